Source: an optimization exercise on an open RTL-to-GDS flow (aim: small area and a short achievable clock period). Production flows keep margins and buffers that such runs may drop.
At most, simulation tests tie the RTL to the original design; equivalence was not proved.
Order is by start time. A run may have started before the one above it ended, and the first run may already hold edits.
Some runs may be left out. An edit can pass the tests and still lose a function that they never use.
No functional check of the RTL was part of runs 5 to 7, 9 to 25, 29 to 38, 44 to 47, 55, 56, 60, 61, 69 to 72, 74, 77 to 80, 87, 88 and 90.
Power is estimated from default activity; no workload was simulated.

<file path="design.v">
module FP32Adder2(
    input wire [31:0] a,  
	input wire [31:0] b,  
    output wire [31:0]S,  
    output wire Overflow
);
    wire a_sign;
    wire b_sign;
    wire [7:0] a_exp;
    wire [7:0] b_exp;
    wire [22:0] a_mantissa;
    wire [22:0] b_mantissa;
    wire [22:0] zeros;
    assign zeros = 23'b00000000000000000000000;
    assign a_sign = a[31];
    assign b_sign = b[31];
    assign a_exp  = a[30:23];
    assign b_exp  = b[30:23];
    assign a_mantissa = a[22:0];
    assign b_mantissa = b[22:0];
    wire [23:0] l_mantissa;
    wire [23:0] s_mantissa;
    wire [7:0] c_exp;
    wire l_sign;
    wire s_sign;
    wire cmp;
    assign cmp = (a_exp > b_exp || (a_exp == b_exp && a_mantissa > b_mantissa));
    assign l_mantissa = cmp ? { a_exp != 8'b00000000 , a_mantissa} :
                              { b_exp != 8'b00000000 , b_mantissa};
    assign s_mantissa = cmp ? { b_exp != 8'b00000000 , b_mantissa} >> (a_exp - b_exp) : 
                              { a_exp != 8'b00000000 , a_mantissa} >> (b_exp - a_exp);
    assign c_exp  = cmp ? a_exp : b_exp;
    assign l_sign = cmp ? a_sign : b_sign;
    assign s_sign = cmp ? b_sign : a_sign;
    wire equs;
    assign equs = l_sign ^ s_sign;
    wire [24:0] sum_man; assign sum_man = l_mantissa + s_mantissa;
    wire [22:0] ss_m;
    wire [7:0] ss_exp;
    assign ss_m   = sum_man[24] ? sum_man[23:1] : sum_man[22:0];
    assign ss_exp = sum_man[24] ? c_exp + 1 : c_exp;
    wire [24:0] sum_dif; assign sum_dif = l_mantissa - s_mantissa;
    wire [22:0] ds_m;
    wire [7:0] ds_exp_offset;
    assign ds_m = sum_dif[23] ?  sum_dif[22:0] :
                  sum_dif[22] ? {sum_dif[21:0],zeros[0   ]} :
                  sum_dif[21] ? {sum_dif[20:0],zeros[1:0 ]} :
                  sum_dif[20] ? {sum_dif[19:0],zeros[2:0 ]} :
                  sum_dif[19] ? {sum_dif[18:0],zeros[3:0 ]} :
                  sum_dif[18] ? {sum_dif[17:0],zeros[4:0 ]} :
                  sum_dif[17] ? {sum_dif[16:0],zeros[5:0 ]} :
                  sum_dif[16] ? {sum_dif[15:0],zeros[6:0 ]} :
                  sum_dif[15] ? {sum_dif[14:0],zeros[7:0 ]} :
                  sum_dif[14] ? {sum_dif[13:0],zeros[8:0 ]} :
                  sum_dif[13] ? {sum_dif[12:0],zeros[9:0 ]} :
                  sum_dif[12] ? {sum_dif[11:0],zeros[10:0]} :
                  sum_dif[11] ? {sum_dif[10:0],zeros[11:0]} :
                  sum_dif[10] ? {sum_dif[9:0 ],zeros[11:0]} :
                  sum_dif[9]  ? {sum_dif[8:0 ],zeros[12:0]} :
                  sum_dif[8]  ? {sum_dif[7:0 ],zeros[13:0]} :
                  sum_dif[7]  ? {sum_dif[6:0 ],zeros[14:0]} :
                  sum_dif[6]  ? {sum_dif[5:0 ],zeros[15:0]} :
                  sum_dif[5]  ? {sum_dif[4:0 ],zeros[16:0]} :
                  sum_dif[4]  ? {sum_dif[3:0 ],zeros[17:0]} :
                  sum_dif[3]  ? {sum_dif[2:0 ],zeros[18:0]} :
                  sum_dif[2]  ? {sum_dif[1:0 ],zeros[19:0]} :
                  sum_dif[1]  ? {sum_dif[0   ],zeros[20:0]} :
                  sum_dif[0]  ? zeros[22:0] : zeros[22:0];
    assign ds_exp_offset = 
                  sum_dif[23] ? 8'b00000000 :  
                  sum_dif[22] ? 8'b11111111 :  
                  sum_dif[21] ? 8'b11111110 :  
                  sum_dif[20] ? 8'b11111101 :  
                  sum_dif[19] ? 8'b11111100 :  
                  sum_dif[18] ? 8'b11111011 :  
                  sum_dif[17] ? 8'b11111010 :  
                  sum_dif[16] ? 8'b11111001 :  
                  sum_dif[15] ? 8'b11111000 :  
                  sum_dif[14] ? 8'b11110111 :  
                  sum_dif[13] ? 8'b11110110 :  
                  sum_dif[12] ? 8'b11110101 :  
                  sum_dif[11] ? 8'b11110100 :  
                  sum_dif[10] ? 8'b11110011 :  
                  sum_dif[9]  ? 8'b11110010 :  
                  sum_dif[8]  ? 8'b11110001 :  
                  sum_dif[7]  ? 8'b11110000 :  
                  sum_dif[6]  ? 8'b11101111 :  
                  sum_dif[5]  ? 8'b11101110 :  
                  sum_dif[4]  ? 8'b11101101 :  
                  sum_dif[3]  ? 8'b11101100 :  
                  sum_dif[2]  ? 8'b11101011 :  
                  sum_dif[1]  ? 8'b11101010 :  
                  sum_dif[0]  ? 8'b11101001 :  
                        8'b01111111; 
    wire [7:0] ds_exp;
    assign ds_exp = ds_exp_offset[7] | (!ds_exp_offset[0]) ? c_exp + ds_exp_offset : 8'b00000000;
    assign S[31]    = l_sign;
    assign S[30:23] = equs ? ds_exp : ss_exp;
    assign S[22:0]  = equs ? ds_m   : ss_m  ;
    assign Overflow = c_exp == 8'b11111111 || S[30:23] == 8'b11111111;
endmodule
module SyncFP32Adder2(
    input wire [31:0] a,
    input wire [31:0] b,
    output wire [31:0] S,
    output wire Overflow,
    input wire clk,
    input wire rst
);
    reg [31:0] in_a;
    reg [31:0] in_b;
    reg [31:0] out_S;
    reg out_Overflow;
    assign S = out_S;
    assign Overflow = out_Overflow;
    wire [31:0] temp_S;
    wire temp_Overflow;
    FP32Adder2 add(
        .a(in_a),
        .b(in_b),
        .S(temp_S),
        .Overflow(temp_Overflow)
    );
    always @(posedge clk, posedge rst) begin
        if (rst) begin
            in_a <= 32'b0;
            in_b <= 32'b0;
            out_S <= 32'b0;
            out_Overflow <= 1'b0;
        end else begin
            in_a <= a;
            in_b <= b;
            out_S <= temp_S;
            out_Overflow <= temp_Overflow;
        end
    end
endmodule
</file>
<file path="constraint.sdc">
create_clock -name core_clock -period 9.5 [get_ports {clk}]
set_input_delay 1.9000 -clock core_clock [delete_from_list [all_inputs] [get_ports {clk}]]
set_output_delay 1.9000 -clock core_clock [all_outputs]
set_load 0.01 [all_outputs]
</file>
<file path="run.sh">
#!/bin/bash
# synth_recipe.tcl (not shown) runs the flow's synth.tcl, then flattens the netlist and writes it again
# the make line also repeats each setting of config.mk as NAME=value (left out here)
make -C /OpenROAD-flow-scripts/flow DESIGN_CONFIG=/design/flow/config.mk WORK_HOME=/design/flow/orfs CLKGATE_MAP_FILE= SYNTH_SCRIPT=/design/flow/synth_recipe.tcl finish
</file>
<file path="config.mk">
export PLATFORM = sky130hd
export DESIGN_NAME = SyncFP32Adder2
export DESIGN_NICKNAME = SyncFP32Adder2
export VERILOG_FILES = /design/flow/design.v
export SDC_FILE = /design/flow/constraint.sdc
export NUM_CORES = 8
export LEC_CHECK = 0
export CAP_MARGIN = 20
export CORE_MARGIN = 2
export CORE_UTILIZATION = 40
export SLEW_MARGIN = 20
</file>
==> results of run 1 <==
[critical path, delay by kind of cell, from the launching register on]
kind,cells,cell delay [ps]
AND/OR/NAND/NOR,7,1840
flip-flops,1,440
adder cells (fa/ha/maj),4,1130
buffers and inverters,5,760
AO/OA/AOI/OAI,21,4570
XOR/XNOR,1,150
[cell usage in the layout, fill, tap and decap left out, types with 11 or more instances in the layout]
cell type	count
nand2b_1	17
or3_1	13
buf_4	68
nand2_1	184
clkdlybuf4s50_1	98
a21o_1	20
nand3_1	57
a22oi_1	24
o22ai_1	37
nor2b_1	22
dfrtp_1	97
inv_1	82
o21ai_0	142
mux2i_1	35
a211o_1	17
o21a_1	11
nor2_1	150
mux2_2	13
a31oi_1	24
ha_1	95
o211ai_1	29
a211oi_1	37
or2_2	12
a221oi_1	32
a21oi_1	141
nor3_1	29
xor2_1	13
nand4_1	20
xnor2_1	37
a22o_1	13
o21bai_1	12
[metrics by stage]
stage / instances / instance area (sq um) / hold WS (ps) / setup WS (ps)
finish: 2201 / 14800 / 642 / 475
global route: 2201 / 14800 / 677 / 20.1
CTS: 2200 / 14700 / 647 / 137
detailed placement: 2184 / 14400 / 630 / 192
global placement: 2184 / 14400 / 629 / 399
floorplan: 1752 / 12900 / 543 / 1130
[what timing repair did]
action	CTS	global route
setup endpoints to repair	0	2
gates resized for setup	0	10
buffers inserted	0	0
[area by class of cell]
type / instances / area [sq um]
inverters: 83 / 314
clock inverters: 7 / 83.8
fillers: 3176 / 16900
repair buffers: 167 / 1500
clock buffers: 9 / 225
well taps: 402 / 503
flip-flops and latches: 97 / 2430
multi-input cells: 1436 / 9730
[final timing paths]
kind	from	end	slack, ps	cells past startpoint
worst max-delay path	in_a[23]	out_Overflow	470	38
worst min-delay path	in_b[31]	out_S[31]	640	1
worst max register to register	in_a[23]	out_Overflow	470	38
worst min register to register	in_b[31]	out_S[31]	640	1
max in group asynchronous	rst	in_a[4]	6570	3
min in group asynchronous	rst	in_a[28]	1940	2
[report_power, final]
part	switching, mW	internal, mW	leakage (nW)
clock network	0.176	0.209	0.154
logic	1.53	0.821	4.66
registers	0.0315	0.480	1.14
[registers in the layout, summed over array words and instances, names as in the netlist]
signal,flops
in_a,32
out_Overflow,1
out_S,32
in_b,32
[layer usage]
layer	GRT usage, %	share of wire [%]	routed length, microns	vias to the layer above
li1	-	-	-	6597
met1	38.4	41	21200	6651
met2	49.6	46	24000	704
met3	4.00	6.1	3150	161
met4	18.3	6.2	3210	0
met5	0	0	0	-
[logic make-up (layout without fill, tap and decap cells)]
kind of cell	Yosys count	after routing	synth area share, %
AOI/OAI and AO/OA	660	660	34.5
and+or+nand+nor	558	558	20.1
buffers and inverters	219	266	6.75
adders and majority gates	100	100	9.99
DFF	97	97	18.8
xor gates and xnor gates	60	60	4.19
muxes	58	58	5.59
==> flow_metrics.env, run 1 <==
export IMPL_clkLatencyLatePin_ps=380
export IMPL_hpwl_mm=40.4
export IMPL_rsz0062_at_grt="no"
export IMPL_finalCriticalPeriod_ps=9030
export IMPL_diodes=0
export IMPL_synth_commonest_cells="nand2_1, nor2_1, a21oi_1, o21ai_0, dfrtp_1"
export IMPL_max_vdd_ir_drop_mv=0.140
export IMPL_worstSetupPathType="register to register"
export IMPL_max_slew_worst_pin_slew_ps=1070
export IMPL_routed_wl_mm=51.6
export IMPL_path_clk_slew_ps=70
export IMPL_syn_nets=1918
export IMPL_numCtsBuffers=9
export IMPL_drc=0
export IMPL_drt_first_pass_iters=5
export IMPL_synthTopCellsByArea="dfrtp_1, ha_1, a21oi_1"
export IMPL_syn_avg_cell_area_sq_um=7.37
export IMPL_vias=14100
export IMPL_leakagePower_nw=5.96
export IMPL_timing_fmax_mhz=111
export IMPL_clock_root_buffer="clkbuf_16"
export IMPL_htreeDepth=3
export IMPL_ys_flop_type="dfrtp_1"
export IMPL_io_pins=99
export IMPL_timing_hold_violations_final=0
export IMPL_syn_inst=1752
export IMPL_synth_most_common_cell="nand2_1"
export IMPL_synth_top_area_share_pct=18.8
export IMPL_ys_warn_count=1
export IMPL_initialDrtViolationCount=1676
export IMPL_hp_class="register to register"
export IMPL_ant_nets=0
export IMPL_fin_crit_sh_pct=95.0
export IMPL_asyncSetResetFlopFracSynth_pct=100
export IMPL_grt_max_degree=51
export IMPL_timing_final_max_slew_violations=0
export IMPL_gp_congestion=0.994
export IMPL_start_util_pct=40.8
export IMPL_antenna_found_initial=0
export IMPL_slowest_delay_ps=580
export IMPL_max_slew_margin_pct=28.4
export IMPL_grt_pass1_wl_mm=78.4
export IMPL_ys_types=83
export IMPL_crit_required_ps=9780
export IMPL_area_growth_pct=14.6
export IMPL_seq_area_frac_synth_pct=18.8
export IMPL_cts_hold_buffers=0
export IMPL_crit_path_end_kind="register"
export IMPL_finalNetCount=1960
export IMPL_via_per_inst=6.41
export IMPL_p_total_mw=3.25
export IMPL_cts_tree="yes"
export IMPL_clock_sinks=97
export IMPL_grt_pass1_vias=13300
export IMPL_drv_cap=0
export IMPL_die_h_microns=184
export IMPL_grt_overflow_total=0
export IMPL_die_w_microns=184
export IMPL_synth_edf_count=0
export IMPL_port_buffers=98
export IMPL_crit_fanout=23
export IMPL_core_sq_mm=0.0316
export IMPL_synth_seq_cells=97
export IMPL_clock_skew_final_ps=11.0
export IMPL_crit_arrival_ps=9300
export IMPL_synth_area_sq_mm=0.0129
export IMPL_final_layout_size_suffix_gt1_share_pct=9.12
export IMPL_status="no timing/DRC/antenna violations"
export IMPL_fin_util_pct=46.7
export IMPL_finalSetupTns_ps=0
export IMPL_synth_top_cell_by_area="dfrtp_1"
export IMPL_crit_slowest_cell="or4_4"
export IMPL_wl_per_cell_microns=23.4
export IMPL_setup_violations=0
export IMPL_die_area_sq_mm=0.0337
export IMPL_worstSetupStartpointType="register"
export IMPL_row_count=65
export IMPL_grtUsageTotal_pct=30.4
export IMPL_clockBufferDepth=2
export IMPL_powerDensity_mw_per_mm2=219
==> run 2, diff against run 1 <==
==> design.v (replaced) <==
module FP32Adder2_align(
    input  wire [31:0] a,
    input  wire [31:0] b,
    output wire        l_sign,
    output wire [7:0]  l_exp,
    output wire [22:0] l_man,
    output wire        sub,
    output wire [23:0] t_man
);
    wire gt = a[30:0] > b[30:0];
    wire [31:0] L = gt ? a : b;
    wire [31:0] T = gt ? b : a;
    wire [8:0] dab = {1'b0, a[30:23]} - {1'b0, b[30:23]};
    wire [7:0] dba = b[30:23] - a[30:23];
    wire [7:0] d = dab[8] ? dba : dab[7:0];
    wire [23:0] tfull = {|T[30:23], T[22:0]};
    assign t_man  = (|d[7:5]) ? 24'd0 : (tfull >> d[4:0]);
    assign l_sign = L[31];
    assign l_exp  = L[30:23];
    assign l_man  = L[22:0];
    assign sub    = a[31] ^ b[31];
endmodule
module FP32Adder2(
    input  wire        l_sign,
    input  wire [7:0]  l_exp,
    input  wire [22:0] l_man,
    input  wire        sub,
    input  wire [23:0] t_man,
    output wire [31:0] S,
    output wire        l_exp_max
);
    wire [23:0] lm = {|l_exp, l_man};
    wire [24:0] r = sub ? {1'b0, lm} - {1'b0, t_man} : {1'b0, lm} + {1'b0, t_man};
    reg [4:0] lz;
    integer i;
    always @* begin
        lz = 5'd24;
        for (i = 0; i < 24; i = i + 1)
            if (r[i]) lz = 23 - i;
    end
    wire zero  = ~|r[23:0];
    wire quirk = lz >= 5'd13;
    wire [4:0] sh = quirk ? lz - 5'd1 : lz;
    wire [23:0] n = r[23:0] << sh;
    wire [22:0] mant_d = {n[22] & n[23], n[21:0]};
    wire [7:0]  exp_d  = zero ? 8'd0 : l_exp - {3'd0, lz};
    wire [22:0] mant_a = r[24] ? r[23:1] : r[22:0];
    wire [7:0]  exp_a  = l_exp + {7'd0, r[24]};
    assign S = {l_sign, sub ? exp_d : exp_a, sub ? mant_d : mant_a};
    assign l_exp_max = &l_exp;
endmodule
module SyncFP32Adder2(
    input wire [31:0] a,
    input wire [31:0] b,
    output wire [31:0] S,
    output wire Overflow,
    input wire clk,
    input wire rst
);
    wire        l_sign_d, sub_d;
    wire [7:0]  l_exp_d;
    wire [22:0] l_man_d;
    wire [23:0] t_man_d;
    FP32Adder2_align align(
        .a(a), .b(b),
        .l_sign(l_sign_d), .l_exp(l_exp_d), .l_man(l_man_d),
        .sub(sub_d), .t_man(t_man_d)
    );
    reg        l_sign_q, sub_q;
    reg [7:0]  l_exp_q;
    reg [22:0] l_man_q;
    reg [23:0] t_man_q;
    wire [31:0] sum_d;
    wire        l_exp_max_d;
    FP32Adder2 add(
        .l_sign(l_sign_q), .l_exp(l_exp_q), .l_man(l_man_q),
        .sub(sub_q), .t_man(t_man_q),
        .S(sum_d), .l_exp_max(l_exp_max_d)
    );
    reg [31:0] out_S;
    reg        l_exp_max_q;
    always @(posedge clk, posedge rst) begin
        if (rst) begin
            l_sign_q    <= 1'b0;
            sub_q       <= 1'b0;
            l_exp_q     <= 8'd0;
            l_man_q     <= 23'd0;
            t_man_q     <= 24'd0;
            out_S       <= 32'd0;
            l_exp_max_q <= 1'b0;
        end else begin
            l_sign_q    <= l_sign_d;
            sub_q       <= sub_d;
            l_exp_q     <= l_exp_d;
            l_man_q     <= l_man_d;
            t_man_q     <= t_man_d;
            out_S       <= sum_d;
            l_exp_max_q <= l_exp_max_d;
        end
    end
    assign S = out_S;
    assign Overflow = l_exp_max_q | (&out_S[30:23]);
endmodule
==> run 2 against run 1 <==
Still clean. First-iteration DRC count shrank 61%. Routed wire length shrank 45%. Via count shrank 33%. Sequential share of layout area grew 3.0 points. Count of clock-buffer cells in the layout is the same. Critical path depth shrank 14.
==> flow_metrics.env, run 2 <==
export IMPL_nClkBuffers=9
export IMPL_path_clk_slew_ps=80
export IMPL_crit_arrival_ps=7980
export IMPL_synth_commonest_cells="nand2_1, nor2_1, o21ai_0"
export IMPL_start_util_pct=40.9
export IMPL_synth_top_area_share_pct=22.5
export IMPL_multi_input_area_share_pct=62.7
export IMPL_syn_avg_cell_area_sq_um=8.03
export IMPL_cts_tree="yes"
export IMPL_clkLatencyLatePin_ps=360
export IMPL_nMultiInputCombCells=1027
export IMPL_clkCellAreaFrac_pct=2.76
export IMPL_synth_area_sq_mm=0.0100
export IMPL_routed_wl_mm=28.6
export IMPL_worstSetupPathType="register to register"
export IMPL_drv_cap=0
export IMPL_clock_sinks=90
export IMPL_place_area_sq_mm=0.0113
export IMPL_syn_inst=1247
export IMPL_initialDrtViolationCount=661
export IMPL_finalSetupTns_ps=0
export IMPL_diodes=0
export IMPL_finalWorstSetupSlack_ps=1780
export IMPL_cts_resized=0
export IMPL_max_slew_margin_pct=35.4
export IMPL_status="no timing/DRC/antenna violations"
export IMPL_ant_nets=0
export IMPL_tapCellCount=324
export IMPL_max_slew_worst_pin_slew_ps=961
export IMPL_sh_seq_area_pct=19.4
export IMPL_fin_crit_sh_pct=81.2
export IMPL_core_sq_mm=0.0245
export IMPL_slowest_delay_ps=680
export IMPL_grt_overflow_total=0
export IMPL_crit_slowest_cell="or2_1"
export IMPL_timing_final_max_slew_violations=0
export IMPL_clockBufferDepth=2
export IMPL_signal_buffers=110
export IMPL_crit_required_ps=9760
export IMPL_seq_cell_count=90
export IMPL_vias=9423
export IMPL_place_inst=1624
export IMPL_holdWs_ps=350
export IMPL_row_count=57
export IMPL_asyncSetResetFlopFracSynth_pct=100
export IMPL_synth_most_common_cell="nand2_1"
export IMPL_wl_per_cell_microns=17.4
export IMPL_die_w_microns=162
export IMPL_drt_first_pass_iters=5
-- run 2: changes by cell type after synthesis, sizes merged, moves of 29 or more --
cell	delta
mux2i	+46
nand2	-35
nand3	-29
a21oi	-52
o21ai	-41
nor2	-41
clkbuf	-55
-- run 2: cells by family (layout without fill, tap and decap cells) --
family	count (synthesis)	in the layout	synth area share, %
compound gates	366	366	24.8
xor+xnor	63	63	5.51
fa+ha+maj	76	76	9.79
buf+inv	130	199	5.21
flops	90	90	22.5
mux	111	111	13.5
simple gates	411	411	18.8
-- run 2: worst paths after layout --
check,endpoint,slack (ps),cells after the start,start
worst min register to register,out_S[31],350,0,l_sign_q
worst min-delay path,out_S[31],350,0,l_sign_q
max in group asynchronous,out_S[8],6490,3,rst
min in group asynchronous,out_S[27],1770,2,rst
worst max register to register,out_S[22],1780,24,t_man_q[5]
worst max-delay path,out_S[22],1780,24,t_man_q[5]
-- run 2: layer usage --
metal / vias up / part of all wire, % / global-route usage, %
met3: 43 / 2.8 / 1.63
met5: - / 0 / 0
met4: 0 / 2.5 / 7.24
met1: 4488 / 47 / 29.4
met2: 229 / 47 / 37.1
li1: 4663 / - / -
Power of run 2 is not shown: the default activity estimate is doubtful for this run.
==> run 3, diff against run 2 <==
--- a/config.mk
+++ b/config.mk
@@ -8,4 +8,5 @@
 export CAP_MARGIN = 20
 export CORE_MARGIN = 2
 export CORE_UTILIZATION = 40
+export SETUP_SLACK_MARGIN = 3
 export SLEW_MARGIN = 20
==> run 3 against run 2 <==
Still clean on timing, DRC and antenna. Cell area is 3.1% higher. Register-to-register slack better by 1500 ps. Utilization grew 1.4 points. Area after synthesis is the same. Worst hold slack hardly changed. Via count grew 1.1%. Non-clock buffer count increased by 21. Worst setup slack better by 1500 ps. Sequential cell count is the same. Critical endpoint is now out_S[14].
==> flow_metrics.env, run 3 <==
export IMPL_nMultiInputCombCells=1028
export IMPL_seq_cell_count=90
export IMPL_status="no timing/DRC/antenna violations"
export IMPL_top_layer_used="met4"
export IMPL_syn_inst=1247
export IMPL_drt_first_pass_iters=5
export IMPL_synth_top_family_by_area="compound AO/OA/AOI/OAI gates"
export IMPL_sh_seq_area_pct=18.9
export IMPL_routed_wl_mm=29.1
export IMPL_worstSetupPathType="register to register"
export IMPL_clock_sinks=90
export IMPL_asyncSetResetFlopFracSynth_pct=100
export IMPL_row_count=57
export IMPL_multi_input_area_share_pct=62.4
export IMPL_core_sq_mm=0.0245
export IMPL_start_util_pct=40.9
export IMPL_grt_overflow_total=0
export IMPL_cts_tree="yes"
export IMPL_finalSetupTns_ps=0
export IMPL_synth_commonest_cells="nand2_1, nor2_1, o21ai_0"
export IMPL_yosys_mux_area_fraction_pct=13.5
export IMPL_crit_slowest_cell="dfrtp_2"
export IMPL_nClkBuffers=9
export IMPL_yosys_area_share_simple_pct=18.8
export IMPL_drt_met1_wl_mm=13.5
export IMPL_wl_per_cell_microns=17.5
export IMPL_synth_xor_area_share_pct=5.51
export IMPL_die_w_microns=162
export IMPL_signal_buffers=131
export IMPL_diodes=0
export IMPL_clkCellAreaFrac_pct=2.68
export IMPL_wl_met3_microns=917
export IMPL_cts_resized=16
export IMPL_fin_crit_sh_pct=65.6
export IMPL_tapCellCount=324
export IMPL_max_slew_worst_pin_slew_ps=988
export IMPL_syn_avg_cell_area_sq_um=8.03
export IMPL_timing_final_max_slew_violations=0
export IMPL_path_clk_slew_ps=80
export IMPL_synthAdderAreaFrac_pct=9.79
export IMPL_clkLatencyLatePin_ps=370
export IMPL_ant_nets=0
export IMPL_clockBufferDepth=2
export IMPL_synth_area_sq_mm=0.0100
export IMPL_slowest_delay_ps=440
export IMPL_max_slew_margin_pct=34.1
export IMPL_synth_most_common_cell="nand2_1"
export IMPL_crit_arrival_ps=6480
export IMPL_synth_top_area_share_pct=22.5
==> run 3: cell counts after synthesis <==
No cell type changed its count.
==> run 3: per-layer routing <==
layer | vias to the layer above | global-route usage, %
met5 | - | 0
met4 | 0 | 8.09
met2 | 255 | 37.1
met1 | 4502 | 29.4
li1 | 4704 | -
met3 | 64 | 1.61
==> run 3: path summary, 6_finish.rpt <==
kind	from	slack, ps	depth (start not counted)	endpoint
worst max register to register	t_man_q[4]	3270	27	out_S[14]
worst min register to register	l_sign_q	350	0	out_S[31]
min in group asynchronous	rst	1760	2	out_S[27]
worst min-delay path	l_sign_q	350	0	out_S[31]
worst max-delay path	t_man_q[4]	3270	27	out_S[14]
max in group asynchronous	rst	6440	3	t_man_q[4]
==> run 3: metrics by stage <==
stage	instances	instance area, sq um	hold slack, ps	util [%]	worst slack (ps)
after floorplan	1247	10000	331	-	3450
after global placement	1624	11300	332	46.1	2340
after detailed placement	1624	11300	335	46.1	2090
after CTS	1645	11700	350	47.8	3010
after global routing	1662	12000	377	48.9	2930
final	1662	12000	350	48.9	3270
Power of run 3 is not shown: the default activity estimate is doubtful for this run.
==> run 4, diff against run 3 <==
--- a/config.mk
+++ b/config.mk
@@ -8,5 +8,5 @@
 export CAP_MARGIN = 20
 export CORE_MARGIN = 2
 export CORE_UTILIZATION = 40
-export SETUP_SLACK_MARGIN = 3
+export SETUP_SLACK_MARGIN = 5
 export SLEW_MARGIN = 20
==> run 4 against run 3 <==
Cell area rose by 20%. Register-to-register slack improved by 400 ps. Still clean. Maximum frequency rose by 6.9%.
==> flow_metrics.env, run 4 <==
export IMPL_status="no timing/DRC/antenna violations"
export IMPL_crit_arrival_ps=6080
export IMPL_rr_startpoint="t_man_q[4]"
export IMPL_wl_per_cell_microns=18.9
export IMPL_max_slew_worst_pin_slew_ps=931
export IMPL_largest_reg_flops=32
export IMPL_path_clk_slew_ps=70
export IMPL_gr_usage_met1_pct=31.7
export IMPL_slowest_delay_ps=430
export IMPL_crit_path_end="out_S[12]"
export IMPL_die_w_microns=162
export IMPL_crit_start="t_man_q[4]"
export IMPL_syn_inst=1247
export IMPL_hp_start="l_sign_q"
export IMPL_core_sq_mm=0.0245
export IMPL_rrSetupSlack_ps=3670
export IMPL_clock_sinks=90
export IMPL_place_ws_ps=2570
export IMPL_holdPathEnd="out_S[31]"
export IMPL_use_met2_pct=42.2
export IMPL_fin_util_pct=58.6
export IMPL_reg2regPathDepth=25
export IMPL_hold_path_cell_count=0
export IMPL_drt_first_pass_iters=5
export IMPL_worstSetupPathType="register to register"
export IMPL_start_util_pct=40.9
export IMPL_syn_avg_cell_area_sq_um=8.03
export IMPL_final_layout_size_suffix_gt1_share_pct=32.7
export IMPL_diodes=0
export IMPL_cts_tree="yes"
export IMPL_timing_final_max_slew_violations=0
export IMPL_finalNonFillerCells=1766
export IMPL_holdWs_ps=356
export IMPL_clockBufferDepth=2
export IMPL_synth_top_area_share_pct=22.5
export IMPL_routed_wl_mm=33.4
export IMPL_grt_max_degree=59
export IMPL_synth_most_common_cell="nand2_1"
export IMPL_row_count=57
export IMPL_critical_path_depth=25
export IMPL_fin_crit_sh_pct=61.4
export IMPL_max_slew_margin_pct=37.5
export IMPL_r2r_end="out_S[12]"
export IMPL_use_met3_pct=2.45
export IMPL_finalWorstSetupSlack_ps=3670
export IMPL_place_area_sq_mm=0.0116
export IMPL_finalSetupTns_ps=0
export IMPL_synth_area_sq_mm=0.0100
export IMPL_grt_most_used_layer="met2"
==> run 4: cell counts after synthesis <==
No cell type changed its count.
==> run 4: kinds of logic after synthesis <==
family | after synthesis | share of synthesized area, %
simple gates | 411 | 18.8
compound gates | 366 | 24.8
buf+inv | 130 | 5.21
mux | 111 | 13.5
flops | 90 | 22.5
fa+ha+maj | 76 | 9.79
xor+xnor | 63 | 5.51
==> run 4: layout make-up <==
| type | count | area, sq um | area share (%) |
|---|---|---|---|
| multi-input cells | 1030 | 8790 | 61.3 |
| repair buffers | 233 | 2270 | 15.8 |
| flip-flops and latches | 90 | 2260 | 15.7 |
| well taps | 324 | 405 | 2.83 |
| inverters | 73 | 300 | 2.09 |
| clock buffers | 10 | 229 | 1.60 |
| clock inverters | 6 | 96.3 | 0.672 |
==> run 4: metal layers <==
metal,vias to the layer above,routed length (microns)
met5,-,0
met4,0,1500
met3,110,1540
met2,363,16200
met1,4905,14200
li1,4929,-
==> run 4: what timing repair did <==
item,in CTS,in global routing
resized for setup,313,126
pin swaps,91,68
cloned,7,3
setup buffers,80,36
setup endpoints to repair,87,69
Power of run 4 is left out: the tool's default activity adds up to more than one toggle a clock period on the data nets, which glitch-free logic cannot reach.
==> run 5, diff against run 4 <==
--- a/design.v
+++ b/design.v
@@ -7,14 +7,17 @@
     output wire        sub,
     output wire [23:0] t_man
 );
-    wire gt = a[30:0] > b[30:0];
-    wire [31:0] L = gt ? a : b;
-    wire [31:0] T = gt ? b : a;
-    wire [8:0] dab = {1'b0, a[30:23]} - {1'b0, b[30:23]};
-    wire [7:0] dba = b[30:23] - a[30:23];
-    wire [7:0] d = dab[8] ? dba : dab[7:0];
-    wire [23:0] tfull = {|T[30:23], T[22:0]};
-    assign t_man  = (|d[7:5]) ? 24'd0 : (tfull >> d[4:0]);
+    wire [7:0] ea = a[30:23];
+    wire [7:0] eb = b[30:23];
+    wire [8:0] y  = {1'b0, ea} + {1'b0, ~eb};    
+    wire       c  = y[8];
+    wire [7:0] d  = c ? y[7:0] + 8'd1 : ~y[7:0];  
+    wire [31:0] L = c ? a : b;
+    wire [31:0] T = c ? b : a;
+    wire       th = c ? |eb : |ea;
+    wire [23:0] tfull = {th, T[22:0]};
+    wire       far = |d[7:5] | (d[4] & d[3]);
+    assign t_man  = far ? 24'd0 : (tfull >> d[4:0]);
     assign l_sign = L[31];
     assign l_exp  = L[30:23];
     assign l_man  = L[22:0];
@@ -29,25 +32,63 @@
     output wire [31:0] S,
     output wire        l_exp_max
 );
-    wire [23:0] lm = {|l_exp, l_man};
-    wire [24:0] r = sub ? {1'b0, lm} - {1'b0, t_man} : {1'b0, lm} + {1'b0, t_man};
-    reg [4:0] lz;
+    wire [23:0] A = {|l_exp, l_man};
+    wire [23:0] B = t_man ^ {24{sub}};
+    wire [23:0] p0 = A ^ B;
+    wire [23:0] g0 = A & B;
+    wire [23:0] G, P;
+    prefix24 pt(.g(g0), .p(p0), .G(G), .P(P));
+    wire        c2  = G[23];
+    wire        cin = sub & c2;
+    wire        inv = sub & ~c2;
+    wire [23:0] k   = {G[22:0] | (P[22:0] & {23{cin}}), cin};
+    wire [24:0] r   = {c2 & ~sub, p0 ^ k ^ {24{inv}}};
+    wire        zero = ~|r[23:0];
+    wire [23:0] w = {r[23:12], r[11] | r[10], r[9:0], 1'b0};
+    reg [4:0] sh;
     integer i;
     always @* begin
-        lz = 5'd24;
+        sh = 5'd24;
         for (i = 0; i < 24; i = i + 1)
-            if (r[i]) lz = 23 - i;
+            if (w[i]) sh = 23 - i;
     end
-    wire zero  = ~|r[23:0];
-    wire quirk = lz >= 5'd13;
-    wire [4:0] sh = quirk ? lz - 5'd1 : lz;
+    wire q = ~|r[23:11];
     wire [23:0] n = r[23:0] << sh;
     wire [22:0] mant_d = {n[22] & n[23], n[21:0]};
-    wire [7:0]  exp_d  = zero ? 8'd0 : l_exp - {3'd0, lz};
+    wire [7:0]  exp_d  = zero ? 8'd0 : l_exp - {3'd0, sh} - {7'd0, q};
     wire [22:0] mant_a = r[24] ? r[23:1] : r[22:0];
     wire [7:0]  exp_a  = l_exp + {7'd0, r[24]};
-    assign S = {l_sign, sub ? exp_d : exp_a, sub ? mant_d : mant_a};
+    wire        sign   = l_sign ^ (sub & ~c2 & ~zero);
+    assign S = {sign, sub ? exp_d : exp_a, sub ? mant_d : mant_a};
     assign l_exp_max = &l_exp;
+endmodule
+module prefix24(
+    input  wire [23:0] g,
+    input  wire [23:0] p,
+    output wire [23:0] G,
+    output wire [23:0] P
+);
+    wire [23:0] gl [0:5];
+    wire [23:0] pl [0:5];
+    assign gl[0] = g;
+    assign pl[0] = p;
+    genvar l, i;
+    generate
+        for (l = 0; l < 5; l = l + 1) begin : lv
+            for (i = 0; i < 24; i = i + 1) begin : bt
+                if ((i >> l) & 1) begin : m
+                    localparam integer J = ((i >> l) << l) - 1;
+                    assign gl[l+1][i] = gl[l][i] | (pl[l][i] & gl[l][J]);
+                    assign pl[l+1][i] = pl[l][i] & pl[l][J];
+                end else begin : t
+                    assign gl[l+1][i] = gl[l][i];
+                    assign pl[l+1][i] = pl[l][i];
+                end
+            end
+        end
+    endgenerate
+    assign G = gl[5];
+    assign P = pl[5];
 endmodule
 module SyncFP32Adder2(
     input wire [31:0] a,
--- a/config.mk
+++ b/config.mk
@@ -8,5 +8,5 @@
 export CAP_MARGIN = 20
 export CORE_MARGIN = 2
 export CORE_UTILIZATION = 40
-export SETUP_SLACK_MARGIN = 5
+export SETUP_SLACK_MARGIN = 3
 export SLEW_MARGIN = 20
==> run 5 against run 4 <==
Maximum frequency shrank 6.8%. Utilization shrank 7.7 points. Clock skew shrank 3.5 ps. Register-to-register slack lost 430 ps. Highest routed layer unchanged. Worst hold slack gained 83 ps. Die area shrank 1.3%. Synthesized cell count shrank 4.4%. Cell area shrank 14%. Global-route usage shrank 1.3 points.
==> flow_metrics.env, run 5 <==
export IMPL_fin_crit_sh_pct=65.9
export IMPL_crit_arrival_ps=6530
export IMPL_drt_first_pass_iters=5
export IMPL_nMultiInputCombCells=988
export IMPL_wl_per_cell_microns=19.6
export IMPL_synth_area_sq_mm=0.00988
export IMPL_io_pins=99
export IMPL_clockBufferDepth=2
export IMPL_clkCellAreaFrac_pct=2.20
export IMPL_die_w_microns=161
export IMPL_routed_wl_mm=31.5
export IMPL_final_layout_size_suffix_gt1_share_pct=19.5
export IMPL_seqPwrFrac_pct=14.4
export IMPL_cts_tree="yes"
export IMPL_nClkBuffers=11
export IMPL_path_clk_slew_ps=70
export IMPL_largest_reg_flops=32
export IMPL_cts_resized=73
export IMPL_tapCellCount=324
export IMPL_holdWs_ps=439
export IMPL_clock_sinks=90
export IMPL_worstSetupPathType="register to register"
export IMPL_status="no timing/DRC/antenna violations"
export IMPL_nNonClkInverters=48
export IMPL_finalWorstSetupSlack_ps=3240
export IMPL_synth_top_area_share_pct=22.8
export IMPL_synth_most_common_cell="nor2_1"
export IMPL_diodes=0
export IMPL_largestClassByArea="multi-input combinational cells"
export IMPL_grt_overflow_total=0
export IMPL_finalSetupTns_ps=0
export IMPL_syn_inst=1192
export IMPL_signal_buffers=141
export IMPL_buffer_area_share_pct=10.8
export IMPL_final_common_cell="nor2_1"
export IMPL_place_ws_ps=2120
export IMPL_finalNonFillerCells=1607
export IMPL_core_sq_mm=0.0243
export IMPL_row_count=57
export IMPL_start_util_pct=40.6
export IMPL_syn_avg_cell_area_sq_um=8.29
export IMPL_slowest_delay_ps=510
export IMPL_fin_util_pct=50.9
export IMPL_max_slew_margin_pct=44.9
export IMPL_multi_input_area_share_pct=64.0
export IMPL_regArea_sq_mm=0.00226
export IMPL_max_vdd_ir_drop_mv=0.132
export IMPL_place_area_sq_mm=0.0111
export IMPL_multi_input_area_sq_mm=0.00793
-- run 5: worst paths after layout --
check / from / end / slack [ps] / cells past startpoint
worst max-delay path: sub_q / out_S[29] / 3240 / 27
worst min-delay path: l_sign_q / out_S[31] / 440 / 1
worst max register to register: sub_q / out_S[29] / 3240 / 27
worst min register to register: l_sign_q / out_S[31] / 440 / 1
max in group asynchronous: rst / sub_q / 6500 / 3
min in group asynchronous: rst / out_S[31] / 1900 / 2
-- run 5: cells by family (layout without fill, tap and decap cells) --
family	count (synthesis)	count (layout)	share of synthesized area [%]
fa+ha+maj	47	47	6.10
buf+inv	117	205	5.10
mux	145	145	15.5
compound gates	326	326	23.6
flops	90	90	22.8
xor+xnor	86	87	7.77
simple gates	381	383	19.1
-- run 5: critical path, delay by kind of cell, from the launching register on --
kind	cells	cell delay, ps
adders and majority gates	4	1130
AOI/OAI and AO/OA	9	1910
buffers and inverters	2	230
DFF	1	510
and+or+nand+nor	9	1930
xor gates and xnor gates	3	460
-- run 5: routing by layer --
layer / track usage, % / wire length [microns]
met5: 0 / 0
met1: 29.5 / 13400
met2: 40.9 / 15500
met3: 3.03 / 1500
met4: 8.36 / 1130
==> run 6, diff against run 5 <==
--- a/config.mk
+++ b/config.mk
@@ -8,5 +8,4 @@
 export CAP_MARGIN = 20
 export CORE_MARGIN = 2
 export CORE_UTILIZATION = 40
-export SETUP_SLACK_MARGIN = 3
 export SLEW_MARGIN = 20
==> run 6 against run 5 <==
Maximum frequency decreased by 16%. Cell count is 2.2% lower. Die area stayed put. Global-route usage decreased by 0.60 points. Largest power group unchanged. Critical endpoint unchanged. Synthesized cell count did not move. Still clean on timing, DRC and antenna. Critical path depth is 1 lower. Count of clock-buffer cells in the layout is 1 higher.
==> flow_metrics.env, run 6 <==
export IMPL_largest_reg_flops=32
export IMPL_cts_resized=0
export IMPL_wl_per_cell_microns=18.8
export IMPL_die_w_microns=161
export IMPL_row_count=57
export IMPL_synth_compound_area_share_pct=23.6
export IMPL_cts_tree="yes"
export IMPL_max_slew_margin_pct=33.7
export IMPL_wl_met2_mm=14.0
export IMPL_rr_startpoint="sub_q"
export IMPL_top_layer_used="met4"
export IMPL_seqPwrFrac_pct=15.7
export IMPL_diodes=0
export IMPL_use_met3_pct=3.11
export IMPL_clock_sinks=90
export IMPL_yosys_area_share_simple_pct=19.1
export IMPL_synth_most_common_cell="nor2_1"
export IMPL_r2r_end="out_S[29]"
export IMPL_max_vdd_ir_drop_mv=0.139
export IMPL_drt_first_pass_iters=5
export IMPL_final_common_cell="nor2_1"
export IMPL_path_clk_slew_ps=60
export IMPL_synth_top_area_share_pct=22.8
export IMPL_synth_area_sq_mm=0.00988
export IMPL_finalNonFillerCells=1572
export IMPL_crit_start="sub_q"
export IMPL_final_layout_size_suffix_gt1_share_pct=10.6
export IMPL_crit_arrival_ps=7700
export IMPL_core_sq_mm=0.0243
export IMPL_hp_start="l_sign_q"
export IMPL_synth_xor_area_share_pct=7.77
export IMPL_cp_buffers_inverters=1
export IMPL_use_met2_pct=38.5
export IMPL_wl_met3_mm=1.43
export IMPL_io_pins=99
export IMPL_fin_crit_sh_pct=78.2
export IMPL_drt_met1_wl_mm=13.0
export IMPL_holdPathEnd="out_S[31]"
export IMPL_crit_path_end="out_S[29]"
export IMPL_critical_path_depth=26
export IMPL_yosys_mux_area_fraction_pct=15.5
export IMPL_routed_wl_mm=29.6
export IMPL_status="no timing/DRC/antenna violations"
export IMPL_critical_path_top_delay_family="compound AO/OA/AOI/OAI gates"
export IMPL_start_util_pct=40.6
export IMPL_grt_most_used_layer="met2"
export IMPL_synth_top_family_by_area="compound AO/OA/AOI/OAI gates"
export IMPL_slowest_delay_ps=830
export IMPL_synthAdderAreaFrac_pct=6.10
==> run 6: stage by stage <==
| stage | total power, mW | setup WS (ps) | util, % | instance area, sq um |
|---|---|---|---|---|
| final | 3.28 | 2070 | 46.6 | 11300 |
| after CTS | 3.25 | 2020 | 46.6 | 11300 |
| after global placement | 2.91 | 2210 | 45.5 | 11100 |
| after detailed placement | 2.90 | 2070 | 45.5 | 11100 |
| after global routing | 3.53 | 1510 | 46.6 | 11300 |
| after floorplan | 2.22 | 2440 | - | 9880 |
==> run 6: power by group through the flow <==
stage	Clock (mW)	Combinational, mW	Sequential (mW)
floorplan	0	1.67	0.547
global placement	0	2.38	0.526
detailed placement	0	2.37	0.525
CTS	0.354	2.38	0.518
global route	0.373	2.63	0.526
finish	0.347	2.42	0.516
==> run 6: layout make-up <==
| class | instances | area [sq um] |
|---|---|---|
| Fill cell | 2430 | 13000 |
| Clock buffer | 12 | 246 |
| Tap cell | 324 | 405 |
| Multi-Input combinational cell | 985 | 7150 |
| Inverter | 48 | 181 |
| Clock inverter | 4 | 35.0 |
| Timing Repair Buffer | 109 | 1060 |
| Sequential cell | 90 | 2250 |
==> run 7, diff against run 6 <==
--- a/config.mk
+++ b/config.mk
@@ -5,7 +5,9 @@
 export SDC_FILE = /design/flow/constraint.sdc
 export NUM_CORES = 8
 export LEC_CHECK = 0
+export ABC_AREA = 1
 export CAP_MARGIN = 20
 export CORE_MARGIN = 2
 export CORE_UTILIZATION = 40
+export SETUP_SLACK_MARGIN = 3
 export SLEW_MARGIN = 20
==> run 7 against run 6 <==
Utilization is 6.7 points higher. Sequential share of layout area increased by 0.12 points. Still clean on timing, DRC and antenna. Critical path depth up 21. Largest power group unchanged. Routed wire length fell by 9.4%. Maximum frequency grew 18%. First-iteration DRC count increased by 22%. Clock skew decreased by 6.4 ps.
==> flow_metrics.env, run 7 <==
export IMPL_use_met3_pct=2.47
export IMPL_slowest_delay_ps=580
export IMPL_clkCellAreaFrac_pct=2.68
export IMPL_row_count=53
export IMPL_fill_cells=1997
export IMPL_regArea_sq_mm=0.00226
export IMPL_wl_per_cell_microns=15.3
export IMPL_yosys_area_share_simple_pct=32.5
export IMPL_fin_crit_sh_pct=66.2
export IMPL_place_area_sq_mm=0.00978
export IMPL_cts_resized=3
export IMPL_largest_reg_flops=32
export IMPL_buffer_area_share_pct=15.2
export IMPL_nNonClkInverters=174
export IMPL_signal_buffers=183
export IMPL_fin_util_pct=53.4
export IMPL_crit_arrival_ps=6500
export IMPL_yosys_mux_area_fraction_pct=0.347
export IMPL_tapCellCount=275
export IMPL_status="no timing/DRC/antenna violations"
export IMPL_synth_compound_area_share_pct=15.9
export IMPL_synthAdderAreaFrac_pct=6.97
export IMPL_final_common_cell="nand2_1"
export IMPL_finalWorstSetupSlack_ps=3210
export IMPL_drt_first_pass_iters=6
export IMPL_synth_top_area_share_pct=26.0
export IMPL_nMultiInputCombCells=1008
export IMPL_diodes=0
export IMPL_max_slew_margin_pct=22.7
export IMPL_critical_path_depth=47
export IMPL_final_layout_size_suffix_gt1_share_pct=16.0
export IMPL_start_util_pct=40.9
export IMPL_largestClassByArea="multi-input combinational cells"
export IMPL_finalNonFillerCells=1746
export IMPL_synth_xor_area_share_pct=7.86
export IMPL_die_w_microns=151
export IMPL_synth_most_common_cell="nand2_1"
export IMPL_core_sq_mm=0.0212
export IMPL_io_pins=99
export IMPL_rr_startpoint="sub_q"
export IMPL_cp_buffers_inverters=8
export IMPL_path_clk_slew_ps=70
export IMPL_r2r_end="out_S[29]"
export IMPL_synth_area_sq_mm=0.00865
export IMPL_clock_sinks=90
export IMPL_grt_most_used_layer="met2"
export IMPL_use_met2_pct=36.3
export IMPL_routed_wl_mm=26.8
export IMPL_place_ws_ps=2150
run 7: cell count changes in the layout (fill, tap and decap cells not counted), moves of 18 or more:
cell / before / now
nand2_1: 99 / 373
inv_1: 45 / 144
mux2i_1: 98 / 3
buf_4: 11 / 76
nand3_1: 38 / 100
mux2_2: 44 / 0
o21ai_0: 59 / 101
a21oi_1: 64 / 24
nor2_1: 106 / 74
xnor2_1: 44 / 12
nand2_2: 1 / 27
nand2b_1: 18 / 0
run 7: power breakdown:
group,internal [mW],switching (mW)
logic,1.03,1.64
clock network,0.213,0.161
registers,0.482,0.0434
run 7: worst min path at each step:
| stage | from | endpoint | depth (start not counted) |
|---|---|---|---|
| finish | l_sign_q | out_S[31] | 1 |
| global route | l_sign_q | out_S[31] | 1 |
| CTS | l_sign_q | out_S[31] | 1 |
| detailed placement | l_sign_q | out_S[31] | 1 |
| global placement | l_sign_q | out_S[31] | 1 |
| floorplan | l_sign_q | out_S[31] | 1 |
run 7: metal layers:
metal  wire, microns  vias up
li1                -     4579
met1           12100     4122
met2           12400      319
met3            1360       66
met4             902        0
met5               0        -
==> run 8, diff against run 7 <==
==> design.v: back to that of run 2 <==
==> run 8 against run 7 <==
First-iteration DRC count fell by 10%. Largest cell class unchanged. Routed wire length is 20% higher. Still clean. Sequential cell count did not move. Via count rose by 14%. Non-clock buffer count fell by 62. Cell count rose by 12%. Register-to-register slack better by 160 ps. Critical endpoint is now out_S[22]. Sequential share of layout area down 0.69 points.
==> flow_metrics.env, run 8 <==
export IMPL_largest_reg_flops=32
export IMPL_status="no timing/DRC/antenna violations"
export IMPL_final_common_cell="nand2_1"
export IMPL_fin_util_pct=48.0
export IMPL_r2r_end="out_S[22]"
export IMPL_crit_arrival_ps=6390
export IMPL_area_growth_pct=17.9
export IMPL_synth_area_sq_mm=0.00990
export IMPL_finalNetCount=1771
export IMPL_clock_sinks=90
export IMPL_final_layout_size_suffix_gt1_share_pct=8.20
export IMPL_wl_per_cell_microns=16.4
export IMPL_max_slew_worst_pin_slew_ps=873
export IMPL_clockBufferDepth=2
export IMPL_fill_cells=2569
export IMPL_cts_resized=9
export IMPL_max_slew_margin_pct=41.6
export IMPL_routed_wl_mm=32.1
export IMPL_fin_crit_sh_pct=64.5
export IMPL_row_count=57
export IMPL_place_area_sq_mm=0.0111
export IMPL_hp_start="l_sign_q"
export IMPL_place_ws_ps=2220
export IMPL_diodes=0
export IMPL_cp_buffers_inverters=7
export IMPL_clock_root_buffer="clkbuf_16"
export IMPL_critical_path_depth=37
export IMPL_rr_startpoint="t_man_q[1]"
export IMPL_reg2regPathDepth=37
export IMPL_finalNonFillerCells=1958
export IMPL_core_sq_mm=0.0243
export IMPL_die_w_microns=161
export IMPL_slowest_delay_ps=480
export IMPL_clock_skew_final_ps=8.79
export IMPL_drv_cap=0
export IMPL_start_util_pct=40.7
export IMPL_io_pins=99
export IMPL_finalWorstSetupSlack_ps=3370
export IMPL_drt_first_pass_iters=7
export IMPL_holdPathEnd="out_S[31]"
export IMPL_grt_max_degree=56
export IMPL_synth_seq_cells=90
export IMPL_regArea_sq_mm=0.00225
export IMPL_path_clk_slew_ps=70
export IMPL_synth_top_area_share_pct=22.8
export IMPL_rrSetupSlack_ps=3370
export IMPL_ant_nets=0
export IMPL_hold_path_cell_count=0
export IMPL_synth_most_common_cell="nand2_1"
run 8: changes by cell type in the layout (fill, tap and decap cells not counted), sizes merged, moves of 22 or more:
cell,change
a21oi,+48
buf,-60
ha,+27
inv,+23
nand2,+70
nand3,+48
o21ai,+25
xor2,-22
run 8: cell families (layout without fill, tap and decap cells):
logic type	after synthesis	in the layout	synth area share, %
AO/OA/AOI/OAI	287	288	16.5
multiplexers	5	5	0.506
XOR/XNOR	48	48	4.89
adder cells (fa/ha/maj)	76	76	9.91
flip-flops	90	90	22.8
buffers and inverters	250	334	10.1
AND/OR/NAND/NOR	793	793	35.4
run 8: routing by layer:
metal	share of wire, %	up-vias	GRT usage (%)
met3	4.7	42	4.29
met4	2.2	0	7.18
met2	46	310	40.2
li1	-	5258	-
met5	0	-	0
met1	48	4777	34.4
run 8: layout make-up:
cell class                 instances  share of cell area [%]
multi-input combinational       1210                    58.1
timing repair inverter             1                  0.0643
tap                              324                    3.47
clock buffer                      10                    1.96
inverter                         196                    6.35
timing repair buffer             121                    9.92
clock inverter                     6                   0.836
sequential                        90                    19.3
Power of run 8 is left out: the tool's default activity adds up to more than one toggle a clock period on the data nets, which glitch-free logic cannot reach.
==> run 9, diff against run 8 <==
==> design.v (replaced) <==
module FP32Adder2_align(
    input  wire [31:0] a,
    input  wire [31:0] b,
    output wire        l_sign,
    output wire [7:0]  l_exp,
    output wire [22:0] l_man,
    output wire        sub,
    output wire [23:0] t_man
);
    assign sub    = a[31] ^ b[31];
    wire [7:0] ea = a[30:23];
    wire [7:0] eb = b[30:23];
    wire [8:0] dab = {1'b0, ea} - {1'b0, eb};
    wire [7:0] dba = eb - ea;
    wire       c  = ~dab[8] & |dab[7:0];    
    wire [7:0] d  = c ? dab[7:0] : dba;     
    wire [31:0] L = c ? a : b;
    wire [31:0] T = c ? b : a;
    wire       th = c ? |eb : |ea;
    wire [23:0] tfull = {th, T[22:0]};
    wire       far = |d[7:5] | (d[4] & d[3]);
    assign t_man  = (far ? 24'd0 : (tfull >> d[4:0])) ^ {24{sub}};
    assign l_sign = L[31];
    assign l_exp  = L[30:23];
    assign l_man  = L[22:0];
endmodule
module FP32Adder2(
    input  wire        l_sign,
    input  wire [7:0]  l_exp,
    input  wire [22:0] l_man,
    input  wire        sub,
    input  wire [23:0] t_man,     
    output wire [23:0] v,         
    output wire [4:0]  sh,        
    output wire [7:0]  exp,
    output wire        sign,
    output wire        l_exp_max
);
    wire [23:0] A = {|l_exp, l_man};
    wire [23:0] B = t_man;
    wire [23:0] p0 = A ^ B;
    wire [23:0] g0 = A & B;
    wire [23:0] G, P;
    prefix24 pt(.g(g0), .p(p0), .G(G), .P(P));
    wire        c2  = G[23];
    wire        cin = sub & c2;
    wire        inv = sub & ~c2;
    wire [23:0] k   = {G[22:0] | (P[22:0] & {23{cin}}), cin};
    wire [23:0] r   = p0 ^ k ^ {24{inv}};
    wire        ovf = c2 & ~sub;         
    wire [23:0] w = {r[23:12], r[11] | r[10], r[9:0], 1'b0};
    wire [4:0]  lz;
    wire        zero;
    lzc32 lzc(.x({w, 8'hff}), .n(lz), .z());
    assign zero = ~|r;
    wire q = ~|r[23:11];
    assign sh   = sub ? lz : 5'd0;
    assign v    = ovf ? {1'b1, r[23:1]} : r;
    wire [8:0] exp_s = {l_exp, 1'b1} + {3'b111, ~lz, ~q};
    assign exp  = sub ? (zero ? 8'd0 : exp_s[8:1]) : l_exp + {7'd0, ovf};
    assign sign = l_sign ^ (inv & ~zero);
    assign l_exp_max = &l_exp;
endmodule
module FP32Adder2_norm(
    input  wire [23:0] v,
    input  wire [4:0]  sh,
    input  wire        sub,
    output wire [22:0] mant
);
    wire [23:0] n = v << sh;
    assign mant = {n[22] & (n[23] | ~sub), n[21:0]};
endmodule
module prefix24(
    input  wire [23:0] g,
    input  wire [23:0] p,
    output wire [23:0] G,
    output wire [23:0] P
);
    wire [23:0] gl [0:5];
    wire [23:0] pl [0:5];
    assign gl[0] = g;
    assign pl[0] = p;
    genvar l, i;
    generate
        for (l = 0; l < 5; l = l + 1) begin : lv
            for (i = 0; i < 24; i = i + 1) begin : bt
                if ((i >> l) & 1) begin : m
                    localparam integer J = ((i >> l) << l) - 1;
                    assign gl[l+1][i] = gl[l][i] | (pl[l][i] & gl[l][J]);
                    assign pl[l+1][i] = pl[l][i] & pl[l][J];
                end else begin : t
                    assign gl[l+1][i] = gl[l][i];
                    assign pl[l+1][i] = pl[l][i];
                end
            end
        end
    endgenerate
    assign G = gl[5];
    assign P = pl[5];
endmodule
module lzc32(
    input  wire [31:0] x,
    output wire [4:0]  n,
    output wire        z
);
    wire [15:0] a1;  wire [15:0] c1;
    wire [7:0]  a2;  wire [15:0] c2;
    wire [3:0]  a3;  wire [11:0] c3;
    wire [1:0]  a4;  wire [7:0]  c4;
    genvar i;
    generate
        for (i = 0; i < 16; i = i + 1) begin : l1
            assign a1[i] = x[2*i+1] | x[2*i];
            assign c1[i] = ~x[2*i+1];
        end
        for (i = 0; i < 8; i = i + 1) begin : l2
            assign a2[i] = a1[2*i+1] | a1[2*i];
            assign c2[2*i+1:2*i] = a1[2*i+1] ? {1'b0, c1[2*i+1]} : {1'b1, c1[2*i]};
        end
        for (i = 0; i < 4; i = i + 1) begin : l3
            assign a3[i] = a2[2*i+1] | a2[2*i];
            assign c3[3*i+2:3*i] = a2[2*i+1] ? {1'b0, c2[4*i+3:4*i+2]} : {1'b1, c2[4*i+1:4*i]};
        end
        for (i = 0; i < 2; i = i + 1) begin : l4
            assign a4[i] = a3[2*i+1] | a3[2*i];
            assign c4[4*i+3:4*i] = a3[2*i+1] ? {1'b0, c3[6*i+5:6*i+3]} : {1'b1, c3[6*i+2:6*i]};
        end
    endgenerate
    assign z = ~(a4[1] | a4[0]);
    assign n = a4[1] ? {1'b0, c4[7:4]} : {1'b1, c4[3:0]};
endmodule
module SyncFP32Adder2(
    input wire [31:0] a,
    input wire [31:0] b,
    output wire [31:0] S,
    output wire Overflow,
    input wire clk,
    input wire rst
);
    wire        l_sign_d, sub_d;
    wire [7:0]  l_exp_d;
    wire [22:0] l_man_d;
    wire [23:0] t_man_d;
    FP32Adder2_align align(
        .a(a), .b(b),
        .l_sign(l_sign_d), .l_exp(l_exp_d), .l_man(l_man_d),
        .sub(sub_d), .t_man(t_man_d)
    );
    reg        l_sign_q, sub_q;
    reg [7:0]  l_exp_q;
    reg [22:0] l_man_q;
    reg [23:0] t_man_q;
    wire [23:0] v_d;
    wire [4:0]  sh_d;
    wire [7:0]  exp_d;
    wire        sign_d, l_exp_max_d;
    FP32Adder2 add(
        .l_sign(l_sign_q), .l_exp(l_exp_q), .l_man(l_man_q),
        .sub(sub_q), .t_man(t_man_q),
        .v(v_d), .sh(sh_d), .exp(exp_d), .sign(sign_d), .l_exp_max(l_exp_max_d)
    );
    reg [23:0] v_q;
    reg [4:0]  sh_q;
    reg [7:0]  exp_q;
    reg        sign_q, l_exp_max_q, sub2_q;
    always @(posedge clk, posedge rst) begin
        if (rst) begin
            l_sign_q    <= 1'b0;
            sub_q       <= 1'b0;
            l_exp_q     <= 8'd0;
            l_man_q     <= 23'd0;
            t_man_q     <= 24'd0;
            v_q         <= 24'd0;
            sh_q        <= 5'd0;
            exp_q       <= 8'd0;
            sign_q      <= 1'b0;
            l_exp_max_q <= 1'b0;
            sub2_q      <= 1'b0;
        end else begin
            l_sign_q    <= l_sign_d;
            sub_q       <= sub_d;
            l_exp_q     <= l_exp_d;
            l_man_q     <= l_man_d;
            t_man_q     <= t_man_d;
            v_q         <= v_d;
            sh_q        <= sh_d;
            exp_q       <= exp_d;
            sign_q      <= sign_d;
            l_exp_max_q <= l_exp_max_d;
            sub2_q      <= sub_q;
        end
    end
    wire [22:0] mant;
    FP32Adder2_norm norm(.v(v_q), .sh(sh_q), .sub(sub2_q), .mant(mant));
    assign S = {sign_q, exp_q, mant};
    assign Overflow = l_exp_max_q | (&exp_q);
endmodule
--- a/config.mk
+++ b/config.mk
@@ -5,7 +5,6 @@
 export SDC_FILE = /design/flow/constraint.sdc
 export NUM_CORES = 8
 export LEC_CHECK = 0
-export ABC_AREA = 1
 export CAP_MARGIN = 20
 export CORE_MARGIN = 2
 export CORE_UTILIZATION = 40
==> run 9 against run 8 <==
Highest routed layer unchanged. Worst hold slack better by 92 ps. Still clean. Cell area is 3.1% higher. Die area is 5.2% higher.
==> flow_metrics.env, run 9 <==
export IMPL_synth_seq_cells=97
export IMPL_use_met3_pct=1.87
export IMPL_status="no timing/DRC/antenna violations"
export IMPL_grt_pass1_wl_mm=49.1
export IMPL_clock_skew_final_ps=10.1
export IMPL_clock_root_buffer="clkbuf_16"
export IMPL_finalNetCount=1404
export IMPL_ant_nets=0
export IMPL_area_growth_pct=15.4
export IMPL_clock_sinks=97
export IMPL_synth_top_area_share_pct=23.3
export IMPL_max_slew_margin_pct=25.0
export IMPL_place_ws_ps=2410
export IMPL_synth_top_family_by_area="compound AO/OA/AOI/OAI gates"
export IMPL_wl_met2_mm=14.8
export IMPL_wl_per_cell_microns=18.9
export IMPL_hp_class="register to register"
export IMPL_finalWorstSetupSlack_ps=3230
export IMPL_use_met2_pct=38.4
export IMPL_yosys_area_share_simple_pct=20.7
export IMPL_row_count=59
export IMPL_synth_compound_area_share_pct=22.1
export IMPL_crit_arrival_ps=6500
export IMPL_max_slew_worst_pin_slew_ps=1120
export IMPL_synthAdderAreaFrac_pct=6.10
export IMPL_grt_most_used_layer="met2"
export IMPL_synth_xor_area_share_pct=6.90
export IMPL_drv_cap=0
export IMPL_top_layer_used="met4"
export IMPL_core_sq_mm=0.0258
export IMPL_die_w_microns=165
export IMPL_synth_most_common_cell="nand2_1"
export IMPL_path_clk_slew_ps=70
export IMPL_drt_met1_wl_mm=14.5
export IMPL_fin_crit_sh_pct=66.0
export IMPL_synth_area_sq_mm=0.0104
export IMPL_fill_cells=2553
export IMPL_gr_usage_met1_pct=31.6
export IMPL_final_layout_size_suffix_gt1_share_pct=11.8
export IMPL_timing_final_max_slew_violations=0
export IMPL_io_pins=99
export IMPL_grtUsageTotal_pct=22.7
export IMPL_wl_met3_microns=991
export IMPL_clockBufferDepth=2
export IMPL_finalNonFillerCells=1628
export IMPL_fin_util_pct=46.6
export IMPL_grt_max_degree=85
export IMPL_start_util_pct=40.4
export IMPL_drt_first_pass_iters=6
-- run 9: layout make-up --
cell class	count	area [sq um]	area share [%]
clock buffer	10	229	1.90
timing repair buffer	118	1130	9.43
inverter	34	130	1.08
clock inverter	5	40.0	0.333
multi-input combinational	1029	7650	63.6
tap	335	419	3.48
sequential	97	2430	20.2
-- run 9: worst max-delay path, delay by kind of cell (launching register included) --
kind	cells	cell delay [ps]
AND/OR/NAND/NOR	8	2240
AO/OA/AOI/OAI	10	2330
XOR/XNOR	1	260
flip-flops	1	480
adder cells (fa/ha/maj)	2	820
-- run 9: final timing paths --
path	from	to	slack, ps	cells past startpoint
min in group asynchronous	rst	exp_q[5]	1810	2
max in group asynchronous	rst	t_man_q[11]	6710	3
setup reg to reg	l_exp_q[0]	exp_q[6]	3230	21
setup / recovery	l_exp_q[0]	exp_q[6]	3230	21
hold reg to reg	l_sign_q	sign_q	450	1
hold / removal	l_sign_q	sign_q	450	1
-- run 9: what timing repair did --
item / CTS / global route
gates cloned: 1 / 0
pin swaps: 1 / 3
endpoints found under the setup margin: 14 / 27
resized for setup: 8 / 24
buffers inserted: 0 / 11
==> run 10, diff against run 9 <==
--- a/config.mk
+++ b/config.mk
@@ -5,6 +5,7 @@
 export SDC_FILE = /design/flow/constraint.sdc
 export NUM_CORES = 8
 export LEC_CHECK = 0
+export ABC_AREA = 1
 export CAP_MARGIN = 20
 export CORE_MARGIN = 2
 export CORE_UTILIZATION = 40
==> run 10 against run 9 <==
Still clean. Combinational power decreased by 17%. Sequential share of layout area increased by 2.8 points. Synthesized cell count increased by 17%. Area after synthesis decreased by 12%. Worst hold slack improved by 16 ps. Cell count increased by 10%. Critical path type is now input pin to register. Largest power group unchanged. Highest routed layer unchanged.
==> flow_metrics.env, run 10 <==
export IMPL_core_sq_mm=0.0225
export IMPL_row_count=55
export IMPL_drv_cap=0
export IMPL_critical_path_top_delay_family="simple AND/OR/NAND/NOR gates"
export IMPL_max_slew_margin_pct=45.1
export IMPL_clock_skew_final_ps=11.9
export IMPL_rr_startpoint="l_exp_q[0]"
export IMPL_timing_final_max_slew_violations=0
export IMPL_clock_root_buffer="clkbuf_16"
export IMPL_status="no timing/DRC/antenna violations"
export IMPL_synth_xor_area_share_pct=4.98
export IMPL_io_pins=99
export IMPL_clock_sinks=97
export IMPL_cts_resized=0
export IMPL_finalNonFillerCells=1798
export IMPL_synth_top_area_share_pct=26.6
export IMPL_finalWorstSetupSlack_ps=3400
export IMPL_fin_util_pct=47.0
export IMPL_synth_top_family_by_area="simple AND/OR/NAND/NOR gates"
export IMPL_holdPathEnd="sign_q"
export IMPL_drt_met1_wl_mm=11.4
export IMPL_crit_arrival_ps=6340
export IMPL_rrSetupSlack_ps=3850
export IMPL_synth_seq_cells=97
export IMPL_crit_path_end="t_man_q[19]"
export IMPL_area_growth_pct=15.8
export IMPL_die_w_microns=155
export IMPL_grtUsageTotal_pct=22.0
export IMPL_start_util_pct=40.6
export IMPL_synthAdderAreaFrac_pct=6.96
export IMPL_path_clk_slew_ps=80
export IMPL_grt_pass1_wl_mm=42.9
export IMPL_synth_most_common_cell="nand2_1"
export IMPL_place_ws_ps=2770
export IMPL_final_layout_size_suffix_gt1_share_pct=4.63
export IMPL_r2r_end="exp_q[7]"
export IMPL_grt_max_degree=88
export IMPL_use_met3_pct=2.40
export IMPL_hold_path_cell_count=1
export IMPL_wl_met2_mm=12.1
export IMPL_postCtsSetupBuffers=0
export IMPL_finalNetCount=1623
export IMPL_hp_class="register to register"
export IMPL_synth_compound_area_share_pct=12.0
export IMPL_use_met2_pct=37.9
export IMPL_wl_met3_microns=805
export IMPL_fin_crit_sh_pct=64.2
export IMPL_cp_buffers_inverters=3
export IMPL_ant_nets=0
run 10: cell types whose count changed in the layout (fill, tap and decap cells not counted), moves of 17 or more:
cell      previous run  this run
a211oi_1            22         0
a31oi_1             22         3
and2_1              17         0
inv_1               29       118
mux2_2              35         0
mux2i_1             73         2
mux4_2              23         0
nand2_1            119       525
nand2b_1            27         0
nand3_1             43       189
nor2_1              98        78
o21ai_0             72        96
xnor2_1             63        15
xor2_1              12        35
run 10: area by class of cell:
class	instances	area, sq um
Clock buffer	9	225
Clock inverter	7	86.3
Fill cell	2364	11900
Inverter	134	508
Multi-Input combinational cell	1157	5900
Sequential cell	97	2430
Tap cell	285	357
Timing Repair Buffer	109	1070
run 10: power by group through the flow:
stage                     clock, mW  sequential (mW)  combinational (mW)
after CTS                     0.382            0.589                1.80
after global placement            0            0.596                1.78
after detailed placement          0            0.597                1.80
final                         0.372            0.586                1.80
after global routing          0.401            0.600                2.06
after floorplan                   0            0.582                1.25
==> run 11, diff against run 10 <==
--- a/design.v
+++ b/design.v
@@ -5,32 +5,30 @@
     output wire [7:0]  l_exp,
     output wire [22:0] l_man,
     output wire        sub,
-    output wire [23:0] t_man
+    output wire [23:0] t_man      
 );
-    assign sub    = a[31] ^ b[31];
+    assign sub = a[31] ^ b[31];
     wire [7:0] ea = a[30:23];
     wire [7:0] eb = b[30:23];
-    wire [8:0] dab = {1'b0, ea} - {1'b0, eb};
-    wire [7:0] dba = eb - ea;
-    wire       c  = ~dab[8] & |dab[7:0];    
-    wire [7:0] d  = c ? dab[7:0] : dba;     
-    wire [31:0] L = c ? a : b;
-    wire [31:0] T = c ? b : a;
-    wire       th = c ? |eb : |ea;
-    wire [23:0] tfull = {th, T[22:0]};
-    wire       far = |d[7:5] | (d[4] & d[3]);
-    assign t_man  = (far ? 24'd0 : (tfull >> d[4:0])) ^ {24{sub}};
-    assign l_sign = L[31];
-    assign l_exp  = L[30:23];
-    assign l_man  = L[22:0];
+    wire [8:0] y  = {1'b0, ea} + {1'b0, ~eb};
+    wire       c  = y[8];
+    wire [7:0] s  = y[7:0] ^ {8{~c}};
+    wire [23:0] ta = {|ea, a[22:0]};
+    wire [23:0] tb = {|eb, b[22:0]};
+    wire [23:0] t  = c ? {1'b0, tb[23:1]} : ta;
+    wire [4:0]  sa = s[4:0] | {5{|s[7:5]}};       
+    assign t_man  = (t >> sa) ^ {24{sub}};
+    assign l_sign = c ? a[31] : b[31];
+    assign l_exp  = c ? ea : eb;
+    assign l_man  = c ? a[22:0] : b[22:0];
 endmodule
 module FP32Adder2(
     input  wire        l_sign,
     input  wire [7:0]  l_exp,
     input  wire [22:0] l_man,
     input  wire        sub,
-    input  wire [23:0] t_man,     
-    output wire [23:0] v,         
+    input  wire [23:0] t_man,
+    output wire [24:0] v,         
     output wire [4:0]  sh,        
     output wire [7:0]  exp,
     output wire        sign,
@@ -48,27 +46,27 @@
     wire [23:0] k   = {G[22:0] | (P[22:0] & {23{cin}}), cin};
     wire [23:0] r   = p0 ^ k ^ {24{inv}};
     wire        ovf = c2 & ~sub;         
-    wire [23:0] w = {r[23:12], r[11] | r[10], r[9:0], 1'b0};
     wire [4:0]  lz;
-    wire        zero;
-    lzc32 lzc(.x({w, 8'hff}), .n(lz), .z());
-    assign zero = ~|r;
-    wire q = ~|r[23:11];
-    assign sh   = sub ? lz : 5'd0;
-    assign v    = ovf ? {1'b1, r[23:1]} : r;
-    wire [8:0] exp_s = {l_exp, 1'b1} + {3'b111, ~lz, ~q};
-    assign exp  = sub ? (zero ? 8'd0 : exp_s[8:1]) : l_exp + {7'd0, ovf};
+    lzc32 lzc(.x({1'b0, r[23:12], r[11] | r[10], r[9:0], 1'b0, 7'h7f}), .n(lz), .z());
+    wire zero = ~|r;
+    wire q    = ~|r[23:11];
+    assign v    = {ovf, r};
+    assign sh   = sub ? lz : {4'd0, ~ovf};
+    wire [7:0] l_exp1 = l_exp + 8'd1;
+    wire [8:0] e_s   = {l_exp1, 1'b1} + {3'b111, ~(lz & {5{sub}}), sub ? ~q : ovf};
+    wire [7:0] e_r   = e_s[8:1];
+    assign exp  = (sub & zero) ? 8'd0 : e_r;
     assign sign = l_sign ^ (inv & ~zero);
     assign l_exp_max = &l_exp;
 endmodule
 module FP32Adder2_norm(
-    input  wire [23:0] v,
+    input  wire [24:0] v,
     input  wire [4:0]  sh,
     input  wire        sub,
     output wire [22:0] mant
 );
-    wire [23:0] n = v << sh;
-    assign mant = {n[22] & (n[23] | ~sub), n[21:0]};
+    wire [24:0] n = v << sh;
+    assign mant = {n[23] & (n[24] | ~sub), n[22:1]};
 endmodule
 module prefix24(
     input  wire [23:0] g,
@@ -150,7 +148,7 @@
     reg [7:0]  l_exp_q;
     reg [22:0] l_man_q;
     reg [23:0] t_man_q;
-    wire [23:0] v_d;
+    wire [24:0] v_d;
     wire [4:0]  sh_d;
     wire [7:0]  exp_d;
     wire        sign_d, l_exp_max_d;
@@ -159,7 +157,7 @@
         .sub(sub_q), .t_man(t_man_q),
         .v(v_d), .sh(sh_d), .exp(exp_d), .sign(sign_d), .l_exp_max(l_exp_max_d)
     );
-    reg [23:0] v_q;
+    reg [24:0] v_q;
     reg [4:0]  sh_q;
     reg [7:0]  exp_q;
     reg        sign_q, l_exp_max_q, sub2_q;
@@ -170,7 +168,7 @@
             l_exp_q     <= 8'd0;
             l_man_q     <= 23'd0;
             t_man_q     <= 24'd0;
-            v_q         <= 24'd0;
+            v_q         <= 25'd0;
             sh_q        <= 5'd0;
             exp_q       <= 8'd0;
             sign_q      <= 1'b0;
--- a/config.mk
+++ b/config.mk
@@ -9,5 +9,5 @@
 export CAP_MARGIN = 20
 export CORE_MARGIN = 2
 export CORE_UTILIZATION = 40
-export SETUP_SLACK_MARGIN = 3
+export SETUP_SLACK_MARGIN = 4
 export SLEW_MARGIN = 20
==> run 11 against run 10 <==
Via count shrank 3.5%. Still clean on timing, DRC and antenna. Worst hold slack gained 8.3 ps. Clock power barely moved. Die area fell by 3.5%. Sequential cell count is 1 higher. Global-route usage about the same. Critical endpoint is now t_man_q[13].
==> flow_metrics.env, run 11 <==
export IMPL_ant_nets=0
export IMPL_buffer_area_share_pct=11.5
export IMPL_area_growth_pct=20.4
export IMPL_io_pins=99
export IMPL_clkCellAreaFrac_pct=2.94
export IMPL_multi_input_area_sq_mm=0.00559
export IMPL_use_met3_pct=2.36
export IMPL_hold_path_cell_count=2
export IMPL_grtUsageTotal_pct=22.0
export IMPL_grt_max_degree=69
export IMPL_largestClassByArea="multi-input combinational cells"
export IMPL_cp_buffers_inverters=9
export IMPL_core_sq_mm=0.0217
export IMPL_die_w_microns=152
export IMPL_fin_crit_sh_pct=56.1
export IMPL_seq_cell_count=98
export IMPL_signal_buffers=126
export IMPL_holdPathEnd="sign_q"
export IMPL_wl_met2_mm=12.8
export IMPL_crit_arrival_ps=5540
export IMPL_clock_skew_final_ps=7.31
export IMPL_synth_top_family_by_area="simple AND/OR/NAND/NOR gates"
export IMPL_stdcell_area_sq_mm=0.0106
export IMPL_rr_startpoint="l_exp_q[7]"
export IMPL_nClkBuffers=9
export IMPL_max_slew_margin_pct=46.0
export IMPL_rrSetupSlack_ps=4350
export IMPL_finalNetCount=1554
export IMPL_synth_xor_area_share_pct=5.13
export IMPL_row_count=54
export IMPL_via_per_inst=5.14
export IMPL_critical_path_top_delay_family="buffers and inverters"
export IMPL_status="no timing/DRC/antenna violations"
export IMPL_nMultiInputCombCells=1042
export IMPL_synth_compound_area_share_pct=11.6
export IMPL_drv_cap=0
export IMPL_grt_pass1_vias=8415
export IMPL_synth_top_area_share_pct=27.9
export IMPL_wl_met3_mm=1.07
export IMPL_multi_input_area_share_pct=52.7
export IMPL_grt_pass1_wl_mm=42.1
export IMPL_crit_path_end="t_man_q[13]"
export IMPL_r2r_end="exp_q[5]"
export IMPL_hp_class="register to register"
export IMPL_numCtsBuffers=9
export IMPL_use_met2_pct=39.1
export IMPL_tapCellCount=280
export IMPL_synth_seq_cells=98
export IMPL_fill_cells=2252
## run 11: cell count changes after synthesis, sizes merged, moves of 4 or more
| cell | previous run | this run |
|---|---|---|
| nand2 | 536 | 429 |
| inv | 131 | 167 |
| nand3 | 193 | 208 |
| buf | 30 | 20 |
| clkbuf | 31 | 40 |
| nor2 | 86 | 77 |
| o21ai | 104 | 95 |
| a21oi | 51 | 43 |
| ha | 46 | 39 |
| o211ai | 7 | 2 |
| nor4 | 4 | 8 |
| o21bai | 7 | 3 |
| or2 | 3 | 7 |
| xnor2 | 16 | 12 |
## run 11: where the power goes
part           internal (mW)  switching, mW
Combinational          0.593          0.884
Sequential             0.522         0.0709
Clock                  0.209          0.165
## run 11: stage by stage
step | instances | util (%) | setup slack, ps
after floorplan | 1365 | - | 4960
after global placement | 1694 | 45.9 | 3090
after detailed placement | 1694 | 45.9 | 3050
after CTS | 1720 | 47.8 | 4010
after global routing | 1732 | 48.9 | 3930
final | 1732 | 48.9 | 4170
## run 11: timing repair
item                       in CTS  in global routing
buffers inserted                7                 10
hold buffers                    0                  0
gates cloned                    3                  2
gates resized for setup        11                 30
pin swaps                       1                  5
setup endpoints to repair      26                 29
==> run 12, diff against run 11 <==
--- a/config.mk
+++ b/config.mk
@@ -9,5 +9,5 @@
 export CAP_MARGIN = 20
 export CORE_MARGIN = 2
 export CORE_UTILIZATION = 40
-export SETUP_SLACK_MARGIN = 4
+export SETUP_SLACK_MARGIN = 5
 export SLEW_MARGIN = 20
==> run 12 against run 11 <==
Still clean. Critical path depth up 9. Register-to-register slack better by 370 ps. Worst setup slack better by 550 ps. Cell count up 5.4%. Non-clock buffer count up 85. Routed wire length up 20%. Area after synthesis unchanged. Largest power group unchanged.
==> flow_metrics.env, run 12 <==
export IMPL_ant_nets=0
export IMPL_rrSetupSlack_ps=4720
export IMPL_hold_path_cell_count=2
export IMPL_clkCellAreaFrac_pct=2.53
export IMPL_status="no timing/DRC/antenna violations"
export IMPL_p_comb_mw=1.95
export IMPL_finalNonFillerCells=1825
export IMPL_place_inst=1690
export IMPL_numCtsBuffers=9
export IMPL_seqPwrFrac_pct=20.4
export IMPL_r2r_end="exp_q[7]"
export IMPL_power_switching_mw=1.33
export IMPL_row_count=54
export IMPL_finalNetCount=1648
export IMPL_signal_buffers=211
export IMPL_stdcell_area_sq_mm=0.0125
export IMPL_critical_path_top_delay_family="simple AND/OR/NAND/NOR gates"
export IMPL_swShare_pct=45.3
export IMPL_area_growth_pct=41.8
export IMPL_drv_cap=0
export IMPL_nClkBuffers=9
export IMPL_via_per_inst=5.40
export IMPL_p_clk_share_pct=13.2
export IMPL_clock_skew_final_ps=4.56
export IMPL_p_comb_share_pct=66.4
export IMPL_holdPathEnd="sign_q"
export IMPL_hp_class="register to register"
export IMPL_buffer_area_share_pct=16.8
export IMPL_core_sq_mm=0.0217
export IMPL_grt_pass1_vias=9375
export IMPL_die_w_microns=152
export IMPL_finalWorstSetupSlack_ps=4720
export IMPL_largestClassByArea="multi-input combinational cells"
export IMPL_io_pins=99
export IMPL_grtUsageTotal_pct=24.8
export IMPL_maxPowerGroup="combinational logic"
export IMPL_wl_met2_mm=15.5
export IMPL_fill_cells=1957
export IMPL_max_slew_margin_pct=39.4
export IMPL_synth_top_area_share_pct=27.9
export IMPL_synth_seq_cells=98
export IMPL_rr_startpoint="l_exp_q[0]"
export IMPL_fin_util_pct=57.5
export IMPL_nMultiInputCombCells=1044
export IMPL_crit_arrival_ps=5020
export IMPL_fin_crit_sh_pct=50.4
export IMPL_grt_pass1_wl_mm=47.0
export IMPL_powerClk_mw=0.388
export IMPL_multi_input_area_sq_mm=0.00649
[run 12: cell counts after synthesis]
Identical to the previous run, type by type.
[run 12: how the worst max path moves through the flow]
stage / start / to / slack [ps] / cells past startpoint
finish: l_exp_q[0] / exp_q[7] / 4720 / 30
global route: l_exp_q[7] / exp_q[7] / 4500 / 36
CTS: l_exp_q[6] / exp_q[7] / 4880 / 32
detailed placement: b[23] / t_man_q[6] / 3220 / 17
global placement: b[27] / t_man_q[18] / 3220 / 19
floorplan: b[23] / t_man_q[6] / 5030 / 18
[run 12: timing repair]
action                                  CTS  global route
endpoints found under the setup margin   55            43
cloned                                   17             3
setup buffers                            74            26
hold buffers                              0             0
resized for setup                       194           155
pin swaps                                61            76
[run 12: logic make-up (layout without fill, tap and decap cells)]
family,count (synthesis),in the layout,share of synthesized area (%)
adder cells (fa/ha/maj),41,41,6.00
AO/OA/AOI/OAI,178,178,11.6
flip-flops,98,98,27.9
XOR/XNOR,49,49,5.13
multiplexers,5,5,0.569
AND/OR/NAND/NOR,766,771,38.6
buffers and inverters,228,403,10.3
==> run 13, diff against run 12 <==
--- a/config.mk
+++ b/config.mk
@@ -8,6 +8,6 @@
 export ABC_AREA = 1
 export CAP_MARGIN = 20
 export CORE_MARGIN = 2
-export CORE_UTILIZATION = 40
-export SETUP_SLACK_MARGIN = 5
+export CORE_UTILIZATION = 60
+export SETUP_SLACK_MARGIN = 4
 export SLEW_MARGIN = 20
==> run 13 against run 12 <==
Sequential share of layout area grew 3.8 points. Sequential cell count is the same. Area after synthesis is the same. Synthesized cell count is the same. Critical path depth shrank 11. Worst setup slack lost 580 ps. Routed wire length shrank 18%. Combinational power shrank 24%. Die area shrank 33%. Critical path type is now input pin to register. Critical endpoint is now t_man_q[5]. Largest cell class unchanged. Largest power group unchanged.
==> flow_metrics.env, run 13 <==
export IMPL_grt_pass1_wl_mm=40.6
export IMPL_core_sq_mm=0.0144
export IMPL_drv_cap=0
export IMPL_finalNonFillerCells=1626
export IMPL_finalWorstSetupSlack_ps=4130
export IMPL_yosys_mux_area_fraction_pct=0.569
export IMPL_clkCellAreaFrac_pct=3.00
export IMPL_p_clk_share_pct=15.7
export IMPL_cts_hold_buffers=0
export IMPL_power_switching_mw=1.12
export IMPL_grt_pass1_vias=8479
export IMPL_powerClk_mw=0.387
export IMPL_signal_buffers=117
export IMPL_wl_met2_mm=12.6
export IMPL_p_comb_mw=1.48
export IMPL_place_inst=1596
export IMPL_area_growth_pct=18.5
export IMPL_finalNetCount=1545
export IMPL_synth_top_area_share_pct=27.9
export IMPL_critical_path_top_delay_family="simple AND/OR/NAND/NOR gates"
export IMPL_synth_xor_area_share_pct=5.13
export IMPL_synthAdderAreaFrac_pct=6.00
export IMPL_via_per_inst=5.68
export IMPL_seqPwrFrac_pct=24.1
export IMPL_fin_crit_sh_pct=56.5
export IMPL_io_pins=99
export IMPL_synth_compound_area_share_pct=11.6
export IMPL_die_w_microns=125
export IMPL_clock_skew_final_ps=6.20
export IMPL_status="no timing/DRC/antenna violations"
export IMPL_largestClassByArea="multi-input combinational cells"
export IMPL_ant_nets=0
export IMPL_synth_seq_cells=98
export IMPL_fill_cells=1240
## run 13: cell count changes in the layout (fill, tap and decap cells not counted), moves of 11 or more
cell,change
nand3_2,-48
a21oi_1,+12
nand3_1,+58
clkbuf_2,-11
buf_4,-59
inv_1,+15
nand3_4,-11
nand2_2,-27
clkdlybuf4s50_1,+21
a21oi_2,-12
nand2_1,+34
buf_6,-27
## run 13: logic make-up after synthesis
family	after synthesis
xor gates and xnor gates	49
AOI/OAI and AO/OA	178
adders and majority gates	41
and+or+nand+nor	766
muxes	5
buffers and inverters	228
DFF	98
## run 13: final timing paths
check / slack [ps] / end / cells past startpoint / from
min in group asynchronous: 1970 / t_man_q[22] / 2 / rst
worst max register to register: 4200 / exp_q[5] / 31 / l_exp_q[7]
max in group asynchronous: 6460 / l_man_q[4] / 3 / rst
worst min-delay path: 540 / sign_q / 2 / l_sign_q
worst max-delay path: 4130 / t_man_q[5] / 19 / b[27]
worst min register to register: 540 / sign_q / 2 / l_sign_q
## run 13: repair_timing
item | 4_1_cts | 5_1_grt
pin swaps | 1 | 3
resized for setup | 21 | 20
cloned | 4 | 3
endpoints found under the setup margin | 26 | 28
buffers inserted | 3 | 5
==> run 14, diff against run 13 <==
==> design.v (replaced) <==
module FP32Adder2_align(
    input  wire [31:0] a,
    input  wire [31:0] b,
    output wire        l_sign,
    output wire [7:0]  l_exp1,    
    output wire        l_hid,     
    output wire [22:0] l_man,
    output wire        sub,
    output wire [23:0] t_man,     
    output wire [1:0]  t_sh       
);
    assign sub = a[31] ^ b[31];
    wire [7:0] ea = a[30:23];
    wire [7:0] eb = b[30:23];
    wire [8:0] y  = {1'b0, ea} + {1'b0, ~eb};
    wire       c  = y[8];
    wire [7:0] s  = y[7:0] ^ {8{~c}};
    wire       ha = |ea;
    wire       hb = |eb;
    wire [23:0] ta = {ha, a[22:0]};
    wire [23:0] tb = {hb, b[22:0]};
    wire [23:0] t  = c ? {1'b0, tb[23:1]} : ta;
    wire [4:0]  sa = s[4:0] | {5{|s[7:5]}};       
    assign t_man  = (t >> {sa[4:2], 2'b00}) ^ {24{sub}};
    assign t_sh   = sa[1:0];
    wire [7:0] el = c ? ea : eb;
    assign l_exp1 = el + 8'd1;
    assign l_hid  = c ? ha : hb;
    assign l_sign = c ? a[31] : b[31];
    assign l_man  = c ? a[22:0] : b[22:0];
endmodule
module FP32Adder2(
    input  wire        l_sign,
    input  wire        l_hid,
    input  wire [22:0] l_man,
    input  wire        sub,
    input  wire [23:0] t_man,
    input  wire [1:0]  t_sh,
    output wire [24:0] v,         
    output wire [4:0]  sh,        
    output wire        q,         
    output wire        zero,      
    output wire        sign
);
    wire [23:0] A = {l_hid, l_man};
    wire [26:0] te = {{3{sub}}, t_man} >> t_sh;
    wire [23:0] B = te[23:0];
    wire [23:0] p0 = A ^ B;
    wire [23:0] g0 = A & B;
    wire [23:0] G, P;
    prefix24 pt(.g(g0), .p(p0), .G(G), .P(P));
    wire        c2  = G[23];
    wire        cin = sub & c2;
    wire        inv = sub & ~c2;
    wire [23:0] k   = {G[22:0] | (P[22:0] & {23{cin}}), cin};
    wire [23:0] r   = p0 ^ k ^ {24{inv}};
    wire        ovf = c2 & ~sub;         
    wire [4:0]  lz;
    lzc32 lzc(.x({1'b0, r[23:12], r[11] | r[10], r[9:0], 1'b0, 7'h7f}), .n(lz), .z());
    wire rz = ~|r;
    assign v    = {ovf, r};
    assign sh   = sub ? lz : {4'd0, ~ovf};
    assign q    = sub & ~|r[23:11];
    assign zero = sub & rz;
    assign sign = l_sign ^ (inv & ~rz);
endmodule
module FP32Adder2_norm(
    input  wire [24:0] v,
    input  wire [4:0]  sh,
    input  wire        q,
    input  wire        zero,
    input  wire        sub,
    input  wire [7:0]  l_exp1,
    output wire [22:0] mant,
    output wire [7:0]  exp,
    output wire        ovf
);
    wire [24:0] n = v << sh;
    assign mant = {n[23] & (n[24] | ~sub), n[22:1]};
    wire [8:0] e = {l_exp1, 1'b1} + {3'b111, ~sh, ~q};
    assign exp = zero ? 8'd0 : e[8:1];
    assign ovf = ~|l_exp1 | &exp;
endmodule
module prefix24(
    input  wire [23:0] g,
    input  wire [23:0] p,
    output wire [23:0] G,
    output wire [23:0] P
);
    wire [23:0] gl [0:5];
    wire [23:0] pl [0:5];
    assign gl[0] = g;
    assign pl[0] = p;
    genvar l, i;
    generate
        for (l = 0; l < 5; l = l + 1) begin : lv
            for (i = 0; i < 24; i = i + 1) begin : bt
                if ((i >> l) & 1) begin : m
                    localparam integer J = ((i >> l) << l) - 1;
                    assign gl[l+1][i] = gl[l][i] | (pl[l][i] & gl[l][J]);
                    assign pl[l+1][i] = pl[l][i] & pl[l][J];
                end else begin : t
                    assign gl[l+1][i] = gl[l][i];
                    assign pl[l+1][i] = pl[l][i];
                end
            end
        end
    endgenerate
    assign G = gl[5];
    assign P = pl[5];
endmodule
module lzc32(
    input  wire [31:0] x,
    output wire [4:0]  n,
    output wire        z
);
    wire [15:0] a1;  wire [15:0] c1;
    wire [7:0]  a2;  wire [15:0] c2;
    wire [3:0]  a3;  wire [11:0] c3;
    wire [1:0]  a4;  wire [7:0]  c4;
    genvar i;
    generate
        for (i = 0; i < 16; i = i + 1) begin : l1
            assign a1[i] = x[2*i+1] | x[2*i];
            assign c1[i] = ~x[2*i+1];
        end
        for (i = 0; i < 8; i = i + 1) begin : l2
            assign a2[i] = a1[2*i+1] | a1[2*i];
            assign c2[2*i+1:2*i] = a1[2*i+1] ? {1'b0, c1[2*i+1]} : {1'b1, c1[2*i]};
        end
        for (i = 0; i < 4; i = i + 1) begin : l3
            assign a3[i] = a2[2*i+1] | a2[2*i];
            assign c3[3*i+2:3*i] = a2[2*i+1] ? {1'b0, c2[4*i+3:4*i+2]} : {1'b1, c2[4*i+1:4*i]};
        end
        for (i = 0; i < 2; i = i + 1) begin : l4
            assign a4[i] = a3[2*i+1] | a3[2*i];
            assign c4[4*i+3:4*i] = a3[2*i+1] ? {1'b0, c3[6*i+5:6*i+3]} : {1'b1, c3[6*i+2:6*i]};
        end
    endgenerate
    assign z = ~(a4[1] | a4[0]);
    assign n = a4[1] ? {1'b0, c4[7:4]} : {1'b1, c4[3:0]};
endmodule
module SyncFP32Adder2(
    input wire [31:0] a,
    input wire [31:0] b,
    output wire [31:0] S,
    output wire Overflow,
    input wire clk,
    input wire rst
);
    wire        l_sign_d, l_hid_d, sub_d;
    wire [7:0]  l_exp1_d;
    wire [22:0] l_man_d;
    wire [23:0] t_man_d;
    wire [1:0]  t_sh_d;
    FP32Adder2_align align(
        .a(a), .b(b),
        .l_sign(l_sign_d), .l_exp1(l_exp1_d), .l_hid(l_hid_d), .l_man(l_man_d),
        .sub(sub_d), .t_man(t_man_d), .t_sh(t_sh_d)
    );
    reg        l_sign_q, l_hid_q, sub_q;
    reg [7:0]  l_exp1_q;
    reg [22:0] l_man_q;
    reg [23:0] t_man_q;
    reg [1:0]  t_sh_q;
    wire [24:0] v_d;
    wire [4:0]  sh_d;
    wire        q_d, zero_d, sign_d;
    FP32Adder2 add(
        .l_sign(l_sign_q), .l_hid(l_hid_q), .l_man(l_man_q),
        .sub(sub_q), .t_man(t_man_q), .t_sh(t_sh_q),
        .v(v_d), .sh(sh_d), .q(q_d), .zero(zero_d), .sign(sign_d)
    );
    reg [24:0] v_q;
    reg [4:0]  sh_q;
    reg        q_q, zero_q, sign_q, sub2_q;
    reg [7:0]  l_exp1_2q;
    always @(posedge clk, posedge rst) begin
        if (rst) begin
            l_sign_q  <= 1'b0;
            l_hid_q   <= 1'b0;
            sub_q     <= 1'b0;
            l_exp1_q  <= 8'd1;
            l_man_q   <= 23'd0;
            t_man_q   <= 24'd0;
            t_sh_q    <= 2'd0;
            v_q       <= 25'd0;
            sh_q      <= 5'd0;
            q_q       <= 1'b0;
            zero_q    <= 1'b1;
            sign_q    <= 1'b0;
            sub2_q    <= 1'b0;
            l_exp1_2q <= 8'd1;
        end else begin
            l_sign_q  <= l_sign_d;
            l_hid_q   <= l_hid_d;
            sub_q     <= sub_d;
            l_exp1_q  <= l_exp1_d;
            l_man_q   <= l_man_d;
            t_man_q   <= t_man_d;
            t_sh_q    <= t_sh_d;
            v_q       <= v_d;
            sh_q      <= sh_d;
            q_q       <= q_d;
            zero_q    <= zero_d;
            sign_q    <= sign_d;
            sub2_q    <= sub_q;
            l_exp1_2q <= l_exp1_q;
        end
    end
    wire [22:0] mant;
    wire [7:0]  exp;
    wire        ovf;
    FP32Adder2_norm norm(
        .v(v_q), .sh(sh_q), .q(q_q), .zero(zero_q), .sub(sub2_q), .l_exp1(l_exp1_2q),
        .mant(mant), .exp(exp), .ovf(ovf)
    );
    assign S = {sign_q, exp, mant};
    assign Overflow = ovf;
endmodule
--- a/config.mk
+++ b/config.mk
@@ -8,6 +8,6 @@
 export ABC_AREA = 1
 export CAP_MARGIN = 20
 export CORE_MARGIN = 2
-export CORE_UTILIZATION = 60
+export CORE_UTILIZATION = 40
 export SETUP_SLACK_MARGIN = 4
 export SLEW_MARGIN = 20
==> run 14 against run 13 <==
Die area grew 52%. Sequential share of layout area grew 0.83 points. Synthesized cell count grew 5.0%. Critical path depth shrank 4. Maximum frequency shrank 0.84%. Still clean. Sequential power grew 7.3%. Non-clock buffer count shrank 7.
==> flow_metrics.env, run 14 <==
export IMPL_status="no timing/DRC/antenna violations"
export IMPL_crit_slowest_cell="dfrtp_4"
export IMPL_die_w_microns=154
export IMPL_drv_cap=0
export IMPL_place_area_sq_mm=0.0101
export IMPL_slowest_delay_ps=580
export IMPL_synth_seq_cells=102
export IMPL_seqPwrFrac_pct=20.3
export IMPL_p_comb_mw=2.12
export IMPL_stdcell_area_sq_mm=0.0105
export IMPL_cts_resized=6
export IMPL_nClkBuffers=10
export IMPL_drt_first_pass_iters=5
export IMPL_clock_skew_final_ps=7.12
export IMPL_final_common_cell="nand2_1"
export IMPL_worstSetupStartpointType="register"
export IMPL_p_clk_share_pct=12.1
export IMPL_postCtsSetupBuffers=1
export IMPL_cts_hold_buffers=0
export IMPL_synth_top_area_share_pct=27.5
export IMPL_power_switching_mw=1.56
export IMPL_hold_path_cell_count=0
export IMPL_finalSetupTns_ps=0
export IMPL_p_int_mw=1.57
export IMPL_use_met3_pct=2.87
export IMPL_via_per_inst=5.09
export IMPL_grt_pass1_wl_mm=41.0
export IMPL_drc=0
export IMPL_wl_met2_mm=11.3
export IMPL_reg2regPathDepth=22
export IMPL_fin_crit_sh_pct=57.0
export IMPL_grt_pass1_vias=8182
export IMPL_powerClk_mw=0.378
export IMPL_top_register="v_q"
export IMPL_area_growth_pct=16.9
export IMPL_clkCellAreaFrac_pct=2.92
export IMPL_setup_violations=0
export IMPL_finalWorstSetupSlack_ps=4090
export IMPL_signal_buffers=110
export IMPL_io_pins=99
export IMPL_core_sq_mm=0.0220
export IMPL_seq_cell_power_mw=0.636
export IMPL_place_inst=1758
export IMPL_finalNonFillerCells=1780
export IMPL_rrSetupSlack_ps=4630
export IMPL_ys_flop_type="dfrtp_1"
export IMPL_largestClassByArea="multi-input combinational cells"
export IMPL_crit_fanout=25
export IMPL_ant_nets=0
==> run 14: changes by cell type in the layout (fill, tap and decap cells not counted), moves of 11 or more <==
cell     delta
a21oi_1    +11
nand2_1    +91
nand3_1    -75
nor2_1     +16
o21ai_0    +26
==> run 14: cell families after synthesis <==
logic type	count (synthesis)	share of synthesized area, %
fa+ha+maj	40	5.72
mux	6	0.680
xor+xnor	34	3.30
compound gates	211	12.9
buf+inv	237	10.3
flops	102	28.4
simple gates	803	38.7
==> run 14: final timing paths <==
check | from | end
max | sh_q[1] | Overflow
min reg2reg | l_exp1_q[7] | l_exp1_2q[7]
max reg2reg | sub_q | q_q
max in group asynchronous | rst | sh_q[2]
min | l_exp1_q[7] | l_exp1_2q[7]
min in group asynchronous | rst | l_man_q[18]
==> run 14: worst max-delay path, delay by kind of cell (launching register included) <==
kind	cells	cell delay (ps)
AO/OA/AOI/OAI	5	840
adder cells (fa/ha/maj)	1	350
buffers and inverters	5	1000
flip-flops	1	580
AND/OR/NAND/NOR	4	380
==> run 15, diff against run 14 <==
==> flow/run.sh (new file) <==
#!/bin/bash
set -euo pipefail
export BUFFER_PORTS_ARGS="-buffer_cell sky130_fd_sc_hd__buf_2"
bash standard.sh > make.log 2>&1
==> standard.sh (new file) <==
#!/bin/bash
# synth_recipe.tcl (not shown) runs the flow's synth.tcl, then flattens the netlist and writes it again
# the make line also repeats each setting of config.mk as NAME=value (left out here)
make -C /OpenROAD-flow-scripts/flow DESIGN_CONFIG=/design/flow/config.mk WORK_HOME=/design/flow/orfs CLKGATE_MAP_FILE= SYNTH_SCRIPT=/design/flow/synth_recipe.tcl "${@:-finish}"
removed: run.sh
==> run 15 against run 14 <==
Register-to-register slack lost 50 ps. Routed wire length shrank 0.97%. Highest routed layer unchanged. First-iteration DRC count grew 6.3%.
==> flow_metrics.env, run 15 <==
export IMPL_status="no timing/DRC/antenna violations"
export IMPL_reg2regPathDepth=25
export IMPL_p_comb_mw=1.92
export IMPL_synth_xor_area_share_pct=3.30
export IMPL_ant_nets=0
export IMPL_drc=0
export IMPL_r2r_end="q_q"
export IMPL_start_util_pct=41.0
export IMPL_finalNonFillerCells=1773
export IMPL_io_pins=99
export IMPL_cp_buffers_inverters=3
export IMPL_rrSetupSlack_ps=4580
export IMPL_use_met3_pct=2.34
export IMPL_clock_skew_final_ps=6.42
export IMPL_cts_hold_buffers=0
export IMPL_critical_path_top_delay_family="simple AND/OR/NAND/NOR gates"
export IMPL_hp_start="l_exp1_q[3]"
export IMPL_powerClk_mw=0.375
export IMPL_p_int_mw=1.41
export IMPL_nClkBuffers=9
export IMPL_largestClassByArea="multi-input combinational cells"
export IMPL_signal_buffers=104
export IMPL_rr_startpoint="t_sh_q[0]"
export IMPL_holdPathEnd="l_exp1_2q[3]"
export IMPL_place_inst=1755
export IMPL_grt_pass1_wl_mm=40.4
export IMPL_die_w_microns=154
export IMPL_drv_cap=0
export IMPL_synth_seq_cells=102
export IMPL_power_switching_mw=1.55
export IMPL_seq_cell_power_mw=0.656
export IMPL_ys_flop_type="dfrtp_1"
export IMPL_seqPwrFrac_pct=22.2
export IMPL_p_clk_share_pct=12.7
export IMPL_drt_first_pass_iters=5
export IMPL_top_register="v_q"
export IMPL_area_growth_pct=10.8
export IMPL_cts_resized=3
export IMPL_postCtsSetupBuffers=0
export IMPL_clkCellAreaFrac_pct=3.07
export IMPL_hold_path_cell_count=0
export IMPL_wl_met2_mm=11.2
export IMPL_synth_compound_area_share_pct=12.9
export IMPL_worstSetupStartpointType="register"
export IMPL_yosys_mux_area_fraction_pct=0.680
export IMPL_yosys_area_share_simple_pct=38.7
export IMPL_finalSetupTns_ps=0
export IMPL_synthAdderAreaFrac_pct=5.72
export IMPL_crit_slowest_cell="dfrtp_2"
run 15: cell counts after synthesis:
No cell type changed its count.
run 15: how the worst max path moves through the flow:
| stage | startpoint | to | slack [ps] | depth (start not counted) |
|---|---|---|---|---|
| floorplan | sh_q[0] | Overflow | 4860 | 17 |
| global placement | a[23] | t_man_q[14] | 3870 | 16 |
| detailed placement | a[23] | t_man_q[10] | 3830 | 17 |
| CTS | sh_q[1] | Overflow | 4010 | 15 |
| global route | sh_q[0] | Overflow | 3750 | 16 |
| finish | sh_q[0] | Overflow | 4170 | 16 |
run 15: stage by stage:
step | utilization [%] | power, mW | instance area [sq um] | setup WS, ps | hold WS [ps]
floorplan | - | 2.08 | 9010 | 4860 | 331
global placement | 43.9 | 2.56 | 9640 | 3870 | 335
detailed placement | 43.9 | 2.57 | 9640 | 3830 | 335
CTS | 45.3 | 2.96 | 9950 | 4010 | 351
global route | 45.5 | 3.27 | 9980 | 3750 | 358
finish | 45.5 | 2.95 | 9980 | 4170 | 350
run 15: kinds of logic after synthesis:
logic type | count (synthesis)
compound gates | 211
flops | 102
fa+ha+maj | 40
mux | 6
simple gates | 803
xor+xnor | 34
buf+inv | 237
==> run 16, diff against run 15 <==
--- a/config.mk
+++ b/config.mk
@@ -9,5 +9,5 @@
 export CAP_MARGIN = 20
 export CORE_MARGIN = 2
 export CORE_UTILIZATION = 40
-export SETUP_SLACK_MARGIN = 4
+export SETUP_SLACK_MARGIN = 4.5
 export SLEW_MARGIN = 20
==> run 16 against run 15 <==
Count of clock-buffer cells in the layout stayed put. Largest cell class unchanged. Maximum frequency is 11% higher. Clock power is essentially flat. Register-to-register slack better by 340 ps. Combinational power rose by 4%. Worst hold slack about the same. Non-clock buffer count grew 11. Still clean on timing, DRC and antenna. Die area unchanged. Global-route usage grew 0.066 points. Critical path depth shrank 2. Via count up 1.0%. Sequential cell count unchanged.
==> flow_metrics.env, run 16 <==
export IMPL_status="no timing/DRC/antenna violations"
export IMPL_critical_path_depth=14
export IMPL_io_pins=99
export IMPL_top_register="v_q"
export IMPL_ant_nets=0
export IMPL_clock_skew_final_ps=8.48
export IMPL_rr_startpoint="t_sh_q[0]"
export IMPL_p_clk_share_pct=12.5
export IMPL_holdPathEnd="l_exp1_2q[3]"
export IMPL_place_inst=1755
export IMPL_drc=0
export IMPL_yosys_area_share_simple_pct=38.7
export IMPL_seqPwrFrac_pct=21.5
export IMPL_yosys_mux_area_fraction_pct=0.680
export IMPL_cts_hold_buffers=0
export IMPL_ys_types=50
export IMPL_critical_path_top_delay_family="compound AO/OA/AOI/OAI gates"
export IMPL_synth_compound_area_share_pct=12.9
export IMPL_crit_slowest_cell="dfstp_2"
export IMPL_crit_arrival_ps=2900
export IMPL_htreeDepth=3
export IMPL_reg2regPathDepth=25
export IMPL_die_w_microns=154
export IMPL_place_area_sq_mm=0.00964
export IMPL_start_util_pct=41.0
export IMPL_worstSetupStartpointType="register"
export IMPL_area_growth_pct=12.6
export IMPL_synth_seq_cells=102
export IMPL_fin_util_pct=46.2
export IMPL_synthAdderAreaFrac_pct=5.72
export IMPL_p_int_mw=1.44
export IMPL_stdcell_area_sq_mm=0.0101
export IMPL_cp_buffers_inverters=4
export IMPL_finalSetupTns_ps=0
export IMPL_place_ws_ps=3830
export IMPL_max_slew_margin_pct=57.3
export IMPL_power_switching_mw=1.57
export IMPL_hold_path_cell_count=0
export IMPL_synth_xor_area_share_pct=3.30
export IMPL_drv_cap=0
export IMPL_crit_start="l_exp1_2q[0]"
export IMPL_crit_path_end="Overflow"
export IMPL_finalWorstSetupSlack_ps=4700
export IMPL_drt_first_pass_iters=5
export IMPL_rrSetupSlack_ps=4920
export IMPL_holdWs_ps=350
export IMPL_p_total_mw=3.01
export IMPL_crit_fanout=3
export IMPL_hp_start="l_exp1_q[3]"
[run 16: cell counts after synthesis]
Identical to the previous run, type by type.
[run 16: routing by layer]
metal / global-route usage (%) / vias up / share of wire [%]
met1: 29.4 / 4069 / 47
met4: 6.28 / 0 / 2.1
met2: 34.3 / 244 / 46
met3: 2.34 / 39 / 4.5
li1: - / 4755 / -
met5: 0 / - / 0
[run 16: repair_timing]
item,4_1_cts,5_1_grt
pin swaps,0,2
gates resized for setup,12,20
buffers inserted,0,11
gates cloned,2,3
endpoints found under the setup margin,38,37
[run 16: power groups by stage]
stage | Combinational (mW) | Sequential, mW | Clock (mW)
2_1_floorplan | 1.48 | 0.597 | 0
3_3_place_gp | 1.90 | 0.661 | 0
3_5_place_dp | 1.91 | 0.661 | 0
4_1_cts | 1.93 | 0.659 | 0.383
5_1_grt | 2.26 | 0.665 | 0.402
6_report | 1.99 | 0.649 | 0.377
[run 16: area by class of cell]
type	count	area, sq um
clock inverter	7	81.3
fill	2319	11800
timing repair inverter	4	22.5
clock buffer	9	225
inverter	175	686
tap	280	350
sequential	102	2570
multi-input combinational	1095	5560
timing repair buffer	115	646
==> run 17, diff against run 16 <==
--- a/config.mk
+++ b/config.mk
@@ -9,5 +9,5 @@
 export CAP_MARGIN = 20
 export CORE_MARGIN = 2
 export CORE_UTILIZATION = 40
-export SETUP_SLACK_MARGIN = 4.5
+export SETUP_SLACK_MARGIN = 5
 export SLEW_MARGIN = 20
==> run 17 against run 16 <==
Clock power hardly changed. Cell area is 3.4% higher. Largest power group unchanged. Worst setup slack better by 190 ps. Global-route usage is 0.083 points higher. Die area stayed put. Sequential cell count stayed put. Maximum frequency is 4.2% higher. Critical path depth stayed put. Combinational power is 6% higher. Critical path type unchanged. Largest cell class unchanged. Utilization is 1.5 points higher.
==> flow_metrics.env, run 17 <==
export IMPL_status="no timing/DRC/antenna violations"
export IMPL_htreeDepth=3
export IMPL_rr_startpoint="t_sh_q[0]"
export IMPL_regArea_sq_mm=0.00257
export IMPL_holdWs_ps=350
export IMPL_finalWorstSetupSlack_ps=4890
export IMPL_postCtsSetupBuffers=11
export IMPL_crit_arrival_ps=2710
export IMPL_ant_nets=0
export IMPL_worstSetupStartpointType="register"
export IMPL_grt_most_used_layer="met2"
export IMPL_seq_cell_power_mw=0.628
export IMPL_finalSetupTns_ps=0
export IMPL_crit_path_end="Overflow"
export IMPL_power_switching_mw=1.61
export IMPL_top_register="v_q"
export IMPL_top_layer_used="met4"
export IMPL_start_util_pct=41.0
export IMPL_stdcell_area_sq_mm=0.0105
export IMPL_holdPathEnd="l_exp1_2q[7]"
export IMPL_fin_util_pct=47.8
export IMPL_place_area_sq_mm=0.00965
export IMPL_p_comb_mw=2.11
export IMPL_powerClk_mw=0.375
export IMPL_cts_hold_buffers=0
export IMPL_io_pins=99
export IMPL_synth_xor_area_share_pct=3.30
export IMPL_synth_seq_cells=102
export IMPL_max_slew_margin_pct=41.2
export IMPL_synthAdderAreaFrac_pct=5.72
export IMPL_cts_resized=39
export IMPL_rrSetupSlack_ps=5380
export IMPL_place_inst=1756
export IMPL_die_w_microns=154
export IMPL_hp_start="l_exp1_q[7]"
export IMPL_gr_usage_met1_pct=29.5
export IMPL_p_clk_share_pct=12.0
export IMPL_ys_types=50
export IMPL_fill_cells=2268
export IMPL_drt_first_pass_iters=6
export IMPL_wl_met2_mm=11.6
export IMPL_p_total_mw=3.12
export IMPL_reg2regPathDepth=26
export IMPL_p_int_mw=1.51
export IMPL_drv_cap=0
export IMPL_place_ws_ps=3950
export IMPL_yosys_area_share_simple_pct=38.7
export IMPL_crit_start="l_exp1_2q[0]"
export IMPL_drc=0
[run 17: cell counts after synthesis]
Identical to the previous run, type by type.
[run 17: area by class of cell]
class | count | share of cell area [%]
Timing Repair Buffer | 133 | 7.97
Tap cell | 280 | 3.34
Clock inverter | 7 | 0.799
Inverter | 175 | 6.67
Sequential cell | 102 | 24.6
Timing Repair inverter | 3 | 0.191
Clock buffer | 9 | 2.15
Multi-Input combinational cell | 1095 | 54.3
[run 17: logic make-up (layout without fill, tap and decap cells)]
logic type	count (synthesis)	count (layout)
AO/OA/AOI/OAI	211	211
multiplexers	6	6
buffers and inverters	237	327
flip-flops	102	102
XOR/XNOR	34	34
adder cells (fa/ha/maj)	40	40
AND/OR/NAND/NOR	803	804
[run 17: worst max-delay path: stages, from the launching register on]
cell and delay, ps:
dfstp_2 540, inv_2 50, fa_2 420, o31ai_4 270, inv_1 80, nor2_2 120, nor2_1 50, o21ai_1 130
inv_1 90, nand2_2 80, o21ai_2 60, a21oi_2 120, nand4_1 80, o21ai_1 130, buf_2 140
==> run 18, diff against run 17 <==
--- a/design.v
+++ b/design.v
@@ -79,7 +79,15 @@
     assign mant = {n[23] & (n[24] | ~sub), n[22:1]};
     wire [8:0] e = {l_exp1, 1'b1} + {3'b111, ~sh, ~q};
     assign exp = zero ? 8'd0 : e[8:1];
-    assign ovf = ~|l_exp1 | &exp;
+    wire [7:0] d  = l_exp1 ^ {3'd0, sh};
+    wire [7:0] m;
+    assign m[0] = 1'b1;
+    genvar i;
+    generate for (i = 1; i < 8; i = i + 1) begin : tm
+        assign m[i] = &l_exp1[i-1:0];
+    end endgenerate
+    wire top = q ? ~|d : ~|(d ^ m);
+    assign ovf = ~|l_exp1 | (~zero & top);
 endmodule
 module prefix24(
     input  wire [23:0] g,
==> run 18 against run 17 <==
Synthesized cell count grew 1.0%. Die area grew 2.1%. Power grew 2.0%. Highest routed layer unchanged. Utilization grew 0.23 points. Critical path type unchanged. Via count grew 2.9%. Sequential share of layout area shrank 0.89 points.
==> flow_metrics.env, run 18 <==
export IMPL_cp_buffers_inverters=4
export IMPL_tapCellCount=285
export IMPL_sh_seq_area_pct=23.7
export IMPL_place_inst=1770
export IMPL_nMultiInputCombCells=1114
export IMPL_io_pins=99
export IMPL_top_register="v_q"
export IMPL_cts_resized=35
export IMPL_max_slew_margin_pct=50.9
export IMPL_stdcell_area_sq_mm=0.0109
export IMPL_multi_input_area_share_pct=55.3
export IMPL_start_util_pct=40.6
export IMPL_core_sq_mm=0.0226
export IMPL_fill_cells=2338
export IMPL_regArea_sq_mm=0.00257
export IMPL_synth_seq_cells=102
export IMPL_cts_hold_buffers=0
export IMPL_ant_nets=0
export IMPL_fin_util_pct=48.0
export IMPL_ys_types=51
export IMPL_nNonClkInverters=177
export IMPL_htreeDepth=3
export IMPL_die_w_microns=156
export IMPL_drc=0
export IMPL_place_area_sq_mm=0.00979
export IMPL_finalSetupTns_ps=0
export IMPL_place_ws_ps=3350
export IMPL_final_layout_size_suffix_gt1_share_pct=18.9
export IMPL_crit_slowest_cell="dfrtp_4"
export IMPL_buffer_area_share_pct=8.23
export IMPL_via_per_inst=5.13
export IMPL_largestClassByArea="multi-input combinational cells"
export IMPL_crit_chain="buf_4 > buf_4 > nand2_1 > nand2_1 > o21ai_0 > inv_1 > o21ai_0 > o21ai_0 > a31oi_1 > a221oi_2 > buf_2"
export IMPL_status="no timing/DRC/antenna violations"
export IMPL_clkLatencyLatePin_ps=360
export IMPL_crit_fanout=13
export IMPL_worstSetupStartpointType="register"
export IMPL_p_total_mw=3.18
export IMPL_critical_path_depth=11
export IMPL_signal_buffers=147
export IMPL_path_common_cell="o21ai_0"
export IMPL_crit_arrival_ps=2510
export IMPL_seq_cell_count=102
export IMPL_reg2regPathDepth=25
export IMPL_critical_path_top_delay_family="compound AO/OA/AOI/OAI gates"
export IMPL_drv_cap=0
export IMPL_nClkBuffers=9
export IMPL_slowest_delay_ps=510
export IMPL_layout_common_cells="nand2_1, inv_1, o21ai_0, nand3_1, buf_2"
run 18: logic make-up after synthesis:
family | Yosys count | share of synthesized area, %
AND/OR/NAND/NOR | 803 | 38.4
AO/OA/AOI/OAI | 221 | 13.4
adder cells (fa/ha/maj) | 40 | 5.60
XOR/XNOR | 37 | 3.60
flip-flops | 102 | 27.8
multiplexers | 9 | 0.993
buffers and inverters | 236 | 10.3
run 18: path summary, 6_finish.rpt:
check / startpoint / slack, ps / to
setup / recovery: sh_q[0] / 5090 / S[22]
hold / removal: l_exp1_q[2] / 350 / l_exp1_2q[2]
setup reg to reg: t_sh_q[0] / 5390 / sign_q
hold reg to reg: l_exp1_q[2] / 350 / l_exp1_2q[2]
max in group asynchronous: rst / 6960 / t_sh_q[0]
min in group asynchronous: rst / 1490 / l_exp1_q[5]
run 18: where the power goes:
group | switching (mW) | internal, mW
Sequential | 0.0692 | 0.554
Clock | 0.189 | 0.187
Combinational | 1.40 | 0.777
run 18: routing by layer:
metal	track usage, %	wire (microns)	vias up
met3	2.14	1100	39
li1	-	-	4907
met1	29.8	12300	4231
met5	0	0	-
met2	36.2	12700	268
met4	7.95	739	0
==> run 19, diff against run 18 <==
==> flow/run.sh (replaced) <==
#!/bin/bash
set -euo pipefail
export BUFFER_PORTS_ARGS="-buffer_cell sky130_fd_sc_hd__buf_2"
export SETUP_SLACK_MARGIN=6
bash standard.sh > make.log 2>&1
--- a/config.mk
+++ b/config.mk
@@ -9,5 +9,4 @@
 export CAP_MARGIN = 20
 export CORE_MARGIN = 2
 export CORE_UTILIZATION = 40
-export SETUP_SLACK_MARGIN = 5
 export SLEW_MARGIN = 20
==> run 19 against run 18 <==
Still clean. Sequential power is 2% higher. Register-to-register slack improved by 260 ps. Via count is 15% higher. Die area is the same. Cell count grew 9.3%. Combinational power grew 51%. Worst hold slack improved by 2.7 ps. Power increased by 35%. Largest cell class unchanged. Highest routed layer unchanged.
==> flow_metrics.env, run 19 <==
export IMPL_status="no timing/DRC/antenna violations"
export IMPL_grt_overflow_total=0
export IMPL_place_area_sq_mm=0.00999
export IMPL_crit_path_end="S[27]"
export IMPL_syn_inst=1448
export IMPL_holdPathEnd="l_exp1_2q[4]"
export IMPL_cts_hold_buffers=0
export IMPL_crit_arrival_ps=2400
export IMPL_stdcell_area_sq_mm=0.0146
export IMPL_via_per_inst=5.39
export IMPL_drv_cap=0
export IMPL_largest_reg_flops=25
export IMPL_synth_xor_area_share_pct=3.60
export IMPL_htreeDepth=3
export IMPL_io_pins=99
export IMPL_drc=0
export IMPL_postCtsSetupBuffers=129
export IMPL_finalSetupTns_ps=0
export IMPL_synth_top_family_by_area="simple AND/OR/NAND/NOR gates"
export IMPL_yosys_area_share_simple_pct=38.4
export IMPL_p_total_mw=4.30
export IMPL_max_slew_margin_pct=45.9
export IMPL_ant_nets=0
export IMPL_top_register="v_q"
export IMPL_hp_start="l_exp1_q[4]"
export IMPL_synthAdderAreaFrac_pct=5.60
export IMPL_rrSetupSlack_ps=5650
export IMPL_clkLatencyLatePin_ps=370
export IMPL_worstSetupStartpointType="register"
export IMPL_r2r_end="sh_q[0]"
export IMPL_diodes=0
export IMPL_place_inst=1771
export IMPL_final_layout_size_suffix_gt1_share_pct=44.3
export IMPL_die_w_microns=156
export IMPL_start_util_pct=40.6
export IMPL_rr_startpoint="t_sh_q[0]"
export IMPL_grtUsageTotal_pct=25.4
export IMPL_yosys_mux_area_fraction_pct=0.993
export IMPL_crit_start="sh_q[1]"
export IMPL_cts_resized=317
export IMPL_vias=10900
export IMPL_synth_edf_count=0
export IMPL_reg2regPathDepth=26
export IMPL_crit_fanout=5
export IMPL_final_common_cell="nand2_1"
export IMPL_core_sq_mm=0.0226
export IMPL_fin_util_pct=64.3
export IMPL_synth_compound_area_share_pct=13.4
export IMPL_synth_seq_cells=102
[run 19: worst max-delay path: stages (launching register included)]
cell and delay [ps]:
dfrtp_4 510, inv_8 90, ha_4 220, nand2_1 70, nor2_1 50, a211oi_2 180, nor2_1 90, nor2_1 110
o21ai_1 100, buf_4 140, buf_6 100, buf_6 110, nor2_4 100, nor3_2 50, buf_2 140
[run 19: routing by layer]
layer | vias to the layer above | global-route usage (%) | part of all wire [%]
li1 | 5278 | - | -
met3 | 124 | 2.50 | 4.9
met5 | - | 0 | 0
met1 | 5011 | 31.2 | 40
met4 | 0 | 11.9 | 5.4
met2 | 438 | 45.0 | 50
[run 19: cell type report]
cell class	instances	area, sq um
fillers	1829	8080
flip-flops and latches	102	2570
clock buffers	9	225
multi-input cells	1115	7590
well taps	285	357
clock inverters	7	75.1
repair buffers	314	2850
repair inverters	12	129
inverters	169	767
[run 19: power breakdown]
group          switching, mW  internal (mW)
clock                  0.192          0.186
sequential            0.0808          0.554
combinational           1.89           1.40
total                   2.16           2.14
==> run 20, diff against run 19 <==
--- a/design.v
+++ b/design.v
@@ -39,7 +39,6 @@
     output wire [24:0] v,         
     output wire [4:0]  sh,        
     output wire        q,         
-    output wire        zero,      
     output wire        sign
 );
     wire [23:0] A = {l_hid, l_man};
@@ -57,26 +56,26 @@
     wire        ovf = c2 & ~sub;         
     wire [4:0]  lz;
     lzc32 lzc(.x({1'b0, r[23:12], r[11] | r[10], r[9:0], 1'b0, 7'h7f}), .n(lz), .z());
-    wire rz = ~|r;
     assign v    = {ovf, r};
     assign sh   = sub ? lz : {4'd0, ~ovf};
     assign q    = sub & ~|r[23:11];
-    assign zero = sub & rz;
-    assign sign = l_sign ^ (inv & ~rz);
+    assign sign = l_sign ^ inv;
 endmodule
 module FP32Adder2_norm(
     input  wire [24:0] v,
     input  wire [4:0]  sh,
     input  wire        q,
-    input  wire        zero,
-    input  wire        sub,
     input  wire [7:0]  l_exp1,
     output wire [22:0] mant,
+    input  wire        sign_in,
+    output wire        sign,
     output wire [7:0]  exp,
     output wire        ovf
 );
     wire [24:0] n = v << sh;
-    assign mant = {n[23] & (n[24] | ~sub), n[22:1]};
+    assign mant = {n[23] & ~q, n[22:1]};
+    wire zero = sh[4] & sh[3];
+    assign sign = sign_in ^ zero;
     wire [8:0] e = {l_exp1, 1'b1} + {3'b111, ~sh, ~q};
     assign exp = zero ? 8'd0 : e[8:1];
     wire [7:0] d  = l_exp1 ^ {3'd0, sh};
@@ -173,15 +172,15 @@
     reg [1:0]  t_sh_q;
     wire [24:0] v_d;
     wire [4:0]  sh_d;
-    wire        q_d, zero_d, sign_d;
+    wire        q_d, sign_d;
     FP32Adder2 add(
         .l_sign(l_sign_q), .l_hid(l_hid_q), .l_man(l_man_q),
         .sub(sub_q), .t_man(t_man_q), .t_sh(t_sh_q),
-        .v(v_d), .sh(sh_d), .q(q_d), .zero(zero_d), .sign(sign_d)
+        .v(v_d), .sh(sh_d), .q(q_d), .sign(sign_d)
     );
     reg [24:0] v_q;
     reg [4:0]  sh_q;
-    reg        q_q, zero_q, sign_q, sub2_q;
+    reg        q_q, sign_q;
     reg [7:0]  l_exp1_2q;
     always @(posedge clk, posedge rst) begin
         if (rst) begin
@@ -193,11 +192,9 @@
             t_man_q   <= 24'd0;
             t_sh_q    <= 2'd0;
             v_q       <= 25'd0;
-            sh_q      <= 5'd0;
+            sh_q      <= 5'd1;
             q_q       <= 1'b0;
-            zero_q    <= 1'b1;
             sign_q    <= 1'b0;
-            sub2_q    <= 1'b0;
             l_exp1_2q <= 8'd1;
         end else begin
             l_sign_q  <= l_sign_d;
@@ -210,19 +207,17 @@
             v_q       <= v_d;
             sh_q      <= sh_d;
             q_q       <= q_d;
-            zero_q    <= zero_d;
             sign_q    <= sign_d;
-            sub2_q    <= sub_q;
             l_exp1_2q <= l_exp1_q;
         end
     end
     wire [22:0] mant;
     wire [7:0]  exp;
-    wire        ovf;
+    wire        ovf, sign;
     FP32Adder2_norm norm(
-        .v(v_q), .sh(sh_q), .q(q_q), .zero(zero_q), .sub(sub2_q), .l_exp1(l_exp1_2q),
+        .v(v_q), .sh(sh_q), .q(q_q), .l_exp1(l_exp1_2q), .sign_in(sign_q), .sign(sign),
         .mant(mant), .exp(exp), .ovf(ovf)
     );
-    assign S = {sign_q, exp, mant};
+    assign S = {sign, exp, mant};
     assign Overflow = ovf;
 endmodule
==> flow/run.sh (replaced) <==
#!/bin/bash
set -euo pipefail
export BUFFER_PORTS_ARGS="-buffer_cell sky130_fd_sc_hd__buf_2"
bash standard.sh > make.log 2>&1
--- a/config.mk
+++ b/config.mk
@@ -9,4 +9,5 @@
 export CAP_MARGIN = 20
 export CORE_MARGIN = 2
 export CORE_UTILIZATION = 40
+export SETUP_SLACK_MARGIN = 5
 export SLEW_MARGIN = 20
==> run 20 against run 19 <==
Critical endpoint is now Overflow. Largest power group unchanged. Power decreased by 35%. Clock power decreased by 3%. Routed wire length decreased by 23%. Utilization decreased by 17 points. Sequential share of layout area increased by 6.1 points. Critical path type unchanged. Area after synthesis decreased by 1.8%. Critical path depth decreased by 4. Worst setup slack got worse by 160 ps. Cell count decreased by 11%. First-iteration DRC count decreased by 32%.
==> flow_metrics.env, run 20 <==
export IMPL_diodes=0
export IMPL_holdPathEnd="l_exp1_2q[3]"
export IMPL_largestClassByArea="multi-input combinational cells"
export IMPL_finalSetupTns_ps=0
export IMPL_clkLatencyLatePin_ps=360
export IMPL_signal_buffers=138
export IMPL_buffer_area_share_pct=8.17
export IMPL_crit_slowest_cell="dfstp_4"
export IMPL_synth_compound_area_share_pct=14.4
export IMPL_start_util_pct=41.0
export IMPL_crit_start="sh_q[0]"
export IMPL_via_per_inst=5.06
export IMPL_rr_startpoint="t_sh_q[0]"
export IMPL_crit_chain="clkinvlp_4 > ha_4 > a21oi_2 > o21ai_2 > a21oi_1 > o221ai_1 > a2111oi_2 > o211ai_1 > o41ai_1 > buf_2"
export IMPL_seqPwrFrac_pct=21.4
export IMPL_seq_cell_count=99
export IMPL_synth_seq_cells=99
export IMPL_worstSetupStartpointType="register"
export IMPL_tapCellCount=280
export IMPL_multi_input_area_sq_mm=0.00579
export IMPL_drc=0
export IMPL_fill_cells=2307
export IMPL_yosys_area_share_simple_pct=37.2
export IMPL_max_slew_margin_pct=50.1
export IMPL_power_switching_mw=1.44
export IMPL_nNonClkInverters=174
export IMPL_reg2regPathDepth=23
export IMPL_status="no timing/DRC/antenna violations"
export IMPL_nClkBuffers=9
export IMPL_syn_inst=1416
export IMPL_regArea_sq_mm=0.00250
export IMPL_clkCellAreaFrac_pct=2.79
export IMPL_p_total_mw=2.80
export IMPL_cts_hold_buffers=0
export IMPL_grtUsageTotal_pct=21.3
export IMPL_synth_xor_area_share_pct=4.17
export IMPL_hp_start="l_exp1_q[3]"
export IMPL_final_layout_size_suffix_gt1_share_pct=16.9
export IMPL_io_pins=99
export IMPL_place_area_sq_mm=0.00960
export IMPL_ant_nets=0
export IMPL_swShare_pct=51.2
export IMPL_drv_cap=0
export IMPL_powerClk_mw=0.369
export IMPL_place_inst=1733
export IMPL_vias=9055
export IMPL_p_comb_mw=1.83
export IMPL_slowest_delay_ps=660
export IMPL_sh_seq_area_pct=23.8
## run 20: cell types whose count changed in the layout (fill, tap and decap cells not counted), sizes merged, moves of 5 or more
| cell | change |
|---|---|
| nor2 | -20 |
| mux2i | -6 |
| inv | -6 |
| nand3 | -7 |
| nor3 | +7 |
| buf | -171 |
| nand2 | -22 |
| a21oi | +8 |
| o21ai | +6 |
| clkinv | -5 |
## run 20: timing repair
action,4_1_cts,5_1_grt
gates resized for setup,41,29
setup endpoints to repair,64,44
hold endpoints to repair,0,0
pin swaps,5,10
buffers inserted,15,18
cloned,6,3
## run 20: critical path, delay by kind of cell, from the launching register on
kind / cells / cell delay [ps]
AO/OA/AOI/OAI: 7 / 1020
adder cells (fa/ha/maj): 1 / 230
buffers and inverters: 2 / 310
flip-flops: 1 / 660
## run 20: routing by layer
layer	GRT usage, %	vias up	wire length [microns]
li1	-	4784	-
met5	0	-	0
met1	29.5	4060	12300
met3	2.52	21	826
met4	4.50	0	286
met2	35.8	190	12300
==> run 21, diff against run 20 <==
--- a/config.mk
+++ b/config.mk
@@ -9,5 +9,5 @@
 export CAP_MARGIN = 20
 export CORE_MARGIN = 2
 export CORE_UTILIZATION = 40
-export SETUP_SLACK_MARGIN = 5
+export SETUP_SLACK_MARGIN = 4.5
 export SLEW_MARGIN = 20
==> run 21 against run 20 <==
Worst hold slack gained 0.62 ps. Utilization fell by 2.0 points. Area after synthesis did not move. Via count fell by 2.0%. Critical path depth unchanged. Sequential cell count is the same. Die area unchanged. Register-to-register slack got worse by 210 ps. Clock skew is essentially flat. First-iteration DRC count shrank 5.8%. Largest cell class unchanged. Largest power group unchanged.
==> flow_metrics.env, run 21 <==
export IMPL_holdPathEnd="l_exp1_2q[3]"
export IMPL_seq_area_frac_synth_pct=27.5
export IMPL_cts_hold_buffers=0
export IMPL_fill_cells=2356
export IMPL_cts_tree="yes"
export IMPL_drv_cap=0
export IMPL_max_slew_margin_pct=50.1
export IMPL_diodes=0
export IMPL_p_comb_mw=1.70
export IMPL_hpwl_mm=19.0
export IMPL_grtUsageTotal_pct=20.4
export IMPL_rr_startpoint="t_sh_q[1]"
export IMPL_numCtsBuffers=9
export IMPL_port_buffers=98
export IMPL_max_vdd_ir_drop_mv=0.105
export IMPL_status="no timing/DRC/antenna violations"
export IMPL_fin_crit_sh_pct=50.4
export IMPL_reg2regPathDepth=21
export IMPL_ys_flop_type="dfrtp_1"
export IMPL_antenna_found_initial=0
export IMPL_powerClk_mw=0.368
export IMPL_multi_input_area_sq_mm=0.00564
export IMPL_power_switching_mw=1.39
export IMPL_postCtsSetupBuffers=0
export IMPL_final_layout_size_suffix_gt1_share_pct=13.6
export IMPL_finalSetupTns_ps=0
export IMPL_swShare_pct=51.4
export IMPL_ant_nets=0
export IMPL_place_area_sq_mm=0.00960
export IMPL_syn_inst=1416
export IMPL_clkLatencyLatePin_ps=360
export IMPL_start_util_pct=41.0
export IMPL_seqPwrFrac_pct=23.4
export IMPL_rsz0062_at_grt="yes"
export IMPL_regArea_sq_mm=0.00249
export IMPL_synth_area_sq_mm=0.00904
export IMPL_hp_start="l_exp1_q[3]"
export IMPL_finalNonFillerCells=1760
export IMPL_worstSetupStartpointType="register"
export IMPL_drc=0
export IMPL_synth_edf_count=0
export IMPL_wl_per_cell_microns=13.9
export IMPL_clockBufferDepth=2
export IMPL_cts_resized=13
export IMPL_place_inst=1733
export IMPL_p_total_mw=2.70
export IMPL_vias=8875
export IMPL_io_pins=99
export IMPL_synth_seq_cells=99
## run 21: cell counts after synthesis
No cell type changed its count.
## run 21: cell type report
type / instances / area share [%]
multi-input combinational: 1083 / 56.1
sequential: 99 / 24.8
inverter: 169 / 6.56
timing repair buffer: 110 / 5.94
tap: 280 / 3.48
clock buffer: 9 / 2.24
clock inverter: 7 / 0.672
timing repair inverter: 3 / 0.174
## run 21: critical path, cell delays in order (launching register included)
cell,delay (ps)
dfstp_4,800
clkinvlp_4,150
ha_1,330
a21oi_1,120
o21ai_0,120
a21oi_1,130
o221ai_1,110
a2111oi_0,350
o211ai_1,130
o41ai_1,80
buf_2,190
## run 21: cells by family (layout without fill, tap and decap cells)
group	count (synthesis)	count (layout)	synth area share [%]
simple gates	760	762	37.2
buf+inv	236	298	10.7
compound gates	235	235	14.4
flops	99	99	27.5
xor+xnor	43	43	4.17
fa+ha+maj	40	40	5.70
mux	3	3	0.346
## run 21: layer usage
layer	vias up	GRT usage, %	share of wire, %
met2	193	33.7	46
li1	4715	-	-
met4	0	3.97	1.1
met3	15	2.24	3.5
met1	3952	29.1	49
met5	-	0	0
==> run 22, diff against run 21 <==
--- a/design.v
+++ b/design.v
@@ -7,27 +7,59 @@
     output wire [22:0] l_man,
     output wire        sub,
     output wire [23:0] t_man,     
-    output wire [1:0]  t_sh       
+    output wire [1:0]  t_sh,      
+    output wire        t_far      
 );
     assign sub = a[31] ^ b[31];
     wire [7:0] ea = a[30:23];
     wire [7:0] eb = b[30:23];
-    wire [8:0] y  = {1'b0, ea} + {1'b0, ~eb};
-    wire       c  = y[8];
-    wire [7:0] s  = y[7:0] ^ {8{~c}};
+    wire [7:0] y;
+    wire       c;
+    sub8 ed(.x(ea), .y(eb), .d(y), .gt(c));
+    wire [7:0] s  = y ^ {8{~c}};
     wire       ha = |ea;
     wire       hb = |eb;
     wire [23:0] ta = {ha, a[22:0]};
     wire [23:0] tb = {hb, b[22:0]};
     wire [23:0] t  = c ? {1'b0, tb[23:1]} : ta;
-    wire [4:0]  sa = s[4:0] | {5{|s[7:5]}};       
-    assign t_man  = (t >> {sa[4:2], 2'b00}) ^ {24{sub}};
-    assign t_sh   = sa[1:0];
+    assign t_man  = t >> {s[4:2], 2'b00};
+    assign t_sh   = s[1:0];
+    assign t_far  = |s[7:5];
     wire [7:0] el = c ? ea : eb;
     assign l_exp1 = el + 8'd1;
     assign l_hid  = c ? ha : hb;
     assign l_sign = c ? a[31] : b[31];
     assign l_man  = c ? a[22:0] : b[22:0];
+endmodule
+module sub8(
+    input  wire [7:0] x,
+    input  wire [7:0] y,
+    output wire [7:0] d,
+    output wire       gt
+);
+    wire [7:0] p = x ^ ~y;
+    wire [7:0] g = x & ~y;
+    wire [7:0] gl [0:3];
+    wire [7:0] pl [0:3];
+    assign gl[0] = g;
+    assign pl[0] = p;
+    genvar l, i;
+    generate
+        for (l = 0; l < 3; l = l + 1) begin : lv
+            for (i = 0; i < 8; i = i + 1) begin : bt
+                if ((i >> l) & 1) begin : m
+                    localparam integer J = ((i >> l) << l) - 1;
+                    assign gl[l+1][i] = gl[l][i] | (pl[l][i] & gl[l][J]);
+                    assign pl[l+1][i] = pl[l][i] & pl[l][J];
+                end else begin : t
+                    assign gl[l+1][i] = gl[l][i];
+                    assign pl[l+1][i] = pl[l][i];
+                end
+            end
+        end
+    endgenerate
+    assign d  = p ^ {gl[3][6:0], 1'b0};
+    assign gt = gl[3][7];
 endmodule
 module FP32Adder2(
     input  wire        l_sign,
@@ -36,14 +68,15 @@
     input  wire        sub,
     input  wire [23:0] t_man,
     input  wire [1:0]  t_sh,
+    input  wire        t_far,
     output wire [24:0] v,         
     output wire [4:0]  sh,        
     output wire        q,         
     output wire        sign
 );
-    wire [23:0] A = {l_hid, l_man};
-    wire [26:0] te = {{3{sub}}, t_man} >> t_sh;
-    wire [23:0] B = te[23:0];
+    wire [23:0] A  = {l_hid, l_man};
+    wire [23:0] te = t_man >> t_sh;
+    wire [23:0] B  = (t_far ? 24'd0 : te) ^ {24{sub}};
     wire [23:0] p0 = A ^ B;
     wire [23:0] g0 = A & B;
     wire [23:0] G, P;
@@ -54,9 +87,12 @@
     wire [23:0] k   = {G[22:0] | (P[22:0] & {23{cin}}), cin};
     wire [23:0] r   = p0 ^ k ^ {24{inv}};
     wire        ovf = c2 & ~sub;         
+    wire [31:0] x = {1'b0, r[23:12], r[11] | r[10], r[9:0], 1'b0, 7'h7f};
     wire [4:0]  lz;
-    lzc32 lzc(.x({1'b0, r[23:12], r[11] | r[10], r[9:0], 1'b0, 7'h7f}), .n(lz), .z());
-    assign v    = {ovf, r};
+    lzc32 lzc(.x(x), .n(lz), .z());
+    wire [24:0] v0 = {ovf, r};
+    wire [24:0] v1 = sh[4] ? {v0[8:0], 16'd0} : v0;
+    assign v    = sh[3] ? {v1[16:0], 8'd0} : v1;
     assign sh   = sub ? lz : {4'd0, ~ovf};
     assign q    = sub & ~|r[23:11];
     assign sign = l_sign ^ inv;
@@ -66,13 +102,13 @@
     input  wire [4:0]  sh,
     input  wire        q,
     input  wire [7:0]  l_exp1,
-    output wire [22:0] mant,
     input  wire        sign_in,
     output wire        sign,
+    output wire [22:0] mant,
     output wire [7:0]  exp,
     output wire        ovf
 );
-    wire [24:0] n = v << sh;
+    wire [24:0] n = v << sh[2:0];
     assign mant = {n[23] & ~q, n[22:1]};
     wire zero = sh[4] & sh[3];
     assign sign = sign_in ^ zero;
@@ -160,22 +196,24 @@
     wire [22:0] l_man_d;
     wire [23:0] t_man_d;
     wire [1:0]  t_sh_d;
+    wire        t_far_d;
     FP32Adder2_align align(
         .a(a), .b(b),
         .l_sign(l_sign_d), .l_exp1(l_exp1_d), .l_hid(l_hid_d), .l_man(l_man_d),
-        .sub(sub_d), .t_man(t_man_d), .t_sh(t_sh_d)
+        .sub(sub_d), .t_man(t_man_d), .t_sh(t_sh_d), .t_far(t_far_d)
     );
     reg        l_sign_q, l_hid_q, sub_q;
     reg [7:0]  l_exp1_q;
     reg [22:0] l_man_q;
     reg [23:0] t_man_q;
     reg [1:0]  t_sh_q;
+    reg        t_far_q;
     wire [24:0] v_d;
     wire [4:0]  sh_d;
     wire        q_d, sign_d;
     FP32Adder2 add(
         .l_sign(l_sign_q), .l_hid(l_hid_q), .l_man(l_man_q),
-        .sub(sub_q), .t_man(t_man_q), .t_sh(t_sh_q),
+        .sub(sub_q), .t_man(t_man_q), .t_sh(t_sh_q), .t_far(t_far_q),
         .v(v_d), .sh(sh_d), .q(q_d), .sign(sign_d)
     );
     reg [24:0] v_q;
@@ -191,6 +229,7 @@
             l_man_q   <= 23'd0;
             t_man_q   <= 24'd0;
             t_sh_q    <= 2'd0;
+            t_far_q   <= 1'b0;
             v_q       <= 25'd0;
             sh_q      <= 5'd1;
             q_q       <= 1'b0;
@@ -204,6 +243,7 @@
             l_man_q   <= l_man_d;
             t_man_q   <= t_man_d;
             t_sh_q    <= t_sh_d;
+            t_far_q   <= t_far_d;
             v_q       <= v_d;
             sh_q      <= sh_d;
             q_q       <= q_d;
==> flow/run.sh (replaced) <==
#!/bin/bash
set -euo pipefail
export BUFFER_PORTS_ARGS="-buffer_cell sky130_fd_sc_hd__buf_2"
export ADDER_MAP_FILE=
bash standard.sh > make.log 2>&1
--- a/config.mk
+++ b/config.mk
@@ -9,5 +9,5 @@
 export CAP_MARGIN = 20
 export CORE_MARGIN = 2
 export CORE_UTILIZATION = 40
-export SETUP_SLACK_MARGIN = 4.5
+export SETUP_SLACK_MARGIN = 5
 export SLEW_MARGIN = 20
==> run 22 against run 21 <==
Still clean. Count of clock-buffer cells in the layout up 2. Sequential power about the same. Synthesized cell count up 6.6%. First-iteration DRC count up 6.2%. Cell area up 4.3%. Cell count up 7.8%. Maximum frequency up 6.4%. Sequential cell count up 1.
==> flow_metrics.env, run 22 <==
export IMPL_status="no timing/DRC/antenna violations"
export IMPL_ant_nets=0
export IMPL_rsz0062_at_grt="yes"
export IMPL_cts_resized=29
export IMPL_postCtsSetupBuffers=6
export IMPL_buffer_area_share_pct=8.96
export IMPL_wl_met3_mm=1.01
export IMPL_nNonClkInverters=175
export IMPL_crit_chain="nor2_4 > nor3_2 > nor2_1 > o21ai_1 > nand2_1 > inv_2 > nor2_4 > nor2_4 > inv_2 > o21ai_4 > nor2_4 > buf_6 > o21a_1 > buf_2"
export IMPL_slowest_delay_ps=690
export IMPL_antenna_found_initial=0
export IMPL_gr_usage_met1_pct=28.0
export IMPL_drt_met1_wl_mm=12.1
export IMPL_clkCellAreaFrac_pct=2.57
export IMPL_fin_crit_sh_pct=47.4
export IMPL_cts_tree="yes"
export IMPL_seq_area_frac_synth_pct=27.9
export IMPL_p_total_mw=2.36
export IMPL_top_layer_used="met4"
export IMPL_vias=9480
export IMPL_max_vdd_ir_drop_mv=0.0963
export IMPL_wl_per_cell_microns=13.9
export IMPL_place_inst=1833
export IMPL_synth_edf_count=0
export IMPL_synth_seq_cells=100
export IMPL_finalNonFillerCells=1897
export IMPL_grt_most_used_layer="met2"
export IMPL_syn_inst=1509
export IMPL_sh_seq_area_pct=24.1
export IMPL_use_met3_pct=2.34
export IMPL_nClkBuffers=11
export IMPL_clkLatencyLatePin_ps=350
export IMPL_ys_flop_type="dfrtp_1"
export IMPL_crit_slowest_cell="dfstp_4"
export IMPL_numCtsBuffers=9
export IMPL_place_area_sq_mm=0.00955
export IMPL_diodes=0
export IMPL_fill_cells=2346
export IMPL_final_layout_size_suffix_gt1_share_pct=16.0
export IMPL_regArea_sq_mm=0.00252
export IMPL_signal_buffers=143
export IMPL_drc=0
export IMPL_port_buffers=98
export IMPL_cts_hold_buffers=0
export IMPL_start_util_pct=41.0
export IMPL_multi_input_area_share_pct=54.3
export IMPL_use_met2_pct=35.6
export IMPL_finalSetupTns_ps=0
export IMPL_drv_cap=0
-- run 22: cell families after synthesis --
family | count (synthesis) | share of synthesized area, %
XOR/XNOR | 33 | 3.30
AO/OA/AOI/OAI | 208 | 13.0
AND/OR/NAND/NOR | 927 | 44.0
flip-flops | 100 | 27.9
multiplexers | 9 | 1.00
buffers and inverters | 232 | 10.8
-- run 22: where the power goes --
part	leakage [nW]	switching (mW)	internal, mW
sequential	1.19	0.0858	0.546
combinational	4.27	0.890	0.497
clock	0.122	0.163	0.178
-- run 22: worst paths after layout --
| kind | from | end | slack (ps) |
|---|---|---|---|
| worst max-delay path | sh_q[0] | S[29] | 5000 |
| worst min-delay path | l_exp1_q[5] | l_exp1_2q[5] | 350 |
| worst max register to register | t_sh_q[1] | v_q[20] | 5340 |
| worst min register to register | l_exp1_q[5] | l_exp1_2q[5] | 350 |
| max in group asynchronous | rst | t_sh_q[1] | 6610 |
| min in group asynchronous | rst | l_exp1_2q[7] | 1690 |
-- run 22: worst max-delay path, delay by kind of cell, from the launching register on --
family | cells | cell delay (ps)
flops | 1 | 690
simple gates | 7 | 650
compound gates | 3 | 510
buf+inv | 4 | 390
==> run 23, diff against run 22 <==
==> flow/run.sh (replaced) <==
#!/bin/bash
set -euo pipefail
export BUFFER_PORTS_ARGS="-buffer_cell sky130_fd_sc_hd__buf_2"
bash standard.sh > make.log 2>&1
==> run 23 against run 22 <==
Via count down 6.1%. Die area down 2.0%. First-iteration DRC count down 2.3%. Critical endpoint is now l_exp1_q[7]. Area after synthesis down 2.0%. Register-to-register slack worse by 190 ps. Global-route usage about the same. Sequential power about the same. Sequential share of layout area down 0.24 points. Non-clock buffer count up 14. Still clean. Critical path type is now input pin to register.
==> flow_metrics.env, run 23 <==
export IMPL_diodes=0
export IMPL_powerClk_mw=0.388
export IMPL_rrSetupSlack_ps=5150
export IMPL_signal_buffers=157
export IMPL_finalSetupTns_ps=0
export IMPL_status="no timing/DRC/antenna violations"
export IMPL_regArea_sq_mm=0.00252
export IMPL_syn_inst=1337
export IMPL_sh_seq_area_pct=23.8
export IMPL_clkCellAreaFrac_pct=2.99
export IMPL_vias=8905
export IMPL_holdPathEnd="l_exp1_2q[7]"
export IMPL_seq_cell_power_mw=0.630
export IMPL_seq_area_frac_synth_pct=28.5
export IMPL_grt_most_used_layer="met2"
export IMPL_ant_nets=0
export IMPL_postCtsSetupBuffers=16
export IMPL_use_met2_pct=36.4
export IMPL_yosys_mux_area_fraction_pct=1.25
export IMPL_power_switching_mw=1.39
export IMPL_buffer_area_share_pct=9.74
export IMPL_crit_slowest_cell="or3_1"
export IMPL_synth_top_family_by_area="simple AND/OR/NAND/NOR gates"
export IMPL_slowest_delay_ps=470
export IMPL_seqPwrFrac_pct=22.5
export IMPL_rr_startpoint="t_sh_q[0]"
export IMPL_use_met3_pct=2.25
export IMPL_r2r_end="v_q[23]"
export IMPL_p_comb_share_pct=63.7
export IMPL_synth_compound_area_share_pct=14.9
export IMPL_crit_chain="buf_2 > inv_1 > ha_1 > fa_2 > nand2_1 > nand2_1 > a21oi_2 > or3_4 > nand2_4 > buf_12 > clkinvlp_4 > buf_12 > nand2_1 > o21ai_0 > or3_1 > nor2_1 > nand2_1 > xor2_1"
export IMPL_fin_crit_sh_pct=45.9
export IMPL_synth_seq_cells=100
export IMPL_synth_edf_count=0
-- run 23: changes by cell type in the layout (fill, tap and decap cells not counted), sizes merged, moves of 11 or more --
| cell | before | now |
|---|---|---|
| a21oi | 32 | 43 |
| o22ai | 2 | 21 |
| nand3 | 142 | 84 |
| nand2 | 604 | 428 |
| o21ai | 133 | 146 |
| buf | 140 | 154 |
| ha | 0 | 37 |
| nor2 | 129 | 100 |
| xor2 | 22 | 41 |
-- run 23: cells by family after synthesis --
logic type | after synthesis
buffers and inverters | 225
AOI/OAI and AO/OA | 237
and+or+nand+nor | 670
muxes | 11
DFF | 100
adders and majority gates | 41
xor gates and xnor gates | 53
-- run 23: metrics by stage --
| step | power (mW) | std cells | utilization [%] | setup slack, ps | area [sq um] |
|---|---|---|---|---|---|
| final | 2.80 | 1741 | 48.8 | 5140 | 10600 |
| after detailed placement | 2.22 | 1662 | 43.4 | 3780 | 9410 |
| after global routing | 3.08 | 1741 | 48.8 | 4930 | 10600 |
| after floorplan | 1.80 | 1337 | - | 5030 | 8800 |
| after CTS | 2.70 | 1702 | 46.4 | 5000 | 10100 |
| after global placement | 2.22 | 1662 | 43.4 | 3850 | 9410 |
==> run 24, diff against run 23 <==
--- a/config.mk
+++ b/config.mk
@@ -9,5 +9,6 @@
 export CAP_MARGIN = 20
 export CORE_MARGIN = 2
 export CORE_UTILIZATION = 40
+export CTS_BUF_LIST = sky130_fd_sc_hd__clkbuf_8
 export SETUP_SLACK_MARGIN = 5
 export SLEW_MARGIN = 20
==> run 24 against run 23 <==
Routed wire length down 1.0%. Sequential share of layout area up 0.25 points. Synthesized cell count unchanged. Via count down 0.15%. Still clean. Highest routed layer unchanged. Power down 3.2%. Critical path depth down 1.
==> flow_metrics.env, run 24 <==
export IMPL_p_comb_mw=1.79
export IMPL_crit_required_ps=9770
export IMPL_use_met3_pct=2.19
export IMPL_p_comb_share_pct=65.9
export IMPL_clockBufferDepth=2
export IMPL_synth_top_family_by_area="simple AND/OR/NAND/NOR gates"
export IMPL_finalSetupTns_ps=0
export IMPL_syn_inst=1337
export IMPL_finalWorstSetupSlack_ps=5110
export IMPL_seq_area_frac_synth_pct=28.5
export IMPL_buffer_area_share_pct=9.84
export IMPL_worstSetupPathType="input pin to register"
export IMPL_finalNetCount=1561
export IMPL_ant_nets=0
export IMPL_hold_path_cell_count=0
export IMPL_seqPwrFrac_pct=23.3
export IMPL_drv_cap=0
export IMPL_status="no timing/DRC/antenna violations"
export IMPL_powerClk_mw=0.295
export IMPL_vias=8892
export IMPL_postCtsSetupBuffers=18
export IMPL_power_switching_mw=1.37
export IMPL_crit_chain="buf_2 > inv_1 > ha_1 > fa_1 > nand2_1 > nand2_1 > a21oi_2 > or3_4 > nand2_4 > buf_12 > clkinvlp_4 > buf_12 > o21ai_0 > or3_1 > nor2_1 > nand2_1 > xor2_1"
export IMPL_signal_buffers=156
export IMPL_slowest_delay_ps=480
export IMPL_yosys_mux_area_fraction_pct=1.25
export IMPL_fin_crit_sh_pct=46.2
export IMPL_grt_most_used_layer="met2"
export IMPL_clkCellAreaFrac_pct=2.05
export IMPL_yosys_area_share_simple_pct=33.6
export IMPL_sh_seq_area_pct=24.1
export IMPL_crit_slowest_cell="or3_1"
export IMPL_use_met2_pct=36.1
export IMPL_regArea_sq_mm=0.00252
## run 24: cell count changes in the layout (fill, tap and decap cells not counted), moves of 2 or more
cell | before | now
clkbuf_16 | 9 | 0
clkbuf_8 | 1 | 10
nand2_2 | 25 | 16
nand2_1 | 393 | 401
o21ai_0 | 123 | 119
o21ai_1 | 16 | 19
inv_1 | 147 | 149
inv_2 | 9 | 7
## run 24: stage by stage
step | std cells | hold WS (ps) | power, mW | cell area, sq um
after global placement | 1662 | 333 | 2.22 | 9410
final | 1739 | 355 | 2.71 | 10500
after detailed placement | 1662 | 339 | 2.22 | 9410
after floorplan | 1337 | 331 | 1.80 | 8800
after CTS | 1703 | 349 | 2.61 | 9980
after global routing | 1739 | 368 | 2.99 | 10500
## run 24: final timing paths
kind | from | end | slack, ps
worst min register to register | l_exp1_q[0] | l_exp1_2q[0] | 360
worst max register to register | t_sh_q[0] | v_q[19] | 5200
worst max-delay path | b[23] | l_exp1_q[7] | 5110
max in group asynchronous | rst | t_sh_q[0] | 6630
min in group asynchronous | rst | sign_q | 1620
worst min-delay path | l_exp1_q[0] | l_exp1_2q[0] | 360
==> run 25, diff against run 24 <==
--- a/config.mk
+++ b/config.mk
@@ -8,7 +8,7 @@
 export ABC_AREA = 1
 export CAP_MARGIN = 20
 export CORE_MARGIN = 2
-export CORE_UTILIZATION = 40
-export CTS_BUF_LIST = sky130_fd_sc_hd__clkbuf_8
+export CORE_UTILIZATION = 55
+export PLACE_DENSITY = 0.8
 export SETUP_SLACK_MARGIN = 5
 export SLEW_MARGIN = 20
==> run 25 against run 24 <==
Sequential power grew 1%. Cell area shrank 0.74%. Area after synthesis unchanged. Register-to-register slack about the same. Die area fell by 27%. Highest routed layer unchanged. Clock skew is 2.1 ps higher. Combinational power fell by 2%. Critical path depth decreased by 8. Largest power group unchanged. Sequential share of layout area increased by 0.18 points. Clock power rose by 21%. Critical path type is now register to primary output. Maximum frequency grew 0.84%.
==> flow_metrics.env, run 25 <==
export IMPL_max_vdd_ir_drop_mv=0.144
export IMPL_htreeDepth=3
export IMPL_grt_most_used_layer="met2"
export IMPL_seqPwrFrac_pct=23.3
export IMPL_ys_types=53
export IMPL_vias=8936
export IMPL_drv_cap=0
export IMPL_finalNonFillerCells=1668
export IMPL_fin_crit_sh_pct=45.8
export IMPL_crit_slowest_cell="dfrtp_4"
export IMPL_use_met2_pct=48.8
export IMPL_powerClk_mw=0.356
export IMPL_power_switching_mw=1.36
export IMPL_p_comb_share_pct=63.7
export IMPL_status="no timing/DRC/antenna violations"
export IMPL_worstSetupPathType="register to primary output"
export IMPL_yosys_mux_area_fraction_pct=1.25
export IMPL_p_comb_mw=1.75
export IMPL_place_inst=1596
export IMPL_finalSetupTns_ps=0
export IMPL_crit_chain="clkinvlp_4 > ha_1 > xor2_1 > a2111oi_1 > o2111ai_1 > nand2_1 > nand2_1 > nand2_1 > buf_2"
export IMPL_regArea_sq_mm=0.00252
export IMPL_seq_area_frac_synth_pct=28.5
export IMPL_finalWorstSetupSlack_ps=5150
export IMPL_p_total_mw=2.75
export IMPL_postCtsSetupBuffers=13
export IMPL_holdWs_ps=348
export IMPL_crit_required_ps=7600
export IMPL_grt_overflow_total=0
export IMPL_yosys_area_share_simple_pct=33.6
export IMPL_finalNetCount=1554
export IMPL_clockBufferDepth=2
export IMPL_stdcell_area_sq_mm=0.0104
export IMPL_use_met3_pct=2.81
==> run 25: cells by family after synthesis <==
logic type               after synthesis
XOR/XNOR                              53
AO/OA/AOI/OAI                        237
multiplexers                          11
AND/OR/NAND/NOR                      670
flip-flops                           100
buffers and inverters                225
adder cells (fa/ha/maj)               41
==> run 25: layout make-up <==
class | instances | area share [%]
Inverter | 166 | 6.42
Timing Repair inverter | 7 | 0.409
Timing Repair Buffer | 146 | 8.84
Clock buffer | 10 | 2.30
Tap cell | 216 | 2.60
Sequential cell | 100 | 24.2
Clock inverter | 6 | 0.529
Multi-Input combinational cell | 1017 | 54.7
==> run 25: worst paths after layout <==
kind                            cells after the start  slack (ps)        start           end
worst max-delay path                                9        5150      sh_q[2]      Overflow
worst min-delay path                                0         350  l_exp1_q[4]  l_exp1_2q[4]
worst max register to register                     25        5190    t_sh_q[0]        v_q[9]
worst min register to register                      0         350  l_exp1_q[4]  l_exp1_2q[4]
max in group asynchronous                           3        6610          rst     t_sh_q[0]
min in group asynchronous                           2        1650          rst  l_exp1_2q[2]
==> run 26, diff against run 25 <==
--- a/design.v
+++ b/design.v
@@ -3,12 +3,10 @@
     input  wire [31:0] b,
     output wire        l_sign,
     output wire [7:0]  l_exp1,    
-    output wire        l_hid,     
-    output wire [22:0] l_man,
+    output wire [23:0] l_manx,    
     output wire        sub,
     output wire [23:0] t_man,     
-    output wire [1:0]  t_sh,      
-    output wire        t_far      
+    output wire [1:0]  t_sh       
 );
     assign sub = a[31] ^ b[31];
     wire [7:0] ea = a[30:23];
@@ -17,19 +15,19 @@
     wire       c;
     sub8 ed(.x(ea), .y(eb), .d(y), .gt(c));
     wire [7:0] s  = y ^ {8{~c}};
+    wire       far = |s[7:5];                   
+    wire [2:0] sc  = s[4:2] | {3{far}};
     wire       ha = |ea;
     wire       hb = |eb;
     wire [23:0] ta = {ha, a[22:0]};
     wire [23:0] tb = {hb, b[22:0]};
     wire [23:0] t  = c ? {1'b0, tb[23:1]} : ta;
-    assign t_man  = t >> {s[4:2], 2'b00};
+    assign t_man  = t >> {sc, 2'b00};
     assign t_sh   = s[1:0];
-    assign t_far  = |s[7:5];
     wire [7:0] el = c ? ea : eb;
     assign l_exp1 = el + 8'd1;
-    assign l_hid  = c ? ha : hb;
+    assign l_manx = (c ? ta : tb) ^ {24{sub}};
     assign l_sign = c ? a[31] : b[31];
-    assign l_man  = c ? a[22:0] : b[22:0];
 endmodule
 module sub8(
     input  wire [7:0] x,
@@ -63,30 +61,26 @@
 endmodule
 module FP32Adder2(
     input  wire        l_sign,
-    input  wire        l_hid,
-    input  wire [22:0] l_man,
+    input  wire [23:0] l_manx,
     input  wire        sub,
     input  wire [23:0] t_man,
     input  wire [1:0]  t_sh,
-    input  wire        t_far,
     output wire [24:0] v,         
     output wire [4:0]  sh,        
     output wire        q,         
     output wire        sign
 );
-    wire [23:0] A  = {l_hid, l_man};
-    wire [23:0] te = t_man >> t_sh;
-    wire [23:0] B  = (t_far ? 24'd0 : te) ^ {24{sub}};
-    wire [23:0] p0 = A ^ B;
-    wire [23:0] g0 = A & B;
+    wire [23:0] B  = t_man >> t_sh;
+    wire [23:0] p0 = l_manx ^ B;
+    wire [23:0] g0 = l_manx & B;
     wire [23:0] G, P;
     prefix24 pt(.g(g0), .p(p0), .G(G), .P(P));
-    wire        c2  = G[23];
-    wire        cin = sub & c2;
-    wire        inv = sub & ~c2;
-    wire [23:0] k   = {G[22:0] | (P[22:0] & {23{cin}}), cin};
-    wire [23:0] r   = p0 ^ k ^ {24{inv}};
-    wire        ovf = c2 & ~sub;         
+    wire        co = G[23];              
+    wire [23:0] m;
+    assign m[0] = sub;
+    assign m[23:1] = sub ? (co ? G[22:0] | P[22:0] : ~G[22:0]) : G[22:0];
+    wire [23:0] r   = p0 ^ m;
+    wire        ovf = co & ~sub;         
     wire [31:0] x = {1'b0, r[23:12], r[11] | r[10], r[9:0], 1'b0, 7'h7f};
     wire [4:0]  lz;
     lzc32 lzc(.x(x), .n(lz), .z());
@@ -95,15 +89,13 @@
     assign v    = sh[3] ? {v1[16:0], 8'd0} : v1;
     assign sh   = sub ? lz : {4'd0, ~ovf};
     assign q    = sub & ~|r[23:11];
-    assign sign = l_sign ^ inv;
+    assign sign = l_sign ^ (sub & co);
 endmodule
 module FP32Adder2_norm(
     input  wire [24:0] v,
     input  wire [4:0]  sh,
     input  wire        q,
     input  wire [7:0]  l_exp1,
-    input  wire        sign_in,
-    output wire        sign,
     output wire [22:0] mant,
     output wire [7:0]  exp,
     output wire        ovf
@@ -111,7 +103,6 @@
     wire [24:0] n = v << sh[2:0];
     assign mant = {n[23] & ~q, n[22:1]};
     wire zero = sh[4] & sh[3];
-    assign sign = sign_in ^ zero;
     wire [8:0] e = {l_exp1, 1'b1} + {3'b111, ~sh, ~q};
     assign exp = zero ? 8'd0 : e[8:1];
     wire [7:0] d  = l_exp1 ^ {3'd0, sh};
@@ -191,29 +182,27 @@
     input wire clk,
     input wire rst
 );
-    wire        l_sign_d, l_hid_d, sub_d;
+    wire        l_sign_d, sub_d;
     wire [7:0]  l_exp1_d;
-    wire [22:0] l_man_d;
+    wire [23:0] l_manx_d;
     wire [23:0] t_man_d;
     wire [1:0]  t_sh_d;
-    wire        t_far_d;
     FP32Adder2_align align(
         .a(a), .b(b),
-        .l_sign(l_sign_d), .l_exp1(l_exp1_d), .l_hid(l_hid_d), .l_man(l_man_d),
-        .sub(sub_d), .t_man(t_man_d), .t_sh(t_sh_d), .t_far(t_far_d)
+        .l_sign(l_sign_d), .l_exp1(l_exp1_d), .l_manx(l_manx_d),
+        .sub(sub_d), .t_man(t_man_d), .t_sh(t_sh_d)
     );
-    reg        l_sign_q, l_hid_q, sub_q;
+    reg        l_sign_q, sub_q;
     reg [7:0]  l_exp1_q;
-    reg [22:0] l_man_q;
+    reg [23:0] l_manx_q;
     reg [23:0] t_man_q;
     reg [1:0]  t_sh_q;
-    reg        t_far_q;
     wire [24:0] v_d;
     wire [4:0]  sh_d;
     wire        q_d, sign_d;
     FP32Adder2 add(
-        .l_sign(l_sign_q), .l_hid(l_hid_q), .l_man(l_man_q),
-        .sub(sub_q), .t_man(t_man_q), .t_sh(t_sh_q), .t_far(t_far_q),
+        .l_sign(l_sign_q), .l_manx(l_manx_q),
+        .sub(sub_q), .t_man(t_man_q), .t_sh(t_sh_q),
         .v(v_d), .sh(sh_d), .q(q_d), .sign(sign_d)
     );
     reg [24:0] v_q;
@@ -223,13 +212,11 @@
     always @(posedge clk, posedge rst) begin
         if (rst) begin
             l_sign_q  <= 1'b0;
-            l_hid_q   <= 1'b0;
             sub_q     <= 1'b0;
             l_exp1_q  <= 8'd1;
-            l_man_q   <= 23'd0;
+            l_manx_q  <= 24'd0;
             t_man_q   <= 24'd0;
             t_sh_q    <= 2'd0;
-            t_far_q   <= 1'b0;
             v_q       <= 25'd0;
             sh_q      <= 5'd1;
             q_q       <= 1'b0;
@@ -237,13 +224,11 @@
             l_exp1_2q <= 8'd1;
         end else begin
             l_sign_q  <= l_sign_d;
-            l_hid_q   <= l_hid_d;
             sub_q     <= sub_d;
             l_exp1_q  <= l_exp1_d;
-            l_man_q   <= l_man_d;
+            l_manx_q  <= l_manx_d;
             t_man_q   <= t_man_d;
             t_sh_q    <= t_sh_d;
-            t_far_q   <= t_far_d;
             v_q       <= v_d;
             sh_q      <= sh_d;
             q_q       <= q_d;
@@ -253,11 +238,11 @@
     end
     wire [22:0] mant;
     wire [7:0]  exp;
-    wire        ovf, sign;
+    wire        ovf;
     FP32Adder2_norm norm(
-        .v(v_q), .sh(sh_q), .q(q_q), .l_exp1(l_exp1_2q), .sign_in(sign_q), .sign(sign),
+        .v(v_q), .sh(sh_q), .q(q_q), .l_exp1(l_exp1_2q),
         .mant(mant), .exp(exp), .ovf(ovf)
     );
-    assign S = {sign, exp, mant};
+    assign S = {sign_q, exp, mant};
     assign Overflow = ovf;
 endmodule
--- a/config.mk
+++ b/config.mk
@@ -8,7 +8,6 @@
 export ABC_AREA = 1
 export CAP_MARGIN = 20
 export CORE_MARGIN = 2
-export CORE_UTILIZATION = 55
-export PLACE_DENSITY = 0.8
+export CORE_UTILIZATION = 40
 export SETUP_SLACK_MARGIN = 5
 export SLEW_MARGIN = 20
==> run 26 against run 25 <==
Still clean on timing, DRC and antenna. Die area is 37% higher. Critical path depth rose by 4. Clock skew is 1.8 ps lower. Via count decreased by 3.9%. Critical path type unchanged. Largest cell class unchanged.
==> flow_metrics.env, run 26 <==
export IMPL_yosys_mux_area_fraction_pct=3.18
export IMPL_drc=0
export IMPL_seqPwrFrac_pct=26.1
export IMPL_p_total_mw=2.29
export IMPL_powerDensity_mw_per_mm2=223
export IMPL_largestClassByArea="multi-input combinational cells"
export IMPL_nNonClkInverters=161
export IMPL_place_inst=1681
export IMPL_reg2regPathDepth=27
export IMPL_stdcell_area_sq_mm=0.0103
export IMPL_final_common_cell="nand2_1"
export IMPL_grt_overflow_total=0
export IMPL_tapCellCount=280
export IMPL_ys_flop_type="dfrtp_1"
export IMPL_nClkBuffers=11
export IMPL_postCtsSetupBuffers=10
export IMPL_hold_path_cell_count=0
export IMPL_critical_path_depth=13
export IMPL_sh_seq_area_pct=24.4
export IMPL_synth_area_sq_mm=0.00881
export IMPL_drv_cap=0
export IMPL_seq_cell_count=99
export IMPL_htreeDepth=3
export IMPL_max_vdd_ir_drop_mv=0.0831
export IMPL_holdWs_ps=348
export IMPL_finalSetupTns_ps=0
export IMPL_finalNetCount=1559
export IMPL_crit_slowest_cell="dfstp_4"
export IMPL_status="no timing/DRC/antenna violations"
export IMPL_buffer_area_share_pct=7.62
export IMPL_multi_input_area_share_pct=55.2
export IMPL_max_slew_margin_pct=37.3
export IMPL_finalWorstSetupSlack_ps=5040
export IMPL_regArea_sq_mm=0.00250
export IMPL_finalNonFillerCells=1736
export IMPL_final_layout_size_suffix_gt1_share_pct=17.6
export IMPL_fin_crit_sh_pct=47.0
export IMPL_worstSetupPathType="register to primary output"
export IMPL_signal_buffers=131
export IMPL_core_sq_mm=0.0218
export IMPL_nMultiInputCombCells=1049
export IMPL_routed_wl_mm=23.7
export IMPL_yosys_area_share_simple_pct=34.1
export IMPL_seq_area_frac_synth_pct=28.2
export IMPL_power_switching_mw=1.08
export IMPL_vias=8589
export IMPL_crit_required_ps=7600
export IMPL_ys_types=51
export IMPL_timing_fmax_mhz=224
run 26: per-layer routing:
metal  vias to the layer above  share of wire [%]  GRT usage [%]
met5                         -                  0              0
met4                         0                2.0           5.47
met3                        32                3.5           2.45
met2                       188                 48           34.7
met1                      3825                 46           26.4
li1                       4544                  -              -
run 26: cells by family after synthesis:
kind of cell,Yosys count
and+or+nand+nor,700
AOI/OAI and AO/OA,232
buffers and inverters,212
DFF,99
xor gates and xnor gates,44
adders and majority gates,42
muxes,28
run 26: worst paths after layout:
kind                              from            to
min reg2reg                l_exp1_q[5]  l_exp1_2q[5]
max reg2reg                  t_sh_q[0]       v_q[17]
min                        l_exp1_q[5]  l_exp1_2q[5]
max in group asynchronous          rst       sh_q[1]
max                            sh_q[0]         S[29]
min in group asynchronous          rst  l_exp1_2q[5]
run 26: power groups by stage:
stage                     Clock (mW)  Combinational [mW]  Sequential [mW]
after floorplan                    0               0.931            0.563
after global placement             0                1.19            0.620
after detailed placement           0                1.20            0.622
after CTS                      0.360                1.26            0.606
after global routing           0.376                1.51            0.609
final                          0.353                1.34            0.597
==> run 27, diff against run 26 <==
--- a/config.mk
+++ b/config.mk
@@ -8,6 +8,8 @@
 export ABC_AREA = 1
 export CAP_MARGIN = 20
 export CORE_MARGIN = 2
-export CORE_UTILIZATION = 40
+export CORE_UTILIZATION = 55
+export CTS_BUF_LIST = sky130_fd_sc_hd__clkbuf_8
+export PLACE_DENSITY = 0.8
 export SETUP_SLACK_MARGIN = 5
 export SLEW_MARGIN = 20
==> run 27 against run 26 <==
Die area down 27%. Global-route usage is 6.8 points higher. Synthesized cell count unchanged. Clock skew is 5.7 ps higher. Power fell by 3.6%. Clock power decreased by 16%. Worst setup slack better by 170 ps. Routed wire length decreased by 2.2%. Still clean on timing, DRC and antenna.
==> flow_metrics.env, run 27 <==
export IMPL_maxPowerGroup="combinational logic"
export IMPL_synth_area_sq_mm=0.00881
export IMPL_holdWs_ps=365
export IMPL_timing_fmax_mhz=233
export IMPL_synth_seq_cells=99
export IMPL_nNonClkInverters=161
export IMPL_vias=8931
export IMPL_htreeDepth=3
export IMPL_tapCellCount=216
export IMPL_crit_path_end="S[29]"
export IMPL_p_total_mw=2.20
export IMPL_synth_edf_count=0
export IMPL_nMultiInputCombCells=1051
export IMPL_core_sq_mm=0.0158
export IMPL_r2r_end="v_q[16]"
export IMPL_grt_pass1_vias=7891
export IMPL_status="no timing/DRC/antenna violations"
export IMPL_rr_startpoint="t_sh_q[0]"
export IMPL_grt_overflow_total=0
export IMPL_reg2regPathDepth=28
export IMPL_stdcell_area_sq_mm=0.0101
export IMPL_fin_crit_sh_pct=45.1
export IMPL_powerClk_mw=0.296
export IMPL_crit_arrival_ps=2390
export IMPL_largestClassByArea="multi-input combinational cells"
export IMPL_place_inst=1617
export IMPL_max_vdd_ir_drop_mv=0.105
export IMPL_seq_cell_power_mw=0.591
export IMPL_hold_path_cell_count=0
export IMPL_crit_start="sh_q[0]"
export IMPL_powerDensity_mw_per_mm2=218
export IMPL_seq_area_frac_synth_pct=28.2
export IMPL_p_comb_mw=1.32
export IMPL_final_layout_size_suffix_gt1_share_pct=17.0
export IMPL_ys_flop_type="dfrtp_1"
export IMPL_finalWorstSetupSlack_ps=5210
export IMPL_final_common_cell="nand2_1"
export IMPL_drv_cap=0
export IMPL_signal_buffers=130
export IMPL_regArea_sq_mm=0.00250
export IMPL_max_slew_margin_pct=40.0
export IMPL_seqPwrFrac_pct=26.8
export IMPL_routed_wl_mm=23.1
export IMPL_drc=0
export IMPL_seq_cell_count=99
export IMPL_worstSetupPathType="register to primary output"
export IMPL_sh_seq_area_pct=24.8
export IMPL_power_switching_mw=1.06
export IMPL_hp_start="l_exp1_q[2]"
run 27: logic make-up (layout without fill, tap and decap cells):
group	Yosys count	count (layout)	synth area share, %
simple gates	700	705	34.1
compound gates	232	232	14.2
buf+inv	212	307	9.66
flops	99	99	28.2
xor+xnor	44	44	4.37
fa+ha+maj	42	42	6.30
mux	28	28	3.18
run 27: critical path, stage by stage, from the launching register on:
cell        delay [ps]
dfstp_4            630
clkinvlp_4         100
ha_4               280
nand2_1             50
o21ai_2            130
nand2_1             60
inv_1               70
nor2_1              40
o21bai_1           170
nand2_1            100
inv_2               70
nor4_1              40
nor3_1             120
buf_2              150
run 27: per-layer routing:
| layer | up-vias | global-route usage (%) | share of wire (%) |
|---|---|---|---|
| li1 | 4540 | - | - |
| met1 | 3988 | 31.7 | 40 |
| met2 | 338 | 48.5 | 50 |
| met3 | 65 | 3.05 | 5.3 |
| met4 | 0 | 13.1 | 4.5 |
| met5 | - | 0 | 0 |
==> run 28, diff against run 27 <==
==> flow/run.sh (replaced) <==
#!/bin/bash
set -euo pipefail
export BUFFER_PORTS_ARGS="-buffer_cell sky130_fd_sc_hd__buf_1"
bash standard.sh > make.log 2>&1
==> run 28 against run 27 <==
Still clean. Non-clock buffer count fell by 7. Area after synthesis did not move. Power down 3.3%. Clock skew fell by 4.2 ps. Sequential share of layout area rose by 0.51 points. First-iteration DRC count is 20% lower. Clock power decreased by about 10%. Critical endpoint is now t_man_q[2].
==> flow_metrics.env, run 28 <==
export IMPL_power_switching_mw=1.05
export IMPL_wl_met2_mm=10.9
export IMPL_drc=0
export IMPL_grt_pass1_vias=7747
export IMPL_wl_met3_microns=943
export IMPL_crit_arrival_ps=4630
export IMPL_vias=8705
export IMPL_place_inst=1617
export IMPL_status="no timing/DRC/antenna violations"
export IMPL_seq_cell_power_mw=0.589
export IMPL_reg2regPathDepth=30
export IMPL_seq_cell_count=99
export IMPL_powerDensity_mw_per_mm2=216
export IMPL_tapCellCount=216
export IMPL_signal_buffers=123
export IMPL_core_sq_mm=0.0158
export IMPL_powerClk_mw=0.265
export IMPL_r2r_end="v_q[16]"
export IMPL_seq_area_frac_synth_pct=28.2
export IMPL_routed_wl_mm=21.9
export IMPL_final_common_cell="nand2_1"
export IMPL_maxPowerGroup="combinational logic"
export IMPL_max_vdd_ir_drop_mv=0.100
export IMPL_crit_path_end="t_man_q[2]"
export IMPL_hold_path_cell_count=0
export IMPL_final_layout_size_suffix_gt1_share_pct=9.86
export IMPL_synth_edf_count=0
export IMPL_gr_usage_met1_pct=31.1
export IMPL_seqPwrFrac_pct=27.7
export IMPL_largestClassByArea="multi-input combinational cells"
export IMPL_nMultiInputCombCells=1051
export IMPL_drt_met1_wl_mm=9.30
export IMPL_use_met3_pct=2.69
export IMPL_grt_most_used_layer="met2"
export IMPL_top_layer_used="met4"
export IMPL_worstSetupPathType="input pin to register"
export IMPL_max_slew_margin_pct=45.5
export IMPL_nNonClkInverters=162
export IMPL_rr_startpoint="t_sh_q[0]"
export IMPL_sh_seq_area_pct=25.3
export IMPL_synth_seq_cells=99
export IMPL_stdcell_area_sq_mm=0.00987
export IMPL_p_total_mw=2.13
export IMPL_timing_fmax_mhz=229
export IMPL_crit_start="b[23]"
export IMPL_p_comb_mw=1.28
export IMPL_synth_area_sq_mm=0.00881
export IMPL_drv_cap=0
export IMPL_ys_flop_type="dfrtp_1"
run 28: cell counts after synthesis:
No cell type changed its count.
run 28: repair_timing:
item / 4_1_cts / 5_1_grt
hold buffers: 0 / 0
pin swaps: 0 / 7
resized for setup: 26 / 31
cloned: 6 / 7
endpoints found under the hold margin: 0 / 0
endpoints found under the setup margin: 80 / 58
buffers inserted: 6 / 15
run 28: critical path: stages:
cell        delay (ps)
buf_1              120
inv_1               60
ha_1               190
fa_1               390
nand3_1             80
nand2_1            110
fa_1               430
xnor2_2            170
nand4_1            190
nand2_4            200
nand2_8            100
clkinvlp_4         200
nand2_1             90
nand2_1             70
nand2_1            100
o21ai_0            210
run 28: cells by family (layout without fill, tap and decap cells):
kind of cell,after synthesis,in the layout,share of synthesized area (%)
XOR/XNOR,44,44,4.37
multiplexers,28,28,3.18
flip-flops,99,99,28.2
buffers and inverters,212,300,9.66
AND/OR/NAND/NOR,700,705,34.1
adder cells (fa/ha/maj),42,42,6.30
AO/OA/AOI/OAI,232,232,14.2
==> run 29, diff against run 28 <==
--- a/design.v
+++ b/design.v
@@ -16,13 +16,13 @@
     sub8 ed(.x(ea), .y(eb), .d(y), .gt(c));
     wire [7:0] s  = y ^ {8{~c}};
     wire       far = |s[7:5];                   
-    wire [2:0] sc  = s[4:2] | {3{far}};
     wire       ha = |ea;
     wire       hb = |eb;
     wire [23:0] ta = {ha, a[22:0]};
     wire [23:0] tb = {hb, b[22:0]};
     wire [23:0] t  = c ? {1'b0, tb[23:1]} : ta;
-    assign t_man  = t >> {sc, 2'b00};
+    wire [23:0] t1 = t >> {s[3:2], 2'b00};
+    assign t_man  = far ? 24'd0 : s[4] ? {16'd0, t1[23:16]} : t1;
     assign t_sh   = s[1:0];
     wire [7:0] el = c ? ea : eb;
     assign l_exp1 = el + 8'd1;
@@ -103,8 +103,10 @@
     wire [24:0] n = v << sh[2:0];
     assign mant = {n[23] & ~q, n[22:1]};
     wire zero = sh[4] & sh[3];
-    wire [8:0] e = {l_exp1, 1'b1} + {3'b111, ~sh, ~q};
-    assign exp = zero ? 8'd0 : e[8:1];
+    wire [6:0] el = {1'b0, l_exp1[4:0], 1'b1} + {1'b0, ~sh, ~q};
+    wire [2:0] hm = l_exp1[7:5] - 3'd1;
+    wire [7:0] e  = {el[6] ? l_exp1[7:5] : hm, el[5:1]};
+    assign exp = zero ? 8'd0 : e;
     wire [7:0] d  = l_exp1 ^ {3'd0, sh};
     wire [7:0] m;
     assign m[0] = 1'b1;
==> flow/run.sh (replaced) <==
#!/bin/bash
set -euo pipefail
export BUFFER_PORTS_ARGS="-buffer_cell sky130_fd_sc_hd__buf_2"
bash standard.sh > make.log 2>&1
==> run 29 against run 28 <==
Largest power group unchanged. Maximum frequency shrank 1.6%. Global-route usage grew 3.3 points. Routed wire length grew 11%. Cell area grew 2.5%. Area after synthesis grew 0.37%. Synthesized cell count shrank 1.3%. Utilization grew 1.4 points. Count of clock-buffer cells in the layout grew 1. Clock skew grew 2.4 ps. Register-to-register slack lost 20 ps.
==> flow_metrics.env, run 29 <==
export IMPL_status="no timing/DRC/antenna violations"
export IMPL_wl_met3_mm=1.21
export IMPL_final_common_cell="nand2_1"
export IMPL_stdcell_area_sq_mm=0.0101
export IMPL_cts_resized=22
export IMPL_p_comb_mw=1.59
export IMPL_max_vdd_ir_drop_mv=0.127
export IMPL_cp_buffers_inverters=2
export IMPL_seq_cell_count=99
export IMPL_synth_compound_area_share_pct=13.9
export IMPL_seq_area_frac_synth_pct=28.1
export IMPL_place_inst=1606
export IMPL_synth_xor_area_share_pct=4.36
export IMPL_crit_chain="clkinvlp_4 > ha_2 > nand2_2 > nor2_2 > a211oi_2 > o21ai_1 > a21oi_2 > nand2_1 > o21ai_0 > a21oi_1 > buf_2"
export IMPL_critical_path_top_delay_family="compound AO/OA/AOI/OAI gates"
export IMPL_top_layer_used="met4"
export IMPL_synth_top_family_by_area="simple AND/OR/NAND/NOR gates"
export IMPL_cts_hold_buffers=0
export IMPL_nMultiInputCombCells=1042
export IMPL_postCtsSetupBuffers=10
export IMPL_tapCellCount=216
export IMPL_synth_edf_count=0
export IMPL_synthAdderAreaFrac_pct=6.56
export IMPL_routed_wl_mm=24.4
export IMPL_worstSetupPathType="register to primary output"
export IMPL_maxPowerGroup="combinational logic"
export IMPL_timing_fmax_mhz=226
export IMPL_seq_cell_power_mw=0.614
export IMPL_final_layout_size_suffix_gt1_share_pct=18.2
export IMPL_signal_buffers=136
export IMPL_powerDensity_mw_per_mm2=246
export IMPL_nNonClkInverters=154
export IMPL_wl_met2_mm=12.1
export IMPL_crit_slowest_cell="dfrtp_4"
[run 29: changes by cell type after synthesis, sizes merged, moves of 4 or more]
cell,delta
nand4,+10
a21oi,+10
o21ai,-23
inv,-6
nand3b,+4
buf,-5
a211oi,+13
nand2,-21
mux2i,-4
a31oi,-7
nand3,+13
xnor2,-4
xor2,+4
[run 29: through the flow]
stage          setup slack [ps]  total power, mW
3_3_place_gp               4140             2.04
4_1_cts                    5010             2.40
2_1_floorplan              5010             1.68
5_1_grt                    4960             2.71
3_5_place_dp               4020             2.07
6_report                   5070             2.49
[run 29: final timing paths]
check,start,end,slack [ps],cells after the start
worst max-delay path,sh_q[2],S[30],5070,11
worst min-delay path,l_exp1_q[7],l_exp1_2q[7],360,0
worst max register to register,t_sh_q[0],v_q[16],5290,28
worst min register to register,l_exp1_q[7],l_exp1_2q[7],360,0
max in group asynchronous,rst,t_sh_q[1],6780,3
min in group asynchronous,rst,sign_q,1500,2
[run 29: routing by layer]
layer | vias to the layer above | GRT usage (%)
met5 | - | 0
met1 | 4066 | 35.5
li1 | 4544 | -
met2 | 362 | 49.4
met3 | 68 | 3.66
met4 | 0 | 13.5
==> run 30, diff against run 29 <==
--- a/design.v
+++ b/design.v
@@ -211,31 +211,32 @@
     reg [4:0]  sh_q;
     reg        q_q, sign_q;
     reg [7:0]  l_exp1_2q;
+    reg first;
+    always @(posedge clk, posedge rst) begin
+        if (rst) first <= 1'b1;
+        else     first <= 1'b0;
+    end
+    always @(posedge clk) begin
+        l_sign_q  <= l_sign_d;
+        sub_q     <= sub_d;
+        l_exp1_q  <= l_exp1_d;
+        l_manx_q  <= l_manx_d;
+        t_man_q   <= t_man_d;
+        t_sh_q    <= t_sh_d;
+    end
     always @(posedge clk, posedge rst) begin
         if (rst) begin
-            l_sign_q  <= 1'b0;
-            sub_q     <= 1'b0;
-            l_exp1_q  <= 8'd1;
-            l_manx_q  <= 24'd0;
-            t_man_q   <= 24'd0;
-            t_sh_q    <= 2'd0;
             v_q       <= 25'd0;
             sh_q      <= 5'd1;
             q_q       <= 1'b0;
             sign_q    <= 1'b0;
             l_exp1_2q <= 8'd1;
         end else begin
-            l_sign_q  <= l_sign_d;
-            sub_q     <= sub_d;
-            l_exp1_q  <= l_exp1_d;
-            l_manx_q  <= l_manx_d;
-            t_man_q   <= t_man_d;
-            t_sh_q    <= t_sh_d;
-            v_q       <= v_d;
-            sh_q      <= sh_d;
+            v_q       <= first ? 25'd0 : v_d;
+            sh_q      <= sh_d | {first, first, 3'd0};
             q_q       <= q_d;
-            sign_q    <= sign_d;
-            l_exp1_2q <= l_exp1_q;
+            sign_q    <= sign_d & ~first;
+            l_exp1_2q <= l_exp1_q | {7'd0, first};
         end
     end
     wire [22:0] mant;
==> flow/run.sh (replaced) <==
#!/bin/bash
set -euo pipefail
export BUFFER_PORTS_ARGS="-buffer_cell sky130_fd_sc_hd__buf_1"
bash standard.sh > make.log 2>&1
==> run 30 against run 29 <==
Utilization shrank 0.46 points. First-iteration DRC count shrank 16%. Register-to-register slack lost 20 ps. Count of clock-buffer cells in the layout shrank 1. Clock skew shrank 2.5 ps. Clock power shrank 19%. Sequential cell count grew 1. Largest cell class unchanged. Largest power group unchanged. Highest routed layer unchanged.
==> flow_metrics.env, run 30 <==
export IMPL_clock_skew_final_ps=11.7
export IMPL_crit_path_end="S[30]"
export IMPL_place_ws_ps=4090
export IMPL_powerDensity_mw_per_mm2=228
export IMPL_stdcell_area_sq_mm=0.00972
export IMPL_p_comb_mw=1.40
export IMPL_crit_start="l_exp1_2q[0]"
export IMPL_p_total_mw=2.22
export IMPL_wl_met3_mm=1.18
export IMPL_rr_startpoint="t_sh_q[0]"
export IMPL_maxPowerGroup="combinational logic"
export IMPL_place_area_sq_mm=0.00913
export IMPL_seq_area_frac_synth_pct=25.4
export IMPL_max_vdd_ir_drop_mv=0.0951
export IMPL_holdWs_ps=334
export IMPL_r2r_end="v_q[15]"
export IMPL_grt_most_used_layer="met2"
export IMPL_finalWorstSetupSlack_ps=5190
export IMPL_top_layer_used="met4"
export IMPL_seq_cell_power_mw=0.587
export IMPL_reg2regPathDepth=25
export IMPL_status="no timing/DRC/antenna violations"
export IMPL_cts_hold_buffers=0
export IMPL_use_met3_pct=1.97
export IMPL_use_met2_pct=47.0
export IMPL_wl_met2_mm=10.7
export IMPL_timing_fmax_mhz=232
export IMPL_rsz0062_at_grt="no"
export IMPL_worstSetupPathType="register to primary output"
export IMPL_place_inst=1602
export IMPL_routed_wl_mm=22.0
export IMPL_hp_class="register to register"
export IMPL_synth_seq_cells=100
export IMPL_hp_start="l_exp1_q[4]"
-- run 30: cell type report --
cell class,instances,area (sq um)
Inverter,158,616
Clock buffer,9,124
Fill cell,1481,5590
Tap cell,211,264
Timing Repair Buffer,135,677
Sequential cell,100,2220
Clock inverter,7,36.3
Multi-Input combinational cell,1030,5760
Timing Repair inverter,4,20.0
-- run 30: cells by family (layout without fill, tap and decap cells) --
family / after synthesis / in the layout / share of synthesized area, %
buf+inv: 212 / 313 / 9.83
xor+xnor: 47 / 47 / 4.74
fa+ha+maj: 44 / 44 / 6.68
mux: 36 / 36 / 4.15
simple gates: 669 / 670 / 34.3
flops: 100 / 100 / 25.4
other cells: 1 / 1 / 0.0431
compound gates: 232 / 232 / 14.9
-- run 30: worst max-delay path: stages (launching register included) --
cell and delay [ps]:
dfstp_2 590, inv_1 100, fa_1 470, nor2_1 150, a211oi_2 70, o21ai_1 160, a21oi_2 110, nand2_1 90
o21ai_1 60, a21oi_1 110, clkbuf_2 140
-- run 30: what timing repair did --
action,CTS,global route
cloned,4,1
buffers inserted,9,22
pin swaps,0,6
gates resized for setup,22,22
endpoints found under the setup margin,61,54
==> run 31, diff against run 30 <==
--- a/design.v
+++ b/design.v
@@ -16,13 +16,13 @@
     sub8 ed(.x(ea), .y(eb), .d(y), .gt(c));
     wire [7:0] s  = y ^ {8{~c}};
     wire       far = |s[7:5];                   
+    wire [2:0] sc  = s[4:2] | {3{far}};
     wire       ha = |ea;
     wire       hb = |eb;
     wire [23:0] ta = {ha, a[22:0]};
     wire [23:0] tb = {hb, b[22:0]};
     wire [23:0] t  = c ? {1'b0, tb[23:1]} : ta;
-    wire [23:0] t1 = t >> {s[3:2], 2'b00};
-    assign t_man  = far ? 24'd0 : s[4] ? {16'd0, t1[23:16]} : t1;
+    assign t_man  = t >> {sc, 2'b00};
     assign t_sh   = s[1:0];
     wire [7:0] el = c ? ea : eb;
     assign l_exp1 = el + 8'd1;
@@ -76,10 +76,11 @@
     wire [23:0] G, P;
     prefix24 pt(.g(g0), .p(p0), .G(G), .P(P));
     wire        co = G[23];              
-    wire [23:0] m;
-    assign m[0] = sub;
-    assign m[23:1] = sub ? (co ? G[22:0] | P[22:0] : ~G[22:0]) : G[22:0];
-    wire [23:0] r   = p0 ^ m;
+    wire [23:0] k1 = {sub ? G[22:0] | P[22:0] : G[22:0], sub};
+    wire [23:0] k0 = {sub ? ~G[22:0] : G[22:0], sub};
+    wire [23:0] r1 = p0 ^ k1;
+    wire [23:0] r0 = p0 ^ k0;
+    wire [23:0] r  = co ? r1 : r0;
     wire        ovf = co & ~sub;         
     wire [31:0] x = {1'b0, r[23:12], r[11] | r[10], r[9:0], 1'b0, 7'h7f};
     wire [4:0]  lz;
@@ -103,10 +104,8 @@
     wire [24:0] n = v << sh[2:0];
     assign mant = {n[23] & ~q, n[22:1]};
     wire zero = sh[4] & sh[3];
-    wire [6:0] el = {1'b0, l_exp1[4:0], 1'b1} + {1'b0, ~sh, ~q};
-    wire [2:0] hm = l_exp1[7:5] - 3'd1;
-    wire [7:0] e  = {el[6] ? l_exp1[7:5] : hm, el[5:1]};
-    assign exp = zero ? 8'd0 : e;
+    wire [8:0] e = {l_exp1, 1'b1} + {3'b111, ~sh, ~q};
+    assign exp = zero ? 8'd0 : e[8:1];
     wire [7:0] d  = l_exp1 ^ {3'd0, sh};
     wire [7:0] m;
     assign m[0] = 1'b1;
@@ -211,32 +210,31 @@
     reg [4:0]  sh_q;
     reg        q_q, sign_q;
     reg [7:0]  l_exp1_2q;
-    reg first;
-    always @(posedge clk, posedge rst) begin
-        if (rst) first <= 1'b1;
-        else     first <= 1'b0;
-    end
-    always @(posedge clk) begin
-        l_sign_q  <= l_sign_d;
-        sub_q     <= sub_d;
-        l_exp1_q  <= l_exp1_d;
-        l_manx_q  <= l_manx_d;
-        t_man_q   <= t_man_d;
-        t_sh_q    <= t_sh_d;
-    end
     always @(posedge clk, posedge rst) begin
         if (rst) begin
+            l_sign_q  <= 1'b0;
+            sub_q     <= 1'b0;
+            l_exp1_q  <= 8'd1;
+            l_manx_q  <= 24'd0;
+            t_man_q   <= 24'd0;
+            t_sh_q    <= 2'd0;
             v_q       <= 25'd0;
             sh_q      <= 5'd1;
             q_q       <= 1'b0;
             sign_q    <= 1'b0;
             l_exp1_2q <= 8'd1;
         end else begin
-            v_q       <= first ? 25'd0 : v_d;
-            sh_q      <= sh_d | {first, first, 3'd0};
+            l_sign_q  <= l_sign_d;
+            sub_q     <= sub_d;
+            l_exp1_q  <= l_exp1_d;
+            l_manx_q  <= l_manx_d;
+            t_man_q   <= t_man_d;
+            t_sh_q    <= t_sh_d;
+            v_q       <= v_d;
+            sh_q      <= sh_d;
             q_q       <= q_d;
-            sign_q    <= sign_d & ~first;
-            l_exp1_2q <= l_exp1_q | {7'd0, first};
+            sign_q    <= sign_d;
+            l_exp1_2q <= l_exp1_q;
         end
     end
     wire [22:0] mant;
==> flow/run.sh (replaced) <==
#!/bin/bash
set -euo pipefail
export BUFFER_PORTS_ARGS="-buffer_cell sky130_fd_sc_hd__buf_2"
bash standard.sh > make.log 2>&1
==> run 31 against run 30 <==
Still clean on timing, DRC and antenna. Via count grew 4.2%. Critical path depth grew 3. Count of clock-buffer cells in the layout is the same. Maximum frequency shrank 3.1%. Register-to-register slack gained 70 ps. Cell area grew 4.9%. Global-route usage grew 0.68 points. Routed wire length grew 9.3%. Power grew 3.2%. Non-clock buffer count shrank 1.
==> flow_metrics.env, run 31 <==
export IMPL_critical_path_depth=13
export IMPL_holdWs_ps=354
export IMPL_rr_startpoint="t_sh_q[0]"
export IMPL_place_area_sq_mm=0.00955
export IMPL_path_common_cell="nand2_1"
export IMPL_crit_path_end="S[29]"
export IMPL_synth_xor_area_share_pct=5.16
export IMPL_max_vdd_ir_drop_mv=0.148
export IMPL_yosys_mux_area_fraction_pct=3.29
export IMPL_cp_buffers_inverters=4
export IMPL_hp_class="register to register"
export IMPL_cts_hold_buffers=0
export IMPL_powerDensity_mw_per_mm2=224
export IMPL_synthAdderAreaFrac_pct=6.19
export IMPL_rsz0062_at_grt="yes"
export IMPL_seq_area_frac_synth_pct=27.6
export IMPL_slowest_delay_ps=670
export IMPL_crit_slowest_cell="dfstp_4"
export IMPL_critical_path_top_delay_family="flip-flops"
export IMPL_clock_skew_final_ps=20.6
export IMPL_stdcell_area_sq_mm=0.0102
export IMPL_seq_cell_power_mw=0.590
export IMPL_reg2regPathDepth=24
export IMPL_place_inst=1645
export IMPL_synth_top_family_by_area="simple AND/OR/NAND/NOR gates"
export IMPL_synth_seq_cells=99
export IMPL_routed_wl_mm=24.0
export IMPL_yosys_area_share_simple_pct=34.9
export IMPL_status="no timing/DRC/antenna violations"
export IMPL_crit_start="sh_q[0]"
export IMPL_crit_chain="clkinvlp_4 > ha_1 > nand2_1 > o21ai_2 > nand2_1 > inv_1 > o21ai_1 > nand2_1 > nand2_1 > inv_1 > nor4_2 > nor3_1 > buf_2"
export IMPL_p_total_mw=2.29
export IMPL_r2r_end="v_q[4]"
export IMPL_maxPowerGroup="combinational logic"
run 31: cell count changes after synthesis, moves of 9 or more:
cell      before  now
a211oi_1       9    0
nand3_1       93   78
nand2_1      423  497
inv_1        149  139
mux2i_1       36   25
a21oi_1       39   52
dfrtp_1       37   96
dfxtp_1       60    0
run 31: metal layers:
metal / track usage, % / vias to the layer above / share of wire, %
met1: 32.6 / 4088 / 42
met2: 47.3 / 348 / 49
met5: 0 / - / 0
met3: 3.58 / 74 / 5.3
li1: - / 4655 / -
met4: 13.6 / 0 / 4.1
run 31: repair_timing:
action | in CTS | in global routing
pin swaps | 2 | 5
buffers inserted | 10 | 17
gates cloned | 3 | 8
gates resized for setup | 21 | 29
setup endpoints to repair | 62 | 55
run 31: layout make-up:
cell class                 count  area, sq um
tap                          216          270
clock inverter                 7         60.1
fill                        1481         5740
multi-input combinational   1078         5800
timing repair inverter         8         50.0
timing repair buffer         134          815
inverter                     148          591
sequential                    99         2490
clock buffer                   9          124
run 31: through the flow:
stage               util (%)  setup slack [ps]
finish                  64.0              5050
global route            64.0              4940
CTS                     62.2              4980
detailed placement      59.9              4220
global placement        59.9              4290
floorplan                  -              5010
==> run 32, diff against run 31 <==
--- a/design.v
+++ b/design.v
@@ -2,7 +2,7 @@
     input  wire [31:0] a,
     input  wire [31:0] b,
     output wire        l_sign,
-    output wire [7:0]  l_exp1,    
+    output wire [7:0]  l_exp,     
     output wire [23:0] l_manx,    
     output wire        sub,
     output wire [23:0] t_man,     
@@ -24,8 +24,7 @@
     wire [23:0] t  = c ? {1'b0, tb[23:1]} : ta;
     assign t_man  = t >> {sc, 2'b00};
     assign t_sh   = s[1:0];
-    wire [7:0] el = c ? ea : eb;
-    assign l_exp1 = el + 8'd1;
+    assign l_exp  = c ? ea : eb;
     assign l_manx = (c ? ta : tb) ^ {24{sub}};
     assign l_sign = c ? a[31] : b[31];
 endmodule
@@ -61,6 +60,7 @@
 endmodule
 module FP32Adder2(
     input  wire        l_sign,
+    input  wire [7:0]  l_exp,
     input  wire [23:0] l_manx,
     input  wire        sub,
     input  wire [23:0] t_man,
@@ -68,7 +68,9 @@
     output wire [24:0] v,         
     output wire [4:0]  sh,        
     output wire        q,         
-    output wire        sign
+    output wire        sign,
+    output wire [7:0]  e_base,    
+    output wire        e_max      
 );
     wire [23:0] B  = t_man >> t_sh;
     wire [23:0] p0 = l_manx ^ B;
@@ -76,11 +78,10 @@
     wire [23:0] G, P;
     prefix24 pt(.g(g0), .p(p0), .G(G), .P(P));
     wire        co = G[23];              
-    wire [23:0] k1 = {sub ? G[22:0] | P[22:0] : G[22:0], sub};
-    wire [23:0] k0 = {sub ? ~G[22:0] : G[22:0], sub};
-    wire [23:0] r1 = p0 ^ k1;
-    wire [23:0] r0 = p0 ^ k0;
-    wire [23:0] r  = co ? r1 : r0;
+    wire [23:0] m;
+    assign m[0] = sub;
+    assign m[23:1] = sub ? (co ? G[22:0] | P[22:0] : ~G[22:0]) : G[22:0];
+    wire [23:0] r   = p0 ^ m;
     wire        ovf = co & ~sub;         
     wire [31:0] x = {1'b0, r[23:12], r[11] | r[10], r[9:0], 1'b0, 7'h7f};
     wire [4:0]  lz;
@@ -91,12 +92,15 @@
     assign sh   = sub ? lz : {4'd0, ~ovf};
     assign q    = sub & ~|r[23:11];
     assign sign = l_sign ^ (sub & co);
+    assign e_base = q ? l_exp : l_exp + 8'd1;
+    assign e_max  = &l_exp;
 endmodule
 module FP32Adder2_norm(
     input  wire [24:0] v,
     input  wire [4:0]  sh,
     input  wire        q,
-    input  wire [7:0]  l_exp1,
+    input  wire [7:0]  e_base,
+    input  wire        e_max,
     output wire [22:0] mant,
     output wire [7:0]  exp,
     output wire        ovf
@@ -104,17 +108,16 @@
     wire [24:0] n = v << sh[2:0];
     assign mant = {n[23] & ~q, n[22:1]};
     wire zero = sh[4] & sh[3];
-    wire [8:0] e = {l_exp1, 1'b1} + {3'b111, ~sh, ~q};
-    assign exp = zero ? 8'd0 : e[8:1];
-    wire [7:0] d  = l_exp1 ^ {3'd0, sh};
+    wire [7:0] e = e_base - {3'd0, sh};
+    assign exp = zero ? 8'd0 : e;
+    wire [7:0] d = e_base ^ {3'd0, sh};
     wire [7:0] m;
     assign m[0] = 1'b1;
     genvar i;
     generate for (i = 1; i < 8; i = i + 1) begin : tm
-        assign m[i] = &l_exp1[i-1:0];
+        assign m[i] = &e_base[i-1:0];
     end endgenerate
-    wire top = q ? ~|d : ~|(d ^ m);
-    assign ovf = ~|l_exp1 | (~zero & top);
+    assign ovf = e_max | (~zero & ~|(d ^ m));
 endmodule
 module prefix24(
     input  wire [23:0] g,
@@ -184,64 +187,68 @@
     input wire rst
 );
     wire        l_sign_d, sub_d;
-    wire [7:0]  l_exp1_d;
+    wire [7:0]  l_exp_d;
     wire [23:0] l_manx_d;
     wire [23:0] t_man_d;
     wire [1:0]  t_sh_d;
     FP32Adder2_align align(
         .a(a), .b(b),
-        .l_sign(l_sign_d), .l_exp1(l_exp1_d), .l_manx(l_manx_d),
+        .l_sign(l_sign_d), .l_exp(l_exp_d), .l_manx(l_manx_d),
         .sub(sub_d), .t_man(t_man_d), .t_sh(t_sh_d)
     );
     reg        l_sign_q, sub_q;
-    reg [7:0]  l_exp1_q;
+    reg [7:0]  l_exp_q;
     reg [23:0] l_manx_q;
     reg [23:0] t_man_q;
     reg [1:0]  t_sh_q;
     wire [24:0] v_d;
     wire [4:0]  sh_d;
-    wire        q_d, sign_d;
+    wire        q_d, sign_d, e_max_d;
+    wire [7:0]  e_base_d;
     FP32Adder2 add(
-        .l_sign(l_sign_q), .l_manx(l_manx_q),
+        .l_sign(l_sign_q), .l_exp(l_exp_q), .l_manx(l_manx_q),
         .sub(sub_q), .t_man(t_man_q), .t_sh(t_sh_q),
-        .v(v_d), .sh(sh_d), .q(q_d), .sign(sign_d)
+        .v(v_d), .sh(sh_d), .q(q_d), .sign(sign_d), .e_base(e_base_d), .e_max(e_max_d)
     );
     reg [24:0] v_q;
     reg [4:0]  sh_q;
-    reg        q_q, sign_q;
-    reg [7:0]  l_exp1_2q;
+    reg        q_q, sign_q, e_max_q;
+    reg [7:0]  e_base_q;
+    reg first;
+    always @(posedge clk, posedge rst) begin
+        if (rst) first <= 1'b1;
+        else     first <= 1'b0;
+    end
+    always @(posedge clk) begin
+        l_sign_q  <= l_sign_d;
+        sub_q     <= sub_d;
+        l_exp_q   <= l_exp_d;
+        l_manx_q  <= l_manx_d;
+        t_man_q   <= t_man_d;
+        t_sh_q    <= t_sh_d;
+    end
     always @(posedge clk, posedge rst) begin
         if (rst) begin
-            l_sign_q  <= 1'b0;
-            sub_q     <= 1'b0;
-            l_exp1_q  <= 8'd1;
-            l_manx_q  <= 24'd0;
-            t_man_q   <= 24'd0;
-            t_sh_q    <= 2'd0;
             v_q       <= 25'd0;
-            sh_q      <= 5'd1;
+            sh_q      <= 5'd0;
             q_q       <= 1'b0;
             sign_q    <= 1'b0;
-            l_exp1_2q <= 8'd1;
+            e_base_q  <= 8'd0;
+            e_max_q   <= 1'b0;
         end else begin
-            l_sign_q  <= l_sign_d;
-            sub_q     <= sub_d;
-            l_exp1_q  <= l_exp1_d;
-            l_manx_q  <= l_manx_d;
-            t_man_q   <= t_man_d;
-            t_sh_q    <= t_sh_d;
-            v_q       <= v_d;
-            sh_q      <= sh_d;
+            v_q       <= first ? 25'd0 : v_d;
+            sh_q      <= sh_d | {first, first, 3'd0};
             q_q       <= q_d;
-            sign_q    <= sign_d;
-            l_exp1_2q <= l_exp1_q;
+            sign_q    <= sign_d & ~first;
+            e_base_q  <= e_base_d;
+            e_max_q   <= e_max_d & ~first;
         end
     end
     wire [22:0] mant;
     wire [7:0]  exp;
     wire        ovf;
     FP32Adder2_norm norm(
-        .v(v_q), .sh(sh_q), .q(q_q), .l_exp1(l_exp1_2q),
+        .v(v_q), .sh(sh_q), .q(q_q), .e_base(e_base_q), .e_max(e_max_q),
         .mant(mant), .exp(exp), .ovf(ovf)
     );
     assign S = {sign_q, exp, mant};
==> flow/run.sh (replaced) <==
#!/bin/bash
set -euo pipefail
export BUFFER_PORTS_ARGS="-buffer_cell sky130_fd_sc_hd__buf_1"
bash standard.sh > make.log 2>&1
==> run 32 against run 31 <==
Sequential share of layout area decreased by 1.4 points. Cell count decreased by 0.82%. Worst setup slack got worse by 8.1 ps. Worst hold slack improved by 130 ps. Non-clock buffer count decreased by 6. Via count decreased by 2.9%. Synthesized cell count decreased by 0.14%. Power decreased by 11%. Critical endpoint is now S[30]. Global-route usage increased by 0.081 points. Count of clock-buffer cells in the layout unchanged. Still clean on timing, DRC and antenna.
==> flow_metrics.env, run 32 <==
export IMPL_top_layer_used="met4"
export IMPL_routed_wl_mm=22.8
export IMPL_nClkBuffers=9
export IMPL_sh_seq_area_pct=23.0
export IMPL_cts_resized=22
export IMPL_reg2regPathDepth=28
export IMPL_crit_start="sh_q[1]"
export IMPL_rsz0062_at_grt="no"
export IMPL_status="no timing/DRC/antenna violations"
export IMPL_nNonClkInverters=168
export IMPL_seq_cell_power_mw=0.570
export IMPL_nMultiInputCombCells=1061
export IMPL_multi_input_area_sq_mm=0.00570
export IMPL_signal_buffers=128
export IMPL_seq_area_frac_synth_pct=25.8
export IMPL_wl_met2_mm=11.4
export IMPL_largestClassByArea="multi-input combinational cells"
export IMPL_clock_skew_final_ps=15.6
export IMPL_rr_startpoint="t_sh_q[0]"
export IMPL_fin_util_pct=63.9
export IMPL_tapCellCount=211
export IMPL_clkCellAreaFrac_pct=1.96
export IMPL_max_vdd_ir_drop_mv=0.0954
export IMPL_postCtsSetupBuffers=12
export IMPL_place_inst=1638
export IMPL_grt_most_used_layer="met2"
export IMPL_slowest_delay_ps=530
export IMPL_seq_cell_count=101
export IMPL_p_total_mw=2.03
export IMPL_r2r_end="v_q[11]"
export IMPL_wl_met3_microns=985
export IMPL_gr_usage_met1_pct=33.1
export IMPL_use_met3_pct=2.27
export IMPL_crit_slowest_cell="dfrtp_4"
==> run 32: how the worst max path moves through the flow <==
| stage | cells past startpoint | endpoint | slack (ps) |
|---|---|---|---|
| 2_1_floorplan | 16 | t_man_q[5] | 5030 |
| 3_3_place_gp | 20 | t_man_q[4] | 4090 |
| 3_5_place_dp | 18 | t_man_q[4] | 3940 |
| 4_1_cts | 14 | S[30] | 4910 |
| 5_1_grt | 14 | S[30] | 4890 |
| 6_report | 14 | S[30] | 5040 |
==> run 32: cells by family after synthesis <==
| kind of cell | count (synthesis) | share of synthesized area, % |
|---|---|---|
| fa+ha+maj | 42 | 6.44 |
| simple gates | 703 | 34.6 |
| buf+inv | 220 | 10.0 |
| other cells | 1 | 0.0434 |
| xor+xnor | 45 | 4.57 |
| flops | 101 | 25.8 |
| mux | 31 | 3.60 |
| compound gates | 237 | 14.9 |
==> run 32: per-stage QoR <==
stage	setup WS, ps	cell area [sq um]
after floorplan	5030	8630
after global placement	4090	9060
final	5040	9750
after CTS	4910	9440
after global routing	4890	9750
after detailed placement	3940	9060
==> run 33, diff against run 32 <==
==> flow/run.sh (replaced) <==
#!/bin/bash
set -euo pipefail
mkdir -p scripts
cp -r "$FLOW_HOME/scripts/." scripts/
cp flow/abc.script scripts/abc_area.script
export SCRIPTS_DIR="$PWD/scripts"
export BUFFER_PORTS_ARGS="-buffer_cell sky130_fd_sc_hd__buf_1"
bash standard.sh > make.log 2>&1
==> flow/abc.script (new file) <==
strash
dch
amap
topo
stime -c
buffer -c
upsize -c
dnsize -c
==> run 33 against run 32 <==
Combinational power rose by 55%. Clock power is essentially flat. Utilization increased by 15 points. Critical path depth is 19 higher. Worst setup slack lost 970 ps. Sequential power about the same. Count of clock-buffer cells in the layout unchanged. Worst hold slack worse by 4.5 ps. Area after synthesis down 15%. First-iteration DRC count rose by 140%. Clock skew grew 1.4 ps. Critical path type is now register to register. Highest routed layer unchanged.
==> flow_metrics.env, run 33 <==
export IMPL_status="no timing/DRC/antenna violations"
export IMPL_crit_start="t_sh_q[0]"
export IMPL_place_ws_ps=3020
export IMPL_slowest_delay_ps=370
export IMPL_p_total_mw=2.69
export IMPL_hp_start="l_exp_q[7]"
export IMPL_nClkBuffers=9
export IMPL_synth_top_cell_by_area="dfxtp_1"
export IMPL_crit_slowest_cell="nor3_1"
export IMPL_p_clk_share_pct=9.8
export IMPL_place_area_sq_mm=0.00775
export IMPL_gr_usage_met1_pct=41.6
export IMPL_use_met3_pct=5.84
export IMPL_nNonClkInverters=102
export IMPL_sh_seq_area_pct=21.8
export IMPL_signal_buffers=263
export IMPL_finalWorstSetupSlack_ps=4070
export IMPL_tapCellCount=176
export IMPL_r2r_end="v_q[18]"
export IMPL_asyncSetResetFlopFracSynth_pct=40.6
export IMPL_multi_input_area_sq_mm=0.00542
export IMPL_drt_first_pass_iters=8
export IMPL_htreeDepth=3
export IMPL_fin_util_pct=78.8
export IMPL_rsz0062_at_grt="yes"
export IMPL_seq_area_frac_synth_pct=30.5
export IMPL_synth_area_sq_mm=0.00730
export IMPL_diodes=0
export IMPL_cts_resized=131
export IMPL_critical_path_depth=33
export IMPL_max_slew_margin_pct=24.5
export IMPL_rr_startpoint="t_sh_q[0]"
export IMPL_place_inst=1205
export IMPL_seq_cell_power_mw=0.570
export IMPL_largestClassByArea="multi-input combinational cells"
export IMPL_clock_skew_final_ps=17.0
export IMPL_max_vdd_ir_drop_mv=0.113
export IMPL_postCtsSetupBuffers=121
export IMPL_nMultiInputCombCells=734
export IMPL_crit_path_end="v_q[18]"
export IMPL_clkCellAreaFrac_pct=1.73
export IMPL_routed_wl_mm=29.3
export IMPL_rrSetupSlack_ps=4070
export IMPL_critical_path_top_delay_family="buffers and inverters"
export IMPL_stdcell_area_sq_mm=0.0103
export IMPL_seq_cell_count=101
export IMPL_grt_most_used_layer="met2"
export IMPL_drv_cap=0
export IMPL_reg2regPathDepth=33
-- run 33: cell types whose count changed after synthesis, moves of 11 or more --
cell / delta
nand3_1: -74
mux2i_1: -31
xor2_1: -35
o22ai_1: +162
o21ai_0: -123
inv_1: -78
a211oi_1: +11
o22a_1: +21
nor2_1: +53
a21oi_1: +64
nand2_1: -392
-- run 33: layer usage --
layer  up-vias  part of all wire, %  wire length, microns
li1       4075                    -                     -
met1      4227                   37                 10700
met2       782                   46                 13400
met3       254                  9.5                  2780
met4         0                  8.2                  2400
met5         -                    0                     0
-- run 33: logic make-up (layout without fill, tap and decap cells) --
| kind of cell | count (synthesis) | count (layout) | synth area share, % |
|---|---|---|---|
| XOR/XNOR | 3 | 3 | 0.360 |
| AND/OR/NAND/NOR | 280 | 286 | 16.9 |
| flip-flops | 101 | 101 | 30.5 |
| AO/OA/AOI/OAI | 402 | 402 | 35.8 |
| other | 1 | 1 | 0.0514 |
| buffers and inverters | 159 | 381 | 8.74 |
| adder cells (fa/ha/maj) | 42 | 42 | 7.61 |
==> run 34, diff against run 33 <==
--- a/design.v
+++ b/design.v
@@ -108,7 +108,11 @@
     wire [24:0] n = v << sh[2:0];
     assign mant = {n[23] & ~q, n[22:1]};
     wire zero = sh[4] & sh[3];
-    wire [7:0] e = e_base - {3'd0, sh};
+    wire [4:0] el;
+    wire       bl;
+    sub5 es(.x(e_base[4:0]), .y(sh), .d(el), .bo(bl));
+    wire [2:0] eh = e_base[7:5] - 3'd1;
+    wire [7:0] e  = {bl ? eh : e_base[7:5], el};
     assign exp = zero ? 8'd0 : e;
     wire [7:0] d = e_base ^ {3'd0, sh};
     wire [7:0] m;
@@ -118,6 +122,36 @@
         assign m[i] = &e_base[i-1:0];
     end endgenerate
     assign ovf = e_max | (~zero & ~|(d ^ m));
+endmodule
+module sub5(
+    input  wire [4:0] x,
+    input  wire [4:0] y,
+    output wire [4:0] d,
+    output wire       bo
+);
+    wire [4:0] p = x ^ ~y;
+    wire [4:0] g = x & ~y;
+    wire [4:0] gl [0:3];
+    wire [4:0] pl [0:3];
+    assign gl[0] = g | (p & 5'b00001);
+    assign pl[0] = p;
+    genvar l, i;
+    generate
+        for (l = 0; l < 3; l = l + 1) begin : lv
+            for (i = 0; i < 5; i = i + 1) begin : bt
+                if ((i >> l) & 1) begin : m
+                    localparam integer J = ((i >> l) << l) - 1;
+                    assign gl[l+1][i] = gl[l][i] | (pl[l][i] & gl[l][J]);
+                    assign pl[l+1][i] = pl[l][i] & pl[l][J];
+                end else begin : t
+                    assign gl[l+1][i] = gl[l][i];
+                    assign pl[l+1][i] = pl[l][i];
+                end
+            end
+        end
+    endgenerate
+    assign d  = p ^ {gl[3][3:0], 1'b1};
+    assign bo = ~gl[3][4];
 endmodule
 module prefix24(
     input  wire [23:0] g,
==> flow/run.sh (replaced) <==
#!/bin/bash
set -euo pipefail
export BUFFER_PORTS_ARGS="-buffer_cell sky130_fd_sc_hd__buf_1"
bash standard.sh > make.log 2>&1
removed: flow/abc.script
==> run 34 against run 33 <==
Non-clock buffer count shrank 133. Cell area shrank 5.6%. Clock power shrank 2%. Worst hold slack lost 5.5 ps. Area after synthesis grew 17%. Routed wire length shrank 23%. Critical path depth shrank 24. Synthesized cell count grew 34%. Clock skew shrank 3.6 ps. Power shrank 26%. Via count shrank 7.0%. Combinational power shrank 38%. Critical path type is now register to primary output. Critical endpoint is now S[30]. Largest cell class unchanged. Largest power group unchanged.
==> flow_metrics.env, run 34 <==
export IMPL_diodes=0
export IMPL_synth_top_cell_by_area="nand2_1"
export IMPL_rr_startpoint="t_sh_q[0]"
export IMPL_use_met3_pct=3.08
export IMPL_htreeDepth=3
export IMPL_asyncSetResetFlopFracSynth_pct=40.6
export IMPL_place_inst=1560
export IMPL_tapCellCount=188
export IMPL_nMultiInputCombCells=1027
export IMPL_routed_wl_mm=22.5
export IMPL_synth_compound_area_share_pct=15.1
export IMPL_fin_util_pct=64.1
export IMPL_clkCellAreaFrac_pct=1.95
export IMPL_reg2regPathDepth=29
export IMPL_max_vdd_ir_drop_mv=0.0896
export IMPL_largestClassByArea="multi-input combinational cells"
export IMPL_yosys_area_share_simple_pct=34.1
export IMPL_synth_xor_area_share_pct=4.40
export IMPL_hp_start="l_exp_q[5]"
export IMPL_seq_cell_power_mw=0.574
export IMPL_slowest_delay_ps=570
export IMPL_status="no timing/DRC/antenna violations"
export IMPL_critical_path_depth=9
export IMPL_drt_first_pass_iters=5
export IMPL_signal_buffers=130
export IMPL_synthAdderAreaFrac_pct=7.10
export IMPL_crit_start="sh_q[2]"
export IMPL_top_layer_used="met4"
export IMPL_drt_met1_wl_mm=9.74
export IMPL_nNonClkInverters=146
export IMPL_grt_most_used_layer="met2"
export IMPL_max_slew_margin_pct=27.3
export IMPL_synth_area_sq_mm=0.00857
export IMPL_synth_top_family_by_area="simple AND/OR/NAND/NOR gates"
## run 34: changes by cell type in the layout (fill, tap and decap cells not counted), sizes merged, moves of 45 or more
| cell | delta |
|---|---|
| buf | -132 |
| inv | +45 |
| nor2 | -52 |
| o22ai | -162 |
| nand3 | +73 |
| a21oi | -56 |
| o21ai | +120 |
| nand2 | +368 |
## run 34: worst min-delay path by stage
stage                  end  depth (start not counted)
2_1_floorplan  e_base_q[1]                          2
6_report       e_base_q[5]                          2
4_1_cts        e_base_q[5]                          2
3_5_place_dp   e_base_q[5]                          2
3_3_place_gp   e_base_q[5]                          2
5_1_grt        e_base_q[5]                          2
## run 34: metrics by stage
step	total power, mW	cell area (sq um)	setup WS (ps)
final	1.99	9740	5160
after global routing	2.15	9740	4930
after CTS	1.91	9360	4980
after detailed placement	1.61	8950	3980
after global placement	1.59	8950	4010
after floorplan	1.36	8570	5060
## run 34: what timing repair did
action                                  in CTS  in global routing
cloned                                       4                  6
endpoints found under the setup margin      77                 63
setup buffers                                6                 16
resized for setup                           30                 44
pin swaps                                    1                 11
==> run 35, diff against run 34 <==
==> design.v: back to that of run 30 <==
==> flow/run.sh (replaced) <==
#!/bin/bash
set -euo pipefail
mkdir -p scripts
cp -r "$FLOW_HOME/scripts/." scripts/
cp flow/abc.script scripts/abc_area.script
export SCRIPTS_DIR="$PWD/scripts"
export BUFFER_PORTS_ARGS="-buffer_cell sky130_fd_sc_hd__buf_1"
bash standard.sh > make.log 2>&1
==> flow/abc.script (new file) <==
strash
&get -n
&dch -f
&nf -R 1000
&put
buffer -c
topo
stime -c
upsize -c
dnsize -c
==> run 35 against run 34 <==
Worst hold slack worse by 140 ps. Count of clock-buffer cells in the layout is the same. Largest power group unchanged. Critical endpoint is now v_q[19]. Synthesized cell count fell by 31%. First-iteration DRC count grew 38%. Register-to-register slack worse by 460 ps. Critical path type is now register to register. Maximum frequency is 9.5% lower. Still clean.
==> flow_metrics.env, run 35 <==
export IMPL_cts_resized=83
export IMPL_die_w_microns=123
export IMPL_reg2regPathDepth=21
export IMPL_yosys_area_share_simple_pct=16.2
export IMPL_routed_wl_mm=27.4
export IMPL_hp_start="l_exp1_q[6]"
export IMPL_hold_path_cell_count=0
export IMPL_place_ws_ps=3230
export IMPL_slowest_delay_ps=550
export IMPL_rr_startpoint="t_sh_q[0]"
export IMPL_synth_area_sq_mm=0.00774
export IMPL_postCtsSetupBuffers=39
export IMPL_stdcell_area_sq_mm=0.0104
export IMPL_synth_top_cell_by_area="dfxtp_1"
export IMPL_drt_first_pass_iters=9
export IMPL_fin_util_pct=75.2
export IMPL_synth_compound_area_share_pct=17.3
export IMPL_max_vdd_ir_drop_mv=0.123
export IMPL_fill_cells=880
export IMPL_synth_top_family_by_area="multiplexers"
export IMPL_grt_most_used_layer="met2"
export IMPL_asyncSetResetFlopFracSynth_pct=40.0
export IMPL_htreeDepth=3
export IMPL_crit_path_end_kind="register"
export IMPL_place_inst=1144
export IMPL_use_met3_pct=2.28
export IMPL_status="no timing/DRC/antenna violations"
export IMPL_p_total_mw=2.54
export IMPL_wl_met3_mm=2.19
export IMPL_synthAdderAreaFrac_pct=7.50
export IMPL_holdPathEnd="l_exp1_2q[6]"
export IMPL_row_count=43
export IMPL_place_area_sq_mm=0.00828
export IMPL_top_layer_used="met4"
## run 35: cell count changes in the layout (fill, tap and decap cells not counted), moves of 36 or more
cell	delta
buf_4	+74
inv_1	-99
mux2i_1	+44
nand2_1	-306
nand3_1	-56
o21ai_0	-90
xnor2_1	+36
## run 35: worst max-delay path by stage
stage	start	to	slack (ps)	cells after the start
after floorplan	b[23]	l_exp1_q[7]	4810	19
after detailed placement	b[23]	t_man_q[1]	3230	19
after CTS	t_sh_q[0]	v_q[9]	5000	19
after global placement	b[23]	t_man_q[0]	3370	19
final	t_sh_q[0]	v_q[19]	4700	21
after global routing	t_sh_q[0]	v_q[19]	4540	21
## run 35: power breakdown
| group | switching (mW) | leakage [nW] | internal [mW] |
|---|---|---|---|
| sequential | 0.0672 | 0.995 | 0.520 |
| clock | 0.152 | 0.0906 | 0.0942 |
| combinational | 0.971 | 3.39 | 0.731 |
## run 35: cell type report
type	instances	area [sq um]	area share (%)
inverter	28	124	1.19
timing repair buffer	216	1520	14.6
clock inverter	7	43.8	0.421
multi-input combinational	740	6130	59.0
sequential	100	2220	21.4
timing repair inverter	1	5.00	0.0481
tap	180	225	2.17
clock buffer	9	124	1.19
==> run 36, diff against run 35 <==
==> flow/run.sh (replaced) <==
#!/bin/bash
set -euo pipefail
export BUFFER_PORTS_ARGS="-buffer_cell sky130_fd_sc_hd__buf_1"
export SETUP_SLACK_MARGIN=5.3
bash standard.sh > make.log 2>&1
--- a/config.mk
+++ b/config.mk
@@ -11,5 +11,4 @@
 export CORE_UTILIZATION = 55
 export CTS_BUF_LIST = sky130_fd_sc_hd__clkbuf_8
 export PLACE_DENSITY = 0.8
-export SETUP_SLACK_MARGIN = 5
 export SLEW_MARGIN = 20
removed: flow/abc.script
==> run 36 against run 35 <==
Cell count rose by 30%. Non-clock buffer count shrank 69. Area after synthesis is 12% higher. First-iteration DRC count fell by 17%. Sequential share of layout area up 0.59 points. Power down 7.2%. Worst hold slack worse by 8.6 ps. Largest cell class unchanged. Critical path type is now register to primary output.
==> flow_metrics.env, run 36 <==
export IMPL_multi_input_area_share_pct=59.5
export IMPL_critical_path_depth=11
export IMPL_routed_wl_mm=23.0
export IMPL_row_count=45
export IMPL_drt_first_pass_iters=5
export IMPL_slowest_delay_ps=510
export IMPL_syn_avg_cell_area_sq_um=6.48
export IMPL_crit_path_end_kind="primary output"
export IMPL_p_total_mw=2.35
export IMPL_asyncSetResetFlopFracSynth_pct=40.0
export IMPL_multi_input_area_sq_mm=0.00602
export IMPL_sh_seq_area_pct=22.0
export IMPL_crit_path_end="S[30]"
export IMPL_status="no timing/DRC/antenna violations"
export IMPL_place_area_sq_mm=0.00914
export IMPL_synthAdderAreaFrac_pct=6.68
export IMPL_nMultiInputCombCells=1034
export IMPL_regArea_sq_mm=0.00222
export IMPL_yosys_area_share_simple_pct=34.3
export IMPL_rr_startpoint="t_sh_q[0]"
export IMPL_clkCellAreaFrac_pct=1.82
export IMPL_reg2regPathDepth=25
export IMPL_place_ws_ps=4290
export IMPL_fill_cells=1400
export IMPL_synth_area_sq_mm=0.00869
export IMPL_hp_start="l_exp1_q[6]"
export IMPL_htreeDepth=3
export IMPL_signal_buffers=147
export IMPL_synth_top_family_by_area="simple AND/OR/NAND/NOR gates"
export IMPL_synth_top_cell_by_area="nand2_1"
export IMPL_nNonClkInverters=161
export IMPL_seq_cell_count=100
export IMPL_place_inst=1603
export IMPL_hold_path_cell_count=0
==> run 36: cell count changes after synthesis, sizes merged, moves of 16 or more <==
cell,delta
nand2,+348
inv,+129
nand3,+72
o21ai,+69
mux2i,-50
xnor2,-49
a21oi,-27
xor2,+20
mux4,-16
==> run 36: worst reg2reg max path: cells and delay by family (launching register included) <==
kind | cells | cell delay, ps
buffers and inverters | 4 | 560
adder cells (fa/ha/maj) | 1 | 350
AND/OR/NAND/NOR | 18 | 2090
multiplexers | 1 | 280
AO/OA/AOI/OAI | 1 | 140
flip-flops | 1 | 410
==> run 36: repair_timing <==
item                                   CTS  global route
setup buffers                           23            19
gates resized for setup                 45            74
setup endpoints to repair               85            77
pin swaps                                9            29
endpoints found under the hold margin    0             0
hold buffers                             0             0
cloned                                   5             3
==> run 36: layer usage <==
metal	vias to the layer above	global-route usage, %	part of all wire, %
li1	4581	-	-
met1	4000	32.9	42
met2	323	48.4	49
met3	66	2.26	4.9
met4	0	13.2	3.9
met5	-	0	0
==> run 36: power by group <==
group / internal (mW) / switching [mW]
Clock: 0.119 / 0.140
Sequential: 0.521 / 0.0615
Combinational: 0.534 / 0.977
==> run 37, diff against run 36 <==
--- a/design.v
+++ b/design.v
@@ -6,7 +6,7 @@
     output wire [23:0] l_manx,    
     output wire        sub,
     output wire [23:0] t_man,     
-    output wire [1:0]  t_sh       
+    output wire [2:0]  t_sh       
 );
     assign sub = a[31] ^ b[31];
     wire [7:0] ea = a[30:23];
@@ -21,9 +21,9 @@
     wire [23:0] ta = {ha, a[22:0]};
     wire [23:0] tb = {hb, b[22:0]};
     wire [23:0] t  = c ? {1'b0, tb[23:1]} : ta;
-    wire [23:0] t1 = t >> {s[3:2], 2'b00};
+    wire [23:0] t1 = s[3] ? {8'd0, t[23:8]} : t;
     assign t_man  = far ? 24'd0 : s[4] ? {16'd0, t1[23:16]} : t1;
-    assign t_sh   = s[1:0];
+    assign t_sh   = s[2:0];
     wire [7:0] el = c ? ea : eb;
     assign l_exp1 = el + 8'd1;
     assign l_manx = (c ? ta : tb) ^ {24{sub}};
@@ -64,7 +64,7 @@
     input  wire [23:0] l_manx,
     input  wire        sub,
     input  wire [23:0] t_man,
-    input  wire [1:0]  t_sh,
+    input  wire [2:0]  t_sh,
     output wire [24:0] v,         
     output wire [4:0]  sh,        
     output wire        q,         
@@ -85,8 +85,7 @@
     wire [4:0]  lz;
     lzc32 lzc(.x(x), .n(lz), .z());
     wire [24:0] v0 = {ovf, r};
-    wire [24:0] v1 = sh[4] ? {v0[8:0], 16'd0} : v0;
-    assign v    = sh[3] ? {v1[16:0], 8'd0} : v1;
+    assign v    = sh[4] ? {v0[8:0], 16'd0} : v0;
     assign sh   = sub ? lz : {4'd0, ~ovf};
     assign q    = sub & ~|r[23:11];
     assign sign = l_sign ^ (sub & co);
@@ -100,7 +99,7 @@
     output wire [7:0]  exp,
     output wire        ovf
 );
-    wire [24:0] n = v << sh[2:0];
+    wire [24:0] n = v << sh[3:0];
     assign mant = {n[23] & ~q, n[22:1]};
     wire zero = sh[4] & sh[3];
     wire [6:0] el = {1'b0, l_exp1[4:0], 1'b1} + {1'b0, ~sh, ~q};
@@ -188,7 +187,7 @@
     wire [7:0]  l_exp1_d;
     wire [23:0] l_manx_d;
     wire [23:0] t_man_d;
-    wire [1:0]  t_sh_d;
+    wire [2:0]  t_sh_d;
     FP32Adder2_align align(
         .a(a), .b(b),
         .l_sign(l_sign_d), .l_exp1(l_exp1_d), .l_manx(l_manx_d),
@@ -198,7 +197,7 @@
     reg [7:0]  l_exp1_q;
     reg [23:0] l_manx_q;
     reg [23:0] t_man_q;
-    reg [1:0]  t_sh_q;
+    reg [2:0]  t_sh_q;
     wire [24:0] v_d;
     wire [4:0]  sh_d;
     wire        q_d, sign_d;
==> flow/run.sh (replaced) <==
#!/bin/bash
set -euo pipefail
export BUFFER_PORTS_ARGS="-buffer_cell sky130_fd_sc_hd__buf_1"
bash standard.sh > make.log 2>&1
--- a/config.mk
+++ b/config.mk
@@ -11,4 +11,5 @@
 export CORE_UTILIZATION = 55
 export CTS_BUF_LIST = sky130_fd_sc_hd__clkbuf_8
 export PLACE_DENSITY = 0.8
+export SETUP_SLACK_MARGIN = 5
 export SLEW_MARGIN = 20
==> run 37 against run 36 <==
Synthesized cell count unchanged. Register-to-register slack got worse by 220 ps. Largest cell class unchanged. Area after synthesis fell by 2.1%. Critical endpoint unchanged.
==> flow_metrics.env, run 37 <==
export IMPL_crit_path_end="S[30]"
export IMPL_asyncSetResetFlopFracSynth_pct=39.6
export IMPL_place_inst=1577
export IMPL_path_common_cell="nor2_1"
export IMPL_max_vdd_ir_drop_mv=0.0923
export IMPL_drt_first_pass_iters=5
export IMPL_swShare_pct=52.5
export IMPL_rr_startpoint="t_sh_q[0]"
export IMPL_p_int_mw=1.23
export IMPL_routed_wl_mm=22.0
export IMPL_nMultiInputCombCells=1044
export IMPL_hp_start="l_exp1_q[7]"
export IMPL_nClkBuffers=10
export IMPL_wl_met3_mm=1.04
export IMPL_power_switching_mw=1.36
export IMPL_slowest_delay_ps=580
export IMPL_synth_area_sq_mm=0.00851
export IMPL_fill_cells=1446
export IMPL_top_layer_used="met4"
export IMPL_gr_usage_met1_pct=33.1
export IMPL_htreeDepth=3
export IMPL_seq_cell_count=101
export IMPL_row_count=45
export IMPL_signal_buffers=142
export IMPL_sh_seq_area_pct=23.3
export IMPL_synth_top_cell_by_area="nand2_1"
export IMPL_seqPwrFrac_pct=23.7
export IMPL_syn_avg_cell_area_sq_um=6.35
export IMPL_grt_most_used_layer="met2"
export IMPL_p_comb_share_pct=65.8
export IMPL_status="no timing/DRC/antenna violations"
export IMPL_regArea_sq_mm=0.00224
export IMPL_hold_path_cell_count=0
export IMPL_synth_top_area_share_pct=19.1
export IMPL_powerClk_mw=0.273
export IMPL_layout_common_cells="nand2_1, inv_1, o21ai_0, nor2_1, buf_1"
export IMPL_seq_cell_power_mw=0.614
export IMPL_maxPowerGroup="combinational logic"
export IMPL_drt_met1_wl_mm=9.55
export IMPL_clkCellAreaFrac_pct=2.11
export IMPL_p_clk_share_pct=10.5
export IMPL_p_comb_mw=1.70
export IMPL_nNonClkInverters=147
export IMPL_final_layout_size_suffix_gt1_share_pct=9.66
export IMPL_crit_path_end_kind="primary output"
export IMPL_reg2regPathDepth=29
export IMPL_wl_met2_mm=10.6
export IMPL_use_met2_pct=43.8
export IMPL_use_met3_pct=3.45
## run 37: timing repair
action / 4_1_cts / 5_1_grt
hold buffers: 0 / 0
hold endpoints to repair: 0 / 0
cloned: 4 / 3
endpoints found under the setup margin: 59 / 68
buffers inserted: 4 / 34
pin swaps: 0 / 11
gates resized for setup: 18 / 42
## run 37: worst max-delay path: cells and delay by family (launching register included)
kind	cells	cell delay, ps
AO/OA/AOI/OAI	4	440
adder cells (fa/ha/maj)	1	410
buffers and inverters	2	250
flip-flops	1	580
AND/OR/NAND/NOR	5	420
## run 37: logic make-up (layout without fill, tap and decap cells)
group | after synthesis | after routing | share of synthesized area (%)
other cells | 1 | 1 | 0.0441
xor+xnor | 44 | 44 | 4.53
simple gates | 685 | 687 | 34.1
fa+ha+maj | 44 | 44 | 6.82
compound gates | 236 | 236 | 15.4
buf+inv | 198 | 305 | 9.20
flops | 101 | 101 | 26.2
mux | 32 | 32 | 3.76
## run 37: metrics by stage
step / area (sq um) / power [mW]
CTS: 9220 / 2.49
floorplan: 8510 / 1.83
finish: 9620 / 2.59
global placement: 8920 / 2.16
global route: 9620 / 2.86
detailed placement: 8920 / 2.18
==> run 38, diff against run 37 <==
--- a/design.v
+++ b/design.v
@@ -6,7 +6,7 @@
     output wire [23:0] l_manx,    
     output wire        sub,
     output wire [23:0] t_man,     
-    output wire [2:0]  t_sh       
+    output wire [1:0]  t_sh       
 );
     assign sub = a[31] ^ b[31];
     wire [7:0] ea = a[30:23];
@@ -21,9 +21,9 @@
     wire [23:0] ta = {ha, a[22:0]};
     wire [23:0] tb = {hb, b[22:0]};
     wire [23:0] t  = c ? {1'b0, tb[23:1]} : ta;
-    wire [23:0] t1 = s[3] ? {8'd0, t[23:8]} : t;
+    wire [23:0] t1 = t >> {s[3:2], 2'b00};
     assign t_man  = far ? 24'd0 : s[4] ? {16'd0, t1[23:16]} : t1;
-    assign t_sh   = s[2:0];
+    assign t_sh   = s[1:0];
     wire [7:0] el = c ? ea : eb;
     assign l_exp1 = el + 8'd1;
     assign l_manx = (c ? ta : tb) ^ {24{sub}};
@@ -61,14 +61,17 @@
 endmodule
 module FP32Adder2(
     input  wire        l_sign,
+    input  wire [7:0]  l_exp1,
     input  wire [23:0] l_manx,
     input  wire        sub,
     input  wire [23:0] t_man,
-    input  wire [2:0]  t_sh,
+    input  wire [1:0]  t_sh,
     output wire [24:0] v,         
     output wire [4:0]  sh,        
     output wire        q,         
-    output wire        sign
+    output wire        sign,
+    output wire [7:0]  e_base,    
+    output wire        e_max      
 );
     wire [23:0] B  = t_man >> t_sh;
     wire [23:0] p0 = l_manx ^ B;
@@ -89,12 +92,15 @@
     assign sh   = sub ? lz : {4'd0, ~ovf};
     assign q    = sub & ~|r[23:11];
     assign sign = l_sign ^ (sub & co);
+    assign e_base = {sh[4] ? l_exp1[7:4] - 4'd1 : l_exp1[7:4], l_exp1[3:0]};
+    assign e_max  = ~|l_exp1;
 endmodule
 module FP32Adder2_norm(
     input  wire [24:0] v,
     input  wire [4:0]  sh,
     input  wire        q,
-    input  wire [7:0]  l_exp1,
+    input  wire [7:0]  e_base,
+    input  wire        e_max,
     output wire [22:0] mant,
     output wire [7:0]  exp,
     output wire        ovf
@@ -102,19 +108,19 @@
     wire [24:0] n = v << sh[3:0];
     assign mant = {n[23] & ~q, n[22:1]};
     wire zero = sh[4] & sh[3];
-    wire [6:0] el = {1'b0, l_exp1[4:0], 1'b1} + {1'b0, ~sh, ~q};
-    wire [2:0] hm = l_exp1[7:5] - 3'd1;
-    wire [7:0] e  = {el[6] ? l_exp1[7:5] : hm, el[5:1]};
+    wire [5:0] el = {1'b0, e_base[3:0], 1'b1} + {1'b0, ~sh[3:0], ~q};
+    wire [3:0] hm = e_base[7:4] - 4'd1;
+    wire [7:0] e  = {el[5] ? e_base[7:4] : hm, el[4:1]};
     assign exp = zero ? 8'd0 : e;
-    wire [7:0] d  = l_exp1 ^ {3'd0, sh};
+    wire [7:0] d  = e_base ^ {4'd0, sh[3:0]};
     wire [7:0] m;
     assign m[0] = 1'b1;
     genvar i;
     generate for (i = 1; i < 8; i = i + 1) begin : tm
-        assign m[i] = &l_exp1[i-1:0];
+        assign m[i] = &e_base[i-1:0];
     end endgenerate
     wire top = q ? ~|d : ~|(d ^ m);
-    assign ovf = ~|l_exp1 | (~zero & top);
+    assign ovf = e_max | (~zero & top);
 endmodule
 module prefix24(
     input  wire [23:0] g,
@@ -187,7 +193,7 @@
     wire [7:0]  l_exp1_d;
     wire [23:0] l_manx_d;
     wire [23:0] t_man_d;
-    wire [2:0]  t_sh_d;
+    wire [1:0]  t_sh_d;
     FP32Adder2_align align(
         .a(a), .b(b),
         .l_sign(l_sign_d), .l_exp1(l_exp1_d), .l_manx(l_manx_d),
@@ -197,19 +203,21 @@
     reg [7:0]  l_exp1_q;
     reg [23:0] l_manx_q;
     reg [23:0] t_man_q;
-    reg [2:0]  t_sh_q;
+    reg [1:0]  t_sh_q;
     wire [24:0] v_d;
     wire [4:0]  sh_d;
-    wire        q_d, sign_d;
+    wire        q_d, sign_d, e_max_d;
+    wire [7:0]  e_base_d;
     FP32Adder2 add(
-        .l_sign(l_sign_q), .l_manx(l_manx_q),
+        .l_sign(l_sign_q), .l_exp1(l_exp1_q), .l_manx(l_manx_q),
         .sub(sub_q), .t_man(t_man_q), .t_sh(t_sh_q),
-        .v(v_d), .sh(sh_d), .q(q_d), .sign(sign_d)
+        .v(v_d), .sh(sh_d), .q(q_d), .sign(sign_d), .e_base(e_base_d), .e_max(e_max_d)
     );
     reg [24:0] v_q;
     reg [4:0]  sh_q;
     reg        q_q, sign_q;
-    reg [7:0]  l_exp1_2q;
+    reg [7:0]  e_base_q;
+    reg        e_max_q;
     reg first;
     always @(posedge clk, posedge rst) begin
         if (rst) first <= 1'b1;
@@ -226,23 +234,25 @@
     always @(posedge clk, posedge rst) begin
         if (rst) begin
             v_q       <= 25'd0;
-            sh_q      <= 5'd1;
+            sh_q      <= 5'd0;
             q_q       <= 1'b0;
             sign_q    <= 1'b0;
-            l_exp1_2q <= 8'd1;
+            e_base_q  <= 8'd0;
+            e_max_q   <= 1'b0;
         end else begin
             v_q       <= first ? 25'd0 : v_d;
             sh_q      <= sh_d | {first, first, 3'd0};
             q_q       <= q_d;
             sign_q    <= sign_d & ~first;
-            l_exp1_2q <= l_exp1_q | {7'd0, first};
+            e_base_q  <= e_base_d;
+            e_max_q   <= e_max_d & ~first;
         end
     end
     wire [22:0] mant;
     wire [7:0]  exp;
     wire        ovf;
     FP32Adder2_norm norm(
-        .v(v_q), .sh(sh_q), .q(q_q), .l_exp1(l_exp1_2q),
+        .v(v_q), .sh(sh_q), .q(q_q), .e_base(e_base_q), .e_max(e_max_q),
         .mant(mant), .exp(exp), .ovf(ovf)
     );
     assign S = {sign_q, exp, mant};
==> run 38 against run 37 <==
Power fell by 14%. Non-clock buffer count shrank 9. Routed wire length is 0.54% higher. Sequential share of layout area down 0.30 points. Utilization rose by 0.12 points. Critical path type unchanged. Critical endpoint unchanged. Largest cell class unchanged. Largest power group unchanged. Highest routed layer unchanged.
==> flow_metrics.env, run 38 <==
export IMPL_signal_buffers=133
export IMPL_status="no timing/DRC/antenna violations"
export IMPL_cp_buffers_inverters=3
export IMPL_syn_avg_cell_area_sq_um=6.35
export IMPL_htreeDepth=3
export IMPL_routed_wl_mm=22.1
export IMPL_layout_common_cells="nand2_1, o21ai_0, inv_1, nor2_1, buf_1"
export IMPL_drt_met1_wl_mm=9.64
export IMPL_synth_top_area_share_pct=18.8
export IMPL_power_switching_mw=1.10
export IMPL_hp_start="l_exp1_q[1]"
export IMPL_postCtsSetupBuffers=3
export IMPL_grt_most_used_layer="met2"
export IMPL_stdcell_area_sq_mm=0.00975
export IMPL_drt_first_pass_iters=5
export IMPL_row_count=45
export IMPL_max_vdd_ir_drop_mv=0.0842
export IMPL_use_met2_pct=44.5
export IMPL_synth_top_cell_by_area="nand2_1"
export IMPL_seq_cell_power_mw=0.582
export IMPL_crit_path_end_kind="primary output"
export IMPL_final_layout_size_suffix_gt1_share_pct=9.34
export IMPL_p_total_mw=2.22
export IMPL_critical_path_depth=12
export IMPL_regArea_sq_mm=0.00224
export IMPL_powerClk_mw=0.277
export IMPL_clkCellAreaFrac_pct=2.12
export IMPL_nNonClkInverters=161
export IMPL_hold_path_cell_count=0
export IMPL_nMultiInputCombCells=1056
export IMPL_rr_startpoint="t_sh_q[0]"
export IMPL_wl_met2_mm=10.4
export IMPL_slowest_delay_ps=430
export IMPL_asyncSetResetFlopFracSynth_pct=40.6
export IMPL_grt_pass1_vias=7886
export IMPL_seqPwrFrac_pct=26.2
export IMPL_fill_cells=1453
export IMPL_top_layer_used="met4"
export IMPL_reg2regPathDepth=26
export IMPL_p_clk_share_pct=12.5
export IMPL_p_int_mw=1.12
export IMPL_swShare_pct=49.6
export IMPL_p_comb_share_pct=61.4
export IMPL_seq_cell_count=101
export IMPL_p_comb_mw=1.36
export IMPL_maxPowerGroup="combinational logic"
export IMPL_place_inst=1628
export IMPL_sh_seq_area_pct=23.0
export IMPL_critical_path_top_delay_family="compound AO/OA/AOI/OAI gates"
## run 38: worst paths after layout
| path | slack (ps) | end |
|---|---|---|
| max | 5120 | S[30] |
| min | 350 | e_base_q[1] |
| max reg2reg | 5400 | v_q[18] |
| min reg2reg | 350 | e_base_q[1] |
| max in group asynchronous | 7510 | sh_q[0] |
| min in group asynchronous | 1590 | e_base_q[7] |
## run 38: kinds of logic after synthesis
kind of cell,Yosys count,synth area share [%]
simple gates,677,33.3
compound gates,249,15.6
buf+inv,209,9.49
flops,101,25.7
fa+ha+maj,47,7.13
xor+xnor,45,4.55
mux,36,4.16
other cells,1,0.0433
## run 38: worst register-to-register path: stages, from the launching register on
cell and delay, ps:
dfxtp_1 370, buf_12 200, mux2i_1 240, inv_1 70, nand2_1 50, o21ai_0 80
ha_1 360, nand2_1 120, nor2_1 170, nand2_1 90, nand2_2 150, nand2_2 90
nand2_4 130, nand2_4 150, nand3_4 190, inv_2 110, or2_1 230, nand3_1 70
nand2_1 150, inv_1 110, nand2_1 100, nor2_4 190, nand2_2 150, nor2_8 190
nand2_1 80, nand2_1 90, nor2_1 50
==> run 39, diff against run 38 <==
--- a/design.v
+++ b/design.v
@@ -61,7 +61,6 @@
 endmodule
 module FP32Adder2(
     input  wire        l_sign,
-    input  wire [7:0]  l_exp1,
     input  wire [23:0] l_manx,
     input  wire        sub,
     input  wire [23:0] t_man,
@@ -69,9 +68,7 @@
     output wire [24:0] v,         
     output wire [4:0]  sh,        
     output wire        q,         
-    output wire        sign,
-    output wire [7:0]  e_base,    
-    output wire        e_max      
+    output wire        sign
 );
     wire [23:0] B  = t_man >> t_sh;
     wire [23:0] p0 = l_manx ^ B;
@@ -92,15 +89,12 @@
     assign sh   = sub ? lz : {4'd0, ~ovf};
     assign q    = sub & ~|r[23:11];
     assign sign = l_sign ^ (sub & co);
-    assign e_base = {sh[4] ? l_exp1[7:4] - 4'd1 : l_exp1[7:4], l_exp1[3:0]};
-    assign e_max  = ~|l_exp1;
 endmodule
 module FP32Adder2_norm(
     input  wire [24:0] v,
     input  wire [4:0]  sh,
     input  wire        q,
-    input  wire [7:0]  e_base,
-    input  wire        e_max,
+    input  wire [7:0]  l_exp1,
     output wire [22:0] mant,
     output wire [7:0]  exp,
     output wire        ovf
@@ -108,19 +102,19 @@
     wire [24:0] n = v << sh[3:0];
     assign mant = {n[23] & ~q, n[22:1]};
     wire zero = sh[4] & sh[3];
-    wire [5:0] el = {1'b0, e_base[3:0], 1'b1} + {1'b0, ~sh[3:0], ~q};
-    wire [3:0] hm = e_base[7:4] - 4'd1;
-    wire [7:0] e  = {el[5] ? e_base[7:4] : hm, el[4:1]};
+    wire [6:0] el = {1'b0, l_exp1[4:0], 1'b1} + {1'b0, ~sh, ~q};
+    wire [2:0] hm = l_exp1[7:5] - 3'd1;
+    wire [7:0] e  = {el[6] ? l_exp1[7:5] : hm, el[5:1]};
     assign exp = zero ? 8'd0 : e;
-    wire [7:0] d  = e_base ^ {4'd0, sh[3:0]};
+    wire [7:0] d  = l_exp1 ^ {3'd0, sh};
     wire [7:0] m;
     assign m[0] = 1'b1;
     genvar i;
     generate for (i = 1; i < 8; i = i + 1) begin : tm
-        assign m[i] = &e_base[i-1:0];
+        assign m[i] = &l_exp1[i-1:0];
     end endgenerate
     wire top = q ? ~|d : ~|(d ^ m);
-    assign ovf = e_max | (~zero & top);
+    assign ovf = ~|l_exp1 | (~zero & top);
 endmodule
 module prefix24(
     input  wire [23:0] g,
@@ -206,18 +200,16 @@
     reg [1:0]  t_sh_q;
     wire [24:0] v_d;
     wire [4:0]  sh_d;
-    wire        q_d, sign_d, e_max_d;
-    wire [7:0]  e_base_d;
+    wire        q_d, sign_d;
     FP32Adder2 add(
-        .l_sign(l_sign_q), .l_exp1(l_exp1_q), .l_manx(l_manx_q),
+        .l_sign(l_sign_q), .l_manx(l_manx_q),
         .sub(sub_q), .t_man(t_man_q), .t_sh(t_sh_q),
-        .v(v_d), .sh(sh_d), .q(q_d), .sign(sign_d), .e_base(e_base_d), .e_max(e_max_d)
+        .v(v_d), .sh(sh_d), .q(q_d), .sign(sign_d)
     );
     reg [24:0] v_q;
     reg [4:0]  sh_q;
     reg        q_q, sign_q;
-    reg [7:0]  e_base_q;
-    reg        e_max_q;
+    reg [7:0]  l_exp1_2q;
     reg first;
     always @(posedge clk, posedge rst) begin
         if (rst) first <= 1'b1;
@@ -234,25 +226,23 @@
     always @(posedge clk, posedge rst) begin
         if (rst) begin
             v_q       <= 25'd0;
-            sh_q      <= 5'd0;
+            sh_q      <= 5'd1;
             q_q       <= 1'b0;
             sign_q    <= 1'b0;
-            e_base_q  <= 8'd0;
-            e_max_q   <= 1'b0;
+            l_exp1_2q <= 8'd1;
         end else begin
             v_q       <= first ? 25'd0 : v_d;
             sh_q      <= sh_d | {first, first, 3'd0};
             q_q       <= q_d;
             sign_q    <= sign_d & ~first;
-            e_base_q  <= e_base_d;
-            e_max_q   <= e_max_d & ~first;
+            l_exp1_2q <= l_exp1_q | {7'd0, first};
         end
     end
     wire [22:0] mant;
     wire [7:0]  exp;
     wire        ovf;
     FP32Adder2_norm norm(
-        .v(v_q), .sh(sh_q), .q(q_q), .e_base(e_base_q), .e_max(e_max_q),
+        .v(v_q), .sh(sh_q), .q(q_q), .l_exp1(l_exp1_2q),
         .mant(mant), .exp(exp), .ovf(ovf)
     );
     assign S = {sign_q, exp, mant};
==> flow/run.sh (replaced) <==
#!/bin/bash
set -euo pipefail
export BUFFER_PORTS_ARGS="-buffer_cell sky130_fd_sc_hd__buf_1"
export ADDER_MAP_FILE=
bash standard.sh > make.log 2>&1
==> run 39 against run 38 <==
Routed wire length is 2.0% higher. First-iteration DRC count is 3.5% lower. Cell count is 7.3% higher. Critical endpoint unchanged. Combinational power is 5% higher. Worst hold slack worse by 13 ps. Count of clock-buffer cells in the layout stayed put. Die area is 0.52% higher. Power is 3.0% higher. Global-route usage is 0.50 points higher. Largest power group unchanged. Sequential cell count is 1 lower. Via count is 2.9% higher. Area after synthesis is 0.53% higher.
==> flow_metrics.env, run 39 <==
export IMPL_status="no timing/DRC/antenna violations"
export IMPL_synth_top_cell_by_area="nand2_1"
export IMPL_asyncSetResetFlopFracSynth_pct=40.0
export IMPL_nNonClkInverters=195
export IMPL_htreeDepth=3
export IMPL_layout_common_cells="nand2_1, inv_1, nor2_1, o21ai_0, nand3_1"
export IMPL_fill_cells=1564
export IMPL_p_clk_share_pct=11.1
export IMPL_drt_first_pass_iters=5
export IMPL_grt_most_used_layer="met2"
export IMPL_synth_top_family_by_area="simple AND/OR/NAND/NOR gates"
export IMPL_synthAdderAreaFrac_pct=0
export IMPL_seqPwrFrac_pct=26.4
export IMPL_clkCellAreaFrac_pct=1.89
export IMPL_synth_top_area_share_pct=23.6
export IMPL_top_layer_used="met4"
export IMPL_critical_path_top_delay_family="simple AND/OR/NAND/NOR gates"
export IMPL_crit_path_end_kind="primary output"
export IMPL_holdPathEnd="l_exp1_2q[6]"
export IMPL_critical_path_depth=16
export IMPL_hold_path_cell_count=0
export IMPL_final_layout_size_suffix_gt1_share_pct=10.2
export IMPL_routed_wl_mm=22.5
export IMPL_p_comb_share_pct=62.5
export IMPL_postCtsSetupBuffers=11
export IMPL_sh_seq_area_pct=23.0
export IMPL_r2r_end="v_q[21]"
export IMPL_drt_met1_wl_mm=10.0
export IMPL_rrSetupSlack_ps=5530
export IMPL_cp_buffers_inverters=4
export IMPL_reg2regPathDepth=25
export IMPL_crit_path_end="S[30]"
export IMPL_row_count=46
export IMPL_power_switching_mw=1.18
-- run 39: cell count changes after synthesis, moves of 15 or more --
cell / before / now
a21oi_1: 60 / 41
ha_1: 43 / 0
inv_1: 145 / 173
mux2i_1: 36 / 21
nand2_1: 433 / 547
nand3_1: 66 / 118
nor2_1: 107 / 130
o21ai_0: 148 / 122
-- run 39: power groups by stage --
stage | registers, mW | clock network [mW] | logic, mW
2_1_floorplan | 0.564 | 0 | 1.10
3_3_place_gp | 0.612 | 0 | 1.29
3_5_place_dp | 0.615 | 0 | 1.31
4_1_cts | 0.602 | 0.257 | 1.37
5_1_grt | 0.619 | 0.277 | 1.63
6_report | 0.604 | 0.254 | 1.43
-- run 39: per-stage QoR --
stage | std cells | worst slack [ps] | instance area, sq um | power [mW] | hold slack, ps
after floorplan | 1493 | 5260 | 8710 | 1.66 | 316
after global placement | 1755 | 4130 | 9080 | 1.90 | 321
after detailed placement | 1755 | 4010 | 9080 | 1.93 | 320
after CTS | 1789 | 4860 | 9480 | 2.23 | 334
after global routing | 1801 | 4730 | 9680 | 2.53 | 342
final | 1801 | 4960 | 9680 | 2.29 | 333
==> run 40, diff against run 39 <==
==> flow/run.sh (replaced) <==
#!/bin/bash
set -euo pipefail
export BUFFER_PORTS_ARGS="-buffer_cell sky130_fd_sc_hd__buf_1"
bash standard.sh > make.log 2>&1
--- a/config.mk
+++ b/config.mk
@@ -11,5 +11,4 @@
 export CORE_UTILIZATION = 55
 export CTS_BUF_LIST = sky130_fd_sc_hd__clkbuf_8
 export PLACE_DENSITY = 0.8
-export SETUP_SLACK_MARGIN = 5
 export SLEW_MARGIN = 20
==> run 40 against run 39 <==
Still clean on timing, DRC and antenna. Maximum frequency fell by 19%. First-iteration DRC count rose by 2.0%. Via count down 7.8%. Worst setup slack lost 1100 ps. Non-clock buffer count down 22. Die area fell by 1.3%. Sequential power decreased by 1%. Sequential share of layout area rose by 1.1 points. Critical path depth down 5. Cell count fell by 11%. Cell area decreased by 5.1%. Power fell by 8.4%. Largest cell class unchanged.
==> flow_metrics.env, run 40 <==
export IMPL_status="no timing/DRC/antenna violations"
export IMPL_powerClk_mw=0.250
export IMPL_crit_path_end_kind="primary output"
export IMPL_rrSetupSlack_ps=4450
export IMPL_synth_top_family_by_area="simple AND/OR/NAND/NOR gates"
export IMPL_place_area_sq_mm=0.00901
export IMPL_p_clk_share_pct=11.9
export IMPL_routed_wl_mm=21.5
export IMPL_row_count=45
export IMPL_layout_common_cells="nand2_1, inv_1, o21ai_0, buf_1, nor2_1"
export IMPL_place_ws_ps=4060
export IMPL_p_total_mw=2.10
export IMPL_reg2regPathDepth=23
export IMPL_hold_path_cell_count=0
export IMPL_synth_top_area_share_pct=18.0
export IMPL_finalWorstSetupSlack_ps=3890
export IMPL_synthAdderAreaFrac_pct=6.76
export IMPL_place_inst=1587
export IMPL_p_comb_share_pct=59.6
export IMPL_stdcell_area_sq_mm=0.00919
export IMPL_maxPowerGroup="combinational logic"
export IMPL_holdWs_ps=331
export IMPL_power_switching_mw=1.07
export IMPL_finalNonFillerCells=1603
export IMPL_seqPwrFrac_pct=28.5
export IMPL_sh_seq_area_pct=24.0
export IMPL_htreeDepth=3
export IMPL_holdPathEnd="l_exp1_2q[4]"
export IMPL_nNonClkInverters=146
export IMPL_drt_met1_wl_mm=9.44
export IMPL_r2r_end="v_q[7]"
export IMPL_synth_top_cell_by_area="nand2_1"
export IMPL_postCtsSetupBuffers=0
export IMPL_grt_most_used_layer="met2"
[run 40: cell types whose count changed after synthesis, moves of 13 or more]
| cell | delta |
|---|---|
| ha_1 | +40 |
| nor2_2 | +13 |
| nor2_1 | -41 |
| inv_1 | -36 |
| nand2_1 | -136 |
| a21oi_1 | +15 |
| nand3_1 | -46 |
| mux2i_1 | +19 |
[run 40: worst max path at each step]
| stage | start | slack [ps] | cells past startpoint | end |
|---|---|---|---|---|
| 6_report | sh_q[2] | 3890 | 11 | S[30] |
| 5_1_grt | sh_q[2] | 3460 | 11 | S[30] |
| 4_1_cts | sh_q[2] | 3890 | 11 | S[30] |
| 3_5_place_dp | b[23] | 4060 | 16 | t_man_q[0] |
| 3_3_place_gp | b[23] | 4130 | 16 | t_man_q[0] |
| 2_1_floorplan | b[23] | 5220 | 13 | t_man_q[0] |
[run 40: worst max-delay path, stage by stage, from the launching register on]
cell,delay [ps]
dfrtp_1,700
clkinv_1,670
ha_1,580
nand2_1,110
nor2_1,40
a211oi_1,280
o21ai_0,130
a21oi_1,320
nand2_1,110
xor2_1,160
nor2_1,80
buf_1,150
==> run 41, diff against run 40 <==
--- a/config.mk
+++ b/config.mk
@@ -11,4 +11,5 @@
 export CORE_UTILIZATION = 55
 export CTS_BUF_LIST = sky130_fd_sc_hd__clkbuf_8
 export PLACE_DENSITY = 0.8
+export SETUP_SLACK_MARGIN = 4.5
 export SLEW_MARGIN = 20
==> run 41 against run 40 <==
Critical path depth did not move. Maximum frequency rose by 15%. Synthesized cell count did not move. Worst setup slack improved by 730 ps. Non-clock buffer count rose by 2. Global-route usage rose by 0.097 points. Largest cell class unchanged.
==> flow_metrics.env, run 41 <==
export IMPL_place_ws_ps=4060
export IMPL_seqPwrFrac_pct=28.5
export IMPL_crit_chain="clkinvlp_4 > ha_1 > nand2_1 > nor2_1 > a211oi_1 > o21ai_0 > a21oi_2 > nand2_1 > xor2_1 > nor2_1 > buf_1"
export IMPL_crit_path_end_kind="primary output"
export IMPL_p_comb_share_pct=59.6
export IMPL_clock_skew_final_ps=10.5
export IMPL_final_common_cell="nand2_1"
export IMPL_fill_cells=1502
export IMPL_finalNonFillerCells=1607
export IMPL_slowest_delay_ps=590
export IMPL_crit_path_end="S[30]"
export IMPL_place_area_sq_mm=0.00901
export IMPL_synth_top_cell_by_area="nand2_1"
export IMPL_hpwl_mm=17.4
export IMPL_power_switching_mw=1.08
export IMPL_finalWorstSetupSlack_ps=4630
export IMPL_place_inst=1587
export IMPL_layout_common_cells="nand2_1, inv_1, o21ai_0, buf_1, nor2_1"
export IMPL_p_clk_share_pct=11.9
export IMPL_synth_commonest_cells="nand2_1, inv_1, o21ai_0"
export IMPL_rrSetupSlack_ps=4980
export IMPL_area_growth_pct=7.69
export IMPL_stdcell_area_sq_mm=0.00925
export IMPL_holdWs_ps=331
export IMPL_maxPowerGroup="combinational logic"
export IMPL_p_total_mw=2.12
export IMPL_powerClk_mw=0.252
export IMPL_critical_path_depth=11
export IMPL_crit_start="sh_q[1]"
export IMPL_status="no timing/DRC/antenna violations"
export IMPL_synth_top_area_share_pct=18.0
export IMPL_die_h_microns=129
export IMPL_grt_overflow_total=0
export IMPL_powerDensity_mw_per_mm2=229
export IMPL_path_clk_slew_ps=90
export IMPL_reg2regPathDepth=23
export IMPL_grt_most_used_layer="met2"
export IMPL_drt_met1_wl_mm=9.53
export IMPL_r2r_end="v_q[7]"
export IMPL_max_slew_margin_pct=35.3
export IMPL_fin_crit_sh_pct=51.3
export IMPL_routed_wl_mm=21.9
export IMPL_diodes=0
export IMPL_critical_path_top_delay_family="compound AO/OA/AOI/OAI gates"
export IMPL_row_count=45
export IMPL_crit_slowest_cell="dfrtp_4"
export IMPL_hold_path_cell_count=0
export IMPL_seq_cell_power_mw=0.605
export IMPL_cp_buffers_inverters=2
-- run 41: cell counts after synthesis --
No cell type changed its count.
-- run 41: cells by family (layout without fill, tap and decap cells) --
family | count (synthesis) | after routing | synth area share (%)
compound gates | 244 | 244 | 16.0
xor+xnor | 47 | 47 | 4.79
fa+ha+maj | 44 | 44 | 6.76
buf+inv | 201 | 269 | 9.41
flops | 100 | 100 | 25.7
mux | 40 | 40 | 4.66
other cells | 1 | 1 | 0.0436
simple gates | 651 | 651 | 32.6
-- run 41: area by class of cell --
class                      instances  area, sq um  share of cell area (%)
multi-input combinational       1027         5590                    60.5
sequential                       100         2220                    24.0
timing repair buffer             105          420                    4.54
clock buffer                       9          124                    1.34
inverter                         146          572                    6.18
tap                              211          264                    2.85
clock inverter                     7         48.8                   0.527
timing repair inverter             2         10.0                   0.108
-- run 41: repair_timing --
item | CTS | global route
gates cloned | 1 | 1
pin swaps | 0 | 0
resized for setup | 7 | 8
buffers inserted | 0 | 2
setup endpoints to repair | 8 | 31
==> run 42, diff against run 41 <==
==> flow/run.sh (replaced) <==
#!/bin/bash
set -euo pipefail
export BUFFER_PORTS_ARGS="-buffer_cell sky130_fd_sc_hd__buf_1"
export SETUP_SLACK_MARGIN=5.5
bash standard.sh > make.log 2>&1
--- a/config.mk
+++ b/config.mk
@@ -11,5 +11,4 @@
 export CORE_UTILIZATION = 55
 export CTS_BUF_LIST = sky130_fd_sc_hd__clkbuf_8
 export PLACE_DENSITY = 0.8
-export SETUP_SLACK_MARGIN = 4.5
 export SLEW_MARGIN = 20
==> run 42 against run 41 <==
Die area stayed put. Clock skew increased by 0.52 ps. First-iteration DRC count is 17% higher. Count of clock-buffer cells in the layout did not move. Area after synthesis did not move. Global-route usage is 2.6 points higher. Utilization grew 9.7 points. Critical path depth did not move. Highest routed layer unchanged.
==> flow_metrics.env, run 42 <==
export IMPL_crit_path_end_kind="primary output"
export IMPL_clkCellAreaFrac_pct=1.98
export IMPL_fill_cells=1245
export IMPL_regArea_sq_mm=0.00223
export IMPL_place_area_sq_mm=0.00904
export IMPL_grt_overflow_total=0
export IMPL_powerDensity_mw_per_mm2=241
export IMPL_largestClassByArea="multi-input combinational cells"
export IMPL_crit_chain="clkinvlp_4 > ha_4 > nand2_4 > nor2_4 > a211oi_2 > o21ai_1 > a21oi_2 > buf_4 > xor2_1 > nor2_1 > buf_2"
export IMPL_status="no timing/DRC/antenna violations"
export IMPL_p_total_mw=2.58
export IMPL_nNonClkInverters=153
export IMPL_diodes=0
export IMPL_multi_input_area_sq_mm=0.00627
export IMPL_max_slew_margin_pct=30.0
export IMPL_cts_resized=123
export IMPL_multi_input_area_share_pct=58.4
export IMPL_synth_top_cell_by_area="nand2_1"
export IMPL_finalWorstSetupSlack_ps=5240
export IMPL_path_clk_slew_ps=100
export IMPL_signal_buffers=175
export IMPL_rrSetupSlack_ps=5690
export IMPL_stdcell_area_sq_mm=0.0107
export IMPL_nMultiInputCombCells=1032
export IMPL_place_inst=1587
export IMPL_postCtsSetupBuffers=23
export IMPL_hpwl_mm=17.5
export IMPL_die_h_microns=129
export IMPL_layout_common_cells="nand2_1, inv_1, o21ai_0, nor2_1, nand3_1"
export IMPL_holdWs_ps=333
export IMPL_tapCellCount=211
export IMPL_finalNonFillerCells=1687
export IMPL_nClkBuffers=9
export IMPL_synth_top_area_share_pct=18.0
export IMPL_crit_start="sh_q[1]"
export IMPL_synth_edf_count=0
export IMPL_final_common_cell="nand2_1"
export IMPL_buffer_area_share_pct=10.3
export IMPL_reg2regPathDepth=27
export IMPL_r2r_end="v_q[22]"
export IMPL_place_ws_ps=4440
export IMPL_synth_most_common_cell="nand2_1"
export IMPL_crit_path_end="S[28]"
export IMPL_row_count=45
export IMPL_seq_cell_count=100
export IMPL_sh_seq_area_pct=20.8
export IMPL_clock_skew_final_ps=11.0
export IMPL_crit_slowest_cell="dfrtp_4"
export IMPL_synth_commonest_cells="nand2_1, inv_1, o21ai_0"
-- run 42: kinds of logic (layout without fill, tap and decap cells) --
group                      count (synthesis)  count (layout)  share of synthesized area [%]
muxes                                     40              40                           4.66
xor gates and xnor gates                  47              47                           4.79
AOI/OAI and AO/OA                        244             244                           16.0
buffers and inverters                    201             344                           9.41
other                                      1               1                         0.0436
adders and majority gates                 44              44                           6.76
and+or+nand+nor                          651             656                           32.6
DFF                                      100             100                           25.7
-- run 42: power breakdown --
group          internal [mW]  switching, mW
logic                  0.634           1.06
clock network          0.130          0.169
registers              0.518         0.0743
-- run 42: layer usage --
layer	vias up	global-route usage [%]	part of all wire [%]
li1	4610	-	-
met2	394	49.8	49
met5	-	0	0
met3	86	3.58	6.1
met4	0	13.7	3.9
met1	4239	35.9	41
-- run 42: critical path: cells and delay by family, from the launching register on --
family          cells  cell delay, ps
compound gates      3             510
simple gates        3             180
buf+inv             3             400
flops               1             460
xor+xnor            1             140
fa+ha+maj           1             280
==> run 43, diff against run 42 <==
==> flow/run.sh (replaced) <==
#!/bin/bash
set -euo pipefail
export BUFFER_PORTS_ARGS="-buffer_cell sky130_fd_sc_hd__buf_1"
export SETUP_SLACK_MARGIN=5.8
bash standard.sh > make.log 2>&1
==> run 43 against run 42 <==
Worst setup slack worse by 92 ps. Critical path type unchanged. First-iteration DRC count is 86% higher. Die area unchanged. Largest cell class unchanged. Register-to-register slack got worse by 110 ps. Clock skew rose by 6.6 ps. Cell count increased by 3.6%. Critical endpoint is now S[30]. Still clean on timing, DRC and antenna.
==> flow_metrics.env, run 43 <==
export IMPL_powerClk_mw=0.329
export IMPL_r2r_end="v_q[18]"
export IMPL_status="no timing/DRC/antenna violations"
export IMPL_buffer_area_share_pct=14.9
export IMPL_nClkBuffers=9
export IMPL_p_comb_share_pct=69.2
export IMPL_stdcell_area_sq_mm=0.0121
export IMPL_use_met2_pct=57.8
export IMPL_seq_cell_power_mw=0.595
export IMPL_layout_common_cells="nand2_1, inv_1, buf_4, nor2_1, buf_1"
export IMPL_largestClassByArea="multi-input combinational cells"
export IMPL_rrSetupSlack_ps=5580
export IMPL_signal_buffers=235
export IMPL_maxPowerGroup="combinational logic"
export IMPL_drt_met1_wl_mm=11.8
export IMPL_synth_edf_count=0
export IMPL_crit_slowest_cell="dfstp_4"
export IMPL_finalWorstSetupSlack_ps=5140
export IMPL_synth_top_cell_by_area="nand2_1"
export IMPL_max_slew_margin_pct=22.6
export IMPL_cts_resized=175
export IMPL_nMultiInputCombCells=1033
export IMPL_crit_path_end_kind="primary output"
export IMPL_powerDensity_mw_per_mm2=249
export IMPL_seq_cell_count=100
export IMPL_place_area_sq_mm=0.00919
export IMPL_use_met3_pct=4.78
export IMPL_hpwl_mm=17.3
export IMPL_row_count=45
export IMPL_grt_most_used_layer="met2"
export IMPL_reg2regPathDepth=28
export IMPL_p_total_mw=3.01
export IMPL_tapCellCount=211
export IMPL_clock_skew_final_ps=17.5
==> run 43: cell counts after synthesis <==
No cell type changed its count.
==> run 43: cells by family (layout without fill, tap and decap cells) <==
kind of cell | Yosys count | count (layout) | synth area share [%]
compound gates | 244 | 244 | 16.0
xor+xnor | 47 | 47 | 4.79
fa+ha+maj | 44 | 44 | 6.76
buf+inv | 201 | 403 | 9.41
flops | 100 | 100 | 25.7
mux | 40 | 40 | 4.66
other cells | 1 | 1 | 0.0436
simple gates | 651 | 657 | 32.6
==> run 43: worst register-to-register path: cells and delay by family, from the launching register on <==
family                     cells  cell delay [ps]
buffers and inverters          5              700
muxes                          1              220
adders and majority gates      1              320
and+or+nand+nor               19             2000
AOI/OAI and AO/OA              2              160
DFF                            1              440
==> run 43: worst max path at each step <==
stage	cells after the start	start	slack, ps	endpoint
after global placement	18	b[23]	4340	t_man_q[6]
final	9	sh_q[0]	5140	S[30]
after detailed placement	18	b[23]	4210	t_man_q[6]
after floorplan	13	b[23]	5520	t_man_q[2]
after CTS	9	sh_q[0]	5260	S[30]
after global routing	9	sh_q[0]	5050	S[30]
==> run 44, diff against run 43 <==
--- a/design.v
+++ b/design.v
@@ -61,6 +61,7 @@
 endmodule
 module FP32Adder2(
     input  wire        l_sign,
+    input  wire [7:0]  l_exp1,
     input  wire [23:0] l_manx,
     input  wire        sub,
     input  wire [23:0] t_man,
@@ -68,7 +69,9 @@
     output wire [24:0] v,         
     output wire [4:0]  sh,        
     output wire        q,         
-    output wire        sign
+    output wire        sign,
+    output wire [7:0]  e_base,    
+    output wire        e_max      
 );
     wire [23:0] B  = t_man >> t_sh;
     wire [23:0] p0 = l_manx ^ B;
@@ -89,12 +92,19 @@
     assign sh   = sub ? lz : {4'd0, ~ovf};
     assign q    = sub & ~|r[23:11];
     assign sign = l_sign ^ (sub & co);
+    wire [4:0] eh  = l_exp1[7:3];
+    wire [4:0] eh1 = eh - 5'd1;
+    wire [4:0] eh2 = eh - 5'd2;
+    wire [4:0] eh3 = eh - 5'd3;
+    assign e_base = {sh[4] ? (sh[3] ? eh3 : eh2) : (sh[3] ? eh1 : eh), l_exp1[2:0]};
+    assign e_max  = ~|l_exp1;
 endmodule
 module FP32Adder2_norm(
     input  wire [24:0] v,
     input  wire [4:0]  sh,
     input  wire        q,
-    input  wire [7:0]  l_exp1,
+    input  wire [7:0]  e_base,
+    input  wire        e_max,
     output wire [22:0] mant,
     output wire [7:0]  exp,
     output wire        ovf
@@ -102,19 +112,19 @@
     wire [24:0] n = v << sh[3:0];
     assign mant = {n[23] & ~q, n[22:1]};
     wire zero = sh[4] & sh[3];
-    wire [6:0] el = {1'b0, l_exp1[4:0], 1'b1} + {1'b0, ~sh, ~q};
-    wire [2:0] hm = l_exp1[7:5] - 3'd1;
-    wire [7:0] e  = {el[6] ? l_exp1[7:5] : hm, el[5:1]};
+    wire [4:0] el = {1'b0, e_base[2:0], 1'b1} + {1'b0, ~sh[2:0], ~q};
+    wire [4:0] hm = e_base[7:3] - 5'd1;
+    wire [7:0] e  = {el[4] ? e_base[7:3] : hm, el[3:1]};
     assign exp = zero ? 8'd0 : e;
-    wire [7:0] d  = l_exp1 ^ {3'd0, sh};
+    wire [7:0] d  = e_base ^ {5'd0, sh[2:0]};
     wire [7:0] m;
     assign m[0] = 1'b1;
     genvar i;
     generate for (i = 1; i < 8; i = i + 1) begin : tm
-        assign m[i] = &l_exp1[i-1:0];
+        assign m[i] = &e_base[i-1:0];
     end endgenerate
     wire top = q ? ~|d : ~|(d ^ m);
-    assign ovf = ~|l_exp1 | (~zero & top);
+    assign ovf = e_max | (~zero & top);
 endmodule
 module prefix24(
     input  wire [23:0] g,
@@ -200,16 +210,18 @@
     reg [1:0]  t_sh_q;
     wire [24:0] v_d;
     wire [4:0]  sh_d;
-    wire        q_d, sign_d;
+    wire        q_d, sign_d, e_max_d;
+    wire [7:0]  e_base_d;
     FP32Adder2 add(
-        .l_sign(l_sign_q), .l_manx(l_manx_q),
+        .l_sign(l_sign_q), .l_exp1(l_exp1_q), .l_manx(l_manx_q),
         .sub(sub_q), .t_man(t_man_q), .t_sh(t_sh_q),
-        .v(v_d), .sh(sh_d), .q(q_d), .sign(sign_d)
+        .v(v_d), .sh(sh_d), .q(q_d), .sign(sign_d), .e_base(e_base_d), .e_max(e_max_d)
     );
     reg [24:0] v_q;
     reg [4:0]  sh_q;
     reg        q_q, sign_q;
-    reg [7:0]  l_exp1_2q;
+    reg [7:0]  e_base_q;
+    reg        e_max_q;
     reg first;
     always @(posedge clk, posedge rst) begin
         if (rst) first <= 1'b1;
@@ -226,23 +238,25 @@
     always @(posedge clk, posedge rst) begin
         if (rst) begin
             v_q       <= 25'd0;
-            sh_q      <= 5'd1;
+            sh_q      <= 5'd0;
             q_q       <= 1'b0;
             sign_q    <= 1'b0;
-            l_exp1_2q <= 8'd1;
+            e_base_q  <= 8'd0;
+            e_max_q   <= 1'b0;
         end else begin
             v_q       <= first ? 25'd0 : v_d;
             sh_q      <= sh_d | {first, first, 3'd0};
             q_q       <= q_d;
             sign_q    <= sign_d & ~first;
-            l_exp1_2q <= l_exp1_q | {7'd0, first};
+            e_base_q  <= e_base_d;
+            e_max_q   <= e_max_d & ~first;
         end
     end
     wire [22:0] mant;
     wire [7:0]  exp;
     wire        ovf;
     FP32Adder2_norm norm(
-        .v(v_q), .sh(sh_q), .q(q_q), .l_exp1(l_exp1_2q),
+        .v(v_q), .sh(sh_q), .q(q_q), .e_base(e_base_q), .e_max(e_max_q),
         .mant(mant), .exp(exp), .ovf(ovf)
     );
     assign S = {sign_q, exp, mant};
==> flow/run.sh (replaced) <==
#!/bin/bash
set -euo pipefail
export BUFFER_PORTS_ARGS="-buffer_cell sky130_fd_sc_hd__buf_1"
bash standard.sh > make.log 2>&1
--- a/config.mk
+++ b/config.mk
@@ -11,4 +11,5 @@
 export CORE_UTILIZATION = 55
 export CTS_BUF_LIST = sky130_fd_sc_hd__clkbuf_8
 export PLACE_DENSITY = 0.8
+export SETUP_SLACK_MARGIN = 5
 export SLEW_MARGIN = 20
==> run 44 against run 43 <==
Clock power shrank 22%. Area after synthesis grew 3.7%. Critical path type unchanged. Highest routed layer unchanged. Largest cell class unchanged. Cell area shrank 19%.
==> flow_metrics.env, run 44 <==
export IMPL_synthAdderAreaFrac_pct=7.07
export IMPL_clockBufferDepth=2
export IMPL_die_h_microns=131
export IMPL_io_pins=99
export IMPL_maxPowerGroup="combinational logic"
export IMPL_synth_most_common_cell="nand2_1"
export IMPL_crit_slowest_cell="dfrtp_2"
export IMPL_p_total_mw=2.23
export IMPL_max_slew_worst_pin_slew_ps=1190
export IMPL_powerDensity_mw_per_mm2=227
export IMPL_setup_violations=0
export IMPL_crit_required_ps=7600
export IMPL_synth_xor_area_share_pct=5.57
export IMPL_die_area_sq_mm=0.0172
export IMPL_layout_common_cells="nand2_1, inv_1, o21ai_0, buf_1, nor2_1"
export IMPL_yosys_mux_area_fraction_pct=4.60
export IMPL_stdcell_area_sq_mm=0.00984
export IMPL_finalNetCount=1579
export IMPL_max_vdd_ir_drop_mv=0.0982
export IMPL_finalWorstSetupSlack_ps=5140
export IMPL_finalSetupTns_ps=0
export IMPL_synth_top_cell_by_area="nand2_1"
export IMPL_seq_cell_power_mw=0.595
export IMPL_synth_compound_area_share_pct=15.7
export IMPL_powerClk_mw=0.256
export IMPL_max_slew_margin_pct=20.6
export IMPL_clock_skew_final_ps=13.4
export IMPL_grt_pass1_vias=8074
export IMPL_hpwl_mm=17.9
export IMPL_die_w_microns=131
export IMPL_numCtsBuffers=9
export IMPL_swShare_pct=51.5
export IMPL_row_count=46
export IMPL_timing_hold_violations_final=0
export IMPL_clkLatencyLatePin_ps=380
export IMPL_grtUsageTotal_pct=26.1
export IMPL_synth_edf_count=0
export IMPL_p_comb_mw=1.38
export IMPL_p_comb_share_pct=61.8
export IMPL_htreeDepth=3
export IMPL_crit_path_end_kind="primary output"
export IMPL_synth_top_family_by_area="simple AND/OR/NAND/NOR gates"
export IMPL_ys_types=58
export IMPL_place_area_sq_mm=0.00936
export IMPL_yosys_area_share_simple_pct=32.4
export IMPL_synthTopCellsByArea="nand2_1, dfxtp_1, dfrtp_1"
export IMPL_cts_hold_buffers=0
export IMPL_port_buffers=98
export IMPL_status="no timing/DRC/antenna violations"
-- run 44: layout make-up --
class	count	area (sq um)
Timing Repair Buffer	119	554
Tap cell	216	270
Clock buffer	9	124
Clock inverter	7	61.3
Timing Repair inverter	4	20.0
Inverter	165	651
Sequential cell	101	2240
Fill cell	1537	6050
Multi-Input combinational cell	1065	5920
-- run 44: final timing paths --
path,startpoint,endpoint,slack (ps),cells past startpoint
max,sh_q[2],S[30],5140,9
min,l_exp1_q[0],e_base_q[0],350,0
max reg2reg,t_sh_q[0],v_q[17],5320,27
min reg2reg,l_exp1_q[0],e_base_q[0],350,0
max in group asynchronous,rst,sh_q[1],7520,3
min in group asynchronous,rst,v_q[1],1600,3
-- run 44: routing by layer --
metal  global-route usage [%]  share of wire [%]  vias to the layer above
li1                         -                  -                     4648
met1                     34.5                 45                     4028
met2                     43.9                 46                      323
met3                     3.51                6.9                       45
met4                     9.00                2.4                        0
met5                        0                  0                        -
-- run 44: timing repair --
action / CTS / global route
setup buffers: 0 / 15
endpoints found under the setup margin: 62 / 54
gates cloned: 2 / 4
resized for setup: 16 / 23
==> run 45, diff against run 44 <==
==> flow/run.sh (replaced) <==
#!/bin/bash
set -euo pipefail
export BUFFER_PORTS_ARGS="-buffer_cell sky130_fd_sc_hd__buf_1"
export SETUP_SLACK_MARGIN=5.5
bash standard.sh > make.log 2>&1
--- a/config.mk
+++ b/config.mk
@@ -11,5 +11,4 @@
 export CORE_UTILIZATION = 55
 export CTS_BUF_LIST = sky130_fd_sc_hd__clkbuf_8
 export PLACE_DENSITY = 0.8
-export SETUP_SLACK_MARGIN = 5
 export SLEW_MARGIN = 20
==> run 45 against run 44 <==
Synthesized cell count is the same. Critical path depth is 1 higher. Critical endpoint is now Overflow. Via count increased by 11%. Register-to-register slack better by 190 ps. Sequential power barely moved. Cell count up 4.6%. Highest routed layer unchanged. Combinational power is 28% higher. Maximum frequency up 3.2%. Global-route usage grew 2.3 points. Utilization up 9.1 points.
==> flow_metrics.env, run 45 <==
export IMPL_status="no timing/DRC/antenna violations"
export IMPL_swShare_pct=50.9
export IMPL_synth_xor_area_share_pct=5.57
export IMPL_die_h_microns=131
export IMPL_use_met2_pct=48.1
export IMPL_rr_startpoint="t_sh_q[0]"
export IMPL_grtUsageTotal_pct=28.4
export IMPL_fill_cells=1237
export IMPL_nNonClkInverters=169
export IMPL_finalSetupTns_ps=0
export IMPL_place_area_sq_mm=0.00945
export IMPL_timing_hold_violations_final=0
export IMPL_die_w_microns=131
export IMPL_max_slew_worst_pin_slew_ps=872
export IMPL_max_slew_margin_pct=41.8
export IMPL_crit_path_end_kind="primary output"
export IMPL_signal_buffers=190
export IMPL_numCtsBuffers=9
export IMPL_yosys_mux_area_fraction_pct=4.60
export IMPL_synthTopCellsByArea="nand2_1, dfxtp_1, dfrtp_1"
export IMPL_clock_skew_final_ps=14.3
export IMPL_synth_edf_count=0
export IMPL_max_vdd_ir_drop_mv=0.103
export IMPL_ys_types=58
export IMPL_top_layer_used="met4"
export IMPL_synth_top_cell_by_area="nand2_1"
export IMPL_grt_pass1_vias=8608
export IMPL_rrSetupSlack_ps=5510
export IMPL_sh_seq_area_pct=19.9
export IMPL_finalNetCount=1656
export IMPL_clkCellAreaFrac_pct=1.94
export IMPL_crit_start="e_base_q[0]"
export IMPL_finalWorstSetupSlack_ps=5280
export IMPL_hpwl_mm=17.9
export IMPL_wl_met3_mm=2.21
export IMPL_synth_most_common_cell="nand2_1"
export IMPL_htreeDepth=3
export IMPL_cts_hold_buffers=0
export IMPL_crit_required_ps=7600
export IMPL_row_count=46
export IMPL_io_pins=99
export IMPL_tapCellCount=216
export IMPL_synthAdderAreaFrac_pct=7.07
export IMPL_cts_resized=59
export IMPL_largestClassByArea="multi-input combinational cells"
export IMPL_p_total_mw=2.65
export IMPL_die_area_sq_mm=0.0172
export IMPL_synth_compound_area_share_pct=15.7
export IMPL_clockBufferDepth=2
==> run 45: cell counts after synthesis <==
No cell type changed its count.
==> run 45: how the worst min path moves through the flow <==
stage                           start           to  cells after the start
final                     l_exp1_q[0]  e_base_q[0]                      0
after global routing      l_exp1_q[2]  e_base_q[2]                      0
after global placement    l_exp1_q[2]  e_base_q[2]                      0
after floorplan           l_exp1_q[2]  e_base_q[2]                      0
after CTS                 l_exp1_q[2]  e_base_q[2]                      0
after detailed placement  l_exp1_q[2]  e_base_q[2]                      0
==> run 45: power groups by stage <==
stage          sequential (mW)  clock [mW]  combinational, mW
3_5_place_dp             0.605           0               1.30
3_3_place_gp             0.602           0               1.28
6_report                 0.594       0.301               1.76
4_1_cts                  0.582       0.296               1.43
2_1_floorplan            0.560           0               1.06
5_1_grt                  0.603       0.316               1.92
==> run 45: logic make-up after synthesis <==
logic type / Yosys count
AOI/OAI and AO/OA: 248
xor gates and xnor gates: 55
adders and majority gates: 48
buffers and inverters: 219
DFF: 101
muxes: 41
other: 1
and+or+nand+nor: 670
==> run 46, diff against run 45 <==
--- a/design.v
+++ b/design.v
@@ -112,9 +112,16 @@
     wire [24:0] n = v << sh[3:0];
     assign mant = {n[23] & ~q, n[22:1]};
     wire zero = sh[4] & sh[3];
-    wire [4:0] el = {1'b0, e_base[2:0], 1'b1} + {1'b0, ~sh[2:0], ~q};
+    wire [2:0] x  = e_base[2:0];
+    wire [2:0] y  = sh[2:0];
+    wire [2:0] bg = ~x & y;
+    wire [2:0] bp = ~(x ^ y);
+    wire b0 = bg[0] | (bp[0] & q);
+    wire b1 = bg[1] | (bp[1] & bg[0]) | (bp[1] & bp[0] & q);
+    wire b2 = bg[2] | (bp[2] & bg[1]) | (bp[2] & bp[1] & bg[0]) | (bp[2] & bp[1] & bp[0] & q);
+    wire [2:0] dl = ~bp ^ {b1, b0, q};
     wire [4:0] hm = e_base[7:3] - 5'd1;
-    wire [7:0] e  = {el[4] ? e_base[7:3] : hm, el[3:1]};
+    wire [7:0] e  = {b2 ? hm : e_base[7:3], dl};
     assign exp = zero ? 8'd0 : e;
     wire [7:0] d  = e_base ^ {5'd0, sh[2:0]};
     wire [7:0] m;
==> flow/run.sh (replaced) <==
#!/bin/bash
set -euo pipefail
export BUFFER_PORTS_ARGS="-buffer_cell sky130_fd_sc_hd__buf_1"
export ADDER_MAP_FILE=
bash standard.sh > make.log 2>&1
--- a/config.mk
+++ b/config.mk
@@ -11,4 +11,5 @@
 export CORE_UTILIZATION = 55
 export CTS_BUF_LIST = sky130_fd_sc_hd__clkbuf_8
 export PLACE_DENSITY = 0.8
+export SETUP_SLACK_MARGIN = 5
 export SLEW_MARGIN = 20
==> run 46 against run 45 <==
Utilization decreased by 8.9 points. Clock power decreased by 3%. Sequential power increased by 4.9%. Highest routed layer unchanged. Power decreased by 6.5%. Critical endpoint is now S[30].
==> flow_metrics.env, run 46 <==
export IMPL_hp_start="l_exp1_q[2]"
export IMPL_die_area_sq_mm=0.0174
export IMPL_cts_hold_buffers=0
export IMPL_status="no timing/DRC/antenna violations"
export IMPL_clock_skew_final_ps=15.1
export IMPL_hpwl_mm=18.2
export IMPL_wl_met3_mm=1.27
export IMPL_place_area_sq_mm=0.00942
export IMPL_rrSetupSlack_ps=5470
export IMPL_timing_hold_violations_final=0
export IMPL_p_comb_mw=1.57
export IMPL_die_w_microns=132
export IMPL_crit_required_ps=7600
export IMPL_synth_edf_count=0
export IMPL_finalNetCount=1666
export IMPL_syn_nets=1591
export IMPL_fill_cells=1550
export IMPL_crit_path_end_kind="primary output"
export IMPL_rr_startpoint="t_sh_q[0]"
export IMPL_area_growth_pct=10.1
export IMPL_finalSetupTns_ps=0
export IMPL_numCtsBuffers=9
export IMPL_htreeDepth=3
export IMPL_max_slew_margin_pct=42.0
export IMPL_hold_path_cell_count=0
export IMPL_swShare_pct=53.2
export IMPL_row_count=46
export IMPL_p_total_mw=2.48
export IMPL_synthTopCellsByArea="nand2_1, dfxtp_1, dfrtp_1"
export IMPL_core_sq_mm=0.0159
export IMPL_die_h_microns=132
export IMPL_powerClk_mw=0.291
export IMPL_maxPowerGroup="combinational logic"
export IMPL_io_pins=99
export IMPL_wl_met2_mm=10.8
export IMPL_max_vdd_ir_drop_mv=0.102
export IMPL_clockBufferDepth=2
export IMPL_wl_per_cell_microns=12.8
export IMPL_grt_pass1_vias=8411
export IMPL_max_slew_worst_pin_slew_ps=869
export IMPL_synth_top_area_share_pct=22.9
export IMPL_crit_start="sh_q[0]"
export IMPL_holdPathEnd="e_base_q[2]"
export IMPL_place_inst=1791
export IMPL_cts_resized=27
export IMPL_top_layer_used="met4"
export IMPL_grtUsageTotal_pct=26.4
export IMPL_synth_most_common_cell="nand2_1"
export IMPL_finalWorstSetupSlack_ps=5160
-- run 46: cells by family after synthesis --
logic type	synth area share, %
buffers and inverters	10.6
flip-flops	24.8
AO/OA/AOI/OAI	13.5
AND/OR/NAND/NOR	43.7
XOR/XNOR	5.06
other	0.0417
multiplexers	2.45
-- run 46: area by class of cell --
class	instances	area, sq um	area share, %
Tap cell	216	270	2.73
Timing Repair Buffer	114	505	5.10
Multi-Input combinational cell	1192	5950	60.0
Clock buffer	9	124	1.25
Timing Repair inverter	2	10.0	0.101
Clock inverter	7	90.1	0.909
Sequential cell	101	2240	22.6
Inverter	180	716	7.22
-- run 46: per-layer routing --
layer / global-route usage [%] / vias up
li1: - / 5004
met1: 34.8 / 4215
met2: 44.7 / 307
met3: 2.58 / 42
met4: 10.4 / 0
met5: 0 / -
-- run 46: critical path, stage by stage (launching register included) --
cell and delay (ps):
dfrtp_1 410, buf_12 170, clkinvlp_4 110, nor2_4 50, nor2_2 120, a21oi_2 90, a21oi_2 180, a21oi_2 90
nor2_2 130, inv_1 70, nor2_1 90, inv_1 70, nor2_2 110, o21ai_0 80, a21oi_1 130, buf_2 150
==> run 47, diff against run 46 <==
==> flow/run.sh (replaced) <==
#!/bin/bash
set -euo pipefail
export BUFFER_PORTS_ARGS="-buffer_cell sky130_fd_sc_hd__buf_1"
bash standard.sh > make.log 2>&1
==> run 47 against run 46 <==
Via count shrank 5.1%. Still clean on timing, DRC and antenna. Largest power group unchanged. Area after synthesis is 1.4% lower. Power decreased by 3.6%. Non-clock buffer count rose by 2. Critical endpoint is now t_man_q[6]. Register-to-register slack worse by 210 ps. Utilization is 0.49 points lower. First-iteration DRC count decreased by 5.6%. Highest routed layer unchanged. Maximum frequency is the same.
==> flow_metrics.env, run 47 <==
export IMPL_place_area_sq_mm=0.00934
export IMPL_htreeDepth=3
export IMPL_synth_edf_count=0
export IMPL_wl_per_cell_microns=13.6
export IMPL_grt_most_used_layer="met2"
export IMPL_multi_input_area_sq_mm=0.00591
export IMPL_crit_start="b[23]"
export IMPL_nClkBuffers=9
export IMPL_multi_input_area_share_pct=60.6
export IMPL_max_slew_margin_pct=53.5
export IMPL_nNonClkInverters=161
export IMPL_cts_hold_buffers=0
export IMPL_max_slew_worst_pin_slew_ps=697
export IMPL_crit_required_ps=9840
export IMPL_synthTopCellsByArea="nand2_1, dfxtp_1, dfrtp_1"
export IMPL_holdPathEnd="e_base_q[0]"
export IMPL_die_w_microns=131
export IMPL_core_sq_mm=0.0158
export IMPL_grtUsageTotal_pct=26.2
export IMPL_hpwl_mm=17.5
export IMPL_synthAdderAreaFrac_pct=7.10
export IMPL_rr_startpoint="t_sh_q[0]"
export IMPL_synth_top_family_by_area="simple AND/OR/NAND/NOR gates"
export IMPL_finalNetCount=1562
export IMPL_p_total_mw=2.39
export IMPL_clock_skew_final_ps=13.7
export IMPL_place_inst=1639
export IMPL_wl_met2_mm=10.4
export IMPL_die_area_sq_mm=0.0172
export IMPL_crit_path_end_kind="register"
export IMPL_area_growth_pct=9.92
export IMPL_rrSetupSlack_ps=5260
export IMPL_signal_buffers=116
export IMPL_status="no timing/DRC/antenna violations"
-- run 47: changes by cell type in the layout (fill, tap and decap cells not counted), moves of 12 or more --
cell     change
nand2_2     -14
mux2i_1     +22
ha_1        +42
nand2_1    -135
nor2_1      -33
nand3_1     -69
a21oi_1     +38
inv_1       -12
o21ai_0     +24
-- run 47: critical path, cell delays in order --
cell and delay (ps):
buf_1 90, inv_1 60, ha_1 190, fa_1 420, nand3_1 90, nand2_1 100, nand4_1 100, nand2_2 130
buf_12 240, xor2_1 170, buf_4 220, inv_1 380, nand3_1 210, a21oi_1 170, o21ai_0 110, inv_1 60
-- run 47: what timing repair did --
item | in CTS | in global routing
pin swaps | 0 | 2
endpoints found under the setup margin | 27 | 68
cloned | 0 | 4
buffers inserted | 2 | 8
hold endpoints to repair | 0 | 0
gates resized for setup | 6 | 28
-- run 47: power groups by stage --
stage	Clock, mW	Sequential [mW]	Combinational, mW
final	0.257	0.598	1.54
after global routing	0.276	0.610	1.75
after CTS	0.259	0.598	1.46
after detailed placement	0	0.613	1.45
after global placement	0	0.611	1.42
after floorplan	0	0.578	1.15
==> run 48, diff against run 47 <==
==> design.v: back to that of run 39 <==
==> run 48 against run 47 <==
Sequential cell count shrank 1. Count of clock-buffer cells in the layout is the same. Register-to-register slack gained 80 ps. Largest cell class unchanged. Still clean on timing, DRC and antenna. Area after synthesis shrank 3.2%. Sequential power shrank 2%.
==> flow_metrics.env, run 48 <==
export IMPL_status="no timing/DRC/antenna violations"
export IMPL_signal_buffers=120
export IMPL_crit_slowest_cell="dfstp_2"
export IMPL_critical_path_depth=10
export IMPL_multi_input_area_sq_mm=0.00566
export IMPL_nNonClkInverters=150
export IMPL_regArea_sq_mm=0.00222
export IMPL_synth_edf_count=0
export IMPL_cts_resized=19
export IMPL_grt_max_degree=70
export IMPL_cts_hold_buffers=0
export IMPL_grt_most_used_layer="met2"
export IMPL_place_inst=1587
export IMPL_antenna_found_initial=0
export IMPL_wl_met2_mm=10.8
export IMPL_finalNetCount=1519
export IMPL_critical_path_top_delay_family="flip-flops"
export IMPL_nClkBuffers=9
export IMPL_die_area_sq_mm=0.0166
export IMPL_drc=0
export IMPL_core_sq_mm=0.0153
export IMPL_crit_path_end_kind="primary output"
export IMPL_clock_skew_final_ps=11.7
export IMPL_die_h_microns=129
export IMPL_grt_overflow_total=0
export IMPL_hpwl_mm=17.4
export IMPL_nMultiInputCombCells=1028
export IMPL_cp_buffers_inverters=3
export IMPL_tapCellCount=211
export IMPL_path_common_cell="nor2_1"
export IMPL_crit_chain="inv_1 > fa_1 > nor2_1 > a211oi_2 > o21ai_2 > a21oi_2 > buf_4 > xor2_1 > nor2_1 > buf_1"
export IMPL_area_growth_pct=10.1
export IMPL_finalNonFillerCells=1625
export IMPL_postCtsSetupBuffers=5
export IMPL_multi_input_area_share_pct=59.9
export IMPL_grtUsageTotal_pct=27.1
export IMPL_crit_fanout=3
export IMPL_die_w_microns=129
export IMPL_p_total_mw=2.18
export IMPL_place_area_sq_mm=0.00901
export IMPL_slowest_delay_ps=550
export IMPL_max_slew_worst_pin_slew_ps=993
export IMPL_grt_pass1_vias=7573
export IMPL_htreeDepth=3
export IMPL_crit_required_ps=7600
export IMPL_port_buffers=98
export IMPL_wl_per_cell_microns=14.0
export IMPL_synthTopCellsByArea="nand2_1, dfxtp_1, dfrtp_1"
export IMPL_max_slew_margin_pct=33.7
[run 48: path summary, 6_finish.rpt]
kind	from	end	slack (ps)
max in group asynchronous	rst	sh_q[1]	7540
worst max-delay path	l_exp1_2q[0]	S[28]	5100
worst max register to register	t_sh_q[0]	v_q[6]	5340
min in group asynchronous	rst	l_exp1_2q[7]	1580
worst min register to register	l_exp1_q[4]	l_exp1_2q[4]	330
worst min-delay path	l_exp1_q[4]	l_exp1_2q[4]	330
[run 48: power by group]
part / switching (mW) / total (mW) / internal [mW]
clock network: 0.155 / 0.252 / 0.0962
registers: 0.0697 / 0.588 / 0.518
logic: 0.885 / 1.34 / 0.450
total: 1.11 / 2.18 / 1.06
[run 48: kinds of logic after synthesis]
group / Yosys count / synth area share (%)
AND/OR/NAND/NOR: 651 / 32.6
buffers and inverters: 201 / 9.41
other: 1 / 0.0436
multiplexers: 40 / 4.66
flip-flops: 100 / 25.7
adder cells (fa/ha/maj): 44 / 6.76
AO/OA/AOI/OAI: 244 / 16.0
XOR/XNOR: 47 / 4.79
==> run 49, diff against run 48 <==
--- a/config.mk
+++ b/config.mk
@@ -8,8 +8,8 @@
 export ABC_AREA = 1
 export CAP_MARGIN = 20
 export CORE_MARGIN = 2
-export CORE_UTILIZATION = 55
+export CORE_UTILIZATION = 65
 export CTS_BUF_LIST = sky130_fd_sc_hd__clkbuf_8
-export PLACE_DENSITY = 0.8
+export PLACE_DENSITY = 0.9
 export SETUP_SLACK_MARGIN = 5
 export SLEW_MARGIN = 20
==> run 49 against run 48 <==
Power up 1.5%. Cell count down 1.8%. Maximum frequency up 0.58%. Worst hold slack better by 1.4 ps. Count of clock-buffer cells in the layout unchanged. Critical path type unchanged.
==> flow_metrics.env, run 49 <==
export IMPL_status="no timing/DRC/antenna violations"
export IMPL_p_clk_share_pct=12.3
export IMPL_drc=0
export IMPL_signal_buffers=125
export IMPL_grt_max_degree=70
export IMPL_crit_path_end_kind="primary output"
export IMPL_regArea_sq_mm=0.00222
export IMPL_area_growth_pct=10.1
export IMPL_htreeDepth=3
export IMPL_die_h_microns=119
export IMPL_power_switching_mw=1.13
export IMPL_yosys_area_share_simple_pct=32.6
export IMPL_critical_path_top_delay_family="flip-flops"
export IMPL_finalNonFillerCells=1595
export IMPL_p_comb_mw=1.35
export IMPL_nNonClkInverters=150
export IMPL_p_int_mw=1.08
export IMPL_cp_buffers_inverters=3
export IMPL_die_w_microns=119
export IMPL_die_area_sq_mm=0.0142
export IMPL_finalNetCount=1524
export IMPL_antenna_found_initial=0
export IMPL_place_area_sq_mm=0.00897
export IMPL_port_buffers=98
export IMPL_synth_top_family_by_area="simple AND/OR/NAND/NOR gates"
export IMPL_clock_skew_final_ps=13.8
export IMPL_place_inst=1552
export IMPL_seqPwrFrac_pct=26.7
export IMPL_synth_xor_area_share_pct=4.79
export IMPL_tapCellCount=176
export IMPL_multi_input_area_share_pct=59.8
export IMPL_maxPowerGroup="combinational logic"
export IMPL_max_slew_worst_pin_slew_ps=952
export IMPL_wl_met2_mm=11.3
export IMPL_seq_cell_power_mw=0.589
export IMPL_yosys_mux_area_fraction_pct=4.66
export IMPL_multi_input_area_sq_mm=0.00565
export IMPL_crit_fanout=8
export IMPL_synth_edf_count=0
export IMPL_synthTopCellsByArea="nand2_1, dfxtp_1, dfrtp_1"
export IMPL_synthAdderAreaFrac_pct=6.76
export IMPL_slowest_delay_ps=710
export IMPL_p_comb_share_pct=61.1
export IMPL_grt_overflow_total=0
export IMPL_nMultiInputCombCells=1028
export IMPL_crit_slowest_cell="dfstp_4"
export IMPL_rr_startpoint="t_sh_q[1]"
export IMPL_crit_required_ps=7600
export IMPL_powerClk_mw=0.271
[run 49: path summary, 6_finish.rpt]
| kind | endpoint | slack, ps | cells past startpoint |
|---|---|---|---|
| max reg2reg | v_q[7] | 5320 | 23 |
| max | S[27] | 5130 | 11 |
| min | l_exp1_2q[5] | 330 | 0 |
| min in group asynchronous | l_exp1_2q[7] | 1580 | 3 |
| min reg2reg | l_exp1_2q[5] | 330 | 0 |
| max in group asynchronous | sh_q[3] | 7550 | 3 |
[run 49: repair_timing]
item / 4_1_cts / 5_1_grt
buffers inserted: 6 / 16
pin swaps: 0 / 2
endpoints found under the setup margin: 69 / 55
gates resized for setup: 17 / 16
cloned: 4 / 1
[run 49: metrics by stage]
step	hold WS [ps]	worst slack (ps)	total power [mW]	util, %
finish	333	5130	2.21	72.3
global route	339	4960	2.38	72.3
CTS	334	4930	2.14	70.8
detailed placement	320	4070	1.84	68.6
global placement	318	4190	1.81	68.6
floorplan	316	5220	1.54	-
==> run 50, diff against run 49 <==
--- a/config.mk
+++ b/config.mk
@@ -8,8 +8,8 @@
 export ABC_AREA = 1
 export CAP_MARGIN = 20
 export CORE_MARGIN = 2
-export CORE_UTILIZATION = 65
-export CTS_BUF_LIST = sky130_fd_sc_hd__clkbuf_8
-export PLACE_DENSITY = 0.9
+export CORE_UTILIZATION = 55
+export CTS_BUF_LIST = sky130_fd_sc_hd__clkbuf_4 sky130_fd_sc_hd__clkbuf_8
+export PLACE_DENSITY = 0.8
 export SETUP_SLACK_MARGIN = 5
 export SLEW_MARGIN = 20
==> run 50 against run 49 <==
Still clean. Register-to-register slack about the same. Via count decreased by 2.7%. First-iteration DRC count decreased by 17%. Power decreased by 1.3%. Cell area about the same. Maximum frequency decreased by 0.58%. Combinational power about the same. Critical endpoint is now S[28].
==> flow_metrics.env, run 50 <==
export IMPL_status="no timing/DRC/antenna violations"
export IMPL_synth_xor_area_share_pct=4.79
export IMPL_synthTopCellsByArea="nand2_1, dfxtp_1, dfrtp_1"
export IMPL_crit_path_end="S[28]"
export IMPL_fin_util_pct=62.0
export IMPL_power_switching_mw=1.11
export IMPL_drc=0
export IMPL_gr_usage_met1_pct=33.9
export IMPL_yosys_area_share_simple_pct=32.6
export IMPL_die_w_microns=129
export IMPL_synthAdderAreaFrac_pct=6.76
export IMPL_finalWorstSetupSlack_ps=5100
export IMPL_rrSetupSlack_ps=5330
export IMPL_rr_startpoint="t_sh_q[0]"
export IMPL_grt_overflow_total=0
export IMPL_synth_edf_count=0
export IMPL_crit_required_ps=7600
export IMPL_crit_slowest_cell="dfstp_2"
export IMPL_finalNetCount=1519
export IMPL_holdWs_ps=331
export IMPL_layout_common_cells="nand2_1, inv_1, o21ai_0, buf_1, nor2_1"
export IMPL_crit_path_end_kind="primary output"
export IMPL_die_h_microns=129
export IMPL_r2r_end="v_q[6]"
export IMPL_grt_most_used_layer="met2"
export IMPL_p_clk_share_pct=11.7
export IMPL_synth_top_family_by_area="simple AND/OR/NAND/NOR gates"
export IMPL_place_inst=1587
export IMPL_slowest_delay_ps=550
export IMPL_port_buffers=98
export IMPL_reg2regPathDepth=24
export IMPL_cp_buffers_inverters=3
export IMPL_finalCriticalPeriod_ps=4400
export IMPL_holdPathEnd="l_exp1_2q[4]"
export IMPL_ys_flop_type="dfxtp_1"
export IMPL_p_int_mw=1.07
export IMPL_die_area_sq_mm=0.0166
export IMPL_finalNonFillerCells=1625
export IMPL_crit_fanout=3
export IMPL_hold_path_cell_count=0
export IMPL_swShare_pct=51.0
export IMPL_max_slew_worst_pin_slew_ps=987
export IMPL_p_comb_share_pct=61.3
export IMPL_yosys_mux_area_fraction_pct=4.66
export IMPL_grt_max_degree=70
export IMPL_p_total_mw=2.18
export IMPL_htreeDepth=3
export IMPL_area_growth_pct=10.1
export IMPL_clock_skew_final_ps=12.0
## run 50: cell count changes in the layout (fill, tap and decap cells not counted), sizes merged
cell	previous run	this run
clkbuf	9	11
clkinv	6	5
buf	125	119
## run 50: cell type report
class,instances,area [sq um],area share (%)
Multi-Input combinational cell,1028,5660,59.8
Sequential cell,100,2220,23.5
Inverter,146,582,6.15
Timing Repair Buffer,120,536,5.66
Tap cell,211,264,2.79
Clock buffer,10,131,1.39
Clock inverter,6,45.0,0.476
Timing Repair inverter,4,20.0,0.212
## run 50: repair_timing
item | CTS | global route
gates cloned | 4 | 1
resized for setup | 19 | 16
endpoints found under the setup margin | 57 | 54
pin swaps | 0 | 2
buffers inserted | 5 | 12
## run 50: power by group through the flow
stage          Sequential, mW  Clock, mW  Combinational (mW)
2_1_floorplan           0.553          0               0.992
3_3_place_gp            0.604          0                1.22
3_5_place_dp            0.606          0                1.23
4_1_cts                 0.596      0.259                1.27
5_1_grt                 0.596      0.278                1.49
6_report                0.588      0.256                1.34
==> run 51, diff against run 50 <==
==> config.mk (replaced) <==
export PLATFORM = sky130hd
export DESIGN_NAME = SyncFP32Adder2
export DESIGN_NICKNAME = SyncFP32Adder2
export VERILOG_FILES = /design/flow/design.v
export SDC_FILE = /design/flow/constraint.sdc
export NUM_CORES = 8
export LEC_CHECK = 0
export CAP_MARGIN = 20
export CORE_MARGIN = 2
export CORE_UTILIZATION = 55
export CTS_BUF_LIST = sky130_fd_sc_hd__clkbuf_8
export PLACE_DENSITY = 0.8
export SETUP_SLACK_MARGIN = 5
export SLEW_MARGIN = 20
==> run 51 against run 50 <==
Non-clock buffer count grew 87. Power grew 2.4%. Critical path depth grew 7. Maximum frequency shrank 4.3%. Clock skew shrank 4.2 ps. Routed wire length grew 22%. Combinational power grew 5%. Clock power is essentially flat. First-iteration DRC count grew 59%. Worst setup slack lost 200 ps. Cell count shrank 16%. Critical endpoint is now v_q[21].
==> flow_metrics.env, run 51 <==
export IMPL_crit_path_end_kind="register"
export IMPL_p_comb_mw=1.41
export IMPL_cp_buffers_inverters=4
export IMPL_area_growth_pct=27.8
export IMPL_p_total_mw=2.23
export IMPL_status="no timing/DRC/antenna violations"
export IMPL_synth_edf_count=0
export IMPL_finalWorstSetupSlack_ps=4910
export IMPL_grt_most_used_layer="met2"
export IMPL_ys_flop_type="dfxtp_1"
export IMPL_finalNetCount=1266
export IMPL_finalNonFillerCells=1372
export IMPL_crit_required_ps=9790
export IMPL_holdWs_ps=333
export IMPL_powerClk_mw=0.254
export IMPL_crit_slowest_cell="or4_4"
export IMPL_multi_input_area_sq_mm=0.00676
export IMPL_die_h_microns=129
export IMPL_port_buffers=98
export IMPL_die_w_microns=129
export IMPL_grt_overflow_total=0
export IMPL_slowest_delay_ps=520
export IMPL_crit_fanout=8
export IMPL_regArea_sq_mm=0.00222
export IMPL_fin_util_pct=72.2
export IMPL_p_comb_share_pct=63.0
export IMPL_gr_usage_met1_pct=37.1
export IMPL_grt_max_degree=41
export IMPL_clock_skew_final_ps=7.79
export IMPL_synth_top_family_by_area="compound AO/OA/AOI/OAI gates"
export IMPL_p_clk_share_pct=11.4
export IMPL_yosys_area_share_simple_pct=19.9
export IMPL_max_slew_worst_pin_slew_ps=997
export IMPL_layout_common_cells="buf_1, buf_4, mux2i_1, nor2_1, nand2_1"
## run 51: changes by cell type after synthesis, moves of 38 or more
cell / before / now
nand3_1: 72 / 26
o21ai_0: 131 / 30
mux2i_1: 40 / 85
xnor2_1: 7 / 45
inv_1: 137 / 35
nand2_1: 411 / 73
## run 51: path summary, 6_finish.rpt
| kind | start | to | slack [ps] | cells past startpoint |
|---|---|---|---|---|
| worst max-delay path | t_sh_q[1] | v_q[21] | 4910 | 17 |
| worst min-delay path | l_exp1_q[4] | l_exp1_2q[4] | 330 | 0 |
| worst max register to register | t_sh_q[1] | v_q[21] | 4910 | 17 |
| worst min register to register | l_exp1_q[4] | l_exp1_2q[4] | 330 | 0 |
| max in group asynchronous | rst | sh_q[2] | 7520 | 3 |
| min in group asynchronous | rst | l_exp1_2q[6] | 1590 | 3 |
## run 51: cell type report
type / count / area share, %
Multi-Input combinational cell: 799 / 61.1
Sequential cell: 100 / 20.1
Timing Repair Buffer: 207 / 13.2
Tap cell: 211 / 2.39
Inverter: 38 / 1.52
Clock buffer: 10 / 1.24
Clock inverter: 6 / 0.430
Timing Repair inverter: 1 / 0.0453
==> run 52, diff against run 51 <==
==> flow/run.sh (replaced) <==
#!/bin/bash
set -euo pipefail
export BUFFER_PORTS_ARGS="-buffer_cell sky130_fd_sc_hd__buf_1"
export RECOVER_POWER=100
bash standard.sh > make.log 2>&1
--- a/config.mk
+++ b/config.mk
@@ -5,6 +5,7 @@
 export SDC_FILE = /design/flow/constraint.sdc
 export NUM_CORES = 8
 export LEC_CHECK = 0
+export ABC_AREA = 1
 export CAP_MARGIN = 20
 export CORE_MARGIN = 2
 export CORE_UTILIZATION = 55
==> run 52 against run 51 <==
Now fails the layout checks on max-capacitance violations, max-slew violations. Power decreased by 3.6%. Sequential power increased by 2%. Global-route usage decreased by 2.3 points. Highest routed layer unchanged. Largest power group unchanged. Area after synthesis decreased by 0.74%.
==> flow_metrics.env, run 52 <==
export IMPL_nNonClkInverters=150
export IMPL_yosys_area_share_simple_pct=32.6
export IMPL_die_w_microns=129
export IMPL_ys_flop_type="dfxtp_1"
export IMPL_clock_skew_final_ps=13.6
export IMPL_multi_input_area_share_pct=59.7
export IMPL_p_comb_share_pct=61.1
export IMPL_failed_checks="max-capacitance violations, max-slew violations"
export IMPL_synth_top_family_by_area="simple AND/OR/NAND/NOR gates"
export IMPL_grt_overflow_total=0
export IMPL_tapCellCount=211
export IMPL_timing_final_max_slew_violations=111
export IMPL_crit_fanout=69
export IMPL_die_h_microns=129
export IMPL_crit_slowest_cell="clkbuf_1"
export IMPL_signal_buffers=120
export IMPL_slowest_delay_ps=2080
export IMPL_regArea_sq_mm=0.00222
export IMPL_status="failed layout checks"
export IMPL_max_vdd_ir_drop_mv=0.0894
export IMPL_gp_congestion=0.989
export IMPL_port_buffers=98
export IMPL_io_pins=99
export IMPL_holdWs_ps=331
export IMPL_drv_cap=2
export IMPL_crit_path_end_kind="register"
export IMPL_synth_area_sq_mm=0.00859
export IMPL_p_total_mw=2.15
export IMPL_rsz0062_at_grt="no"
export IMPL_finalNetCount=1519
export IMPL_crit_required_ps=9740
export IMPL_p_comb_mw=1.32
export IMPL_p_clk_share_pct=11.7
export IMPL_nMultiInputCombCells=1028
export IMPL_synth_top_area_share_pct=18.0
export IMPL_cp_buffers_inverters=2
export IMPL_area_growth_pct=8.65
export IMPL_powerClk_mw=0.251
export IMPL_final_layout_size_suffix_gt1_share_pct=7.07
export IMPL_layout_common_cells="nand2_1, inv_1, o21ai_0, buf_1, nor2_1"
export IMPL_synth_edf_count=0
export IMPL_nClkBuffers=9
export IMPL_grtUsageTotal_pct=27.1
export IMPL_seq_cell_count=100
export IMPL_sh_seq_area_pct=23.8
export IMPL_finalWorstSetupSlack_ps=3070
export IMPL_buffer_area_share_pct=5.46
export IMPL_grt_max_degree=70
export IMPL_multi_input_area_sq_mm=0.00557
[run 52: kinds of logic after synthesis]
family                   after synthesis
AND/OR/NAND/NOR                      651
AO/OA/AOI/OAI                        244
buffers and inverters                201
flip-flops                           100
XOR/XNOR                              47
adder cells (fa/ha/maj)               44
multiplexers                          40
other                                  1
[run 52: metal layers]
| layer | GRT usage, % | routed length, microns |
|---|---|---|
| met1 | 33.9 | 9750 |
| met2 | 47.1 | 10900 |
| met3 | 3.70 | 1370 |
| met4 | 10.9 | 823 |
| met5 | 0 | 0 |
[run 52: final timing paths]
kind	cells after the start	end	start	slack (ps)
min in group asynchronous	3	l_exp1_2q[7]	rst	2190
max in group asynchronous	3	sh_q[1]	rst	5900
worst min register to register	0	l_exp1_2q[4]	l_exp1_q[4]	330
worst min-delay path	0	l_exp1_2q[4]	l_exp1_q[4]	330
worst max register to register	24	v_q[7]	t_sh_q[0]	3080
worst max-delay path	11	t_man_q[13]	a[23]	3070
[run 52: per-stage QoR]
stage,utilization [%],area [sq um]
floorplan,-,8590
global placement,59.1,9010
detailed placement,59.1,9010
CTS,61.0,9300
global route,61.2,9340
finish,61.2,9340
==> run 53, diff against run 52 <==
==> flow/run.sh (replaced) <==
#!/bin/bash
set -euo pipefail
export BUFFER_PORTS_ARGS="-buffer_cell sky130_fd_sc_hd__buf_1"
export SETUP_SLACK_MARGIN=5.2
bash standard.sh > make.log 2>&1
--- a/config.mk
+++ b/config.mk
@@ -11,5 +11,4 @@
 export CORE_UTILIZATION = 55
 export CTS_BUF_LIST = sky130_fd_sc_hd__clkbuf_8
 export PLACE_DENSITY = 0.8
-export SETUP_SLACK_MARGIN = 5
 export SLEW_MARGIN = 20
==> run 53 against run 52 <==
Now clean on timing, DRC and antenna. Critical endpoint is now S[28]. Via count is 0.77% higher. Utilization grew 2.5 points. Sequential cell count unchanged.
==> flow_metrics.env, run 53 <==
export IMPL_status="no timing/DRC/antenna violations"
export IMPL_holdWs_ps=331
export IMPL_drv_cap=0
export IMPL_rrSetupSlack_ps=5480
export IMPL_grtUsageTotal_pct=27.4
export IMPL_gp_congestion=0.989
export IMPL_synth_area_sq_mm=0.00859
export IMPL_grt_overflow_total=0
export IMPL_area_growth_pct=13.1
export IMPL_powerClk_mw=0.252
export IMPL_die_w_microns=129
export IMPL_max_vdd_ir_drop_mv=0.0873
export IMPL_crit_path_end_kind="primary output"
export IMPL_port_buffers=98
export IMPL_crit_start="l_exp1_2q[0]"
export IMPL_multi_input_area_sq_mm=0.00578
export IMPL_p_comb_mw=1.41
export IMPL_gr_usage_met1_pct=34.2
export IMPL_grt_most_used_layer="met2"
export IMPL_rsz0062_at_grt="yes"
export IMPL_clock_skew_final_ps=15.3
export IMPL_hold_path_cell_count=0
export IMPL_cp_buffers_inverters=3
export IMPL_crit_fanout=3
export IMPL_synth_top_area_share_pct=18.0
export IMPL_p_clk_share_pct=11.2
export IMPL_p_total_mw=2.25
export IMPL_reg2regPathDepth=23
export IMPL_r2r_end="v_q[7]"
export IMPL_holdPathEnd="l_exp1_2q[4]"
export IMPL_hp_start="l_exp1_q[4]"
export IMPL_crit_path_end="S[28]"
export IMPL_die_h_microns=129
export IMPL_layout_common_cells="nand2_1, inv_1, o21ai_0, buf_1, nor2_1"
export IMPL_diodes=0
export IMPL_use_met2_pct=47.8
export IMPL_fin_util_pct=63.7
export IMPL_p_comb_share_pct=62.8
export IMPL_ys_flop_type="dfxtp_1"
export IMPL_regArea_sq_mm=0.00222
export IMPL_power_switching_mw=1.14
export IMPL_crit_slowest_cell="dfstp_2"
export IMPL_synth_edf_count=0
export IMPL_grt_max_degree=70
export IMPL_stdcell_area_sq_mm=0.00972
export IMPL_critical_path_depth=10
export IMPL_place_area_sq_mm=0.00901
export IMPL_finalWorstSetupSlack_ps=5230
export IMPL_io_pins=99
[run 53: cell counts after synthesis]
No cell type changed its count.
[run 53: cell families (layout without fill, tap and decap cells)]
kind of cell             count (synthesis)  in the layout  share of synthesized area [%]
AO/OA/AOI/OAI                          244            244                           16.0
XOR/XNOR                                47             47                           4.79
adder cells (fa/ha/maj)                 44             44                           6.76
buffers and inverters                  201            299                           9.41
flip-flops                             100            100                           25.7
multiplexers                            40             40                           4.66
other                                    1              1                         0.0436
AND/OR/NAND/NOR                        651            653                           32.6
[run 53: cell type report]
type                            count  share of cell area [%]
Tap cell                          211                    2.72
Timing Repair inverter              6                   0.373
Inverter                          146                    6.06
Multi-Input combinational cell   1029                    59.5
Timing Repair Buffer              131                    6.74
Clock buffer                        9                    1.27
Sequential cell                   100                    22.9
Clock inverter                      7                   0.502
[run 53: layer usage]
layer / routed length [microns] / vias to the layer above
li1: - / 4503
met1: 9970 / 3934
met2: 11300 / 328
met3: 1290 / 46
met4: 741 / 0
met5: 0 / -
==> run 54, diff against run 53 <==
==> flow/run.sh (replaced) <==
#!/bin/bash
set -euo pipefail
export BUFFER_PORTS_ARGS="-buffer_cell sky130_fd_sc_hd__buf_1"
export SETUP_SLACK_MARGIN=5.1
bash standard.sh > make.log 2>&1
==> run 54 against run 53 <==
Critical path type unchanged. Sequential share of layout area grew 0.44 points. First-iteration DRC count fell by 3.5%. Worst hold slack about the same. Combinational power is 4% lower. Register-to-register slack worse by 120 ps.
==> flow_metrics.env, run 54 <==
export IMPL_status="no timing/DRC/antenna violations"
export IMPL_power_switching_mw=1.12
export IMPL_crit_path_end_kind="primary output"
export IMPL_layout_common_cells="nand2_1, inv_1, o21ai_0, buf_1, nor2_1"
export IMPL_p_comb_mw=1.36
export IMPL_rrSetupSlack_ps=5360
export IMPL_path_common_cell="nor2_1"
export IMPL_place_area_sq_mm=0.00901
export IMPL_die_w_microns=129
export IMPL_clock_skew_final_ps=14.1
export IMPL_synth_area_sq_mm=0.00859
export IMPL_grtUsageTotal_pct=27.2
export IMPL_crit_slowest_cell="dfstp_2"
export IMPL_drc=0
export IMPL_holdWs_ps=331
export IMPL_p_comb_share_pct=61.7
export IMPL_gp_congestion=0.989
export IMPL_rsz0062_at_grt="yes"
export IMPL_port_buffers=98
export IMPL_reg2regPathDepth=24
export IMPL_stdcell_area_sq_mm=0.00954
export IMPL_top_layer_used="met4"
export IMPL_p_clk_share_pct=11.5
export IMPL_drt_met1_wl_mm=9.86
export IMPL_grt_overflow_total=0
export IMPL_grt_max_degree=70
export IMPL_wl_met3_mm=1.32
export IMPL_grt_most_used_layer="met2"
export IMPL_crit_start="l_exp1_2q[0]"
export IMPL_finalWorstSetupSlack_ps=5120
export IMPL_holdPathEnd="l_exp1_2q[4]"
export IMPL_cp_buffers_inverters=3
export IMPL_max_vdd_ir_drop_mv=0.0880
export IMPL_powerClk_mw=0.252
export IMPL_crit_fanout=3
export IMPL_synth_edf_count=0
export IMPL_diodes=0
export IMPL_hp_start="l_exp1_q[4]"
export IMPL_gr_usage_met1_pct=34.1
export IMPL_area_growth_pct=11.0
export IMPL_drt_first_pass_iters=5
export IMPL_fin_util_pct=62.5
export IMPL_io_pins=99
export IMPL_r2r_end="v_q[7]"
export IMPL_p_total_mw=2.19
export IMPL_crit_path_end="S[28]"
export IMPL_synth_seq_cells=100
export IMPL_routed_wl_mm=23.0
export IMPL_ys_flop_type="dfxtp_1"
## run 54: changes by cell type in the layout (fill, tap and decap cells not counted), moves of 3 or more
cell     before  now
buf_1        90   94
o21ai_1      13    8
o21ai_0     119  126
buf_2         4    1
nand2_4       9    6
buf_4        29   21
nand2_1     405  408
## run 54: area by class of cell
type	instances	area, sq um
flip-flops and latches	100	2220
repair inverters	5	31.3
repair buffers	123	563
multi-input cells	1028	5700
inverters	146	586
clock buffers	9	124
well taps	211	264
fillers	1475	5720
clock inverters	7	48.8
## run 54: cells by family (layout without fill, tap and decap cells)
family                   Yosys count  after routing  share of synthesized area [%]
AND/OR/NAND/NOR                  651            652                           32.6
AO/OA/AOI/OAI                    244            244                           16.0
XOR/XNOR                          47             47                           4.79
buffers and inverters            201            290                           9.41
flip-flops                       100            100                           25.7
other                              1              1                         0.0436
multiplexers                      40             40                           4.66
adder cells (fa/ha/maj)           44             44                           6.76
## run 54: what timing repair did
item / 4_1_cts / 5_1_grt
pin swaps: 0 / 4
cloned: 4 / 2
setup buffers: 7 / 13
resized for setup: 20 / 29
hold buffers: 0 / 0
setup endpoints to repair: 70 / 55
==> run 55, diff against run 54 <==
--- a/design.v
+++ b/design.v
@@ -81,7 +81,7 @@
     assign m[23:1] = sub ? (co ? G[22:0] | P[22:0] : ~G[22:0]) : G[22:0];
     wire [23:0] r   = p0 ^ m;
     wire        ovf = co & ~sub;         
-    wire [31:0] x = {1'b0, r[23:12], r[11] | r[10], r[9:0], 1'b0, 7'h7f};
+    wire [31:0] x = {1'b0, r, 7'h7f};
     wire [4:0]  lz;
     lzc32 lzc(.x(x), .n(lz), .z());
     wire [24:0] v0 = {ovf, r};
@@ -100,11 +100,11 @@
     output wire        ovf
 );
     wire [24:0] n = v << sh[3:0];
-    assign mant = {n[23] & ~q, n[22:1]};
-    wire zero = sh[4] & sh[3];
-    wire [6:0] el = {1'b0, l_exp1[4:0], 1'b1} + {1'b0, ~sh, ~q};
+    assign mant = q ? {1'b0, n[23:2]} : n[23:1];
+    wire zero = sh[4] & sh[3] & sh[0];   
+    wire [5:0] el = {1'b0, l_exp1[4:0]} - {1'b0, sh};
     wire [2:0] hm = l_exp1[7:5] - 3'd1;
-    wire [7:0] e  = {el[6] ? l_exp1[7:5] : hm, el[5:1]};
+    wire [7:0] e  = {el[5] ? hm : l_exp1[7:5], el[4:0]};
     assign exp = zero ? 8'd0 : e;
     wire [7:0] d  = l_exp1 ^ {3'd0, sh};
     wire [7:0] m;
@@ -113,7 +113,7 @@
     generate for (i = 1; i < 8; i = i + 1) begin : tm
         assign m[i] = &l_exp1[i-1:0];
     end endgenerate
-    wire top = q ? ~|d : ~|(d ^ m);
+    wire top = ~|(d ^ m);
     assign ovf = ~|l_exp1 | (~zero & top);
 endmodule
 module prefix24(
@@ -232,7 +232,7 @@
             l_exp1_2q <= 8'd1;
         end else begin
             v_q       <= first ? 25'd0 : v_d;
-            sh_q      <= sh_d | {first, first, 3'd0};
+            sh_q      <= sh_d | {first, first, 2'd0, first};
             q_q       <= q_d;
             sign_q    <= sign_d & ~first;
             l_exp1_2q <= l_exp1_q | {7'd0, first};
==> flow/run.sh (replaced) <==
#!/bin/bash
set -euo pipefail
export BUFFER_PORTS_ARGS="-buffer_cell sky130_fd_sc_hd__buf_1"
export SETUP_SLACK_MARGIN=5.2
bash standard.sh > make.log 2>&1
==> run 55 against run 54 <==
Still clean. Clock power grew 11%. Routed wire length grew 4.2%. Utilization grew 2.3 points. Critical path depth shrank 1. Cell area grew 6.7%. Largest power group unchanged.
==> flow_metrics.env, run 55 <==
export IMPL_status="no timing/DRC/antenna violations"
export IMPL_path_common_cell="nor2_1"
export IMPL_synthAdderAreaFrac_pct=6.48
export IMPL_synth_top_cell_by_area="nand2_1"
export IMPL_port_buffers=98
export IMPL_synth_xor_area_share_pct=4.20
export IMPL_crit_path_end="S[27]"
export IMPL_powerClk_mw=0.280
export IMPL_grtUsageTotal_pct=26.6
export IMPL_yosys_mux_area_fraction_pct=4.80
export IMPL_crit_slowest_cell="dfstp_2"
export IMPL_synth_area_sq_mm=0.00876
export IMPL_yosys_area_share_simple_pct=33.6
export IMPL_rsz0062_at_grt="yes"
export IMPL_drt_first_pass_iters=5
export IMPL_finalWorstSetupSlack_ps=5180
export IMPL_die_w_microns=130
export IMPL_p_comb_share_pct=64.1
export IMPL_grt_max_degree=66
export IMPL_holdPathEnd="l_exp1_2q[3]"
export IMPL_crit_path_end_kind="primary output"
export IMPL_rrSetupSlack_ps=5500
export IMPL_hp_start="l_exp1_q[3]"
export IMPL_crit_start="l_exp1_2q[0]"
export IMPL_diodes=0
export IMPL_cp_buffers_inverters=2
export IMPL_reg2regPathDepth=28
export IMPL_area_growth_pct=16.2
export IMPL_fin_util_pct=64.8
export IMPL_io_pins=99
export IMPL_gp_congestion=0.962
export IMPL_r2r_end="v_q[22]"
export IMPL_synth_edf_count=0
export IMPL_clock_skew_final_ps=15.2
export IMPL_drc=0
export IMPL_place_area_sq_mm=0.00921
export IMPL_fill_cells=1437
export IMPL_ys_flop_type="dfxtp_1"
export IMPL_max_vdd_ir_drop_mv=0.0990
export IMPL_crit_fanout=5
export IMPL_p_total_mw=2.43
export IMPL_p_clk_share_pct=11.5
export IMPL_p_comb_mw=1.56
export IMPL_synth_top_family_by_area="simple AND/OR/NAND/NOR gates"
export IMPL_power_switching_mw=1.25
export IMPL_holdWs_ps=333
export IMPL_synth_seq_cells=100
export IMPL_grt_overflow_total=0
export IMPL_layout_common_cells="nand2_1, inv_1, nor2_1, o21ai_0, buf_1"
run 55: cell types whose count changed in the layout (fill, tap and decap cells not counted), sizes merged, moves of 5 or more:
cell    before  now
buf        118  137
inv        143  163
nand2      427  471
nand3       76   83
nor2       116  110
o21bai       4    9
or2          4   10
xor2        40   33
run 55: final cells by class:
class	instances	area, sq um	area share, %
repair buffers	139	736	7.23
clock buffers	10	138	1.35
multi-input cells	1073	6020	59.2
flip-flops and latches	100	2220	21.8
repair inverters	8	53.8	0.529
inverters	167	672	6.60
well taps	216	270	2.66
clock inverters	6	67.6	0.664
run 55: routing by layer:
metal | vias up | track usage [%] | share of wire [%]
li1 | 4705 | - | -
met2 | 316 | 47.5 | 49
met4 | 0 | 8.79 | 3.5
met1 | 4157 | 33.1 | 42
met3 | 72 | 3.69 | 5.3
met5 | - | 0 | 0
run 55: what timing repair did:
item,in CTS,in global routing
hold buffers,0,0
buffers inserted,10,24
resized for setup,36,137
endpoints found under the setup margin,78,75
gates cloned,4,10
pin swaps,3,25
==> run 56, diff against run 55 <==
==> flow/run.sh (replaced) <==
#!/bin/bash
set -euo pipefail
export BUFFER_PORTS_ARGS="-buffer_cell sky130_fd_sc_hd__buf_1"
bash standard.sh > make.log 2>&1
--- a/config.mk
+++ b/config.mk
@@ -11,4 +11,5 @@
 export CORE_UTILIZATION = 55
 export CTS_BUF_LIST = sky130_fd_sc_hd__clkbuf_8
 export PLACE_DENSITY = 0.8
+export SETUP_SLACK_MARGIN = 5
 export SLEW_MARGIN = 20
==> run 56 against run 55 <==
Utilization decreased by 3.1 points. Still clean. Count of clock-buffer cells in the layout decreased by 1. Combinational power decreased by 8%. Maximum frequency decreased by 2.9%.
==> flow_metrics.env, run 56 <==
export IMPL_grt_max_degree=66
export IMPL_holdWs_ps=324
export IMPL_rsz0062_at_grt="yes"
export IMPL_worstSetupStartpointType="register"
export IMPL_postCtsSetupBuffers=2
export IMPL_use_met2_pct=48.5
export IMPL_cts_hold_buffers=0
export IMPL_layout_common_cells="nand2_1, inv_1, o21ai_0, nor2_1, buf_1"
export IMPL_p_comb_share_pct=62.6
export IMPL_port_buffers=98
export IMPL_p_clk_share_pct=11.5
export IMPL_cts_resized=17
export IMPL_syn_nets=1501
export IMPL_path_common_cell="o21ai_0"
export IMPL_crit_slowest_cell="dfstp_4"
export IMPL_cts_tree="yes"
export IMPL_crit_fanout=8
export IMPL_drc=0
export IMPL_p_comb_mw=1.43
export IMPL_max_slew_margin_pct=49.2
export IMPL_grtUsageTotal_pct=27.6
export IMPL_io_pins=99
export IMPL_synth_area_sq_mm=0.00876
export IMPL_clock_skew_final_ps=7.32
export IMPL_gr_usage_met1_pct=34.0
export IMPL_die_w_microns=130
export IMPL_diodes=0
export IMPL_crit_path_end_kind="primary output"
export IMPL_power_switching_mw=1.16
export IMPL_top_layer_used="met4"
export IMPL_ys_flop_type="dfxtp_1"
export IMPL_place_area_sq_mm=0.00920
export IMPL_crit_start="sh_q[0]"
export IMPL_finalWorstSetupSlack_ps=5050
export IMPL_synth_top_cell_by_area="nand2_1"
export IMPL_synth_edf_count=0
export IMPL_crit_required_ps=7600
export IMPL_area_growth_pct=10.6
export IMPL_gp_congestion=0.985
export IMPL_p_total_mw=2.28
export IMPL_synth_seq_cells=100
export IMPL_powerClk_mw=0.262
export IMPL_wl_met3_mm=1.28
export IMPL_swShare_pct=50.9
export IMPL_grt_most_used_layer="met2"
export IMPL_status="no timing/DRC/antenna violations"
export IMPL_numCtsBuffers=9
export IMPL_max_vdd_ir_drop_mv=0.0836
export IMPL_fin_util_pct=61.7
-- run 56: cell counts after synthesis --
No cell type changed its count.
-- run 56: kinds of logic (layout without fill, tap and decap cells) --
logic type               Yosys count  after routing  synth area share, %
AND/OR/NAND/NOR                  694            696                 33.6
AO/OA/AOI/OAI                    245            245                 15.6
buffers and inverters            225            304                 10.1
flip-flops                       100            100                 25.2
adder cells (fa/ha/maj)           43             43                 6.48
XOR/XNOR                          42             42                 4.20
multiplexers                      42             42                 4.80
other                              1              1               0.0428
-- run 56: worst paths after layout --
kind	end	slack, ps	cells after the start
min reg2reg	l_exp1_2q[1]	320	0
min in group asynchronous	l_exp1_2q[6]	1590	3
max	S[11]	5050	8
min	l_exp1_2q[1]	320	0
max in group asynchronous	sh_q[0]	7540	3
max reg2reg	v_q[17]	5320	18
-- run 56: cell type report --
class / count / area, sq um
inverter: 167 / 653
tap: 216 / 270
timing repair inverter: 4 / 30.0
fill: 1517 / 6020
timing repair buffer: 118 / 531
clock inverter: 6 / 65.1
sequential: 100 / 2220
multi-input combinational: 1069 / 5800
clock buffer: 9 / 124
==> run 57, diff against run 56 <==
--- a/design.v
+++ b/design.v
@@ -81,7 +81,7 @@
     assign m[23:1] = sub ? (co ? G[22:0] | P[22:0] : ~G[22:0]) : G[22:0];
     wire [23:0] r   = p0 ^ m;
     wire        ovf = co & ~sub;         
-    wire [31:0] x = {1'b0, r, 7'h7f};
+    wire [31:0] x = {1'b0, r[23:12], r[11] | r[10], r[9:0], 1'b0, 7'h7f};
     wire [4:0]  lz;
     lzc32 lzc(.x(x), .n(lz), .z());
     wire [24:0] v0 = {ovf, r};
@@ -95,17 +95,18 @@
     input  wire [4:0]  sh,
     input  wire        q,
     input  wire [7:0]  l_exp1,
+    input  wire        off,       
     output wire [22:0] mant,
     output wire [7:0]  exp,
     output wire        ovf
 );
     wire [24:0] n = v << sh[3:0];
-    assign mant = q ? {1'b0, n[23:2]} : n[23:1];
-    wire zero = sh[4] & sh[3] & sh[0];   
-    wire [5:0] el = {1'b0, l_exp1[4:0]} - {1'b0, sh};
+    assign mant = {n[23] & ~q, n[22:1]} & {23{~off}};
+    wire zero = sh[4] & sh[3];
+    wire [6:0] el = {1'b0, l_exp1[4:0], 1'b1} + {1'b0, ~sh, ~q};
     wire [2:0] hm = l_exp1[7:5] - 3'd1;
-    wire [7:0] e  = {el[5] ? hm : l_exp1[7:5], el[4:0]};
-    assign exp = zero ? 8'd0 : e;
+    wire [7:0] e  = {el[6] ? l_exp1[7:5] : hm, el[5:1]};
+    assign exp = (zero | off) ? 8'd0 : e;
     wire [7:0] d  = l_exp1 ^ {3'd0, sh};
     wire [7:0] m;
     assign m[0] = 1'b1;
@@ -113,8 +114,8 @@
     generate for (i = 1; i < 8; i = i + 1) begin : tm
         assign m[i] = &l_exp1[i-1:0];
     end endgenerate
-    wire top = ~|(d ^ m);
-    assign ovf = ~|l_exp1 | (~zero & top);
+    wire top = q ? ~|d : ~|(d ^ m);
+    assign ovf = ~off & (~|l_exp1 | (~zero & top));
 endmodule
 module prefix24(
     input  wire [23:0] g,
@@ -210,10 +211,15 @@
     reg [4:0]  sh_q;
     reg        q_q, sign_q;
     reg [7:0]  l_exp1_2q;
-    reg first;
+    reg first, off;
     always @(posedge clk, posedge rst) begin
-        if (rst) first <= 1'b1;
-        else     first <= 1'b0;
+        if (rst) begin
+            first <= 1'b1;
+            off   <= 1'b1;
+        end else begin
+            first <= 1'b0;
+            off   <= first;
+        end
     end
     always @(posedge clk) begin
         l_sign_q  <= l_sign_d;
@@ -222,29 +228,19 @@
         l_manx_q  <= l_manx_d;
         t_man_q   <= t_man_d;
         t_sh_q    <= t_sh_d;
-    end
-    always @(posedge clk, posedge rst) begin
-        if (rst) begin
-            v_q       <= 25'd0;
-            sh_q      <= 5'd1;
-            q_q       <= 1'b0;
-            sign_q    <= 1'b0;
-            l_exp1_2q <= 8'd1;
-        end else begin
-            v_q       <= first ? 25'd0 : v_d;
-            sh_q      <= sh_d | {first, first, 2'd0, first};
-            q_q       <= q_d;
-            sign_q    <= sign_d & ~first;
-            l_exp1_2q <= l_exp1_q | {7'd0, first};
-        end
+        v_q       <= v_d;
+        sh_q      <= sh_d;
+        q_q       <= q_d;
+        sign_q    <= sign_d;
+        l_exp1_2q <= l_exp1_q;
     end
     wire [22:0] mant;
     wire [7:0]  exp;
     wire        ovf;
     FP32Adder2_norm norm(
-        .v(v_q), .sh(sh_q), .q(q_q), .l_exp1(l_exp1_2q),
+        .v(v_q), .sh(sh_q), .q(q_q), .l_exp1(l_exp1_2q), .off(off),
         .mant(mant), .exp(exp), .ovf(ovf)
     );
-    assign S = {sign_q, exp, mant};
+    assign S = {sign_q & ~off, exp, mant};
     assign Overflow = ovf;
 endmodule
==> run 57 against run 56 <==
Global-route usage down 1.9 points. Cell count down 6.5%. Cell area down 5.1%. Count of clock-buffer cells in the layout unchanged. Sequential power up 5.1%. Clock skew up 8.7 ps. Synthesized cell count down 5.5%. Critical endpoint is now t_man_q[1]. Largest power group unchanged. Highest routed layer unchanged.
==> flow_metrics.env, run 57 <==
export IMPL_max_vdd_ir_drop_mv=0.0881
export IMPL_drc=0
export IMPL_worstSetupStartpointType="input pin"
export IMPL_syn_nets=1425
export IMPL_gr_usage_met1_pct=33.6
export IMPL_ys_flop_type="dfxtp_1"
export IMPL_area_growth_pct=10.7
export IMPL_status="no timing/DRC/antenna violations"
export IMPL_rsz0062_at_grt="yes"
export IMPL_tapCellCount=184
export IMPL_clock_skew_final_ps=16.0
export IMPL_p_clk_share_pct=11.6
export IMPL_hold_path_cell_count=0
export IMPL_cts_hold_buffers=0
export IMPL_nNonClkInverters=160
export IMPL_synth_area_sq_mm=0.00831
export IMPL_multi_input_area_share_pct=60.5
export IMPL_grt_max_degree=67
export IMPL_buffer_area_share_pct=5.85
export IMPL_crit_slowest_cell="o21ai_0"
export IMPL_io_pins=99
export IMPL_powerClk_mw=0.264
export IMPL_die_w_microns=127
export IMPL_power_switching_mw=1.16
export IMPL_nMultiInputCombCells=1007
export IMPL_swShare_pct=50.9
export IMPL_largestClassByArea="multi-input combinational cells"
export IMPL_grt_most_used_layer="met2"
export IMPL_path_common_cell="inv_1"
export IMPL_critical_path_depth=17
export IMPL_crit_required_ps=9750
export IMPL_top_layer_used="met4"
export IMPL_max_slew_margin_pct=36.1
export IMPL_crit_fanout=33
export IMPL_rrSetupSlack_ps=5390
export IMPL_port_buffers=98
export IMPL_cts_tree="yes"
export IMPL_sh_seq_area_pct=22.3
export IMPL_multi_input_area_sq_mm=0.00556
export IMPL_postCtsSetupBuffers=2
export IMPL_regArea_sq_mm=0.00205
export IMPL_seq_cell_count=101
export IMPL_gp_congestion=0.957
export IMPL_nClkBuffers=9
export IMPL_signal_buffers=111
export IMPL_fill_cells=1389
export IMPL_p_comb_mw=1.39
export IMPL_synth_edf_count=0
export IMPL_clkCellAreaFrac_pct=2.05
-- run 57: stage by stage --
stage	area, sq um	hold WS [ps]	power (mW)	utilization (%)	setup WS [ps]
floorplan	8310	310	1.62	-	5230
global placement	8750	311	1.90	59.8	4230
detailed placement	8750	312	1.93	59.8	4100
CTS	9010	336	2.21	61.6	4970
global route	9200	339	2.49	62.8	4900
finish	9200	335	2.27	62.8	5160
-- run 57: logic make-up after synthesis --
group,count (synthesis),synth area share (%)
flip-flops,101,24.5
AO/OA/AOI/OAI,238,16.6
other,1,0.0451
adder cells (fa/ha/maj),44,6.99
multiplexers,33,3.98
buffers and inverters,207,9.67
AND/OR/NAND/NOR,644,33.3
XOR/XNOR,47,4.95
-- run 57: worst max path at each step --
| stage | from | end | slack, ps |
|---|---|---|---|
| floorplan | b[23] | t_man_q[1] | 5230 |
| global placement | b[23] | t_man_q[7] | 4230 |
| detailed placement | b[23] | t_man_q[3] | 4100 |
| CTS | b[23] | t_man_q[23] | 4970 |
| global route | b[23] | t_man_q[1] | 4900 |
| finish | b[23] | t_man_q[1] | 5160 |
==> run 58, diff against run 57 <==
==> flow/run.sh (replaced) <==
#!/bin/bash
set -euo pipefail
export BUFFER_PORTS_ARGS="-buffer_cell sky130_fd_sc_hd__buf_1"
export SETUP_SLACK_MARGIN=5.3
bash standard.sh > make.log 2>&1
--- a/config.mk
+++ b/config.mk
@@ -11,5 +11,4 @@
 export CORE_UTILIZATION = 55
 export CTS_BUF_LIST = sky130_fd_sc_hd__clkbuf_8
 export PLACE_DENSITY = 0.8
-export SETUP_SLACK_MARGIN = 5
 export SLEW_MARGIN = 20
==> run 58 against run 57 <==
Still clean. Area after synthesis did not move. Worst setup slack gained 180 ps. Maximum frequency rose by 4.3%. Sequential power about the same. Sequential cell count is the same. Non-clock buffer count rose by 17. Worst hold slack got worse by 4.3 ps. Clock power grew 3%. Cell area rose by 4.3%. Count of clock-buffer cells in the layout increased by 1. Combinational power rose by 7%. Critical endpoint is now S[27]. Largest power group unchanged.
==> flow_metrics.env, run 58 <==
export IMPL_worstSetupStartpointType="register"
export IMPL_powerClk_mw=0.272
export IMPL_drc=0
export IMPL_hold_path_cell_count=0
export IMPL_status="no timing/DRC/antenna violations"
export IMPL_p_total_mw=2.38
export IMPL_cts_hold_buffers=0
export IMPL_top_layer_used="met4"
export IMPL_holdWs_ps=331
export IMPL_die_w_microns=127
export IMPL_crit_arrival_ps=2260
export IMPL_syn_nets=1425
export IMPL_gp_congestion=0.936
export IMPL_regArea_sq_mm=0.00205
export IMPL_grt_max_degree=34
export IMPL_crit_path_end_kind="primary output"
export IMPL_ys_flop_type="dfxtp_1"
export IMPL_reg2regPathDepth=25
export IMPL_crit_path_end="S[27]"
export IMPL_multi_input_area_sq_mm=0.00569
export IMPL_place_ws_ps=4130
export IMPL_synth_edf_count=0
export IMPL_crit_required_ps=7600
export IMPL_finalWorstSetupSlack_ps=5340
export IMPL_postCtsSetupBuffers=5
export IMPL_p_int_mw=1.19
export IMPL_clock_skew_final_ps=14.2
export IMPL_holdPathEnd="l_exp1_2q[0]"
export IMPL_stdcell_area_sq_mm=0.00959
export IMPL_port_buffers=98
export IMPL_max_vdd_ir_drop_mv=0.0958
export IMPL_start_util_pct=56.7
export IMPL_io_pins=99
export IMPL_synth_area_sq_mm=0.00831
export IMPL_p_comb_mw=1.49
export IMPL_drt_first_pass_iters=6
export IMPL_fill_cells=1317
export IMPL_rsz0062_at_grt="yes"
export IMPL_diodes=0
export IMPL_max_slew_margin_pct=34.4
export IMPL_cts_tree="yes"
export IMPL_gr_usage_met1_pct=33.7
export IMPL_area_growth_pct=15.5
export IMPL_crit_fanout=6
export IMPL_fin_util_pct=65.5
export IMPL_power_switching_mw=1.19
export IMPL_place_area_sq_mm=0.00876
export IMPL_crit_start="sh_q[0]"
export IMPL_p_clk_share_pct=11.4
[run 58: cell counts after synthesis]
Identical to the previous run, type by type.
[run 58: critical path, stage by stage, from the launching register on]
cell	delay (ps)
dfxtp_4	390
buf_12	130
clkinvlp_4	150
ha_4	310
a21oi_2	50
o21bai_1	210
nand2_1	100
inv_2	60
o21ai_1	50
nand2_1	90
o21ai_1	60
a21oi_1	130
buf_2	140
[run 58: cell type report]
| cell class | instances | area share, % |
|---|---|---|
| Multi-Input combinational cell | 1009 | 59.3 |
| Clock buffer | 10 | 1.43 |
| Clock inverter | 6 | 0.652 |
| Inverter | 157 | 6.40 |
| Timing Repair inverter | 2 | 0.130 |
| Sequential cell | 101 | 21.4 |
| Timing Repair Buffer | 128 | 8.27 |
| Tap cell | 184 | 2.40 |
[run 58: cells by family (layout without fill, tap and decap cells)]
kind of cell	after synthesis	count (layout)	synth area share [%]
AO/OA/AOI/OAI	238	238	16.6
XOR/XNOR	47	47	4.95
adder cells (fa/ha/maj)	44	44	6.99
buffers and inverters	207	303	9.67
flip-flops	101	101	24.5
multiplexers	33	33	3.98
other	1	1	0.0451
AND/OR/NAND/NOR	644	646	33.3
==> run 59, diff against run 58 <==
==> flow/run.sh (replaced) <==
#!/bin/bash
set -euo pipefail
export BUFFER_PORTS_ARGS="-buffer_cell sky130_fd_sc_hd__buf_1"
export SETUP_SLACK_MARGIN=5.4
bash standard.sh > make.log 2>&1
==> run 59 against run 58 <==
Clock power is 5% lower. Die area stayed put. Highest routed layer unchanged. Via count increased by 4.6%. Worst setup slack worse by 74 ps. Synthesized cell count unchanged. Critical path depth fell by 2. Sequential cell count is the same. Largest power group unchanged. Critical endpoint is now S[29]. Worst hold slack worse by 4.3 ps. Maximum frequency is 1.7% lower. Clock skew increased by 2.3 ps.
==> flow_metrics.env, run 59 <==
export IMPL_area_growth_pct=19.8
export IMPL_multi_input_area_share_pct=58.5
export IMPL_yosys_mux_area_fraction_pct=3.98
export IMPL_regArea_sq_mm=0.00205
export IMPL_path_common_cell="nor2_2"
export IMPL_multi_input_area_sq_mm=0.00582
export IMPL_synth_compound_area_share_pct=16.6
export IMPL_nMultiInputCombCells=1012
export IMPL_rsz0062_at_grt="yes"
export IMPL_synthAdderAreaFrac_pct=6.99
export IMPL_cp_buffers_inverters=3
export IMPL_buffer_area_share_pct=10.3
export IMPL_tapCellCount=184
export IMPL_p_total_mw=2.47
export IMPL_max_vdd_ir_drop_mv=0.104
export IMPL_largestClassByArea="multi-input combinational cells"
export IMPL_crit_chain="buf_12 > fa_2 > nor2_2 > o21a_1 > nor2_2 > o21ai_1 > a21oi_2 > buf_4 > a211oi_2 > buf_2"
export IMPL_worstSetupStartpointType="register"
export IMPL_seq_cell_count=101
export IMPL_io_pins=99
export IMPL_status="no timing/DRC/antenna violations"
export IMPL_grt_max_degree=35
export IMPL_crit_required_ps=7600
export IMPL_ys_flop_type="dfxtp_1"
export IMPL_gr_usage_met1_pct=34.2
export IMPL_syn_nets=1425
export IMPL_nClkBuffers=9
export IMPL_critical_path_top_delay_family="compound AO/OA/AOI/OAI gates"
export IMPL_stdcell_area_sq_mm=0.00995
export IMPL_clkCellAreaFrac_pct=1.84
export IMPL_place_ws_ps=3460
export IMPL_sh_seq_area_pct=20.6
export IMPL_synth_top_family_by_area="simple AND/OR/NAND/NOR gates"
export IMPL_die_w_microns=127
[run 59: final timing paths]
path	startpoint	end	slack, ps	cells past startpoint
max reg2reg	t_sh_q[0]	q_q	5570	24
min	l_exp1_q[0]	l_exp1_2q[0]	330	0
max in group asynchronous	rst	first	7970	2
min reg2reg	l_exp1_q[0]	l_exp1_2q[0]	330	0
min in group asynchronous	rst	first	1510	2
max	sh_q[0]	S[29]	5260	10
[run 59: cell families (layout without fill, tap and decap cells)]
| group | after synthesis | after routing |
|---|---|---|
| fa+ha+maj | 44 | 44 |
| simple gates | 644 | 649 |
| xor+xnor | 47 | 47 |
| flops | 101 | 101 |
| compound gates | 238 | 238 |
| buf+inv | 207 | 342 |
| mux | 33 | 33 |
| other cells | 1 | 1 |
[run 59: timing repair]
action,CTS,global route
gates cloned,7,6
setup buffers,9,49
gates resized for setup,52,81
endpoints found under the setup margin,97,87
pin swaps,6,29
[run 59: power by group]
part	switching (mW)	total (mW)	internal [mW]
registers	0.0699	0.613	0.543
clock network	0.159	0.259	0.0995
logic	1.01	1.60	0.592
==> run 60, diff against run 59 <==
--- a/design.v
+++ b/design.v
@@ -61,6 +61,7 @@
 endmodule
 module FP32Adder2(
     input  wire        l_sign,
+    input  wire [7:0]  l_exp1,
     input  wire [23:0] l_manx,
     input  wire        sub,
     input  wire [23:0] t_man,
@@ -68,7 +69,9 @@
     output wire [24:0] v,         
     output wire [4:0]  sh,        
     output wire        q,         
-    output wire        sign
+    output wire        sign,
+    output wire [7:0]  e_base,    
+    output wire        e_max      
 );
     wire [23:0] B  = t_man >> t_sh;
     wire [23:0] p0 = l_manx ^ B;
@@ -85,37 +88,45 @@
     wire [4:0]  lz;
     lzc32 lzc(.x(x), .n(lz), .z());
     wire [24:0] v0 = {ovf, r};
-    assign v    = sh[4] ? {v0[8:0], 16'd0} : v0;
+    wire [24:0] v1 = sh[4] ? {v0[8:0], 16'd0} : v0;
+    assign v    = sh[3] ? {v1[16:0], 8'd0} : v1;
     assign sh   = sub ? lz : {4'd0, ~ovf};
     assign q    = sub & ~|r[23:11];
     assign sign = l_sign ^ (sub & co);
+    wire [4:0] eh  = l_exp1[7:3];
+    wire [4:0] eh1 = eh - 5'd1;
+    wire [4:0] eh2 = eh - 5'd2;
+    wire [4:0] eh3 = eh - 5'd3;
+    assign e_base = {sh[4] ? (sh[3] ? eh3 : eh2) : (sh[3] ? eh1 : eh), l_exp1[2:0]};
+    assign e_max  = ~|l_exp1;
 endmodule
 module FP32Adder2_norm(
     input  wire [24:0] v,
     input  wire [4:0]  sh,
     input  wire        q,
-    input  wire [7:0]  l_exp1,
+    input  wire [7:0]  e_base,
+    input  wire        e_max,
     input  wire        off,       
     output wire [22:0] mant,
     output wire [7:0]  exp,
     output wire        ovf
 );
-    wire [24:0] n = v << sh[3:0];
+    wire [24:0] n = v << sh[2:0];
     assign mant = {n[23] & ~q, n[22:1]} & {23{~off}};
     wire zero = sh[4] & sh[3];
-    wire [6:0] el = {1'b0, l_exp1[4:0], 1'b1} + {1'b0, ~sh, ~q};
-    wire [2:0] hm = l_exp1[7:5] - 3'd1;
-    wire [7:0] e  = {el[6] ? l_exp1[7:5] : hm, el[5:1]};
+    wire [4:0] el = {1'b0, e_base[2:0], 1'b1} + {1'b0, ~sh[2:0], ~q};
+    wire [4:0] hm = e_base[7:3] - 5'd1;
+    wire [7:0] e  = {el[4] ? e_base[7:3] : hm, el[3:1]};
     assign exp = (zero | off) ? 8'd0 : e;
-    wire [7:0] d  = l_exp1 ^ {3'd0, sh};
+    wire [7:0] d  = e_base ^ {5'd0, sh[2:0]};
     wire [7:0] m;
     assign m[0] = 1'b1;
     genvar i;
     generate for (i = 1; i < 8; i = i + 1) begin : tm
-        assign m[i] = &l_exp1[i-1:0];
+        assign m[i] = &e_base[i-1:0];
     end endgenerate
     wire top = q ? ~|d : ~|(d ^ m);
-    assign ovf = ~off & (~|l_exp1 | (~zero & top));
+    assign ovf = ~off & (e_max | (~zero & top));
 endmodule
 module prefix24(
     input  wire [23:0] g,
@@ -201,16 +212,18 @@
     reg [1:0]  t_sh_q;
     wire [24:0] v_d;
     wire [4:0]  sh_d;
-    wire        q_d, sign_d;
+    wire        q_d, sign_d, e_max_d;
+    wire [7:0]  e_base_d;
     FP32Adder2 add(
-        .l_sign(l_sign_q), .l_manx(l_manx_q),
+        .l_sign(l_sign_q), .l_exp1(l_exp1_q), .l_manx(l_manx_q),
         .sub(sub_q), .t_man(t_man_q), .t_sh(t_sh_q),
-        .v(v_d), .sh(sh_d), .q(q_d), .sign(sign_d)
+        .v(v_d), .sh(sh_d), .q(q_d), .sign(sign_d), .e_base(e_base_d), .e_max(e_max_d)
     );
     reg [24:0] v_q;
     reg [4:0]  sh_q;
     reg        q_q, sign_q;
-    reg [7:0]  l_exp1_2q;
+    reg [7:0]  e_base_q;
+    reg        e_max_q;
     reg first, off;
     always @(posedge clk, posedge rst) begin
         if (rst) begin
@@ -232,13 +245,14 @@
         sh_q      <= sh_d;
         q_q       <= q_d;
         sign_q    <= sign_d;
-        l_exp1_2q <= l_exp1_q;
+        e_base_q  <= e_base_d;
+        e_max_q   <= e_max_d;
     end
     wire [22:0] mant;
     wire [7:0]  exp;
     wire        ovf;
     FP32Adder2_norm norm(
-        .v(v_q), .sh(sh_q), .q(q_q), .l_exp1(l_exp1_2q), .off(off),
+        .v(v_q), .sh(sh_q), .q(q_q), .e_base(e_base_q), .e_max(e_max_q), .off(off),
         .mant(mant), .exp(exp), .ovf(ovf)
     );
     assign S = {sign_q & ~off, exp, mant};
==> flow/run.sh (replaced) <==
#!/bin/bash
set -euo pipefail
export BUFFER_PORTS_ARGS="-buffer_cell sky130_fd_sc_hd__buf_1"
export SETUP_SLACK_MARGIN=5.3
bash standard.sh > make.log 2>&1
==> run 60 against run 59 <==
Still clean on timing, DRC and antenna. Maximum frequency is 1.9% higher. Sequential cell count is 1 higher. Area after synthesis is 3.0% higher. Via count is 3.4% higher. First-iteration DRC count is 10% higher. Non-clock buffer count is 9 lower. Register-to-register slack worse by 230 ps. Global-route usage is 0.29 points higher. Cell area is 2.5% higher. Sequential power is 1% higher. Power is 0.55% lower. Critical path depth is 18 higher. Critical endpoint is now e_base_q[7]. Largest cell class unchanged.
==> flow_metrics.env, run 60 <==
export IMPL_crit_required_ps=9760
export IMPL_powerClk_mw=0.324
export IMPL_gr_usage_met1_pct=35.0
export IMPL_synth_top_family_by_area="simple AND/OR/NAND/NOR gates"
export IMPL_crit_start="t_sh_q[0]"
export IMPL_critical_path_top_delay_family="simple AND/OR/NAND/NOR gates"
export IMPL_p_comb_share_pct=61.6
export IMPL_final_common_cell="nand2_1"
export IMPL_reg2regPathDepth=28
export IMPL_power_switching_mw=1.19
export IMPL_area_growth_pct=19.3
export IMPL_hold_path_cell_count=0
export IMPL_worstSetupStartpointType="register"
export IMPL_p_int_mw=1.26
export IMPL_swShare_pct=48.6
export IMPL_seqPwrFrac_pct=25.2
export IMPL_die_w_microns=129
export IMPL_status="no timing/DRC/antenna violations"
export IMPL_path_common_cell="nand2_1"
export IMPL_hp_start="l_exp1_q[0]"
export IMPL_hp_class="register to register"
export IMPL_r2r_end="e_base_q[7]"
export IMPL_maxPowerGroup="combinational logic"
export IMPL_p_comb_mw=1.51
export IMPL_p_total_mw=2.46
export IMPL_yosys_mux_area_fraction_pct=4.10
export IMPL_syn_nets=1464
export IMPL_p_clk_share_pct=13.2
export IMPL_path_clk_slew_ps=100
export IMPL_max_vdd_ir_drop_mv=0.102
export IMPL_synthAdderAreaFrac_pct=7.37
export IMPL_rrSetupSlack_ps=5340
export IMPL_io_pins=99
export IMPL_synth_compound_area_share_pct=15.6
run 60: changes by cell type after synthesis, sizes merged, moves of 5 or more:
| cell | delta |
|---|---|
| o21bai | -6 |
| nand3 | +22 |
| a21oi | +13 |
| nand2 | -14 |
| o22ai | +8 |
| o21ai | -9 |
| inv | +5 |
| xnor2 | +5 |
| nor2 | +8 |
run 60: cell type report:
| cell class | instances | area, sq um |
|---|---|---|
| fill | 1317 | 5000 |
| multi-input combinational | 1041 | 6060 |
| inverter | 160 | 632 |
| clock inverter | 7 | 114 |
| timing repair buffer | 156 | 911 |
| timing repair inverter | 8 | 50.0 |
| sequential | 102 | 2070 |
| clock buffer | 9 | 124 |
| tap | 188 | 235 |
run 60: what timing repair did:
item,CTS,global route
setup endpoints to repair,94,66
endpoints found under the hold margin,0,0
gates resized for setup,41,76
cloned,9,10
pin swaps,2,34
setup buffers,15,34
run 60: stage by stage:
step                      setup slack (ps)  area (sq um)
final                                 5340         10200
after global placement                4350          8970
after CTS                             5240          9530
after global routing                  5160         10200
after detailed placement              4250          8970
after floorplan                       5310          8560
==> run 61, diff against run 60 <==
==> flow/run.sh (replaced) <==
#!/bin/bash
set -euo pipefail
export BUFFER_PORTS_ARGS="-buffer_cell sky130_fd_sc_hd__buf_1"
export SETUP_SLACK_MARGIN=5.2
bash standard.sh > make.log 2>&1
==> run 61 against run 60 <==
Non-clock buffer count decreased by 17. Critical path depth is 17 lower. Area after synthesis stayed put. Sequential cell count unchanged. Register-to-register slack better by 20 ps. Largest power group unchanged.
==> flow_metrics.env, run 61 <==
export IMPL_core_sq_mm=0.0152
export IMPL_multi_input_area_sq_mm=0.00589
export IMPL_area_growth_pct=15.1
export IMPL_die_area_sq_mm=0.0166
export IMPL_finalSetupTns_ps=0
export IMPL_reg2regPathDepth=26
export IMPL_maxPowerGroup="combinational logic"
export IMPL_rrSetupSlack_ps=5360
export IMPL_max_vdd_ir_drop_mv=0.111
export IMPL_worstSetupPathType="input pin to register"
export IMPL_path_clk_slew_ps=90
export IMPL_die_w_microns=129
export IMPL_regArea_sq_mm=0.00207
export IMPL_fill_cells=1377
export IMPL_status="no timing/DRC/antenna violations"
export IMPL_crit_required_ps=9830
export IMPL_p_comb_share_pct=61.4
export IMPL_row_count=45
export IMPL_final_common_cell="nand2_1"
export IMPL_seqPwrFrac_pct=26.4
export IMPL_crit_start="b[23]"
export IMPL_ys_types=54
export IMPL_powerClk_mw=0.288
export IMPL_worstSetupStartpointType="input pin"
export IMPL_crit_path_end="t_man_q[5]"
export IMPL_hp_start="l_exp1_q[2]"
export IMPL_power_switching_mw=1.16
export IMPL_cts_resized=30
export IMPL_postCtsSetupBuffers=5
export IMPL_syn_nets=1464
export IMPL_io_pins=99
export IMPL_synth_most_common_cell="nand2_1"
export IMPL_synth_top_family_by_area="simple AND/OR/NAND/NOR gates"
export IMPL_swShare_pct=49.5
export IMPL_yosys_mux_area_fraction_pct=4.10
export IMPL_r2r_end="v_q[18]"
export IMPL_clockBufferDepth=2
export IMPL_synth_xor_area_share_pct=5.73
export IMPL_p_comb_mw=1.44
export IMPL_p_clk_share_pct=12.2
export IMPL_wl_per_cell_microns=14.3
export IMPL_htreeDepth=3
export IMPL_leakagePower_nw=4.76
export IMPL_clock_root_buffer="clkbuf_8"
export IMPL_synthAdderAreaFrac_pct=7.37
export IMPL_p_int_mw=1.19
export IMPL_p_total_mw=2.35
export IMPL_hp_class="register to register"
export IMPL_synth_compound_area_share_pct=15.6
[run 61: cell counts after synthesis]
No cell type changed its count.
[run 61: per-stage QoR]
step | instances | area (sq um) | setup slack, ps | hold slack, ps
floorplan | 1350 | 8550 | 5250 | 331
global placement | 1588 | 8970 | 3970 | 343
detailed placement | 1588 | 8970 | 3840 | 344
CTS | 1617 | 9380 | 5200 | 361
global route | 1648 | 9840 | 5100 | 365
finish | 1648 | 9840 | 5300 | 360
[run 61: layer usage]
metal	global-route usage [%]	wire length, microns	up-vias
met3	3.70	1410	68
met5	0	0	-
met4	10.9	801	0
li1	-	-	4587
met1	36.0	10400	3982
met2	46.0	10900	355
[run 61: final cells by class]
cell class | instances | share of cell area (%)
multi-input combinational | 1037 | 59.8
inverter | 160 | 6.46
clock inverter | 6 | 0.712
timing repair buffer | 139 | 7.82
tap | 188 | 2.39
timing repair inverter | 6 | 0.381
clock buffer | 10 | 1.40
sequential | 102 | 21.0
[run 61: worst max-delay path, cell delays in order]
cell        delay, ps
buf_1             120
inv_1              50
ha_1              180
fa_1              420
nand3_1            90
nand2_1           110
fa_1              610
xor2_4            360
clkinvlp_4        260
a221o_1           310
a21oi_1           120
==> run 62, diff against run 61 <==
==> design.v: back to that of run 57 <==
==> run 62 against run 61 <==
Still clean on timing, DRC and antenna. Non-clock buffer count decreased by 19. Sequential cell count decreased by 1. Global-route usage shrank 1.6 points. Count of clock-buffer cells in the layout fell by 1. Power down 0.93%. Sequential share of layout area increased by 0.82 points. Synthesized cell count shrank 2.6%. Clock skew down 2.2 ps. Maximum frequency about the same. Sequential power hardly changed. Critical path type is now register to primary output. Largest power group unchanged.
==> flow_metrics.env, run 62 <==
export IMPL_status="no timing/DRC/antenna violations"
export IMPL_worstSetupPathType="register to primary output"
export IMPL_reg2regPathDepth=26
export IMPL_wl_per_cell_microns=13.8
export IMPL_synth_xor_area_share_pct=4.95
export IMPL_syn_nets=1425
export IMPL_clockBufferDepth=2
export IMPL_ys_types=60
export IMPL_row_count=44
export IMPL_final_common_cell="nand2_1"
export IMPL_fill_cells=1351
export IMPL_critical_path_depth=12
export IMPL_die_area_sq_mm=0.0161
export IMPL_grt_most_used_layer="met2"
export IMPL_crit_slowest_cell="dfxtp_4"
export IMPL_finalWorstSetupSlack_ps=5300
export IMPL_synth_top_family_by_area="simple AND/OR/NAND/NOR gates"
export IMPL_crit_required_ps=7600
export IMPL_synth_compound_area_share_pct=16.6
export IMPL_p_total_mw=2.33
export IMPL_stdcell_area_sq_mm=0.00940
export IMPL_drt_met1_wl_mm=9.42
export IMPL_top_layer_used="met4"
export IMPL_cp_buffers_inverters=3
export IMPL_yosys_mux_area_fraction_pct=3.98
export IMPL_synth_most_common_cell="nand2_1"
export IMPL_rrSetupSlack_ps=5530
export IMPL_worstSetupStartpointType="register"
export IMPL_place_area_sq_mm=0.00875
export IMPL_p_int_mw=1.15
export IMPL_hp_start="l_exp1_q[6]"
export IMPL_crit_start="sh_q[1]"
export IMPL_holdWs_ps=336
export IMPL_die_w_microns=127
## run 62: cell type report
| type | instances | area (sq um) | area share [%] |
|---|---|---|---|
| multi-input combinational | 1009 | 5650 | 60.1 |
| timing repair buffer | 120 | 656 | 6.98 |
| sequential | 101 | 2050 | 21.8 |
| inverter | 157 | 611 | 6.50 |
| clock inverter | 7 | 65.1 | 0.692 |
| clock buffer | 9 | 124 | 1.32 |
| timing repair inverter | 2 | 12.5 | 0.133 |
| tap | 184 | 230 | 2.45 |
## run 62: what timing repair did
| action | 4_1_cts | 5_1_grt |
|---|---|---|
| endpoints found under the setup margin | 81 | 62 |
| setup buffers | 5 | 7 |
| pin swaps | 1 | 10 |
| resized for setup | 27 | 46 |
| cloned | 2 | 6 |
## run 62: power by group through the flow
stage | combinational, mW | sequential [mW] | clock [mW]
after global placement | 1.27 | 0.626 | 0
after detailed placement | 1.30 | 0.629 | 0
after floorplan | 1.04 | 0.587 | 0
after global routing | 1.63 | 0.629 | 0.284
final | 1.45 | 0.617 | 0.266
after CTS | 1.36 | 0.610 | 0.265
==> run 63, diff against run 62 <==
--- a/config.mk
+++ b/config.mk
@@ -10,5 +10,6 @@
 export CORE_MARGIN = 2
 export CORE_UTILIZATION = 55
 export CTS_BUF_LIST = sky130_fd_sc_hd__clkbuf_8
+export CTS_CLUSTER_SIZE = 35
 export PLACE_DENSITY = 0.8
 export SLEW_MARGIN = 20
==> run 63 against run 62 <==
Still clean on timing, DRC and antenna. Cell count did not move. First-iteration DRC count did not move. Non-clock buffer count unchanged. Clock skew did not move. Utilization is the same. Worst setup slack stayed put. Critical path type unchanged. Largest cell class unchanged. Highest routed layer unchanged.
==> flow_metrics.env, run 63 <==
export IMPL_status="no timing/DRC/antenna violations"
export IMPL_multi_input_area_sq_mm=0.00565
export IMPL_final_common_cell="nand2_1"
export IMPL_maxPowerGroup="combinational logic"
export IMPL_die_w_microns=127
export IMPL_synth_top_cell_by_area="dfxtp_1"
export IMPL_p_int_mw=1.15
export IMPL_fill_cells=1351
export IMPL_syn_nets=1425
export IMPL_syn_inst=1315
export IMPL_postCtsSetupBuffers=5
export IMPL_worstSetupStartpointType="register"
export IMPL_ys_flop_type="dfxtp_1"
export IMPL_rsz0062_at_grt="no"
export IMPL_synth_compound_area_share_pct=16.6
export IMPL_synth_area_sq_mm=0.00831
export IMPL_finalNonFillerCells=1589
export IMPL_p_comb_mw=1.45
export IMPL_crit_slowest_cell="dfxtp_4"
export IMPL_cts_tree="yes"
export IMPL_drv_cap=0
export IMPL_row_count=44
export IMPL_die_h_microns=127
export IMPL_cts_resized=27
export IMPL_wl_per_cell_microns=13.8
export IMPL_via_per_inst=5.45
export IMPL_worstSetupPathType="register to primary output"
export IMPL_fin_crit_sh_pct=44.2
export IMPL_leakagePower_nw=4.68
export IMPL_clockBufferDepth=2
export IMPL_ant_nets=0
export IMPL_cp_buffers_inverters=3
export IMPL_yosys_mux_area_fraction_pct=3.98
export IMPL_path_clk_slew_ps=100
export IMPL_crit_required_ps=7600
export IMPL_setup_violations=0
export IMPL_clock_sinks=101
export IMPL_die_area_sq_mm=0.0161
export IMPL_synth_top_family_by_area="simple AND/OR/NAND/NOR gates"
export IMPL_synth_xor_area_share_pct=4.95
export IMPL_regArea_sq_mm=0.00205
export IMPL_seq_cell_power_mw=0.617
export IMPL_p_clk_share_pct=11.4
export IMPL_ys_types=60
export IMPL_synth_most_common_cell="nand2_1"
export IMPL_crit_fanout=4
export IMPL_powerClk_mw=0.266
export IMPL_holdWs_ps=336
export IMPL_place_inst=1553
run 63: cell counts after synthesis:
Identical to the previous run, type by type.
run 63: path summary, 6_finish.rpt:
check	start	end	slack [ps]	cells past startpoint
min in group asynchronous	rst	off	1540	2
max in group asynchronous	rst	first	7940	2
min reg2reg	l_exp1_q[6]	l_exp1_2q[6]	340	0
max	sh_q[1]	S[30]	5300	12
min	l_exp1_q[6]	l_exp1_2q[6]	340	0
max reg2reg	t_sh_q[0]	v_q[1]	5530	26
run 63: cell type report:
class	count	area share (%)
multi-input combinational	1009	60.1
sequential	101	21.8
timing repair buffer	120	6.98
inverter	157	6.50
tap	184	2.45
clock buffer	9	1.32
clock inverter	7	0.692
timing repair inverter	2	0.133
run 63: metal layers:
metal	GRT usage [%]	up-vias	part of all wire, %
li1	-	4416	-
met1	33.7	3824	43
met2	43.9	356	47
met3	2.28	67	6.1
met4	11.6	0	3.7
met5	0	-	0
run 63: per-stage QoR:
step	area (sq um)	power, mW	setup WS, ps
after floorplan	8310	1.62	5230
after global placement	8750	1.90	4230
after detailed placement	8750	1.93	4100
after CTS	9090	2.23	5130
after global routing	9400	2.55	5180
final	9400	2.33	5300
==> run 64, diff against run 63 <==
==> flow/run.sh (replaced) <==
#!/bin/bash
set -euo pipefail
mkdir -p scripts
cp -r "$FLOW_HOME/scripts/." scripts/
cp flow/abc.script scripts/abc_area.script
export SCRIPTS_DIR="$PWD/scripts"
export BUFFER_PORTS_ARGS="-buffer_cell sky130_fd_sc_hd__buf_1"
export SETUP_SLACK_MARGIN=5.2
bash standard.sh > make.log 2>&1
==> flow/abc.script (new file) <==
strash
dch
map -B 0.5
topo
stime -c
buffer -c
upsize -c
dnsize -c
--- a/config.mk
+++ b/config.mk
@@ -10,6 +10,5 @@
 export CORE_MARGIN = 2
 export CORE_UTILIZATION = 55
 export CTS_BUF_LIST = sky130_fd_sc_hd__clkbuf_8
-export CTS_CLUSTER_SIZE = 35
 export PLACE_DENSITY = 0.8
 export SLEW_MARGIN = 20
==> run 64 against run 63 <==
Global-route usage grew 1.7 points. Still clean. First-iteration DRC count up 3.3%. Critical endpoint is now S[28]. Maximum frequency is 0.67% lower. Largest power group unchanged. Sequential power fell by 1%.
==> flow_metrics.env, run 64 <==
export IMPL_crit_required_ps=7600
export IMPL_via_per_inst=5.60
export IMPL_nMultiInputCombCells=947
export IMPL_nClkBuffers=10
export IMPL_worstSetupPathType="register to primary output"
export IMPL_hold_path_cell_count=0
export IMPL_reg2regPathDepth=21
export IMPL_gr_usage_met1_pct=34.4
export IMPL_rsz0062_at_grt="yes"
export IMPL_drv_cap=0
export IMPL_p_clk_share_pct=11.8
export IMPL_multi_input_area_share_pct=58.4
export IMPL_fill_cells=1289
export IMPL_synth_top_family_by_area="simple AND/OR/NAND/NOR gates"
export IMPL_leakagePower_nw=4.66
export IMPL_finalWorstSetupSlack_ps=5270
export IMPL_ant_nets=0
export IMPL_holdWs_ps=331
export IMPL_cts_tree="yes"
export IMPL_clkCellAreaFrac_pct=2.28
export IMPL_clock_sinks=101
export IMPL_die_h_microns=126
export IMPL_seq_cell_power_mw=0.609
export IMPL_setup_violations=0
export IMPL_regArea_sq_mm=0.00205
export IMPL_cts_resized=35
export IMPL_synth_area_sq_mm=0.00816
export IMPL_synth_xor_area_share_pct=4.61
export IMPL_postCtsSetupBuffers=16
export IMPL_signal_buffers=144
export IMPL_place_ws_ps=3280
export IMPL_maxPowerGroup="combinational logic"
export IMPL_tapCellCount=184
export IMPL_synth_compound_area_share_pct=18.9
export IMPL_finalNonFillerCells=1549
export IMPL_grt_most_used_layer="met2"
export IMPL_die_area_sq_mm=0.0158
export IMPL_powerClk_mw=0.289
export IMPL_syn_nets=1356
export IMPL_crit_slowest_cell="fa_2"
export IMPL_sh_seq_area_pct=21.3
export IMPL_p_comb_mw=1.54
export IMPL_nNonClkInverters=157
export IMPL_status="no timing/DRC/antenna violations"
export IMPL_final_common_cell="nand2_1"
export IMPL_ys_types=54
export IMPL_seq_cell_count=101
export IMPL_use_met3_pct=3.74
export IMPL_die_w_microns=126
==> run 64: kinds of logic after synthesis <==
logic type,Yosys count
fa+ha+maj,44
buf+inv,201
xor+xnor,43
flops,101
simple gates,531
other cells,1
compound gates,277
mux,48
==> run 64: final timing paths <==
kind | from | endpoint | slack (ps)
hold reg to reg | l_exp1_q[0] | l_exp1_2q[0] | 330
max in group asynchronous | rst | off | 7990
setup / recovery | sh_q[0] | S[28] | 5270
min in group asynchronous | rst | first | 1490
setup reg to reg | t_sh_q[0] | sh_q[1] | 5490
hold / removal | l_exp1_q[0] | l_exp1_2q[0] | 330
==> run 64: per-stage QoR <==
step	total power, mW	instance area, sq um
5_1_grt	2.64	9610
6_report	2.44	9610
3_5_place_dp	1.96	8650
4_1_cts	2.32	9240
3_3_place_gp	1.94	8650
2_1_floorplan	1.65	8220
==> run 64: metal layers <==
metal	vias to the layer above	part of all wire, %
met5	-	0
met4	0	4.3
met3	71	6.9
met2	398	47
met1	3851	42
li1	4353	-
==> run 65, diff against run 64 <==
==> flow/run.sh (replaced) <==
#!/bin/bash
set -euo pipefail
export BUFFER_PORTS_ARGS="-buffer_cell sky130_fd_sc_hd__buf_1"
export SETUP_SLACK_MARGIN=5.2
export CTS_ARGS="-sink_clustering_enable -repair_clock_nets -buf_list sky130_fd_sc_hd__clkbuf_8 -dont_use_dummy_load"
export ADDER_MAP_FILE=
bash standard.sh > make.log 2>&1
removed: flow/abc.script
==> run 65 against run 64 <==
First-iteration DRC count up 4.0%. Sequential share of layout area about the same. Sequential power up 5.1%. Clock power down 26%. Still clean. Global-route usage down 0.32 points. Worst setup slack worse by 86 ps. Largest cell class unchanged. Utilization down 2.7 points. Count of clock-buffer cells in the layout down 1. Non-clock buffer count down 4. Sequential cell count unchanged. Largest power group unchanged.
==> flow_metrics.env, run 65 <==
export IMPL_clock_sinks=101
export IMPL_rrSetupSlack_ps=5670
export IMPL_gr_usage_met1_pct=34.3
export IMPL_place_ws_ps=3870
export IMPL_tapCellCount=188
export IMPL_r2r_end="v_q[19]"
export IMPL_rsz0062_at_grt="yes"
export IMPL_ant_nets=0
export IMPL_finalWorstSetupSlack_ps=5190
export IMPL_status="no timing/DRC/antenna violations"
export IMPL_nMultiInputCombCells=1126
export IMPL_wl_met3_mm=1.17
export IMPL_sh_seq_area_pct=21.3
export IMPL_hp_start="l_exp1_q[7]"
export IMPL_p_clk_share_pct=8.3
export IMPL_crit_required_ps=7600
export IMPL_nClkBuffers=9
export IMPL_nNonClkInverters=198
export IMPL_final_common_cell="nand2_1"
export IMPL_reg2regPathDepth=26
export IMPL_wl_met2_mm=10.3
export IMPL_grt_most_used_layer="met2"
export IMPL_synth_area_sq_mm=0.00851
export IMPL_syn_nets=1538
export IMPL_clkCellAreaFrac_pct=1.29
export IMPL_hold_path_cell_count=0
export IMPL_via_per_inst=5.24
export IMPL_die_area_sq_mm=0.0165
export IMPL_drt_met1_wl_mm=9.70
export IMPL_die_w_microns=128
export IMPL_drv_cap=0
export IMPL_holdPathEnd="l_exp1_2q[7]"
export IMPL_cts_tree="yes"
export IMPL_setup_violations=0
export IMPL_worstSetupPathType="register to primary output"
export IMPL_crit_path_end="S[30]"
export IMPL_regArea_sq_mm=0.00205
export IMPL_signal_buffers=140
export IMPL_leakagePower_nw=5.00
export IMPL_finalNonFillerCells=1762
export IMPL_fill_cells=1454
export IMPL_top_layer_used="met4"
export IMPL_crit_start="sh_q[0]"
export IMPL_cts_resized=36
export IMPL_holdWs_ps=313
export IMPL_seq_cell_count=101
export IMPL_postCtsSetupBuffers=22
export IMPL_p_total_mw=2.59
export IMPL_crit_slowest_cell="dfxtp_2"
==> run 65: cell count changes in the layout (fill, tap and decap cells not counted), moves of 17 or more <==
cell	change
ha_1	-36
nor2_1	+20
nand2_1	+241
nand3_1	+52
mux2i_1	-34
a21oi_1	-32
inv_1	+28
inv_2	+17
==> run 65: kinds of logic (layout without fill, tap and decap cells) <==
| family | after synthesis | after routing | share of synthesized area [%] |
|---|---|---|---|
| AO/OA/AOI/OAI | 226 | 226 | 15.3 |
| XOR/XNOR | 50 | 50 | 5.37 |
| buffers and inverters | 246 | 347 | 11.8 |
| flip-flops | 101 | 101 | 23.9 |
| multiplexers | 12 | 12 | 1.41 |
| other | 1 | 1 | 0.0441 |
| AND/OR/NAND/NOR | 836 | 837 | 42.2 |
==> run 65: power by group through the flow <==
stage	clock network (mW)	logic [mW]	registers, mW
after CTS	0.216	1.67	0.638
final	0.215	1.74	0.640
after global placement	0	1.54	0.646
after floorplan	0	1.30	0.598
after global routing	0.234	1.99	0.653
after detailed placement	0	1.56	0.650
==> run 66, diff against run 65 <==
==> flow/run.sh (replaced) <==
#!/bin/bash
set -euo pipefail
mkdir -p scripts
cp -r "$FLOW_HOME/scripts/." scripts/
cp flow/abc.script scripts/abc_area.script
export SCRIPTS_DIR="$PWD/scripts"
export BUFFER_PORTS_ARGS="-buffer_cell sky130_fd_sc_hd__buf_1"
export SETUP_SLACK_MARGIN=5.2
export CTS_ARGS="-sink_clustering_enable -repair_clock_nets -buf_list sky130_fd_sc_hd__clkbuf_8 -dont_use_dummy_load"
bash standard.sh > make.log 2>&1
==> flow/abc.script (new file) <==
strash
dch -f
map -B 0.9
topo
stime -c
buffer -c
upsize -c
dnsize -c
==> run 66 against run 65 <==
Worst hold slack better by 20 ps. Clock power is 2% lower. Cell area is 0.43% higher. Area after synthesis is 2.7% lower. Cell count is 6.0% lower. Maximum frequency is 3.2% higher. Non-clock buffer count is 1 lower. Worst setup slack better by 130 ps. Combinational power is 16% lower. Sequential share of layout area is 0.10 points lower. Clock skew is 2.6 ps higher. Routed wire length is 3.3% higher. Largest cell class unchanged. Largest power group unchanged.
==> flow_metrics.env, run 66 <==
export IMPL_die_area_sq_mm=0.0161
export IMPL_synth_xor_area_share_pct=4.76
export IMPL_syn_nets=1477
export IMPL_hp_start="l_exp1_q[2]"
export IMPL_cts_tree="yes"
export IMPL_p_total_mw=2.27
export IMPL_drt_first_pass_iters=6
export IMPL_leakagePower_nw=4.64
export IMPL_finalNetCount=1584
export IMPL_rrSetupSlack_ps=5530
export IMPL_synth_compound_area_share_pct=17.4
export IMPL_timing_hold_violations_final=0
export IMPL_synth_top_family_by_area="simple AND/OR/NAND/NOR gates"
export IMPL_yosys_area_share_simple_pct=34.7
export IMPL_wl_met2_mm=11.2
export IMPL_finalNonFillerCells=1656
export IMPL_drv_cap=0
export IMPL_maxPowerGroup="combinational logic"
export IMPL_via_per_inst=5.41
export IMPL_setup_violations=0
export IMPL_holdPathEnd="l_exp1_2q[2]"
export IMPL_swShare_pct=49.5
export IMPL_reg2regPathDepth=26
export IMPL_cts_resized=40
export IMPL_status="no timing/DRC/antenna violations"
export IMPL_crit_start="a[23]"
export IMPL_crit_path_end="t_man_q[0]"
export IMPL_clock_sinks=101
export IMPL_hpwl_mm=17.1
export IMPL_hold_path_cell_count=0
export IMPL_gr_usage_met1_pct=34.5
export IMPL_p_comb_mw=1.46
export IMPL_top_layer_used="met4"
export IMPL_crit_required_ps=9820
export IMPL_path_clk_slew_ps=100
export IMPL_postCtsSetupBuffers=12
export IMPL_yosys_mux_area_fraction_pct=0.967
export IMPL_worstSetupPathType="input pin to register"
export IMPL_initialDrtViolationCount=724
export IMPL_powerClk_mw=0.211
export IMPL_grt_most_used_layer="met2"
export IMPL_seq_cell_power_mw=0.600
export IMPL_synthAdderAreaFrac_pct=7.01
export IMPL_timing_final_max_slew_violations=0
export IMPL_final_common_cell="nand2_1"
export IMPL_p_clk_share_pct=9.3
export IMPL_crit_slowest_cell="fa_2"
export IMPL_rsz0062_at_grt="no"
export IMPL_grtUsageTotal_pct=27.4
[run 66: changes by cell type after synthesis, moves of 6 or more]
cell,previous run,this run
a31oi_1,3,17
buf_6,8,0
clkbuf_1,32,40
ha_1,0,40
inv_1,174,162
inv_2,18,4
nand2_1,528,480
nand2_2,26,14
nand3_1,114,63
nor2_1,115,81
nor3_1,3,9
o21ai_0,113,145
o21ai_1,13,4
[run 66: metrics by stage]
| step | hold WS, ps | worst slack [ps] | area (sq um) |
|---|---|---|---|
| floorplan | 310 | 5210 | 8320 |
| global placement | 310 | 3860 | 8710 |
| detailed placement | 312 | 3730 | 8710 |
| CTS | 332 | 5110 | 9170 |
| global route | 338 | 5170 | 9640 |
| finish | 333 | 5320 | 9640 |
[run 66: area by class of cell]
| class | instances | area, sq um |
|---|---|---|
| multi-input combinational | 1045 | 5680 |
| fill | 1342 | 5000 |
| sequential | 101 | 2050 |
| timing repair buffer | 139 | 826 |
| inverter | 170 | 686 |
| tap | 184 | 230 |
| clock buffer | 9 | 124 |
| timing repair inverter | 8 | 55.1 |
==> run 67, diff against run 66 <==
==> flow/run.sh (replaced) <==
#!/bin/bash
set -euo pipefail
export BUFFER_PORTS_ARGS="-buffer_cell sky130_fd_sc_hd__buf_1"
export SETUP_SLACK_MARGIN=5.2
export CTS_ARGS="-sink_clustering_enable -repair_clock_nets -buf_list sky130_fd_sc_hd__clkbuf_8 -dont_use_dummy_load"
bash standard.sh > make.log 2>&1
--- a/config.mk
+++ b/config.mk
@@ -9,6 +9,5 @@
 export CAP_MARGIN = 20
 export CORE_MARGIN = 2
 export CORE_UTILIZATION = 55
-export CTS_BUF_LIST = sky130_fd_sc_hd__clkbuf_8
-export PLACE_DENSITY = 0.8
+export PLACE_DENSITY = 0.75
 export SLEW_MARGIN = 20
removed: flow/abc.script
==> run 67 against run 66 <==
Largest power group unchanged. First-iteration DRC count fell by 23%. Utilization shrank 1.7 points. Synthesized cell count fell by 3.8%. Maximum frequency down 0.71%. Sequential power is 2% higher. Still clean on timing, DRC and antenna. Sequential share of layout area rose by 0.58 points. Sequential cell count did not move. Global-route usage fell by 1.8 points. Largest cell class unchanged. Count of clock-buffer cells in the layout stayed put. Clock skew up 8.9 ps. Critical endpoint is now S[28].
==> flow_metrics.env, run 67 <==
export IMPL_status="no timing/DRC/antenna violations"
export IMPL_crit_slowest_cell="dfxtp_4"
export IMPL_tapCellCount=184
export IMPL_initialDrtViolationCount=558
export IMPL_stdcell_area_sq_mm=0.00939
export IMPL_via_per_inst=5.32
export IMPL_worstSetupPathType="register to primary output"
export IMPL_timing_hold_violations_final=0
export IMPL_p_total_mw=2.26
export IMPL_synth_xor_area_share_pct=4.95
export IMPL_nNonClkInverters=159
export IMPL_top_layer_used="met4"
export IMPL_finalWorstSetupSlack_ps=5290
export IMPL_final_common_cell="nand2_1"
export IMPL_nMultiInputCombCells=1009
export IMPL_seq_cell_power_mw=0.609
export IMPL_multi_input_area_share_pct=59.9
export IMPL_swShare_pct=49.9
export IMPL_drt_first_pass_iters=5
export IMPL_regArea_sq_mm=0.00205
export IMPL_seq_cell_count=101
export IMPL_timing_final_max_slew_violations=0
export IMPL_finalNetCount=1517
export IMPL_powerClk_mw=0.212
export IMPL_rsz0062_at_grt="yes"
export IMPL_signal_buffers=127
export IMPL_crit_required_ps=7600
export IMPL_hpwl_mm=16.2
export IMPL_cts_tree="yes"
export IMPL_die_area_sq_mm=0.0161
export IMPL_fill_cells=1370
export IMPL_grt_most_used_layer="met2"
export IMPL_gr_usage_met1_pct=34.2
export IMPL_syn_nets=1425
-- run 67: timing repair --
action                                  CTS  global route
resized for setup                        30            45
hold endpoints to repair                  0             0
buffers inserted                          5            13
cloned                                    2             6
endpoints found under the setup margin   65            68
pin swaps                                 2             6
-- run 67: through the flow --
stage                     hold WS (ps)  cells
after floorplan                    310   1315
after global placement             310   1554
after detailed placement           313   1554
after CTS                          301   1570
after global routing               302   1589
final                              302   1589
-- run 67: final timing paths --
check	start	end	slack [ps]	cells past startpoint
worst max-delay path	sh_q[1]	S[28]	5290	12
worst min-delay path	l_exp1_q[0]	l_exp1_2q[0]	300	0
worst max register to register	t_sh_q[0]	q_q	5560	16
worst min register to register	l_exp1_q[0]	l_exp1_2q[0]	300	0
max in group asynchronous	rst	off	7920	2
min in group asynchronous	rst	first	1560	2
-- run 67: worst register-to-register path, stage by stage (launching register included) --
cell and delay [ps]:
dfxtp_1 370, buf_12 190, mux2i_1 290, o21ai_0 130
ha_1 360, a21oi_1 290, o21ai_1 210, a21oi_4 340
nand3_4 240, or2_1 330, nand3b_1 80, nand2_1 80
inv_1 130, nand2_2 110, nor2_8 190, nand2_1 90
nor4_2 310
==> run 68, diff against run 67 <==
--- a/config.mk
+++ b/config.mk
@@ -9,5 +9,5 @@
 export CAP_MARGIN = 20
 export CORE_MARGIN = 2
 export CORE_UTILIZATION = 55
-export PLACE_DENSITY = 0.75
+export PLACE_DENSITY = 0.85
 export SLEW_MARGIN = 20
==> run 68 against run 67 <==
First-iteration DRC count grew 3.2%. Clock power hardly changed. Cell count rose by 0.25%.
==> flow_metrics.env, run 68 <==
export IMPL_status="no timing/DRC/antenna violations"
export IMPL_grt_most_used_layer="met2"
export IMPL_die_w_microns=127
export IMPL_maxPowerGroup="combinational logic"
export IMPL_place_inst=1554
export IMPL_tapCellCount=184
export IMPL_swShare_pct=49.9
export IMPL_crit_required_ps=7600
export IMPL_nNonClkInverters=159
export IMPL_crit_slowest_cell="fa_2"
export IMPL_initialDrtViolationCount=576
export IMPL_via_per_inst=5.43
export IMPL_max_slew_margin_pct=33.8
export IMPL_rsz0062_at_grt="yes"
export IMPL_timing_final_max_slew_violations=0
export IMPL_p_total_mw=2.27
export IMPL_seq_cell_count=101
export IMPL_finalNonFillerCells=1593
export IMPL_finalCriticalPeriod_ps=4200
export IMPL_gr_usage_met1_pct=32.1
export IMPL_timing_hold_violations_final=0
export IMPL_holdWs_ps=315
export IMPL_drc=0
export IMPL_regArea_sq_mm=0.00205
export IMPL_signal_buffers=131
export IMPL_nMultiInputCombCells=1009
export IMPL_powerClk_mw=0.209
export IMPL_cts_tree="yes"
export IMPL_drt_first_pass_iters=5
export IMPL_syn_nets=1425
export IMPL_area_growth_pct=13.5
export IMPL_wl_met2_mm=9.94
export IMPL_worstSetupPathType="register to primary output"
export IMPL_finalWorstSetupSlack_ps=5300
export IMPL_finalNetCount=1521
export IMPL_multi_input_area_share_pct=59.9
export IMPL_die_area_sq_mm=0.0161
export IMPL_grtUsageTotal_pct=25.6
export IMPL_hpwl_mm=15.9
export IMPL_seq_area_frac_synth_pct=24.5
export IMPL_final_common_cell="nand2_1"
export IMPL_gp_congestion=0.968
export IMPL_clock_sinks=101
export IMPL_seq_cell_power_mw=0.608
export IMPL_top_layer_used="met4"
export IMPL_vias=8652
export IMPL_stdcell_area_sq_mm=0.00943
export IMPL_sh_seq_area_pct=21.7
export IMPL_fill_cells=1297
-- run 68: worst paths after layout --
path                             start            to  slack [ps]  cells past startpoint
min in group asynchronous          rst         first        1530                      2
hold reg to reg            l_exp1_q[0]  l_exp1_2q[0]         310                      0
setup / recovery               sh_q[0]         S[29]        5300                     10
hold / removal             l_exp1_q[0]  l_exp1_2q[0]         310                      0
setup reg to reg             t_sh_q[0]        v_q[1]        5560                     27
max in group asynchronous          rst           off        7950                      2
-- run 68: cells by family after synthesis --
logic type / after synthesis / synth area share, %
buffers and inverters: 207 / 9.67
AO/OA/AOI/OAI: 238 / 16.6
multiplexers: 33 / 3.98
AND/OR/NAND/NOR: 644 / 33.3
adder cells (fa/ha/maj): 44 / 6.99
flip-flops: 101 / 24.5
XOR/XNOR: 47 / 4.95
other: 1 / 0.0451
-- run 68: repair_timing --
item | in CTS | in global routing
hold buffers | 0 | 0
setup buffers | 5 | 17
gates cloned | 4 | 4
endpoints found under the setup margin | 58 | 73
pin swaps | 2 | 8
resized for setup | 29 | 40
==> run 69, diff against run 68 <==
--- a/design.v
+++ b/design.v
@@ -103,9 +103,18 @@
     wire [24:0] n = v << sh[3:0];
     assign mant = {n[23] & ~q, n[22:1]} & {23{~off}};
     wire zero = sh[4] & sh[3];
-    wire [6:0] el = {1'b0, l_exp1[4:0], 1'b1} + {1'b0, ~sh, ~q};
+    wire [4:0] x  = l_exp1[4:0];
+    wire [4:0] bg = ~x & sh;
+    wire [4:0] bp = ~(x ^ sh);
+    wire [5:0] b;
+    assign b[0] = q;
+    assign b[1] = bg[0] | (bp[0] & q);
+    assign b[2] = bg[1] | (bp[1] & bg[0]) | (&bp[1:0] & q);
+    assign b[3] = bg[2] | (bp[2] & bg[1]) | (&bp[2:1] & bg[0]) | (&bp[2:0] & q);
+    assign b[4] = bg[3] | (bp[3] & bg[2]) | (&bp[3:2] & bg[1]) | (&bp[3:1] & bg[0]) | (&bp[3:0] & q);
+    assign b[5] = bg[4] | (bp[4] & bg[3]) | (&bp[4:3] & bg[2]) | (&bp[4:2] & bg[1]) | (&bp[4:1] & bg[0]) | (&bp[4:0] & q);
     wire [2:0] hm = l_exp1[7:5] - 3'd1;
-    wire [7:0] e  = {el[6] ? l_exp1[7:5] : hm, el[5:1]};
+    wire [7:0] e  = {b[5] ? hm : l_exp1[7:5], ~bp ^ b[4:0]};
     assign exp = (zero | off) ? 8'd0 : e;
     wire [7:0] d  = l_exp1 ^ {3'd0, sh};
     wire [7:0] m;
--- a/config.mk
+++ b/config.mk
@@ -9,5 +9,5 @@
 export CAP_MARGIN = 20
 export CORE_MARGIN = 2
 export CORE_UTILIZATION = 55
-export PLACE_DENSITY = 0.85
+export PLACE_DENSITY = 0.8
 export SLEW_MARGIN = 20
==> run 69 against run 68 <==
Routed wire length is 1.6% higher. Utilization is 0.38 points lower. Area after synthesis is 0.12% lower. Synthesized cell count is 0.46% higher. Clock skew is 8.3 ps higher. Worst hold slack better by 23 ps.
==> flow_metrics.env, run 69 <==
export IMPL_status="no timing/DRC/antenna violations"
export IMPL_crit_path_end="t_man_q[14]"
export IMPL_die_w_microns=127
export IMPL_rr_startpoint="t_sh_q[0]"
export IMPL_clock_sinks=101
export IMPL_seq_cell_power_mw=0.618
export IMPL_crit_slowest_cell="fa_2"
export IMPL_seq_area_frac_synth_pct=24.5
export IMPL_powerClk_mw=0.216
export IMPL_yosys_mux_area_fraction_pct=4.58
export IMPL_synth_compound_area_share_pct=16.0
export IMPL_yosys_area_share_simple_pct=32.6
export IMPL_drc=0
export IMPL_area_growth_pct=12.9
export IMPL_timing_final_max_slew_violations=0
export IMPL_die_area_sq_mm=0.0161
export IMPL_hpwl_mm=16.3
export IMPL_multi_input_area_share_pct=59.7
export IMPL_drt_first_pass_iters=5
export IMPL_worstSetupPathType="input pin to register"
export IMPL_maxPowerGroup="combinational logic"
export IMPL_regArea_sq_mm=0.00204
export IMPL_max_slew_margin_pct=41.0
export IMPL_syn_nets=1431
export IMPL_top_layer_used="met4"
export IMPL_synth_xor_area_share_pct=4.86
export IMPL_finalWorstSetupSlack_ps=5230
export IMPL_reg2regPathDepth=28
export IMPL_signal_buffers=128
export IMPL_grtUsageTotal_pct=26.0
export IMPL_tapCellCount=184
export IMPL_timing_hold_violations_final=0
export IMPL_seq_cell_count=101
export IMPL_nNonClkInverters=173
export IMPL_sh_seq_area_pct=21.8
export IMPL_initialDrtViolationCount=512
export IMPL_holdPathEnd="l_exp1_2q[3]"
export IMPL_gr_usage_met1_pct=33.4
export IMPL_critical_path_depth=22
export IMPL_finalNetCount=1528
export IMPL_nMultiInputCombCells=1005
export IMPL_rrSetupSlack_ps=5640
export IMPL_synth_top_family_by_area="simple AND/OR/NAND/NOR gates"
export IMPL_cts_tree="yes"
export IMPL_swShare_pct=50.8
export IMPL_crit_required_ps=9780
export IMPL_vias=8592
export IMPL_cts_hold_buffers=0
export IMPL_hp_start="l_exp1_q[3]"
[run 69: changes by cell type after synthesis, moves of 6 or more]
cell,delta
a21oi_1,+12
clkbuf_1,-9
inv_2,+9
nand2_1,-6
nand2_2,+9
nand4_1,-6
nor2_1,-12
[run 69: repair_timing]
| item | CTS | global route |
|---|---|---|
| endpoints found under the hold margin | 0 | 0 |
| gates resized for setup | 23 | 47 |
| setup endpoints to repair | 73 | 76 |
| pin swaps | 1 | 12 |
| cloned | 5 | 5 |
| setup buffers | 4 | 17 |
[run 69: stage by stage]
| stage | total power, mW | utilization (%) | hold slack [ps] | cell area, sq um | std cells |
|---|---|---|---|---|---|
| 5_1_grt | 2.57 | 64.0 | 350 | 9370 | 1600 |
| 3_3_place_gp | 1.99 | 59.7 | 311 | 8740 | 1560 |
| 4_1_cts | 2.26 | 61.6 | 338 | 9020 | 1578 |
| 6_report | 2.34 | 64.0 | 337 | 9370 | 1600 |
| 3_5_place_dp | 2.02 | 59.7 | 312 | 8740 | 1560 |
| 2_1_floorplan | 1.70 | - | 310 | 8300 | 1321 |
==> run 70, diff against run 69 <==
--- a/design.v
+++ b/design.v
@@ -24,8 +24,9 @@
     wire [23:0] t1 = t >> {s[3:2], 2'b00};
     assign t_man  = far ? 24'd0 : s[4] ? {16'd0, t1[23:16]} : t1;
     assign t_sh   = s[1:0];
-    wire [7:0] el = c ? ea : eb;
-    assign l_exp1 = el + 8'd1;
+    wire [7:0] ea1 = ea + 8'd1;
+    wire [7:0] eb1 = eb + 8'd1;
+    assign l_exp1 = c ? ea1 : eb1;
     assign l_manx = (c ? ta : tb) ^ {24{sub}};
     assign l_sign = c ? a[31] : b[31];
 endmodule
==> run 70 against run 69 <==
Non-clock buffer count shrank 2. Critical endpoint is now t_man_q[8]. Area after synthesis is the same. Count of clock-buffer cells in the layout is the same. Clock skew grew 1.8 ps.
==> flow_metrics.env, run 70 <==
export IMPL_worstSetupPathType="input pin to register"
export IMPL_finalNetCount=1529
export IMPL_grt_pass1_vias=7822
export IMPL_timing_hold_violations_final=0
export IMPL_place_inst=1559
export IMPL_powerClk_mw=0.216
export IMPL_timing_final_max_slew_violations=0
export IMPL_seq_cell_power_mw=0.632
export IMPL_synth_top_family_by_area="simple AND/OR/NAND/NOR gates"
export IMPL_via_per_inst=5.44
export IMPL_critical_path_depth=19
export IMPL_clock_sinks=101
export IMPL_place_area_sq_mm=0.00873
export IMPL_postCtsSetupBuffers=8
export IMPL_cts_hold_buffers=0
export IMPL_ys_types=54
export IMPL_die_area_sq_mm=0.0161
export IMPL_drt_first_pass_iters=5
export IMPL_die_w_microns=127
export IMPL_area_growth_pct=14.0
export IMPL_holdWs_ps=338
export IMPL_crit_slowest_cell="fa_2"
export IMPL_vias=8707
export IMPL_cts_resized=27
export IMPL_syn_inst=1321
export IMPL_finalNonFillerCells=1601
export IMPL_initialDrtViolationCount=561
export IMPL_synth_xor_area_share_pct=4.86
export IMPL_status="no timing/DRC/antenna violations"
export IMPL_syn_nets=1431
export IMPL_stdcell_area_sq_mm=0.00946
export IMPL_seq_area_frac_synth_pct=24.5
export IMPL_cts_tree="yes"
export IMPL_crit_required_ps=9760
export IMPL_drc=0
export IMPL_yosys_mux_area_fraction_pct=4.58
export IMPL_hpwl_mm=16.3
export IMPL_fin_util_pct=64.6
export IMPL_swShare_pct=51.1
export IMPL_yosys_area_share_simple_pct=32.6
export IMPL_clockBufferDepth=2
export IMPL_crit_chain="clkbuf_2 > inv_1 > ha_2 > fa_2 > nand3_2 > nand2_2 > nand2_1 > nand2_2 > a21o_1 > nand2_2 > nand2_4 > buf_4 > bufbuf_16 > nand2_1 > o21ai_0 > o21ai_1 > inv_1 > o21ai_0 > inv_1"
export IMPL_p_int_mw=1.16
export IMPL_gr_usage_met1_pct=33.8
export IMPL_drv_cap=0
export IMPL_maxPowerGroup="combinational logic"
export IMPL_max_slew_margin_pct=41.5
export IMPL_grtUsageTotal_pct=26.6
export IMPL_synth_most_common_cell="nand2_1"
[run 70: final cells by class]
class / count / area, sq um / share of cell area (%)
Inverter: 169 / 666 / 7.04
Timing Repair Buffer: 126 / 707 / 7.47
Multi-Input combinational cell: 1007 / 5650 / 59.8
Tap cell: 184 / 230 / 2.43
Sequential cell: 101 / 2050 / 21.6
Clock buffer: 9 / 124 / 1.31
Timing Repair inverter: 5 / 30.0 / 0.318
[run 70: per-layer routing]
metal | part of all wire [%] | up-vias | wire length (microns)
li1 | - | 4430 | -
met4 | 3.9 | 0 | 873
met5 | 0 | - | 0
met2 | 47 | 375 | 10400
met1 | 43 | 3825 | 9440
met3 | 6.3 | 77 | 1390
[run 70: final timing paths]
check                                  from            to  slack [ps]
worst max-delay path                  b[23]    t_man_q[8]        5250
worst min-delay path            l_exp1_q[1]  l_exp1_2q[1]         340
worst max register to register    t_sh_q[1]        v_q[6]        5590
worst min register to register  l_exp1_q[1]  l_exp1_2q[1]         340
max in group asynchronous               rst           off        7980
min in group asynchronous               rst         first        1500
==> run 71, diff against run 70 <==
--- a/design.v
+++ b/design.v
@@ -24,9 +24,8 @@
     wire [23:0] t1 = t >> {s[3:2], 2'b00};
     assign t_man  = far ? 24'd0 : s[4] ? {16'd0, t1[23:16]} : t1;
     assign t_sh   = s[1:0];
-    wire [7:0] ea1 = ea + 8'd1;
-    wire [7:0] eb1 = eb + 8'd1;
-    assign l_exp1 = c ? ea1 : eb1;
+    wire [7:0] el = c ? ea : eb;
+    assign l_exp1 = el + 8'd1;
     assign l_manx = (c ? ta : tb) ^ {24{sub}};
     assign l_sign = c ? a[31] : b[31];
 endmodule
--- a/config.mk
+++ b/config.mk
@@ -9,5 +9,5 @@
 export CAP_MARGIN = 20
 export CORE_MARGIN = 2
 export CORE_UTILIZATION = 55
-export PLACE_DENSITY = 0.8
+export PLACE_DENSITY = 0.75
 export SLEW_MARGIN = 20
==> run 71 against run 70 <==
Largest power group unchanged. Worst hold slack got worse by 2.0 ps. Highest routed layer unchanged. Worst setup slack got worse by 21 ps. Utilization decreased by 0.17 points. Combinational power about the same. Maximum frequency decreased by 0.50%. Global-route usage decreased by 0.51 points.
==> flow_metrics.env, run 71 <==
export IMPL_wl_met3_mm=1.15
export IMPL_syn_nets=1431
export IMPL_seq_area_frac_synth_pct=24.5
export IMPL_status="no timing/DRC/antenna violations"
export IMPL_powerClk_mw=0.211
export IMPL_powerDensity_mw_per_mm2=249
export IMPL_rr_startpoint="t_sh_q[0]"
export IMPL_syn_inst=1321
export IMPL_grt_pass1_vias=7619
export IMPL_finalNetCount=1526
export IMPL_crit_required_ps=9760
export IMPL_die_area_sq_mm=0.0161
export IMPL_seq_cell_power_mw=0.637
export IMPL_drc=0
export IMPL_maxPowerGroup="combinational logic"
export IMPL_wl_met2_mm=10.1
export IMPL_worstSetupPathType="input pin to register"
export IMPL_top_layer_used="met4"
export IMPL_area_growth_pct=13.7
export IMPL_via_per_inst=5.36
export IMPL_synth_most_common_cell="nand2_1"
export IMPL_clockBufferDepth=2
export IMPL_timing_final_max_slew_violations=0
export IMPL_cts_tree="yes"
export IMPL_crit_start="b[23]"
export IMPL_grt_most_used_layer="met2"
export IMPL_synthTopCellsByArea="dfxtp_1, nand2_1, o21ai_0"
export IMPL_holdPathEnd="l_exp1_2q[7]"
export IMPL_finalNonFillerCells=1598
export IMPL_yosys_mux_area_fraction_pct=4.58
export IMPL_swShare_pct=51.0
export IMPL_place_inst=1558
export IMPL_hpwl_mm=16.3
export IMPL_synth_top_family_by_area="simple AND/OR/NAND/NOR gates"
export IMPL_yosys_area_share_simple_pct=32.6
export IMPL_hp_start="l_exp1_q[7]"
export IMPL_max_slew_margin_pct=41.1
export IMPL_ys_types=54
export IMPL_grtUsageTotal_pct=26.1
export IMPL_clock_sinks=101
export IMPL_synth_xor_area_share_pct=4.86
export IMPL_p_int_mw=1.15
export IMPL_gr_usage_met1_pct=34.4
export IMPL_synth_area_sq_mm=0.00830
export IMPL_drv_cap=0
export IMPL_drt_first_pass_iters=5
export IMPL_die_w_microns=127
export IMPL_rrSetupSlack_ps=5610
export IMPL_gp_congestion=0.949
## run 71: layout make-up
class                      instances  area (sq um)
sequential                       101          2050
clock buffer                       9           124
fill                            1399          5210
tap                              184           230
inverter                         169           671
timing repair buffer             125           678
timing repair inverter             3          17.5
multi-input combinational       1007          5660
## run 71: worst max-delay path: stages
cell	delay, ps
buf_4	100
inv_1	40
ha_2	170
fa_2	380
nand3_2	80
nand2_2	70
nand2_2	70
nand2_2	70
a21o_1	210
nand2_2	100
nand2_4	100
buf_12	160
clkinvlp_4	150
or2_4	160
o21ai_4	60
inv_2	70
nand2_2	50
nor2_2	140
nand3b_1	130
nor2_1	120
nand2_1	70
xor2_1	150
## run 71: timing repair
action,4_1_cts,5_1_grt
setup endpoints to repair,97,77
resized for setup,39,62
gates cloned,6,5
hold buffers,0,0
pin swaps,2,12
endpoints found under the hold margin,0,0
setup buffers,7,13
## run 71: stage by stage
stage               area (sq um)  utilization [%]  power, mW  hold slack, ps
finish                      9430             64.4       2.35             336
CTS                         9070             62.0       2.27             336
detailed placement          8720             59.6       2.02             312
global route                9430             64.4       2.58             347
floorplan                   8300                -       1.70             310
global placement            8720             59.6       2.00             312
==> run 72, diff against run 71 <==
==> flow/run.sh (replaced) <==
#!/bin/bash
set -euo pipefail
export BUFFER_PORTS_ARGS="-buffer_cell sky130_fd_sc_hd__buf_1"
export SETUP_SLACK_MARGIN=5.3
export CTS_ARGS="-sink_clustering_enable -repair_clock_nets -buf_list sky130_fd_sc_hd__clkbuf_8 -dont_use_dummy_load"
bash standard.sh > make.log 2>&1
--- a/config.mk
+++ b/config.mk
@@ -9,5 +9,5 @@
 export CAP_MARGIN = 20
 export CORE_MARGIN = 2
 export CORE_UTILIZATION = 55
-export PLACE_DENSITY = 0.75
+export PLACE_DENSITY = 0.8
 export SLEW_MARGIN = 20
==> run 72 against run 71 <==
Still clean on timing, DRC and antenna. Critical endpoint is now t_man_q[4]. Via count shrank 0.37%. Sequential cell count is the same. Critical path depth decreased by 3. Power up 0.22%. Sequential power fell by 2%. Critical path type unchanged.
==> flow_metrics.env, run 72 <==
export IMPL_drt_first_pass_iters=5
export IMPL_grt_most_used_layer="met2"
export IMPL_die_w_microns=127
export IMPL_holdWs_ps=335
export IMPL_top_layer_used="met4"
export IMPL_synth_most_common_cell="nand2_1"
export IMPL_hpwl_mm=16.1
export IMPL_status="no timing/DRC/antenna violations"
export IMPL_regArea_sq_mm=0.00204
export IMPL_clkCellAreaFrac_pct=1.31
export IMPL_timing_final_max_slew_violations=0
export IMPL_seq_area_frac_synth_pct=24.5
export IMPL_rrSetupSlack_ps=5670
export IMPL_die_area_sq_mm=0.0161
export IMPL_wl_met3_mm=1.24
export IMPL_fill_cells=1320
export IMPL_place_area_sq_mm=0.00874
export IMPL_nClkBuffers=9
export IMPL_largestClassByArea="multi-input combinational cells"
export IMPL_maxPowerGroup="combinational logic"
export IMPL_synth_area_sq_mm=0.00830
export IMPL_gr_usage_met1_pct=32.8
export IMPL_crit_required_ps=9780
export IMPL_area_growth_pct=14.4
export IMPL_slowest_delay_ps=380
export IMPL_max_slew_margin_pct=41.2
export IMPL_cts_tree="yes"
export IMPL_p_int_mw=1.16
export IMPL_drc=0
export IMPL_ys_types=54
export IMPL_via_per_inst=5.34
export IMPL_grtUsageTotal_pct=25.5
export IMPL_tapCellCount=184
export IMPL_crit_start="b[23]"
export IMPL_buffer_area_share_pct=7.53
export IMPL_crit_slowest_cell="fa_2"
export IMPL_worstSetupPathType="input pin to register"
export IMPL_fin_util_pct=64.8
export IMPL_multi_input_area_share_pct=59.7
export IMPL_nMultiInputCombCells=1006
export IMPL_powerClk_mw=0.213
export IMPL_path_common_cell="nand2_2"
export IMPL_powerDensity_mw_per_mm2=248
export IMPL_rr_startpoint="t_sh_q[0]"
export IMPL_seq_cell_count=101
export IMPL_p_total_mw=2.35
export IMPL_swShare_pct=50.6
export IMPL_nNonClkInverters=172
export IMPL_holdPathEnd="l_exp1_2q[6]"
[run 72: cell counts after synthesis]
No cell type changed its count.
[run 72: critical path: cells and delay by family]
kind,cells,cell delay [ps]
and+or+nand+nor,10,1100
adders and majority gates,2,530
AOI/OAI and AO/OA,3,490
buffers and inverters,4,400
[run 72: cells by family (layout without fill, tap and decap cells)]
| group | Yosys count | in the layout | share of synthesized area (%) |
|---|---|---|---|
| xor gates and xnor gates | 46 | 46 | 4.86 |
| other | 1 | 1 | 0.0452 |
| buffers and inverters | 218 | 307 | 10.3 |
| DFF | 101 | 101 | 24.5 |
| AOI/OAI and AO/OA | 240 | 240 | 16.0 |
| muxes | 38 | 38 | 4.58 |
| adders and majority gates | 44 | 44 | 7.00 |
| and+or+nand+nor | 633 | 637 | 32.6 |
[run 72: what timing repair did]
action | in CTS | in global routing
pin swaps | 2 | 19
setup endpoints to repair | 66 | 65
cloned | 4 | 6
endpoints found under the hold margin | 0 | 0
resized for setup | 36 | 76
buffers inserted | 7 | 12
==> run 73, diff against run 72 <==
--- a/design.v
+++ b/design.v
@@ -103,18 +103,9 @@
     wire [24:0] n = v << sh[3:0];
     assign mant = {n[23] & ~q, n[22:1]} & {23{~off}};
     wire zero = sh[4] & sh[3];
-    wire [4:0] x  = l_exp1[4:0];
-    wire [4:0] bg = ~x & sh;
-    wire [4:0] bp = ~(x ^ sh);
-    wire [5:0] b;
-    assign b[0] = q;
-    assign b[1] = bg[0] | (bp[0] & q);
-    assign b[2] = bg[1] | (bp[1] & bg[0]) | (&bp[1:0] & q);
-    assign b[3] = bg[2] | (bp[2] & bg[1]) | (&bp[2:1] & bg[0]) | (&bp[2:0] & q);
-    assign b[4] = bg[3] | (bp[3] & bg[2]) | (&bp[3:2] & bg[1]) | (&bp[3:1] & bg[0]) | (&bp[3:0] & q);
-    assign b[5] = bg[4] | (bp[4] & bg[3]) | (&bp[4:3] & bg[2]) | (&bp[4:2] & bg[1]) | (&bp[4:1] & bg[0]) | (&bp[4:0] & q);
+    wire [6:0] el = {1'b0, l_exp1[4:0], 1'b1} + {1'b0, ~sh, ~q};
     wire [2:0] hm = l_exp1[7:5] - 3'd1;
-    wire [7:0] e  = {b[5] ? hm : l_exp1[7:5], ~bp ^ b[4:0]};
+    wire [7:0] e  = {el[6] ? l_exp1[7:5] : hm, el[5:1]};
     assign exp = (zero | off) ? 8'd0 : e;
     wire [7:0] d  = l_exp1 ^ {3'd0, sh};
     wire [7:0] m;
==> flow/run.sh (replaced) <==
#!/bin/bash
set -euo pipefail
export BUFFER_PORTS_ARGS="-buffer_cell sky130_fd_sc_hd__buf_1"
export SETUP_SLACK_MARGIN=5.2
export CTS_ARGS="-sink_clustering_enable -repair_clock_nets -buf_list sky130_fd_sc_hd__clkbuf_8 -dont_use_dummy_load"
bash standard.sh > make.log 2>&1
--- a/config.mk
+++ b/config.mk
@@ -9,5 +9,6 @@
 export CAP_MARGIN = 20
 export CORE_MARGIN = 2
 export CORE_UTILIZATION = 55
+export CTS_BUF_LIST = sky130_fd_sc_hd__clkbuf_8
 export PLACE_DENSITY = 0.8
 export SLEW_MARGIN = 20
==> run 73 against run 72 <==
Worst hold slack got worse by 2.9 ps. Clock skew down 1.9 ps. Critical path type is now register to primary output. Register-to-register slack got worse by 130 ps. Largest cell class unchanged. Critical path depth down 8. Sequential cell count is the same. Still clean on timing, DRC and antenna. Power down 3.0%. Cell count fell by 0.75%. Die area is 0.12% higher.
==> flow_metrics.env, run 73 <==
export IMPL_status="no timing/DRC/antenna violations"
export IMPL_holdPathEnd="l_exp1_2q[6]"
export IMPL_regArea_sq_mm=0.00205
export IMPL_max_slew_margin_pct=33.1
export IMPL_clkCellAreaFrac_pct=1.32
export IMPL_powerClk_mw=0.211
export IMPL_buffer_area_share_pct=7.31
export IMPL_fill_cells=1349
export IMPL_place_area_sq_mm=0.00875
export IMPL_rr_startpoint="t_sh_q[0]"
export IMPL_multi_input_area_share_pct=60.2
export IMPL_critical_path_depth=11
export IMPL_drv_cap=0
export IMPL_p_total_mw=2.28
export IMPL_cts_tree="yes"
export IMPL_hpwl_mm=16.4
export IMPL_seq_area_frac_synth_pct=24.5
export IMPL_synth_most_common_cell="nand2_1"
export IMPL_drt_first_pass_iters=8
export IMPL_path_common_cell="nor2_2"
export IMPL_timing_final_max_slew_violations=0
export IMPL_tapCellCount=184
export IMPL_critical_path_top_delay_family="compound AO/OA/AOI/OAI gates"
export IMPL_swShare_pct=50.2
export IMPL_fin_util_pct=64.0
export IMPL_cp_buffers_inverters=3
export IMPL_leakagePower_nw=4.67
export IMPL_syn_nets=1425
export IMPL_area_growth_pct=12.8
export IMPL_powerDensity_mw_per_mm2=243
export IMPL_synth_area_sq_mm=0.00831
export IMPL_antenna_found_initial=0
export IMPL_largestClassByArea="multi-input combinational cells"
export IMPL_slowest_delay_ps=370
export IMPL_worstSetupStartpointType="register"
export IMPL_die_area_sq_mm=0.0161
export IMPL_die_w_microns=127
export IMPL_crit_slowest_cell="dfxtp_4"
export IMPL_seq_cell_count=101
export IMPL_maxPowerGroup="combinational logic"
export IMPL_drc=0
export IMPL_crit_start="sh_q[1]"
export IMPL_via_per_inst=5.43
export IMPL_nNonClkInverters=159
export IMPL_worstSetupPathType="register to primary output"
export IMPL_grtUsageTotal_pct=25.8
export IMPL_holdWs_ps=332
export IMPL_nMultiInputCombCells=1009
export IMPL_rrSetupSlack_ps=5540
==> run 73: cell types whose count changed after synthesis, sizes merged, moves of 6 or more <==
cell	previous run	this run
clkbuf	29	38
inv	168	154
a21oi	58	45
buf	20	12
nand4	5	11
nor2	82	91
==> run 73: routing by layer <==
metal / up-vias / global-route usage (%) / routed length, microns
met2: 359 / 42.6 / 10200
li1: 4414 / - / -
met3: 65 / 3.16 / 1400
met1: 3775 / 33.8 / 9350
met4: 0 / 11.8 / 875
met5: - / 0 / 0
==> run 73: cell families (layout without fill, tap and decap cells) <==
group                      after synthesis  after routing  synth area share [%]
AOI/OAI and AO/OA                      238            238                  16.6
buffers and inverters                  207            292                  9.67
and+or+nand+nor                        644            646                  33.3
xor gates and xnor gates                47             47                  4.95
DFF                                    101            101                  24.5
muxes                                   33             33                  3.98
other                                    1              1                0.0451
adders and majority gates               44             44                  6.99
==> run 73: timing repair <==
action                                 in CTS  in global routing
resized for setup                          27                 49
endpoints found under the hold margin       0                  0
hold buffers                                0                  0
pin swaps                                   1                  9
setup endpoints to repair                  81                 58
setup buffers                               5                 11
gates cloned                                2                  6
==> run 74, diff against run 73 <==
--- a/design.v
+++ b/design.v
@@ -65,12 +65,14 @@
     input  wire        sub,
     input  wire [23:0] t_man,
     input  wire [1:0]  t_sh,
+    input  wire [1:0]  t_shn,     
     output wire [24:0] v,         
     output wire [4:0]  sh,        
     output wire        q,         
     output wire        sign
 );
-    wire [23:0] B  = t_man >> t_sh;
+    wire [23:0] b1 = ({24{t_shn[0]}} & t_man) | ({24{t_sh[0]}} & {1'b0, t_man[23:1]});
+    wire [23:0] B  = ({24{t_shn[1]}} & b1) | ({24{t_sh[1]}} & {2'b0, b1[23:2]});
     wire [23:0] p0 = l_manx ^ B;
     wire [23:0] g0 = l_manx & B;
     wire [23:0] G, P;
@@ -93,6 +95,7 @@
 module FP32Adder2_norm(
     input  wire [24:0] v,
     input  wire [4:0]  sh,
+    input  wire [3:0]  shn,       
     input  wire        q,
     input  wire [7:0]  l_exp1,
     input  wire        off,       
@@ -100,7 +103,10 @@
     output wire [7:0]  exp,
     output wire        ovf
 );
-    wire [24:0] n = v << sh[3:0];
+    wire [24:0] n1 = ({25{shn[0]}} & v)  | ({25{sh[0]}} & {v[23:0], 1'b0});
+    wire [24:0] n2 = ({25{shn[1]}} & n1) | ({25{sh[1]}} & {n1[22:0], 2'b0});
+    wire [24:0] n3 = ({25{shn[2]}} & n2) | ({25{sh[2]}} & {n2[20:0], 4'b0});
+    wire [24:0] n  = ({25{shn[3]}} & n3) | ({25{sh[3]}} & {n3[16:0], 8'b0});
     assign mant = {n[23] & ~q, n[22:1]} & {23{~off}};
     wire zero = sh[4] & sh[3];
     wire [6:0] el = {1'b0, l_exp1[4:0], 1'b1} + {1'b0, ~sh, ~q};
@@ -198,17 +204,18 @@
     reg [7:0]  l_exp1_q;
     reg [23:0] l_manx_q;
     reg [23:0] t_man_q;
-    reg [1:0]  t_sh_q;
+    reg [1:0]  t_sh_q, t_shn_q;
     wire [24:0] v_d;
     wire [4:0]  sh_d;
     wire        q_d, sign_d;
     FP32Adder2 add(
         .l_sign(l_sign_q), .l_manx(l_manx_q),
-        .sub(sub_q), .t_man(t_man_q), .t_sh(t_sh_q),
+        .sub(sub_q), .t_man(t_man_q), .t_sh(t_sh_q), .t_shn(t_shn_q),
         .v(v_d), .sh(sh_d), .q(q_d), .sign(sign_d)
     );
     reg [24:0] v_q;
     reg [4:0]  sh_q;
+    reg [3:0]  shn_q;
     reg        q_q, sign_q;
     reg [7:0]  l_exp1_2q;
     reg first, off;
@@ -228,8 +235,10 @@
         l_manx_q  <= l_manx_d;
         t_man_q   <= t_man_d;
         t_sh_q    <= t_sh_d;
+        t_shn_q   <= ~t_sh_d;
         v_q       <= v_d;
         sh_q      <= sh_d;
+        shn_q     <= ~sh_d[3:0];
         q_q       <= q_d;
         sign_q    <= sign_d;
         l_exp1_2q <= l_exp1_q;
@@ -238,7 +247,7 @@
     wire [7:0]  exp;
     wire        ovf;
     FP32Adder2_norm norm(
-        .v(v_q), .sh(sh_q), .q(q_q), .l_exp1(l_exp1_2q), .off(off),
+        .v(v_q), .sh(sh_q), .shn(shn_q), .q(q_q), .l_exp1(l_exp1_2q), .off(off),
         .mant(mant), .exp(exp), .ovf(ovf)
     );
     assign S = {sign_q & ~off, exp, mant};
--- a/config.mk
+++ b/config.mk
@@ -9,6 +9,5 @@
 export CAP_MARGIN = 20
 export CORE_MARGIN = 2
 export CORE_UTILIZATION = 55
-export CTS_BUF_LIST = sky130_fd_sc_hd__clkbuf_8
 export PLACE_DENSITY = 0.8
 export SLEW_MARGIN = 20
==> run 74 against run 73 <==
Die area increased by 1.9%. Via count rose by 1.0%. Cell count up 3.2%. Highest routed layer unchanged. Register-to-register slack lost 40 ps. Maximum frequency is 0.45% lower. Clock skew rose by 8.5 ps. First-iteration DRC count grew 16%. Still clean on timing, DRC and antenna. Largest cell class unchanged. Clock power up 2%. Synthesized cell count is 3.7% higher.
==> flow_metrics.env, run 74 <==
export IMPL_drt_first_pass_iters=5
export IMPL_yosys_area_share_simple_pct=26.4
export IMPL_rrSetupSlack_ps=5500
export IMPL_rr_startpoint="t_sh_q[0]"
export IMPL_leakagePower_nw=4.63
export IMPL_antenna_found_initial=0
export IMPL_die_area_sq_mm=0.0164
export IMPL_largestClassByArea="multi-input combinational cells"
export IMPL_regArea_sq_mm=0.00218
export IMPL_stdcell_area_sq_mm=0.00946
export IMPL_via_per_inst=5.32
export IMPL_place_area_sq_mm=0.00889
export IMPL_holdWs_ps=332
export IMPL_synthAdderAreaFrac_pct=6.85
export IMPL_clkCellAreaFrac_pct=1.31
export IMPL_multi_input_area_sq_mm=0.00519
export IMPL_drv_cap=0
export IMPL_fill_cells=1446
export IMPL_syn_nets=1473
export IMPL_synth_compound_area_share_pct=20.5
export IMPL_slowest_delay_ps=350
export IMPL_nMultiInputCombCells=925
export IMPL_status="no timing/DRC/antenna violations"
export IMPL_nNonClkInverters=292
export IMPL_area_growth_pct=11.6
export IMPL_worstSetupPathType="input pin to register"
export IMPL_holdPathEnd="l_exp1_2q[0]"
export IMPL_multi_input_area_share_pct=54.9
export IMPL_vias=8701
export IMPL_yosys_mux_area_fraction_pct=1.18
export IMPL_timing_final_max_slew_violations=0
export IMPL_cts_hold_buffers=0
export IMPL_p_total_mw=2.23
export IMPL_fin_util_pct=62.4
export IMPL_synth_top_family_by_area="simple AND/OR/NAND/NOR gates"
export IMPL_die_w_microns=128
export IMPL_buffer_area_share_pct=5.90
export IMPL_hpwl_mm=16.5
export IMPL_powerDensity_mw_per_mm2=236
export IMPL_cts_tree="yes"
export IMPL_synth_area_sq_mm=0.00847
export IMPL_crit_slowest_cell="fa_1"
export IMPL_crit_start="a[23]"
export IMPL_seq_cell_count=107
export IMPL_max_slew_margin_pct=39.9
export IMPL_synth_xor_area_share_pct=4.55
export IMPL_drc=0
export IMPL_grtUsageTotal_pct=25.5
export IMPL_tapCellCount=188
[run 74: cell types whose count changed after synthesis, sizes merged, moves of 5 or more]
| cell | change |
|---|---|
| inv | +125 |
| nand2 | -114 |
| o22ai | +87 |
| mux2i | -23 |
| o21ai | -13 |
| nor2 | -10 |
| dfxtp | +6 |
| nand3 | +5 |
| nor3 | +5 |
[run 74: timing repair]
action | CTS | global route
resized for setup | 25 | 45
setup endpoints to repair | 31 | 65
setup buffers | 4 | 8
pin swaps | 1 | 9
cloned | 3 | 11
[run 74: critical path: cells and delay by family]
kind	cells	cell delay, ps
buffers and inverters	6	880
and+or+nand+nor	4	550
adders and majority gates	2	520
AOI/OAI and AO/OA	3	510
xor gates and xnor gates	1	80
[run 74: power breakdown]
group	internal (mW)	total (mW)	switching, mW
logic	0.473	1.38	0.904
registers	0.575	0.642	0.0669
clock network	0.0852	0.215	0.130
total	1.13	2.23	1.10
[run 74: routing by layer]
layer	up-vias	GRT usage, %	routed length, microns
met4	0	7.24	665
met3	49	3.30	990
met2	261	43.8	10600
met1	3828	33.5	9880
met5	-	0	0
li1	4563	-	-
==> run 75, diff against run 74 <==
==> design.v: back to that of run 57 <==
--- a/config.mk
+++ b/config.mk
@@ -9,5 +9,6 @@
 export CAP_MARGIN = 20
 export CORE_MARGIN = 2
 export CORE_UTILIZATION = 55
+export GPL_TIMING_DRIVEN = 0
 export PLACE_DENSITY = 0.8
 export SLEW_MARGIN = 20
==> run 75 against run 74 <==
Critical path depth stayed put. Worst setup slack got worse by 30 ps. Cell area grew 0.20%. Sequential power decreased by 6.2%. Routed wire length is 1.2% higher. Combinational power up 9%. Sequential share of layout area is 1.4 points lower. Global-route usage grew 1.9 points. Critical path type unchanged.
==> flow_metrics.env, run 75 <==
export IMPL_status="no timing/DRC/antenna violations"
export IMPL_synthAdderAreaFrac_pct=6.99
export IMPL_fill_cells=1367
export IMPL_powerClk_mw=0.213
export IMPL_cts_hold_buffers=0
export IMPL_tapCellCount=184
export IMPL_nNonClkInverters=157
export IMPL_die_area_sq_mm=0.0161
export IMPL_holdWs_ps=311
export IMPL_antenna_found_initial=0
export IMPL_seqPwrFrac_pct=25.9
export IMPL_power_switching_mw=1.17
export IMPL_die_w_microns=127
export IMPL_p_clk_share_pct=9.2
export IMPL_syn_nets=1425
export IMPL_rr_startpoint="t_sh_q[1]"
export IMPL_area_growth_pct=14.0
export IMPL_synth_compound_area_share_pct=16.6
export IMPL_postCtsSetupBuffers=2
export IMPL_seq_area_frac_synth_pct=24.5
export IMPL_yosys_mux_area_fraction_pct=3.98
export IMPL_buffer_area_share_pct=8.70
export IMPL_p_comb_mw=1.51
export IMPL_fin_util_pct=64.7
export IMPL_swShare_pct=50.1
export IMPL_synth_xor_area_share_pct=4.95
export IMPL_multi_input_area_share_pct=59.6
export IMPL_p_total_mw=2.33
export IMPL_rrSetupSlack_ps=5510
export IMPL_timing_final_max_slew_violations=0
export IMPL_via_per_inst=5.29
export IMPL_crit_start="b[23]"
export IMPL_maxPowerGroup="combinational logic"
export IMPL_holdPathEnd="l_exp1_2q[0]"
export IMPL_multi_input_area_sq_mm=0.00565
export IMPL_hpwl_mm=18.4
export IMPL_p_int_mw=1.16
export IMPL_vias=8584
export IMPL_cts_resized=53
export IMPL_powerDensity_mw_per_mm2=246
export IMPL_nMultiInputCombCells=1007
export IMPL_seq_cell_power_mw=0.602
export IMPL_yosys_area_share_simple_pct=33.3
export IMPL_clkCellAreaFrac_pct=1.31
export IMPL_grtUsageTotal_pct=27.3
export IMPL_regArea_sq_mm=0.00204
export IMPL_cts_tree="yes"
export IMPL_worstSetupPathType="input pin to register"
export IMPL_drc=0
run 75: cell count changes in the layout (fill, tap and decap cells not counted), sizes merged, moves of 10 or more:
| cell | before | now |
|---|---|---|
| nand2 | 348 | 461 |
| o22ai | 100 | 13 |
| nor2 | 81 | 91 |
| clkinvlp | 19 | 0 |
| o21ai | 115 | 128 |
| mux2i | 10 | 33 |
| clkbuf | 12 | 39 |
| buf | 112 | 136 |
| inv | 272 | 155 |
run 75: per-layer routing:
layer / track usage [%] / vias up / routed length (microns)
met3: 2.66 / 56 / 1130
met4: 11.2 / 0 / 777
met5: 0 / - / 0
met1: 33.8 / 3738 / 9720
met2: 48.7 / 295 / 10800
li1: - / 4495 / -
run 75: critical path, stage by stage:
cell      delay (ps)
buf_1            150
inv_1             60
ha_1             190
fa_1             400
nand3_1          100
nand2_1          110
nand4_1          100
nand2_1           90
buf_2            230
clkbuf_2         240
nand2_1           90
o21ai_0          180
o21ai_1          420
inv_1             80
nand2_1           80
a32oi_1           50
==> run 76, diff against run 75 <==
--- a/config.mk
+++ b/config.mk
@@ -9,6 +9,6 @@
 export CAP_MARGIN = 20
 export CORE_MARGIN = 2
 export CORE_UTILIZATION = 55
-export GPL_TIMING_DRIVEN = 0
+export GPL_ROUTABILITY_DRIVEN = 0
 export PLACE_DENSITY = 0.8
 export SLEW_MARGIN = 20
==> run 76 against run 75 <==
Routed wire length is 2.9% lower. Register-to-register slack gained 30 ps. Largest cell class unchanged. Critical endpoint is now S[30]. Largest power group unchanged. Cell count decreased by 2.3%. Highest routed layer unchanged. Area after synthesis did not move. Synthesized cell count unchanged. Still clean. Worst setup slack better by 49 ps. Count of clock-buffer cells in the layout unchanged.
==> flow_metrics.env, run 76 <==
export IMPL_slowest_delay_ps=370
export IMPL_p_total_mw=2.28
export IMPL_crit_chain="clkinvlp_4 > ha_4 > inv_2 > nor2_2 > o21a_1 > nor2_2 > o21ai_1 > a21oi_2 > nand2_1 > a21oi_1 > clkbuf_2"
export IMPL_gr_usage_met1_pct=33.8
export IMPL_p_int_mw=1.14
export IMPL_drt_met1_wl_mm=9.35
export IMPL_top_layer_used="met4"
export IMPL_cp_buffers_inverters=3
export IMPL_powerDensity_mw_per_mm2=243
export IMPL_crit_slowest_cell="dfxtp_4"
export IMPL_wl_met2_mm=10.2
export IMPL_status="no timing/DRC/antenna violations"
export IMPL_grt_most_used_layer="met2"
export IMPL_cts_tree="yes"
export IMPL_yosys_mux_area_fraction_pct=3.98
export IMPL_drc=0
export IMPL_seqPwrFrac_pct=27.1
export IMPL_hpwl_mm=16.4
export IMPL_swShare_pct=50.2
export IMPL_power_switching_mw=1.14
export IMPL_holdWs_ps=332
export IMPL_syn_nets=1425
export IMPL_seq_area_frac_synth_pct=24.5
export IMPL_worstSetupPathType="register to primary output"
export IMPL_antenna_found_initial=0
export IMPL_synth_xor_area_share_pct=4.95
export IMPL_p_clk_share_pct=9.2
export IMPL_path_common_cell="nor2_2"
export IMPL_synthAdderAreaFrac_pct=6.99
export IMPL_critical_path_top_delay_family="compound AO/OA/AOI/OAI gates"
export IMPL_via_per_inst=5.43
export IMPL_use_met3_pct=3.16
export IMPL_use_met2_pct=42.6
export IMPL_wl_met3_mm=1.40
## run 76: final timing paths
kind | endpoint | slack [ps] | cells after the start
max | S[30] | 5320 | 11
min | l_exp1_2q[6] | 330 | 0
max reg2reg | v_q[1] | 5540 | 26
min reg2reg | l_exp1_2q[6] | 330 | 0
max in group asynchronous | first | 7910 | 2
min in group asynchronous | off | 1570 | 2
## run 76: repair_timing
item | CTS | global route
gates cloned | 2 | 6
pin swaps | 1 | 9
endpoints found under the setup margin | 81 | 58
setup buffers | 5 | 11
gates resized for setup | 27 | 49
## run 76: power by group through the flow
stage	logic (mW)	clock network [mW]	registers (mW)
3_5_place_dp	1.30	0	0.629
5_1_grt	1.64	0.233	0.630
2_1_floorplan	1.04	0	0.587
3_3_place_gp	1.27	0	0.626
6_report	1.45	0.211	0.618
4_1_cts	1.35	0.214	0.611
## run 76: cell type report
type | count | area (sq um)
inverters | 157 | 622
well taps | 184 | 230
repair inverters | 2 | 12.5
repair buffers | 124 | 686
clock buffers | 9 | 124
flip-flops and latches | 101 | 2050
fillers | 1349 | 5270
multi-input cells | 1009 | 5650
==> run 77, diff against run 76 <==
--- a/design.v
+++ b/design.v
@@ -21,8 +21,9 @@
     wire [23:0] ta = {ha, a[22:0]};
     wire [23:0] tb = {hb, b[22:0]};
     wire [23:0] t  = c ? {1'b0, tb[23:1]} : ta;
-    wire [23:0] t1 = t >> {s[3:2], 2'b00};
-    assign t_man  = far ? 24'd0 : s[4] ? {16'd0, t1[23:16]} : t1;
+    wire [23:0] t1 = s[2] ? {4'd0, t[23:4]} : t;
+    wire [23:0] t2 = (s[3] | far) ? {8'd0, t1[23:8]} : t1;
+    assign t_man  = (s[4] | far) ? {16'd0, t2[23:16]} : t2;
     assign t_sh   = s[1:0];
     wire [7:0] el = c ? ea : eb;
     assign l_exp1 = el + 8'd1;
--- a/config.mk
+++ b/config.mk
@@ -9,6 +9,5 @@
 export CAP_MARGIN = 20
 export CORE_MARGIN = 2
 export CORE_UTILIZATION = 55
-export GPL_ROUTABILITY_DRIVEN = 0
 export PLACE_DENSITY = 0.8
 export SLEW_MARGIN = 20
==> run 77 against run 76 <==
Clock power is essentially flat. Critical path depth grew 4. Routed wire length grew 3.5%. Via count grew 1.0%.
==> flow_metrics.env, run 77 <==
export IMPL_crit_chain="clkbuf_2 > inv_1 > ha_1 > fa_2 > nand3_2 > nand2_2 > fa_2 > xnor2_2 > or2_4 > o31ai_4 > nand2_4 > clkinv_8 > buf_4 > a21oi_1 > a211oi_1"
export IMPL_use_met3_pct=3.87
export IMPL_fill_cells=1359
export IMPL_r2r_end="v_q[0]"
export IMPL_path_common_cell="fa_2"
export IMPL_place_ws_ps=3200
export IMPL_syn_nets=1409
export IMPL_p_total_mw=2.05
export IMPL_maxPowerGroup="combinational logic"
export IMPL_drc=0
export IMPL_seq_area_frac_synth_pct=24.9
export IMPL_wl_met2_mm=10.6
export IMPL_p_comb_mw=1.25
export IMPL_swShare_pct=48.8
export IMPL_seqPwrFrac_pct=28.6
export IMPL_slowest_delay_ps=360
export IMPL_cp_buffers_inverters=4
export IMPL_p_int_mw=1.05
export IMPL_gr_usage_met1_pct=35.5
export IMPL_yosys_mux_area_fraction_pct=4.04
export IMPL_hpwl_mm=16.5
export IMPL_cts_resized=30
export IMPL_worstSetupPathType="input pin to register"
export IMPL_synthAdderAreaFrac_pct=7.10
export IMPL_crit_slowest_cell="fa_2"
export IMPL_holdPathEnd="l_exp1_2q[3]"
export IMPL_top_layer_used="met4"
export IMPL_postCtsSetupBuffers=10
export IMPL_drt_met1_wl_mm=9.74
export IMPL_grt_most_used_layer="met2"
export IMPL_antenna_found_initial=0
export IMPL_powerDensity_mw_per_mm2=221
export IMPL_via_per_inst=5.52
export IMPL_hold_path_cell_count=0
export IMPL_p_clk_share_pct=10.2
export IMPL_wl_per_cell_microns=14.3
export IMPL_holdWs_ps=333
export IMPL_seq_cell_power_mw=0.587
export IMPL_reg2regPathDepth=27
export IMPL_powerClk_mw=0.210
export IMPL_wl_met3_mm=1.57
export IMPL_critical_path_top_delay_family="adder cells"
export IMPL_use_met2_pct=44.1
export IMPL_cts_tree="yes"
export IMPL_synth_xor_area_share_pct=4.71
export IMPL_status="no timing/DRC/antenna violations"
export IMPL_ys_flop_type="dfxtp_1"
export IMPL_power_switching_mw=0.999
export IMPL_clockBufferDepth=2
==> run 77: changes by cell type after synthesis, sizes merged, moves of 6 or more <==
cell,delta
inv,-9
o21bai,-6
a21oi,+8
o211ai,+6
nor2,-6
nand3,+10
==> run 77: layout make-up <==
cell class	instances	area, sq um	share of cell area (%)
tap	184	230	2.48
timing repair buffer	125	687	7.40
multi-input combinational	1001	5520	59.5
sequential	101	2050	22.1
inverter	151	621	6.69
timing repair inverter	6	47.5	0.512
clock buffer	9	124	1.33
==> run 77: logic make-up (layout without fill, tap and decap cells) <==
logic type,count (synthesis),count (layout)
simple gates,637,639
compound gates,240,240
buf+inv,199,291
flops,101,101
fa+ha+maj,44,44
xor+xnor,44,44
mux,33,33
other cells,1,1
==> run 77: worst max path at each step <==
stage	cells past startpoint	slack, ps	end	from
after floorplan	14	5210	t_man_q[6]	b[23]
after global placement	18	3290	t_man_q[1]	b[23]
after detailed placement	18	3200	t_man_q[1]	b[23]
after CTS	18	5140	t_man_q[1]	b[23]
after global routing	14	5130	t_man_q[9]	b[23]
final	15	5200	t_man_q[14]	b[23]
==> run 78, diff against run 77 <==
--- a/design.v
+++ b/design.v
@@ -12,8 +12,9 @@
     wire [7:0] ea = a[30:23];
     wire [7:0] eb = b[30:23];
     wire [7:0] y;
-    wire       c;
-    sub8 ed(.x(ea), .y(eb), .d(y), .gt(c));
+    wire       c, c_slow;
+    sub8 ed(.x(ea), .y(eb), .d(y), .gt(c_slow));
+    gt8 ec(.x(ea), .y(eb), .gt(c));
     wire [7:0] s  = y ^ {8{~c}};
     wire       far = |s[7:5];                   
     wire       ha = |ea;
@@ -21,14 +22,35 @@
     wire [23:0] ta = {ha, a[22:0]};
     wire [23:0] tb = {hb, b[22:0]};
     wire [23:0] t  = c ? {1'b0, tb[23:1]} : ta;
-    wire [23:0] t1 = s[2] ? {4'd0, t[23:4]} : t;
-    wire [23:0] t2 = (s[3] | far) ? {8'd0, t1[23:8]} : t1;
-    assign t_man  = (s[4] | far) ? {16'd0, t2[23:16]} : t2;
+    wire [23:0] t1 = t >> {s[3:2], 2'b00};
+    assign t_man  = far ? 24'd0 : s[4] ? {16'd0, t1[23:16]} : t1;
     assign t_sh   = s[1:0];
     wire [7:0] el = c ? ea : eb;
     assign l_exp1 = el + 8'd1;
     assign l_manx = (c ? ta : tb) ^ {24{sub}};
     assign l_sign = c ? a[31] : b[31];
+endmodule
+module gt8(
+    input  wire [7:0] x,
+    input  wire [7:0] y,
+    output wire       gt
+);
+    wire [7:0] g1 = x & ~y;
+    wire [7:0] e1 = ~(x ^ y);
+    wire [3:0] g2, e2;
+    wire [1:0] g3, e3;
+    genvar i;
+    generate
+        for (i = 0; i < 4; i = i + 1) begin : l2
+            assign g2[i] = g1[2*i+1] | (e1[2*i+1] & g1[2*i]);
+            assign e2[i] = e1[2*i+1] & e1[2*i];
+        end
+        for (i = 0; i < 2; i = i + 1) begin : l3
+            assign g3[i] = g2[2*i+1] | (e2[2*i+1] & g2[2*i]);
+            assign e3[i] = e2[2*i+1] & e2[2*i];
+        end
+    endgenerate
+    assign gt = g3[1] | (e3[1] & g3[0]);
 endmodule
 module sub8(
     input  wire [7:0] x,
==> run 78 against run 77 <==
First-iteration DRC count fell by 6.5%. Utilization barely moved. Worst setup slack improved by 75 ps. Clock skew rose by 7.8 ps. Global-route usage fell by 0.47 points. Critical path depth fell by 4. Power rose by 8.2%.
==> flow_metrics.env, run 78 <==
export IMPL_reg2regPathDepth=27
export IMPL_cts_resized=25
export IMPL_nClkBuffers=9
export IMPL_p_comb_mw=1.39
export IMPL_multi_input_area_sq_mm=0.00565
export IMPL_r2r_end="q_q"
export IMPL_clkCellAreaFrac_pct=1.32
export IMPL_wl_met2_mm=10.4
export IMPL_cp_buffers_inverters=4
export IMPL_status="no timing/DRC/antenna violations"
export IMPL_p_int_mw=1.10
export IMPL_seq_cell_count=101
export IMPL_swShare_pct=50.2
export IMPL_signal_buffers=123
export IMPL_syn_nets=1434
export IMPL_postCtsSetupBuffers=9
export IMPL_cts_tree="yes"
export IMPL_regArea_sq_mm=0.00205
export IMPL_powerClk_mw=0.215
export IMPL_maxPowerGroup="combinational logic"
export IMPL_synth_xor_area_share_pct=4.94
export IMPL_wl_per_cell_microns=13.8
export IMPL_p_clk_share_pct=9.7
export IMPL_holdPathEnd="l_exp1_2q[0]"
export IMPL_drc=0
export IMPL_tapCellCount=184
export IMPL_wl_met3_mm=1.35
export IMPL_holdWs_ps=315
export IMPL_grt_most_used_layer="met2"
export IMPL_top_layer_used="met4"
export IMPL_crit_start="sh_q[0]"
export IMPL_place_ws_ps=3550
export IMPL_path_common_cell="nand2_1"
export IMPL_sh_seq_area_pct=21.9
export IMPL_power_switching_mw=1.11
export IMPL_largestClassByArea="multi-input combinational cells"
export IMPL_seq_cell_power_mw=0.610
export IMPL_use_met3_pct=3.94
export IMPL_gr_usage_met1_pct=34.3
export IMPL_crit_chain="buf_12 > clkinvlp_2 > nand2_1 > nand2_1 > inv_1 > nand2_1 > o21ai_0 > nand2_1 > nand2_1 > a2111oi_0 > buf_1"
export IMPL_hold_path_cell_count=0
export IMPL_seqPwrFrac_pct=27.5
export IMPL_fill_cells=1347
export IMPL_antenna_found_initial=0
export IMPL_via_per_inst=5.32
export IMPL_use_met2_pct=45.0
export IMPL_powerDensity_mw_per_mm2=237
export IMPL_yosys_mux_area_fraction_pct=3.85
export IMPL_crit_path_end="S[22]"
[run 78: changes by cell type after synthesis, sizes merged, moves of 5 or more]
cell	delta
inv	+22
nand2	+15
a21oi	+10
buf	-7
nand3	-7
nor2	-7
nor3	+7
o21ai	+7
clkbuf	+6
or2	-6
clkinv	-5
o211ai	-5
[run 78: metrics by stage]
stage / cells / area [sq um]
6_report: 1601 / 9360
5_1_grt: 1601 / 9360
4_1_cts: 1588 / 9090
3_5_place_dp: 1564 / 8770
3_3_place_gp: 1564 / 8770
2_1_floorplan: 1324 / 8350
[run 78: worst reg2reg max path: stages, from the launching register on]
cell and delay [ps]:
dfxtp_1 370, buf_12 200, inv_1 150, or2_2 300
o21ai_0 90, mux2i_1 100, ha_1 320, nand2_1 160
inv_2 40, nand2_1 50, nand2_1 70, nand2_1 110
nand2_4 100, nand2_2 100, nand2_4 100, nand2_4 180
nand3_4 180, nand2_2 140, nand2_1 60, nand2_1 50
nand2_1 40, inv_1 160, nand2_1 150, nor2_4 150
nand2_4 90, inv_1 110, nand3_1 120, nor3_2 310
==> run 79, diff against run 78 <==
--- a/design.v
+++ b/design.v
@@ -12,9 +12,8 @@
     wire [7:0] ea = a[30:23];
     wire [7:0] eb = b[30:23];
     wire [7:0] y;
-    wire       c, c_slow;
-    sub8 ed(.x(ea), .y(eb), .d(y), .gt(c_slow));
-    gt8 ec(.x(ea), .y(eb), .gt(c));
+    wire       c;
+    sub8 ed(.x(ea), .y(eb), .d(y), .gt(c));
     wire [7:0] s  = y ^ {8{~c}};
     wire       far = |s[7:5];                   
     wire       ha = |ea;
@@ -22,35 +21,14 @@
     wire [23:0] ta = {ha, a[22:0]};
     wire [23:0] tb = {hb, b[22:0]};
     wire [23:0] t  = c ? {1'b0, tb[23:1]} : ta;
-    wire [23:0] t1 = t >> {s[3:2], 2'b00};
-    assign t_man  = far ? 24'd0 : s[4] ? {16'd0, t1[23:16]} : t1;
+    wire [23:0] t1 = s[2] ? {4'd0, t[23:4]} : t;
+    wire [23:0] t2 = (s[3] | far) ? {8'd0, t1[23:8]} : t1;
+    assign t_man  = (s[4] | far) ? {16'd0, t2[23:16]} : t2;
     assign t_sh   = s[1:0];
     wire [7:0] el = c ? ea : eb;
     assign l_exp1 = el + 8'd1;
     assign l_manx = (c ? ta : tb) ^ {24{sub}};
     assign l_sign = c ? a[31] : b[31];
-endmodule
-module gt8(
-    input  wire [7:0] x,
-    input  wire [7:0] y,
-    output wire       gt
-);
-    wire [7:0] g1 = x & ~y;
-    wire [7:0] e1 = ~(x ^ y);
-    wire [3:0] g2, e2;
-    wire [1:0] g3, e3;
-    genvar i;
-    generate
-        for (i = 0; i < 4; i = i + 1) begin : l2
-            assign g2[i] = g1[2*i+1] | (e1[2*i+1] & g1[2*i]);
-            assign e2[i] = e1[2*i+1] & e1[2*i];
-        end
-        for (i = 0; i < 2; i = i + 1) begin : l3
-            assign g3[i] = g2[2*i+1] | (e2[2*i+1] & g2[2*i]);
-            assign e3[i] = e2[2*i+1] & e2[2*i];
-        end
-    endgenerate
-    assign gt = g3[1] | (e3[1] & g3[0]);
 endmodule
 module sub8(
     input  wire [7:0] x,
==> flow/run.sh (replaced) <==
#!/bin/bash
set -euo pipefail
export BUFFER_PORTS_ARGS="-buffer_cell sky130_fd_sc_hd__buf_1"
export SETUP_SLACK_MARGIN=5.3
export CTS_ARGS="-sink_clustering_enable -repair_clock_nets -buf_list sky130_fd_sc_hd__clkbuf_8 -dont_use_dummy_load"
bash standard.sh > make.log 2>&1
==> run 79 against run 78 <==
Utilization is 2.3 points higher. Worst hold slack improved by 19 ps. Via count is 6.2% higher. First-iteration DRC count grew 26%. Register-to-register slack improved by 130 ps. Synthesized cell count decreased by 1.9%. Clock power decreased by 2%. Non-clock buffer count up 24. Largest power group unchanged. Highest routed layer unchanged.
==> flow_metrics.env, run 79 <==
export IMPL_p_int_mw=1.09
export IMPL_wl_met2_mm=11.0
export IMPL_p_clk_share_pct=10.0
export IMPL_crit_chain="clkinvlp_4 > ha_4 > inv_4 > nor2_2 > nor2_1 > nor2_1 > nor2_1 > o21ai_1 > a21oi_2 > nand2_1 > o21ai_1 > a21oi_1 > clkbuf_2"
export IMPL_cts_tree="yes"
export IMPL_wl_per_cell_microns=14.8
export IMPL_multi_input_area_sq_mm=0.00566
export IMPL_powerClk_mw=0.211
export IMPL_swShare_pct=48.5
export IMPL_cts_resized=40
export IMPL_wl_met3_mm=1.82
export IMPL_hold_path_cell_count=0
export IMPL_place_ws_ps=3420
export IMPL_power_switching_mw=1.03
export IMPL_seqPwrFrac_pct=27.9
export IMPL_maxPowerGroup="combinational logic"
export IMPL_p_comb_mw=1.31
export IMPL_use_met2_pct=46.7
export IMPL_top_layer_used="met4"
export IMPL_gr_usage_met1_pct=36.2
export IMPL_place_inst=1539
export IMPL_regArea_sq_mm=0.00205
export IMPL_yosys_mux_area_fraction_pct=4.04
export IMPL_reg2regPathDepth=28
export IMPL_cp_buffers_inverters=3
export IMPL_r2r_end="v_q[1]"
export IMPL_status="no timing/DRC/antenna violations"
export IMPL_antenna_found_initial=0
export IMPL_syn_nets=1409
export IMPL_powerDensity_mw_per_mm2=220
export IMPL_synthAdderAreaFrac_pct=7.10
export IMPL_drc=0
export IMPL_seq_cell_power_mw=0.589
export IMPL_path_common_cell="nor2_1"
## run 79: cell count changes in the layout (fill, tap and decap cells not counted), moves of 8 or more
cell | previous run | this run
o21ai_0 | 128 | 118
nor2_1 | 64 | 72
nand2_2 | 30 | 21
buf_4 | 20 | 35
inv_1 | 148 | 130
a21oi_1 | 58 | 45
## run 79: through the flow
step | hold slack [ps] | instance area, sq um | util (%)
finish | 334 | 9630 | 66.2
global route | 342 | 9630 | 66.2
CTS | 334 | 9200 | 63.3
detailed placement | 312 | 8700 | 59.9
global placement | 310 | 8700 | 59.9
floorplan | 310 | 8290 | -
## run 79: worst max path at each step
stage	from	end	slack [ps]	depth (start not counted)
after floorplan	b[23]	t_man_q[6]	5290	14
after global placement	b[23]	t_man_q[1]	3560	17
after detailed placement	b[23]	t_man_q[1]	3420	17
after CTS	l_exp1_2q[0]	S[30]	5200	12
after global routing	sh_q[1]	S[30]	5130	13
final	sh_q[1]	S[30]	5280	13
## run 79: final cells by class
type	count	share of cell area [%]
tap	184	2.39
multi-input combinational	1003	58.8
sequential	101	21.3
clock buffer	9	1.29
timing repair buffer	147	9.31
inverter	151	6.62
timing repair inverter	4	0.338
==> run 80, diff against run 79 <==
--- a/design.v
+++ b/design.v
@@ -12,8 +12,9 @@
     wire [7:0] ea = a[30:23];
     wire [7:0] eb = b[30:23];
     wire [7:0] y;
-    wire       c;
-    sub8 ed(.x(ea), .y(eb), .d(y), .gt(c));
+    wire       c, c_slow;
+    sub8 ed(.x(ea), .y(eb), .d(y), .gt(c_slow));
+    gt8 ec(.x(ea), .y(eb), .gt(c));
     wire [7:0] s  = y ^ {8{~c}};
     wire       far = |s[7:5];                   
     wire       ha = |ea;
@@ -21,14 +22,35 @@
     wire [23:0] ta = {ha, a[22:0]};
     wire [23:0] tb = {hb, b[22:0]};
     wire [23:0] t  = c ? {1'b0, tb[23:1]} : ta;
-    wire [23:0] t1 = s[2] ? {4'd0, t[23:4]} : t;
-    wire [23:0] t2 = (s[3] | far) ? {8'd0, t1[23:8]} : t1;
-    assign t_man  = (s[4] | far) ? {16'd0, t2[23:16]} : t2;
+    wire [23:0] t1 = t >> {s[3:2], 2'b00};
+    assign t_man  = far ? 24'd0 : s[4] ? {16'd0, t1[23:16]} : t1;
     assign t_sh   = s[1:0];
     wire [7:0] el = c ? ea : eb;
     assign l_exp1 = el + 8'd1;
     assign l_manx = (c ? ta : tb) ^ {24{sub}};
     assign l_sign = c ? a[31] : b[31];
+endmodule
+module gt8(
+    input  wire [7:0] x,
+    input  wire [7:0] y,
+    output wire       gt
+);
+    wire [7:0] g1 = x & ~y;
+    wire [7:0] e1 = ~(x ^ y);
+    wire [3:0] g2, e2;
+    wire [1:0] g3, e3;
+    genvar i;
+    generate
+        for (i = 0; i < 4; i = i + 1) begin : l2
+            assign g2[i] = g1[2*i+1] | (e1[2*i+1] & g1[2*i]);
+            assign e2[i] = e1[2*i+1] & e1[2*i];
+        end
+        for (i = 0; i < 2; i = i + 1) begin : l3
+            assign g3[i] = g2[2*i+1] | (e2[2*i+1] & g2[2*i]);
+            assign e3[i] = e2[2*i+1] & e2[2*i];
+        end
+    endgenerate
+    assign gt = g3[1] | (e3[1] & g3[0]);
 endmodule
 module sub8(
     input  wire [7:0] x,
==> run 80 against run 79 <==
Still clean. Global-route usage is 0.84 points lower. Clock skew is 10 ps higher. Sequential share of layout area is 0.057 points higher. Sequential cell count stayed put. Largest power group unchanged. Highest routed layer unchanged.
==> flow_metrics.env, run 80 <==
export IMPL_antenna_found_initial=0
export IMPL_synthAdderAreaFrac_pct=6.97
export IMPL_crit_chain="buf_6 > inv_2 > ha_4 > fa_2 > nand3_2 > nand2_2 > fa_2 > xnor2_2 > xor2_1 > nor3_2 > inv_2 > nor2_4 > clkinvlp_4 > nor3_2"
export IMPL_multi_input_area_sq_mm=0.00573
export IMPL_stdcell_area_sq_mm=0.00963
export IMPL_use_met2_pct=45.6
export IMPL_asyncSetResetFlopFracSynth_pct=1.98
export IMPL_p_comb_mw=1.46
export IMPL_regArea_sq_mm=0.00205
export IMPL_wl_met2_mm=10.8
export IMPL_yosys_mux_area_fraction_pct=3.85
export IMPL_powerDensity_mw_per_mm2=237
export IMPL_drc=0
export IMPL_cp_buffers_inverters=4
export IMPL_place_ws_ps=3880
export IMPL_top_layer_used="met4"
export IMPL_clock_root_buffer="clkbuf_8"
export IMPL_wl_per_cell_microns=14.3
export IMPL_synth_xor_area_share_pct=4.94
export IMPL_fin_util_pct=65.8
export IMPL_syn_nets=1434
export IMPL_htreeDepth=3
export IMPL_status="no timing/DRC/antenna violations"
export IMPL_seq_cell_power_mw=0.614
export IMPL_seqPwrFrac_pct=26.8
export IMPL_rsz0062_at_grt="yes"
export IMPL_die_w_microns=127
export IMPL_die_h_microns=127
export IMPL_power_switching_mw=1.14
export IMPL_place_inst=1564
export IMPL_powerClk_mw=0.215
export IMPL_use_met3_pct=3.98
export IMPL_holdWs_ps=312
export IMPL_port_buffers=98
export IMPL_maxPowerGroup="combinational logic"
export IMPL_swShare_pct=50.1
export IMPL_finalNetCount=1540
export IMPL_worstSetupPathType="input pin to register"
export IMPL_wl_met3_mm=1.54
export IMPL_slowest_delay_ps=380
export IMPL_finalCriticalPeriod_ps=4210
export IMPL_p_int_mw=1.14
export IMPL_place_area_sq_mm=0.00878
export IMPL_cts_tree="yes"
export IMPL_grt_pass1_vias=7727
export IMPL_synth_seq_cells=101
export IMPL_crit_start="b[23]"
export IMPL_gr_usage_met1_pct=35.6
export IMPL_via_per_inst=5.44
[run 80: cell types whose count changed after synthesis, moves of 6 or more]
cell,delta
nand3_1,-9
clkbuf_1,+6
nor3_1,+8
nor2_1,-8
nand2_2,+8
a21oi_1,+10
inv_1,+19
[run 80: path summary, 6_finish.rpt]
| path | end | slack (ps) | cells after the start |
|---|---|---|---|
| max reg2reg | q_q | 5480 | 27 |
| max in group asynchronous | off | 7980 | 2 |
| min in group asynchronous | first | 1500 | 2 |
| max | t_man_q[16] | 5290 | 14 |
| min | l_exp1_2q[0] | 310 | 0 |
| min reg2reg | l_exp1_2q[0] | 310 | 0 |
[run 80: final cells by class]
type | count | share of cell area (%)
Clock buffer | 9 | 1.29
Inverter | 168 | 6.99
Multi-Input combinational cell | 1010 | 59.6
Sequential cell | 101 | 21.3
Tap cell | 184 | 2.39
Timing Repair Buffer | 135 | 8.11
Timing Repair inverter | 5 | 0.338
[run 80: repair_timing]
item,in CTS,in global routing
pin swaps,2,18
cloned,7,3
resized for setup,34,71
buffers inserted,9,20
setup endpoints to repair,86,81
==> run 81, diff against run 80 <==
--- a/design.v
+++ b/design.v
@@ -12,9 +12,8 @@
     wire [7:0] ea = a[30:23];
     wire [7:0] eb = b[30:23];
     wire [7:0] y;
-    wire       c, c_slow;
-    sub8 ed(.x(ea), .y(eb), .d(y), .gt(c_slow));
-    gt8 ec(.x(ea), .y(eb), .gt(c));
+    wire       c;
+    sub8 ed(.x(ea), .y(eb), .d(y), .gt(c));
     wire [7:0] s  = y ^ {8{~c}};
     wire       far = |s[7:5];                   
     wire       ha = |ea;
@@ -29,28 +28,6 @@
     assign l_exp1 = el + 8'd1;
     assign l_manx = (c ? ta : tb) ^ {24{sub}};
     assign l_sign = c ? a[31] : b[31];
-endmodule
-module gt8(
-    input  wire [7:0] x,
-    input  wire [7:0] y,
-    output wire       gt
-);
-    wire [7:0] g1 = x & ~y;
-    wire [7:0] e1 = ~(x ^ y);
-    wire [3:0] g2, e2;
-    wire [1:0] g3, e3;
-    genvar i;
-    generate
-        for (i = 0; i < 4; i = i + 1) begin : l2
-            assign g2[i] = g1[2*i+1] | (e1[2*i+1] & g1[2*i]);
-            assign e2[i] = e1[2*i+1] & e1[2*i];
-        end
-        for (i = 0; i < 2; i = i + 1) begin : l3
-            assign g3[i] = g2[2*i+1] | (e2[2*i+1] & g2[2*i]);
-            assign e3[i] = e2[2*i+1] & e2[2*i];
-        end
-    endgenerate
-    assign gt = g3[1] | (e3[1] & g3[0]);
 endmodule
 module sub8(
     input  wire [7:0] x,
==> flow/run.sh (replaced) <==
#!/bin/bash
set -euo pipefail
export BUFFER_PORTS_ARGS="-buffer_cell sky130_fd_sc_hd__buf_1"
export SETUP_SLACK_MARGIN=5.2
export CTS_ARGS="-sink_clustering_enable -repair_clock_nets -buf_list sky130_fd_sc_hd__clkbuf_8 -dont_use_dummy_load"
export SKIP_GATE_CLONING=1
bash standard.sh > make.log 2>&1
==> run 81 against run 80 <==
Still clean. Area after synthesis shrank 0.24%. Maximum frequency grew 0.80%. Routed wire length shrank 6.7%. Power shrank 0.79%. Register-to-register slack is essentially flat. Cell area shrank 3.7%. Synthesized cell count shrank 0.68%. Cell count shrank 2.0%. Utilization shrank 2.4 points. Sequential share of layout area grew 0.77 points. Critical path type is now register to primary output. Critical endpoint is now S[30].
==> flow_metrics.env, run 81 <==
export IMPL_p_int_mw=1.13
export IMPL_maxPowerGroup="combinational logic"
export IMPL_holdPathEnd="l_exp1_2q[6]"
export IMPL_cts_tree="yes"
export IMPL_grt_pass1_vias=7391
export IMPL_power_switching_mw=1.14
export IMPL_place_area_sq_mm=0.00875
export IMPL_die_w_microns=127
export IMPL_use_met3_pct=3.16
export IMPL_swShare_pct=50.2
export IMPL_cts_resized=27
export IMPL_postCtsSetupBuffers=8
export IMPL_gr_usage_met1_pct=33.8
export IMPL_place_ws_ps=4100
export IMPL_finalNetCount=1508
export IMPL_powerClk_mw=0.212
export IMPL_place_inst=1553
export IMPL_syn_nets=1425
export IMPL_status="no timing/DRC/antenna violations"
export IMPL_finalCriticalPeriod_ps=4170
export IMPL_worstSetupPathType="register to primary output"
export IMPL_synth_seq_cells=101
export IMPL_die_h_microns=127
export IMPL_hold_path_cell_count=0
export IMPL_slowest_delay_ps=370
export IMPL_via_per_inst=5.39
export IMPL_seqPwrFrac_pct=27.2
export IMPL_crit_chain="clkinvlp_4 > ha_4 > inv_2 > nor2_2 > o21a_1 > nor2_2 > o21ai_1 > a21oi_2 > nand2_1 > a21oi_1 > clkbuf_2"
export IMPL_r2r_end="v_q[1]"
export IMPL_wl_met3_mm=1.27
export IMPL_rsz0062_at_grt="no"
export IMPL_reg2regPathDepth=27
export IMPL_top_layer_used="met4"
export IMPL_wl_per_cell_microns=13.6
-- run 81: cells by family after synthesis --
logic type / count (synthesis) / share of synthesized area (%)
adders and majority gates: 44 / 6.99
and+or+nand+nor: 644 / 33.3
other: 1 / 0.0451
DFF: 101 / 24.5
xor gates and xnor gates: 47 / 4.95
AOI/OAI and AO/OA: 238 / 16.6
buffers and inverters: 207 / 9.67
muxes: 33 / 3.98
-- run 81: worst max path at each step --
| stage | start | to | slack, ps | cells after the start |
|---|---|---|---|---|
| 2_1_floorplan | b[23] | t_man_q[1] | 5230 | 10 |
| 3_3_place_gp | b[23] | t_man_q[7] | 4230 | 17 |
| 3_5_place_dp | b[23] | t_man_q[3] | 4100 | 18 |
| 4_1_cts | l_exp1_2q[0] | S[30] | 5140 | 11 |
| 5_1_grt | b[23] | l_exp1_q[7] | 5150 | 20 |
| 6_report | sh_q[1] | S[30] | 5330 | 11 |
-- run 81: layout make-up --
type                            instances  area share [%]
Clock buffer                            9            1.34
Inverter                              157            6.70
Multi-Input combinational cell       1007            60.7
Sequential cell                       101            22.1
Tap cell                              184            2.48
Timing Repair Buffer                  122            6.68
==> run 82, diff against run 81 <==
==> flow/run.sh (replaced) <==
#!/bin/bash
set -euo pipefail
export BUFFER_PORTS_ARGS="-buffer_cell sky130_fd_sc_hd__buf_1"
export SETUP_SLACK_MARGIN=5.2
export CTS_ARGS="-sink_clustering_enable -repair_clock_nets -buf_list sky130_fd_sc_hd__clkbuf_8 -dont_use_dummy_load"
export SETUP_MOVE_SEQUENCE="unbuffer,sizeup,swap,buffer"
bash standard.sh > make.log 2>&1
==> run 82 against run 81 <==
Sequential cell count is the same. Clock power is essentially flat. Non-clock buffer count shrank 2. Count of clock-buffer cells in the layout stayed put. Area after synthesis stayed put. Clock skew decreased by 0.71 ps. Utilization up 0.67 points. Sequential power is 2% higher. Still clean. Synthesized cell count stayed put. Cell count down 0.13%. Cell area up 1.1%. Sequential share of layout area is 0.30 points lower.
==> flow_metrics.env, run 82 <==
export IMPL_nNonClkInverters=157
export IMPL_largestClassByArea="multi-input combinational cells"
export IMPL_die_h_microns=127
export IMPL_wl_per_cell_microns=13.4
export IMPL_signal_buffers=120
export IMPL_reg2regPathDepth=25
export IMPL_nClkBuffers=9
export IMPL_clkCellAreaFrac_pct=1.32
export IMPL_status="no timing/DRC/antenna violations"
export IMPL_worstSetupPathType="register to primary output"
export IMPL_cts_tree="yes"
export IMPL_nMultiInputCombCells=1007
export IMPL_finalCriticalPeriod_ps=4730
export IMPL_crit_chain="clkinvlp_4 > ha_4 > inv_4 > buf_4 > buf_6 > o21bai_4 > nand2_1 > inv_2 > o21ai_2 > nand2_2 > o21ai_2 > a21oi_2 > buf_2"
export IMPL_crit_start="sh_q[1]"
export IMPL_hold_path_cell_count=0
export IMPL_rsz0062_at_grt="yes"
export IMPL_grt_pass1_vias=7441
export IMPL_synth_edf_count=0
export IMPL_finalNetCount=1506
export IMPL_place_ws_ps=4100
export IMPL_seq_cell_count=101
export IMPL_synth_seq_cells=101
export IMPL_buffer_area_share_pct=6.55
export IMPL_hp_class="register to register"
export IMPL_via_per_inst=5.36
export IMPL_multi_input_area_share_pct=61.2
export IMPL_place_inst=1553
export IMPL_r2r_end="v_q[1]"
export IMPL_slowest_delay_ps=490
export IMPL_place_area_sq_mm=0.00875
export IMPL_syn_nets=1425
export IMPL_die_w_microns=127
export IMPL_tapCellCount=184
## run 82: repair_timing
| item | 4_1_cts | 5_1_grt |
|---|---|---|
| gates cloned | 0 | 0 |
| buffers inserted | 8 | 8 |
| gates resized for setup | 41 | 75 |
| setup endpoints to repair | 81 | 58 |
| pin swaps | 10 | 23 |
## run 82: kinds of logic (layout without fill, tap and decap cells)
kind of cell / after synthesis / in the layout / share of synthesized area (%)
and+or+nand+nor: 644 / 644 / 33.3
adders and majority gates: 44 / 44 / 6.99
xor gates and xnor gates: 47 / 47 / 4.95
DFF: 101 / 101 / 24.5
other: 1 / 1 / 0.0451
AOI/OAI and AO/OA: 238 / 238 / 16.6
buffers and inverters: 207 / 286 / 9.67
muxes: 33 / 33 / 3.98
## run 82: report_power, final
| part | internal (mW) | switching [mW] |
|---|---|---|
| combinational | 0.535 | 0.948 |
| sequential | 0.543 | 0.0853 |
| clock | 0.0852 | 0.127 |
| total | 1.16 | 1.16 |
## run 82: layer usage
metal,GRT usage (%),up-vias,share of wire [%]
met1,33.6,3692,44
li1,-,4400,-
met2,43.1,298,47
met4,11.3,0,3.7
met5,0,-,0
met3,3.12,63,5.8
==> run 83, diff against run 82 <==
==> flow/run.sh (replaced) <==
#!/bin/bash
set -euo pipefail
export BUFFER_PORTS_ARGS="-buffer_cell sky130_fd_sc_hd__buf_1"
export SETUP_SLACK_MARGIN=5.1
export CTS_ARGS="-sink_clustering_enable -repair_clock_nets -buf_list sky130_fd_sc_hd__clkbuf_8 -dont_use_dummy_load"
export SKIP_GATE_CLONING=1

bash standard.sh > make.log 2>&1
==> run 83 against run 82 <==
Still clean. Maximum frequency increased by 11%. First-iteration DRC count fell by 7.1%. Global-route usage is 0.062 points lower. Worst hold slack improved by 0.81 ps. Sequential power decreased by 2%. Worst setup slack improved by 470 ps. Critical path depth grew 1. Count of clock-buffer cells in the layout did not move. Cell count about the same. Sequential share of layout area is 0.46 points higher. Register-to-register slack got worse by 80 ps. Synthesized cell count is the same. Highest routed layer unchanged.
==> flow_metrics.env, run 83 <==
export IMPL_use_met3_pct=2.91
export IMPL_hold_path_cell_count=0
export IMPL_seqPwrFrac_pct=27.5
export IMPL_p_int_mw=1.12
export IMPL_top_layer_used="met4"
export IMPL_seq_cell_power_mw=0.615
export IMPL_place_inst=1553
export IMPL_swShare_pct=50.2
export IMPL_status="no timing/DRC/antenna violations"
export IMPL_rsz0062_at_grt="no"
export IMPL_grt_pass1_vias=7397
export IMPL_via_per_inst=5.35
export IMPL_p_comb_share_pct=63.1
export IMPL_die_h_microns=127
export IMPL_p_comb_mw=1.41
export IMPL_wl_met2_mm=9.76
export IMPL_wl_per_cell_microns=13.4
export IMPL_worstSetupPathType="input pin to register"
export IMPL_crit_chain="buf_1 > inv_1 > ha_1 > fa_1 > nand3_1 > nand2_1 > fa_1 > xnor2_1 > xor2_1 > nor2_1 > nand2_1 > nor2_2 > nand3_1 > a32oi_1"
export IMPL_crit_start="b[23]"
export IMPL_finalNetCount=1507
export IMPL_powerClk_mw=0.212
export IMPL_synth_edf_count=0
export IMPL_place_ws_ps=4100
export IMPL_drt_met1_wl_mm=9.35
export IMPL_grt_most_used_layer="met2"
export IMPL_wl_met3_mm=1.19
export IMPL_maxPowerGroup="combinational logic"
export IMPL_power_switching_mw=1.12
export IMPL_cts_tree="yes"
export IMPL_syn_nets=1425
export IMPL_use_met2_pct=42.6
export IMPL_r2r_end="v_q[1]"
export IMPL_gr_usage_met1_pct=33.9
[run 83: metrics by stage]
| step | total power [mW] | area, sq um | hold WS [ps] |
|---|---|---|---|
| 4_1_cts | 2.17 | 8980 | 334 |
| 2_1_floorplan | 1.62 | 8310 | 310 |
| 3_3_place_gp | 1.90 | 8750 | 311 |
| 3_5_place_dp | 1.93 | 8750 | 312 |
| 6_report | 2.24 | 9200 | 332 |
| 5_1_grt | 2.46 | 9200 | 336 |
[run 83: cells by family after synthesis]
family | Yosys count | share of synthesized area, %
DFF | 101 | 24.5
xor gates and xnor gates | 47 | 4.95
buffers and inverters | 207 | 9.67
and+or+nand+nor | 644 | 33.3
muxes | 33 | 3.98
other | 1 | 0.0451
AOI/OAI and AO/OA | 238 | 16.6
adders and majority gates | 44 | 6.99
[run 83: final cells by class]
class                   count  area share [%]
clock buffers               9            1.35
inverters                 157            6.69
multi-input cells        1007            60.6
flip-flops and latches    101            22.3
well taps                 184            2.50
repair buffers            121            6.55
[run 83: what timing repair did]
item	4_1_cts	5_1_grt
setup endpoints to repair	66	56
pin swaps	1	4
buffers inserted	7	10
gates resized for setup	20	39
hold buffers	0	0
==> run 84, diff against run 83 <==
==> flow/run.sh (replaced) <==
#!/bin/bash
set -euo pipefail
export BUFFER_PORTS_ARGS="-buffer_cell sky130_fd_sc_hd__buf_1"
export SETUP_SLACK_MARGIN=5.3
export CTS_ARGS="-sink_clustering_enable -repair_clock_nets -buf_list sky130_fd_sc_hd__clkbuf_8 -dont_use_dummy_load"
export SKIP_GATE_CLONING=1

bash standard.sh > make.log 2>&1
--- a/config.mk
+++ b/config.mk
@@ -11,3 +11,4 @@
 export CORE_UTILIZATION = 55
 export PLACE_DENSITY = 0.8
 export SLEW_MARGIN = 20
+export TNS_END_PERCENT = 30
==> run 84 against run 83 <==
Worst hold slack got worse by 2.2 ps. Cell count up 0.70%. Non-clock buffer count increased by 11. Worst setup slack improved by 140 ps. Clock power about the same. Critical path depth down 2.
==> flow_metrics.env, run 84 <==
export IMPL_status="no timing/DRC/antenna violations"
export IMPL_use_met3_pct=2.70
export IMPL_yosys_area_share_simple_pct=33.3
export IMPL_finalNetCount=1518
export IMPL_crit_start="b[23]"
export IMPL_maxPowerGroup="combinational logic"
export IMPL_place_inst=1553
export IMPL_swShare_pct=49.7
export IMPL_power_switching_mw=1.13
export IMPL_synth_compound_area_share_pct=16.6
export IMPL_hold_path_cell_count=0
export IMPL_crit_chain="clkbuf_2 > inv_1 > ha_1 > fa_2 > fa_1 > xnor2_1 > xor2_2 > buf_6 > a221oi_1 > o21ai_0 > o21ai_0 > a22oi_1"
export IMPL_wl_per_cell_microns=13.2
export IMPL_synth_top_family_by_area="simple AND/OR/NAND/NOR gates"
export IMPL_cts_hold_buffers=0
export IMPL_gr_usage_met1_pct=33.5
export IMPL_seqPwrFrac_pct=27.1
export IMPL_via_per_inst=5.38
export IMPL_worstSetupPathType="input pin to register"
export IMPL_seq_cell_power_mw=0.615
export IMPL_synthAdderAreaFrac_pct=6.99
export IMPL_r2r_end="v_q[3]"
export IMPL_die_h_microns=127
export IMPL_cts_tree="yes"
export IMPL_syn_nets=1425
export IMPL_wl_met2_mm=9.53
export IMPL_grt_most_used_layer="met2"
export IMPL_use_met2_pct=41.1
export IMPL_p_comb_share_pct=63.6
export IMPL_drt_met1_wl_mm=9.30
export IMPL_top_layer_used="met4"
export IMPL_synth_xor_area_share_pct=4.95
export IMPL_yosys_mux_area_fraction_pct=3.98
export IMPL_synth_edf_count=0
==> run 84: cell counts after synthesis <==
Identical to the previous run, type by type.
==> run 84: what timing repair did <==
action                                  in CTS  in global routing
gates resized for setup                     33                 46
pin swaps                                    2                 14
buffers inserted                             9                 19
endpoints found under the setup margin      83                 59
==> run 84: per-stage QoR <==
stage	total power [mW]	hold slack, ps	cell area (sq um)	util, %	setup slack, ps
floorplan	1.62	310	8320	-	5310
global placement	1.90	311	8760	59.8	4290
detailed placement	1.92	312	8760	59.8	4130
CTS	2.18	332	9070	61.9	5160
global route	2.49	337	9370	64.0	5210
finish	2.27	330	9370	64.0	5380
==> run 84: worst register-to-register path, delay by kind of cell (launching register included) <==
family	cells	cell delay, ps
AND/OR/NAND/NOR	18	1910
flip-flops	1	370
buffers and inverters	7	830
multiplexers	1	110
adder cells (fa/ha/maj)	1	370
AO/OA/AOI/OAI	1	180
==> run 84: area by class of cell <==
type | instances | area [sq um]
Multi-Input combinational cell | 1007 | 5630
Fill cell | 1360 | 5270
Sequential cell | 101 | 2050
Timing Repair Buffer | 132 | 721
Inverter | 157 | 618
Tap cell | 184 | 230
Clock buffer | 9 | 124
==> run 85, diff against run 84 <==
==> flow/run.sh (replaced) <==
#!/bin/bash
set -euo pipefail
export BUFFER_PORTS_ARGS="-buffer_cell sky130_fd_sc_hd__buf_1"
export SETUP_SLACK_MARGIN=5.4
export CTS_ARGS="-sink_clustering_enable -repair_clock_nets -buf_list sky130_fd_sc_hd__clkbuf_8 -dont_use_dummy_load"
export SKIP_GATE_CLONING=1

bash standard.sh > make.log 2>&1
--- a/config.mk
+++ b/config.mk
@@ -11,4 +11,3 @@
 export CORE_UTILIZATION = 55
 export PLACE_DENSITY = 0.8
 export SLEW_MARGIN = 20
-export TNS_END_PERCENT = 30
==> run 85 against run 84 <==
Cell count up 1.7%. Still clean on timing, DRC and antenna. Worst hold slack worse by 23 ps. Global-route usage up 1.6 points. Synthesized cell count unchanged. Sequential share of layout area down 1.0 points. Critical path depth down 1. Cell area up 4.9%. Die area unchanged. Largest cell class unchanged. Count of clock-buffer cells in the layout unchanged. Maximum frequency down 2.9%. Worst setup slack worse by 130 ps.
==> flow_metrics.env, run 85 <==
export IMPL_finalNetCount=1545
export IMPL_multi_input_area_sq_mm=0.00584
export IMPL_nClkBuffers=9
export IMPL_use_met3_pct=2.74
export IMPL_cts_resized=46
export IMPL_sh_seq_area_pct=20.9
export IMPL_use_met2_pct=45.0
export IMPL_regArea_sq_mm=0.00205
export IMPL_hold_path_cell_count=0
export IMPL_cts_hold_buffers=0
export IMPL_clkCellAreaFrac_pct=1.26
export IMPL_holdPathEnd="l_exp1_2q[0]"
export IMPL_syn_nets=1425
export IMPL_place_area_sq_mm=0.00876
export IMPL_signal_buffers=159
export IMPL_seq_cell_power_mw=0.618
export IMPL_seqPwrFrac_pct=24.9
export IMPL_cts_tree="yes"
export IMPL_synth_edf_count=0
export IMPL_grt_most_used_layer="met2"
export IMPL_postCtsSetupBuffers=21
export IMPL_yosys_area_share_simple_pct=33.3
export IMPL_syn_avg_cell_area_sq_um=6.32
export IMPL_clock_root_buffer="clkbuf_8"
export IMPL_synth_compound_area_share_pct=16.6
export IMPL_worstSetupPathType="register to primary output"
export IMPL_via_per_inst=5.55
export IMPL_buffer_area_share_pct=9.80
export IMPL_power_switching_mw=1.25
export IMPL_wl_met2_mm=11.4
export IMPL_multi_input_area_share_pct=59.4
export IMPL_die_h_microns=127
export IMPL_top_layer_used="met4"
export IMPL_tapCellCount=184
export IMPL_nNonClkInverters=157
export IMPL_wl_met3_mm=1.44
export IMPL_p_comb_share_pct=66.3
export IMPL_nMultiInputCombCells=1007
export IMPL_synth_top_family_by_area="simple AND/OR/NAND/NOR gates"
export IMPL_synthAdderAreaFrac_pct=6.99
export IMPL_die_area_sq_mm=0.0161
export IMPL_swShare_pct=50.4
export IMPL_seq_cell_count=101
export IMPL_gr_usage_met1_pct=34.3
export IMPL_wl_per_cell_microns=14.7
export IMPL_yosys_mux_area_fraction_pct=3.98
export IMPL_drt_met1_wl_mm=9.90
export IMPL_status="no timing/DRC/antenna violations"
export IMPL_r2r_end="v_q[1]"
## run 85: cell count changes in the layout (fill, tap and decap cells not counted), sizes merged
| cell | before | now |
|---|---|---|
| clkinvlp | 3 | 4 |
| clkinv | 1 | 2 |
| buf | 129 | 155 |
| clkbuf | 12 | 13 |
| inv | 153 | 151 |
## run 85: stage by stage
step	worst slack (ps)	power, mW	utilization [%]	hold slack [ps]	instances
6_report	5260	2.48	67.1	307	1617
5_1_grt	5160	2.68	67.1	302	1617
4_1_cts	5330	2.23	63.1	305	1582
3_5_place_dp	3460	1.93	59.9	312	1552
3_3_place_gp	3610	1.90	59.9	311	1552
2_1_floorplan	5390	1.63	-	310	1315
## run 85: how the worst max path moves through the flow
stage / start / end / cells past startpoint
2_1_floorplan: b[23] / t_man_q[1] / 10
3_3_place_gp: b[23] / t_man_q[3] / 17
3_5_place_dp: b[23] / t_man_q[2] / 17
4_1_cts: b[26] / l_exp1_q[6] / 17
5_1_grt: sh_q[1] / S[29] / 12
6_report: l_exp1_2q[0] / S[29] / 11
==> run 86, diff against run 85 <==
==> flow/run.sh (replaced) <==
#!/bin/bash
set -euo pipefail
export BUFFER_PORTS_ARGS="-buffer_cell sky130_fd_sc_hd__buf_1"
export SETUP_SLACK_MARGIN=5.3
export CTS_ARGS="-sink_clustering_enable -repair_clock_nets -buf_list sky130_fd_sc_hd__clkbuf_8 -dont_use_dummy_load"
export SKIP_GATE_CLONING=1

bash standard.sh > make.log 2>&1
==> run 86 against run 85 <==
Power is 8.0% lower. Global-route usage is 1.4 points lower. Worst setup slack better by 110 ps. Non-clock buffer count is 24 lower. Critical endpoint is now S[30]. Largest power group unchanged.
==> flow_metrics.env, run 86 <==
export IMPL_synthAdderAreaFrac_pct=6.99
export IMPL_wl_met2_mm=9.63
export IMPL_wl_met3_mm=1.14
export IMPL_synth_top_family_by_area="simple AND/OR/NAND/NOR gates"
export IMPL_sh_seq_area_pct=21.8
export IMPL_yosys_area_share_simple_pct=33.3
export IMPL_synth_edf_count=0
export IMPL_seqPwrFrac_pct=27.0
export IMPL_gr_usage_met1_pct=33.5
export IMPL_leakagePower_nw=4.71
export IMPL_place_area_sq_mm=0.00876
export IMPL_cts_tree="yes"
export IMPL_wl_per_cell_microns=13.2
export IMPL_syn_nets=1425
export IMPL_clkCellAreaFrac_pct=1.32
export IMPL_top_layer_used="met4"
export IMPL_multi_input_area_share_pct=60.0
export IMPL_timing_fmax_mhz=242
export IMPL_finalNetCount=1521
export IMPL_use_met2_pct=41.6
export IMPL_status="no timing/DRC/antenna violations"
export IMPL_synth_compound_area_share_pct=16.6
export IMPL_nClkBuffers=9
export IMPL_cts_resized=37
export IMPL_syn_avg_cell_area_sq_um=6.32
export IMPL_nNonClkInverters=157
export IMPL_use_met3_pct=2.70
export IMPL_die_h_microns=127
export IMPL_holdWs_ps=330
export IMPL_p_comb_share_pct=63.7
export IMPL_buffer_area_share_pct=7.86
export IMPL_p_total_mw=2.29
export IMPL_place_ws_ps=4130
export IMPL_signal_buffers=135
export IMPL_postCtsSetupBuffers=10
export IMPL_yosys_mux_area_fraction_pct=3.98
export IMPL_place_inst=1553
export IMPL_tapCellCount=184
export IMPL_worstSetupPathType="register to primary output"
export IMPL_drt_met1_wl_mm=9.41
export IMPL_power_switching_mw=1.14
export IMPL_multi_input_area_sq_mm=0.00563
export IMPL_layout_common_cells="nand2_1, inv_1, o21ai_0, dfxtp_1, buf_1"
export IMPL_finalWorstSetupSlack_ps=5370
export IMPL_cts_hold_buffers=0
export IMPL_grt_pass1_vias=7383
export IMPL_clock_root_buffer="clkbuf_8"
export IMPL_regArea_sq_mm=0.00205
export IMPL_finalNonFillerCells=1593
[run 86: cell counts after synthesis]
No cell type changed its count.
[run 86: final timing paths]
| path | startpoint | endpoint | slack [ps] | cells past startpoint |
|---|---|---|---|---|
| worst max-delay path | sh_q[0] | S[30] | 5370 | 11 |
| worst min-delay path | l_exp1_q[0] | l_exp1_2q[0] | 330 | 0 |
| worst max register to register | t_sh_q[0] | v_q[3] | 5620 | 28 |
| worst min register to register | l_exp1_q[0] | l_exp1_2q[0] | 330 | 0 |
| max in group asynchronous | rst | first | 7930 | 2 |
| min in group asynchronous | rst | off | 1550 | 2 |
[run 86: power by group through the flow]
| stage | logic (mW) | registers [mW] | clock network [mW] |
|---|---|---|---|
| 3_5_place_dp | 1.29 | 0.629 | 0 |
| 4_1_cts | 1.36 | 0.612 | 0.213 |
| 2_1_floorplan | 1.04 | 0.587 | 0 |
| 3_3_place_gp | 1.27 | 0.625 | 0 |
| 6_report | 1.46 | 0.616 | 0.213 |
| 5_1_grt | 1.65 | 0.629 | 0.228 |
==> run 87, diff against run 86 <==
--- a/design.v
+++ b/design.v
@@ -21,8 +21,9 @@
     wire [23:0] ta = {ha, a[22:0]};
     wire [23:0] tb = {hb, b[22:0]};
     wire [23:0] t  = c ? {1'b0, tb[23:1]} : ta;
-    wire [23:0] t1 = t >> {s[3:2], 2'b00};
-    assign t_man  = far ? 24'd0 : s[4] ? {16'd0, t1[23:16]} : t1;
+    wire [23:0] t1 = s[2] ? {4'd0, t[23:4]} : t;
+    wire [23:0] t2 = (s[3] | far) ? {8'd0, t1[23:8]} : t1;
+    assign t_man  = (s[4] | far) ? {16'd0, t2[23:16]} : t2;
     assign t_sh   = s[1:0];
     wire [7:0] el = c ? ea : eb;
     assign l_exp1 = el + 8'd1;
==> run 87 against run 86 <==
Still clean. Sequential cell count is the same. Cell area grew 1.3%. Clock power is essentially flat. Cell count shrank 0.13%. Critical endpoint unchanged. Highest routed layer unchanged.
==> flow_metrics.env, run 87 <==
export IMPL_status="no timing/DRC/antenna violations"
export IMPL_gr_usage_met1_pct=36.7
export IMPL_wl_met3_mm=1.47
export IMPL_rrSetupSlack_ps=5520
export IMPL_clkCellAreaFrac_pct=1.30
export IMPL_reg2regPathDepth=26
export IMPL_vias=8722
export IMPL_cts_tree="yes"
export IMPL_hp_start="l_exp1_q[1]"
export IMPL_finalNetCount=1519
export IMPL_grt_pass1_vias=8052
export IMPL_worstSetupPathType="register to primary output"
export IMPL_syn_nets=1409
export IMPL_timing_fmax_mhz=237
export IMPL_place_inst=1539
export IMPL_place_ws_ps=3420
export IMPL_synth_top_family_by_area="simple AND/OR/NAND/NOR gates"
export IMPL_synth_edf_count=0
export IMPL_use_met3_pct=3.70
export IMPL_numCtsBuffers=9
export IMPL_multi_input_area_share_pct=59.1
export IMPL_yosys_area_share_simple_pct=33.3
export IMPL_cts_hold_buffers=0
export IMPL_wl_per_cell_microns=14.3
export IMPL_drt_met1_wl_mm=10.0
export IMPL_grtUsageTotal_pct=28.1
export IMPL_seq_cell_power_mw=0.588
export IMPL_finalWorstSetupSlack_ps=5280
export IMPL_postCtsSetupBuffers=24
export IMPL_sh_seq_area_pct=21.5
export IMPL_synthAdderAreaFrac_pct=7.10
export IMPL_tapCellCount=184
export IMPL_signal_buffers=147
export IMPL_yosys_mux_area_fraction_pct=4.04
export IMPL_rr_startpoint="t_sh_q[0]"
export IMPL_wl_met2_mm=10.6
export IMPL_leakagePower_nw=4.74
export IMPL_cts_resized=42
export IMPL_clock_root_buffer="clkbuf_8"
export IMPL_p_comb_share_pct=61.8
export IMPL_layout_common_cells="nand2_1, inv_1, o21ai_0, dfxtp_1, buf_1"
export IMPL_place_area_sq_mm=0.00870
export IMPL_buffer_area_share_pct=9.04
export IMPL_holdPathEnd="l_exp1_2q[1]"
export IMPL_powerClk_mw=0.214
export IMPL_regArea_sq_mm=0.00205
export IMPL_seqPwrFrac_pct=28.0
export IMPL_nNonClkInverters=151
export IMPL_hold_path_cell_count=0
==> run 87: critical path: cells and delay by family, from the launching register on <==
kind,cells,cell delay (ps)
buffers and inverters,3,330
DFF,1,380
AOI/OAI and AO/OA,4,490
adders and majority gates,1,330
and+or+nand+nor,5,400
==> run 87: metrics by stage <==
stage,hold WS [ps],utilization [%]
after global routing,341,65.4
final,334,65.4
after detailed placement,312,59.9
after floorplan,310,-
after CTS,334,63.2
after global placement,310,59.9
==> run 87: worst max path at each step <==
stage	start	to	slack, ps	depth (start not counted)
2_1_floorplan	b[23]	t_man_q[6]	5290	14
3_3_place_gp	b[23]	t_man_q[1]	3560	17
3_5_place_dp	b[23]	t_man_q[1]	3420	17
4_1_cts	l_exp1_2q[0]	S[30]	5200	12
5_1_grt	sh_q[1]	S[30]	5120	13
6_report	sh_q[1]	S[30]	5280	13
==> run 87: cell families (layout without fill, tap and decap cells) <==
group	Yosys count	after routing
AOI/OAI and AO/OA	240	240
xor gates and xnor gates	44	44
adders and majority gates	44	44
buffers and inverters	199	307
DFF	101	101
muxes	33	33
other	1	1
and+or+nand+nor	637	637
==> run 88, diff against run 87 <==
--- a/design.v
+++ b/design.v
@@ -12,8 +12,9 @@
     wire [7:0] ea = a[30:23];
     wire [7:0] eb = b[30:23];
     wire [7:0] y;
-    wire       c;
-    sub8 ed(.x(ea), .y(eb), .d(y), .gt(c));
+    wire       c, c_slow;
+    sub8 ed(.x(ea), .y(eb), .d(y), .gt(c_slow));
+    gt8 ec(.x(ea), .y(eb), .gt(c));
     wire [7:0] s  = y ^ {8{~c}};
     wire       far = |s[7:5];                   
     wire       ha = |ea;
@@ -21,14 +22,35 @@
     wire [23:0] ta = {ha, a[22:0]};
     wire [23:0] tb = {hb, b[22:0]};
     wire [23:0] t  = c ? {1'b0, tb[23:1]} : ta;
-    wire [23:0] t1 = s[2] ? {4'd0, t[23:4]} : t;
-    wire [23:0] t2 = (s[3] | far) ? {8'd0, t1[23:8]} : t1;
-    assign t_man  = (s[4] | far) ? {16'd0, t2[23:16]} : t2;
+    wire [23:0] t1 = t >> {s[3:2], 2'b00};
+    assign t_man  = far ? 24'd0 : s[4] ? {16'd0, t1[23:16]} : t1;
     assign t_sh   = s[1:0];
     wire [7:0] el = c ? ea : eb;
     assign l_exp1 = el + 8'd1;
     assign l_manx = (c ? ta : tb) ^ {24{sub}};
     assign l_sign = c ? a[31] : b[31];
+endmodule
+module gt8(
+    input  wire [7:0] x,
+    input  wire [7:0] y,
+    output wire       gt
+);
+    wire [7:0] g1 = x & ~y;
+    wire [7:0] e1 = ~(x ^ y);
+    wire [3:0] g2, e2;
+    wire [1:0] g3, e3;
+    genvar i;
+    generate
+        for (i = 0; i < 4; i = i + 1) begin : l2
+            assign g2[i] = g1[2*i+1] | (e1[2*i+1] & g1[2*i]);
+            assign e2[i] = e1[2*i+1] & e1[2*i];
+        end
+        for (i = 0; i < 2; i = i + 1) begin : l3
+            assign g3[i] = g2[2*i+1] | (e2[2*i+1] & g2[2*i]);
+            assign e3[i] = e2[2*i+1] & e2[2*i];
+        end
+    endgenerate
+    assign gt = g3[1] | (e3[1] & g3[0]);
 endmodule
 module sub8(
     input  wire [7:0] x,
==> run 88 against run 87 <==
First-iteration DRC count decreased by 12%. Register-to-register slack got worse by 40 ps. Routed wire length decreased by 0.63%. Die area increased by 1.7%. Worst setup slack improved by 29 ps. Synthesized cell count increased by 1.9%. Via count increased by 0.16%. Utilization decreased by 0.60 points. Non-clock buffer count decreased by 9. Still clean on timing, DRC and antenna. Largest cell class unchanged.
==> flow_metrics.env, run 88 <==
export IMPL_status="no timing/DRC/antenna violations"
export IMPL_leakagePower_nw=4.76
export IMPL_numCtsBuffers=9
export IMPL_cts_tree="yes"
export IMPL_gp_congestion=0.963
export IMPL_crit_path_end="S[30]"
export IMPL_timing_fmax_mhz=239
export IMPL_holdWs_ps=314
export IMPL_max_vdd_ir_drop_mv=0.0955
export IMPL_finalWorstSetupSlack_ps=5310
export IMPL_place_inst=1564
export IMPL_r2r_end="q_q"
export IMPL_hold_path_cell_count=0
export IMPL_rr_startpoint="t_sh_q[0]"
export IMPL_hp_start="l_exp1_q[0]"
export IMPL_cts_resized=36
export IMPL_wl_per_cell_microns=14.1
export IMPL_critical_path_top_delay_family="compound AO/OA/AOI/OAI gates"
export IMPL_place_ws_ps=3880
export IMPL_fin_util_pct=64.8
export IMPL_vias=8736
export IMPL_crit_start="sh_q[2]"
export IMPL_cts_hold_buffers=0
export IMPL_layout_common_cells="nand2_1, inv_1, o21ai_0, dfxtp_1, buf_1"
export IMPL_finalNetCount=1536
export IMPL_place_area_sq_mm=0.00878
export IMPL_path_clk_slew_ps=100
export IMPL_holdPathEnd="l_exp1_2q[0]"
export IMPL_synth_edf_count=0
export IMPL_grt_pass1_vias=7689
export IMPL_syn_nets=1434
export IMPL_grtUsageTotal_pct=27.3
export IMPL_cp_buffers_inverters=3
export IMPL_rrSetupSlack_ps=5480
run 88: power by group:
group	internal, mW	switching [mW]
registers	0.539	0.0703
logic	0.511	0.934
clock network	0.0852	0.132
total	1.13	1.14
run 88: kinds of logic (layout without fill, tap and decap cells):
| family | after synthesis | count (layout) | synth area share (%) |
|---|---|---|---|
| other | 1 | 1 | 0.0450 |
| muxes | 32 | 32 | 3.85 |
| xor gates and xnor gates | 47 | 47 | 4.94 |
| DFF | 101 | 101 | 24.4 |
| buffers and inverters | 215 | 315 | 10.2 |
| adders and majority gates | 44 | 44 | 6.97 |
| and+or+nand+nor | 636 | 636 | 33.0 |
| AOI/OAI and AO/OA | 248 | 248 | 16.5 |
run 88: layer usage:
metal	share of wire, %	wire length (microns)	GRT usage, %
met1	44	9900	35.6
met2	47	10600	45.7
met3	6.4	1440	3.98
met4	3.1	712	11.0
met5	0	0	0
run 88: area by class of cell:
cell class	instances	area (sq um)	share of cell area, %
Tap cell	184	230	2.42
Clock buffer	9	124	1.30
Sequential cell	101	2050	21.6
Multi-Input combinational cell	1008	5650	59.5
Timing Repair Buffer	138	769	8.10
Inverter	168	669	7.05
==> run 89, diff against run 88 <==
--- a/design.v
+++ b/design.v
@@ -12,9 +12,8 @@
     wire [7:0] ea = a[30:23];
     wire [7:0] eb = b[30:23];
     wire [7:0] y;
-    wire       c, c_slow;
-    sub8 ed(.x(ea), .y(eb), .d(y), .gt(c_slow));
-    gt8 ec(.x(ea), .y(eb), .gt(c));
+    wire       c;
+    sub8 ed(.x(ea), .y(eb), .d(y), .gt(c));
     wire [7:0] s  = y ^ {8{~c}};
     wire       far = |s[7:5];                   
     wire       ha = |ea;
@@ -29,28 +28,6 @@
     assign l_exp1 = el + 8'd1;
     assign l_manx = (c ? ta : tb) ^ {24{sub}};
     assign l_sign = c ? a[31] : b[31];
-endmodule
-module gt8(
-    input  wire [7:0] x,
-    input  wire [7:0] y,
-    output wire       gt
-);
-    wire [7:0] g1 = x & ~y;
-    wire [7:0] e1 = ~(x ^ y);
-    wire [3:0] g2, e2;
-    wire [1:0] g3, e3;
-    genvar i;
-    generate
-        for (i = 0; i < 4; i = i + 1) begin : l2
-            assign g2[i] = g1[2*i+1] | (e1[2*i+1] & g1[2*i]);
-            assign e2[i] = e1[2*i+1] & e1[2*i];
-        end
-        for (i = 0; i < 2; i = i + 1) begin : l3
-            assign g3[i] = g2[2*i+1] | (e2[2*i+1] & g2[2*i]);
-            assign e3[i] = e2[2*i+1] & e2[2*i];
-        end
-    endgenerate
-    assign gt = g3[1] | (e3[1] & g3[0]);
 endmodule
 module sub8(
     input  wire [7:0] x,
--- a/config.mk
+++ b/config.mk
@@ -9,5 +9,5 @@
 export CAP_MARGIN = 20
 export CORE_MARGIN = 2
 export CORE_UTILIZATION = 55
-export PLACE_DENSITY = 0.8
+export PLACE_DENSITY = 0.85
 export SLEW_MARGIN = 20
==> run 89 against run 88 <==
Maximum frequency is 0.67% higher. Register-to-register slack better by 130 ps. Synthesized cell count is 0.68% lower. Via count is 0.25% higher. Worst hold slack better by 20 ps. Clock skew is 19 ps lower. Die area is 0.23% lower. Critical endpoint is now S[28]. Highest routed layer unchanged.
==> flow_metrics.env, run 89 <==
export IMPL_status="no timing/DRC/antenna violations"
export IMPL_holdWs_ps=334
export IMPL_seq_cell_power_mw=0.607
export IMPL_nClkBuffers=9
export IMPL_drt_met1_wl_mm=9.31
export IMPL_cts_tree="yes"
export IMPL_synth_compound_area_share_pct=16.6
export IMPL_syn_nets=1425
export IMPL_hp_start="l_exp1_q[2]"
export IMPL_numCtsBuffers=9
export IMPL_powerClk_mw=0.215
export IMPL_multi_input_area_share_pct=59.6
export IMPL_rrSetupSlack_ps=5610
export IMPL_power_switching_mw=1.15
export IMPL_max_vdd_ir_drop_mv=0.0966
export IMPL_wl_met2_mm=10.6
export IMPL_swShare_pct=49.9
export IMPL_cp_buffers_inverters=4
export IMPL_vias=8758
export IMPL_seq_cell_count=101
export IMPL_timing_fmax_mhz=240
export IMPL_synth_xor_area_share_pct=4.95
export IMPL_gp_congestion=0.939
export IMPL_hold_path_cell_count=0
export IMPL_grt_pass1_vias=7499
export IMPL_synth_top_family_by_area="simple AND/OR/NAND/NOR gates"
export IMPL_nMultiInputCombCells=1007
export IMPL_p_int_mw=1.16
export IMPL_regArea_sq_mm=0.00205
export IMPL_rr_startpoint="t_sh_q[1]"
export IMPL_holdPathEnd="l_exp1_2q[2]"
export IMPL_crit_path_end="S[28]"
export IMPL_synthAdderAreaFrac_pct=6.99
export IMPL_clkCellAreaFrac_pct=1.31
export IMPL_p_clk_share_pct=9.3
export IMPL_buffer_area_share_pct=8.51
export IMPL_r2r_end="v_q[0]"
export IMPL_largestClassByArea="multi-input combinational cells"
export IMPL_use_met3_pct=2.45
export IMPL_gr_usage_met1_pct=32.5
export IMPL_p_comb_mw=1.49
export IMPL_use_met2_pct=44.9
export IMPL_top_layer_used="met4"
export IMPL_yosys_area_share_simple_pct=33.3
export IMPL_tapCellCount=184
export IMPL_crit_start="sh_q[1]"
export IMPL_cts_hold_buffers=0
export IMPL_maxPowerGroup="combinational logic"
export IMPL_p_comb_share_pct=64.5
-- run 89: changes by cell type in the layout (fill, tap and decap cells not counted), moves of 5 or more --
| cell | previous run | this run |
|---|---|---|
| inv_2 | 12 | 7 |
| a21oi_1 | 57 | 41 |
| nor3_2 | 7 | 2 |
| nor2_2 | 6 | 12 |
| nor2_4 | 9 | 3 |
| o21ai_0 | 125 | 117 |
| nand4_1 | 5 | 11 |
| nor2_1 | 62 | 74 |
| a211oi_1 | 1 | 8 |
| nand2_2 | 31 | 18 |
-- run 89: stage by stage --
stage / power, mW / area [sq um] / utilization, % / worst slack (ps) / instances
6_report: 2.31 / 9470 / 64.6 / 5340 / 1598
5_1_grt: 2.52 / 9470 / 64.6 / 5160 / 1598
4_1_cts: 2.19 / 9110 / 62.2 / 5270 / 1572
3_5_place_dp: 1.92 / 8770 / 59.9 / 4020 / 1554
3_3_place_gp: 1.89 / 8770 / 59.9 / 4280 / 1554
2_1_floorplan: 1.62 / 8320 / - / 5310 / 1315
-- run 89: timing repair --
action,in CTS,in global routing
endpoints found under the setup margin,81,71
gates resized for setup,37,53
pin swaps,2,20
buffers inserted,9,26
==> run 90, diff against run 89 <==
--- a/design.v
+++ b/design.v
@@ -103,9 +103,18 @@
     wire [24:0] n = v << sh[3:0];
     assign mant = {n[23] & ~q, n[22:1]} & {23{~off}};
     wire zero = sh[4] & sh[3];
-    wire [6:0] el = {1'b0, l_exp1[4:0], 1'b1} + {1'b0, ~sh, ~q};
+    wire [4:0] x  = l_exp1[4:0];
+    wire [4:0] bg = ~x & sh;
+    wire [4:0] bp = ~(x ^ sh);
+    wire [5:0] b;
+    assign b[0] = q;
+    assign b[1] = bg[0] | (bp[0] & q);
+    assign b[2] = bg[1] | (bp[1] & bg[0]) | (&bp[1:0] & q);
+    assign b[3] = bg[2] | (bp[2] & bg[1]) | (&bp[2:1] & bg[0]) | (&bp[2:0] & q);
+    assign b[4] = bg[3] | (bp[3] & bg[2]) | (&bp[3:2] & bg[1]) | (&bp[3:1] & bg[0]) | (&bp[3:0] & q);
+    assign b[5] = bg[4] | (bp[4] & bg[3]) | (&bp[4:3] & bg[2]) | (&bp[4:2] & bg[1]) | (&bp[4:1] & bg[0]) | (&bp[4:0] & q);
     wire [2:0] hm = l_exp1[7:5] - 3'd1;
-    wire [7:0] e  = {el[6] ? l_exp1[7:5] : hm, el[5:1]};
+    wire [7:0] e  = {b[5] ? hm : l_exp1[7:5], ~bp ^ b[4:0]};
     assign exp = (zero | off) ? 8'd0 : e;
     wire [7:0] d  = l_exp1 ^ {3'd0, sh};
     wire [7:0] m;
--- a/config.mk
+++ b/config.mk
@@ -9,5 +9,5 @@
 export CAP_MARGIN = 20
 export CORE_MARGIN = 2
 export CORE_UTILIZATION = 55
-export PLACE_DENSITY = 0.85
+export PLACE_DENSITY = 0.8
 export SLEW_MARGIN = 20
==> run 90 against run 89 <==
Still clean on timing, DRC and antenna. Synthesized cell count is 0.46% higher. Global-route usage down 0.42 points. First-iteration DRC count decreased by 23%. Sequential share of layout area fell by 0.18 points. Count of clock-buffer cells in the layout did not move. Largest cell class unchanged.
==> flow_metrics.env, run 90 <==
export IMPL_holdWs_ps=335
export IMPL_grt_pass1_vias=7464
export IMPL_max_slew_worst_pin_slew_ps=871
export IMPL_p_total_mw=2.36
export IMPL_fin_crit_sh_pct=44.2
export IMPL_status="no timing/DRC/antenna violations"
export IMPL_place_ws_ps=4150
export IMPL_place_area_sq_mm=0.00874
export IMPL_synth_xor_area_share_pct=4.86
export IMPL_gp_congestion=0.925
export IMPL_seq_cell_power_mw=0.620
export IMPL_synth_area_sq_mm=0.00830
export IMPL_cts_hold_buffers=0
export IMPL_powerClk_mw=0.213
export IMPL_synth_top_family_by_area="simple AND/OR/NAND/NOR gates"
export IMPL_p_comb_share_pct=64.8
export IMPL_reg2regPathDepth=19
export IMPL_hp_start="l_exp1_q[1]"
export IMPL_swShare_pct=50.4
export IMPL_rrSetupSlack_ps=5610
export IMPL_hold_path_cell_count=0
export IMPL_asyncSetResetFlopFracSynth_pct=1.98
export IMPL_crit_path_end="t_man_q[6]"
export IMPL_yosys_area_share_simple_pct=32.6
export IMPL_p_int_mw=1.17
export IMPL_p_clk_share_pct=9.0
export IMPL_crit_slowest_cell="fa_2"
export IMPL_clock_sinks=101
export IMPL_power_switching_mw=1.19
export IMPL_crit_start="a[23]"
export IMPL_r2r_end="v_q[0]"
export IMPL_synthAdderAreaFrac_pct=7.00
export IMPL_cts_tree="yes"
export IMPL_finalWorstSetupSlack_ps=5300
export IMPL_maxPowerGroup="combinational logic"
export IMPL_grt_pass1_wl_mm=33.9
export IMPL_diodes=0
export IMPL_holdPathEnd="l_exp1_2q[1]"
export IMPL_numCtsBuffers=9
export IMPL_p_comb_mw=1.53
export IMPL_place_inst=1560
export IMPL_row_count=44
export IMPL_postCtsSetupBuffers=8
export IMPL_vias=8538
export IMPL_stdcell_area_sq_mm=0.00953
export IMPL_clkLatencyLatePin_ps=370
export IMPL_syn_nets=1431
export IMPL_rr_startpoint="t_sh_q[0]"
export IMPL_finalNonFillerCells=1607
run 90: cell types whose count changed after synthesis, moves of 6 or more:
cell / delta
a21oi_1: +12
nor2_1: -12
nand2_1: -6
inv_2: +9
clkbuf_1: -9
nand4_1: -6
nand2_2: +9
run 90: cell type report:
type                            count  area (sq um)  area share (%)
Clock buffer                        9           124            1.30
Inverter                          169           676            7.09
Multi-Input combinational cell   1002          5620            58.9
Sequential cell                   101          2040            21.4
Tap cell                          184           230            2.42
Timing Repair Buffer              142           842            8.83
run 90: routing by layer:
metal	share of wire [%]	vias to the layer above	GRT usage (%)	routed length [microns]
met3	5.4	44	2.45	1160
met4	3.1	0	8.47	676
met2	48	314	44.3	10200
met5	0	-	0	0
met1	44	3742	33.0	9430
li1	-	4438	-	-
run 90: worst max-delay path, delay by kind of cell:
kind / cells / cell delay (ps)
mux: 1 / 270
compound gates: 2 / 360
fa+ha+maj: 2 / 510
simple gates: 9 / 710
buf+inv: 6 / 720
==> run 91, diff against run 90 <==
--- a/design.v
+++ b/design.v
@@ -103,18 +103,9 @@
     wire [24:0] n = v << sh[3:0];
     assign mant = {n[23] & ~q, n[22:1]} & {23{~off}};
     wire zero = sh[4] & sh[3];
-    wire [4:0] x  = l_exp1[4:0];
-    wire [4:0] bg = ~x & sh;
-    wire [4:0] bp = ~(x ^ sh);
-    wire [5:0] b;
-    assign b[0] = q;
-    assign b[1] = bg[0] | (bp[0] & q);
-    assign b[2] = bg[1] | (bp[1] & bg[0]) | (&bp[1:0] & q);
-    assign b[3] = bg[2] | (bp[2] & bg[1]) | (&bp[2:1] & bg[0]) | (&bp[2:0] & q);
-    assign b[4] = bg[3] | (bp[3] & bg[2]) | (&bp[3:2] & bg[1]) | (&bp[3:1] & bg[0]) | (&bp[3:0] & q);
-    assign b[5] = bg[4] | (bp[4] & bg[3]) | (&bp[4:3] & bg[2]) | (&bp[4:2] & bg[1]) | (&bp[4:1] & bg[0]) | (&bp[4:0] & q);
+    wire [6:0] el = {1'b0, l_exp1[4:0], 1'b1} + {1'b0, ~sh, ~q};
     wire [2:0] hm = l_exp1[7:5] - 3'd1;
-    wire [7:0] e  = {b[5] ? hm : l_exp1[7:5], ~bp ^ b[4:0]};
+    wire [7:0] e  = {el[6] ? l_exp1[7:5] : hm, el[5:1]};
     assign exp = (zero | off) ? 8'd0 : e;
     wire [7:0] d  = l_exp1 ^ {3'd0, sh};
     wire [7:0] m;
--- a/config.mk
+++ b/config.mk
@@ -9,5 +9,5 @@
 export CAP_MARGIN = 20
 export CORE_MARGIN = 2
 export CORE_UTILIZATION = 55
-export PLACE_DENSITY = 0.8
+export PLACE_DENSITY = 0.75
 export SLEW_MARGIN = 20
==> run 91 against run 90 <==
First-iteration DRC count fell by 4.7%. Count of clock-buffer cells in the layout did not move. Clock power fell by 2%. Maximum frequency rose by 0.14%. Synthesized cell count fell by 0.45%. Global-route usage rose by 0.45 points.
==> flow_metrics.env, run 91 <==
export IMPL_multi_input_area_share_pct=59.7
export IMPL_seq_cell_count=101
export IMPL_cts_hold_buffers=0
export IMPL_place_inst=1554
export IMPL_status="no timing/DRC/antenna violations"
export IMPL_critical_path_top_delay_family="compound AO/OA/AOI/OAI gates"
export IMPL_place_area_sq_mm=0.00877
export IMPL_synth_xor_area_share_pct=4.95
export IMPL_clkCellAreaFrac_pct=1.30
export IMPL_seq_cell_power_mw=0.608
export IMPL_numCtsBuffers=9
export IMPL_place_ws_ps=4070
export IMPL_multi_input_area_sq_mm=0.00568
export IMPL_diodes=0
export IMPL_swShare_pct=49.8
export IMPL_synth_top_family_by_area="simple AND/OR/NAND/NOR gates"
export IMPL_stdcell_area_sq_mm=0.00952
export IMPL_p_comb_share_pct=65.0
export IMPL_p_comb_mw=1.52
export IMPL_nMultiInputCombCells=1007
export IMPL_p_clk_share_pct=8.9
export IMPL_grt_pass1_vias=7343
export IMPL_gp_congestion=0.905
export IMPL_synthAdderAreaFrac_pct=6.99
export IMPL_sh_seq_area_pct=21.5
export IMPL_p_int_mw=1.17
export IMPL_synth_commonest_cells="nand2_1, inv_1, o21ai_0"
export IMPL_path_clk_slew_ps=100
export IMPL_p_total_mw=2.33
export IMPL_fin_crit_sh_pct=44.1
export IMPL_finalNonFillerCells=1601
export IMPL_fin_util_pct=65.0
export IMPL_max_slew_worst_pin_slew_ps=947
export IMPL_grt_pass1_wl_mm=34.4
export IMPL_crit_slowest_cell="dfxtp_4"
export IMPL_cp_buffers_inverters=3
export IMPL_maxPowerGroup="combinational logic"
export IMPL_powerClk_mw=0.208
export IMPL_asyncSetResetFlopFracSynth_pct=1.98
export IMPL_vias=8521
export IMPL_synth_area_sq_mm=0.00831
export IMPL_buffer_area_share_pct=8.58
export IMPL_clkLatencyLatePin_ps=370
export IMPL_nClkBuffers=9
export IMPL_cts_tree="yes"
export IMPL_setup_violations=0
export IMPL_power_switching_mw=1.16
export IMPL_holdWs_ps=317
export IMPL_tapCellCount=184
[run 91: cell types whose count changed after synthesis, sizes merged, moves of 6 or more]
cell    change
inv        -14
buf         -8
clkbuf      +9
a21oi      -13
nand4       +6
nor2        +9
[run 91: metal layers]
layer / routed length (microns) / track usage (%) / up-vias
li1: - / - / 4442
met1: 9900 / 34.0 / 3806
met2: 10500 / 43.8 / 230
met3: 992 / 3.04 / 43
met4: 652 / 9.50 / 0
met5: 0 / 0 / -
[run 91: worst paths after layout]
path	slack, ps	to	depth (start not counted)	start
worst max-delay path	5310	Overflow	10	sh_q[1]
worst min-delay path	320	l_exp1_2q[0]	0	l_exp1_q[0]
worst max register to register	5600	v_q[1]	29	t_sh_q[0]
worst min register to register	320	l_exp1_2q[0]	0	l_exp1_q[0]
max in group asynchronous	7950	first	2	rst
min in group asynchronous	1530	off	2	rst
[run 91: timing repair]
action                                  in CTS  in global routing
hold endpoints to repair                     0                  0
resized for setup                           41                 60
pin swaps                                    2                 18
endpoints found under the setup margin      76                 58
setup buffers                               10                 28

-- what the ideal ports hide --
How much do the figures lean on ideal ports? The routed layouts below were timed once more, with nothing changed but the port constraints.
Step 1 sets driving cells, clkbuf_16 on the clock port and buf_2 on the other inputs (assumed; they add their load-dependent delay and slew).
Step 2 moves the port delays by t, midway between the first and last clock arrival at a register: inputs arrive t later, outputs are due t later. That takes back most of the time a late clock gives input paths.
Slacks: ideal / step 1 / step 2; pairs: ideal / step 1.
run | t, ns | slack for setup (ns) | hold WS [ns] | cell pins on the clock port's net
run 1 | 0.428 | 0.475 / 0.475 / 0.475 | 0.642 / 0.642 / 0.642 | 1
run 2 | 0.402 | 1.783 / 1.783 / 1.783 | 0.350 / 0.350 / 0.350 | 1
run 3 | 0.406 | 3.268 / 3.268 / 2.964 | 0.350 / 0.350 / 0.350 | 1
run 4 | 0.402 | 3.669 / 3.669 / 3.669 | 0.356 / 0.356 / 0.356 | 1
run 5 | 0.398 | 3.242 / 3.242 / 3.083 | 0.439 / 0.439 / 0.439 | 1
run 6 | 0.399 | 2.072 / 2.072 / 2.072 | 0.441 / 0.441 / 0.441 | 1
run 7 | 0.396 | 3.211 / 3.211 / 3.154 | 0.466 / 0.466 / 0.466 | 1
run 8 | 0.406 | 3.368 / 3.368 / 3.242 | 0.354 / 0.354 / 0.354 | 1
run 9 | 0.383 | 3.230 / 3.230 / 2.979 | 0.445 / 0.445 / 0.445 | 1
run 10 | 0.392 | 3.399 / 3.421 / 3.030 | 0.461 / 0.461 / 0.461 | 1
run 11 | 0.375 | 4.170 / 4.186 / 3.811 | 0.469 / 0.469 / 0.469 | 1
run 12 | 0.385 | 4.715 / 4.715 / 4.467 | 0.469 / 0.469 / 0.469 | 1
run 13 | 0.392 | 4.133 / 4.146 / 3.754 | 0.537 / 0.537 / 0.537 | 1
run 14 | 0.391 | 4.087 / 4.040 / 4.111 | 0.351 / 0.351 / 0.351 | 1
run 15 | 0.391 | 4.172 / 4.126 / 4.104 | 0.350 / 0.350 / 0.350 | 1
run 16 | 0.386 | 4.695 / 4.654 / 4.472 | 0.350 / 0.350 / 0.350 | 1
run 17 | 0.395 | 4.890 / 4.844 / 4.859 | 0.350 / 0.350 / 0.350 | 1
run 18 | 0.401 | 5.094 / 5.050 / 4.751 | 0.350 / 0.350 / 0.350 | 1
run 19 | 0.402 | 5.198 / 5.156 / 4.773 | 0.352 / 0.352 / 0.352 | 1
run 20 | 0.400 | 5.035 / 4.991 / 4.763 | 0.350 / 0.350 / 0.350 | 1
run 21 | 0.399 | 4.710 / 4.666 / 4.376 | 0.351 / 0.351 / 0.351 | 1
run 22 | 0.394 | 5.000 / 4.957 / 4.829 | 0.354 / 0.354 / 0.354 | 1
run 23 | 0.396 | 5.138 / 5.123 / 4.765 | 0.349 / 0.349 / 0.349 | 1
run 24 | 0.428 | 5.109 / 5.081 / 4.697 | 0.355 / 0.355 / 0.355 | 1
run 25 | 0.387 | 5.145 / 5.107 / 4.797 | 0.348 / 0.348 / 0.348 | 1
run 26 | 0.394 | 5.040 / 4.997 / 4.782 | 0.348 / 0.348 / 0.348 | 1
run 27 | 0.406 | 5.215 / 5.181 / 4.827 | 0.365 / 0.365 / 0.365 | 1
run 28 | 0.398 | 5.142 / 5.154 / 4.756 | 0.352 / 0.352 / 0.352 | 1
run 29 | 0.411 | 5.071 / 5.033 / 4.787 | 0.356 / 0.356 / 0.356 | 1
run 30 | 0.404 | 5.188 / 5.149 / 4.856 | 0.334 / 0.334 / 0.334 | 1
run 31 | 0.430 | 5.049 / 5.011 / 4.806 | 0.354 / 0.354 / 0.354 | 1
run 32 | 0.418 | 5.041 / 5.004 / 4.741 | 0.485 / 0.485 / 0.485 | 1
run 33 | 0.426 | 4.074 / 4.074 / 4.074 | 0.481 / 0.481 / 0.481 | 1
run 34 | 0.413 | 5.156 / 5.119 / 4.793 | 0.475 / 0.475 / 0.475 | 1
run 35 | 0.418 | 4.698 / 4.698 / 4.285 | 0.339 / 0.339 / 0.339 | 1
run 36 | 0.407 | 5.296 / 5.262 / 5.045 | 0.331 / 0.331 / 0.331 | 1
run 37 | 0.410 | 5.143 / 5.107 / 4.775 | 0.334 / 0.334 / 0.334 | 1
run 38 | 0.403 | 5.125 / 5.090 / 4.758 | 0.346 / 0.346 / 0.346 | 1
run 39 | 0.409 | 4.957 / 4.923 / 4.815 | 0.333 / 0.333 / 0.333 | 1
run 40 | 0.420 | 3.892 / 3.855 / 3.999 | 0.331 / 0.331 / 0.331 | 1
run 41 | 0.422 | 4.626 / 4.589 / 4.454 | 0.331 / 0.331 / 0.331 | 1
run 42 | 0.430 | 5.236 / 5.195 / 5.050 | 0.333 / 0.333 / 0.333 | 1
run 43 | 0.426 | 5.143 / 5.109 / 5.112 | 0.333 / 0.333 / 0.333 | 1
run 44 | 0.413 | 5.144 / 5.102 / 4.822 | 0.348 / 0.348 / 0.348 | 1
run 45 | 0.422 | 5.279 / 5.241 / 5.127 | 0.364 / 0.364 / 0.364 | 1
run 46 | 0.421 | 5.164 / 5.125 / 4.796 | 0.357 / 0.357 / 0.357 | 1
run 47 | 0.418 | 5.164 / 5.124 / 4.766 | 0.343 / 0.343 / 0.343 | 1
run 48 | 0.424 | 5.104 / 5.067 / 4.738 | 0.331 / 0.331 / 0.331 | 1
run 49 | 0.424 | 5.129 / 5.092 / 4.769 | 0.333 / 0.333 / 0.333 | 1
run 50 | 0.424 | 5.104 / 5.067 / 4.729 | 0.331 / 0.331 / 0.331 | 1
run 51 | 0.414 | 4.908 / 4.908 / 4.613 | 0.333 / 0.333 / 0.333 | 1
run 52 | 0.423 | 3.073 / 3.083 / 2.662 | 0.331 / 0.331 / 0.331 | 1
run 53 | 0.422 | 5.233 / 5.195 / 4.893 | 0.331 / 0.331 / 0.331 | 1
run 54 | 0.424 | 5.116 / 5.079 / 4.771 | 0.331 / 0.331 / 0.331 | 1
run 55 | 0.414 | 5.179 / 5.142 / 4.874 | 0.333 / 0.333 / 0.333 | 1
run 56 | 0.408 | 5.048 / 5.010 / 4.801 | 0.324 / 0.324 / 0.324 | 1
run 57 | 0.410 | 5.159 / 5.141 / 4.763 | 0.335 / 0.335 / 0.335 | 1
run 58 | 0.402 | 5.338 / 5.306 / 5.017 | 0.331 / 0.331 / 0.331 | 1
run 59 | 0.407 | 5.264 / 5.230 / 5.078 | 0.327 / 0.327 / 0.327 | 1
run 60 | 0.395 | 5.344 / 5.333 / 4.993 | 0.349 / 0.349 / 0.349 | 1
run 61 | 0.434 | 5.296 / 5.309 / 4.875 | 0.360 / 0.360 / 0.360 | 1
run 62 | 0.409 | 5.300 / 5.266 / 4.943 | 0.336 / 0.336 / 0.336 | 1
run 63 | 0.409 | 5.300 / 5.266 / 4.943 | 0.336 / 0.336 / 0.336 | 1
run 64 | 0.424 | 5.272 / 5.229 / 4.864 | 0.331 / 0.331 / 0.331 | 1
run 65 | 0.406 | 5.185 / 5.150 / 5.062 | 0.313 / 0.313 / 0.313 | 1
run 66 | 0.398 | 5.320 / 5.305 / 4.937 | 0.333 / 0.333 / 0.333 | 1
run 67 | 0.388 | 5.290 / 5.253 / 5.004 | 0.302 / 0.302 / 0.302 | 1
run 68 | 0.395 | 5.295 / 5.262 / 4.959 | 0.315 / 0.315 / 0.315 | 1
run 69 | 0.393 | 5.231 / 5.241 / 4.848 | 0.337 / 0.337 / 0.337 | 1
run 70 | 0.398 | 5.252 / 5.262 / 4.864 | 0.338 / 0.338 / 0.338 | 1
run 71 | 0.387 | 5.230 / 5.244 / 4.857 | 0.336 / 0.336 / 0.336 | 1
run 72 | 0.388 | 5.351 / 5.338 / 4.950 | 0.335 / 0.335 / 0.335 | 1
run 73 | 0.395 | 5.318 / 5.283 / 4.964 | 0.332 / 0.332 / 0.332 | 1
run 74 | 0.404 | 5.299 / 5.262 / 4.908 | 0.332 / 0.332 / 0.332 | 1
run 75 | 0.391 | 5.269 / 5.246 / 4.892 | 0.311 / 0.311 / 0.311 | 1
run 76 | 0.395 | 5.318 / 5.283 / 4.964 | 0.332 / 0.332 / 0.332 | 1
run 77 | 0.394 | 5.196 / 5.206 / 4.813 | 0.333 / 0.333 / 0.333 | 1
run 78 | 0.408 | 5.271 / 5.236 / 4.953 | 0.315 / 0.315 / 0.315 | 1
run 79 | 0.397 | 5.282 / 5.245 / 4.911 | 0.334 / 0.334 / 0.334 | 1
run 80 | 0.409 | 5.292 / 5.271 / 4.885 | 0.312 / 0.312 / 0.312 | 1
run 81 | 0.393 | 5.326 / 5.291 / 4.950 | 0.332 / 0.332 / 0.332 | 1
run 82 | 0.399 | 4.775 / 4.738 / 4.973 | 0.332 / 0.332 / 0.332 | 1
run 83 | 0.397 | 5.244 / 5.233 / 4.862 | 0.332 / 0.332 / 0.332 | 1
run 84 | 0.380 | 5.384 / 5.353 / 5.005 | 0.330 / 0.330 / 0.330 | 1
run 85 | 0.403 | 5.258 / 5.225 / 4.979 | 0.307 / 0.307 / 0.307 | 1
run 86 | 0.381 | 5.369 / 5.337 / 5.028 | 0.330 / 0.330 / 0.330 | 1
run 87 | 0.404 | 5.280 / 5.243 / 4.974 | 0.334 / 0.334 / 0.334 | 1
run 88 | 0.413 | 5.310 / 5.269 / 4.937 | 0.314 / 0.314 / 0.314 | 1
run 89 | 0.397 | 5.337 / 5.305 / 4.971 | 0.334 / 0.334 / 0.334 | 1
run 90 | 0.387 | 5.300 / 5.305 / 4.919 | 0.335 / 0.335 / 0.335 | 1
run 91 | 0.396 | 5.306 / 5.269 / 4.975 | 0.317 / 0.317 / 0.317 | 1
The setup slack of run 19, which loses most, moves by -0.042 ns with the drivers and by -0.425 ns with both steps.
